From an optimization exercise on the open Yosys and OpenROAD flow, aimed at small area and a short achievable clock period; shortcuts taken in it are not production practice. RTL that was checked went through simulation tests only; none was proved equivalent to the original. The runs stand in the order in which they began. Some may have run side by side, so a run need not build on the results above it, and the first need not be the original design. Some runs may be left out. An edit can pass the tests and still lose a function that they never use. For runs 4 to 7, 15, 16, 23, 30 to 32, 34, 39 and 40, only the layout was checked, not whether the RTL still works. Power and IR drop assume default switching activity.

**config.mk**
```make
export PLATFORM = sky130hd
export DESIGN_NAME = float_adder
export DESIGN_NICKNAME = float_adder
export VERILOG_FILES = /design/flow/design.v
export SDC_FILE = /design/flow/constraint.sdc
export NUM_CORES = 4
export LEC_CHECK = 0
export CAP_MARGIN = 20
export CORE_MARGIN = 2
export CORE_UTILIZATION = 40
export SLEW_MARGIN = 20
```
**constraint.sdc**
```tcl
create_clock -name core_clock -period 5.0 [get_ports {clk}]
set_input_delay 1.0000 -clock core_clock [delete_from_list [all_inputs] [get_ports {clk}]]
set_output_delay 1.0000 -clock core_clock [all_outputs]
set_load 0.01 [all_outputs]
```
**run.sh**
```bash
#!/bin/bash
# synth_recipe.tcl (not shown) runs the flow's synth.tcl, then flattens the netlist and writes it again
# the make line also repeats each setting of config.mk as NAME=value (left out here)
make -C /OpenROAD-flow-scripts/flow DESIGN_CONFIG=/design/flow/config.mk WORK_HOME=/design/flow/orfs CLKGATE_MAP_FILE= SYNTH_SCRIPT=/design/flow/synth_recipe.tcl finish
```
**design.v**
```verilog
module float_adder(
    input   clk,
    input   rst,
    input   [31:0]  x,
    input   [31:0]  y,
    output  reg [31:0]  z,
    output  reg [1:0]   overflow  
);
    reg [24:0] m_x, m_y, m_z;
    reg [27:0] m_x_ext, m_y_ext, m_z_ext;
    reg [7:0] e_x, e_y, e_z;
    reg [2:0] s_x, s_y, s_z;
    reg [2:0] state_now;
    parameter S_start = 3'b000;
    parameter S_align = 3'b001;
    parameter S_add = 3'b010;
    parameter S_normal = 3'b011;
    parameter S_overflow = 3'b100;
    parameter S_zerocheck = 3'b101;
    parameter S_IDLE = 3'b110;
    wire [5:0] shift_bit;
    FHB32 fhb32_x(
        .x({4'b0, m_z_ext}),
        .high_bit(shift_bit)
    );
    always @(posedge clk or negedge rst) begin
        if (!rst) begin
            state_now <= S_start;
        end
        else begin
            case(state_now)
                S_start: begin
                    if ((x[30:23] == 8'd255 && x[22:0] != 0) || (y[30:23] == 8'd255 && y[22:0] != 0))
                        state_now <= S_overflow;
                    else if ((x[30:23] == 8'd255 && x[22:0] == 0) || (y[30:23] == 8'd255 && y[22:0] == 0))
                        state_now <= S_overflow;
                    else
                        state_now <= S_zerocheck;
                end
                S_zerocheck: begin
                    if ((m_x[22:0] == 0 && e_x == 8'b0) || (m_y[22:0] == 0 && e_y == 8'b0))
                        state_now <= S_overflow;
                    else
                        state_now <= S_align;
                end
                S_align: state_now <= S_add;
                S_add: begin
                    if (s_x != s_y && m_x_ext == m_y_ext)
                        state_now <= S_overflow;
                    else
                        state_now <= S_normal;
                end
                S_normal: state_now <= S_overflow;
                default: state_now <= S_IDLE;
            endcase
        end
    end
    always @(posedge clk) begin
        case(state_now)
            S_start: begin
                e_x <= x[30:23];
                e_y <= y[30:23];
                m_x <= {2'b01, x[22:0]};  
                m_y <= {2'b01, y[22:0]};
                s_x <= {2'b0, x[31]};
                s_y <= {2'b0, y[31]};
                if ((x[30:23] == 8'd255 && x[22:0] != 0) || (y[30:23] == 8'd255 && y[22:0] != 0)) begin
                    overflow <= 2'b11;
                    s_z <= 3'd1;
                    e_z <= 8'd255;
                    m_z <= 25'h7fffff;
                end
                else if ((x[30:23] == 8'd255 && x[22:0] == 0) || (y[30:23] == 8'd255 && y[22:0] == 0)) begin
                    overflow <= 2'b11;
                    s_z <= {2'b0, x[31]};
                    e_z <= 8'd255;
                    if ((x[30:23] == 8'd255 && x[22:0] == 0) && (y[30:23] == 8'd255 && y[22:0] == 0) && x[31] != y[31]) begin
                        m_z <= 25'h7fffff;
                    end else begin
                        m_z <= 25'b0;
                    end
                end
                else begin
                    overflow <= 2'b00;
                end
            end
            S_zerocheck: begin
                if (m_x[22:0] == 0 && e_x == 8'b0) begin
                    s_z <= s_y;
                    e_z <= e_y;
                    m_z <= m_y;
                end
                else if (m_y[22:0] == 0 && e_y == 8'b0) begin
                    s_z <= s_x;
                    e_z <= e_x;
                    m_z <= m_x;
                end
            end
            S_align: begin
                if (e_x == e_y) begin
                    e_z <= e_x;
                    m_x_ext <= {m_x[23:0], 3'b0};
                    m_y_ext <= {m_y[23:0], 3'b0};
                end else if (e_x < e_y) begin
                    e_z <= e_y;
                    m_x_ext <= {m_x >> (e_y - e_x), 3'b0};
                    m_y_ext <= {m_y[23:0], 3'b0};
                end else begin
                    e_z <= e_x;
                    m_x_ext <= {m_x[23:0], 3'b0};
                    m_y_ext <= {m_y >> (e_x - e_y), 3'b0};
                end
            end
            S_add: begin
                if (s_x == s_y) begin
                    m_z_ext <= m_x_ext + m_y_ext;
                    s_z <= s_x;
                end else begin
                    if (m_x_ext < m_y_ext) begin
                        m_z_ext <= m_y_ext - m_x_ext;
                        s_z <= s_y;
                    end else if (m_x_ext > m_y_ext) begin
                        m_z_ext <= m_x_ext - m_y_ext;
                        s_z <= s_x;
                    end else begin
                        m_z <= 25'd0;
                        e_z <= 8'd0;
                        s_z <= 3'd0;
                    end
                end
            end
            S_normal: begin
                if (m_z_ext[27] == 1'b1) begin
                    if (e_z == 8'd254) begin
                        s_z <= s_x;
                        e_z <= 8'd255;
                        m_z <= 0;
                        overflow <= 2'b01;
                    end else begin
                        m_z <= {1'b0, m_z_ext[26:4]};
                        e_z <= e_z + 8'b1;
                    end
                end else begin
                    if (m_z_ext[26] == 1'b0 && e_z >= 1) begin
                        m_z <= (m_z_ext << (6'd26 - shift_bit)) >> 3;
                        e_z <= e_z + shift_bit - 6'd26;
                    end
                    else begin
                        m_z <= m_z_ext[27:3];
                    end
                end
            end
            S_overflow: begin
                z <= {s_z[0], e_z[7:0], m_z[22:0]};
            end
            default: ;
        endcase
    end
endmodule
module FHB32(
    input [31:0] x,
    output reg [5:0] high_bit
);
    integer i;
    always @(*) begin
        high_bit = 0;
        for (i = 0; i < 32; i = i + 1)
            if (x[i] == 1'b1) high_bit = i[5:0];
    end
endmodule
```
==> flow_metrics.env, run 1 <==
export IMPL_status="finished clean"
export IMPL_h_tree_depth=1
export IMPL_finish_instance_area_um2=19800
export IMPL_critPathMaxFanout=22
export IMPL_cp_arrival_ps=4870
export IMPL_syn2layout_area_growth_pct=13.3
export IMPL_post_route_drc_count=0
export IMPL_drive_above_1_share_pct=9.61
export IMPL_min_period_ps=4530
export IMPL_cts_hold_buf=0
export IMPL_fmax_mhz=221
export IMPL_dpl_cell_area_um2=19000
export IMPL_r2r_end="m_x_ext[23]"
export IMPL_grtUsageTotal_pct=26.4
export IMPL_syn_area_um2=17400
export IMPL_die_h_um=213
export IMPL_yosysTopAreaCell="edfxtp_1"
export IMPL_first_global_vias=15100
export IMPL_gp_congestion=1.01
export IMPL_grt_pass1_wl_um=91500
export IMPL_post_drt_wl_per_cell_um=23.6
export IMPL_worstRegToRegCells=12
export IMPL_crit_path_start_kind="flip-flop"
export IMPL_cts_sinks=206
export IMPL_slew_headroom_pct=29.5
export IMPL_slew_viol_final=0
export IMPL_clkTransAtPathRegs_ps=60
export IMPL_hold_class="flip-flop to flip-flop"
export IMPL_critPathSlowestCell="nor3_1"
export IMPL_num_io_pins=100
export IMPL_crit_path_end_kind="flip-flop"
export IMPL_port_buffers=99
export IMPL_dr_pass1_iters=6
export IMPL_clk_latency_ps=550
export IMPL_cts_tree="done"
export IMPL_synth_top_cell_area_share_pct=34.9
export IMPL_timing_final_crit_share_pct=90.6
export IMPL_synth_ff_type="edfxtp_1"
export IMPL_synth_cells=1929
export IMPL_synth_edf_count=203
export IMPL_rsz0062_at_grt="no"
export IMPL_core_area_um2=43100
export IMPL_rrSetupSlack_ps=470
export IMPL_ant_nets=0
export IMPL_holdWs_ps=417
export IMPL_rows=76
export IMPL_worst_slew_pin_slew_ps=1060
export IMPL_post_cts_setup_buffer_count=0
export IMPL_cp_depth=12
export IMPL_syn_nets=2108
export IMPL_path_cells="inv_1 -> ha_2 -> inv_1 -> fa_1 -> a21o_1 -> a21oi_1 -> o21bai_1 -> a2111oi_0 -> o21bai_2 -> nor3_1 -> nand3_1 -> o21ai_0"
export IMPL_synth_common_cells="203 x edfxtp_1, 187 x a21oi_1, 166 x nand2_1"
export IMPL_via_per_inst=6.18
export IMPL_clockRootBuffer="clkbuf_16"
export IMPL_ctsResizeCount=0
export IMPL_antenna_found_initial=1
export IMPL_ys_warn_count=2
export IMPL_critical_path_max_stage_delay_ps=740
export IMPL_required_ps=5340
export IMPL_dpl_hpwl_um=46700
export IMPL_synthMostInstantiatedCell="edfxtp_1"
export IMPL_hold_violations=0
export IMPL_grt_overflow_total=0
export IMPL_wl_um=60700
export IMPL_synth_area_leaders="edfxtp_1 35%, ha_1 7.7%, a21oi_1 5.4%, nand2_1 3.6%, o21ai_0 3.5%"
export IMPL_drv_cap=0
export IMPL_yosysSeqAreaShare_pct=35.4
export IMPL_path_buf_inv=2
export IMPL_async_flop_share_pct=1.46
export IMPL_vias=15900
export IMPL_grt_max_degree=66
export IMPL_setup_violations=0
export IMPL_die_x_um=213
export IMPL_cpLargestDelayFamily="compound AO/OA/AOI/OAI gates"
export IMPL_crit_end="m_x_ext[23]"
export IMPL_dieArea_um2=45300
export IMPL_initial_core_util_pct=40.5
export IMPL_reg2reg_from="e_x[0]"
export IMPL_dr_first_iter_drc_count=1806
export IMPL_critical_path_most_common_cell="inv_1"
export IMPL_instances_no_fill=2573
export IMPL_fin_skew_ps=15.2
export IMPL_cts_path_max_buffers=3
export IMPL_crit_type="flip-flop to flip-flop"
export IMPL_dpl_cell_count=2528
export IMPL_syn_avg_cell_area_um2=9.04
export IMPL_synth_distinct_cells=107
export IMPL_ys_ff_latch=206
export IMPL_cts_buffers=24
export IMPL_diodes=0
export IMPL_critPathLaunch="e_x[0]"
export IMPL_setup_tns_ps=0
export IMPL_nets=2149
-- logic make-up (layout without fill, tap and decap cells) --
family          Yosys count  count (layout)  share of synthesized area, %
fa+ha+maj               113             113                          8.36
mux                     102             102                          7.40
xor+xnor                 43              43                          2.31
flops                   206             206                          35.4
compound gates          639             639                          24.3
simple gates            574             574                          16.3
buf+inv                 252             311                          5.92
-- worst min-delay path by stage --
stage,from,end,slack [ps],cells after the start
after global routing,m_z[16],z[16],430,0
final,m_z[7],z[7],420,0
after detailed placement,m_z[7],z[7],410,0
after floorplan,m_z[0],z[0],400,0
after global placement,m_z[7],z[7],400,0
after CTS,m_z[7],z[7],420,0
-- sequential cells by signal, summed over array words and instances, names as in the netlist, 3 cells and up --
name and count:
m_y_ext 24, m_z_ext 25, z 32, m_y 23
m_x_ext 24, e_z 8, m_x 23, m_z 23
e_x 8, state_now 3, e_y 8
-- worst reg2reg max path, stage by stage (launching register included) --
cell and delay [ps]:
edfxtp_1 460, inv_1 110, ha_2 180, inv_1 50, fa_1 460, a21o_1 210, a21oi_1 250, o21bai_1 120
a2111oi_0 630, o21bai_2 480, nor3_1 750, nand3_1 250, o21ai_0 370
-- stage by stage --
stage               worst slack, ps  util [%]
CTS                             487      45.8
global placement                638      44.0
finish                          470      45.9
detailed placement              481      44.1
floorplan                       187         -
global route                    244      45.9
-- area by class of cell --
class / instances / area [um2]
Multi-Input combinational cell: 1471 / 10300
Tap cell: 585 / 732
Clock inverter: 12 / 111
Sequential cell: 206 / 6170
Timing Repair Buffer: 138 / 1290
Clock buffer: 32 / 652
Fill cell: 4101 / 23300
Inverter: 129 / 492
-- metal layers --
layer  vias up  wire length, um  track usage (%)
met5         -                0                0
met4         0             2850             11.2
met3       155             4720             3.87
met2       847            28100             43.0
met1      7569            25100             35.1
li1       7343                -                -
-- layout by cell type, fill, tap and decap left out, types with 25 or more instances in the layout --
cell type	count
a31oi_1	25
ha_1	106
xnor2_1	27
nor3_1	54
nor2_1	128
clkbuf_16	25
a21oi_1	185
nor4_1	42
nand3_1	36
nand2_1	166
clkdlybuf4s50_1	99
mux2i_1	61
a21o_1	33
inv_1	124
buf_4	38
edfxtp_1	203
a211oi_1	42
o21ai_0	123
Power of run 1 is not shown: the default activity estimate is doubtful for this run.
==> run 2, diff against run 1 <==
==> design.v (replaced) <==
module float_adder(
    input   clk,
    input   rst,
    input   [31:0]  x,
    input   [31:0]  y,
    output  reg [31:0]  z,
    output  reg [1:0]   overflow  
);
    reg [1:0] cnt;
    always @(posedge clk or negedge rst) begin
        if (!rst)
            cnt <= 2'd0;
        else if (cnt != 2'd3)
            cnt <= cnt + 2'd1;
    end
    reg [31:0] xr, yr;
    always @(posedge clk) begin
        xr <= x;
        yr <= y;
    end
    wire [7:0] ex = xr[30:23], ey = yr[30:23];
    wire [22:0] mx = xr[22:0], my = yr[22:0];
    wire sx = xr[31], sy = yr[31];
    wire zx = (xr[30:0] == 31'd0);
    wire zy = (yr[30:0] == 31'd0);
    wire hx = ~zx;           
    wire hy = ~zy | zx;      
    wire x_big = xr[30:0] > yr[30:0];
    wire [7:0] dxy = ex - ey;
    wire [7:0] dyx = ey - ex;
    wire [7:0] de = x_big ? dxy : dyx;
    wire [22:0] m_big = x_big ? mx : my;        
    wire [23:0] s_sml = x_big ? {hy, my} : {hx, mx};
    wire [7:0]  e_big = x_big ? ex : ey;
    wire [23:0] s_al = (de[7:5] != 3'd0) ? 24'd0 : (s_sml >> de[4:0]);
    wire nanx = (ex == 8'd255) && (mx != 23'd0);
    wire nany = (ey == 8'd255) && (my != 23'd0);
    wire infx = (ex == 8'd255) && (mx == 23'd0);
    wire infy = (ey == 8'd255) && (my == 23'd0);
    wire spec = (ex == 8'd255) || (ey == 8'd255);
    wire ones = nanx || nany || (infx && infy && (sx != sy));
    wire sgn = spec ? (sx | nanx | nany) : (x_big ? sx : sy);
    reg [22:0] a_big;
    reg [23:0] a_sml;
    reg [7:0]  a_e;
    reg a_sgn, a_sub, a_spec, a_ones;
    always @(posedge clk) begin
        a_big  <= m_big;
        a_sml  <= s_al;
        a_e    <= e_big;
        a_sgn  <= sgn;
        a_sub  <= sx ^ sy;
        a_spec <= spec;
        a_ones <= ones;
    end
    wire [24:0] s_add = {1'b0, 1'b1, a_big} + {1'b0, a_sml};
    wire [24:0] s_sub = {1'b0, 1'b1, a_big} - {1'b0, a_sml};
    wire [24:0] s_res = a_sub ? {1'b0, s_sub[23:0]} : s_add;
    reg [24:0] m_sum;
    reg [7:0]  m_e;
    reg m_sgn, m_spec, m_ones;
    always @(posedge clk) begin
        if (cnt == 2'd2) begin
            m_sum  <= s_res;
            m_e    <= a_e;
            m_sgn  <= a_sgn;
            m_spec <= a_spec;
            m_ones <= a_ones;
        end
    end
    reg [4:0] lz;
    integer i;
    always @(*) begin
        lz = 5'd0;
        for (i = 0; i < 24; i = i + 1)
            if (m_sum[i]) lz = 5'd23 - i[4:0];
    end
    wire [4:0]  nsh = (m_e == 8'd0) ? 5'd0 : lz;
    wire [23:0] nrm = m_sum[23:0] << nsh;
    wire [7:0]  e_n = m_e - {3'd0, nsh};
    wire zero = (m_sum == 25'd0);
    wire ovf  = m_sum[24] && (m_e == 8'd254);
    always @(posedge clk) begin
        if (m_spec) begin
            z <= {m_sgn, 8'd255, {23{m_ones}}};
            overflow <= 2'b11;
        end else if (zero) begin
            z <= 32'd0;
            overflow <= 2'b00;
        end else if (m_sum[24]) begin
            z <= ovf ? {m_sgn, 8'd255, 23'd0} : {m_sgn, m_e + 8'd1, m_sum[23:1]};
            overflow <= {1'b0, ovf};
        end else begin
            z <= {m_sgn, e_n, nrm[22:0]};
            overflow <= 2'b00;
        end
    end
endmodule
==> flow_metrics.env, run 2 <==
export IMPL_reg2reg_from="xr[26]"
export IMPL_post_drt_wl_per_cell_um=17.7
export IMPL_post_cts_setup_buffer_count=0
export IMPL_core_area_um2=29500
export IMPL_slew_viol_final=0
export IMPL_worstHoldPathCells=0
export IMPL_syn_nets=1445
export IMPL_r2r_end="a_sml[0]"
export IMPL_nets=1529
export IMPL_p_sw_share_pct=32.4
export IMPL_h_tree_depth=4
export IMPL_crit_path_start_kind="flip-flop"
export IMPL_syn2layout_area_growth_pct=16.4
export IMPL_synthMostInstantiatedCell="dfxtp_1"
export IMPL_clkTransAtPathRegs_ps=80
export IMPL_cts_sinks=195
export IMPL_post_route_drc_count=0
export IMPL_setup_violations=0
export IMPL_timing_final_crit_share_pct=86.6
export IMPL_drive_above_1_share_pct=8.43
export IMPL_rrSetupSlack_ps=670
export IMPL_vias=9651
export IMPL_synth_common_cells="157 x dfxtp_1, 105 x inv_1, 95 x ha_1"
export IMPL_die_h_um=177
export IMPL_first_global_vias=9607
export IMPL_rows=63
export IMPL_seqPwrFrac_pct=41.5
export IMPL_ys_ff_latch=195
export IMPL_async_flop_share_pct=1.03
export IMPL_diodes=0
export IMPL_vdd_ir_drop_max_mv=0.230
export IMPL_syn_avg_cell_area_um2=9.33
export IMPL_cts_tree="done"
export IMPL_synth_distinct_cells=84
export IMPL_grtUsageMet3_pct=2.75
export IMPL_crit_type="flip-flop to flip-flop"
export IMPL_rsz0062_at_grt="no"
export IMPL_p_int_mw=2.89
export IMPL_die_x_um=177
export IMPL_status="finished clean"
export IMPL_regArea_um2=4270
export IMPL_gp_congestion=0.901
export IMPL_synth_top_cell_area_share_pct=26.3
export IMPL_hold_end="m_spec"
export IMPL_cts_buffers=17
export IMPL_combPwrFrac_pct=26.5
export IMPL_nFillCells=2869
export IMPL_dpl_cell_area_um2=13300
export IMPL_dieArea_um2=31200
export IMPL_dpl_hpwl_um=24500
export IMPL_yosysSeqAreaShare_pct=35.8
export IMPL_slew_headroom_pct=37.9
export IMPL_globalRouteMet2Util_pct=34.4
export IMPL_critPathMaxFanout=30
export IMPL_min_period_ps=4330
export IMPL_worstHoldStart="a_spec"
export IMPL_required_ps=5300
export IMPL_crit_path_end_kind="flip-flop"
export IMPL_clk_latency_ps=450
export IMPL_power_frac_clock_pct=32.0
export IMPL_grtUsageTotal_pct=20.2
export IMPL_hold_violations=0
export IMPL_antenna_found_initial=0
export IMPL_yosysTopAreaCell="dfxtp_1"
export IMPL_met1_usage_pct=25.3
export IMPL_fin_skew_ps=16.7
export IMPL_ctsResizeCount=0
export IMPL_grt_pass1_wl_um=50000
export IMPL_fin_util_pct=47.1
export IMPL_wl_um=31200
export IMPL_ant_nets=0
export IMPL_final_common_cell="dfxtp_1"
export IMPL_reg_top3="xr: 32 flops, yr: 32 flops, z: 32 flops"
export IMPL_cts_hold_buf=0
export IMPL_grt_busiest_layer="met2"
export IMPL_dr_first_iter_drc_count=709
export IMPL_worstRegToRegCells=12
export IMPL_p_switching_mw=1.38
export IMPL_grt_overflow_total=0
export IMPL_setup_tns_ps=0
export IMPL_dr_pass1_iters=5
export IMPL_syn_area_um2=11900
export IMPL_hold_class="flip-flop to flip-flop"
export IMPL_clockRootBuffer="clkbuf_16"
export IMPL_mostFrequentLayoutCells="157 x dfxtp_1, 105 x inv_1, 99 x clkdlybuf4s50_1"
export IMPL_multi_input_area_um2=7000
export IMPL_worst_slew_pin_slew_ps=928
export IMPL_cts_path_max_buffers=2
export IMPL_port_buffers=99
export IMPL_grt_max_degree=47
export IMPL_synth_ff_type="dfxtp_1"
export IMPL_synth_area_leaders="dfxtp_1 26%, ha_1 10%, edfxtp_1 9.1%, mux2i_1 6.8%, inv_1 3.3%"
export IMPL_p_leak_nw=5.80
export IMPL_finish_instance_area_um2=13900
export IMPL_via_per_inst=5.46
export IMPL_num_io_pins=100
export IMPL_drv_cap=0
export IMPL_initial_core_util_pct=40.5
export IMPL_synth_cells=1279
export IMPL_cp_arrival_ps=4640
export IMPL_fmax_mhz=231
export IMPL_synth_edf_count=36
export IMPL_ys_warn_count=1
export IMPL_holdWs_ps=404
export IMPL_power_density_nw_per_um2=308
run 2: cell count changes in the layout (fill, tap and decap cells not counted), sizes merged, moves of 18 or more:
| cell | delta |
|---|---|
| mux2i | +22 |
| dfxtp | +157 |
| buf | -21 |
| a211oi | -31 |
| a21oi | -111 |
| o21ai | -58 |
| edfxtp | -167 |
| nor3 | -32 |
| nor4 | -24 |
| a31oi | -18 |
| nor2 | -54 |
| nand2 | -77 |
run 2: cell families after synthesis:
logic type	after synthesis	share of synthesized area (%)
AO/OA/AOI/OAI	312	17.1
buffers and inverters	160	5.71
XOR/XNOR	43	3.34
AND/OR/NAND/NOR	334	13.6
multiplexers	135	13.7
flip-flops	195	35.8
adder cells (fa/ha/maj)	100	10.8
run 2: per-stage QoR:
step           instances  total power, mW  worst slack [ps]
2_1_floorplan       1279             2.63              1330
3_3_place_gp        1734             2.92               808
3_5_place_dp        1734             2.92               704
4_1_cts             1766             4.30               694
5_1_grt             1766             4.49               419
6_report            1766             4.27               669
run 2: area by class of cell:
| class | instances | area share, % |
|---|---|---|
| multi-input cells | 924 | 50.4 |
| flip-flops and latches | 195 | 30.8 |
| repair buffers | 117 | 8.20 |
| well taps | 390 | 3.51 |
| clock buffers | 18 | 3.16 |
| inverters | 108 | 2.92 |
| clock inverters | 14 | 1.08 |
run 2: critical path, cell delays in order, from the launching register on:
cell      delay (ps)
dfxtp_1          380
inv_1             80
ha_1             480
and4_4           280
a211o_1          290
o22a_1           190
a41oi_1          210
a21o_4           390
buf_4            450
mux4_1           670
mux2_2           310
o21ai_0          300
o221ai_2         150
run 2: worst max-delay path by stage:
stage | start | endpoint | slack [ps] | cells past startpoint
after detailed placement | xr[26] | a_sml[0] | 700 | 12
final | xr[26] | a_sml[0] | 670 | 12
after global routing | xr[26] | a_sml[0] | 420 | 15
after floorplan | m_e[1] | z[30] | 1330 | 18
after global placement | xr[26] | a_sml[9] | 810 | 13
after CTS | xr[26] | a_sml[0] | 690 | 12
run 2: power by group through the flow:
| stage | combinational [mW] | sequential (mW) | clock (mW) |
|---|---|---|---|
| finish | 1.13 | 1.77 | 1.37 |
| global route | 1.25 | 1.78 | 1.46 |
| CTS | 1.12 | 1.77 | 1.40 |
| detailed placement | 1.11 | 1.81 | 0 |
| global placement | 1.11 | 1.81 | 0 |
| floorplan | 0.855 | 1.78 | 0 |
run 2: routing by layer:
metal | wire length [um] | up-vias
met1 | 14100 | 4501
met3 | 1190 | 71
li1 | - | 4799
met4 | 1290 | 0
met5 | 0 | -
met2 | 14700 | 280
==> run 3, diff against run 2 <==
--- a/config.mk
+++ b/config.mk
@@ -8,4 +8,5 @@
 export CAP_MARGIN = 20
 export CORE_MARGIN = 2
 export CORE_UTILIZATION = 40
+export SETUP_SLACK_MARGIN = 2.0
 export SLEW_MARGIN = 20
==> flow_metrics.env, run 3 <==
export IMPL_status="finished clean"
export IMPL_die_x_um=177
export IMPL_num_io_pins=100
export IMPL_syn_area_um2=11900
export IMPL_hold_violations=0
export IMPL_first_global_vias=10200
export IMPL_synth_cells=1279
export IMPL_cts_buffers=17
export IMPL_vdd_ir_drop_max_mv=0.190
export IMPL_wl_um=36700
export IMPL_worstRegToRegCells=15
export IMPL_required_ps=5320
export IMPL_ys_ff_latch=195
export IMPL_ant_nets=0
export IMPL_worstHoldStart="a_ones"
export IMPL_synth_distinct_cells=84
export IMPL_slew_viol_final=0
export IMPL_grt_max_degree=47
export IMPL_diodes=0
export IMPL_cts_path_max_buffers=2
export IMPL_ys_warn_count=1
export IMPL_fin_util_pct=56.0
export IMPL_drv_cap=0
export IMPL_grtUsageTotal_pct=22.5
export IMPL_grt_overflow_total=0
export IMPL_async_flop_share_pct=1.03
export IMPL_crit_path_end_kind="flip-flop"
export IMPL_r2r_end="a_sml[0]"
export IMPL_syn2layout_area_growth_pct=38.4
export IMPL_cp_arrival_ps=3820
export IMPL_grt_pass1_wl_um=55000
export IMPL_finish_instance_area_um2=16500
export IMPL_min_period_ps=3500
export IMPL_port_buffers=99
export IMPL_initial_core_util_pct=40.5
export IMPL_final_common_cell="dfxtp_1"
export IMPL_cts_hold_buf=0
export IMPL_dieArea_um2=31200
export IMPL_timing_final_crit_share_pct=70.1
export IMPL_clkTransAtPathRegs_ps=70
export IMPL_dr_pass1_iters=5
export IMPL_synth_area_leaders="dfxtp_1 26%, ha_1 10%, edfxtp_1 9.1%, mux2i_1 6.8%, inv_1 3.3%"
export IMPL_worstHoldPathCells=0
export IMPL_clk_latency_ps=440
export IMPL_rsz0062_at_grt="yes"
export IMPL_cts_tree="done"
export IMPL_antenna_found_initial=0
export IMPL_rows=63
export IMPL_nets=1661
export IMPL_vias=10700
export IMPL_core_area_um2=29500
export IMPL_cts_sinks=195
export IMPL_mostFrequentLayoutCells="122 x dfxtp_1, 114 x buf_4, 99 x clkdlybuf4s50_1"
export IMPL_hold_class="flip-flop to flip-flop"
export IMPL_dpl_hpwl_um=24900
export IMPL_synth_top_cell_area_share_pct=26.3
export IMPL_reg2reg_from="yr[23]"
export IMPL_yosysTopAreaCell="dfxtp_1"
export IMPL_setup_violations=0
export IMPL_gp_congestion=0.903
export IMPL_drive_above_1_share_pct=30.2
export IMPL_setup_tns_ps=0
export IMPL_power_density_nw_per_um2=285
export IMPL_hold_end="m_ones"
export IMPL_die_h_um=177
export IMPL_dpl_cell_area_um2=13500
export IMPL_syn_avg_cell_area_um2=9.33
export IMPL_h_tree_depth=4
export IMPL_dr_first_iter_drc_count=954
export IMPL_clockRootBuffer="clkbuf_16"
export IMPL_synth_common_cells="157 x dfxtp_1, 105 x inv_1, 95 x ha_1"
export IMPL_syn_nets=1445
export IMPL_post_drt_wl_per_cell_um=19.3
export IMPL_via_per_inst=5.65
export IMPL_yosysSeqAreaShare_pct=35.8
export IMPL_p_leak_nw=6.64
export IMPL_crit_path_start_kind="flip-flop"
export IMPL_synthMostInstantiatedCell="dfxtp_1"
export IMPL_synth_ff_type="dfxtp_1"
export IMPL_synth_edf_count=36
export IMPL_reg_top3="xr: 32 flops, yr: 32 flops, z: 32 flops"
export IMPL_crit_type="flip-flop to flip-flop"
export IMPL_post_route_drc_count=0
export IMPL_slew_headroom_pct=52.4
export IMPL_nFillCells=2556
export IMPL_critPathMaxFanout=8
export IMPL_rrSetupSlack_ps=1500
export IMPL_worst_slew_pin_slew_ps=711
export IMPL_fmax_mhz=285
export IMPL_fin_skew_ps=11.3
run 3: cell counts after synthesis:
Identical to the previous run, type by type.
run 3: where the power goes:
| group | total (mW) | switching, mW | internal (mW) |
|---|---|---|---|
| Clock | 1.32 | 0.616 | 0.703 |
| Combinational | 1.62 | 0.826 | 0.790 |
| Sequential | 1.78 | 0.0746 | 1.70 |
run 3: kinds of logic (layout without fill, tap and decap cells):
logic type | Yosys count | count (layout) | share of synthesized area [%]
xor gates and xnor gates | 43 | 45 | 3.34
AOI/OAI and AO/OA | 312 | 314 | 17.1
DFF | 195 | 195 | 35.8
and+or+nand+nor | 334 | 336 | 13.6
muxes | 135 | 135 | 13.7
adders and majority gates | 100 | 100 | 10.8
buffers and inverters | 160 | 383 | 5.71
run 3: per-layer routing:
layer / part of all wire (%) / routed length, um / vias up / GRT usage [%]
met2: 50 / 18200 / 421 / 38.6
met1: 41 / 15000 / 5089 / 27.3
met4: 5.2 / 1910 / 0 / 12.1
met5: 0 / 0 / - / 0
li1: - / - / 5085 / -
met3: 4.3 / 1570 / 127 / 3.24
run 3: layout make-up:
class / instances / area [um2] / share of cell area (%)
Inverter: 108 / 418 / 2.53
Clock buffer: 21 / 450 / 2.73
Multi-Input combinational cell: 930 / 8400 / 50.8
Sequential cell: 195 / 4350 / 26.3
Timing Repair Buffer: 243 / 2320 / 14.0
Tap cell: 390 / 488 / 2.95
Clock inverter: 11 / 101 / 0.613
run 3: what timing repair did:
| item | in CTS | in global routing |
|---|---|---|
| endpoints found under the hold margin | 0 | 0 |
| setup buffers | 69 | 57 |
| endpoints found under the setup margin | 75 | 58 |
| pin swaps | 31 | 62 |
| resized for setup | 138 | 163 |
| cloned | 6 | 4 |
run 3: critical path, stage by stage (launching register included):
cell and delay [ps]:
dfxtp_4 350, inv_2 40, ha_4 150, fa_2 360, a211o_1 270, o22a_4 230, a41oi_4 210, a21o_4 280
buf_6 140, mux2i_4 270, buf_12 170, buf_6 130, mux2_4 340, a21oi_4 180, or2b_1 140, o221ai_2 70
run 3: through the flow:
step	hold slack (ps)	setup slack, ps	cells	power, mW
final	404	1500	1898	4.71
after floorplan	386	1780	1279	2.68
after CTS	404	1560	1837	4.53
after global placement	389	880	1730	2.95
after global routing	411	1410	1898	4.95
after detailed placement	389	851	1730	2.95
run 3: how the worst max path moves through the flow:
stage | start | endpoint | depth (start not counted)
3_5_place_dp | xr[25] | a_sml[1] | 14
4_1_cts | yr[23] | a_sml[7] | 14
2_1_floorplan | m_e[1] | z[30] | 19
5_1_grt | yr[23] | a_sml[4] | 15
3_3_place_gp | yr[23] | a_sml[1] | 14
6_report | yr[23] | a_sml[0] | 15
==> run 4, diff against run 3 <==
==> design.v (replaced) <==
module float_adder(
    input   clk,
    input   rst,
    input   [31:0]  x,
    input   [31:0]  y,
    output  [31:0]  z,
    output  [1:0]   overflow  
);
    reg [1:0] cnt;
    always @(posedge clk or negedge rst) begin
        if (!rst)
            cnt <= 2'd0;
        else if (cnt != 2'd3)
            cnt <= cnt + 2'd1;
    end
    wire [7:0] ex = x[30:23], ey = y[30:23];
    wire [8:0] dxy = {1'b0, ex} - {1'b0, ey};
    wire [7:0] dyx = ey - ex;
    wire [7:0] ad = dxy[8] ? dyx : dxy[7:0];
    wire x_gt = (ex > ey) || ((ex == ey) && (x[22:0] > y[22:0]));
    reg [31:0] xr, yr;
    reg [4:0]  i_sh;
    reg        i_far, i_xb;
    always @(posedge clk) begin
        xr    <= x;
        yr    <= y;
        i_sh  <= ad[4:0];
        i_far <= ad[7:5] != 3'd0;
        i_xb  <= x_gt;
    end
    wire [7:0] rex = xr[30:23], rey = yr[30:23];
    wire [22:0] mx = xr[22:0], my = yr[22:0];
    wire sx = xr[31], sy = yr[31];
    wire zx = (xr[30:0] == 31'd0);
    wire zy = (yr[30:0] == 31'd0);
    wire hx = ~zx;           
    wire hy = ~zy | zx;      
    wire [22:0] m_big = i_xb ? mx : my;         
    wire [23:0] s_sml = i_xb ? {hy, my} : {hx, mx};
    wire [7:0]  e_big = i_xb ? rex : rey;
    wire [23:0] s_al  = i_far ? 24'd0 : (s_sml >> i_sh);
    wire ex1 = (rex == 8'd255), ey1 = (rey == 8'd255);
    wire nan  = (ex1 && (mx != 23'd0)) || (ey1 && (my != 23'd0));
    wire spec = ex1 || ey1;
    wire ones = nan || (ex1 && ey1 && (sx != sy));
    wire sgn = spec ? (sx | nan) : (i_xb ? sx : sy);
    reg [22:0] a_big;
    reg [23:0] a_sml;
    reg [7:0]  a_e;
    reg a_sgn, a_sub, a_spec, a_ones;
    always @(posedge clk) begin
        a_big  <= m_big;
        a_sml  <= s_al;
        a_e    <= e_big;
        a_sgn  <= sgn;
        a_sub  <= sx ^ sy;
        a_spec <= spec;
        a_ones <= ones;
    end
    wire [24:0] s_res = {2'b01, a_big} + ({1'b0, a_sml} ^ {25{a_sub}}) + {24'd0, a_sub};
    reg [24:0] m_sum;
    reg [7:0]  m_e;
    reg m_sgn, m_spec, m_ones;
    always @(posedge clk) begin
        if (cnt == 2'd2) begin
            m_sum  <= {s_res[24] & ~a_sub, s_res[23:0]};
            m_e    <= a_e;
            m_sgn  <= a_sgn;
            m_spec <= a_spec;
            m_ones <= a_ones;
        end
    end
    reg [4:0] lz;
    integer i;
    always @(*) begin
        lz = 5'd0;
        for (i = 0; i < 24; i = i + 1)
            if (m_sum[i]) lz = 5'd23 - i[4:0];
    end
    wire carry = m_sum[24];
    wire zero  = (m_sum == 25'd0);
    wire [4:0]  nsh = (m_e == 8'd0 || carry) ? 5'd0 : lz;
    wire [23:0] crs = m_sum[23:0] << {nsh[4:3], 3'b000};
    wire ovf = carry && (m_e == 8'd254);
    wire [7:0] e_res = carry ? m_e + 8'd1 : m_e - {3'd0, nsh};
    reg [23:0] n_m;
    reg [2:0]  n_sh;
    reg        n_car, n_ones, n_clr;
    reg [7:0]  n_e;
    reg        n_s;
    reg [1:0]  n_ov;
    always @(posedge clk) begin
        n_m    <= crs;
        n_sh   <= nsh[2:0];
        n_car  <= carry;
        n_ones <= m_spec & m_ones;
        n_clr  <= m_spec | ovf | zero;
        n_e    <= (m_spec | ovf) ? 8'd255 : (zero ? 8'd0 : e_res);
        n_s    <= zero & ~m_spec ? 1'b0 : m_sgn;
        n_ov   <= m_spec ? 2'b11 : {1'b0, ovf};
    end
    wire [23:0] fin = n_m << n_sh;
    reg [22:0] z_m;
    always @(posedge clk) begin
        if (n_ones)
            z_m <= {23{1'b1}};
        else if (n_clr)
            z_m <= 23'd0;
        else if (n_car)
            z_m <= n_m[23:1];
        else
            z_m <= fin[22:0];
    end
    assign z = {n_s, n_e, z_m};
    assign overflow = n_ov;
endmodule
--- a/config.mk
+++ b/config.mk
@@ -8,5 +8,4 @@
 export CAP_MARGIN = 20
 export CORE_MARGIN = 2
 export CORE_UTILIZATION = 40
-export SETUP_SLACK_MARGIN = 2.0
 export SLEW_MARGIN = 20
==> flow_metrics.env, run 4 <==
export IMPL_rrSetupSlack_ps=1130
export IMPL_grt_pass1_wl_um=43100
export IMPL_ant_nets=0
export IMPL_path_cells="nor2_1 -> a211oi_1 -> o311a_1 -> nor3_1 -> inv_1 -> ha_1 -> nor2b_1 -> ha_1 -> a21o_1 -> a21oi_1 -> o21ai_0 -> o41ai_1 -> xor2_1 -> xnor2_1 -> o21ai_1"
export IMPL_critical_path_max_stage_delay_ps=500
export IMPL_cts_tree="done"
export IMPL_p_leak_nw=5.66
export IMPL_grt_max_degree=44
export IMPL_h_tree_depth=1
export IMPL_worstRegToRegCells=15
export IMPL_syn_area_um2=11800
export IMPL_p_total_mw=5.21
export IMPL_reg2reg_from="m_sum[7]"
export IMPL_clkTransAtPathRegs_ps=60
export IMPL_syn_avg_cell_area_um2=10.1
export IMPL_r2r_end="n_e[7]"
export IMPL_dpl_hpwl_um=20800
export IMPL_via_per_inst=5.18
export IMPL_synth_ff_type="dfxtp_1"
export IMPL_power_density_nw_per_um2=371
export IMPL_port_buffers=99
export IMPL_slew_headroom_pct=37.6
export IMPL_post_cts_setup_buffer_count=0
export IMPL_worst_slew_pin_slew_ps=934
export IMPL_num_io_pins=100
export IMPL_first_global_vias=8372
export IMPL_die_h_um=176
export IMPL_fin_skew_ps=24.7
export IMPL_required_ps=5380
export IMPL_cts_hold_buf=0
export IMPL_dr_first_iter_drc_count=536
export IMPL_reg_top3="xr: 32 flops, yr: 32 flops, m_sum: 25 flops"
export IMPL_synth_common_cells="194 x dfxtp_1, 103 x nand2_1, 78 x nor2_1"
export IMPL_vdd_ir_drop_max_mv=0.286
export IMPL_cts_buffers=26
export IMPL_post_drt_wl_per_cell_um=15.9
export IMPL_post_place_ws_ps=1080
export IMPL_antenna_found_initial=0
export IMPL_yosysSeqAreaShare_pct=42.5
export IMPL_setup_tns_ps=0
export IMPL_crit_path_end_kind="flip-flop"
export IMPL_drive_above_1_share_pct=10.7
export IMPL_cts_path_max_buffers=3
export IMPL_crit_path_start_kind="flip-flop"
export IMPL_drv_cap=0
export IMPL_synth_top_cell_area_share_pct=32.9
export IMPL_diodes=0
export IMPL_post_route_drc_count=0
export IMPL_critPathMaxFanout=5
export IMPL_fin_ws_ps=1130
export IMPL_ctsResizeCount=0
export IMPL_rsz0062_at_grt="no"
export IMPL_rows=62
export IMPL_fin_util_pct=48.6
export IMPL_crit_end="n_e[7]"
export IMPL_cp_arrival_ps=4250
export IMPL_hold_violations=0
export IMPL_setup_violations=0
export IMPL_critPathLaunch="m_sum[7]"
export IMPL_ys_ff_latch=232
export IMPL_clockRootBuffer="clkbuf_16"
export IMPL_mostFrequentLayoutCells="192 x dfxtp_1, 103 x nand2_1, 99 x clkdlybuf4s50_1"
export IMPL_instances_no_fill=1653
export IMPL_min_period_ps=3870
export IMPL_synth_area_leaders="dfxtp_1 33%, edfxtp_1 9.2%, ha_1 7.4%, mux2i_1 4.7%, mux4_2 4.6%"
export IMPL_dpl_cell_count=1607
export IMPL_grtUsageTotal_pct=17.1
export IMPL_initial_core_util_pct=40.9
export IMPL_slew_viol_final=0
export IMPL_hold_class="flip-flop to flip-flop"
export IMPL_syn_nets=1305
export IMPL_async_flop_share_pct=0.862
export IMPL_synthMostInstantiatedCell="dfxtp_1"
export IMPL_fmax_mhz=259
export IMPL_synth_cells=1165
export IMPL_critPathSlowestCell="edfxtp_1"
export IMPL_syn2layout_area_growth_pct=18.8
export IMPL_die_x_um=176
export IMPL_core_area_um2=28900
export IMPL_timing_final_crit_share_pct=77.3
export IMPL_synth_edf_count=36
export IMPL_vias=8561
export IMPL_dr_pass1_iters=5
export IMPL_crit_type="flip-flop to flip-flop"
export IMPL_ys_warn_count=1
export IMPL_dieArea_um2=30900
export IMPL_status="finished clean"
export IMPL_grt_overflow_total=0
export IMPL_synth_distinct_cells=79
export IMPL_wl_um=26400
export IMPL_final_common_cell="dfxtp_1"
export IMPL_clk_latency_ps=530
export IMPL_gp_congestion=0.891
export IMPL_nets=1391
export IMPL_cts_sinks=232
export IMPL_critical_path_most_common_cell="ha_1"
export IMPL_yosysTopAreaCell="dfxtp_1"
-- run 4: cell count changes after synthesis, sizes merged, moves of 25 or more --
cell	delta
mux2i	-27
xor2	+26
dfxtp	+37
inv	-40
ha	-25
o21ai	-38
-- run 4: report_power, final --
| part | internal [mW] | switching (mW) |
|---|---|---|
| logic | 0.514 | 0.575 |
| registers | 2.02 | 0.125 |
| clock network | 1.23 | 0.742 |
| total | 3.77 | 1.44 |
-- run 4: logic make-up after synthesis --
| logic type | after synthesis | synth area share, % |
|---|---|---|
| buffers and inverters | 114 | 4.08 |
| AND/OR/NAND/NOR | 308 | 12.5 |
| AO/OA/AOI/OAI | 257 | 14.9 |
| adder cells (fa/ha/maj) | 74 | 8.10 |
| multiplexers | 123 | 13.7 |
| flip-flops | 232 | 42.5 |
| XOR/XNOR | 57 | 4.23 |
-- run 4: critical path: cells and delay by family, from the launching register on --
family	cells	cell delay (ps)
fa+ha+maj	2	550
buf+inv	1	90
compound gates	7	1370
xor+xnor	2	370
simple gates	3	850
flops	1	500
-- run 4: final cells by class --
| type | count | area [um2] |
|---|---|---|
| repair buffers | 106 | 1040 |
| multi-input cells | 819 | 6310 |
| clock inverters | 9 | 118 |
| clock buffers | 37 | 806 |
| fillers | 2709 | 14800 |
| flip-flops and latches | 232 | 5020 |
| inverters | 66 | 248 |
| well taps | 384 | 480 |
-- run 4: per-stage QoR --
stage / hold WS (ps) / instance area [um2]
2_1_floorplan: 386 / 11800
3_3_place_gp: 390 / 13100
3_5_place_dp: 396 / 13100
4_1_cts: 412 / 14000
5_1_grt: 413 / 14000
6_report: 408 / 14000
-- run 4: how the worst min path moves through the flow --
stage	startpoint	to	cells past startpoint
6_report	a_spec	m_spec	0
5_1_grt	a_spec	m_spec	0
4_1_cts	a_e[4]	m_e[4]	0
3_5_place_dp	a_spec	m_spec	0
3_3_place_gp	a_e[0]	m_e[0]	0
2_1_floorplan	a_e[0]	m_e[0]	0
-- run 4: layer usage --
| metal | global-route usage (%) | vias up | part of all wire, % | wire length (um) |
|---|---|---|---|---|
| met2 | 30.2 | 194 | 49 | 12900 |
| met3 | 2.08 | 44 | 3.7 | 985 |
| li1 | - | 4373 | - | - |
| met1 | 21.9 | 3950 | 45 | 11800 |
| met5 | 0 | - | 0 | 0 |
| met4 | 4.96 | 0 | 2.4 | 631 |
==> run 5, diff against run 4 <==
--- a/config.mk
+++ b/config.mk
@@ -8,4 +8,5 @@
 export CAP_MARGIN = 20
 export CORE_MARGIN = 2
 export CORE_UTILIZATION = 40
+export SETUP_SLACK_MARGIN = 2.5
 export SLEW_MARGIN = 20
==> flow_metrics.env, run 5 <==
export IMPL_critPathMaxFanout=3
export IMPL_globalRouteMet2Util_pct=32.2
export IMPL_syn_avg_cell_area_um2=10.1
export IMPL_met1_usage_pct=21.9
export IMPL_synthSimpleGateAreaFrac_pct=12.5
export IMPL_post_route_drc_count=0
export IMPL_syn_nets=1305
export IMPL_ys_ff_latch=232
export IMPL_h_tree_depth=1
export IMPL_rows=62
export IMPL_diodes=0
export IMPL_mostFrequentLayoutCells="188 x dfxtp_1, 106 x buf_4, 97 x nand2_1"
export IMPL_critical_path_max_stage_delay_ps=490
export IMPL_setup_violations=0
export IMPL_initial_core_util_pct=40.9
export IMPL_core_area_um2=28900
export IMPL_fin_skew_ps=17.7
export IMPL_p_sw_share_pct=29.1
export IMPL_antenna_found_initial=0
export IMPL_nets=1504
export IMPL_fmax_mhz=297
export IMPL_synth_cells=1165
export IMPL_final_common_cell="dfxtp_1"
export IMPL_ys_warn_count=1
export IMPL_p_switching_mw=1.56
export IMPL_post_drt_wl_per_cell_um=16.5
export IMPL_synthMostInstantiatedCell="dfxtp_1"
export IMPL_vdd_ir_drop_max_mv=0.254
export IMPL_via_per_inst=5.24
export IMPL_clockRootBuffer="clkbuf_16"
export IMPL_syn_area_um2=11800
export IMPL_vias=9258
export IMPL_synth_edf_count=36
export IMPL_dpl_hpwl_um=20300
export IMPL_yosysSeqAreaShare_pct=42.5
export IMPL_power_density_nw_per_um2=343
export IMPL_grtUsageTotal_pct=17.9
export IMPL_synthAdderAreaFrac_pct=8.10
export IMPL_synth_distinct_cells=79
export IMPL_p_leak_nw=6.32
export IMPL_synth_top_family_by_area="compound AO/OA/AOI/OAI gates"
export IMPL_cp_arrival_ps=3740
export IMPL_reg_top3="xr: 32 flops, yr: 32 flops, m_sum: 25 flops"
export IMPL_gp_congestion=0.933
export IMPL_hold_class="flip-flop to flip-flop"
export IMPL_first_global_vias=8754
export IMPL_setup_tns_ps=0
export IMPL_post_place_ws_ps=1320
export IMPL_async_flop_share_pct=0.862
export IMPL_clkTransAtPathRegs_ps=60
export IMPL_dieArea_um2=30900
export IMPL_fin_util_pct=54.1
export IMPL_rsz0062_at_grt="yes"
export IMPL_crit_type="flip-flop to flip-flop"
export IMPL_syn2layout_area_growth_pct=32.2
export IMPL_num_io_pins=100
export IMPL_combPwrFrac_pct=25.9
export IMPL_ant_nets=0
export IMPL_yosysTopAreaCell="dfxtp_1"
export IMPL_seqPwrFrac_pct=40.2
export IMPL_grt_busiest_layer="met2"
export IMPL_fin_ws_ps=1630
export IMPL_hold_violations=0
export IMPL_worst_slew_pin_slew_ps=892
export IMPL_grtUsageMet3_pct=2.25
export IMPL_critPathSlowestCell="edfxtp_1"
export IMPL_min_period_ps=3370
export IMPL_status="finished clean"
export IMPL_grt_overflow_total=0
export IMPL_grt_max_degree=44
export IMPL_drv_cap=0
export IMPL_die_h_um=176
export IMPL_synth_area_leaders="dfxtp_1 33%, edfxtp_1 9.2%, ha_1 7.4%, mux2i_1 4.7%, mux4_2 4.6%"
export IMPL_cts_tree="done"
export IMPL_synth_top_cell_area_share_pct=32.9
export IMPL_crit_path_end_kind="flip-flop"
export IMPL_port_buffers=99
export IMPL_p_int_mw=3.79
export IMPL_path_cells="buf_4 -> nor2_1 -> o21ai_1 -> a211o_1 -> a31oi_4 -> inv_2 -> ha_4 -> nor2b_4 -> ha_4 -> a21o_1 -> a21oi_2 -> o21ai_2 -> o41ai_2 -> xor2_1 -> xnor2_1 -> o21ai_1"
export IMPL_cts_path_max_buffers=3
export IMPL_power_frac_clock_pct=33.9
export IMPL_synth_ff_type="dfxtp_1"
export IMPL_synth_common_cells="194 x dfxtp_1, 103 x nand2_1, 78 x nor2_1"
export IMPL_cts_sinks=232
export IMPL_rrSetupSlack_ps=1630
export IMPL_required_ps=5380
export IMPL_drive_above_1_share_pct=28.3
export IMPL_synth_xor_area_share_pct=4.23
export IMPL_dr_first_iter_drc_count=589
export IMPL_slew_viol_final=0
export IMPL_die_x_um=176
export IMPL_wl_um=29100
export IMPL_dr_pass1_iters=8
export IMPL_synth_mux_area_fraction_pct=13.7
export IMPL_clk_latency_ps=540
export IMPL_grt_pass1_wl_um=44900
export IMPL_timing_final_crit_share_pct=67.3
export IMPL_synth_compound_area_share_pct=14.9
export IMPL_cts_buffers=26
export IMPL_crit_path_start_kind="flip-flop"
export IMPL_slew_headroom_pct=40.0
[run 5: what timing repair did]
action / CTS / global route
resized for setup: 143 / 80
pin swaps: 55 / 43
gates cloned: 0 / 2
setup endpoints to repair: 45 / 38
setup buffers: 63 / 48
hold buffers: 0 / 0
[run 5: area by class of cell]
| cell class | instances | area, um2 |
|---|---|---|
| fill | 2561 | 13300 |
| multi-input combinational | 819 | 7100 |
| sequential | 232 | 5030 |
| timing repair buffer | 217 | 1890 |
| clock buffer | 37 | 773 |
| tap | 384 | 480 |
| inverter | 66 | 263 |
| clock inverter | 10 | 61.3 |
| timing repair inverter | 2 | 10.0 |
[run 5: final timing paths]
check / depth (start not counted) / endpoint / from
setup / recovery: 16 / n_e[7] / m_sum[5]
hold / removal: 0 / m_e[0] / a_e[0]
setup reg to reg: 16 / n_e[7] / m_sum[5]
hold reg to reg: 0 / m_e[0] / a_e[0]
max in group asynchronous: 1 / cnt[0] / rst
min in group asynchronous: 1 / cnt[1] / rst
[run 5: logic make-up (layout without fill, tap and decap cells)]
family                     count (synthesis)  in the layout
adders and majority gates                 74             74
DFF                                      232            232
xor gates and xnor gates                  57             57
muxes                                    123            123
and+or+nand+nor                          308            308
buffers and inverters                    114            332
AOI/OAI and AO/OA                        257            257
[run 5: metal layers]
metal / part of all wire (%) / wire length [um]
met1: 43 / 12400
met2: 50 / 14600
met3: 3.6 / 1060
met4: 3.4 / 978
met5: 0 / 0
[run 5: metrics by stage]
stage | cells | total power [mW] | hold slack (ps) | cell area (um2)
final | 1767 | 5.35 | 409 | 15600
after global placement | 1607 | 3.27 | 390 | 13200
after floorplan | 1165 | 3.01 | 386 | 12000
after CTS | 1717 | 5.22 | 411 | 15000
after detailed placement | 1607 | 3.27 | 393 | 13200
after global routing | 1767 | 5.60 | 420 | 15600
[run 5: critical path: cells and delay by family, from the launching register on]
kind	cells	cell delay [ps]
AOI/OAI and AO/OA	8	1410
xor gates and xnor gates	2	330
adders and majority gates	2	460
buffers and inverters	2	270
DFF	1	490
and+or+nand+nor	2	240
[run 5: power by group through the flow]
stage | registers, mW | logic, mW | clock network (mW)
2_1_floorplan | 2.10 | 0.905 | 0
3_3_place_gp | 2.19 | 1.08 | 0
3_5_place_dp | 2.19 | 1.08 | 0
4_1_cts | 2.15 | 1.22 | 1.85
5_1_grt | 2.16 | 1.50 | 1.93
6_report | 2.15 | 1.39 | 1.81
==> run 6, diff against run 5 <==
==> design.v (replaced) <==
module float_adder(
    input   clk,
    input   rst,
    input   [31:0]  x,
    input   [31:0]  y,
    output  [31:0]  z,
    output  [1:0]   overflow  
);
    reg [1:0] cnt;
    always @(posedge clk or negedge rst) begin
        if (!rst)
            cnt <= 2'd0;
        else if (cnt != 2'd3)
            cnt <= cnt + 2'd1;
    end
    wire [8:0] d = {1'b0, x[30:23]} - {1'b0, y[30:23]};
    wire x_gt = x[30:0] > y[30:0];       
    reg [31:0] xr, yr;
    reg [8:0]  i_d;
    reg        i_xb;
    always @(posedge clk) begin
        xr   <= x;
        yr   <= y;
        i_d  <= d;
        i_xb <= x_gt;
    end
    wire [7:0] ex = xr[30:23], ey = yr[30:23];
    wire [22:0] mx = xr[22:0], my = yr[22:0];
    wire sx = xr[31], sy = yr[31];
    wire sub = sx ^ sy;
    wire neg = i_d[8];                   
    wire zx = (xr[30:0] == 31'd0);
    wire zy = (yr[30:0] == 31'd0);
    wire hx = ~zx;           
    wire hy = ~zy | zx;      
    wire [23:0] s_sml = i_xb ? {hy, my} : (neg ? {1'b0, hx, mx[22:1]} : {hx, mx});
    wire [4:0]  sh    = i_d[4:0] ^ {5{neg}};
    wire        far   = neg ? (i_d[7:5] != 3'b111) : (i_d[7:5] != 3'b000);
    wire [23:0] s_al  = far ? 24'd0 : (s_sml >> sh);
    wire [22:0] m_big = i_xb ? mx : my;         
    wire [7:0]  e_big = i_xb ? ex : ey;
    wire ex1 = (ex == 8'd255), ey1 = (ey == 8'd255);
    wire nan  = (ex1 && (mx != 23'd0)) || (ey1 && (my != 23'd0));
    wire spec = ex1 || ey1;
    wire ones = nan || (ex1 && ey1 && sub);
    wire sgn = spec ? (sx | nan) : (i_xb ? sx : sy);
    reg [22:0] a_big;
    reg [23:0] a_sml;
    reg [7:0]  a_e;
    reg a_sgn, a_sub, a_spec, a_ones;
    always @(posedge clk) begin
        a_big  <= m_big;
        a_sml  <= s_al ^ {24{sub}};
        a_e    <= e_big;
        a_sgn  <= sgn;
        a_sub  <= sub;
        a_spec <= spec;
        a_ones <= ones;
    end
    wire [25:0] s_res = {2'b01, a_big, 1'b1} + {a_sub, a_sml, a_sub};
    wire [24:0] sum = {s_res[25] & ~a_sub, s_res[24:1]};
    reg [24:0] m_sum;
    reg [7:0]  m_ep1;        
    reg m_sgn, m_spec, m_ones;
    always @(posedge clk) begin
        if (cnt == 2'd2) begin
            m_sum  <= sum;
            m_ep1  <= a_e + 8'd1;
            m_sgn  <= a_sgn;
            m_spec <= a_spec;
            m_ones <= a_ones;
        end
    end
    wire e0 = (m_ep1 == 8'd1);
    wire [24:0] lzin = {m_sum[24], m_sum[23] | e0, m_sum[22:0]};
    reg [4:0] k;
    integer i;
    always @(*) begin
        k = 5'd0;
        for (i = 0; i < 25; i = i + 1)
            if (lzin[i]) k = 5'd24 - i[4:0];
    end
    wire [23:0] crs  = m_sum[23:0] << {k[4:3], 3'b000};
    wire zero = (m_sum == 25'd0);
    wire ovf  = m_sum[24] && (m_ep1 == 8'd255);
    reg [23:0] n_m;
    reg [4:0]  n_k;
    reg [7:0]  n_ep1;
    reg        n_ones, n_clr, n_e255, n_e0;
    reg        n_s;
    reg [1:0]  n_ov;
    always @(posedge clk) begin
        n_m    <= crs;
        n_k    <= k;
        n_ep1  <= m_ep1;
        n_ones <= m_spec & m_ones;
        n_clr  <= m_spec | ovf;
        n_e255 <= m_spec | ovf;
        n_e0   <= zero & ~m_spec;
        n_s    <= (zero & ~m_spec) ? 1'b0 : m_sgn;
        n_ov   <= m_spec ? 2'b11 : {1'b0, ovf};
    end
    wire [23:0] fin = n_m << n_k[2:0];
    reg [22:0] z_m;
    reg [7:0]  z_e;
    always @(posedge clk) begin
        z_m <= n_ones ? {23{1'b1}} : (n_clr ? 23'd0 : fin[23:1]);
        z_e <= n_e255 ? 8'd255 : (n_e0 ? 8'd0 : n_ep1 - {3'd0, n_k});
    end
    assign z = {n_s, z_e, z_m};
    assign overflow = n_ov;
endmodule
==> flow_metrics.env, run 6 <==
export IMPL_status="finished clean"
export IMPL_synth_distinct_cells=72
export IMPL_hold_violations=0
export IMPL_final_common_cell="dfxtp_1"
export IMPL_worstHoldStart="m_ep1[3]"
export IMPL_post_drt_wl_per_cell_um=16.3
export IMPL_cp_arrival_ps=2970
export IMPL_h_tree_depth=1
export IMPL_crit_path_start_kind="flip-flop"
export IMPL_required_ps=5270
export IMPL_fin_skew_ps=19.7
export IMPL_p_leak_nw=6.09
export IMPL_syn2layout_area_growth_pct=26.5
export IMPL_nets=1437
export IMPL_dr_first_iter_drc_count=511
export IMPL_clkTransAtPathRegs_ps=60
export IMPL_async_flop_share_pct=0.816
export IMPL_grtUsageTotal_pct=17.5
export IMPL_regArea_um2=5310
export IMPL_initial_core_util_pct=40.7
export IMPL_dieArea_um2=31600
export IMPL_cts_sinks=245
export IMPL_ant_nets=0
export IMPL_num_io_pins=100
export IMPL_cts_path_max_buffers=3
export IMPL_synth_top_cell_area_share_pct=34.3
export IMPL_p_total_mw=5.73
export IMPL_setup_violations=0
export IMPL_via_per_inst=5.18
export IMPL_cts_buffers=27
export IMPL_reg_top3="xr: 32 flops, yr: 32 flops, m_sum: 25 flops"
export IMPL_min_period_ps=2700
export IMPL_port_buffers=99
export IMPL_timing_final_crit_share_pct=54.0
export IMPL_crit_path_end_kind="flip-flop"
export IMPL_hold_class="flip-flop to flip-flop"
export IMPL_critPathLaunch="a_sml[6]"
export IMPL_synth_edf_count=36
export IMPL_worst_slew_pin_slew_ps=909
export IMPL_multi_input_area_um2=6920
export IMPL_fin_util_pct=51.5
export IMPL_slew_headroom_pct=39.3
export IMPL_critPathMaxFanout=5
export IMPL_slew_viol_final=0
export IMPL_cpLargestDelayFamily="compound AO/OA/AOI/OAI gates"
export IMPL_drive_above_1_share_pct=20.8
export IMPL_grt_overflow_total=0
export IMPL_core_area_um2=29600
export IMPL_syn_nets=1310
export IMPL_crit_type="flip-flop to flip-flop"
export IMPL_vias=8890
export IMPL_cts_tree="done"
export IMPL_fmax_mhz=370
export IMPL_path_buf_inv=0
export IMPL_post_route_drc_count=0
export IMPL_instances_no_fill=1716
export IMPL_synth_cells=1178
export IMPL_clockRootBuffer="clkbuf_16"
export IMPL_antenna_found_initial=0
export IMPL_vdd_ir_drop_max_mv=0.276
export IMPL_reg2reg_from="a_sml[6]"
export IMPL_cts_hold_buf=0
export IMPL_gp_congestion=0.851
export IMPL_nFillCells=2717
export IMPL_dr_pass1_iters=5
export IMPL_grt_max_degree=53
export IMPL_holdWs_ps=396
export IMPL_critical_path_max_stage_delay_ps=450
export IMPL_syn_area_um2=12100
export IMPL_synthMostInstantiatedCell="dfxtp_1"
export IMPL_first_global_vias=8675
export IMPL_drv_cap=0
export IMPL_wl_um=28000
export IMPL_mostFrequentLayoutCells="191 x dfxtp_1, 96 x clkdlybuf4s50_1, 76 x mux2i_1"
export IMPL_ys_ff_latch=245
export IMPL_synth_common_cells="207 x dfxtp_1, 79 x mux2i_1, 71 x nor2_1"
export IMPL_power_density_nw_per_um2=375
export IMPL_dpl_hpwl_um=20900
export IMPL_yosysSeqAreaShare_pct=43.7
export IMPL_syn_avg_cell_area_um2=10.2
export IMPL_clk_latency_ps=540
export IMPL_path_cells="ha_4 -> a211o_1 -> a21oi_2 -> a2bb2oi_2 -> o21ai_2 -> o41ai_4 -> o311a_1 -> o21bai_1 -> a21oi_1 -> xor2_1"
export IMPL_setup_tns_ps=0
export IMPL_rsz0062_at_grt="yes"
export IMPL_ys_warn_count=1
export IMPL_diodes=0
export IMPL_grt_pass1_wl_um=44600
export IMPL_synth_ff_type="dfxtp_1"
export IMPL_die_x_um=178
export IMPL_critPathSlowestCell="o41ai_4"
export IMPL_dpl_cell_count=1630
export IMPL_yosysTopAreaCell="dfxtp_1"
export IMPL_synth_area_leaders="dfxtp_1 34%, edfxtp_1 9.0%, mux2i_1 6.6%, ha_1 6.5%, mux2_2 5.9%"
export IMPL_die_h_um=178
export IMPL_rows=63
==> run 6: cell types whose count changed after synthesis, moves of 7 or more <==
cell and change:
mux2_2 +24, xnor2_1 +19, nor3_1 +7, and3_1 +7
mux4_2 -14, dfxtp_1 +13, mux2i_1 +24, nor2_1 -7
nand2_1 -49, xor2_1 -12, o21ai_1 -7, ha_1 -7
==> run 6: repair_timing <==
| action | CTS | global route |
|---|---|---|
| pin swaps | 40 | 39 |
| setup endpoints to repair | 46 | 48 |
| gates resized for setup | 76 | 61 |
| gates cloned | 0 | 1 |
| buffers inserted | 19 | 16 |
==> run 6: routing by layer <==
metal / vias to the layer above / track usage [%] / routed length (um)
met2: 179 / 32.0 / 14000
met3: 59 / 2.38 / 903
met5: - / 0 / 0
li1: 4523 / - / -
met1: 4129 / 21.1 / 12200
met4: 0 / 5.53 / 858
==> run 6: stage by stage <==
step | worst slack [ps] | cell area [um2]
3_3_place_gp | 1450 | 13500
6_report | 2300 | 15300
2_1_floorplan | 2520 | 12100
3_5_place_dp | 1480 | 13500
4_1_cts | 2340 | 14900
5_1_grt | 2160 | 15300
==> run 6: path summary, 6_finish.rpt <==
path,slack (ps),cells after the start,to
setup reg to reg,2300,10,m_sum[23]
min in group asynchronous,640,1,cnt[1]
max in group asynchronous,4240,1,cnt[0]
hold / removal,400,0,n_ep1[3]
hold reg to reg,400,0,n_ep1[3]
setup / recovery,2300,10,m_sum[23]
==> run 6: final cells by class <==
| class | instances | area share [%] |
|---|---|---|
| inverter | 69 | 1.73 |
| clock buffer | 36 | 4.78 |
| timing repair buffer | 147 | 9.28 |
| tap | 390 | 3.20 |
| sequential | 245 | 34.8 |
| multi-input combinational | 815 | 45.3 |
| clock inverter | 14 | 0.918 |
==> run 6: logic make-up after synthesis <==
kind of cell	share of synthesized area, %
and+or+nand+nor	11.6
muxes	14.3
xor gates and xnor gates	4.91
DFF	43.7
adders and majority gates	7.03
buffers and inverters	3.87
AOI/OAI and AO/OA	14.6
==> run 6: power breakdown <==
part	internal [mW]	leakage, nW	switching (mW)
clock	1.13	0.415	0.771
combinational	0.733	3.61	0.831
sequential	2.16	2.07	0.103
==> run 7, diff against run 6 <==
--- a/config.mk
+++ b/config.mk
@@ -8,5 +8,4 @@
 export CAP_MARGIN = 20
 export CORE_MARGIN = 2
 export CORE_UTILIZATION = 40
-export SETUP_SLACK_MARGIN = 2.5
 export SLEW_MARGIN = 20
==> flow_metrics.env, run 7 <==
export IMPL_fin_skew_ps=15.9
export IMPL_dpl_cell_count=1630
export IMPL_hold_violations=0
export IMPL_worstHoldStart="m_ep1[3]"
export IMPL_antenna_found_initial=0
export IMPL_die_h_um=178
export IMPL_post_cts_setup_buffer_count=0
export IMPL_num_io_pins=100
export IMPL_ctsResizeCount=0
export IMPL_cts_buffers=26
export IMPL_syn_area_um2=12100
export IMPL_async_flop_share_pct=0.816
export IMPL_grt_overflow_total=0
export IMPL_p_switching_mw=1.58
export IMPL_dpl_hpwl_um=21200
export IMPL_syn2layout_area_growth_pct=18.9
export IMPL_slew_viol_final=0
export IMPL_final_common_cell="dfxtp_1"
export IMPL_cts_hold_buf=0
export IMPL_power_frac_clock_pct=35.4
export IMPL_synth_cells=1178
export IMPL_worst_slew_pin_slew_ps=1030
export IMPL_rrSetupSlack_ps=1670
export IMPL_synth_common_cells="207 x dfxtp_1, 79 x mux2i_1, 71 x nor2_1"
export IMPL_die_x_um=178
export IMPL_worstRegToRegCells=7
export IMPL_status="finished clean"
export IMPL_drive_above_1_share_pct=12.1
export IMPL_cts_sinks=245
export IMPL_p_leak_nw=5.82
export IMPL_hold_end="n_ep1[3]"
export IMPL_cts_path_max_buffers=3
export IMPL_reg2reg_from="i_d[8]"
export IMPL_yosysSeqAreaShare_pct=43.7
export IMPL_reg_top3="xr: 32 flops, yr: 32 flops, m_sum: 25 flops"
export IMPL_worstHoldPathCells=0
export IMPL_slew_headroom_pct=31.4
export IMPL_first_global_vias=8543
export IMPL_critPathMaxFanout=44
export IMPL_clk_latency_ps=530
export IMPL_clkTransAtPathRegs_ps=60
export IMPL_dr_first_iter_drc_count=502
export IMPL_syn_avg_cell_area_um2=10.2
export IMPL_ys_ff_latch=245
export IMPL_holdWs_ps=404
export IMPL_crit_path_end_kind="flip-flop"
export IMPL_synth_edf_count=36
export IMPL_seqPwrFrac_pct=40.8
export IMPL_crit_path_start_kind="flip-flop"
export IMPL_instances_no_fill=1677
export IMPL_h_tree_depth=1
export IMPL_synth_distinct_cells=72
export IMPL_cts_tree="done"
export IMPL_yosysTopAreaCell="dfxtp_1"
export IMPL_rows=63
export IMPL_wl_um=27100
export IMPL_rsz0062_at_grt="no"
export IMPL_synth_area_leaders="dfxtp_1 34%, edfxtp_1 9.0%, mux2i_1 6.6%, ha_1 6.5%, mux2_2 5.9%"
export IMPL_timing_final_crit_share_pct=66.5
export IMPL_hold_class="flip-flop to flip-flop"
export IMPL_initial_core_util_pct=40.7
export IMPL_min_period_ps=3330
export IMPL_nets=1401
export IMPL_p_sw_share_pct=28.6
export IMPL_fmax_mhz=301
export IMPL_nFillCells=2806
export IMPL_grt_pass1_wl_um=43500
export IMPL_r2r_end="a_sml[1]"
export IMPL_syn_nets=1310
export IMPL_ant_nets=0
export IMPL_p_int_mw=3.96
export IMPL_mostFrequentLayoutCells="205 x dfxtp_1, 99 x clkdlybuf4s50_1, 79 x mux2i_1"
export IMPL_dieArea_um2=31600
export IMPL_setup_violations=0
export IMPL_gp_congestion=0.956
export IMPL_clockRootBuffer="clkbuf_16"
export IMPL_via_per_inst=5.20
export IMPL_core_area_um2=29600
export IMPL_drv_cap=0
export IMPL_dr_pass1_iters=5
export IMPL_ys_warn_count=1
export IMPL_vias=8713
export IMPL_port_buffers=99
export IMPL_grtUsageTotal_pct=17.0
export IMPL_setup_tns_ps=0
export IMPL_diodes=0
export IMPL_synth_top_cell_area_share_pct=34.3
export IMPL_synth_ff_type="dfxtp_1"
export IMPL_synthMostInstantiatedCell="dfxtp_1"
export IMPL_vdd_ir_drop_max_mv=0.262
export IMPL_power_density_nw_per_um2=386
export IMPL_post_drt_wl_per_cell_um=16.1
export IMPL_cp_arrival_ps=3730
export IMPL_post_route_drc_count=0
export IMPL_required_ps=5400
export IMPL_combPwrFrac_pct=23.7
export IMPL_grt_max_degree=45
export IMPL_crit_type="flip-flop to flip-flop"
-- run 7: cell counts after synthesis --
No cell type changed its count.
-- run 7: layout make-up --
class	instances	area, um2	share of cell area (%)
clock buffers	33	738	5.14
clock inverters	13	153	1.06
inverters	69	259	1.81
multi-input cells	815	6340	44.2
flip-flops and latches	245	5280	36.8
well taps	390	488	3.40
repair buffers	112	1090	7.61
-- run 7: layer usage --
layer,wire length [um],track usage (%),vias up,part of all wire [%]
li1,-,-,4447,-
met1,12000,20.9,4022,44
met2,13200,30.7,178,49
met3,951,2.21,66,3.5
met4,935,5.70,0,3.5
met5,0,0,-,0
-- run 7: stage by stage --
step	worst slack, ps	total power, mW	utilization [%]	cell area (um2)
after detailed placement	1080	3.60	45.4	13400
after floorplan	2350	3.26	-	12100
after CTS	1630	5.58	48.4	14300
final	1670	5.54	48.4	14300
after global placement	1150	3.60	45.4	13400
after global routing	1350	5.83	48.4	14300
-- run 7: cells by family after synthesis --
group                      share of synthesized area [%]
AOI/OAI and AO/OA                                   14.6
xor gates and xnor gates                            4.91
adders and majority gates                           7.03
buffers and inverters                               3.87
DFF                                                 43.7
muxes                                               14.3
and+or+nand+nor                                     11.6
-- run 7: how the worst max path moves through the flow --
stage,cells past startpoint,endpoint,startpoint
after floorplan,10,m_sum[24],a_big[0]
after global placement,8,i_xb,y[29]
after detailed placement,8,i_xb,y[29]
after CTS,8,i_xb,y[29]
after global routing,8,a_sml[0],i_xb
final,7,a_sml[1],i_d[8]
-- run 7: power by group through the flow --
stage                     clock, mW  combinational, mW  sequential (mW)
final                          1.96               1.31             2.26
after global routing           2.10               1.46             2.28
after CTS                      2.01               1.30             2.26
after detailed placement          0               1.29             2.31
after global placement            0               1.29             2.30
after floorplan                   0               1.02             2.24
-- run 7: critical path, stage by stage (launching register included) --
cell     delay (ps)
dfxtp_2        1010
inv_1           370
nand2_1         200
nand3_1         500
nor2_1          690
a221o_1         240
a21oi_1          50
xnor2_1         120
==> run 8, diff against run 7 <==
--- a/design.v
+++ b/design.v
@@ -6,19 +6,23 @@
     output  [31:0]  z,
     output  [1:0]   overflow  
 );
-    reg [1:0] cnt;
+    reg [2:0] cnt;
     always @(posedge clk or negedge rst) begin
         if (!rst)
-            cnt <= 2'd0;
-        else if (cnt != 2'd3)
-            cnt <= cnt + 2'd1;
+            cnt <= 3'd0;
+        else if (cnt != 3'd7)
+            cnt <= cnt + 3'd1;
     end
     wire [8:0] d = {1'b0, x[30:23]} - {1'b0, y[30:23]};
     wire x_gt = x[30:0] > y[30:0];       
+    wire zx = (x[30:0] == 31'd0);
+    wire zy = (y[30:0] == 31'd0);
     reg [31:0] xr, yr;
     reg [8:0]  i_d;
-    reg        i_xb;
+    reg        i_xb, i_hx, i_hy;
     always @(posedge clk) begin
+        i_hx <= ~zx;             
+        i_hy <= ~zy | zx;        
         xr   <= x;
         yr   <= y;
         i_d  <= d;
@@ -29,10 +33,7 @@
     wire sx = xr[31], sy = yr[31];
     wire sub = sx ^ sy;
     wire neg = i_d[8];                   
-    wire zx = (xr[30:0] == 31'd0);
-    wire zy = (yr[30:0] == 31'd0);
-    wire hx = ~zx;           
-    wire hy = ~zy | zx;      
+    wire hx = i_hx, hy = i_hy;
     wire [23:0] s_sml = i_xb ? {hy, my} : (neg ? {1'b0, hx, mx[22:1]} : {hx, mx});
     wire [4:0]  sh    = i_d[4:0] ^ {5{neg}};
     wire        far   = neg ? (i_d[7:5] != 3'b111) : (i_d[7:5] != 3'b000);
@@ -63,13 +64,11 @@
     reg [7:0]  m_ep1;        
     reg m_sgn, m_spec, m_ones;
     always @(posedge clk) begin
-        if (cnt == 2'd2) begin
-            m_sum  <= sum;
-            m_ep1  <= a_e + 8'd1;
-            m_sgn  <= a_sgn;
-            m_spec <= a_spec;
-            m_ones <= a_ones;
-        end
+        m_sum  <= sum;
+        m_ep1  <= a_e + 8'd1;
+        m_sgn  <= a_sgn;
+        m_spec <= a_spec;
+        m_ones <= a_ones;
     end
     wire e0 = (m_ep1 == 8'd1);
     wire [24:0] lzin = {m_sum[24], m_sum[23] | e0, m_sum[22:0]};
@@ -87,9 +86,7 @@
     reg [4:0]  n_k;
     reg [7:0]  n_ep1;
     reg        n_ones, n_clr, n_e255, n_e0;
-    reg        n_s;
-    reg [1:0]  n_ov;
-    always @(posedge clk) begin
+        always @(posedge clk) begin
         n_m    <= crs;
         n_k    <= k;
         n_ep1  <= m_ep1;
@@ -97,16 +94,24 @@
         n_clr  <= m_spec | ovf;
         n_e255 <= m_spec | ovf;
         n_e0   <= zero & ~m_spec;
-        n_s    <= (zero & ~m_spec) ? 1'b0 : m_sgn;
-        n_ov   <= m_spec ? 2'b11 : {1'b0, ovf};
+    end
+    reg        z_s;
+    reg [1:0]  z_ov;
+    always @(posedge clk) begin
+        if (cnt == 3'd3) begin
+            z_s    <= (zero & ~m_spec) ? 1'b0 : m_sgn;
+            z_ov   <= m_spec ? 2'b11 : {1'b0, ovf};
+        end
     end
     wire [23:0] fin = n_m << n_k[2:0];
     reg [22:0] z_m;
     reg [7:0]  z_e;
     always @(posedge clk) begin
+        if (cnt == 3'd4) begin
         z_m <= n_ones ? {23{1'b1}} : (n_clr ? 23'd0 : fin[23:1]);
         z_e <= n_e255 ? 8'd255 : (n_e0 ? 8'd0 : n_ep1 - {3'd0, n_k});
+        end
     end
-    assign z = {n_s, z_e, z_m};
-    assign overflow = n_ov;
+    assign z = {z_s, z_e, z_m};
+    assign overflow = z_ov;
 endmodule
--- a/config.mk
+++ b/config.mk
@@ -8,4 +8,5 @@
 export CAP_MARGIN = 20
 export CORE_MARGIN = 2
 export CORE_UTILIZATION = 40
+export SETUP_SLACK_MARGIN = 3.0
 export SLEW_MARGIN = 20
==> flow_metrics.env, run 8 <==
export IMPL_setup_tns_ps=0
export IMPL_core_area_um2=32400
export IMPL_hold_class="flip-flop to flip-flop"
export IMPL_vdd_ir_drop_max_mv=0.245
export IMPL_synth_top_cell_area_share_pct=32.3
export IMPL_regArea_um2=5360
export IMPL_rows=66
export IMPL_synth_ff_type="dfxtp_1"
export IMPL_critPathMaxFanout=8
export IMPL_dr_pass1_iters=7
export IMPL_setup_violations=0
export IMPL_hold_violations=0
export IMPL_slew_viol_final=0
export IMPL_grt_pass1_wl_um=59700
export IMPL_syn_avg_cell_area_um2=10.2
export IMPL_min_period_ps=2360
export IMPL_nets=1629
export IMPL_dpl_hpwl_um=27300
export IMPL_power_density_nw_per_um2=493
export IMPL_port_buffers=99
export IMPL_clk_latency_ps=550
export IMPL_post_place_ws_ps=1830
export IMPL_slew_headroom_pct=53.3
export IMPL_finish_instance_area_um2=17800
export IMPL_final_common_cell="dfxtp_1"
export IMPL_drive_above_1_share_pct=35.9
export IMPL_syn2layout_area_growth_pct=36.1
export IMPL_grt_overflow_total=0
export IMPL_ys_ff_latch=248
export IMPL_die_x_um=185
export IMPL_synthAdderAreaFrac_pct=6.68
export IMPL_yosysSeqAreaShare_pct=40.7
export IMPL_grt_max_degree=32
export IMPL_h_tree_depth=1
export IMPL_mostFrequentLayoutCells="198 x dfxtp_1, 90 x buf_4, 64 x nand2_1, 64 x nor2_1, 59 x buf_2"
export IMPL_fmax_mhz=423
export IMPL_grtUsageTotal_pct=22.3
export IMPL_synth_distinct_cells=93
export IMPL_ys_warn_count=1
export IMPL_status="finished clean"
export IMPL_via_per_inst=5.63
export IMPL_cts_path_max_buffers=3
export IMPL_p_leak_nw=7.23
export IMPL_synth_mux_area_fraction_pct=13.1
export IMPL_antenna_found_initial=1
export IMPL_drv_cap=0
export IMPL_clkTransAtPathRegs_ps=60
export IMPL_worst_slew_pin_slew_ps=697
export IMPL_crit_path_start_kind="flip-flop"
export IMPL_nFillCells=2815
export IMPL_cp_arrival_ps=2790
export IMPL_synth_common_cells="211 x dfxtp_1, 73 x nand2_1, 73 x nor2_1"
export IMPL_timing_final_crit_share_pct=47.3
export IMPL_crit_path_end_kind="flip-flop"
export IMPL_num_io_pins=100
export IMPL_cts_hold_buf=0
export IMPL_yosysTopAreaCell="dfxtp_1"
export IMPL_required_ps=5420
export IMPL_cts_sinks=248
export IMPL_syn_nets=1417
export IMPL_synth_top_family_by_area="compound AO/OA/AOI/OAI gates"
export IMPL_fin_skew_ps=16.3
export IMPL_gp_congestion=0.947
export IMPL_synth_area_leaders="dfxtp_1 32%, edfxtp_1 7.8%, ha_1 6.2%, mux2_2 4.8%, mux2i_1 3.8%"
export IMPL_synthSimpleGateAreaFrac_pct=12.5
export IMPL_reg_top3="xr: 32 flops, yr: 32 flops, m_sum: 25 flops"
export IMPL_dr_first_iter_drc_count=732
export IMPL_cts_tree="done"
export IMPL_vias=11000
export IMPL_synth_cells=1283
export IMPL_ant_nets=0
export IMPL_initial_core_util_pct=40.4
export IMPL_die_h_um=185
export IMPL_clockRootBuffer="clkbuf_16"
export IMPL_fin_ws_ps=2640
export IMPL_crit_type="flip-flop to flip-flop"
export IMPL_post_drt_wl_per_cell_um=20.2
export IMPL_synth_compound_area_share_pct=17.1
export IMPL_syn_area_um2=13100
export IMPL_first_global_vias=10700
export IMPL_async_flop_share_pct=1.21
export IMPL_post_route_drc_count=0
export IMPL_diodes=0
export IMPL_rsz0062_at_grt="yes"
export IMPL_dpl_cell_area_um2=14600
export IMPL_cts_buffers=27
export IMPL_synthMostInstantiatedCell="dfxtp_1"
export IMPL_synth_xor_area_share_pct=5.22
export IMPL_wl_um=39500
export IMPL_dieArea_um2=34100
export IMPL_synth_edf_count=34
export IMPL_multi_input_area_um2=8550
-- run 8: path summary, 6_finish.rpt --
kind | startpoint | endpoint | slack, ps | depth (start not counted)
max | i_d[8] | a_sml[3] | 2640 | 11
min | a_spec | m_spec | 330 | 0
max reg2reg | i_d[8] | a_sml[3] | 2640 | 11
min reg2reg | a_spec | m_spec | 330 | 0
max in group asynchronous | rst | cnt[0] | 4190 | 1
min in group asynchronous | rst | cnt[2] | 650 | 1
-- run 8: critical path, stage by stage (launching register included) --
cell,delay [ps]
dfxtp_4,400
buf_12,170
xnor2_4,200
buf_12,140
buf_16,120
buf_12,100
o211ai_1,130
a31oi_1,330
mux2i_1,170
a211oi_2,280
a221oi_2,70
xnor2_1,130
-- run 8: report_power, final --
part / internal [mW] / switching (mW) / leakage, nW / total [mW]
logic: 1.95 / 1.94 / 4.69 / 3.88
registers: 2.48 / 0.417 / 2.11 / 2.90
clock network: 1.19 / 0.805 / 0.432 / 1.99
-- run 8: cells by family after synthesis --
| family | count (synthesis) |
|---|---|
| muxes | 135 |
| buffers and inverters | 125 |
| DFF | 248 |
| xor gates and xnor gates | 71 |
| and+or+nand+nor | 322 |
| AOI/OAI and AO/OA | 314 |
| adders and majority gates | 68 |
-- run 8: layout make-up --
class                   count  area share (%)
repair buffers            234            12.0
clock buffers              37            4.12
clock inverters            12           0.886
multi-input cells         915            48.0
inverters                  69            1.74
well taps                 442            3.11
flip-flops and latches    248            30.1
-- run 8: metrics by stage --
| stage | util, % | power, mW | hold WS [ps] | std cells |
|---|---|---|---|---|
| finish | 55.0 | 8.77 | 325 | 1957 |
| global route | 55.0 | 9.23 | 330 | 1957 |
| CTS | 52.6 | 8.41 | 326 | 1918 |
| detailed placement | 45.2 | 5.73 | 312 | 1783 |
| global placement | 45.2 | 5.71 | 312 | 1783 |
| floorplan | - | 5.03 | 310 | 1283 |
-- run 8: repair_timing --
item	in CTS	in global routing
gates cloned	11	3
pin swaps	77	70
gates resized for setup	481	109
endpoints found under the setup margin	106	101
buffers inserted	75	36
-- run 8: routing by layer --
metal  global-route usage (%)  vias to the layer above  share of wire [%]
met4                     8.76                        0                5.0
met5                        0                        -                  0
met1                     28.1                     5203                 41
met3                     3.13                      152                6.4
met2                     38.5                      507                 48
li1                         -                     5160                  -
==> run 9, diff against run 8 <==
--- a/config.mk
+++ b/config.mk
@@ -8,5 +8,5 @@
 export CAP_MARGIN = 20
 export CORE_MARGIN = 2
 export CORE_UTILIZATION = 40
-export SETUP_SLACK_MARGIN = 3.0
+export SETUP_SLACK_MARGIN = 2.5
 export SLEW_MARGIN = 20
==> flow_metrics.env, run 9 <==
export IMPL_drive_above_1_share_pct=16.7
export IMPL_crit_path_start_kind="flip-flop"
export IMPL_cts_sinks=248
export IMPL_via_per_inst=5.44
export IMPL_num_io_pins=100
export IMPL_dpl_cell_area_um2=14400
export IMPL_die_h_um=185
export IMPL_synth_common_cells="211 x dfxtp_1, 73 x nand2_1, 73 x nor2_1"
export IMPL_critical_path_max_stage_delay_ps=380
export IMPL_ant_nets=0
export IMPL_drv_cap=0
export IMPL_path_cells="buf_12 -> buf_4 -> mux2_2 -> mux2i_2 -> mux2i_1 -> a222oi_1 -> a22oi_1 -> o211a_1 -> xnor2_1"
export IMPL_synth_ff_type="dfxtp_1"
export IMPL_initial_core_util_pct=40.4
export IMPL_dr_first_iter_drc_count=597
export IMPL_crit_path_end_kind="flip-flop"
export IMPL_cpLargestDelayFamily="multiplexers"
export IMPL_nFillCells=3041
export IMPL_p_int_mw=5.14
export IMPL_critPathMaxFanout=10
export IMPL_h_tree_depth=1
export IMPL_power_density_nw_per_um2=495
export IMPL_clockRootBuffer="clkbuf_16"
export IMPL_synth_cells=1283
export IMPL_fmax_mhz=399
export IMPL_dr_pass1_iters=7
export IMPL_p_total_mw=7.89
export IMPL_grt_max_degree=81
export IMPL_synth_edf_count=34
export IMPL_core_area_um2=32400
export IMPL_cts_tree="done"
export IMPL_p_switching_mw=2.75
export IMPL_rows=66
export IMPL_yosysSeqAreaShare_pct=40.7
export IMPL_synth_distinct_cells=93
export IMPL_fin_util_pct=49.2
export IMPL_post_drt_wl_per_cell_um=19.0
export IMPL_required_ps=5410
export IMPL_reg_top3="xr: 32 flops, yr: 32 flops, m_sum: 25 flops"
export IMPL_synth_top_cell_area_share_pct=32.3
export IMPL_worstRegToRegCells=9
export IMPL_nets=1527
export IMPL_hold_class="flip-flop to flip-flop"
export IMPL_cts_hold_buf=0
export IMPL_cp_arrival_ps=2910
export IMPL_clk_latency_ps=530
export IMPL_power_frac_clock_pct=25.5
export IMPL_path_buf_inv=2
export IMPL_first_global_vias=10100
export IMPL_combPwrFrac_pct=38.4
export IMPL_syn_nets=1417
export IMPL_synthMostInstantiatedCell="dfxtp_1"
export IMPL_final_common_cell="dfxtp_1"
export IMPL_rsz0062_at_grt="yes"
export IMPL_status="finished clean"
export IMPL_worst_slew_pin_slew_ps=754
export IMPL_clkTransAtPathRegs_ps=60
export IMPL_p_sw_share_pct=34.9
export IMPL_grt_pass1_wl_um=54800
export IMPL_syn2layout_area_growth_pct=21.8
export IMPL_cp_depth=9
export IMPL_worstHoldPathCells=0
export IMPL_port_buffers=99
export IMPL_finish_instance_area_um2=15900
export IMPL_syn_area_um2=13100
export IMPL_slew_headroom_pct=49.5
export IMPL_ys_ff_latch=248
export IMPL_ys_warn_count=1
export IMPL_async_flop_share_pct=1.21
export IMPL_hold_violations=0
export IMPL_mostFrequentLayoutCells="204 x dfxtp_1, 86 x clkdlybuf4s50_1, 73 x nand2_1"
export IMPL_vias=10100
export IMPL_timing_final_crit_share_pct=50.1
export IMPL_syn_avg_cell_area_um2=10.2
export IMPL_die_x_um=185
export IMPL_dpl_hpwl_um=26800
export IMPL_diodes=0
export IMPL_min_period_ps=2500
export IMPL_gp_congestion=0.895
export IMPL_dieArea_um2=34100
export IMPL_setup_violations=0
export IMPL_setup_tns_ps=0
export IMPL_slew_viol_final=0
export IMPL_antenna_found_initial=1
export IMPL_holdWs_ps=324
export IMPL_cts_buffers=27
export IMPL_yosysTopAreaCell="dfxtp_1"
export IMPL_p_leak_nw=6.46
export IMPL_seqPwrFrac_pct=36.0
export IMPL_wl_um=35200
export IMPL_grtUsageTotal_pct=20.3
export IMPL_synth_area_leaders="dfxtp_1 32%, edfxtp_1 7.8%, ha_1 6.2%, mux2_2 4.8%, mux2i_1 3.8%"
export IMPL_critPathSlowestCell="dfxtp_4"
export IMPL_vdd_ir_drop_max_mv=0.229
export IMPL_fin_skew_ps=15.0
export IMPL_post_route_drc_count=0
export IMPL_crit_type="flip-flop to flip-flop"
export IMPL_grt_overflow_total=0
export IMPL_cts_path_max_buffers=3
## run 9: cells by family (layout without fill, tap and decap cells)
logic type	Yosys count	after routing	synth area share (%)
and+or+nand+nor	322	322	12.5
buffers and inverters	125	251	4.68
muxes	135	135	13.1
AOI/OAI and AO/OA	314	314	17.1
adders and majority gates	68	68	6.68
DFF	248	248	40.7
xor gates and xnor gates	71	75	5.22
## run 9: power by group through the flow
stage,logic [mW],clock network (mW),registers [mW]
floorplan,2.22,0,2.71
global placement,2.74,0,2.87
detailed placement,2.75,0,2.88
CTS,2.85,2.05,2.84
global route,3.32,2.13,2.89
finish,3.03,2.01,2.84
## run 9: metal layers
layer | track usage, % | up-vias | wire, um
li1 | - | 4959 | -
met3 | 2.54 | 77 | 1520
met2 | 34.2 | 310 | 16600
met5 | 0 | - | 0
met4 | 6.86 | 0 | 1230
met1 | 26.8 | 4750 | 15900
## run 9: final cells by class
cell class                 count  area (um2)  share of cell area (%)
timing repair buffer         133        1400                    8.79
sequential                   248        5330                    33.5
tap                          442         553                    3.47
clock inverter                 6        58.8                   0.369
inverter                      69         265                    1.67
multi-input combinational    914        7440                    46.8
clock buffer                  43         867                    5.45
## run 9: stage by stage
stage	worst slack, ps	instances
after floorplan	2510	1283
after global placement	1700	1779
after detailed placement	1660	1779
after CTS	2500	1837
after global routing	2460	1855
final	2500	1855
## run 9: worst paths after layout
path                       startpoint  endpoint  slack, ps
min                            a_ones    m_ones        320
max reg2reg                    i_d[8]  a_sml[5]       2500
min reg2reg                    a_ones    m_ones        320
max                            i_d[8]  a_sml[5]       2500
min in group asynchronous         rst    cnt[2]        660
max in group asynchronous         rst    cnt[0]       4180
## run 9: repair_timing
item	in CTS	in global routing
cloned	2	3
endpoints found under the setup margin	38	29
resized for setup	39	51
endpoints found under the hold margin	0	0
buffers inserted	7	15
pin swaps	6	12
## run 9: worst reg2reg max path: cells and delay by family, from the launching register on
family          cells  cell delay [ps]
mux                 3              820
compound gates      3              720
flops               1              380
buf+inv             2              330
xor+xnor            1              140
==> run 10, diff against run 9 <==
--- a/config.mk
+++ b/config.mk
@@ -7,6 +7,6 @@
 export LEC_CHECK = 0
 export CAP_MARGIN = 20
 export CORE_MARGIN = 2
-export CORE_UTILIZATION = 40
+export CORE_UTILIZATION = 65
 export SETUP_SLACK_MARGIN = 2.5
 export SLEW_MARGIN = 20
==> flow_metrics.env, run 10 <==
export IMPL_grtUsageTotal_pct=33.4
export IMPL_synth_edf_count=34
export IMPL_clkTransAtPathRegs_ps=60
export IMPL_post_drt_wl_per_cell_um=22.1
export IMPL_synth_distinct_cells=93
export IMPL_instances_no_fill=1670
export IMPL_nets=1523
export IMPL_hold_class="flip-flop to flip-flop"
export IMPL_synth_top_cell_area_share_pct=32.3
export IMPL_mostFrequentLayoutCells="202 x dfxtp_1, 79 x clkdlybuf4s50_1, 73 x nand2_1, 73 x nor2_1, 64 x inv_1"
export IMPL_clk_latency_ps=510
export IMPL_synth_common_cells="211 x dfxtp_1, 73 x nand2_1, 73 x nor2_1"
export IMPL_async_flop_share_pct=1.21
export IMPL_diodes=0
export IMPL_setup_tns_ps=0
export IMPL_cts_buffers=25
export IMPL_grt_pass1_wl_um=56700
export IMPL_cp_arrival_ps=2950
export IMPL_post_route_drc_count=0
export IMPL_synthMostInstantiatedCell="dfxtp_1"
export IMPL_finish_instance_area_um2=15500
export IMPL_hold_end="m_spec"
export IMPL_core_area_um2=19600
export IMPL_regArea_um2=5330
export IMPL_antenna_found_initial=1
export IMPL_required_ps=5430
export IMPL_port_buffers=99
export IMPL_status="finished clean"
export IMPL_dieArea_um2=21300
export IMPL_syn2layout_area_growth_pct=18.6
export IMPL_worstHoldPathCells=0
export IMPL_slew_headroom_pct=41.1
export IMPL_synth_cells=1283
export IMPL_dpl_hpwl_um=27100
export IMPL_rrSetupSlack_ps=2480
export IMPL_power_density_nw_per_um2=500
export IMPL_r2r_end="a_sml[0]"
export IMPL_critical_path_max_stage_delay_ps=470
export IMPL_crit_path_end_kind="flip-flop"
export IMPL_dr_pass1_iters=5
export IMPL_ant_nets=0
export IMPL_fin_skew_ps=11.3
export IMPL_rows=51
export IMPL_path_cells="buf_4 -> mux2_2 -> o21ai_0 -> mux2i_1 -> a22oi_1 -> a21oi_1 -> o221ai_1 -> xnor2_1"
export IMPL_drv_cap=0
export IMPL_wl_um=37000
export IMPL_synth_area_leaders="dfxtp_1 32%, edfxtp_1 7.8%, ha_1 6.2%, mux2_2 4.8%, mux2i_1 3.8%"
export IMPL_ys_ff_latch=248
export IMPL_reg2reg_from="i_d[8]"
export IMPL_num_io_pins=100
export IMPL_fin_ws_ps=2480
export IMPL_cts_path_max_buffers=3
export IMPL_yosysTopAreaCell="dfxtp_1"
export IMPL_crit_path_start_kind="flip-flop"
export IMPL_nFillCells=1271
export IMPL_final_common_cell="dfxtp_1"
export IMPL_worstHoldStart="a_spec"
export IMPL_critPathMaxFanout=11
export IMPL_drive_above_1_share_pct=16.2
export IMPL_vdd_ir_drop_max_mv=0.279
export IMPL_slew_viol_final=0
export IMPL_post_place_ws_ps=1720
export IMPL_rsz0062_at_grt="yes"
export IMPL_via_per_inst=6.35
export IMPL_gp_congestion=0.982
export IMPL_dr_first_iter_drc_count=880
export IMPL_worstRegToRegCells=8
export IMPL_vias=10600
export IMPL_dpl_cell_area_um2=14100
export IMPL_grt_overflow_total=0
export IMPL_first_global_vias=10500
export IMPL_ys_warn_count=1
export IMPL_h_tree_depth=1
export IMPL_yosysSeqAreaShare_pct=40.7
export IMPL_syn_avg_cell_area_um2=10.2
export IMPL_critPathSlowestCell="dfxtp_4"
export IMPL_die_h_um=146
export IMPL_setup_violations=0
export IMPL_worst_slew_pin_slew_ps=882
export IMPL_dpl_cell_count=1602
export IMPL_p_leak_nw=6.41
export IMPL_min_period_ps=2520
export IMPL_hold_violations=0
export IMPL_grt_max_degree=81
export IMPL_cts_tree="done"
export IMPL_multi_input_area_um2=7420
export IMPL_crit_type="flip-flop to flip-flop"
export IMPL_cts_sinks=248
export IMPL_syn_area_um2=13100
export IMPL_initial_core_util_pct=66.7
export IMPL_cts_hold_buf=0
export IMPL_die_x_um=146
export IMPL_synth_ff_type="dfxtp_1"
export IMPL_fmax_mhz=397
export IMPL_clockRootBuffer="clkbuf_16"
export IMPL_timing_final_crit_share_pct=50.4
export IMPL_reg_top3="xr: 32 flops, yr: 32 flops, m_sum: 25 flops"
export IMPL_syn_nets=1417
-- run 10: cell counts after synthesis --
No cell type changed its count.
-- run 10: worst max-delay path by stage --
stage / start / to / slack, ps / depth (start not counted)
floorplan: y[24] / i_xb / 2510 / 9
global placement: y[24] / i_xb / 1750 / 10
detailed placement: y[24] / i_xb / 1720 / 10
CTS: a_sub / m_sum[17] / 2500 / 9
global route: i_xb / a_sml[5] / 2420 / 8
finish: i_d[8] / a_sml[0] / 2480 / 8
-- run 10: layer usage --
| layer | share of wire [%] | up-vias | global-route usage [%] | wire length (um) |
|---|---|---|---|---|
| met5 | 0 | - | 0 | 0 |
| met4 | 3.1 | 0 | 11.4 | 1150 |
| met3 | 8.0 | 91 | 6.55 | 2950 |
| met2 | 50 | 512 | 58.5 | 18500 |
| met1 | 39 | 5058 | 41.3 | 14300 |
| li1 | - | 4951 | - | - |
-- run 10: repair_timing --
action | in CTS | in global routing
cloned | 2 | 3
endpoints found under the setup margin | 41 | 29
pin swaps | 6 | 15
setup buffers | 8 | 12
gates resized for setup | 39 | 51
-- run 10: cells by family (layout without fill, tap and decap cells) --
kind of cell	count (synthesis)	count (layout)	share of synthesized area, %
and+or+nand+nor	322	322	12.5
xor gates and xnor gates	71	74	5.22
DFF	248	248	40.7
AOI/OAI and AO/OA	314	314	17.1
adders and majority gates	68	68	6.68
buffers and inverters	125	244	4.68
muxes	135	135	13.1
-- run 10: per-stage QoR --
step | utilization [%] | power, mW | hold slack (ps)
6_report | 79.2 | 7.75 | 328
5_1_grt | 79.2 | 8.14 | 336
4_1_cts | 77.4 | 7.55 | 331
3_5_place_dp | 72.2 | 5.66 | 312
3_3_place_gp | 72.2 | 5.60 | 312
2_1_floorplan | - | 4.93 | 310
-- run 10: final cells by class --
class | instances | area share, %
Clock buffer | 36 | 4.62
Clock inverter | 7 | 0.468
Inverter | 69 | 1.71
Multi-Input combinational cell | 913 | 47.8
Sequential cell | 248 | 34.4
Tap cell | 265 | 2.14
Timing Repair Buffer | 132 | 8.83
-- run 10: power by group --
group | internal, mW | switching, mW
registers | 2.47 | 0.407
logic | 1.41 | 1.66
clock network | 1.05 | 0.749
-- run 10: worst max-delay path: cells and delay by family, from the launching register on --
kind	cells	cell delay, ps
xor gates and xnor gates	1	140
DFF	1	470
buffers and inverters	1	190
muxes	2	570
AOI/OAI and AO/OA	4	1070
==> run 11, diff against run 10 <==
--- a/config.mk
+++ b/config.mk
@@ -7,6 +7,8 @@
 export LEC_CHECK = 0
 export CAP_MARGIN = 20
 export CORE_MARGIN = 2
-export CORE_UTILIZATION = 65
+export CORE_UTILIZATION = 50
+export CTS_BUF_LIST = sky130_fd_sc_hd__clkbuf_8
+export CTS_CLUSTER_SIZE = 40
 export SETUP_SLACK_MARGIN = 2.5
 export SLEW_MARGIN = 20
==> flow_metrics.env, run 11 <==
export IMPL_dpl_cell_area_um2=14200
export IMPL_rows=59
export IMPL_path_cells="clkdlybuf4s50_1 -> inv_1 -> ha_4 -> a21o_1 -> a21o_1 -> a21oi_2 -> o21ai_2 -> a211o_1 -> a211oi_2 -> a21oi_1"
export IMPL_grt_pass1_wl_um=56400
export IMPL_reg2reg_from="i_d[8]"
export IMPL_fmax_mhz=398
export IMPL_core_area_um2=25800
export IMPL_initial_core_util_pct=50.6
export IMPL_min_period_ps=2510
export IMPL_critical_path_max_stage_delay_ps=490
export IMPL_drv_cap=0
export IMPL_syn_nets=1417
export IMPL_reg_top3="xr: 32 flops, yr: 32 flops, m_sum: 25 flops"
export IMPL_power_frac_clock_pct=23.1
export IMPL_yosysSeqAreaShare_pct=40.7
export IMPL_cp_depth=10
export IMPL_vias=10400
export IMPL_post_route_drc_count=0
export IMPL_h_tree_depth=2
export IMPL_async_flop_share_pct=1.21
export IMPL_worst_slew_pin_slew_ps=951
export IMPL_yosysTopAreaCell="dfxtp_1"
export IMPL_post_drt_wl_per_cell_um=20.6
export IMPL_clkTransAtPathRegs_ps=60
export IMPL_critPathMaxFanout=5
export IMPL_critPathLaunch="y[28]"
export IMPL_grtUsageTotal_pct=25.8
export IMPL_via_per_inst=5.86
export IMPL_slew_viol_final=0
export IMPL_synth_area_leaders="dfxtp_1 32%, edfxtp_1 7.8%, ha_1 6.2%, mux2_2 4.8%, mux2i_1 3.8%"
export IMPL_p_sw_share_pct=37.1
export IMPL_clockRootBuffer="clkbuf_8"
export IMPL_setup_violations=0
export IMPL_synth_distinct_cells=93
export IMPL_worstHoldStart="a_spec"
export IMPL_synthAdderAreaFrac_pct=6.68
export IMPL_num_io_pins=100
export IMPL_synth_mux_area_fraction_pct=13.1
export IMPL_synth_top_family_by_area="compound AO/OA/AOI/OAI gates"
export IMPL_cts_sinks=248
export IMPL_worstRegToRegCells=8
export IMPL_mostFrequentLayoutCells="203 x dfxtp_1, 92 x clkdlybuf4s50_1, 74 x inv_1"
export IMPL_vdd_ir_drop_max_mv=0.377
export IMPL_nets=1538
export IMPL_synthMostInstantiatedCell="dfxtp_1"
export IMPL_cts_tree="done"
export IMPL_synth_top_cell_area_share_pct=32.3
export IMPL_setup_tns_ps=0
export IMPL_r2r_end="a_sml[5]"
export IMPL_cts_buffers=41
export IMPL_grt_overflow_total=0
export IMPL_p_leak_nw=6.42
export IMPL_dpl_hpwl_um=27500
export IMPL_clk_latency_ps=560
export IMPL_hold_violations=0
export IMPL_dieArea_um2=27500
export IMPL_rsz0062_at_grt="yes"
export IMPL_synth_xor_area_share_pct=5.22
export IMPL_hold_end="m_spec"
export IMPL_seqPwrFrac_pct=37.7
export IMPL_critical_path_most_common_cell="a21o_1"
export IMPL_cpLargestDelayFamily="compound AO/OA/AOI/OAI gates"
export IMPL_wl_um=36400
export IMPL_ys_ff_latch=248
export IMPL_fin_skew_ps=22.4
export IMPL_antenna_found_initial=0
export IMPL_power_density_nw_per_um2=490
export IMPL_drive_above_1_share_pct=17.5
export IMPL_finish_instance_area_um2=15700
export IMPL_combPwrFrac_pct=39.2
export IMPL_timing_final_crit_share_pct=50.2
export IMPL_syn2layout_area_growth_pct=19.7
export IMPL_slew_headroom_pct=36.5
export IMPL_synth_common_cells="211 x dfxtp_1, 73 x nand2_1, 73 x nor2_1"
export IMPL_crit_path_start_kind="input port"
export IMPL_synth_ff_type="dfxtp_1"
export IMPL_syn_area_um2=13100
export IMPL_rrSetupSlack_ps=2580
export IMPL_holdWs_ps=328
export IMPL_fin_util_pct=60.6
export IMPL_worstHoldPathCells=0
export IMPL_gp_congestion=0.945
export IMPL_status="finished clean"
export IMPL_die_x_um=166
export IMPL_first_global_vias=10200
export IMPL_fin_ws_ps=2490
export IMPL_crit_path_end_kind="flip-flop"
export IMPL_p_switching_mw=2.85
export IMPL_dr_first_iter_drc_count=794
export IMPL_grt_max_degree=61
export IMPL_synth_compound_area_share_pct=17.1
export IMPL_dr_pass1_iters=5
export IMPL_syn_avg_cell_area_um2=10.2
export IMPL_synth_edf_count=34
export IMPL_ant_nets=0
export IMPL_critPathSlowestCell="clkdlybuf4s50_1"
export IMPL_die_h_um=166
export IMPL_crit_type="input port to flip-flop"
export IMPL_cts_hold_buf=0
export IMPL_synthSimpleGateAreaFrac_pct=12.5
export IMPL_required_ps=5440
export IMPL_final_common_cell="dfxtp_1"
export IMPL_cts_path_max_buffers=3
export IMPL_ys_warn_count=1
export IMPL_cp_arrival_ps=2950
export IMPL_p_int_mw=4.83
export IMPL_hold_class="flip-flop to flip-flop"
export IMPL_port_buffers=99
export IMPL_path_buf_inv=2
export IMPL_post_place_ws_ps=1780
export IMPL_nFillCells=2306
export IMPL_synth_cells=1283
==> run 11: cell counts after synthesis <==
No cell type changed its count.
==> run 11: metrics by stage <==
| stage | cells | total power, mW |
|---|---|---|
| floorplan | 1283 | 4.93 |
| global placement | 1672 | 5.67 |
| detailed placement | 1672 | 5.67 |
| CTS | 1751 | 7.53 |
| global route | 1768 | 8.13 |
| finish | 1769 | 7.68 |
==> run 11: layout make-up <==
class	instances	area [um2]	area share [%]
Inverter	69	270	1.73
Tap cell	335	419	2.68
Clock buffer	52	716	4.57
Sequential cell	248	5340	34.1
Multi-Input combinational cell	914	7450	47.6
Antenna cell	1	2.50	0.0160
Clock inverter	20	113	0.719
Timing Repair Buffer	130	1350	8.63
==> run 11: power by group through the flow <==
stage          clock, mW  combinational (mW)  sequential, mW
3_3_place_gp           0                2.76            2.91
2_1_floorplan          0                2.22            2.71
3_5_place_dp           0                2.75            2.91
5_1_grt             1.90                3.30            2.94
6_report            1.77                3.01            2.90
4_1_cts             1.81                2.84            2.87
==> run 11: logic make-up (layout without fill, tap and decap cells) <==
family | Yosys count | after routing
buf+inv | 125 | 271
fa+ha+maj | 68 | 68
other cells | 0 | 1
xor+xnor | 71 | 75
simple gates | 322 | 322
flops | 248 | 248
compound gates | 314 | 314
mux | 135 | 135
==> run 11: layer usage <==
layer	vias up	global-route usage, %	wire, um
met2	341	42.3	17000
met5	-	0	0
li1	4992	-	-
met1	4970	34.9	16300
met3	65	4.95	2320
met4	0	7.07	837
==> run 11: timing repair <==
action,in CTS,in global routing
resized for setup,32,55
hold endpoints to repair,0,0
cloned,1,5
setup buffers,6,12
pin swaps,6,11
setup endpoints to repair,34,36
==> run 11: worst max path at each step <==
stage,to
5_1_grt,i_xb
6_report,i_xb
2_1_floorplan,i_xb
4_1_cts,a_sml[10]
3_3_place_gp,i_xb
3_5_place_dp,i_xb
==> run 12, diff against run 11 <==
==> flow/run.sh (new file) <==
#!/bin/bash
# Standard layout, with the port buffers made from a plain buffer cell.
set -euo pipefail
export BUFFER_PORTS_ARGS="-buffer_cell sky130_fd_sc_hd__buf_2"
bash standard.sh > standard.log 2>&1
==> standard.sh (new file) <==
#!/bin/bash
# synth_recipe.tcl (not shown) runs the flow's synth.tcl, then flattens the netlist and writes it again
# the make line also repeats each setting of config.mk as NAME=value (left out here)
make -C /OpenROAD-flow-scripts/flow DESIGN_CONFIG=/design/flow/config.mk WORK_HOME=/design/flow/orfs CLKGATE_MAP_FILE= SYNTH_SCRIPT=/design/flow/synth_recipe.tcl "${@:-finish}"
--- a/config.mk
+++ b/config.mk
@@ -7,8 +7,6 @@
 export LEC_CHECK = 0
 export CAP_MARGIN = 20
 export CORE_MARGIN = 2
-export CORE_UTILIZATION = 50
-export CTS_BUF_LIST = sky130_fd_sc_hd__clkbuf_8
-export CTS_CLUSTER_SIZE = 40
+export CORE_UTILIZATION = 40
 export SETUP_SLACK_MARGIN = 2.5
 export SLEW_MARGIN = 20
removed: run.sh
==> flow_metrics.env, run 12 <==
export IMPL_status="finished clean"
export IMPL_critPathMaxFanout=3
export IMPL_post_drt_wl_per_cell_um=18.8
export IMPL_dpl_hpwl_um=26800
export IMPL_yosysSeqAreaShare_pct=40.7
export IMPL_grt_max_degree=81
export IMPL_worstRegToRegCells=8
export IMPL_core_area_um2=32400
export IMPL_clockRootBuffer="clkbuf_16"
export IMPL_worst_slew_pin_slew_ps=884
export IMPL_vias=10100
export IMPL_crit_path_start_kind="flip-flop"
export IMPL_reg2reg_from="a_big[0]"
export IMPL_synth_distinct_cells=93
export IMPL_synth_area_leaders="dfxtp_1 32%, edfxtp_1 7.8%, ha_1 6.2%, mux2_2 4.8%, mux2i_1 3.8%"
export IMPL_min_period_ps=2440
export IMPL_power_density_nw_per_um2=504
export IMPL_setup_violations=0
export IMPL_cp_arrival_ps=2820
export IMPL_regArea_um2=5340
export IMPL_clkTransAtPathRegs_ps=60
export IMPL_setup_tns_ps=0
export IMPL_clk_latency_ps=530
export IMPL_r2r_end="m_sum[22]"
export IMPL_syn_nets=1417
export IMPL_dieArea_um2=34100
export IMPL_die_h_um=185
export IMPL_timing_final_crit_share_pct=48.8
export IMPL_initial_core_util_pct=40.4
export IMPL_ant_nets=0
export IMPL_post_route_drc_count=0
export IMPL_diodes=0
export IMPL_syn2layout_area_growth_pct=15.5
export IMPL_synth_ff_type="dfxtp_1"
export IMPL_grt_overflow_total=0
export IMPL_crit_path_end_kind="flip-flop"
export IMPL_cts_tree="done"
export IMPL_nets=1524
export IMPL_drive_above_1_share_pct=22.4
export IMPL_synthMostInstantiatedCell="dfxtp_1"
export IMPL_gp_congestion=0.915
export IMPL_dr_pass1_iters=5
export IMPL_synth_common_cells="211 x dfxtp_1, 73 x nand2_1, 73 x nor2_1"
export IMPL_syn_avg_cell_area_um2=10.2
export IMPL_ys_warn_count=1
export IMPL_cts_sinks=248
export IMPL_critPathLaunch="a_big[0]"
export IMPL_syn_area_um2=13100
export IMPL_die_x_um=185
export IMPL_fin_skew_ps=19.1
export IMPL_via_per_inst=5.48
export IMPL_synth_cells=1283
export IMPL_grtUsageTotal_pct=20.1
export IMPL_cts_buffers=26
export IMPL_port_buffers=99
export IMPL_first_global_vias=9930
export IMPL_num_io_pins=100
export IMPL_rrSetupSlack_ps=2560
export IMPL_dr_first_iter_drc_count=594
export IMPL_mostFrequentLayoutCells="202 x dfxtp_1, 99 x buf_2, 73 x nand2_1, 73 x nor2_1, 65 x inv_1"
export IMPL_grt_pass1_wl_um=54100
export IMPL_rows=66
export IMPL_final_common_cell="dfxtp_1"
export IMPL_rsz0062_at_grt="yes"
export IMPL_wl_um=34800
export IMPL_fin_util_pct=46.7
export IMPL_nFillCells=3104
export IMPL_async_flop_share_pct=1.21
export IMPL_h_tree_depth=1
export IMPL_vdd_ir_drop_max_mv=0.278
export IMPL_reg_top3="xr: 32 flops, yr: 32 flops, m_sum: 25 flops"
export IMPL_synth_top_cell_area_share_pct=32.3
export IMPL_slew_viol_final=0
export IMPL_slew_headroom_pct=40.6
export IMPL_multi_input_area_um2=7320
export IMPL_p_leak_nw=6.28
export IMPL_required_ps=5380
export IMPL_hold_class="input port to asynchronous set/reset pin"
export IMPL_ys_ff_latch=248
export IMPL_fmax_mhz=410
export IMPL_antenna_found_initial=0
export IMPL_synth_edf_count=34
export IMPL_hold_violations=0
export IMPL_cts_path_max_buffers=3
export IMPL_drv_cap=0
export IMPL_crit_type="flip-flop to flip-flop"
export IMPL_yosysTopAreaCell="dfxtp_1"
run 12: cell counts after synthesis:
No cell type changed its count.
run 12: power breakdown:
| part | internal [mW] | switching, mW |
|---|---|---|
| logic | 1.37 | 1.56 |
| registers | 2.47 | 0.380 |
| clock network | 1.05 | 0.775 |
| total | 4.89 | 2.72 |
run 12: worst max-delay path by stage:
| stage | cells past startpoint | end | slack (ps) |
|---|---|---|---|
| global placement | 6 | a_sml[2] | 1980 |
| finish | 8 | m_sum[22] | 2560 |
| floorplan | 9 | i_xb | 2510 |
| detailed placement | 8 | a_sml[2] | 1980 |
| CTS | 8 | m_sum[24] | 2470 |
| global route | 8 | a_sml[0] | 2450 |
run 12: cell type report:
| class | instances | area share, % |
|---|---|---|
| well taps | 442 | 3.66 |
| inverters | 69 | 1.76 |
| repair buffers | 132 | 5.33 |
| multi-input cells | 913 | 48.5 |
| flip-flops and latches | 248 | 35.3 |
| clock buffers | 36 | 4.96 |
| clock inverters | 11 | 0.489 |
run 12: logic make-up (layout without fill, tap and decap cells):
group	Yosys count	after routing	share of synthesized area (%)
compound gates	314	314	17.1
xor+xnor	71	74	5.22
fa+ha+maj	68	68	6.68
buf+inv	125	248	4.68
flops	248	248	40.7
mux	135	135	13.1
simple gates	322	322	12.5
run 12: worst max-delay path, stage by stage (launching register included):
cell and delay (ps):
dfxtp_4 360, ha_1 290, a21o_1 190, a211oi_2 220
o211ai_1 140, a311o_1 400, a211o_1 370, nor4_2 260
a311oi_2 60
run 12: metrics by stage:
| stage | std cells | hold slack [ps] | setup WS [ps] | power [mW] | instance area, um2 |
|---|---|---|---|---|---|
| 3_5_place_dp | 1780 | 312 | 1980 | 5.60 | 13900 |
| 5_1_grt | 1851 | 246 | 2450 | 8.06 | 15100 |
| 4_1_cts | 1836 | 243 | 2470 | 7.49 | 14800 |
| 2_1_floorplan | 1283 | 310 | 2510 | 4.93 | 13100 |
| 6_report | 1851 | 267 | 2560 | 7.61 | 15100 |
| 3_3_place_gp | 1780 | 311 | 1980 | 5.60 | 13900 |
run 12: what timing repair did:
item                                    4_1_cts  5_1_grt
setup buffers                                 7       13
hold buffers                                  0        0
endpoints found under the setup margin       34       29
cloned                                        2        2
resized for setup                            11       35
pin swaps                                     3       10
run 12: metal layers:
layer  track usage, %  up-vias  wire length (um)
li1                 -     4965                 -
met1             27.4     4793             16000
met2             32.9      316             16200
met3             2.18       70              1450
met4             7.37        0              1140
met5                0        -                 0
==> run 13, diff against run 12 <==
==> run.sh (new file) <==
#!/bin/bash
# synth_recipe.tcl (not shown) runs the flow's synth.tcl, then flattens the netlist and writes it again
# the make line also repeats each setting of config.mk as NAME=value (left out here)
make -C /OpenROAD-flow-scripts/flow DESIGN_CONFIG=/design/flow/config.mk WORK_HOME=/design/flow/orfs CLKGATE_MAP_FILE= SYNTH_SCRIPT=/design/flow/synth_recipe.tcl finish
--- a/config.mk
+++ b/config.mk
@@ -5,6 +5,7 @@
 export SDC_FILE = /design/flow/constraint.sdc
 export NUM_CORES = 4
 export LEC_CHECK = 0
+export ABC_AREA = 1
 export CAP_MARGIN = 20
 export CORE_MARGIN = 2
 export CORE_UTILIZATION = 40
removed: flow/run.sh
removed: standard.sh
==> flow_metrics.env, run 13 <==
export IMPL_status="finished clean"
export IMPL_worst_slew_pin_slew_ps=632
export IMPL_wl_um=29900
export IMPL_vias=10100
export IMPL_ant_nets=0
export IMPL_port_buffers=99
export IMPL_h_tree_depth=1
export IMPL_setup_violations=0
export IMPL_synth_distinct_cells=45
export IMPL_critPathMaxFanout=1
export IMPL_first_global_vias=9663
export IMPL_fin_ws_ps=2600
export IMPL_synth_top_cell_area_share_pct=35.7
export IMPL_timing_final_crit_share_pct=48.0
export IMPL_post_route_drc_count=0
export IMPL_cts_hold_buf=0
export IMPL_p_leak_nw=6.44
export IMPL_cpLargestDelayFamily="buffers and inverters"
export IMPL_required_ps=4000
export IMPL_via_per_inst=5.10
export IMPL_crit_type="flip-flop to output pin"
export IMPL_path_buf_inv=1
export IMPL_critical_path_max_stage_delay_ps=530
export IMPL_die_x_um=176
export IMPL_gp_congestion=0.892
export IMPL_cts_tree="done"
export IMPL_combPwrFrac_pct=35.9
export IMPL_fmax_mhz=416
export IMPL_antenna_found_initial=0
export IMPL_grt_max_degree=58
export IMPL_grt_overflow_total=0
export IMPL_post_place_ws_ps=1770
export IMPL_reg_top3="xr: 32 flops, yr: 32 flops, m_sum: 25 flops"
export IMPL_post_drt_wl_per_cell_um=15.2
export IMPL_p_int_mw=4.84
export IMPL_critPathSlowestCell="clkdlybuf4s50_1"
export IMPL_synthMostInstantiatedCell="nand2_1"
export IMPL_ys_warn_count=1
export IMPL_clockRootBuffer="clkbuf_16"
export IMPL_hold_class="flip-flop to flip-flop"
export IMPL_hold_violations=0
export IMPL_die_h_um=176
export IMPL_dr_pass1_iters=6
export IMPL_clk_latency_ps=530
export IMPL_yosysSeqAreaShare_pct=44.9
export IMPL_syn_area_um2=11800
export IMPL_synth_cells=1452
export IMPL_mostFrequentLayoutCells="316 x nand2_1, 207 x dfxtp_1, 157 x inv_1"
export IMPL_path_cells="clkdlybuf4s50_1"
export IMPL_synth_ff_type="dfxtp_1"
export IMPL_synth_common_cells="317 x nand2_1, 211 x dfxtp_1, 164 x inv_1"
export IMPL_min_period_ps=2400
export IMPL_drv_cap=0
export IMPL_core_area_um2=29400
export IMPL_syn_nets=1586
export IMPL_cts_sinks=248
export IMPL_holdWs_ps=329
export IMPL_diodes=0
export IMPL_ys_ff_latch=248
export IMPL_yosysTopAreaCell="dfxtp_1"
export IMPL_crit_path_end_kind="output pin"
export IMPL_cts_buffers=27
export IMPL_slew_viol_final=0
export IMPL_drive_above_1_share_pct=7.65
export IMPL_clkTransAtPathRegs_ps=60
export IMPL_synth_area_leaders="dfxtp_1 36%, nand2_1 10%, edfxtp_1 8.6%, ha_1 6.9%, o21ai_0 5.4%"
export IMPL_nets=1695
export IMPL_grtUsageTotal_pct=19.1
export IMPL_synth_edf_count=34
export IMPL_grt_pass1_wl_um=47800
export IMPL_final_common_cell="nand2_1"
export IMPL_rows=63
export IMPL_dieArea_um2=31000
export IMPL_fin_skew_ps=10.2
export IMPL_async_flop_share_pct=1.21
export IMPL_seqPwrFrac_pct=36.6
export IMPL_power_frac_clock_pct=27.4
export IMPL_syn2layout_area_growth_pct=22.6
export IMPL_initial_core_util_pct=40.3
export IMPL_p_sw_share_pct=36.0
export IMPL_nFillCells=2833
export IMPL_crit_path_start_kind="flip-flop"
export IMPL_dpl_hpwl_um=23400
export IMPL_slew_headroom_pct=57.8
export IMPL_p_total_mw=7.56
export IMPL_cp_arrival_ps=1400
export IMPL_setup_tns_ps=0
export IMPL_rsz0062_at_grt="no"
export IMPL_num_io_pins=100
export IMPL_power_density_nw_per_um2=520
export IMPL_vdd_ir_drop_max_mv=0.299
export IMPL_p_switching_mw=2.72
export IMPL_dr_first_iter_drc_count=686
export IMPL_cts_path_max_buffers=3
export IMPL_syn_avg_cell_area_um2=8.16
run 13: final timing paths:
kind	startpoint	to	slack, ps	depth (start not counted)
max in group asynchronous	rst	cnt[0]	4180	1
worst max register to register	a_big[0]	m_sum[23]	2630	13
worst min register to register	a_ones	m_ones	330	0
worst min-delay path	a_ones	m_ones	330	0
min in group asynchronous	rst	cnt[2]	670	1
worst max-delay path	z_e[0]	z[23]	2600	1
run 13: metal layers:
| metal | routed length [um] | track usage [%] |
|---|---|---|
| met1 | 12700 | 23.3 |
| met2 | 14400 | 33.7 |
| met3 | 1410 | 2.69 |
| met4 | 1320 | 7.58 |
| met5 | 0 | 0 |
run 13: logic make-up (layout without fill, tap and decap cells):
family / count (synthesis) / after routing / share of synthesized area [%]
AOI/OAI and AO/OA: 312 / 312 / 14.9
buffers and inverters: 217 / 347 / 7.32
and+or+nand+nor: 515 / 515 / 18.2
muxes: 24 / 24 / 2.07
adders and majority gates: 68 / 68 / 7.37
xor gates and xnor gates: 68 / 68 / 5.22
DFF: 248 / 248 / 44.9
run 13: final cells by class:
cell class,count,area [um2],share of cell area (%)
clock buffers,39,822,5.66
inverters,166,642,4.42
well taps,390,488,3.36
flip-flops and latches,248,5330,36.7
repair buffers,129,1300,8.96
clock inverters,11,144,0.990
multi-input cells,987,5790,39.8
repair inverters,2,10.0,0.0689
run 13: per-stage QoR:
stage	cell area (um2)	util, %	cells
after floorplan	11800	-	1452
after global placement	13200	44.9	1903
after detailed placement	13200	44.9	1903
after CTS	14300	48.6	1961
after global routing	14500	49.4	1972
final	14500	49.4	1972
run 13: power by group through the flow:
| stage | sequential [mW] | clock [mW] | combinational [mW] |
|---|---|---|---|
| CTS | 2.77 | 2.12 | 2.63 |
| detailed placement | 2.81 | 0 | 2.55 |
| global route | 2.82 | 2.20 | 3.08 |
| finish | 2.77 | 2.07 | 2.72 |
| global placement | 2.81 | 0 | 2.55 |
| floorplan | 2.68 | 0 | 1.97 |
run 13: repair_timing:
item,in CTS,in global routing
pin swaps,3,5
gates cloned,1,3
gates resized for setup,19,52
endpoints found under the setup margin,28,44
buffers inserted,7,8
==> run 14, diff against run 13 <==
==> flow/run.sh (new file) <==
#!/bin/bash
# Standard layout, with the port buffers made from a plain buffer cell.
set -euo pipefail
export BUFFER_PORTS_ARGS="-buffer_cell sky130_fd_sc_hd__buf_2"
bash standard.sh > standard.log 2>&1
==> standard.sh (new file) <==
#!/bin/bash
# synth_recipe.tcl (not shown) runs the flow's synth.tcl, then flattens the netlist and writes it again
# the make line also repeats each setting of config.mk as NAME=value (left out here)
make -C /OpenROAD-flow-scripts/flow DESIGN_CONFIG=/design/flow/config.mk WORK_HOME=/design/flow/orfs CLKGATE_MAP_FILE= SYNTH_SCRIPT=/design/flow/synth_recipe.tcl "${@:-finish}"
--- a/config.mk
+++ b/config.mk
@@ -8,6 +8,8 @@
 export ABC_AREA = 1
 export CAP_MARGIN = 20
 export CORE_MARGIN = 2
-export CORE_UTILIZATION = 40
-export SETUP_SLACK_MARGIN = 2.5
+export CORE_UTILIZATION = 50
+export CTS_BUF_LIST = sky130_fd_sc_hd__clkbuf_8
+export CTS_CLUSTER_SIZE = 40
+export SETUP_SLACK_MARGIN = 2.8
 export SLEW_MARGIN = 20
removed: run.sh
==> flow_metrics.env, run 14 <==
export IMPL_status="finished clean"
export IMPL_h_tree_depth=2
export IMPL_multi_input_area_um2=6160
export IMPL_post_drt_wl_per_cell_um=16.4
export IMPL_grtUsageTotal_pct=25.3
export IMPL_cp_arrival_ps=2700
export IMPL_ant_nets=0
export IMPL_synth_area_leaders="dfxtp_1 36%, nand2_1 10%, edfxtp_1 8.6%, ha_1 6.9%, o21ai_0 5.4%"
export IMPL_crit_type="flip-flop to flip-flop"
export IMPL_slew_headroom_pct=56.6
export IMPL_r2r_end="a_sml[3]"
export IMPL_num_io_pins=100
export IMPL_via_per_inst=5.33
export IMPL_required_ps=5450
export IMPL_setup_tns_ps=0
export IMPL_reg2reg_from="i_xb"
export IMPL_final_common_cell="nand2_1"
export IMPL_grt_pass1_wl_um=49200
export IMPL_post_place_ws_ps=1840
export IMPL_ys_ff_latch=248
export IMPL_clk_latency_ps=530
export IMPL_gp_congestion=0.929
export IMPL_rows=56
export IMPL_rsz0062_at_grt="yes"
export IMPL_crit_path_start_kind="flip-flop"
export IMPL_crit_end="a_sml[3]"
export IMPL_power_density_nw_per_um2=524
export IMPL_syn2layout_area_growth_pct=23.9
export IMPL_fin_ws_ps=2760
export IMPL_drive_above_1_share_pct=21.9
export IMPL_cts_tree="done"
export IMPL_worst_slew_pin_slew_ps=650
export IMPL_cts_path_max_buffers=3
export IMPL_setup_violations=0
export IMPL_instances_no_fill=1978
export IMPL_dr_pass1_iters=5
export IMPL_clkTransAtPathRegs_ps=60
export IMPL_mostFrequentLayoutCells="306 x nand2_1, 201 x dfxtp_1, 163 x inv_1"
export IMPL_regArea_um2=5350
export IMPL_synth_distinct_cells=45
export IMPL_min_period_ps=2240
export IMPL_synth_edf_count=34
export IMPL_synth_top_cell_area_share_pct=35.7
export IMPL_critPathMaxFanout=9
export IMPL_syn_area_um2=11800
export IMPL_vias=10500
export IMPL_yosysSeqAreaShare_pct=44.9
export IMPL_synth_ff_type="dfxtp_1"
export IMPL_p_total_mw=7.68
export IMPL_fmax_mhz=446
export IMPL_grt_overflow_total=0
export IMPL_antenna_found_initial=0
export IMPL_nFillCells=2123
export IMPL_diodes=0
export IMPL_synth_common_cells="317 x nand2_1, 211 x dfxtp_1, 164 x inv_1"
export IMPL_cts_hold_buf=0
export IMPL_clockRootBuffer="clkbuf_8"
export IMPL_async_flop_share_pct=1.21
export IMPL_holdWs_ps=254
export IMPL_first_global_vias=9620
export IMPL_wl_um=32300
export IMPL_drv_cap=0
export IMPL_synth_cells=1452
export IMPL_critPathLaunch="i_xb"
export IMPL_die_h_um=158
export IMPL_post_route_drc_count=0
export IMPL_slew_viol_final=0
export IMPL_cts_buffers=40
export IMPL_hold_class="input port to asynchronous set/reset pin"
export IMPL_ys_warn_count=1
export IMPL_dpl_cell_count=1830
export IMPL_die_x_um=158
export IMPL_fin_skew_ps=26.3
export IMPL_core_area_um2=23300
export IMPL_syn_nets=1586
export IMPL_reg_top3="xr: 32 flops, yr: 32 flops, m_sum: 25 flops"
export IMPL_crit_path_end_kind="flip-flop"
export IMPL_dieArea_um2=24900
export IMPL_dpl_hpwl_um=23900
export IMPL_synthMostInstantiatedCell="nand2_1"
export IMPL_rrSetupSlack_ps=2760
export IMPL_nets=1761
export IMPL_port_buffers=99
export IMPL_p_leak_nw=6.68
export IMPL_vdd_ir_drop_max_mv=0.198
export IMPL_initial_core_util_pct=50.8
export IMPL_worstRegToRegCells=12
export IMPL_cts_sinks=248
export IMPL_grt_max_degree=33
export IMPL_dr_first_iter_drc_count=668
export IMPL_syn_avg_cell_area_um2=8.16
export IMPL_hold_violations=0
export IMPL_timing_final_crit_share_pct=44.9
export IMPL_yosysTopAreaCell="dfxtp_1"
[run 14: cell count changes in the layout (fill, tap and decap cells not counted), moves of 18 or more]
cell | before | now
buf_2 | 0 | 96
buf_4 | 23 | 62
clkbuf_16 | 29 | 2
clkbuf_8 | 10 | 51
clkdlybuf4s50_1 | 93 | 0
o21ai_0 | 108 | 88
o21ai_2 | 6 | 24
[run 14: per-layer routing]
layer	share of wire, %	wire [um]	global-route usage (%)	vias to the layer above
li1	-	-	-	5265
met4	3.3	1060	9.70	0
met2	46	15000	41.8	360
met5	0	0	0	-
met3	5.2	1690	3.42	65
met1	45	14600	33.6	4850
[run 14: worst min-delay path by stage]
stage | end | start
after floorplan | m_ones | a_ones
after global placement | m_sgn | a_sgn
after detailed placement | m_ones | a_ones
after CTS | cnt[0] | rst
after global routing | cnt[1] | rst
final | cnt[1] | rst
[run 14: cells by family after synthesis]
kind of cell,synth area share (%)
xor gates and xnor gates,5.22
and+or+nand+nor,18.2
buffers and inverters,7.32
DFF,44.9
AOI/OAI and AO/OA,14.9
muxes,2.07
adders and majority gates,7.37
[run 14: worst max-delay path, cell delays in order (launching register included)]
cell and delay, ps:
dfxtp_4 360, buf_12 100, clkinvlp_4 190, buf_4 230
o21ai_0 320, mux2i_1 120, buf_4 160, o21ai_0 150
o22ai_1 110, nand2_1 110, nand3_1 80, nand2_1 70
xor2_1 160
[run 14: area by class of cell]
class | count | share of cell area (%)
well taps | 319 | 2.72
flip-flops and latches | 248 | 36.4
clock inverters | 23 | 0.904
clock buffers | 51 | 4.78
multi-input cells | 988 | 42.0
inverters | 166 | 4.51
repair buffers | 174 | 8.35
repair inverters | 9 | 0.358
[run 14: what timing repair did]
| action | in CTS | in global routing |
|---|---|---|
| cloned | 6 | 8 |
| resized for setup | 60 | 125 |
| buffers inserted | 20 | 40 |
| pin swaps | 6 | 47 |
| setup endpoints to repair | 77 | 49 |
[run 14: power by group]
part	leakage, nW	switching, mW	internal (mW)
clock	0.478	0.766	0.974
combinational	4.09	1.87	1.29
sequential	2.11	0.296	2.49
total	6.68	2.93	4.76
[run 14: stage by stage]
step           instance area (um2)  utilization (%)
2_1_floorplan                11900                -
3_3_place_gp                 12600             54.1
3_5_place_dp                 12600             54.1
4_1_cts                      13900             59.6
5_1_grt                      14700             62.9
6_report                     14700             62.9
==> run 15, diff against run 14 <==
--- a/design.v
+++ b/design.v
@@ -17,27 +17,34 @@
     wire x_gt = x[30:0] > y[30:0];       
     wire zx = (x[30:0] == 31'd0);
     wire zy = (y[30:0] == 31'd0);
+    wire neg = d[8];                     
+    wire far = neg ? (d[7:5] != 3'b111) : (d[7:5] != 3'b000);
     reg [31:0] xr, yr;
-    reg [8:0]  i_d;
+    reg [4:0]  i_sh;
+    reg        i_neg, i_far;
     reg        i_xb, i_hx, i_hy;
     always @(posedge clk) begin
+        i_sh  <= d[4:0] ^ {5{neg}};
+        i_neg <= neg;
+        i_far <= far;
         i_hx <= ~zx;             
         i_hy <= ~zy | zx;        
         xr   <= x;
         yr   <= y;
-        i_d  <= d;
         i_xb <= x_gt;
     end
     wire [7:0] ex = xr[30:23], ey = yr[30:23];
     wire [22:0] mx = xr[22:0], my = yr[22:0];
     wire sx = xr[31], sy = yr[31];
     wire sub = sx ^ sy;
-    wire neg = i_d[8];                   
     wire hx = i_hx, hy = i_hy;
-    wire [23:0] s_sml = i_xb ? {hy, my} : (neg ? {1'b0, hx, mx[22:1]} : {hx, mx});
-    wire [4:0]  sh    = i_d[4:0] ^ {5{neg}};
-    wire        far   = neg ? (i_d[7:5] != 3'b111) : (i_d[7:5] != 3'b000);
-    wire [23:0] s_al  = far ? 24'd0 : (s_sml >> sh);
+    wire sel_y  = i_xb & ~i_far;
+    wire sel_x1 = ~i_xb & i_neg & ~i_far;
+    wire sel_x0 = ~i_xb & ~i_neg;
+    wire [23:0] s_sml = ({24{sel_y}}  & {hy, my}) |
+                        ({24{sel_x1}} & {1'b0, hx, mx[22:1]}) |
+                        ({24{sel_x0}} & {hx, mx});
+    wire [23:0] s_al  = s_sml >> i_sh;
     wire [22:0] m_big = i_xb ? mx : my;         
     wire [7:0]  e_big = i_xb ? ex : ey;
     wire ex1 = (ex == 8'd255), ey1 = (ey == 8'd255);
==> flow_metrics.env, run 15 <==
export IMPL_crit_path_end_kind="flip-flop"
export IMPL_grt_max_degree=35
export IMPL_nets=1710
export IMPL_cts_tree="done"
export IMPL_cts_path_max_buffers=3
export IMPL_power_density_nw_per_um2=560
export IMPL_ys_ff_latch=246
export IMPL_diodes=0
export IMPL_reg2reg_from="i_xb"
export IMPL_fmax_mhz=426
export IMPL_synth_ff_type="dfxtp_1"
export IMPL_hold_violations=0
export IMPL_critical_path_most_common_cell="a21oi_2"
export IMPL_p_sw_share_pct=38.7
export IMPL_die_h_um=158
export IMPL_clk_latency_ps=570
export IMPL_syn_area_um2=11900
export IMPL_h_tree_depth=2
export IMPL_vias=10300
export IMPL_timing_final_crit_share_pct=47.0
export IMPL_cpLargestDelayFamily="compound AO/OA/AOI/OAI gates"
export IMPL_clkTransAtPathRegs_ps=60
export IMPL_gp_congestion=0.939
export IMPL_setup_tns_ps=0
export IMPL_p_int_mw=4.98
export IMPL_grt_overflow_total=0
export IMPL_fin_skew_ps=27.6
export IMPL_grt_pass1_wl_um=50200
export IMPL_synth_cells=1432
export IMPL_hold_class="input port to asynchronous set/reset pin"
export IMPL_combPwrFrac_pct=39.3
export IMPL_crit_path_start_kind="input port"
export IMPL_post_route_drc_count=0
export IMPL_path_cells="buf_8 -> inv_4 -> ha_4 -> a21oi_2 -> o21ai_2 -> a21o_1 -> a21oi_2 -> inv_1 -> a21oi_2 -> nor2_1 -> nor2_1 -> xor2_1 -> nand3_1 -> nor2_2 -> a21oi_2"
export IMPL_reg_top3="xr: 32 flops, yr: 32 flops, m_sum: 25 flops"
export IMPL_min_period_ps=2350
export IMPL_yosysSeqAreaShare_pct=44.4
export IMPL_drive_above_1_share_pct=20.8
export IMPL_critPathSlowestCell="ha_4"
export IMPL_die_x_um=158
export IMPL_vdd_ir_drop_max_mv=0.281
export IMPL_dr_first_iter_drc_count=687
export IMPL_dpl_cell_count=1807
export IMPL_synth_area_leaders="dfxtp_1 35%, nand2_1 10%, edfxtp_1 8.6%, ha_1 6.8%, inv_1 5.1%"
export IMPL_slew_headroom_pct=43.9
export IMPL_clockRootBuffer="clkbuf_8"
export IMPL_syn_avg_cell_area_um2=8.30
export IMPL_mostFrequentLayoutCells="317 x nand2_1, 195 x dfxtp_1, 162 x inv_1"
export IMPL_synth_common_cells="321 x nand2_1, 209 x dfxtp_1, 163 x inv_1"
export IMPL_status="finished clean"
export IMPL_via_per_inst=5.34
export IMPL_required_ps=5430
export IMPL_cts_buffers=42
export IMPL_p_switching_mw=3.14
export IMPL_drv_cap=0
export IMPL_ant_nets=0
export IMPL_slew_viol_final=0
export IMPL_seqPwrFrac_pct=36.4
export IMPL_ys_warn_count=1
export IMPL_synth_distinct_cells=59
export IMPL_instances_no_fill=1925
export IMPL_syn2layout_area_growth_pct=21.8
export IMPL_rsz0062_at_grt="yes"
export IMPL_p_leak_nw=6.54
export IMPL_dr_pass1_iters=5
export IMPL_grtUsageTotal_pct=26.1
export IMPL_initial_core_util_pct=50.8
export IMPL_fin_ws_ps=2650
export IMPL_crit_type="input port to flip-flop"
export IMPL_antenna_found_initial=0
export IMPL_first_global_vias=9726
export IMPL_wl_um=33200
export IMPL_yosysTopAreaCell="dfxtp_1"
export IMPL_post_drt_wl_per_cell_um=17.2
export IMPL_core_area_um2=23400
export IMPL_async_flop_share_pct=1.22
export IMPL_worst_slew_pin_slew_ps=839
export IMPL_cts_sinks=246
export IMPL_synthMostInstantiatedCell="nand2_1"
export IMPL_post_place_ws_ps=1980
export IMPL_final_common_cell="nand2_1"
export IMPL_cts_hold_buf=0
export IMPL_port_buffers=99
export IMPL_dpl_hpwl_um=25300
export IMPL_critPathMaxFanout=3
export IMPL_cp_arrival_ps=2780
export IMPL_syn_nets=1566
export IMPL_critPathLaunch="y[25]"
export IMPL_dieArea_um2=25000
export IMPL_critical_path_max_stage_delay_ps=200
export IMPL_synth_edf_count=34
export IMPL_holdWs_ps=237
export IMPL_power_frac_clock_pct=24.3
export IMPL_setup_violations=0
export IMPL_rows=56
export IMPL_synth_top_cell_area_share_pct=35.2
export IMPL_num_io_pins=100
export IMPL_path_buf_inv=3
-- run 15: cell types whose count changed in the layout (fill, tap and decap cells not counted), sizes merged, moves of 4 or more --
cell | previous run | this run
nand2 | 318 | 324
nand3 | 53 | 45
nand4 | 20 | 25
mux2i | 20 | 25
o221ai | 4 | 24
a21oi | 83 | 76
buf | 170 | 138
o21ai | 150 | 111
a211oi | 1 | 5
inv | 169 | 174
mux2 | 4 | 0
clkinvlp | 20 | 10
-- run 15: area by class of cell --
type | count | area [um2]
fill | 2111 | 8920
multi-input combinational | 970 | 6240
sequential | 246 | 5310
timing repair buffer | 140 | 886
clock buffer | 52 | 716
inverter | 172 | 688
tap | 319 | 399
clock inverter | 22 | 214
timing repair inverter | 4 | 26.3
-- run 15: path summary, 6_finish.rpt --
check	endpoint	slack, ps	cells past startpoint
setup / recovery	i_far	2650	15
max in group asynchronous	cnt[0]	4660	1
setup reg to reg	a_sml[10]	2760	10
hold reg to reg	m_spec	330	0
min in group core_clock	m_spec	330	0
hold / removal	cnt[1]	240	1
-- run 15: layer usage --
layer | vias to the layer above | global-route usage (%) | routed length (um)
met5 | - | 0 | 0
met4 | 0 | 8.11 | 898
met3 | 69 | 4.41 | 1370
met2 | 270 | 49.0 | 17200
met1 | 4770 | 30.0 | 13700
li1 | 5162 | - | -
-- run 15: power groups by stage --
stage	registers, mW	clock network, mW	logic, mW
3_5_place_dp	2.93	0	2.75
2_1_floorplan	2.73	0	2.20
3_3_place_gp	2.93	0	2.75
4_1_cts	2.91	2.02	2.90
6_report	2.96	1.97	3.19
5_1_grt	3.00	2.10	3.56
-- run 15: repair_timing --
item	in CTS	in global routing
cloned	3	5
buffers inserted	10	26
gates resized for setup	40	95
pin swaps	6	33
endpoints found under the setup margin	60	64
-- run 15: worst register-to-register path: cells and delay by family, from the launching register on --
kind	cells	cell delay (ps)
AO/OA/AOI/OAI	3	540
AND/OR/NAND/NOR	3	470
multiplexers	2	440
flip-flops	1	390
XOR/XNOR	1	160
buffers and inverters	1	130
-- run 15: through the flow --
step                power (mW)  cell area (um2)  utilization [%]
CTS                       7.83            13900             59.2
floorplan                 4.93            11900                -
global placement          5.68            12600             53.9
finish                    8.11            14500             61.9
detailed placement        5.68            12600             53.9
global route              8.67            14500             61.9
-- run 15: cells by family after synthesis --
logic type	Yosys count	share of synthesized area [%]
buffers and inverters	219	7.46
adder cells (fa/ha/maj)	68	7.35
XOR/XNOR	63	4.70
AO/OA/AOI/OAI	289	15.1
multiplexers	25	2.10
AND/OR/NAND/NOR	522	18.9
flip-flops	246	44.4
==> run 16, diff against run 15 <==
--- a/config.mk
+++ b/config.mk
@@ -9,7 +9,5 @@
 export CAP_MARGIN = 20
 export CORE_MARGIN = 2
 export CORE_UTILIZATION = 50
-export CTS_BUF_LIST = sky130_fd_sc_hd__clkbuf_8
-export CTS_CLUSTER_SIZE = 40
 export SETUP_SLACK_MARGIN = 2.8
 export SLEW_MARGIN = 20
==> flow_metrics.env, run 16 <==
export IMPL_status="finished clean"
export IMPL_cts_path_max_buffers=3
export IMPL_reg_top3="xr: 32 flops, yr: 32 flops, m_sum: 25 flops"
export IMPL_cpLargestDelayFamily="compound AO/OA/AOI/OAI gates"
export IMPL_slew_headroom_pct=44.3
export IMPL_yosysTopAreaCell="dfxtp_1"
export IMPL_syn_avg_cell_area_um2=8.30
export IMPL_p_leak_nw=6.44
export IMPL_hold_violations=0
export IMPL_clockRootBuffer="clkbuf_16"
export IMPL_crit_path_start_kind="input port"
export IMPL_via_per_inst=5.35
export IMPL_path_cells="buf_6 -> ha_4 -> a21oi_2 -> o21ai_2 -> a21o_1 -> a21oi_2 -> inv_1 -> a21oi_2 -> nor2_1 -> nor2_1 -> xor2_1 -> nand3_1 -> nor2_2 -> a21oi_2"
export IMPL_rows=56
export IMPL_syn_area_um2=11900
export IMPL_first_global_vias=9599
export IMPL_crit_path_end_kind="flip-flop"
export IMPL_async_flop_share_pct=1.22
export IMPL_grt_overflow_total=0
export IMPL_syn_nets=1566
export IMPL_cts_buffers=27
export IMPL_antenna_found_initial=0
export IMPL_dpl_hpwl_um=25300
export IMPL_hold_class="input port to asynchronous set/reset pin"
export IMPL_setup_violations=0
export IMPL_post_drt_wl_per_cell_um=17.2
export IMPL_path_buf_inv=2
export IMPL_clkTransAtPathRegs_ps=60
export IMPL_yosysSeqAreaShare_pct=44.4
export IMPL_crit_type="input port to flip-flop"
export IMPL_port_buffers=99
export IMPL_cts_tree="done"
export IMPL_h_tree_depth=1
export IMPL_gp_congestion=0.939
export IMPL_critPathMaxFanout=3
export IMPL_dr_pass1_iters=7
export IMPL_synth_distinct_cells=59
export IMPL_mostFrequentLayoutCells="317 x nand2_1, 197 x dfxtp_1, 153 x inv_1"
export IMPL_diodes=0
export IMPL_synth_edf_count=34
export IMPL_post_route_drc_count=0
export IMPL_finish_instance_area_um2=14300
export IMPL_ys_warn_count=1
export IMPL_slew_viol_final=0
export IMPL_drive_above_1_share_pct=18.7
export IMPL_die_x_um=158
export IMPL_setup_tns_ps=0
export IMPL_clk_latency_ps=540
export IMPL_wl_um=32600
export IMPL_nets=1687
export IMPL_synth_ff_type="dfxtp_1"
export IMPL_fmax_mhz=422
export IMPL_cts_hold_buf=0
export IMPL_dpl_cell_area_um2=12600
export IMPL_min_period_ps=2370
export IMPL_dr_first_iter_drc_count=695
export IMPL_grtUsageTotal_pct=25.7
export IMPL_critPathSlowestCell="ha_4"
export IMPL_nFillCells=2134
export IMPL_ys_ff_latch=246
export IMPL_die_h_um=158
export IMPL_dieArea_um2=25000
export IMPL_rsz0062_at_grt="yes"
export IMPL_worst_slew_pin_slew_ps=833
export IMPL_critical_path_most_common_cell="a21oi_2"
export IMPL_ant_nets=0
export IMPL_final_common_cell="nand2_1"
export IMPL_vias=10100
export IMPL_synth_common_cells="321 x nand2_1, 209 x dfxtp_1, 163 x inv_1"
export IMPL_cts_sinks=246
export IMPL_synth_cells=1432
export IMPL_drv_cap=0
export IMPL_grt_max_degree=35
export IMPL_initial_core_util_pct=50.8
export IMPL_synth_area_leaders="dfxtp_1 35%, nand2_1 10%, edfxtp_1 8.6%, ha_1 6.8%, inv_1 5.1%"
export IMPL_synthMostInstantiatedCell="nand2_1"
export IMPL_num_io_pins=100
export IMPL_required_ps=5420
export IMPL_core_area_um2=23400
export IMPL_syn2layout_area_growth_pct=20.4
export IMPL_synth_top_cell_area_share_pct=35.2
export IMPL_fin_skew_ps=9.64
export IMPL_critical_path_max_stage_delay_ps=240
export IMPL_grt_pass1_wl_um=49900
export IMPL_timing_final_crit_share_pct=47.4
export IMPL_vdd_ir_drop_max_mv=0.288
export IMPL_cp_arrival_ps=2780
export IMPL_power_density_nw_per_um2=568
## run 16: worst reg2reg max path, stage by stage, from the launching register on
cell,delay (ps)
dfxtp_4,390
buf_4,160
nor2_8,180
inv_6,110
o22ai_1,160
a21oi_1,80
nand2_1,70
o21ai_1,100
o21ai_2,140
inv_2,50
nand2_1,50
o21ai_1,90
or2_1,250
nand2_1,60
nand2_1,70
xor2_1,140
## run 16: final timing paths
path                       startpoint       end  slack, ps  depth (start not counted)
max reg2reg                      i_xb  a_sml[1]       2780                         15
min reg2reg                    a_ones    m_ones        330                          0
max                             x[25]     i_far       2630                         14
max in group asynchronous         rst    cnt[0]       4650                          1
min in group core_clock        a_ones    m_ones        330                          0
min                               rst    cnt[2]        250                          1
## run 16: stage by stage
stage / hold WS (ps) / instances / setup slack (ps) / utilization (%) / total power [mW]
finish: 250 / 1893 / 2630 / 61.2 / 8.13
global route: 232 / 1893 / 2470 / 61.2 / 8.67
CTS: 231 / 1870 / 2720 / 59.1 / 7.87
detailed placement: 312 / 1807 / 1980 / 53.9 / 5.68
global placement: 311 / 1807 / 2100 / 53.9 / 5.68
floorplan: 310 / 1432 / 2400 / - / 4.93
## run 16: report_power, final
group	leakage (nW)	internal [mW]	total, mW	switching (mW)
Clock	0.467	1.27	2.05	0.784
Sequential	2.09	2.52	2.95	0.426
Combinational	3.89	1.27	3.14	1.86
Total	6.44	5.06	8.13	3.07
## run 16: layout make-up
type | count | area (um2) | area share, %
clock buffer | 40 | 805 | 5.62
clock inverter | 10 | 133 | 0.927
inverter | 172 | 674 | 4.71
multi-input combinational | 969 | 6150 | 43.0
sequential | 246 | 5300 | 37.0
tap | 319 | 399 | 2.79
timing repair buffer | 134 | 826 | 5.77
timing repair inverter | 3 | 20.0 | 0.140
## run 16: logic make-up after synthesis
kind of cell,after synthesis,share of synthesized area (%)
xor+xnor,63,4.70
fa+ha+maj,68,7.35
flops,246,44.4
compound gates,289,15.1
buf+inv,219,7.46
simple gates,522,18.9
mux,25,2.10
## run 16: layer usage
metal | part of all wire (%) | vias up | track usage, % | wire length [um]
met5 | 0 | - | 0 | 0
met4 | 3.0 | 0 | 7.38 | 963
met3 | 4.4 | 78 | 3.61 | 1420
met2 | 51 | 302 | 48.3 | 16700
met1 | 41 | 4653 | 30.3 | 13400
li1 | - | 5104 | - | -
## run 16: timing repair
action / CTS / global route
gates resized for setup: 41 / 78
gates cloned: 3 / 3
setup buffers: 10 / 20
pin swaps: 5 / 26
endpoints found under the hold margin: 0 / 0
endpoints found under the setup margin: 60 / 59
==> run 17, diff against run 16 <==
--- a/design.v
+++ b/design.v
@@ -17,34 +17,27 @@
     wire x_gt = x[30:0] > y[30:0];       
     wire zx = (x[30:0] == 31'd0);
     wire zy = (y[30:0] == 31'd0);
-    wire neg = d[8];                     
-    wire far = neg ? (d[7:5] != 3'b111) : (d[7:5] != 3'b000);
     reg [31:0] xr, yr;
-    reg [4:0]  i_sh;
-    reg        i_neg, i_far;
+    reg [8:0]  i_d;
     reg        i_xb, i_hx, i_hy;
     always @(posedge clk) begin
-        i_sh  <= d[4:0] ^ {5{neg}};
-        i_neg <= neg;
-        i_far <= far;
         i_hx <= ~zx;             
         i_hy <= ~zy | zx;        
         xr   <= x;
         yr   <= y;
+        i_d  <= d;
         i_xb <= x_gt;
     end
     wire [7:0] ex = xr[30:23], ey = yr[30:23];
     wire [22:0] mx = xr[22:0], my = yr[22:0];
     wire sx = xr[31], sy = yr[31];
     wire sub = sx ^ sy;
+    wire neg = i_d[8];                   
     wire hx = i_hx, hy = i_hy;
-    wire sel_y  = i_xb & ~i_far;
-    wire sel_x1 = ~i_xb & i_neg & ~i_far;
-    wire sel_x0 = ~i_xb & ~i_neg;
-    wire [23:0] s_sml = ({24{sel_y}}  & {hy, my}) |
-                        ({24{sel_x1}} & {1'b0, hx, mx[22:1]}) |
-                        ({24{sel_x0}} & {hx, mx});
-    wire [23:0] s_al  = s_sml >> i_sh;
+    wire [23:0] s_sml = i_xb ? {hy, my} : (neg ? {1'b0, hx, mx[22:1]} : {hx, mx});
+    wire [4:0]  sh    = i_d[4:0] ^ {5{neg}};
+    wire        far   = neg ? (i_d[7:5] != 3'b111) : (i_d[7:5] != 3'b000);
+    wire [23:0] s_al  = far ? 24'd0 : (s_sml >> sh);
     wire [22:0] m_big = i_xb ? mx : my;         
     wire [7:0]  e_big = i_xb ? ex : ey;
     wire ex1 = (ex == 8'd255), ey1 = (ey == 8'd255);
--- a/config.mk
+++ b/config.mk
@@ -9,5 +9,7 @@
 export CAP_MARGIN = 20
 export CORE_MARGIN = 2
 export CORE_UTILIZATION = 50
-export SETUP_SLACK_MARGIN = 2.8
+export CTS_BUF_LIST = sky130_fd_sc_hd__clkbuf_8
+export CTS_CLUSTER_SIZE = 40
+export SETUP_SLACK_MARGIN = 2.5
 export SLEW_MARGIN = 20
==> flow_metrics.env, run 17 <==
export IMPL_required_ps=5400
export IMPL_timing_final_crit_share_pct=47.9
export IMPL_vias=10100
export IMPL_mostFrequentLayoutCells="314 x nand2_1, 205 x dfxtp_1, 166 x inv_1"
export IMPL_grtUsageTotal_pct=24.8
export IMPL_synth_edf_count=34
export IMPL_synth_cells=1452
export IMPL_dpl_cell_area_um2=12600
export IMPL_ys_warn_count=1
export IMPL_fin_skew_ps=18.6
export IMPL_grt_pass1_wl_um=48400
export IMPL_cp_depth=12
export IMPL_synth_ff_type="dfxtp_1"
export IMPL_nFillCells=2195
export IMPL_yosysTopAreaCell="dfxtp_1"
export IMPL_combPwrFrac_pct=37.9
export IMPL_dieArea_um2=24900
export IMPL_rows=56
export IMPL_diodes=0
export IMPL_vdd_ir_drop_max_mv=0.269
export IMPL_port_buffers=99
export IMPL_via_per_inst=5.25
export IMPL_p_total_mw=7.32
export IMPL_initial_core_util_pct=50.8
export IMPL_syn2layout_area_growth_pct=17.2
export IMPL_setup_tns_ps=0
export IMPL_core_area_um2=23300
export IMPL_dr_first_iter_drc_count=670
export IMPL_reg_top3="xr: 32 flops, yr: 32 flops, m_sum: 25 flops"
export IMPL_p_leak_nw=6.40
export IMPL_syn_nets=1586
export IMPL_post_route_drc_count=0
export IMPL_cp_arrival_ps=2800
export IMPL_drv_cap=0
export IMPL_synth_common_cells="317 x nand2_1, 211 x dfxtp_1, 164 x inv_1"
export IMPL_critical_path_max_stage_delay_ps=400
export IMPL_die_h_um=158
export IMPL_gp_congestion=0.903
export IMPL_p_int_mw=4.54
export IMPL_clkTransAtPathRegs_ps=60
export IMPL_clockRootBuffer="clkbuf_8"
export IMPL_cts_buffers=40
export IMPL_final_common_cell="nand2_1"
export IMPL_dpl_hpwl_um=23700
export IMPL_syn_avg_cell_area_um2=8.16
export IMPL_path_cells="buf_12 -> xnor2_2 -> buf_4 -> clkinvlp_4 -> buf_4 -> nand2_1 -> o21ai_1 -> o22ai_1 -> nand2_1 -> nand3_1 -> nand3_1 -> xor2_1"
export IMPL_hold_class="input port to asynchronous set/reset pin"
export IMPL_ys_ff_latch=248
export IMPL_synthMostInstantiatedCell="nand2_1"
export IMPL_cpLargestDelayFamily="buffers and inverters"
export IMPL_fmax_mhz=417
export IMPL_crit_type="flip-flop to flip-flop"
export IMPL_min_period_ps=2400
export IMPL_synth_distinct_cells=45
export IMPL_p_sw_share_pct=38.0
export IMPL_seqPwrFrac_pct=38.5
export IMPL_rsz0062_at_grt="no"
export IMPL_status="finished clean"
export IMPL_power_frac_clock_pct=23.7
export IMPL_fin_util_pct=59.5
export IMPL_path_buf_inv=4
export IMPL_hold_violations=0
export IMPL_syn_area_um2=11800
export IMPL_crit_path_end_kind="flip-flop"
export IMPL_synth_top_cell_area_share_pct=35.7
export IMPL_num_io_pins=100
export IMPL_async_flop_share_pct=1.21
export IMPL_worst_slew_pin_slew_ps=693
export IMPL_first_global_vias=9445
export IMPL_drive_above_1_share_pct=15.3
export IMPL_antenna_found_initial=0
export IMPL_synth_area_leaders="dfxtp_1 36%, nand2_1 10%, edfxtp_1 8.6%, ha_1 6.9%, o21ai_0 5.4%"
export IMPL_power_density_nw_per_um2=527
export IMPL_wl_um=31100
export IMPL_post_drt_wl_per_cell_um=16.1
export IMPL_ant_nets=0
export IMPL_dr_pass1_iters=5
export IMPL_clk_latency_ps=540
export IMPL_post_place_ws_ps=1820
export IMPL_cts_tree="done"
export IMPL_p_switching_mw=2.78
export IMPL_grt_overflow_total=0
export IMPL_yosysSeqAreaShare_pct=44.9
export IMPL_setup_violations=0
export IMPL_slew_viol_final=0
export IMPL_critPathSlowestCell="dfxtp_4"
export IMPL_grt_max_degree=41
export IMPL_worstRegToRegCells=12
export IMPL_cts_sinks=248
export IMPL_cts_path_max_buffers=3
export IMPL_crit_path_start_kind="flip-flop"
export IMPL_nets=1714
export IMPL_fin_ws_ps=2600
export IMPL_h_tree_depth=2
export IMPL_finish_instance_area_um2=13900
export IMPL_slew_headroom_pct=53.3
export IMPL_die_x_um=158
export IMPL_critPathMaxFanout=26
==> run 17: power by group through the flow <==
stage / clock [mW] / combinational, mW / sequential, mW
after CTS: 1.78 / 2.60 / 2.82
after floorplan: 0 / 1.97 / 2.68
after detailed placement: 0 / 2.52 / 2.84
after global placement: 0 / 2.52 / 2.84
final: 1.73 / 2.77 / 2.81
after global routing: 1.87 / 3.11 / 2.86
==> run 17: through the flow <==
stage | std cells | hold slack, ps
2_1_floorplan | 1452 | 310
3_3_place_gp | 1830 | 311
3_5_place_dp | 1830 | 315
4_1_cts | 1910 | 200
5_1_grt | 1926 | 211
6_report | 1926 | 240
==> run 17: cell families (layout without fill, tap and decap cells) <==
family / after synthesis / in the layout / synth area share, %
muxes: 24 / 24 / 2.07
xor gates and xnor gates: 68 / 68 / 5.22
and+or+nand+nor: 515 / 515 / 18.2
buffers and inverters: 217 / 372 / 7.32
AOI/OAI and AO/OA: 312 / 312 / 14.9
DFF: 248 / 248 / 44.9
adders and majority gates: 68 / 68 / 7.37
==> run 17: final timing paths <==
path / slack (ps) / end / from
worst min register to register: 330 / m_spec / a_spec
max in group asynchronous: 4640 / cnt[1] / rst
min in group core_clock: 330 / m_spec / a_spec
worst min-delay path: 240 / cnt[2] / rst
worst max-delay path: 2600 / a_sml[0] / i_d[8]
worst max register to register: 2600 / a_sml[0] / i_d[8]
==> run 17: area by class of cell <==
class	instances	area, um2	share of cell area [%]
Multi-Input combinational cell	987	5790	41.7
Sequential cell	248	5340	38.4
Timing Repair Buffer	134	872	6.28
Clock buffer	51	702	5.05
Inverter	166	646	4.65
Tap cell	319	399	2.87
Clock inverter	18	119	0.856
Timing Repair inverter	3	20.0	0.144
==> run 17: repair_timing <==
| item | CTS | global route |
|---|---|---|
| setup endpoints to repair | 36 | 39 |
| gates resized for setup | 24 | 53 |
| hold endpoints to repair | 0 | 0 |
| hold buffers | 0 | 0 |
| pin swaps | 1 | 7 |
| cloned | 4 | 3 |
| buffers inserted | 7 | 13 |
==> run 17: per-layer routing <==
| layer | vias up | track usage (%) | wire length (um) |
|---|---|---|---|
| li1 | 5161 | - | - |
| met1 | 4631 | 33.9 | 14500 |
| met2 | 259 | 40.9 | 14500 |
| met3 | 55 | 3.42 | 1420 |
| met4 | 0 | 7.64 | 708 |
| met5 | - | 0 | 0 |
==> run 17: worst register-to-register path, delay by kind of cell (launching register included) <==
| family | cells | cell delay (ps) |
|---|---|---|
| xor+xnor | 2 | 270 |
| simple gates | 4 | 340 |
| compound gates | 2 | 280 |
| buf+inv | 4 | 990 |
| flops | 1 | 400 |
==> run 18, diff against run 17 <==
==> flow/run.sh (replaced) <==
#!/bin/bash
# Standard layout (standard.sh), with port buffers made from a plain buffer
# cell and clock tree synthesis without dummy loads.
set -euo pipefail
export BUFFER_PORTS_ARGS="-buffer_cell sky130_fd_sc_hd__buf_1"
export CTS_ARGS="-sink_clustering_enable -repair_clock_nets -dont_use_dummy_load -buf_list sky130_fd_sc_hd__clkbuf_8 -sink_clustering_size 40"
bash standard.sh > standard.log 2>&1
==> config.mk (replaced) <==
export PLATFORM = sky130hd
export DESIGN_NAME = float_adder
export DESIGN_NICKNAME = float_adder
export VERILOG_FILES = /design/flow/design.v
export SDC_FILE = /design/flow/constraint.sdc
export NUM_CORES = 4
export LEC_CHECK = 0
export ABC_AREA = 1
export CAP_MARGIN = 10
export CORE_MARGIN = 2
export CORE_UTILIZATION = 50
export SETUP_SLACK_MARGIN = 2.6
export SLEW_MARGIN = 10
==> flow_metrics.env, run 18 <==
export IMPL_cp_arrival_ps=2710
export IMPL_gp_congestion=0.904
export IMPL_status="finished clean"
export IMPL_core_area_um2=23300
export IMPL_finish_instance_area_um2=13700
export IMPL_synth_top_cell_area_share_pct=35.7
export IMPL_post_drt_wl_per_cell_um=16.5
export IMPL_ant_nets=0
export IMPL_cts_buffers=41
export IMPL_yosysSeqAreaShare_pct=44.9
export IMPL_path_buf_inv=4
export IMPL_synth_common_cells="317 x nand2_1, 211 x dfxtp_1, 164 x inv_1"
export IMPL_h_tree_depth=2
export IMPL_die_x_um=158
export IMPL_crit_path_end_kind="flip-flop"
export IMPL_timing_final_crit_share_pct=46.5
export IMPL_die_h_um=158
export IMPL_rows=56
export IMPL_fin_skew_ps=54.7
export IMPL_clk_latency_ps=540
export IMPL_rrSetupSlack_ps=2670
export IMPL_synth_cells=1452
export IMPL_p_leak_nw=6.05
export IMPL_rsz0062_at_grt="yes"
export IMPL_vias=10200
export IMPL_syn_avg_cell_area_um2=8.16
export IMPL_num_io_pins=100
export IMPL_cts_path_max_buffers=3
export IMPL_async_flop_share_pct=1.21
export IMPL_drive_above_1_share_pct=9.79
export IMPL_ys_ff_latch=248
export IMPL_first_global_vias=9542
export IMPL_dpl_hpwl_um=23500
export IMPL_critPathSlowestCell="dfxtp_4"
export IMPL_synth_ff_type="dfxtp_1"
export IMPL_slew_viol_final=0
export IMPL_initial_core_util_pct=50.8
export IMPL_hold_class="input port to asynchronous set/reset pin"
export IMPL_synthMostInstantiatedCell="nand2_1"
export IMPL_crit_path_start_kind="flip-flop"
export IMPL_critical_path_max_stage_delay_ps=390
export IMPL_cts_sinks=248
export IMPL_hold_violations=0
export IMPL_via_per_inst=5.35
export IMPL_grt_overflow_total=0
export IMPL_grtUsageTotal_pct=25.1
export IMPL_vdd_ir_drop_max_mv=0.209
export IMPL_setup_tns_ps=0
export IMPL_syn_area_um2=11800
export IMPL_reg_top3="xr: 32 flops, yr: 32 flops, m_sum: 25 flops"
export IMPL_synth_edf_count=34
export IMPL_wl_um=31500
export IMPL_critPathMaxFanout=26
export IMPL_clkTransAtPathRegs_ps=60
export IMPL_mostFrequentLayoutCells="316 x nand2_1, 205 x dfxtp_1, 157 x inv_1"
export IMPL_cpLargestDelayFamily="buffers and inverters"
export IMPL_clockRootBuffer="clkbuf_8"
export IMPL_slew_headroom_pct=22.8
export IMPL_reg2reg_from="i_d[8]"
export IMPL_syn_nets=1586
export IMPL_synth_area_leaders="dfxtp_1 36%, nand2_1 10%, edfxtp_1 8.6%, ha_1 6.9%, o21ai_0 5.4%"
export IMPL_path_cells="buf_12 -> xnor2_2 -> buf_12 -> clkinvlp_4 -> clkbuf_2 -> nor2_2 -> nand2_1 -> o21ai_2 -> nand2_1 -> a21oi_1 -> nand2_1 -> xor2_1"
export IMPL_synth_distinct_cells=45
export IMPL_dr_pass1_iters=5
export IMPL_final_common_cell="nand2_1"
export IMPL_dr_first_iter_drc_count=558
export IMPL_grt_max_degree=33
export IMPL_worst_slew_pin_slew_ps=1160
export IMPL_p_total_mw=7.07
export IMPL_power_density_nw_per_um2=515
export IMPL_ys_warn_count=1
export IMPL_cts_tree="done"
export IMPL_antenna_found_initial=1
export IMPL_drv_cap=0
export IMPL_dieArea_um2=24900
export IMPL_nFillCells=2190
export IMPL_cts_hold_buf=0
export IMPL_grt_pass1_wl_um=48900
export IMPL_min_period_ps=2330
export IMPL_fmax_mhz=430
export IMPL_r2r_end="a_sml[2]"
export IMPL_nets=1729
export IMPL_critical_path_most_common_cell="nand2_1"
export IMPL_port_buffers=99
export IMPL_diodes=0
export IMPL_required_ps=5380
export IMPL_yosysTopAreaCell="dfxtp_1"
export IMPL_dpl_cell_area_um2=12500
export IMPL_syn2layout_area_growth_pct=15.8
export IMPL_post_route_drc_count=0
export IMPL_crit_type="flip-flop to flip-flop"
export IMPL_worstRegToRegCells=12
export IMPL_setup_violations=0
-- run 18: cell counts after synthesis --
Identical to the previous run, type by type.
-- run 18: how the worst max path moves through the flow --
stage / start / endpoint / slack [ps] / cells after the start
floorplan: y[25] / i_d[7] / 2620 / 12
global placement: n_k[1] / z_e[7] / 1840 / 11
detailed placement: n_k[1] / z_e[7] / 1800 / 11
CTS: a_big[2] / m_sum[19] / 2590 / 12
global route: i_d[8] / a_sml[7] / 2520 / 16
finish: i_d[8] / a_sml[2] / 2670 / 12
-- run 18: cells by family after synthesis --
logic type | count (synthesis) | synth area share [%]
AND/OR/NAND/NOR | 515 | 18.2
AO/OA/AOI/OAI | 312 | 14.9
flip-flops | 248 | 44.9
buffers and inverters | 217 | 7.32
XOR/XNOR | 68 | 5.22
adder cells (fa/ha/maj) | 68 | 7.37
multiplexers | 24 | 2.07
-- run 18: area by class of cell --
| cell class | count | area (um2) | area share [%] |
|---|---|---|---|
| Sequential cell | 248 | 5340 | 38.9 |
| Multi-Input combinational cell | 987 | 5870 | 42.8 |
| Inverter | 166 | 646 | 4.71 |
| Clock buffer | 41 | 564 | 4.11 |
| Timing Repair inverter | 6 | 37.5 | 0.274 |
| Timing Repair Buffer | 145 | 866 | 6.31 |
| Tap cell | 319 | 399 | 2.91 |
-- run 18: timing repair --
item	in CTS	in global routing
cloned	7	4
endpoints found under the setup margin	49	34
pin swaps	2	15
buffers inserted	14	16
gates resized for setup	40	80
-- run 18: routing by layer --
metal | global-route usage, % | up-vias | share of wire, %
li1 | - | 5162 | -
met1 | 34.3 | 4675 | 46
met2 | 40.1 | 322 | 45
met3 | 3.78 | 68 | 5.2
met4 | 9.95 | 0 | 3.5
met5 | 0 | - | 0
-- run 18: worst register-to-register path: stages (launching register included) --
cell,delay [ps]
dfxtp_4,390
buf_12,160
xnor2_2,210
buf_12,210
clkinvlp_4,190
clkbuf_2,200
nor2_2,200
nand2_1,90
o21ai_2,70
nand2_1,100
a21oi_1,130
nand2_1,80
xor2_1,140
-- run 18: per-stage QoR --
step	utilization [%]	worst slack, ps	hold slack [ps]	std cells
final	58.8	2670	267	1912
after global routing	58.8	2520	234	1912
after CTS	57.3	2590	221	1892
after detailed placement	53.4	1800	312	1830
after global placement	53.4	1840	311	1830
after floorplan	-	2620	310	1452
-- run 18: where the power goes --
group          total [mW]  internal, mW  switching, mW
logic                2.85          1.12           1.74
registers            2.81          2.49          0.319
clock network        1.41         0.722          0.686
==> run 19, diff against run 18 <==
==> flow/run.sh (replaced) <==
#!/bin/bash
# Standard layout (standard.sh), with port buffers made from a plain buffer
# cell and clock tree synthesis without dummy loads.
set -euo pipefail
export BUFFER_PORTS_ARGS="-buffer_cell sky130_fd_sc_hd__buf_1"
export CTS_ARGS="-sink_clustering_enable -repair_clock_nets -dont_use_dummy_load -buf_list sky130_fd_sc_hd__clkbuf_16 -sink_clustering_size 30 -sink_clustering_max_diameter 200"
bash standard.sh > standard.log 2>&1
==> flow_metrics.env, run 19 <==
export IMPL_slew_viol_final=0
export IMPL_diodes=0
export IMPL_yosysSeqAreaShare_pct=44.9
export IMPL_syn2layout_area_growth_pct=13.7
export IMPL_regArea_um2=5340
export IMPL_synth_area_leaders="dfxtp_1 36%, nand2_1 10%, edfxtp_1 8.6%, ha_1 6.9%, o21ai_0 5.4%"
export IMPL_worst_slew_pin_slew_ps=1170
export IMPL_drv_cap=0
export IMPL_hold_violations=0
export IMPL_core_area_um2=23300
export IMPL_drive_above_1_share_pct=8.24
export IMPL_rsz0062_at_grt="yes"
export IMPL_initial_core_util_pct=50.8
export IMPL_synthMostInstantiatedCell="nand2_1"
export IMPL_synth_common_cells="317 x nand2_1, 211 x dfxtp_1, 164 x inv_1"
export IMPL_dpl_cell_area_um2=12500
export IMPL_synth_edf_count=34
export IMPL_p_leak_nw=5.92
export IMPL_cts_tree="done"
export IMPL_first_global_vias=9245
export IMPL_synth_top_cell_area_share_pct=35.7
export IMPL_path_cells="ha_2 -> a21oi_2 -> o21ai_4 -> a21oi_4 -> o21ai_4 -> a21oi_4 -> o21bai_4 -> buf_4 -> buf_4 -> buf_4 -> buf_4 -> xor2_1"
export IMPL_cp_arrival_ps=2710
export IMPL_critical_path_max_stage_delay_ps=400
export IMPL_nFillCells=2200
export IMPL_port_buffers=99
export IMPL_timing_final_crit_share_pct=46.7
export IMPL_critPathMaxFanout=5
export IMPL_final_common_cell="nand2_1"
export IMPL_required_ps=5370
export IMPL_async_flop_share_pct=1.21
export IMPL_crit_path_end_kind="flip-flop"
export IMPL_setup_tns_ps=0
export IMPL_syn_nets=1586
export IMPL_synth_cells=1452
export IMPL_cts_path_max_buffers=3
export IMPL_critPathSlowestCell="dfxtp_1"
export IMPL_clkTransAtPathRegs_ps=110
export IMPL_rrSetupSlack_ps=2660
export IMPL_cpLargestDelayFamily="compound AO/OA/AOI/OAI gates"
export IMPL_mostFrequentLayoutCells="315 x nand2_1, 205 x dfxtp_1, 157 x inv_1"
export IMPL_p_total_mw=6.71
export IMPL_path_buf_inv=4
export IMPL_grtUsageTotal_pct=24.6
export IMPL_ant_nets=0
export IMPL_crit_type="flip-flop to flip-flop"
export IMPL_wl_um=31200
export IMPL_post_route_drc_count=0
export IMPL_num_io_pins=100
export IMPL_synth_ff_type="dfxtp_1"
export IMPL_dieArea_um2=24900
export IMPL_vias=10100
export IMPL_min_period_ps=2340
export IMPL_dr_first_iter_drc_count=672
export IMPL_crit_path_start_kind="flip-flop"
export IMPL_slew_headroom_pct=21.6
export IMPL_ys_ff_latch=248
export IMPL_fmax_mhz=428
export IMPL_finish_instance_area_um2=13500
export IMPL_via_per_inst=5.36
export IMPL_yosysTopAreaCell="dfxtp_1"
export IMPL_clockRootBuffer="clkbuf_16"
export IMPL_grt_overflow_total=0
export IMPL_hold_class="input port to asynchronous set/reset pin"
export IMPL_nets=1701
export IMPL_setup_violations=0
export IMPL_dpl_hpwl_um=23500
export IMPL_vdd_ir_drop_max_mv=0.245
export IMPL_cts_sinks=248
export IMPL_clk_latency_ps=480
export IMPL_reg_top3="xr: 32 flops, yr: 32 flops, m_sum: 25 flops"
export IMPL_fin_skew_ps=58.2
export IMPL_critical_path_most_common_cell="buf_4"
export IMPL_ys_warn_count=1
export IMPL_dr_pass1_iters=5
export IMPL_die_h_um=158
export IMPL_rows=56
export IMPL_grt_pass1_wl_um=48200
export IMPL_cts_hold_buf=0
export IMPL_synth_distinct_cells=45
export IMPL_syn_avg_cell_area_um2=8.16
export IMPL_cts_buffers=12
export IMPL_die_x_um=158
export IMPL_grt_max_degree=33
export IMPL_multi_input_area_um2=5880
export IMPL_status="finished clean"
export IMPL_syn_area_um2=11800
export IMPL_post_drt_wl_per_cell_um=16.6
export IMPL_power_density_nw_per_um2=498
export IMPL_h_tree_depth=1
export IMPL_gp_congestion=0.904
export IMPL_antenna_found_initial=0
-- run 19: kinds of logic (layout without fill, tap and decap cells) --
family	Yosys count	after routing	synth area share, %
DFF	248	248	44.9
muxes	24	24	2.07
buffers and inverters	217	330	7.32
AOI/OAI and AO/OA	312	312	14.9
xor gates and xnor gates	68	68	5.22
adders and majority gates	68	68	7.37
and+or+nand+nor	515	515	18.2
-- run 19: final timing paths --
| kind | startpoint | endpoint | cells past startpoint |
|---|---|---|---|
| worst min-delay path | rst | cnt[1] | 1 |
| worst max register to register | a_big[2] | m_sum[19] | 12 |
| worst min register to register | a_spec | m_spec | 0 |
| worst max-delay path | a_big[2] | m_sum[19] | 12 |
| max in group asynchronous | rst | cnt[2] | 1 |
| min in group core_clock | a_spec | m_spec | 0 |
-- run 19: power by group --
part	internal, mW	switching, mW	leakage (nW)
Sequential	2.49	0.312	2.10
Clock	0.435	0.584	0.148
Combinational	1.13	1.76	3.66
Total	4.05	2.66	5.92
-- run 19: area by class of cell --
| cell class | count | area share (%) |
|---|---|---|
| timing repair inverter | 7 | 0.334 |
| tap | 319 | 2.96 |
| multi-input combinational | 987 | 43.6 |
| inverter | 166 | 4.79 |
| clock buffer | 12 | 2.23 |
| sequential | 248 | 39.6 |
| timing repair buffer | 145 | 6.43 |
-- run 19: timing repair --
action | in CTS | in global routing
gates resized for setup | 43 | 79
pin swaps | 2 | 14
endpoints found under the setup margin | 52 | 36
cloned | 8 | 4
setup buffers | 10 | 20
-- run 19: layer usage --
metal | wire (um) | vias up | global-route usage, % | share of wire (%)
li1 | - | 5105 | - | -
met3 | 1360 | 63 | 2.66 | 4.4
met2 | 14200 | 293 | 40.3 | 46
met4 | 1070 | 0 | 6.91 | 3.4
met5 | 0 | - | 0 | 0
met1 | 14500 | 4641 | 34.5 | 47
-- run 19: per-stage QoR --
step / utilization, % / worst slack (ps) / std cells / hold slack [ps]
final: 57.8 / 2660 / 1884 / 318
after global placement: 53.4 / 1840 / 1830 / 311
after detailed placement: 53.4 / 1800 / 1830 / 312
after global routing: 57.8 / 2550 / 1884 / 313
after floorplan: - / 2620 / 1452 / 310
after CTS: 56.1 / 2590 / 1860 / 308
==> run 20, diff against run 19 <==
==> flow/run.sh (replaced) <==
#!/bin/bash
# Standard layout (standard.sh), with port buffers made from a plain buffer
# cell and clock tree synthesis without dummy loads.
set -euo pipefail
export BUFFER_PORTS_ARGS="-buffer_cell sky130_fd_sc_hd__buf_1"
export CTS_ARGS="-sink_clustering_enable -repair_clock_nets -dont_use_dummy_load -buf_list sky130_fd_sc_hd__clkbuf_8 -sink_clustering_size 20 -sink_clustering_max_diameter 200"
bash standard.sh > standard.log 2>&1
==> flow_metrics.env, run 20 <==
export IMPL_critPathSlowestCell="dfxtp_4"
export IMPL_setup_violations=0
export IMPL_synth_common_cells="317 x nand2_1, 211 x dfxtp_1, 164 x inv_1"
export IMPL_syn_avg_cell_area_um2=8.16
export IMPL_clkTransAtPathRegs_ps=120
export IMPL_syn2layout_area_growth_pct=12.8
export IMPL_first_global_vias=9260
export IMPL_clockRootBuffer="clkbuf_8"
export IMPL_path_buf_inv=3
export IMPL_drv_cap=0
export IMPL_port_buffers=99
export IMPL_synth_ff_type="dfxtp_1"
export IMPL_antenna_found_initial=0
export IMPL_die_x_um=158
export IMPL_synth_top_cell_area_share_pct=35.7
export IMPL_grt_max_degree=36
export IMPL_post_route_drc_count=0
export IMPL_drive_above_1_share_pct=8.08
export IMPL_reg_top3="xr: 32 flops, yr: 32 flops, m_sum: 25 flops"
export IMPL_cts_hold_buf=0
export IMPL_ys_warn_count=1
export IMPL_wl_um=31000
export IMPL_rsz0062_at_grt="yes"
export IMPL_vias=10000
export IMPL_fin_ws_ps=2690
export IMPL_critPathLaunch="i_d[8]"
export IMPL_critical_path_max_stage_delay_ps=420
export IMPL_power_density_nw_per_um2=488
export IMPL_cpLargestDelayFamily="buffers and inverters"
export IMPL_nets=1707
export IMPL_yosysSeqAreaShare_pct=44.9
export IMPL_yosysTopAreaCell="dfxtp_1"
export IMPL_dieArea_um2=24900
export IMPL_dr_pass1_iters=5
export IMPL_fin_util_pct=57.3
export IMPL_synth_edf_count=34
export IMPL_core_area_um2=23300
export IMPL_via_per_inst=5.32
export IMPL_grt_pass1_wl_um=48000
export IMPL_clk_latency_ps=510
export IMPL_fmax_mhz=432
export IMPL_post_place_ws_ps=1800
export IMPL_p_total_mw=6.52
export IMPL_synth_distinct_cells=45
export IMPL_synth_cells=1452
export IMPL_p_leak_nw=5.87
export IMPL_nFillCells=2225
export IMPL_crit_end="a_sml[3]"
export IMPL_min_period_ps=2310
export IMPL_cts_path_max_buffers=3
export IMPL_crit_path_start_kind="flip-flop"
export IMPL_crit_type="flip-flop to flip-flop"
export IMPL_syn_nets=1586
export IMPL_setup_tns_ps=0
export IMPL_rrSetupSlack_ps=2690
export IMPL_cts_tree="done"
export IMPL_synthMostInstantiatedCell="nand2_1"
export IMPL_grtUsageTotal_pct=24.5
export IMPL_h_tree_depth=1
export IMPL_slew_viol_final=0
export IMPL_path_cells="buf_12 -> clkinvlp_4 -> buf_6 -> o211ai_1 -> o21ai_1 -> mux2i_1 -> mux2i_1 -> o21ai_1 -> nand2_1 -> nand3_1 -> nand2_1 -> xor2_1"
export IMPL_dpl_hpwl_um=23500
export IMPL_timing_final_crit_share_pct=46.3
export IMPL_dr_first_iter_drc_count=615
export IMPL_cts_sinks=248
export IMPL_cp_arrival_ps=2710
export IMPL_worstRegToRegCells=12
export IMPL_cts_buffers=16
export IMPL_ant_nets=0
export IMPL_hold_class="input port to asynchronous set/reset pin"
export IMPL_final_common_cell="nand2_1"
export IMPL_r2r_end="a_sml[3]"
export IMPL_cp_depth=12
export IMPL_required_ps=5390
export IMPL_rows=56
export IMPL_hold_violations=0
export IMPL_syn_area_um2=11800
export IMPL_ys_ff_latch=248
export IMPL_async_flop_share_pct=1.21
export IMPL_diodes=0
export IMPL_worst_slew_pin_slew_ps=1160
export IMPL_die_h_um=158
export IMPL_fin_skew_ps=60.8
export IMPL_instances_no_fill=1890
export IMPL_dpl_cell_count=1830
export IMPL_status="finished clean"
export IMPL_slew_headroom_pct=22.3
export IMPL_gp_congestion=0.904
export IMPL_synth_area_leaders="dfxtp_1 36%, nand2_1 10%, edfxtp_1 8.6%, ha_1 6.9%, o21ai_0 5.4%"
export IMPL_vdd_ir_drop_max_mv=0.200
export IMPL_mostFrequentLayoutCells="315 x nand2_1, 204 x dfxtp_1, 157 x inv_1"
export IMPL_grt_overflow_total=0
export IMPL_reg2reg_from="i_d[8]"
export IMPL_initial_core_util_pct=50.8
export IMPL_crit_path_end_kind="flip-flop"
export IMPL_critPathMaxFanout=6
export IMPL_num_io_pins=100
export IMPL_post_drt_wl_per_cell_um=16.4
[run 20: layout make-up]
class	instances	area, um2	area share, %
sequential	248	5340	40.0
inverter	166	649	4.86
timing repair inverter	7	45.0	0.337
clock buffer	16	220	1.65
timing repair buffer	147	875	6.54
tap	319	399	2.99
multi-input combinational	987	5840	43.7
[run 20: cell families (layout without fill, tap and decap cells)]
family / count (synthesis) / count (layout) / synth area share, %
and+or+nand+nor: 515 / 515 / 18.2
AOI/OAI and AO/OA: 312 / 312 / 14.9
DFF: 248 / 248 / 44.9
buffers and inverters: 217 / 336 / 7.32
adders and majority gates: 68 / 68 / 7.37
xor gates and xnor gates: 68 / 68 / 5.22
muxes: 24 / 24 / 2.07
[run 20: worst min path at each step]
stage	startpoint	end	slack (ps)	cells past startpoint
5_1_grt	rst	cnt[2]	260	1
3_3_place_gp	a_sgn	m_sgn	310	0
2_1_floorplan	a_ones	m_ones	310	0
6_report	rst	cnt[2]	280	1
3_5_place_dp	a_spec	m_spec	310	0
4_1_cts	rst	cnt[2]	250	1
[run 20: report_power, final]
part	total, mW	switching, mW	internal, mW
sequential	2.79	0.299	2.49
combinational	2.87	1.75	1.12
clock	0.860	0.568	0.292
total	6.52	2.62	3.90
[run 20: routing by layer]
metal	up-vias	share of wire, %	GRT usage [%]
met5	-	0	0
met4	0	3.0	7.68
met3	60	4.4	2.57
met2	260	46	39.5
met1	4616	47	34.6
li1	5112	-	-
[run 20: repair_timing]
item | CTS | global route
pin swaps | 2 | 15
endpoints found under the setup margin | 49 | 36
resized for setup | 40 | 66
cloned | 7 | 5
buffers inserted | 9 | 23
[run 20: metrics by stage]
step	instance area [um2]	hold slack [ps]
5_1_grt	13400	256
4_1_cts	13000	249
2_1_floorplan	11900	310
3_5_place_dp	12500	312
6_report	13400	281
3_3_place_gp	12500	311
==> run 21, diff against run 20 <==
==> flow/run.sh (replaced) <==
#!/bin/bash
# Standard layout (standard.sh), with port buffers made from a plain buffer
# cell and clock tree synthesis without dummy loads.
set -euo pipefail
export BUFFER_PORTS_ARGS="-buffer_cell sky130_fd_sc_hd__buf_1"
export CTS_ARGS="-sink_clustering_enable -repair_clock_nets -dont_use_dummy_load -buf_list sky130_fd_sc_hd__clkbuf_16 -sink_clustering_size 24 -sink_clustering_max_diameter 120"
bash standard.sh > standard.log 2>&1
--- a/config.mk
+++ b/config.mk
@@ -9,5 +9,5 @@
 export CAP_MARGIN = 10
 export CORE_MARGIN = 2
 export CORE_UTILIZATION = 50
-export SETUP_SLACK_MARGIN = 2.6
+export SETUP_SLACK_MARGIN = 2.9
 export SLEW_MARGIN = 10
==> flow_metrics.env, run 21 <==
export IMPL_status="finished clean"
export IMPL_ys_ff_latch=248
export IMPL_dpl_hpwl_um=23700
export IMPL_worstRegToRegCells=15
export IMPL_holdWs_ps=322
export IMPL_wl_um=33000
export IMPL_synth_edf_count=34
export IMPL_min_period_ps=2240
export IMPL_instances_no_fill=1934
export IMPL_rrSetupSlack_ps=2760
export IMPL_critical_path_most_common_cell="nand2_1"
export IMPL_dieArea_um2=24900
export IMPL_crit_path_end_kind="flip-flop"
export IMPL_p_leak_nw=6.22
export IMPL_post_drt_wl_per_cell_um=17.1
export IMPL_gp_congestion=0.923
export IMPL_hold_class="input port to asynchronous set/reset pin"
export IMPL_grtUsageTotal_pct=25.6
export IMPL_synth_ff_type="dfxtp_1"
export IMPL_final_common_cell="nand2_1"
export IMPL_initial_core_util_pct=50.8
export IMPL_yosysTopAreaCell="dfxtp_1"
export IMPL_cts_path_max_buffers=3
export IMPL_crit_end="a_sml[1]"
export IMPL_mostFrequentLayoutCells="303 x nand2_1, 195 x dfxtp_1, 147 x inv_1"
export IMPL_required_ps=5350
export IMPL_critical_path_max_stage_delay_ps=400
export IMPL_reg2reg_from="i_d[8]"
export IMPL_cp_arrival_ps=2580
export IMPL_synthMostInstantiatedCell="nand2_1"
export IMPL_rows=56
export IMPL_clk_latency_ps=470
export IMPL_critPathSlowestCell="dfxtp_4"
export IMPL_vdd_ir_drop_max_mv=0.247
export IMPL_die_x_um=158
export IMPL_fin_skew_ps=35.4
export IMPL_hold_violations=0
export IMPL_port_buffers=99
export IMPL_fmax_mhz=447
export IMPL_fin_util_pct=61.9
export IMPL_timing_final_crit_share_pct=44.7
export IMPL_vias=10500
export IMPL_rsz0062_at_grt="yes"
export IMPL_grt_max_degree=33
export IMPL_syn_area_um2=11800
export IMPL_cts_tree="done"
export IMPL_dpl_cell_count=1830
export IMPL_synth_top_cell_area_share_pct=35.7
export IMPL_synth_distinct_cells=45
export IMPL_nFillCells=2073
export IMPL_ys_warn_count=1
export IMPL_crit_path_start_kind="flip-flop"
export IMPL_grt_pass1_wl_um=50000
export IMPL_synth_cells=1452
export IMPL_async_flop_share_pct=1.21
export IMPL_die_h_um=158
export IMPL_dr_pass1_iters=6
export IMPL_critPathLaunch="i_d[8]"
export IMPL_via_per_inst=5.41
export IMPL_slew_viol_final=0
export IMPL_cts_buffers=14
export IMPL_multi_input_area_um2=6350
export IMPL_critPathMaxFanout=5
export IMPL_regArea_um2=5360
export IMPL_dr_first_iter_drc_count=901
export IMPL_nets=1750
export IMPL_antenna_found_initial=1
export IMPL_drv_cap=0
export IMPL_first_global_vias=9618
export IMPL_slew_headroom_pct=59.9
export IMPL_setup_violations=0
export IMPL_worst_slew_pin_slew_ps=595
export IMPL_synth_area_leaders="dfxtp_1 36%, nand2_1 10%, edfxtp_1 8.6%, ha_1 6.9%, o21ai_0 5.4%"
export IMPL_syn2layout_area_growth_pct=22.0
export IMPL_setup_tns_ps=0
export IMPL_ant_nets=0
export IMPL_h_tree_depth=1
export IMPL_core_area_um2=23300
export IMPL_syn_nets=1586
export IMPL_num_io_pins=100
export IMPL_cpLargestDelayFamily="simple AND/OR/NAND/NOR gates"
export IMPL_post_route_drc_count=0
export IMPL_cts_sinks=248
export IMPL_clockRootBuffer="clkbuf_16"
export IMPL_syn_avg_cell_area_um2=8.16
export IMPL_r2r_end="a_sml[1]"
export IMPL_cp_depth=15
export IMPL_yosysSeqAreaShare_pct=44.9
export IMPL_drive_above_1_share_pct=17.3
export IMPL_crit_type="flip-flop to flip-flop"
export IMPL_grt_overflow_total=0
export IMPL_path_cells="buf_12 -> clkinvlp_4 -> buf_6 -> nand2_1 -> nand3_1 -> o21ai_1 -> mux2i_1 -> nand2_1 -> o21ai_2 -> nand2_1 -> o21ai_2 -> nand2_2 -> a21oi_2 -> nand2_1 -> xor2_1"
export IMPL_path_buf_inv=3
export IMPL_clkTransAtPathRegs_ps=90
export IMPL_power_density_nw_per_um2=503
export IMPL_synth_common_cells="317 x nand2_1, 211 x dfxtp_1, 164 x inv_1"
export IMPL_reg_top3="xr: 32 flops, yr: 32 flops, m_sum: 25 flops"
[run 21: worst reg2reg max path, stage by stage, from the launching register on]
cell	delay, ps
dfxtp_4	400
buf_12	150
clkinvlp_4	120
buf_6	120
nand2_1	50
nand3_1	60
o21ai_1	100
mux2i_1	200
nand2_1	90
o21ai_2	100
nand2_1	130
o21ai_2	110
nand2_2	80
a21oi_2	180
nand2_1	100
xor2_1	140
[run 21: area by class of cell]
| type | count | share of cell area, % |
|---|---|---|
| Antenna cell | 1 | 0.0173 |
| Clock buffer | 14 | 2.42 |
| Inverter | 166 | 4.58 |
| Multi-Input combinational cell | 988 | 43.9 |
| Sequential cell | 248 | 37.1 |
| Tap cell | 319 | 2.76 |
| Timing Repair Buffer | 186 | 8.65 |
| Timing Repair inverter | 12 | 0.554 |
[run 21: through the flow]
stage | worst slack (ps) | area, um2 | power, mW
floorplan | 2700 | 11900 | 4.68
global placement | 1930 | 12500 | 5.37
detailed placement | 1920 | 12500 | 5.37
CTS | 2810 | 13800 | 6.88
global route | 2640 | 14500 | 7.74
finish | 2760 | 14500 | 7.27
[run 21: power breakdown]
group | switching (mW) | leakage [nW] | internal [mW] | total [mW]
Clock | 0.604 | 0.173 | 0.503 | 1.11
Combinational | 1.98 | 3.94 | 1.39 | 3.37
Sequential | 0.297 | 2.11 | 2.49 | 2.79
Total | 2.88 | 6.22 | 4.39 | 7.27
[run 21: what timing repair did]
item	4_1_cts	5_1_grt
setup endpoints to repair	82	51
buffers inserted	40	31
hold buffers	0	0
resized for setup	148	109
pin swaps	43	64
gates cloned	13	4
[run 21: worst min path at each step]
stage | slack, ps | start | to | depth (start not counted)
4_1_cts | 310 | rst | cnt[0] | 1
5_1_grt | 320 | rst | cnt[2] | 1
3_3_place_gp | 310 | a_sgn | m_sgn | 0
3_5_place_dp | 320 | a_spec | m_spec | 0
6_report | 320 | rst | cnt[0] | 1
2_1_floorplan | 310 | a_ones | m_ones | 0
[run 21: logic make-up after synthesis]
group	Yosys count	share of synthesized area [%]
DFF	248	44.9
buffers and inverters	217	7.32
adders and majority gates	68	7.37
xor gates and xnor gates	68	5.22
AOI/OAI and AO/OA	312	14.9
muxes	24	2.07
and+or+nand+nor	515	18.2
[run 21: routing by layer]
metal	global-route usage [%]	share of wire, %	up-vias
met5	0	0	-
met4	7.42	3.2	0
met3	2.87	5.3	75
met2	43.8	48	362
met1	34.1	44	4825
li1	-	-	5199
==> run 22, diff against run 21 <==
--- a/config.mk
+++ b/config.mk
@@ -9,5 +9,5 @@
 export CAP_MARGIN = 10
 export CORE_MARGIN = 2
 export CORE_UTILIZATION = 50
-export SETUP_SLACK_MARGIN = 2.9
+export SETUP_SLACK_MARGIN = 2.6
 export SLEW_MARGIN = 10
==> flow_metrics.env, run 22 <==
export IMPL_first_global_vias=9257
export IMPL_min_period_ps=2320
export IMPL_synth_common_cells="317 x nand2_1, 211 x dfxtp_1, 164 x inv_1"
export IMPL_syn_avg_cell_area_um2=8.16
export IMPL_dpl_hpwl_um=23500
export IMPL_final_common_cell="nand2_1"
export IMPL_vdd_ir_drop_max_mv=0.210
export IMPL_rsz0062_at_grt="yes"
export IMPL_setup_tns_ps=0
export IMPL_reg_top3="xr: 32 flops, yr: 32 flops, m_sum: 25 flops"
export IMPL_grtUsageTotal_pct=24.5
export IMPL_synth_area_leaders="dfxtp_1 36%, nand2_1 10%, edfxtp_1 8.6%, ha_1 6.9%, o21ai_0 5.4%"
export IMPL_yosysTopAreaCell="dfxtp_1"
export IMPL_synth_top_cell_area_share_pct=35.7
export IMPL_dr_first_iter_drc_count=678
export IMPL_dpl_cell_count=1830
export IMPL_synth_distinct_cells=45
export IMPL_ys_ff_latch=248
export IMPL_rows=56
export IMPL_crit_path_end_kind="flip-flop"
export IMPL_dr_pass1_iters=6
export IMPL_slew_viol_final=0
export IMPL_cts_path_max_buffers=3
export IMPL_hold_violations=0
export IMPL_port_buffers=99
export IMPL_grt_max_degree=36
export IMPL_crit_type="flip-flop to flip-flop"
export IMPL_vias=10100
export IMPL_diodes=0
export IMPL_fin_skew_ps=28.2
export IMPL_cts_buffers=14
export IMPL_ant_nets=0
export IMPL_syn_nets=1586
export IMPL_gp_congestion=0.904
export IMPL_critPathMaxFanout=5
export IMPL_cp_arrival_ps=2730
export IMPL_num_io_pins=100
export IMPL_post_place_ws_ps=1800
export IMPL_instances_no_fill=1889
export IMPL_required_ps=5410
export IMPL_yosysSeqAreaShare_pct=44.9
export IMPL_post_route_drc_count=0
export IMPL_synthMostInstantiatedCell="nand2_1"
export IMPL_antenna_found_initial=0
export IMPL_async_flop_share_pct=1.21
export IMPL_h_tree_depth=1
export IMPL_synth_ff_type="dfxtp_1"
export IMPL_crit_path_start_kind="flip-flop"
export IMPL_p_leak_nw=5.93
export IMPL_via_per_inst=5.36
export IMPL_initial_core_util_pct=50.8
export IMPL_dieArea_um2=24900
export IMPL_holdWs_ps=325
export IMPL_fin_ws_ps=2680
export IMPL_drv_cap=0
export IMPL_fmax_mhz=431
export IMPL_status="finished clean"
export IMPL_drive_above_1_share_pct=8.09
export IMPL_grt_pass1_wl_um=48000
export IMPL_ys_warn_count=1
export IMPL_hold_class="input port to asynchronous set/reset pin"
export IMPL_syn2layout_area_growth_pct=14.0
export IMPL_p_total_mw=6.79
export IMPL_worst_slew_pin_slew_ps=1190
export IMPL_grt_overflow_total=0
export IMPL_core_area_um2=23300
export IMPL_cts_tree="done"
export IMPL_synth_cells=1452
export IMPL_clkTransAtPathRegs_ps=100
export IMPL_setup_violations=0
export IMPL_wl_um=31300
export IMPL_clk_latency_ps=480
export IMPL_synth_edf_count=34
export IMPL_timing_final_crit_share_pct=46.4
export IMPL_die_x_um=158
export IMPL_slew_headroom_pct=20.4
export IMPL_power_density_nw_per_um2=503
export IMPL_clockRootBuffer="clkbuf_16"
export IMPL_post_drt_wl_per_cell_um=16.6
export IMPL_syn_area_um2=11800
export IMPL_nets=1706
export IMPL_mostFrequentLayoutCells="316 x nand2_1, 205 x dfxtp_1, 157 x inv_1"
export IMPL_cts_sinks=248
export IMPL_die_h_um=158
==> run 22: cell families (layout without fill, tap and decap cells) <==
kind of cell,after synthesis,count (layout),synth area share (%)
xor+xnor,68,68,5.22
mux,24,24,2.07
buf+inv,217,335,7.32
flops,248,248,44.9
simple gates,515,515,18.2
compound gates,312,312,14.9
fa+ha+maj,68,68,7.37
==> run 22: cell type report <==
type | instances | area (um2)
Timing Repair Buffer | 149 | 877
Fill cell | 2217 | 9830
Inverter | 166 | 646
Tap cell | 319 | 399
Clock buffer | 14 | 350
Multi-Input combinational cell | 987 | 5850
Timing Repair inverter | 6 | 40.0
Sequential cell | 248 | 5340
==> run 22: routing by layer <==
metal  GRT usage, %  routed length, um  vias up
li1               -                  -     5104
met1           34.5              14600     4660
met2           39.7              14400      313
met3           2.60               1530       52
met4           7.51                858        0
met5              0                  0        -
==> run 22: power breakdown <==
| group | total [mW] | internal, mW | switching (mW) |
|---|---|---|---|
| logic | 2.89 | 1.13 | 1.77 |
| registers | 2.79 | 2.49 | 0.298 |
| clock network | 1.11 | 0.503 | 0.608 |
| total | 6.79 | 4.12 | 2.67 |
==> run 22: worst max-delay path, cell delays in order (launching register included) <==
cell	delay (ps)
dfxtp_1	320
ha_2	380
a21oi_1	110
o21ai_0	220
a21oi_2	70
o21a_1	200
o21ai_1	180
nand3_1	90
o211ai_1	180
nand2_1	160
o21ai_1	190
xor2_1	150
==> run 22: through the flow <==
stage          utilization (%)  cell area, um2
3_5_place_dp              53.4           12500
6_report                  57.9           13500
4_1_cts                   56.3           13100
3_3_place_gp              53.4           12500
2_1_floorplan                -           11900
5_1_grt                   57.9           13500
==> run 22: worst paths after layout <==
| kind | end | start | cells past startpoint | slack [ps] |
|---|---|---|---|---|
| setup / recovery | m_sum[22] | a_sml[3] | 11 | 2680 |
| hold / removal | cnt[2] | rst | 1 | 320 |
| setup reg to reg | m_sum[22] | a_sml[3] | 11 | 2680 |
| hold reg to reg | m_sgn | a_sgn | 0 | 330 |
| max in group asynchronous | cnt[0] | rst | 1 | 4510 |
| min in group core_clock | m_sgn | a_sgn | 0 | 330 |
==> run 22: repair_timing <==
| action | in CTS | in global routing |
|---|---|---|
| pin swaps | 2 | 9 |
| hold buffers | 0 | 0 |
| gates resized for setup | 44 | 57 |
| endpoints found under the setup margin | 48 | 36 |
| gates cloned | 6 | 4 |
| buffers inserted | 13 | 22 |
==> run 23, diff against run 22 <==
--- a/design.v
+++ b/design.v
@@ -13,38 +13,42 @@
         else if (cnt != 3'd7)
             cnt <= cnt + 3'd1;
     end
-    wire [8:0] d = {1'b0, x[30:23]} - {1'b0, y[30:23]};
+    wire [7:0] ex = x[30:23], ey = y[30:23];
+    wire [22:0] mx = x[22:0], my = y[22:0];
+    wire [8:0] d = {1'b0, ex} - {1'b0, ey};
     wire x_gt = x[30:0] > y[30:0];       
     wire zx = (x[30:0] == 31'd0);
     wire zy = (y[30:0] == 31'd0);
-    reg [31:0] xr, yr;
-    reg [8:0]  i_d;
-    reg        i_xb, i_hx, i_hy;
+    wire hx = ~zx;           
+    wire hy = ~zy | zx;      
+    reg [22:0] i_bm;         
+    reg [7:0]  i_be;         
+    reg        i_bs;         
+    reg [23:0] i_sml;        
+    reg [8:0]  i_d;          
+    reg        i_sub, i_xb;
     always @(posedge clk) begin
-        i_hx <= ~zx;             
-        i_hy <= ~zy | zx;        
-        xr   <= x;
-        yr   <= y;
-        i_d  <= d;
-        i_xb <= x_gt;
+        i_bm  <= x_gt ? mx : my;
+        i_be  <= x_gt ? ex : ey;
+        i_bs  <= x_gt ? x[31] : y[31];
+        i_sml <= x_gt ? {hy, my} : {hx, mx};
+        i_d   <= d;
+        i_sub <= x[31] ^ y[31];
+        i_xb  <= x_gt;
     end
-    wire [7:0] ex = xr[30:23], ey = yr[30:23];
-    wire [22:0] mx = xr[22:0], my = yr[22:0];
-    wire sx = xr[31], sy = yr[31];
-    wire sub = sx ^ sy;
-    wire neg = i_d[8];                   
-    wire hx = i_hx, hy = i_hy;
-    wire [23:0] s_sml = i_xb ? {hy, my} : (neg ? {1'b0, hx, mx[22:1]} : {hx, mx});
+    wire neg = i_d[8];
+    wire sub = i_sub;
+    wire [23:0] s_sml = neg ? {1'b0, i_sml[23:1]} : i_sml;
     wire [4:0]  sh    = i_d[4:0] ^ {5{neg}};
     wire        far   = neg ? (i_d[7:5] != 3'b111) : (i_d[7:5] != 3'b000);
     wire [23:0] s_al  = far ? 24'd0 : (s_sml >> sh);
-    wire [22:0] m_big = i_xb ? mx : my;         
-    wire [7:0]  e_big = i_xb ? ex : ey;
-    wire ex1 = (ex == 8'd255), ey1 = (ey == 8'd255);
-    wire nan  = (ex1 && (mx != 23'd0)) || (ey1 && (my != 23'd0));
-    wire spec = ex1 || ey1;
-    wire ones = nan || (ex1 && ey1 && sub);
-    wire sgn = spec ? (sx | nan) : (i_xb ? sx : sy);
+    wire [22:0] m_big = i_bm;
+    wire [7:0]  e_big = i_be;
+    wire spec = (i_be == 8'd255);
+    wire nan  = spec && (i_bm != 23'd0);
+    wire ones = nan || (spec && (i_d[7:0] == 8'd0) && sub);
+    wire sx   = i_xb ? i_bs : (i_bs ^ sub);
+    wire sgn = spec ? (sx | nan) : i_bs;
     reg [22:0] a_big;
     reg [23:0] a_sml;
     reg [7:0]  a_e;
==> flow_metrics.env, run 23 <==
export IMPL_power_frac_clock_pct=15.8
export IMPL_largest_register="m_sum"
export IMPL_timing_final_crit_share_pct=50.2
export IMPL_antenna_found_initial=0
export IMPL_instances_no_fill=1861
export IMPL_combPwrFrac_pct=42.1
export IMPL_dpl_cell_count=1808
export IMPL_die_h_um=158
export IMPL_hold_violations=0
export IMPL_ys_ff_latch=239
export IMPL_syn_nets=1565
export IMPL_cts_tree="done"
export IMPL_power_density_nw_per_um2=491
export IMPL_initial_core_util_pct=50.5
export IMPL_fin_skew_ps=35.8
export IMPL_crit_type="input port to flip-flop"
export IMPL_dieArea_um2=24800
export IMPL_syn2layout_area_growth_pct=15.6
export IMPL_wl_um=30700
export IMPL_vdd_ir_drop_max_mv=0.250
export IMPL_syn_area_um2=11800
export IMPL_clkTransAtPathRegs_ps=90
export IMPL_largest_reg_flops=25
export IMPL_ys_warn_count=1
export IMPL_vias=9810
export IMPL_post_drt_wl_per_cell_um=16.5
export IMPL_synthSimpleGateAreaFrac_pct=18.2
export IMPL_synth_compound_area_share_pct=17.0
export IMPL_holdWs_ps=305
export IMPL_port_buffers=99
export IMPL_status="finished clean"
export IMPL_num_io_pins=100
export IMPL_fmax_mhz=399
export IMPL_p_int_mw=4.01
export IMPL_synth_edf_count=34
export IMPL_required_ps=5410
export IMPL_nFillCells=2172
export IMPL_min_period_ps=2510
export IMPL_synth_xor_area_share_pct=5.43
export IMPL_die_x_um=158
export IMPL_rsz0062_at_grt="yes"
export IMPL_crit_path_end_kind="flip-flop"
export IMPL_dr_pass1_iters=5
export IMPL_synthAdderAreaFrac_pct=7.41
export IMPL_seqPwrFrac_pct=42.1
export IMPL_slew_headroom_pct=58.1
export IMPL_setup_tns_ps=0
export IMPL_via_per_inst=5.27
export IMPL_cts_hold_buf=0
export IMPL_slew_viol_final=0
export IMPL_h_tree_depth=1
export IMPL_worst_slew_pin_slew_ps=622
export IMPL_synth_area_leaders="dfxtp_1 34%, nand2_1 10%, edfxtp_1 8.7%, ha_1 6.9%, o21ai_0 4.5%"
export IMPL_synth_distinct_cells=54
export IMPL_cts_path_max_buffers=3
export IMPL_post_route_drc_count=0
export IMPL_drv_cap=0
export IMPL_yosysSeqAreaShare_pct=43.6
export IMPL_grt_max_degree=54
export IMPL_gp_congestion=0.940
export IMPL_async_flop_share_pct=1.26
export IMPL_nets=1678
export IMPL_cp_arrival_ps=2920
export IMPL_p_switching_mw=2.68
export IMPL_synth_top_cell_area_share_pct=34.3
export IMPL_hold_class="input port to asynchronous set/reset pin"
export IMPL_dpl_hpwl_um=23500
export IMPL_clk_latency_ps=490
export IMPL_rows=56
export IMPL_synth_cells=1431
export IMPL_final_common_cell="nand2_1"
export IMPL_cts_buffers=13
export IMPL_grt_pass1_wl_um=47500
export IMPL_synth_ff_type="dfxtp_1"
export IMPL_mostFrequentLayoutCells="302 x nand2_1, 197 x dfxtp_1, 127 x inv_1"
export IMPL_core_area_um2=23300
export IMPL_first_global_vias=9096
export IMPL_diodes=0
export IMPL_clockRootBuffer="clkbuf_16"
export IMPL_critPathMaxFanout=8
export IMPL_crit_path_start_kind="input port"
export IMPL_grt_overflow_total=0
export IMPL_drive_above_1_share_pct=12.9
export IMPL_cts_sinks=239
export IMPL_setup_violations=0
export IMPL_rrSetupSlack_ps=2730
export IMPL_synth_mux_area_fraction_pct=1.10
export IMPL_dr_first_iter_drc_count=638
export IMPL_synthMostInstantiatedCell="nand2_1"
export IMPL_synth_common_cells="316 x nand2_1, 202 x dfxtp_1, 138 x inv_1"
export IMPL_synth_top_family_by_area="simple AND/OR/NAND/NOR gates"
export IMPL_grtUsageTotal_pct=24.3
export IMPL_p_sw_share_pct=40.1
export IMPL_yosysTopAreaCell="dfxtp_1"
export IMPL_syn_avg_cell_area_um2=8.24
export IMPL_ant_nets=0
export IMPL_p_leak_nw=5.84
[run 23: critical path, cell delays in order]
cell and delay, ps:
buf_1 70, inv_1 100, ha_4 290, nand2_1 90, nor2_1 150, a21oi_1 90, o221ai_1 220, nand2_1 80
nand2_1 80, nand3_2 90, nand2_4 100, nand2_8 120, buf_12 160, buf_16 130, o21ai_0 140
[run 23: path summary, 6_finish.rpt]
path,startpoint,end,depth (start not counted)
hold / removal,rst,cnt[1],1
setup / recovery,y[10],i_be[3],15
min in group core_clock,a_spec,m_spec,0
setup reg to reg,i_d[8],a_sml[5],7
hold reg to reg,a_spec,m_spec,0
max in group asynchronous,rst,cnt[2],1
[run 23: kinds of logic (layout without fill, tap and decap cells)]
family / after synthesis / count (layout)
and+or+nand+nor: 503 / 505
AOI/OAI and AO/OA: 337 / 337
DFF: 239 / 239
buffers and inverters: 203 / 311
adders and majority gates: 68 / 68
xor gates and xnor gates: 68 / 69
muxes: 13 / 13
[run 23: power groups by stage]
stage          Combinational (mW)  Clock [mW]  Sequential (mW)
5_1_grt                      3.17        1.14             2.87
2_1_floorplan                2.10           0             2.67
3_3_place_gp                 2.58           0             2.87
3_5_place_dp                 2.59           0             2.87
6_report                     2.82        1.06             2.82
4_1_cts                      2.67        1.08             2.83
[run 23: metal layers]
metal / wire [um] / vias up / share of wire (%) / track usage, %
li1: - / 5047 / - / -
met1: 14900 / 4482 / 48 / 34.7
met2: 14000 / 243 / 46 / 40.1
met3: 1260 / 38 / 4.1 / 2.44
met4: 580 / 0 / 1.9 / 5.24
met5: 0 / - / 0 / 0
[run 23: metrics by stage]
step	util, %	worst slack (ps)	cell area, um2	power, mW
finish	58.4	2490	13600	6.70
floorplan	-	2420	12000	4.77
detailed placement	53.5	1360	12500	5.46
CTS	55.9	2590	13000	6.58
global placement	53.5	1420	12500	5.45
global route	58.4	2400	13600	7.19
[run 23: repair_timing]
item / CTS / global route
endpoints found under the hold margin: 0 / 0
setup buffers: 9 / 23
cloned: 3 / 4
endpoints found under the setup margin: 97 / 85
resized for setup: 34 / 118
pin swaps: 5 / 24
[run 23: final cells by class]
cell class	instances	area (um2)	area share, %
repair inverters	2	16.3	0.119
clock buffers	13	325	2.39
well taps	319	399	2.93
repair buffers	141	882	6.47
multi-input cells	992	6200	45.5
inverters	155	653	4.79
flip-flops and latches	239	5150	37.8
==> run 24, diff against run 23 <==
--- a/design.v
+++ b/design.v
@@ -13,42 +13,38 @@
         else if (cnt != 3'd7)
             cnt <= cnt + 3'd1;
     end
-    wire [7:0] ex = x[30:23], ey = y[30:23];
-    wire [22:0] mx = x[22:0], my = y[22:0];
-    wire [8:0] d = {1'b0, ex} - {1'b0, ey};
+    wire [8:0] d = {1'b0, x[30:23]} - {1'b0, y[30:23]};
     wire x_gt = x[30:0] > y[30:0];       
     wire zx = (x[30:0] == 31'd0);
     wire zy = (y[30:0] == 31'd0);
-    wire hx = ~zx;           
-    wire hy = ~zy | zx;      
-    reg [22:0] i_bm;         
-    reg [7:0]  i_be;         
-    reg        i_bs;         
-    reg [23:0] i_sml;        
-    reg [8:0]  i_d;          
-    reg        i_sub, i_xb;
+    reg [31:0] xr, yr;
+    reg [8:0]  i_d;
+    reg        i_xb, i_hx, i_hy;
     always @(posedge clk) begin
-        i_bm  <= x_gt ? mx : my;
-        i_be  <= x_gt ? ex : ey;
-        i_bs  <= x_gt ? x[31] : y[31];
-        i_sml <= x_gt ? {hy, my} : {hx, mx};
-        i_d   <= d;
-        i_sub <= x[31] ^ y[31];
-        i_xb  <= x_gt;
+        i_hx <= ~zx;             
+        i_hy <= ~zy | zx;        
+        xr   <= x;
+        yr   <= y;
+        i_d  <= d;
+        i_xb <= x_gt;
     end
-    wire neg = i_d[8];
-    wire sub = i_sub;
-    wire [23:0] s_sml = neg ? {1'b0, i_sml[23:1]} : i_sml;
+    wire [7:0] ex = xr[30:23], ey = yr[30:23];
+    wire [22:0] mx = xr[22:0], my = yr[22:0];
+    wire sx = xr[31], sy = yr[31];
+    wire sub = sx ^ sy;
+    wire neg = i_d[8];                   
+    wire hx = i_hx, hy = i_hy;
+    wire [23:0] s_sml = i_xb ? {hy, my} : (neg ? {1'b0, hx, mx[22:1]} : {hx, mx});
     wire [4:0]  sh    = i_d[4:0] ^ {5{neg}};
     wire        far   = neg ? (i_d[7:5] != 3'b111) : (i_d[7:5] != 3'b000);
     wire [23:0] s_al  = far ? 24'd0 : (s_sml >> sh);
-    wire [22:0] m_big = i_bm;
-    wire [7:0]  e_big = i_be;
-    wire spec = (i_be == 8'd255);
-    wire nan  = spec && (i_bm != 23'd0);
-    wire ones = nan || (spec && (i_d[7:0] == 8'd0) && sub);
-    wire sx   = i_xb ? i_bs : (i_bs ^ sub);
-    wire sgn = spec ? (sx | nan) : i_bs;
+    wire [22:0] m_big = i_xb ? mx : my;         
+    wire [7:0]  e_big = i_xb ? ex : ey;
+    wire ex1 = (ex == 8'd255), ey1 = (ey == 8'd255);
+    wire nan  = (ex1 && (mx != 23'd0)) || (ey1 && (my != 23'd0));
+    wire spec = ex1 || ey1;
+    wire ones = nan || (ex1 && ey1 && sub);
+    wire sgn = spec ? (sx | nan) : (i_xb ? sx : sy);
     reg [22:0] a_big;
     reg [23:0] a_sml;
     reg [7:0]  a_e;
--- a/config.mk
+++ b/config.mk
@@ -6,8 +6,8 @@
 export NUM_CORES = 4
 export LEC_CHECK = 0
 export ABC_AREA = 1
-export CAP_MARGIN = 10
+export CAP_MARGIN = 0
 export CORE_MARGIN = 2
-export CORE_UTILIZATION = 50
+export CORE_UTILIZATION = 62
 export SETUP_SLACK_MARGIN = 2.6
-export SLEW_MARGIN = 10
+export SLEW_MARGIN = 0
==> flow_metrics.env, run 24 <==
export IMPL_synth_cells=1452
export IMPL_grt_overflow_total=0
export IMPL_fmax_mhz=436
export IMPL_gp_congestion=0.965
export IMPL_antenna_found_initial=0
export IMPL_rsz0062_at_grt="yes"
export IMPL_vias=10200
export IMPL_power_density_nw_per_um2=506
export IMPL_cts_buffers=14
export IMPL_dpl_hpwl_um=22800
export IMPL_nets=1694
export IMPL_worstRegToRegCells=12
export IMPL_crit_path_end_kind="flip-flop"
export IMPL_port_buffers=99
export IMPL_status="finished clean"
export IMPL_yosysTopAreaCell="dfxtp_1"
export IMPL_grt_pass1_wl_um=46700
export IMPL_synth_top_cell_area_share_pct=35.7
export IMPL_reg_top3="xr: 32 flops, yr: 32 flops, m_sum: 25 flops"
export IMPL_worst_slew_pin_slew_ps=1130
export IMPL_num_io_pins=100
export IMPL_p_total_mw=6.69
export IMPL_setup_tns_ps=0
export IMPL_core_area_um2=18700
export IMPL_slew_viol_final=0
export IMPL_drive_above_1_share_pct=7.19
export IMPL_async_flop_share_pct=1.21
export IMPL_timing_final_crit_share_pct=45.9
export IMPL_die_x_um=142
export IMPL_synth_common_cells="317 x nand2_1, 211 x dfxtp_1, 164 x inv_1"
export IMPL_post_route_drc_count=0
export IMPL_clk_latency_ps=470
export IMPL_p_leak_nw=5.85
export IMPL_synth_edf_count=34
export IMPL_rrSetupSlack_ps=2710
export IMPL_crit_path_start_kind="flip-flop"
export IMPL_cts_path_max_buffers=3
export IMPL_cts_hold_buf=0
export IMPL_drv_cap=0
export IMPL_fin_util_pct=70.7
export IMPL_synthMostInstantiatedCell="nand2_1"
export IMPL_dr_first_iter_drc_count=781
export IMPL_setup_violations=0
export IMPL_r2r_end="a_sml[2]"
export IMPL_rows=50
export IMPL_dr_pass1_iters=5
export IMPL_mostFrequentLayoutCells="315 x nand2_1, 204 x dfxtp_1, 157 x inv_1"
export IMPL_first_global_vias=9275
export IMPL_required_ps=5350
export IMPL_hold_class="input port to asynchronous set/reset pin"
export IMPL_hold_violations=0
export IMPL_synth_ff_type="dfxtp_1"
export IMPL_syn2layout_area_growth_pct=11.6
export IMPL_ys_ff_latch=248
export IMPL_syn_avg_cell_area_um2=8.16
export IMPL_dpl_cell_area_um2=12400
export IMPL_ys_warn_count=1
export IMPL_synth_distinct_cells=45
export IMPL_min_period_ps=2290
export IMPL_diodes=0
export IMPL_grt_max_degree=33
export IMPL_via_per_inst=5.70
export IMPL_initial_core_util_pct=63.3
export IMPL_syn_nets=1586
export IMPL_wl_um=30100
export IMPL_slew_headroom_pct=24.9
export IMPL_crit_end="a_sml[2]"
export IMPL_crit_type="flip-flop to flip-flop"
export IMPL_ant_nets=0
export IMPL_dieArea_um2=20200
export IMPL_clkTransAtPathRegs_ps=90
export IMPL_fin_skew_ps=38.5
export IMPL_h_tree_depth=1
export IMPL_reg2reg_from="i_d[8]"
export IMPL_syn_area_um2=11800
export IMPL_cts_tree="done"
export IMPL_final_common_cell="nand2_1"
export IMPL_die_h_um=142
export IMPL_critPathLaunch="i_d[8]"
export IMPL_finish_instance_area_um2=13200
export IMPL_cp_arrival_ps=2640
export IMPL_vdd_ir_drop_max_mv=0.236
export IMPL_cts_sinks=248
export IMPL_grtUsageTotal_pct=29.1
export IMPL_post_drt_wl_per_cell_um=16.8
export IMPL_critPathMaxFanout=11
export IMPL_clockRootBuffer="clkbuf_16"
export IMPL_synth_area_leaders="dfxtp_1 36%, nand2_1 10%, edfxtp_1 8.6%, ha_1 6.9%, o21ai_0 5.4%"
export IMPL_yosysSeqAreaShare_pct=44.9
run 24: cell types whose count changed in the layout (fill, tap and decap cells not counted), moves of 9 or more:
cell / previous run / this run
o21ai_2: 40 / 8
nand2_2: 12 / 1
o21ai_1: 79 / 34
nand2_1: 302 / 315
buf_1: 85 / 97
nand3_1: 34 / 53
inv_1: 127 / 157
buf_6: 10 / 1
inv_2: 17 / 1
ha_4: 12 / 2
ha_1: 52 / 62
a21oi_1: 69 / 79
o21ai_0: 64 / 107
run 24: final cells by class:
type                    count  area (um2)
multi-input cells         987        5830
fillers                  1564        5480
flip-flops and latches    248        5340
repair buffers            139         731
inverters                 166         649
clock buffers              14         350
well taps                 234         293
repair inverters            4        25.0
run 24: critical path, cell delays in order, from the launching register on:
cell and delay [ps]:
dfxtp_4 410, buf_2 180, clkbuf_4 190, o21ai_0 170, o21ai_1 120, mux2_2 300, nand2_1 60, o21ai_1 80
o21ai_1 200, nand2_1 100, a21oi_1 140, nand2_1 80, xor2_1 140
run 24: layer usage:
layer	routed length (um)	vias to the layer above	global-route usage (%)
met1	13600	4735	40.1
met5	0	-	0
met3	1590	76	3.57
met2	13800	320	47.4
li1	-	5081	-
met4	1120	0	10.3
run 24: cell families (layout without fill, tap and decap cells):
logic type | after synthesis | in the layout | synth area share, %
AOI/OAI and AO/OA | 312 | 312 | 14.9
buffers and inverters | 217 | 323 | 7.32
and+or+nand+nor | 515 | 515 | 18.2
DFF | 248 | 248 | 44.9
muxes | 24 | 24 | 2.07
adders and majority gates | 68 | 68 | 7.37
xor gates and xnor gates | 68 | 68 | 5.22
run 24: through the flow:
stage	hold WS, ps	std cells	setup slack, ps
4_1_cts	320	1768	2570
5_1_grt	319	1792	2540
3_5_place_dp	313	1745	1790
2_1_floorplan	310	1452	2620
6_report	327	1792	2710
3_3_place_gp	310	1745	1840
run 24: where the power goes:
group | switching, mW | internal (mW)
logic | 1.72 | 1.07
registers | 0.308 | 2.49
clock network | 0.590 | 0.502
run 24: what timing repair did:
action | CTS | global route
gates cloned | 3 | 3
setup endpoints to repair | 50 | 33
gates resized for setup | 28 | 52
setup buffers | 6 | 21
pin swaps | 2 | 8
run 24: worst min-delay path by stage:
| stage | startpoint | cells after the start | to |
|---|---|---|---|
| after global routing | rst | 1 | cnt[0] |
| final | rst | 1 | cnt[0] |
| after CTS | rst | 1 | cnt[0] |
| after floorplan | a_ones | 0 | m_ones |
| after detailed placement | a_spec | 0 | m_spec |
| after global placement | a_sgn | 0 | m_sgn |
==> run 25, diff against run 24 <==
--- a/config.mk
+++ b/config.mk
@@ -6,8 +6,9 @@
 export NUM_CORES = 4
 export LEC_CHECK = 0
 export ABC_AREA = 1
-export CAP_MARGIN = 0
+export CAP_MARGIN = 10
 export CORE_MARGIN = 2
 export CORE_UTILIZATION = 62
+export PLACE_DENSITY = 0.75
 export SETUP_SLACK_MARGIN = 2.6
-export SLEW_MARGIN = 0
+export SLEW_MARGIN = 10
==> flow_metrics.env, run 25 <==
export IMPL_wl_um=29700
export IMPL_setup_violations=0
export IMPL_highest_layer="met4"
export IMPL_crit_path_start_kind="input port"
export IMPL_wl_met3_um=1790
export IMPL_nFillCells=1523
export IMPL_power_density_nw_per_um2=504
export IMPL_vdd_ir_drop_max_mv=0.254
export IMPL_drive_above_1_share_pct=7.46
export IMPL_status="finished clean"
export IMPL_synth_common_cells="317 x nand2_1, 211 x dfxtp_1, 164 x inv_1"
export IMPL_die_h_um=142
export IMPL_yosysTopAreaCell="dfxtp_1"
export IMPL_setup_tns_ps=0
export IMPL_critPathMaxFanout=3
export IMPL_ant_nets=0
export IMPL_drv_cap=0
export IMPL_post_route_drc_count=0
export IMPL_cts_tree="done"
export IMPL_dpl_hpwl_um=22200
export IMPL_min_period_ps=2370
export IMPL_multi_input_area_um2=5860
export IMPL_cp_arrival_ps=2780
export IMPL_async_flop_share_pct=1.21
export IMPL_antenna_found_initial=0
export IMPL_gp_congestion=0.991
export IMPL_ys_warn_count=1
export IMPL_grtUsageTotal_pct=29.3
export IMPL_grt_overflow_total=0
export IMPL_holdWs_ps=308
export IMPL_crit_path_end_kind="flip-flop"
export IMPL_dr_pass1_iters=6
export IMPL_worst_slew_pin_slew_ps=654
export IMPL_dieArea_um2=20200
export IMPL_cts_sinks=248
export IMPL_fmax_mhz=423
export IMPL_fin_ws_ps=2630
export IMPL_p_leak_nw=5.88
export IMPL_ys_ff_latch=248
export IMPL_syn2layout_area_growth_pct=12.4
export IMPL_synth_ff_type="dfxtp_1"
export IMPL_yosysSeqAreaShare_pct=44.9
export IMPL_wl_met2_um=14100
export IMPL_mostFrequentLayoutCells="314 x nand2_1, 205 x dfxtp_1, 158 x inv_1"
export IMPL_nets=1692
export IMPL_fin_util_pct=71.2
export IMPL_slew_viol_final=0
export IMPL_port_buffers=99
export IMPL_syn_nets=1586
export IMPL_syn_avg_cell_area_um2=8.16
export IMPL_clockRootBuffer="clkbuf_16"
export IMPL_vias=10200
export IMPL_post_drt_wl_per_cell_um=16.6
export IMPL_via_per_inst=5.70
export IMPL_die_x_um=142
export IMPL_cts_buffers=14
export IMPL_regArea_um2=5340
export IMPL_synthMostInstantiatedCell="nand2_1"
export IMPL_first_global_vias=9410
export IMPL_grt_max_degree=33
export IMPL_reg_top3="xr: 32 flops, yr: 32 flops, m_sum: 25 flops"
export IMPL_synth_area_leaders="dfxtp_1 36%, nand2_1 10%, edfxtp_1 8.6%, ha_1 6.9%, o21ai_0 5.4%"
export IMPL_clkTransAtPathRegs_ps=90
export IMPL_rows=50
export IMPL_m1WireLength_um=12900
export IMPL_initial_core_util_pct=63.3
export IMPL_grt_pass1_wl_um=47300
export IMPL_final_common_cell="nand2_1"
export IMPL_synth_top_cell_area_share_pct=35.7
export IMPL_cts_hold_buf=0
export IMPL_synth_distinct_cells=45
export IMPL_rsz0062_at_grt="yes"
export IMPL_required_ps=5420
export IMPL_cts_path_max_buffers=3
export IMPL_num_io_pins=100
export IMPL_post_place_ws_ps=1900
export IMPL_dr_first_iter_drc_count=819
export IMPL_syn_area_um2=11800
export IMPL_timing_final_crit_share_pct=47.3
export IMPL_fin_skew_ps=48.2
export IMPL_synth_cells=1452
export IMPL_clk_latency_ps=500
export IMPL_diodes=0
export IMPL_core_area_um2=18700
export IMPL_synth_edf_count=34
export IMPL_crit_type="input port to flip-flop"
export IMPL_hold_class="input port to asynchronous set/reset pin"
export IMPL_hold_violations=0
export IMPL_slew_headroom_pct=56.3
export IMPL_h_tree_depth=1
-- run 25: changes by cell type in the layout (fill, tap and decap cells not counted), sizes merged --
cell      delta
buf          -5
bufbuf       +2
clkbuf       -3
clkinvlp     +2
inv          +1
nand2        +1
-- run 25: path summary, 6_finish.rpt --
kind | startpoint | end | slack, ps | cells after the start
max in group asynchronous | rst | cnt[2] | 4530 | 1
min reg2reg | a_spec | m_spec | 340 | 0
min | rst | cnt[0] | 310 | 1
max | y[2] | i_xb | 2630 | 13
min in group core_clock | a_spec | m_spec | 340 | 0
max reg2reg | a_big[2] | m_sum[22] | 2690 | 11
-- run 25: repair_timing --
action                     4_1_cts  5_1_grt
gates resized for setup         31       71
cloned                           6        6
pin swaps                        2       10
setup endpoints to repair       47       42
buffers inserted                 9        9
-- run 25: cells by family (layout without fill, tap and decap cells) --
logic type | count (synthesis) | in the layout | share of synthesized area, %
multiplexers | 24 | 24 | 2.07
XOR/XNOR | 68 | 68 | 5.22
AO/OA/AOI/OAI | 312 | 312 | 14.9
adder cells (fa/ha/maj) | 68 | 68 | 7.37
flip-flops | 248 | 248 | 44.9
buffers and inverters | 217 | 320 | 7.32
AND/OR/NAND/NOR | 515 | 516 | 18.2
-- run 25: power by group --
| part | total [mW] | internal (mW) | switching [mW] |
|---|---|---|---|
| combinational | 2.80 | 1.09 | 1.71 |
| sequential | 2.80 | 2.49 | 0.316 |
| clock | 1.11 | 0.503 | 0.605 |
-- run 25: routing by layer --
| layer | GRT usage, % | vias to the layer above |
|---|---|---|
| li1 | - | 5078 |
| met1 | 39.4 | 4663 |
| met3 | 3.23 | 68 |
| met5 | 0 | - |
| met2 | 50.1 | 386 |
| met4 | 8.26 | 0 |
-- run 25: through the flow --
stage	std cells	power (mW)	instance area [um2]
final	1790	6.71	13300
after global routing	1790	7.18	13300
after CTS	1774	6.52	13000
after detailed placement	1745	5.31	12400
after global placement	1745	5.28	12400
after floorplan	1452	4.66	11900
-- run 25: critical path, stage by stage --
cell	delay, ps
buf_1	130
inv_1	60
ha_1	310
nand2_1	50
o21ai_0	150
a21oi_1	80
nor2_1	90
o21ai_1	90
a21oi_1	160
nor2_1	50
o221ai_1	330
nand2_1	120
a31oi_1	140
-- run 25: cell type report --
type	count	area share (%)
inverters	166	4.85
repair inverters	7	0.320
flip-flops and latches	248	40.1
multi-input cells	988	44.0
clock buffers	14	2.63
repair buffers	133	5.88
well taps	234	2.20
==> run 26, diff against run 25 <==
--- a/config.mk
+++ b/config.mk
@@ -8,7 +8,7 @@
 export ABC_AREA = 1
 export CAP_MARGIN = 10
 export CORE_MARGIN = 2
-export CORE_UTILIZATION = 62
-export PLACE_DENSITY = 0.75
+export CORE_UTILIZATION = 70
+export PLACE_DENSITY = 0.8
 export SETUP_SLACK_MARGIN = 2.6
 export SLEW_MARGIN = 10
==> flow_metrics.env, run 26 <==
export IMPL_status="finished clean"
export IMPL_rsz0062_at_grt="yes"
export IMPL_diodes=0
export IMPL_synth_distinct_cells=45
export IMPL_ys_ff_latch=248
export IMPL_min_period_ps=2400
export IMPL_ant_nets=0
export IMPL_cts_buffers=14
export IMPL_timing_final_crit_share_pct=47.9
export IMPL_synth_area_leaders="dfxtp_1 36%, nand2_1 10%, edfxtp_1 8.6%, ha_1 6.9%, o21ai_0 5.4%"
export IMPL_reg_top3="xr: 32 flops, yr: 32 flops, m_sum: 25 flops"
export IMPL_vias=10800
export IMPL_crit_path_start_kind="flip-flop"
export IMPL_rows=47
export IMPL_power_frac_clock_pct=16.3
export IMPL_yosysSeqAreaShare_pct=44.9
export IMPL_core_area_um2=16600
export IMPL_regArea_um2=5340
export IMPL_clk_latency_ps=470
export IMPL_hold_violations=0
export IMPL_synth_edf_count=34
export IMPL_synth_common_cells="317 x nand2_1, 211 x dfxtp_1, 164 x inv_1"
export IMPL_dr_first_iter_drc_count=1224
export IMPL_slew_headroom_pct=21.5
export IMPL_fin_util_pct=80.4
export IMPL_port_buffers=99
export IMPL_fmax_mhz=417
export IMPL_drv_cap=0
export IMPL_nets=1699
export IMPL_ys_warn_count=1
export IMPL_async_flop_share_pct=1.21
export IMPL_initial_core_util_pct=71.4
export IMPL_dr_pass1_iters=8
export IMPL_nFillCells=1132
export IMPL_syn_avg_cell_area_um2=8.16
export IMPL_first_global_vias=9847
export IMPL_p_sw_share_pct=39.5
export IMPL_holdWs_ps=329
export IMPL_post_drt_wl_per_cell_um=17.8
export IMPL_syn_nets=1586
export IMPL_p_leak_nw=5.91
export IMPL_instances_no_fill=1783
export IMPL_worst_slew_pin_slew_ps=1180
export IMPL_crit_path_end_kind="flip-flop"
export IMPL_via_per_inst=6.04
export IMPL_setup_violations=0
export IMPL_required_ps=5360
export IMPL_num_io_pins=100
export IMPL_clkTransAtPathRegs_ps=100
export IMPL_hold_class="input port to asynchronous set/reset pin"
export IMPL_cts_hold_buf=0
export IMPL_h_tree_depth=1
export IMPL_drive_above_1_share_pct=7.42
export IMPL_die_h_um=134
export IMPL_die_x_um=134
export IMPL_gp_congestion=0.994
export IMPL_clockRootBuffer="clkbuf_16"
export IMPL_antenna_found_initial=1
export IMPL_dpl_cell_count=1729
export IMPL_cp_arrival_ps=2760
export IMPL_mostFrequentLayoutCells="316 x nand2_1, 205 x dfxtp_1, 158 x inv_1"
export IMPL_post_route_drc_count=0
export IMPL_grtUsageTotal_pct=33.2
export IMPL_multi_input_area_um2=5850
export IMPL_dieArea_um2=18000
export IMPL_syn2layout_area_growth_pct=12.5
export IMPL_critPathMaxFanout=7
export IMPL_setup_tns_ps=0
export IMPL_crit_type="flip-flop to flip-flop"
export IMPL_final_common_cell="nand2_1"
export IMPL_fin_skew_ps=44.2
export IMPL_p_int_mw=4.08
export IMPL_cts_sinks=248
export IMPL_synthMostInstantiatedCell="nand2_1"
export IMPL_seqPwrFrac_pct=41.7
export IMPL_combPwrFrac_pct=42.0
export IMPL_power_density_nw_per_um2=506
export IMPL_vdd_ir_drop_max_mv=0.375
export IMPL_synth_cells=1452
export IMPL_p_switching_mw=2.67
export IMPL_grt_pass1_wl_um=47900
export IMPL_grt_overflow_total=0
export IMPL_rrSetupSlack_ps=2600
export IMPL_dpl_hpwl_um=22500
export IMPL_synth_top_cell_area_share_pct=35.7
export IMPL_syn_area_um2=11800
export IMPL_synth_ff_type="dfxtp_1"
export IMPL_slew_viol_final=0
export IMPL_grt_max_degree=42
export IMPL_yosysTopAreaCell="dfxtp_1"
export IMPL_cts_tree="done"
export IMPL_cts_path_max_buffers=3
export IMPL_wl_um=31700
run 26: cell counts after synthesis:
Identical to the previous run, type by type.
run 26: worst max-delay path, stage by stage, from the launching register on:
cell        delay [ps]
dfxtp_4            390
buf_12             160
clkinvlp_4         130
buf_4              140
nand2_1             60
nand3_1             80
o21ai_0            160
mux2i_1            340
o21ai_1            140
mux2i_1            220
nand2_1             70
nand3_1            100
o211ai_1           120
xor2_1             160
run 26: cell type report:
cell class	instances	area share [%]
multi-input cells	988	43.9
flip-flops and latches	248	40.1
repair buffers	142	6.27
inverters	166	4.85
clock buffers	14	2.63
well taps	220	2.07
repair inverters	5	0.244
run 26: layer usage:
| metal | wire length, um | GRT usage [%] | vias up |
|---|---|---|---|
| met4 | 1310 | 13.2 | 0 |
| li1 | - | - | 5102 |
| met1 | 12600 | 43.6 | 4940 |
| met5 | 0 | 0 | - |
| met3 | 2830 | 4.65 | 113 |
| met2 | 14900 | 55.9 | 608 |
run 26: per-stage QoR:
stage	setup WS, ps	power, mW	cell area [um2]
2_1_floorplan	2620	4.66	11900
3_3_place_gp	1900	5.26	12300
3_5_place_dp	1760	5.32	12300
4_1_cts	2600	6.51	12900
5_1_grt	2510	7.17	13300
6_report	2600	6.75	13300
run 26: logic make-up (layout without fill, tap and decap cells):
group | count (synthesis) | count (layout) | share of synthesized area, %
muxes | 24 | 24 | 2.07
xor gates and xnor gates | 68 | 69 | 5.22
AOI/OAI and AO/OA | 312 | 312 | 14.9
adders and majority gates | 68 | 68 | 7.37
buffers and inverters | 217 | 327 | 7.32
DFF | 248 | 248 | 44.9
and+or+nand+nor | 515 | 515 | 18.2
run 26: final timing paths:
path	startpoint	to	cells after the start
max	i_d[8]	a_sml[5]	13
min	rst	cnt[1]	1
max reg2reg	i_d[8]	a_sml[5]	13
min reg2reg	a_ones	m_ones	0
max in group asynchronous	rst	cnt[2]	1
min in group core_clock	a_ones	m_ones	0
run 26: power by group through the flow:
stage,logic (mW),registers (mW),clock network [mW]
after floorplan,1.97,2.68,0
after global placement,2.43,2.83,0
after detailed placement,2.48,2.84,0
after CTS,2.61,2.80,1.10
after global routing,3.14,2.85,1.17
final,2.84,2.81,1.10
run 26: repair_timing:
action	CTS	global route
endpoints found under the hold margin	0	0
resized for setup	34	62
endpoints found under the setup margin	48	33
pin swaps	3	17
gates cloned	4	7
setup buffers	12	17
==> run 27, diff against run 26 <==
--- a/config.mk
+++ b/config.mk
@@ -8,7 +8,6 @@
 export ABC_AREA = 1
 export CAP_MARGIN = 10
 export CORE_MARGIN = 2
-export CORE_UTILIZATION = 70
-export PLACE_DENSITY = 0.8
-export SETUP_SLACK_MARGIN = 2.6
+export CORE_UTILIZATION = 62
+export SETUP_SLACK_MARGIN = 2.5
 export SLEW_MARGIN = 10
==> flow_metrics.env, run 27 <==
export IMPL_syn2layout_area_growth_pct=10.5
export IMPL_dr_pass1_iters=7
export IMPL_synthSimpleGateAreaFrac_pct=18.2
export IMPL_synthMostInstantiatedCell="nand2_1"
export IMPL_synth_xor_area_share_pct=5.22
export IMPL_cp_arrival_ps=2830
export IMPL_seqPwrFrac_pct=42.7
export IMPL_syn_area_um2=11800
export IMPL_die_x_um=142
export IMPL_synth_edf_count=34
export IMPL_synth_mux_area_fraction_pct=2.07
export IMPL_cts_tree="done"
export IMPL_slew_viol_final=0
export IMPL_combPwrFrac_pct=40.5
export IMPL_slew_headroom_pct=23.0
export IMPL_post_drt_wl_per_cell_um=16.9
export IMPL_grt_pass1_wl_um=46800
export IMPL_grtUsageTotal_pct=29.0
export IMPL_num_io_pins=100
export IMPL_wl_met3_um=1850
export IMPL_clockRootBuffer="clkbuf_16"
export IMPL_synth_distinct_cells=45
export IMPL_mostFrequentLayoutCells="316 x nand2_1, 205 x dfxtp_1, 157 x inv_1"
export IMPL_wl_um=30100
export IMPL_status="finished clean"
export IMPL_worstRegToRegCells=8
export IMPL_nFillCells=1562
export IMPL_vdd_ir_drop_max_mv=0.235
export IMPL_hold_class="input port to asynchronous set/reset pin"
export IMPL_critical_path_max_stage_delay_ps=340
export IMPL_p_leak_nw=5.79
export IMPL_final_common_cell="nand2_1"
export IMPL_async_flop_share_pct=1.21
export IMPL_clkTransAtPathRegs_ps=90
export IMPL_finish_instance_area_um2=13100
export IMPL_cts_path_max_buffers=3
export IMPL_fin_skew_ps=44.8
export IMPL_synth_common_cells="317 x nand2_1, 211 x dfxtp_1, 164 x inv_1"
export IMPL_highest_layer="met5"
export IMPL_die_h_um=142
export IMPL_core_area_um2=18700
export IMPL_instances_no_fill=1782
export IMPL_dpl_cell_count=1743
export IMPL_post_route_drc_count=0
export IMPL_rows=50
export IMPL_synth_compound_area_share_pct=14.9
export IMPL_first_global_vias=9407
export IMPL_synth_area_leaders="dfxtp_1 36%, nand2_1 10%, edfxtp_1 8.6%, ha_1 6.9%, o21ai_0 5.4%"
export IMPL_grt_overflow_total=0
export IMPL_path_cells="buf_1 -> inv_1 -> ha_1 -> nand2_1 -> o21ai_0 -> a21oi_1 -> nor2_1 -> o21ai_1 -> a21oi_1 -> nor2_1 -> o221ai_1 -> nand2_1 -> a31oi_1"
export IMPL_timing_final_crit_share_pct=48.5
export IMPL_gp_congestion=0.930
export IMPL_synth_cells=1452
export IMPL_power_frac_clock_pct=16.7
export IMPL_grt_max_degree=61
export IMPL_vias=10300
export IMPL_dieArea_um2=20200
export IMPL_cts_sinks=248
export IMPL_worst_slew_pin_slew_ps=1150
export IMPL_ys_warn_count=1
export IMPL_power_density_nw_per_um2=505
export IMPL_crit_path_start_kind="input port"
export IMPL_rrSetupSlack_ps=2620
export IMPL_port_buffers=99
export IMPL_ys_ff_latch=248
export IMPL_yosysTopAreaCell="dfxtp_1"
export IMPL_wl_met2_um=14100
export IMPL_setup_violations=0
export IMPL_m1WireLength_um=13300
export IMPL_cts_hold_buf=0
export IMPL_crit_type="input port to flip-flop"
export IMPL_crit_path_end_kind="flip-flop"
export IMPL_p_switching_mw=2.60
export IMPL_reg_top3="xr: 32 flops, yr: 32 flops, m_sum: 25 flops"
export IMPL_dpl_hpwl_um=22800
export IMPL_dpl_cell_area_um2=12300
export IMPL_yosysSeqAreaShare_pct=44.9
export IMPL_critPathMaxFanout=3
export IMPL_setup_tns_ps=0
export IMPL_antenna_found_initial=1
export IMPL_r2r_end="a_sml[12]"
export IMPL_required_ps=5400
export IMPL_min_period_ps=2430
export IMPL_ant_nets=0
export IMPL_diodes=0
export IMPL_synth_ff_type="dfxtp_1"
export IMPL_syn_avg_cell_area_um2=8.16
export IMPL_nets=1684
export IMPL_syn_nets=1586
export IMPL_critPathLaunch="y[2]"
export IMPL_synth_top_family_by_area="simple AND/OR/NAND/NOR gates"
export IMPL_critPathSlowestCell="o221ai_1"
export IMPL_synthAdderAreaFrac_pct=7.37
export IMPL_fmax_mhz=412
export IMPL_h_tree_depth=1
export IMPL_clk_latency_ps=480
export IMPL_p_int_mw=4.01
export IMPL_initial_core_util_pct=63.3
export IMPL_synth_top_cell_area_share_pct=35.7
export IMPL_via_per_inst=5.75
export IMPL_reg2reg_from="i_d[8]"
export IMPL_cts_buffers=14
export IMPL_rsz0062_at_grt="yes"
export IMPL_p_sw_share_pct=39.4
export IMPL_hold_violations=0
export IMPL_drv_cap=0
export IMPL_drive_above_1_share_pct=5.56
export IMPL_fin_util_pct=70.0
export IMPL_dr_first_iter_drc_count=935
[run 27: cell counts after synthesis]
No cell type changed its count.
[run 27: logic make-up (layout without fill, tap and decap cells)]
family | count (synthesis) | after routing
AOI/OAI and AO/OA | 312 | 312
xor gates and xnor gates | 68 | 68
adders and majority gates | 68 | 68
buffers and inverters | 217 | 313
DFF | 248 | 248
muxes | 24 | 24
and+or+nand+nor | 515 | 515
[run 27: power by group through the flow]
stage / Clock (mW) / Sequential, mW / Combinational, mW
after floorplan: 0 / 2.68 / 1.97
after global placement: 0 / 2.86 / 2.43
after detailed placement: 0 / 2.86 / 2.46
after CTS: 1.12 / 2.83 / 2.52
after global routing: 1.20 / 2.87 / 3.00
final: 1.11 / 2.83 / 2.68
[run 27: through the flow]
step	hold slack [ps]	setup slack (ps)	total power [mW]
after global routing	302	2440	7.06
after floorplan	310	2550	4.66
after global placement	310	1880	5.29
after CTS	310	2490	6.47
final	326	2570	6.62
after detailed placement	316	1690	5.32
[run 27: layout make-up]
cell class	instances	area [um2]	area share, %
sequential	248	5340	40.8
inverter	166	649	4.96
clock buffer	14	350	2.68
tap	234	293	2.24
timing repair inverter	5	30.0	0.229
multi-input combinational	987	5770	44.1
timing repair buffer	128	662	5.06
[run 27: metal layers]
| layer | global-route usage, % | vias to the layer above |
|---|---|---|
| met5 | 0 | - |
| met4 | 6.95 | 2 |
| met3 | 3.43 | 70 |
| met2 | 49.6 | 415 |
| met1 | 39.5 | 4692 |
| li1 | - | 5076 |
[run 27: how the worst max path moves through the flow]
| stage | to | slack, ps | cells after the start |
|---|---|---|---|
| 6_report | i_xb | 2570 | 13 |
| 5_1_grt | a_sml[3] | 2440 | 11 |
| 4_1_cts | z_e[7] | 2490 | 11 |
| 3_5_place_dp | z_e[7] | 1690 | 11 |
| 3_3_place_gp | z_e[7] | 1880 | 11 |
| 2_1_floorplan | i_d[7] | 2550 | 12 |
[run 27: repair_timing]
action	CTS	global route
resized for setup	18	34
cloned	4	3
endpoints found under the setup margin	37	46
pin swaps	1	3
setup buffers	7	11
[run 27: critical path: cells and delay by family]
family,cells,cell delay (ps)
adders and majority gates,1,310
buffers and inverters,2,200
and+or+nand+nor,4,300
AOI/OAI and AO/OA,6,1020
==> run 28, diff against run 27 <==
--- a/config.mk
+++ b/config.mk
@@ -9,5 +9,5 @@
 export CAP_MARGIN = 10
 export CORE_MARGIN = 2
 export CORE_UTILIZATION = 62
-export SETUP_SLACK_MARGIN = 2.5
+export SETUP_SLACK_MARGIN = 2.7
 export SLEW_MARGIN = 10
==> flow_metrics.env, run 28 <==
export IMPL_yosysSeqAreaShare_pct=44.9
export IMPL_drive_above_1_share_pct=8.95
export IMPL_die_x_um=142
export IMPL_power_frac_clock_pct=16.1
export IMPL_path_cells="bufbuf_16 -> o21ai_0 -> o21ai_1 -> mux2_4 -> nand2_2 -> o21ai_2 -> o21ai_2 -> nand2_1 -> a21oi_1 -> nand2_1 -> xor2_1"
export IMPL_ys_warn_count=1
export IMPL_syn_nets=1586
export IMPL_cpLargestDelayFamily="compound AO/OA/AOI/OAI gates"
export IMPL_p_int_mw=4.13
export IMPL_drv_cap=0
export IMPL_reg2reg_from="i_d[8]"
export IMPL_multi_input_area_um2=5950
export IMPL_ant_nets=0
export IMPL_mostFrequentLayoutCells="314 x nand2_1, 203 x dfxtp_1, 157 x inv_1"
export IMPL_dieArea_um2=20200
export IMPL_critical_path_max_stage_delay_ps=390
export IMPL_slew_viol_final=0
export IMPL_post_drt_wl_per_cell_um=16.9
export IMPL_fmax_mhz=440
export IMPL_clk_latency_ps=480
export IMPL_timing_final_crit_share_pct=45.5
export IMPL_crit_path_start_kind="flip-flop"
export IMPL_nFillCells=1494
export IMPL_final_common_cell="nand2_1"
export IMPL_dr_first_iter_drc_count=920
export IMPL_die_h_um=142
export IMPL_combPwrFrac_pct=42.8
export IMPL_h_tree_depth=1
export IMPL_syn2layout_area_growth_pct=13.7
export IMPL_setup_tns_ps=0
export IMPL_seqPwrFrac_pct=41.1
export IMPL_p_leak_nw=5.94
export IMPL_core_area_um2=18700
export IMPL_nets=1700
export IMPL_gp_congestion=0.959
export IMPL_path_buf_inv=1
export IMPL_slew_headroom_pct=20.4
export IMPL_first_global_vias=9617
export IMPL_syn_avg_cell_area_um2=8.16
export IMPL_num_io_pins=100
export IMPL_hold_class="input port to asynchronous set/reset pin"
export IMPL_grt_overflow_total=0
export IMPL_post_route_drc_count=0
export IMPL_wl_um=30400
export IMPL_antenna_found_initial=0
export IMPL_status="finished clean"
export IMPL_clkTransAtPathRegs_ps=90
export IMPL_reg_top3="xr: 32 flops, yr: 32 flops, m_sum: 25 flops"
export IMPL_p_sw_share_pct=39.3
export IMPL_holdWs_ps=309
export IMPL_cts_tree="done"
export IMPL_syn_area_um2=11800
export IMPL_post_place_ws_ps=1740
export IMPL_synth_edf_count=34
export IMPL_ys_ff_latch=248
export IMPL_rsz0062_at_grt="yes"
export IMPL_cts_buffers=14
export IMPL_initial_core_util_pct=63.3
export IMPL_grtUsageTotal_pct=29.3
export IMPL_clockRootBuffer="clkbuf_16"
export IMPL_synth_ff_type="dfxtp_1"
export IMPL_fin_ws_ps=2730
export IMPL_dpl_hpwl_um=22600
export IMPL_critPathMaxFanout=17
export IMPL_critPathSlowestCell="dfxtp_4"
export IMPL_via_per_inst=5.75
export IMPL_port_buffers=99
export IMPL_min_period_ps=2270
export IMPL_dr_pass1_iters=6
export IMPL_fin_skew_ps=39.2
export IMPL_grt_pass1_wl_um=47400
export IMPL_vias=10300
export IMPL_cts_path_max_buffers=3
export IMPL_cts_sinks=248
export IMPL_worst_slew_pin_slew_ps=1190
export IMPL_yosysTopAreaCell="dfxtp_1"
export IMPL_vdd_ir_drop_max_mv=0.236
export IMPL_power_density_nw_per_um2=505
export IMPL_synth_area_leaders="dfxtp_1 36%, nand2_1 10%, edfxtp_1 8.6%, ha_1 6.9%, o21ai_0 5.4%"
export IMPL_synth_top_cell_area_share_pct=35.7
export IMPL_synth_cells=1452
export IMPL_diodes=0
export IMPL_required_ps=5340
export IMPL_critPathLaunch="i_d[8]"
export IMPL_p_switching_mw=2.67
export IMPL_rows=50
export IMPL_synth_distinct_cells=45
export IMPL_crit_path_end_kind="flip-flop"
export IMPL_cp_arrival_ps=2610
export IMPL_synthMostInstantiatedCell="nand2_1"
export IMPL_synth_common_cells="317 x nand2_1, 211 x dfxtp_1, 164 x inv_1"
export IMPL_hold_violations=0
export IMPL_setup_violations=0
export IMPL_regArea_um2=5340
export IMPL_grt_max_degree=33
export IMPL_async_flop_share_pct=1.21
export IMPL_crit_type="flip-flop to flip-flop"
==> run 28: kinds of logic (layout without fill, tap and decap cells) <==
group                      count (synthesis)  count (layout)  synth area share [%]
and+or+nand+nor                          515             515                  18.2
adders and majority gates                 68              68                  7.37
DFF                                      248             248                  44.9
buffers and inverters                    217             329                  7.32
muxes                                     24              24                  2.07
AOI/OAI and AO/OA                        312             312                  14.9
xor gates and xnor gates                  68              68                  5.22
==> run 28: per-layer routing <==
layer / global-route usage (%) / wire length [um] / up-vias
met5: 0 / 0 / -
met3: 3.67 / 1890 / 67
met1: 39.3 / 13200 / 4781
li1: - / - / 5092
met4: 9.74 / 892 / 0
met2: 49.4 / 14400 / 405
==> run 28: per-stage QoR <==
stage	power, mW	instance area, um2	std cells	util (%)
4_1_cts	6.57	13100	1780	70.0
6_report	6.80	13500	1798	72.0
3_3_place_gp	5.29	12400	1745	66.2
5_1_grt	7.25	13500	1798	72.0
3_5_place_dp	5.32	12400	1745	66.2
2_1_floorplan	4.66	11900	1452	-
==> run 28: timing repair <==
| item | 4_1_cts | 5_1_grt |
|---|---|---|
| cloned | 6 | 4 |
| hold buffers | 0 | 0 |
| setup endpoints to repair | 67 | 46 |
| endpoints found under the hold margin | 0 | 0 |
| pin swaps | 6 | 22 |
| buffers inserted | 15 | 14 |
| gates resized for setup | 49 | 84 |
==> run 28: path summary, 6_finish.rpt <==
check,endpoint,slack (ps),depth (start not counted)
hold reg to reg,m_sgn,340,0
min in group core_clock,m_sgn,340,0
setup reg to reg,a_sml[2],2730,11
max in group asynchronous,cnt[2],4530,1
setup / recovery,a_sml[2],2730,11
hold / removal,cnt[1],310,1
==> run 28: power groups by stage <==
stage	Sequential (mW)	Clock [mW]	Combinational [mW]
floorplan	2.68	0	1.98
global placement	2.83	0	2.46
detailed placement	2.84	0	2.48
CTS	2.80	1.11	2.66
global route	2.83	1.19	3.23
finish	2.79	1.09	2.91
==> run 28: final cells by class <==
class / instances / share of cell area (%)
Tap cell: 234 / 2.17
Inverter: 166 / 4.79
Timing Repair Buffer: 143 / 6.28
Timing Repair inverter: 6 / 0.297
Clock buffer: 14 / 2.60
Multi-Input combinational cell: 987 / 44.2
Sequential cell: 248 / 39.7
==> run 29, diff against run 28 <==
--- a/config.mk
+++ b/config.mk
@@ -9,5 +9,5 @@
 export CAP_MARGIN = 10
 export CORE_MARGIN = 2
 export CORE_UTILIZATION = 62
-export SETUP_SLACK_MARGIN = 2.7
+export SETUP_SLACK_MARGIN = 2.6
 export SLEW_MARGIN = 10
==> flow_metrics.env, run 29 <==
export IMPL_rsz0062_at_grt="yes"
export IMPL_syn_nets=1586
export IMPL_synth_distinct_cells=45
export IMPL_hold_violations=0
export IMPL_ant_nets=0
export IMPL_synth_common_cells="317 x nand2_1, 211 x dfxtp_1, 164 x inv_1"
export IMPL_vias=10200
export IMPL_reg_top3="xr: 32 flops, yr: 32 flops, m_sum: 25 flops"
export IMPL_hold_class="input port to asynchronous set/reset pin"
export IMPL_dpl_hpwl_um=22800
export IMPL_dieArea_um2=20200
export IMPL_synth_edf_count=34
export IMPL_final_common_cell="nand2_1"
export IMPL_rrSetupSlack_ps=2710
export IMPL_drive_above_1_share_pct=7.19
export IMPL_setup_violations=0
export IMPL_num_io_pins=100
export IMPL_cts_tree="done"
export IMPL_h_tree_depth=1
export IMPL_cts_path_max_buffers=3
export IMPL_synth_top_cell_area_share_pct=35.7
export IMPL_diodes=0
export IMPL_port_buffers=99
export IMPL_antenna_found_initial=0
export IMPL_grtUsageTotal_pct=29.1
export IMPL_crit_path_start_kind="flip-flop"
export IMPL_required_ps=5350
export IMPL_drv_cap=0
export IMPL_mostFrequentLayoutCells="315 x nand2_1, 204 x dfxtp_1, 157 x inv_1"
export IMPL_syn_area_um2=11800
export IMPL_status="finished clean"
export IMPL_crit_type="flip-flop to flip-flop"
export IMPL_post_route_drc_count=0
export IMPL_r2r_end="a_sml[2]"
export IMPL_cts_hold_buf=0
export IMPL_p_leak_nw=5.85
export IMPL_post_drt_wl_per_cell_um=16.8
export IMPL_dpl_cell_area_um2=12400
export IMPL_synth_ff_type="dfxtp_1"
export IMPL_cp_arrival_ps=2640
export IMPL_vdd_ir_drop_max_mv=0.236
export IMPL_core_area_um2=18700
export IMPL_die_h_um=142
export IMPL_dr_first_iter_drc_count=781
export IMPL_power_density_nw_per_um2=506
export IMPL_synthMostInstantiatedCell="nand2_1"
export IMPL_worstRegToRegCells=12
export IMPL_grt_pass1_wl_um=46700
export IMPL_synth_cells=1452
export IMPL_finish_instance_area_um2=13200
export IMPL_critPathMaxFanout=11
export IMPL_crit_end="a_sml[2]"
export IMPL_grt_max_degree=33
export IMPL_fmax_mhz=436
export IMPL_slew_viol_final=0
export IMPL_first_global_vias=9275
export IMPL_reg2reg_from="i_d[8]"
export IMPL_yosysSeqAreaShare_pct=44.9
export IMPL_clk_latency_ps=470
export IMPL_cts_buffers=14
export IMPL_syn2layout_area_growth_pct=11.6
export IMPL_yosysTopAreaCell="dfxtp_1"
export IMPL_clockRootBuffer="clkbuf_16"
export IMPL_syn_avg_cell_area_um2=8.16
export IMPL_worst_slew_pin_slew_ps=1130
export IMPL_timing_final_crit_share_pct=45.9
export IMPL_slew_headroom_pct=24.9
export IMPL_min_period_ps=2290
export IMPL_cts_sinks=248
export IMPL_wl_um=30100
export IMPL_rows=50
export IMPL_crit_path_end_kind="flip-flop"
export IMPL_ys_ff_latch=248
export IMPL_die_x_um=142
export IMPL_clkTransAtPathRegs_ps=90
export IMPL_grt_overflow_total=0
export IMPL_gp_congestion=0.965
export IMPL_setup_tns_ps=0
export IMPL_fin_skew_ps=38.5
export IMPL_nets=1694
export IMPL_ys_warn_count=1
export IMPL_critPathLaunch="i_d[8]"
export IMPL_initial_core_util_pct=63.3
export IMPL_synth_area_leaders="dfxtp_1 36%, nand2_1 10%, edfxtp_1 8.6%, ha_1 6.9%, o21ai_0 5.4%"
export IMPL_async_flop_share_pct=1.21
export IMPL_via_per_inst=5.70
export IMPL_dr_pass1_iters=5
==> run 29: cell counts after synthesis <==
No cell type changed its count.
==> run 29: report_power, final <==
part           total, mW  internal (mW)  leakage, nW  switching, mW
Sequential          2.80           2.49         2.10          0.308
Clock               1.09          0.502        0.173          0.590
Combinational       2.80           1.07         3.58           1.72
==> run 29: timing repair <==
item                       in CTS  in global routing
gates cloned                    3                  3
pin swaps                       2                  8
hold endpoints to repair        0                  0
setup buffers                   6                 21
setup endpoints to repair      50                 33
resized for setup              28                 52
==> run 29: stage by stage <==
stage,power (mW),hold WS (ps),utilization [%],instances,setup WS [ps]
global route,7.15,319,70.7,1792,2540
finish,6.69,327,70.7,1792,2710
detailed placement,5.33,313,66.1,1745,1790
CTS,6.49,320,68.9,1768,2570
global placement,5.31,310,66.1,1745,1840
floorplan,4.66,310,-,1452,2620
==> run 29: worst min-delay path by stage <==
stage                     slack [ps]  depth (start not counted)  endpoint
after floorplan                  310                          0    m_ones
after global placement           310                          0     m_sgn
after detailed placement         310                          0    m_spec
after CTS                        320                          1    cnt[0]
after global routing             320                          1    cnt[0]
final                            330                          1    cnt[0]
==> run 29: worst max-delay path, stage by stage (launching register included) <==
cell	delay, ps
dfxtp_4	410
buf_2	180
clkbuf_4	190
o21ai_0	170
o21ai_1	120
mux2_2	300
nand2_1	60
o21ai_1	80
o21ai_1	200
nand2_1	100
a21oi_1	140
nand2_1	80
xor2_1	140
==> run 29: final cells by class <==
cell class              instances  area [um2]
well taps                     234         293
flip-flops and latches        248        5340
fillers                      1564        5480
inverters                     166         649
multi-input cells             987        5830
repair inverters                4        25.0
repair buffers                139         731
clock buffers                  14         350
==> run 29: cells by family (layout without fill, tap and decap cells) <==
group / after synthesis / count (layout) / synth area share, %
buf+inv: 217 / 323 / 7.32
simple gates: 515 / 515 / 18.2
mux: 24 / 24 / 2.07
compound gates: 312 / 312 / 14.9
xor+xnor: 68 / 68 / 5.22
fa+ha+maj: 68 / 68 / 7.37
flops: 248 / 248 / 44.9
==> run 29: metal layers <==
metal  GRT usage [%]  wire, um
met5               0         0
met2            47.4     13800
met3            3.57      1590
met4            10.3      1120
met1            40.1     13600
==> run 30, diff against run 29 <==
--- a/design.v
+++ b/design.v
@@ -13,30 +13,31 @@
         else if (cnt != 3'd7)
             cnt <= cnt + 3'd1;
     end
-    wire [8:0] d = {1'b0, x[30:23]} - {1'b0, y[30:23]};
+    wire [7:0] dxy = x[30:23] - y[30:23];
+    wire [7:0] dyx = y[30:23] - x[30:23];
     wire x_gt = x[30:0] > y[30:0];       
     wire zx = (x[30:0] == 31'd0);
     wire zy = (y[30:0] == 31'd0);
     reg [31:0] xr, yr;
-    reg [8:0]  i_d;
+    reg [7:0]  i_dxy, i_dyx;
     reg        i_xb, i_hx, i_hy;
     always @(posedge clk) begin
         i_hx <= ~zx;             
         i_hy <= ~zy | zx;        
         xr   <= x;
         yr   <= y;
-        i_d  <= d;
+        i_dxy <= dxy;
+        i_dyx <= dyx;
         i_xb <= x_gt;
     end
     wire [7:0] ex = xr[30:23], ey = yr[30:23];
     wire [22:0] mx = xr[22:0], my = yr[22:0];
     wire sx = xr[31], sy = yr[31];
     wire sub = sx ^ sy;
-    wire neg = i_d[8];                   
     wire hx = i_hx, hy = i_hy;
-    wire [23:0] s_sml = i_xb ? {hy, my} : (neg ? {1'b0, hx, mx[22:1]} : {hx, mx});
-    wire [4:0]  sh    = i_d[4:0] ^ {5{neg}};
-    wire        far   = neg ? (i_d[7:5] != 3'b111) : (i_d[7:5] != 3'b000);
+    wire [23:0] s_sml = i_xb ? {hy, my} : {hx, mx};
+    wire [4:0]  sh    = i_xb ? i_dxy[4:0] : i_dyx[4:0];
+    wire        far   = i_xb ? (i_dxy[7:5] != 3'b000) : (i_dyx[7:5] != 3'b000);
     wire [23:0] s_al  = far ? 24'd0 : (s_sml >> sh);
     wire [22:0] m_big = i_xb ? mx : my;         
     wire [7:0]  e_big = i_xb ? ex : ey;
==> flow_metrics.env, run 30 <==
export IMPL_rows=50
export IMPL_die_h_um=143
export IMPL_worstRegToRegCells=11
export IMPL_nFillCells=1571
export IMPL_grt_overflow_total=0
export IMPL_crit_path_start_kind="flip-flop"
export IMPL_syn_avg_cell_area_um2=8.34
export IMPL_fmax_mhz=419
export IMPL_setup_tns_ps=0
export IMPL_synth_top_family_by_area="simple AND/OR/NAND/NOR gates"
export IMPL_p_leak_nw=5.85
export IMPL_drv_cap=0
export IMPL_gp_congestion=0.941
export IMPL_synth_distinct_cells=54
export IMPL_crit_type="flip-flop to flip-flop"
export IMPL_path_cells="ha_1 -> a21oi_1 -> o21ai_0 -> nand2_1 -> o211ai_1 -> a31oi_1 -> o21bai_1 -> a21o_1 -> a21o_1 -> nand4_1 -> o21ai_0"
export IMPL_die_x_um=143
export IMPL_ys_ff_latch=254
export IMPL_synth_top_cell_area_share_pct=36.3
export IMPL_cts_buffers=14
export IMPL_status="finished clean"
export IMPL_synth_xor_area_share_pct=5.11
export IMPL_via_per_inst=5.57
export IMPL_clk_latency_ps=470
export IMPL_post_route_drc_count=0
export IMPL_dr_first_iter_drc_count=681
export IMPL_nets=1672
export IMPL_syn2layout_area_growth_pct=10.1
export IMPL_cp_arrival_ps=2750
export IMPL_synth_edf_count=34
export IMPL_async_flop_share_pct=1.18
export IMPL_critPathMaxFanout=4
export IMPL_synthSimpleGateAreaFrac_pct=17.5
export IMPL_cts_tree="done"
export IMPL_power_density_nw_per_um2=477
export IMPL_critPathSlowestCell="ha_1"
export IMPL_critical_path_max_stage_delay_ps=360
export IMPL_setup_violations=0
export IMPL_synth_cells=1435
export IMPL_syn_area_um2=12000
export IMPL_yosysTopAreaCell="dfxtp_1"
export IMPL_reg_top3="xr: 32 flops, yr: 32 flops, m_sum: 25 flops"
export IMPL_cts_sinks=254
export IMPL_slew_headroom_pct=23.3
export IMPL_dpl_hpwl_um=22100
export IMPL_core_area_um2=18800
export IMPL_ant_nets=0
export IMPL_fin_util_pct=70.0
export IMPL_synth_area_leaders="dfxtp_1 36%, nand2_1 9.8%, edfxtp_1 8.5%, ha_1 7.4%, inv_1 5.1%"
export IMPL_vias=9959
export IMPL_mostFrequentLayoutCells="310 x nand2_1, 211 x dfxtp_1, 160 x inv_1"
export IMPL_num_io_pins=100
export IMPL_diodes=0
export IMPL_final_common_cell="nand2_1"
export IMPL_crit_path_end_kind="flip-flop"
export IMPL_worst_slew_pin_slew_ps=1150
export IMPL_cts_path_max_buffers=3
export IMPL_wl_um=29200
export IMPL_vdd_ir_drop_max_mv=0.208
export IMPL_rsz0062_at_grt="yes"
export IMPL_dieArea_um2=20400
export IMPL_min_period_ps=2380
export IMPL_synth_mux_area_fraction_pct=2.51
export IMPL_ys_warn_count=1
export IMPL_yosysSeqAreaShare_pct=45.4
export IMPL_timing_final_crit_share_pct=47.7
export IMPL_grtUsageTotal_pct=27.7
export IMPL_antenna_found_initial=0
export IMPL_h_tree_depth=1
export IMPL_first_global_vias=9127
export IMPL_initial_core_util_pct=63.6
export IMPL_grt_max_degree=70
export IMPL_required_ps=5360
export IMPL_synthAdderAreaFrac_pct=8.09
export IMPL_hold_violations=0
export IMPL_fin_skew_ps=32.2
export IMPL_cp_depth=11
export IMPL_cpLargestDelayFamily="compound AO/OA/AOI/OAI gates"
export IMPL_clockRootBuffer="clkbuf_16"
export IMPL_post_drt_wl_per_cell_um=16.3
export IMPL_grt_pass1_wl_um=44800
export IMPL_synth_common_cells="311 x nand2_1, 217 x dfxtp_1, 163 x inv_1"
export IMPL_path_buf_inv=0
export IMPL_synthMostInstantiatedCell="nand2_1"
export IMPL_syn_nets=1576
export IMPL_synth_ff_type="dfxtp_1"
export IMPL_cts_hold_buf=0
export IMPL_hold_class="input port to asynchronous set/reset pin"
export IMPL_dr_pass1_iters=5
export IMPL_clkTransAtPathRegs_ps=90
export IMPL_slew_viol_final=0
export IMPL_synth_compound_area_share_pct=14.3
export IMPL_drive_above_1_share_pct=4.97
export IMPL_port_buffers=99
run 30: changes by cell type after synthesis, moves of 7 or more:
cell,delta
a21oi_1,-9
nor2_1,-8
mux2i_1,+10
nand3_1,-10
o211ai_1,-8
xor2_1,+9
o221ai_1,+7
o21ai_0,-9
o21ai_1,-9
run 30: logic make-up (layout without fill, tap and decap cells):
family / after synthesis / in the layout
adders and majority gates: 75 / 75
AOI/OAI and AO/OA: 292 / 295
xor gates and xnor gates: 69 / 69
muxes: 30 / 30
and+or+nand+nor: 498 / 499
DFF: 254 / 254
buffers and inverters: 217 / 307
run 30: per-stage QoR:
step           std cells  cell area (um2)  setup slack, ps  power, mW  hold slack (ps)
2_1_floorplan       1435            12000             2630       4.44              310
5_1_grt             1789            13200             2490       6.71              308
4_1_cts             1768            12900             2600       6.16              305
3_5_place_dp        1748            12500             1820       5.02              314
3_3_place_gp        1748            12500             1920       5.00              310
6_report            1789            13200             2620       6.29              314
run 30: metal layers:
metal | vias up | GRT usage, % | part of all wire (%)
li1 | 5006 | - | -
met1 | 4579 | 38.0 | 45
met2 | 329 | 46.8 | 47
met3 | 45 | 2.68 | 5.7
met4 | 0 | 7.56 | 2.2
met5 | - | 0 | 0
run 30: worst register-to-register path, cell delays in order (launching register included):
cell and delay (ps):
dfxtp_1 350, ha_1 360, a21oi_1 200, o21ai_0 160
nand2_1 100, o211ai_1 110, a31oi_1 290, o21bai_1 170
a21o_1 210, a21o_1 190, nand4_1 80, o21ai_0 80
run 30: timing repair:
| action | 4_1_cts | 5_1_grt |
|---|---|---|
| resized for setup | 22 | 20 |
| setup endpoints to repair | 42 | 48 |
| gates cloned | 3 | 5 |
| pin swaps | 1 | 5 |
| buffers inserted | 3 | 16 |
run 30: power by group:
group | internal [mW] | leakage [nW] | switching, mW | total, mW
Clock | 0.503 | 0.173 | 0.605 | 1.11
Sequential | 2.53 | 2.15 | 0.300 | 2.83
Combinational | 0.885 | 3.52 | 1.47 | 2.35
Total | 3.92 | 5.85 | 2.37 | 6.29
run 30: worst paths after layout:
| kind | start | endpoint | slack [ps] |
|---|---|---|---|
| hold / removal | rst | cnt[2] | 310 |
| min in group core_clock | a_sgn | m_sgn | 330 |
| max in group asynchronous | rst | cnt[1] | 4530 |
| hold reg to reg | a_sgn | m_sgn | 330 |
| setup reg to reg | a_big[1] | m_sum[24] | 2620 |
| setup / recovery | a_big[1] | m_sum[24] | 2620 |
run 30: layout make-up:
class                   count  area (um2)  area share (%)
flip-flops and latches    254        5460            41.4
inverters                 169         659            5.00
multi-input cells         968        5800            44.0
well taps                 260         325            2.47
repair inverters            3        17.5           0.133
clock buffers              14         350            2.66
repair buffers            121         572            4.34
==> run 31, diff against run 30 <==
--- a/design.v
+++ b/design.v
@@ -13,31 +13,30 @@
         else if (cnt != 3'd7)
             cnt <= cnt + 3'd1;
     end
-    wire [7:0] dxy = x[30:23] - y[30:23];
-    wire [7:0] dyx = y[30:23] - x[30:23];
+    wire [8:0] d = {1'b0, x[30:23]} - {1'b0, y[30:23]};
     wire x_gt = x[30:0] > y[30:0];       
     wire zx = (x[30:0] == 31'd0);
     wire zy = (y[30:0] == 31'd0);
     reg [31:0] xr, yr;
-    reg [7:0]  i_dxy, i_dyx;
+    reg [8:0]  i_d;
     reg        i_xb, i_hx, i_hy;
     always @(posedge clk) begin
         i_hx <= ~zx;             
         i_hy <= ~zy | zx;        
         xr   <= x;
         yr   <= y;
-        i_dxy <= dxy;
-        i_dyx <= dyx;
+        i_d  <= d;
         i_xb <= x_gt;
     end
     wire [7:0] ex = xr[30:23], ey = yr[30:23];
     wire [22:0] mx = xr[22:0], my = yr[22:0];
     wire sx = xr[31], sy = yr[31];
     wire sub = sx ^ sy;
+    wire neg = i_d[8];                   
     wire hx = i_hx, hy = i_hy;
-    wire [23:0] s_sml = i_xb ? {hy, my} : {hx, mx};
-    wire [4:0]  sh    = i_xb ? i_dxy[4:0] : i_dyx[4:0];
-    wire        far   = i_xb ? (i_dxy[7:5] != 3'b000) : (i_dyx[7:5] != 3'b000);
+    wire [23:0] s_sml = i_xb ? {hy, my} : (neg ? {1'b0, hx, mx[22:1]} : {hx, mx});
+    wire [4:0]  sh    = i_d[4:0] ^ {5{neg}};
+    wire        far   = neg ? (i_d[7:5] != 3'b111) : (i_d[7:5] != 3'b000);
     wire [23:0] s_al  = far ? 24'd0 : (s_sml >> sh);
     wire [22:0] m_big = i_xb ? mx : my;         
     wire [7:0]  e_big = i_xb ? ex : ey;
@@ -59,8 +58,22 @@
         a_spec <= spec;
         a_ones <= ones;
     end
-    wire [25:0] s_res = {2'b01, a_big, 1'b1} + {a_sub, a_sml, a_sub};
-    wire [24:0] sum = {s_res[25] & ~a_sub, s_res[24:1]};
+    wire [23:0] pa = {1'b1, a_big};
+    wire [24:0] g0 = {pa & a_sml, a_sub};
+    wire [24:0] p0 = {pa ^ a_sml, 1'b0};
+    reg  [24:0] gg, pp;
+    integer l, j;
+    always @(*) begin
+        gg = g0;
+        pp = p0;
+        for (l = 0; l < 5; l = l + 1)
+            for (j = 0; j < 25; j = j + 1)
+                if (j[l]) begin
+                    gg[j] = gg[j] | (pp[j] & gg[((j >> l) << l) - 1]);
+                    pp[j] = pp[j] & pp[((j >> l) << l) - 1];
+                end
+    end
+    wire [24:0] sum = {gg[24] & ~a_sub, p0[24:1] ^ gg[23:0]};
     reg [24:0] m_sum;
     reg [7:0]  m_ep1;        
     reg m_sgn, m_spec, m_ones;
==> flow_metrics.env, run 31 <==
export IMPL_synth_top_cell_area_share_pct=36.1
export IMPL_vdd_ir_drop_max_mv=0.278
export IMPL_num_io_pins=100
export IMPL_fin_util_pct=69.5
export IMPL_dr_first_iter_drc_count=771
export IMPL_cts_hold_buf=0
export IMPL_synthMostInstantiatedCell="nand2_1"
export IMPL_post_drt_wl_per_cell_um=16.5
export IMPL_p_total_mw=6.51
export IMPL_vias=9638
export IMPL_cts_sinks=248
export IMPL_required_ps=5380
export IMPL_critPathMaxFanout=22
export IMPL_core_area_um2=18600
export IMPL_gp_congestion=0.927
export IMPL_crit_type="flip-flop to flip-flop"
export IMPL_timing_final_crit_share_pct=45.4
export IMPL_synth_area_leaders="dfxtp_1 36%, nand2_1 9.5%, edfxtp_1 8.7%, ha_1 6.8%, inv_1 5.0%"
export IMPL_ys_ff_latch=248
export IMPL_synth_distinct_cells=50
export IMPL_yosysSeqAreaShare_pct=45.5
export IMPL_first_global_vias=8739
export IMPL_min_period_ps=2270
export IMPL_slew_viol_final=0
export IMPL_mostFrequentLayoutCells="293 x nand2_1, 206 x dfxtp_1, 151 x inv_1"
export IMPL_syn2layout_area_growth_pct=10.3
export IMPL_fin_skew_ps=45.5
export IMPL_dr_pass1_iters=5
export IMPL_syn_area_um2=11700
export IMPL_synth_ff_type="dfxtp_1"
export IMPL_grt_overflow_total=0
export IMPL_h_tree_depth=1
export IMPL_die_h_um=141
export IMPL_cts_path_max_buffers=3
export IMPL_drive_above_1_share_pct=5.71
export IMPL_port_buffers=99
export IMPL_slew_headroom_pct=21.6
export IMPL_die_x_um=141
export IMPL_dpl_hpwl_um=21500
export IMPL_synth_cells=1393
export IMPL_crit_path_end_kind="flip-flop"
export IMPL_worstRegToRegCells=6
export IMPL_synth_edf_count=34
export IMPL_yosysTopAreaCell="dfxtp_1"
export IMPL_antenna_found_initial=0
export IMPL_nets=1628
export IMPL_reg_top3="xr: 32 flops, yr: 32 flops, m_sum: 25 flops"
export IMPL_initial_core_util_pct=63.0
export IMPL_fmax_mhz=441
export IMPL_p_leak_nw=5.76
export IMPL_syn_nets=1530
export IMPL_rsz0062_at_grt="no"
export IMPL_worst_slew_pin_slew_ps=1180
export IMPL_r2r_end="a_sml[9]"
export IMPL_synth_common_cells="297 x nand2_1, 211 x dfxtp_1, 156 x inv_1"
export IMPL_cp_arrival_ps=2650
export IMPL_power_density_nw_per_um2=504
export IMPL_syn_avg_cell_area_um2=8.40
export IMPL_setup_tns_ps=0
export IMPL_reg2reg_from="i_d[8]"
export IMPL_dieArea_um2=20000
export IMPL_ys_warn_count=1
export IMPL_status="finished clean"
export IMPL_cts_tree="done"
export IMPL_async_flop_share_pct=1.21
export IMPL_grt_max_degree=59
export IMPL_diodes=0
export IMPL_rows=50
export IMPL_hold_class="input port to asynchronous set/reset pin"
export IMPL_cts_buffers=14
export IMPL_wl_um=28400
export IMPL_grt_pass1_wl_um=44100
export IMPL_via_per_inst=5.59
export IMPL_ant_nets=0
export IMPL_clk_latency_ps=480
export IMPL_hold_violations=0
export IMPL_post_route_drc_count=0
export IMPL_clkTransAtPathRegs_ps=100
export IMPL_clockRootBuffer="clkbuf_16"
export IMPL_crit_path_start_kind="flip-flop"
export IMPL_drv_cap=0
export IMPL_final_common_cell="nand2_1"
export IMPL_grtUsageTotal_pct=27.7
export IMPL_setup_violations=0
export IMPL_rrSetupSlack_ps=2730
run 31: metal layers:
metal / track usage [%] / vias up / share of wire (%)
li1: - / 4870 / -
met1: 38.0 / 4360 / 45
met2: 44.5 / 344 / 45
met3: 4.29 / 64 / 6.5
met4: 10.2 / 0 / 3.3
met5: 0 / - / 0
run 31: kinds of logic after synthesis:
family | count (synthesis) | synth area share [%]
multiplexers | 24 | 2.05
XOR/XNOR | 63 | 5.17
buffers and inverters | 212 | 7.39
AO/OA/AOI/OAI | 289 | 14.4
adder cells (fa/ha/maj) | 71 | 8.04
flip-flops | 248 | 45.5
AND/OR/NAND/NOR | 486 | 17.5
run 31: area by class of cell:
cell class              count  area, um2
fillers                  1545       5670
well taps                 234        293
flip-flops and latches    248       5330
clock buffers              14        350
repair buffers            126        631
inverters                 162        639
multi-input cells         935       5640
repair inverters            4       22.5
run 31: how the worst max path moves through the flow:
stage               startpoint  depth (start not counted)   endpoint
global placement        n_k[1]                         11     z_e[7]
detailed placement      n_k[1]                         11     z_e[7]
CTS                     n_k[1]                         11     z_e[7]
floorplan                y[25]                         10     i_d[7]
finish                  i_d[8]                          6   a_sml[9]
global route          a_sml[0]                         12  m_sum[15]
run 31: timing repair:
item                                    CTS  global route
setup buffers                             8            14
resized for setup                        18            29
gates cloned                              4             3
pin swaps                                 6             9
endpoints found under the hold margin     0             0
endpoints found under the setup margin   58            43
run 31: report_power, final:
part / internal (mW) / leakage, nW / switching [mW]
Clock: 0.503 / 0.173 / 0.599
Combinational: 1.00 / 3.49 / 1.57
Sequential: 2.49 / 2.10 / 0.341
Total: 3.99 / 5.76 / 2.51
run 31: per-stage QoR:
step           instance area (um2)  hold WS, ps  worst slack (ps)  std cells
2_1_floorplan                11700          310              2600       1393
3_3_place_gp                 12100          310              2080       1680
3_5_place_dp                 12100          318              1990       1680
4_1_cts                      12700          308              2570       1706
5_1_grt                      12900          306              2600       1723
6_report                     12900          315              2730       1723
run 31: worst max-delay path: stages, from the launching register on:
cell and delay [ps]:
dfxtp_4 380, buf_12 170, xnor2_4 510, clkinvlp_2 580, o21ai_0 290, nor2_1 90, xor2_1 140
==> run 32, diff against run 31 <==
--- a/design.v
+++ b/design.v
@@ -13,8 +13,22 @@
         else if (cnt != 3'd7)
             cnt <= cnt + 3'd1;
     end
-    wire [8:0] d = {1'b0, x[30:23]} - {1'b0, y[30:23]};
-    wire x_gt = x[30:0] > y[30:0];       
+    wire [7:0] dd;
+    wire       nb;           
+    pfx_add #(.W(8)) u_d (.a(x[30:23]), .b(~y[30:23]), .ci(1'b1), .s(dd), .co(nb));
+    wire [8:0] d = {~nb, dd};
+    reg [31:0] cg, ce;
+    integer cl, cj;
+    always @(*) begin
+        cg = {1'b0, x[30:0] & ~y[30:0]};
+        ce = {1'b1, ~(x[30:0] ^ y[30:0])};
+        for (cl = 0; cl < 5; cl = cl + 1)
+            for (cj = 0; cj < 32; cj = cj + (2 << cl)) begin
+                cg[cj] = cg[cj + (1 << cl)] | (ce[cj + (1 << cl)] & cg[cj]);
+                ce[cj] = ce[cj + (1 << cl)] & ce[cj];
+            end
+    end
+    wire x_gt = cg[0];
     wire zx = (x[30:0] == 31'd0);
     wire zy = (y[30:0] == 31'd0);
     reg [31:0] xr, yr;
@@ -58,22 +72,10 @@
         a_spec <= spec;
         a_ones <= ones;
     end
-    wire [23:0] pa = {1'b1, a_big};
-    wire [24:0] g0 = {pa & a_sml, a_sub};
-    wire [24:0] p0 = {pa ^ a_sml, 1'b0};
-    reg  [24:0] gg, pp;
-    integer l, j;
-    always @(*) begin
-        gg = g0;
-        pp = p0;
-        for (l = 0; l < 5; l = l + 1)
-            for (j = 0; j < 25; j = j + 1)
-                if (j[l]) begin
-                    gg[j] = gg[j] | (pp[j] & gg[((j >> l) << l) - 1]);
-                    pp[j] = pp[j] & pp[((j >> l) << l) - 1];
-                end
-    end
-    wire [24:0] sum = {gg[24] & ~a_sub, p0[24:1] ^ gg[23:0]};
+    wire [23:0] s_lo;
+    wire        s_co;
+    pfx_add #(.W(24)) u_s (.a({1'b1, a_big}), .b(a_sml), .ci(a_sub), .s(s_lo), .co(s_co));
+    wire [24:0] sum = {s_co & ~a_sub, s_lo};
     reg [24:0] m_sum;
     reg [7:0]  m_ep1;        
     reg m_sgn, m_spec, m_ones;
@@ -118,14 +120,39 @@
         end
     end
     wire [23:0] fin = n_m << n_k[2:0];
+    wire [7:0]  e_dif;       
+    wire        e_nb;
+    pfx_add #(.W(8)) u_e (.a(n_ep1), .b({3'b111, ~n_k}), .ci(1'b1), .s(e_dif), .co(e_nb));
     reg [22:0] z_m;
     reg [7:0]  z_e;
     always @(posedge clk) begin
         if (cnt == 3'd4) begin
         z_m <= n_ones ? {23{1'b1}} : (n_clr ? 23'd0 : fin[23:1]);
-        z_e <= n_e255 ? 8'd255 : (n_e0 ? 8'd0 : n_ep1 - {3'd0, n_k});
+        z_e <= n_e255 ? 8'd255 : (n_e0 ? 8'd0 : e_dif);
         end
     end
     assign z = {z_s, z_e, z_m};
     assign overflow = z_ov;
 endmodule
+module pfx_add #(parameter W = 8) (
+    input  [W-1:0] a,
+    input  [W-1:0] b,
+    input          ci,
+    output [W-1:0] s,
+    output         co
+);
+    reg [W:0] g, p;
+    integer l, j;
+    always @(*) begin
+        g = {a & b, ci};
+        p = {a ^ b, 1'b0};
+        for (l = 0; (1 << l) <= W; l = l + 1)
+            for (j = 0; j <= W; j = j + 1)
+                if (j[l]) begin
+                    g[j] = g[j] | (p[j] & g[((j >> l) << l) - 1]);
+                    p[j] = p[j] & p[((j >> l) << l) - 1];
+                end
+    end
+    assign s  = (a ^ b) ^ g[W-1:0];
+    assign co = g[W];
+endmodule
==> flow_metrics.env, run 32 <==
export IMPL_status="finished clean"
export IMPL_cts_tree="done"
export IMPL_diodes=0
export IMPL_r2r_end="m_sum[15]"
export IMPL_worstRegToRegCells=13
export IMPL_required_ps=5380
export IMPL_synth_edf_count=34
export IMPL_hold_violations=0
export IMPL_async_flop_share_pct=1.21
export IMPL_synthAdderAreaFrac_pct=8.47
export IMPL_first_global_vias=8617
export IMPL_p_leak_nw=5.80
export IMPL_synth_compound_area_share_pct=14.3
export IMPL_cp_arrival_ps=2790
export IMPL_post_route_drc_count=0
export IMPL_gp_congestion=0.929
export IMPL_cts_sinks=248
export IMPL_power_density_nw_per_um2=496
export IMPL_cts_path_max_buffers=3
export IMPL_ys_ff_latch=248
export IMPL_synth_xor_area_share_pct=5.01
export IMPL_synthMostInstantiatedCell="nand2_1"
export IMPL_grt_pass1_wl_um=43200
export IMPL_hold_class="input port to asynchronous set/reset pin"
export IMPL_fmax_mhz=415
export IMPL_synth_top_cell_area_share_pct=36.2
export IMPL_synth_cells=1385
export IMPL_synth_distinct_cells=51
export IMPL_via_per_inst=5.46
export IMPL_crit_path_end_kind="flip-flop"
export IMPL_clk_latency_ps=480
export IMPL_setup_tns_ps=0
export IMPL_die_x_um=141
export IMPL_cts_buffers=14
export IMPL_drv_cap=0
export IMPL_rsz0062_at_grt="yes"
export IMPL_clockRootBuffer="clkbuf_16"
export IMPL_yosysTopAreaCell="dfxtp_1"
export IMPL_antenna_found_initial=1
export IMPL_dieArea_um2=19900
export IMPL_drive_above_1_share_pct=7.16
export IMPL_worst_slew_pin_slew_ps=1150
export IMPL_ys_warn_count=3
export IMPL_crit_type="flip-flop to flip-flop"
export IMPL_timing_final_crit_share_pct=48.2
export IMPL_synthSimpleGateAreaFrac_pct=17.1
export IMPL_reg2reg_from="a_sub"
export IMPL_h_tree_depth=1
export IMPL_syn_avg_cell_area_um2=8.43
export IMPL_rows=50
export IMPL_slew_headroom_pct=23.4
export IMPL_synth_area_leaders="dfxtp_1 36%, nand2_1 9.5%, edfxtp_1 8.7%, ha_1 6.8%, inv_1 5.3%"
export IMPL_critPathMaxFanout=3
export IMPL_synth_mux_area_fraction_pct=1.97
export IMPL_mostFrequentLayoutCells="288 x nand2_1, 206 x dfxtp_1, 160 x inv_1"
export IMPL_setup_violations=0
export IMPL_vias=9360
export IMPL_final_common_cell="nand2_1"
export IMPL_syn_nets=1524
export IMPL_slew_viol_final=0
export IMPL_syn2layout_area_growth_pct=11.0
export IMPL_yosysSeqAreaShare_pct=45.6
export IMPL_dpl_hpwl_um=20900
export IMPL_rrSetupSlack_ps=2590
export IMPL_grt_overflow_total=0
export IMPL_dr_pass1_iters=8
export IMPL_vdd_ir_drop_max_mv=0.210
export IMPL_wl_um=27100
export IMPL_die_h_um=141
export IMPL_reg_top3="xr: 32 flops, yr: 32 flops, m_sum: 25 flops"
export IMPL_initial_core_util_pct=62.8
export IMPL_synth_top_family_by_area="simple AND/OR/NAND/NOR gates"
export IMPL_synth_ff_type="dfxtp_1"
export IMPL_ant_nets=0
export IMPL_syn_area_um2=11700
export IMPL_grt_max_degree=60
export IMPL_num_io_pins=100
export IMPL_post_drt_wl_per_cell_um=15.8
export IMPL_port_buffers=99
export IMPL_crit_path_start_kind="flip-flop"
export IMPL_synth_common_cells="296 x nand2_1, 211 x dfxtp_1, 164 x inv_1"
export IMPL_clkTransAtPathRegs_ps=90
export IMPL_dr_first_iter_drc_count=652
export IMPL_min_period_ps=2410
export IMPL_core_area_um2=18600
export IMPL_nets=1622
export IMPL_grtUsageTotal_pct=27.0
export IMPL_p_total_mw=6.42
export IMPL_fin_skew_ps=51.7
==> run 32: changes by cell type in the layout (fill, tap and decap cells not counted), sizes merged, moves of 3 or more <==
| cell | before | now |
|---|---|---|
| a211oi | 6 | 2 |
| a21oi | 81 | 65 |
| buf | 124 | 127 |
| clkinvlp | 8 | 3 |
| fa | 7 | 10 |
| inv | 156 | 169 |
| nor2 | 74 | 67 |
| nor4 | 27 | 21 |
| o211ai | 22 | 27 |
| o21a | 1 | 5 |
| o21ai | 129 | 140 |
| xor2 | 49 | 45 |
==> run 32: kinds of logic (layout without fill, tap and decap cells) <==
kind of cell	Yosys count	count (layout)
DFF	248	248
buffers and inverters	222	317
xor gates and xnor gates	62	63
and+or+nand+nor	471	471
adders and majority gates	73	73
AOI/OAI and AO/OA	286	286
muxes	23	23
==> run 32: repair_timing <==
action,4_1_cts,5_1_grt
cloned,2,1
buffers inserted,9,14
endpoints found under the setup margin,61,44
resized for setup,25,33
hold endpoints to repair,0,0
pin swaps,6,9
hold buffers,0,0
==> run 32: where the power goes <==
group / internal [mW] / leakage, nW / switching [mW] / total [mW]
registers: 2.49 / 2.10 / 0.321 / 2.81
clock network: 0.503 / 0.173 / 0.599 / 1.10
logic: 0.984 / 3.52 / 1.53 / 2.51
==> run 32: layout make-up <==
type / count / area (um2)
timing repair inverter: 1 / 5.00
tap: 234 / 293
sequential: 248 / 5340
fill: 1571 / 5620
multi-input combinational: 916 / 5630
timing repair buffer: 129 / 681
inverter: 173 / 664
clock buffer: 14 / 350
==> run 32: critical path, cell delays in order, from the launching register on <==
cell,delay (ps)
dfxtp_4,360
inv_2,40
fa_2,380
inv_2,70
nand3_2,60
nand2_2,90
nand2_2,60
nand2_2,80
nand2_2,80
a31oi_4,200
a21oi_2,90
o21a_2,250
fa_2,520
inv_1,30
==> run 32: how the worst max path moves through the flow <==
stage	start	end	slack [ps]	depth (start not counted)
floorplan	y[25]	i_d[7]	2460	10
global placement	n_k[1]	z_e[7]	1990	10
detailed placement	n_k[1]	z_e[7]	1870	10
CTS	a_big[0]	m_sum[16]	2600	13
global route	a_sub	m_sum[15]	2500	13
finish	a_sub	m_sum[15]	2590	13
==> run 32: layer usage <==
| layer | routed length, um | up-vias | track usage, % |
|---|---|---|---|
| met4 | 565 | 0 | 6.74 |
| met3 | 1440 | 44 | 2.85 |
| li1 | - | 4806 | - |
| met1 | 12400 | 4223 | 37.0 |
| met5 | 0 | - | 0 |
| met2 | 12700 | 287 | 46.0 |
==> run 32: through the flow <==
stage / worst slack, ps / cells / utilization (%) / hold WS [ps] / area, um2
after global placement: 1990 / 1675 / 65.5 / 311 / 12200
after floorplan: 2460 / 1385 / - / 310 / 11700
final: 2590 / 1715 / 69.8 / 309 / 13000
after global routing: 2500 / 1715 / 69.8 / 312 / 13000
after CTS: 2600 / 1700 / 68.3 / 309 / 12700
after detailed placement: 1870 / 1675 / 65.5 / 312 / 12200
==> run 33, diff against run 32 <==
--- a/design.v
+++ b/design.v
@@ -13,10 +13,7 @@
         else if (cnt != 3'd7)
             cnt <= cnt + 3'd1;
     end
-    wire [7:0] dd;
-    wire       nb;           
-    pfx_add #(.W(8)) u_d (.a(x[30:23]), .b(~y[30:23]), .ci(1'b1), .s(dd), .co(nb));
-    wire [8:0] d = {~nb, dd};
+    wire [8:0] d = {1'b0, x[30:23]} - {1'b0, y[30:23]};
     reg [31:0] cg, ce;
     integer cl, cj;
     always @(*) begin
@@ -72,10 +69,22 @@
         a_spec <= spec;
         a_ones <= ones;
     end
-    wire [23:0] s_lo;
-    wire        s_co;
-    pfx_add #(.W(24)) u_s (.a({1'b1, a_big}), .b(a_sml), .ci(a_sub), .s(s_lo), .co(s_co));
-    wire [24:0] sum = {s_co & ~a_sub, s_lo};
+    wire [23:0] pa = {1'b1, a_big};
+    wire [24:0] g0 = {pa & a_sml, a_sub};
+    wire [24:0] p0 = {pa ^ a_sml, 1'b0};
+    reg  [24:0] gg, pp;
+    integer l, j;
+    always @(*) begin
+        gg = g0;
+        pp = p0;
+        for (l = 0; l < 5; l = l + 1)
+            for (j = 0; j < 25; j = j + 1)
+                if (j[l]) begin
+                    gg[j] = gg[j] | (pp[j] & gg[((j >> l) << l) - 1]);
+                    pp[j] = pp[j] & pp[((j >> l) << l) - 1];
+                end
+    end
+    wire [24:0] sum = {gg[24] & ~a_sub, p0[24:1] ^ gg[23:0]};
     reg [24:0] m_sum;
     reg [7:0]  m_ep1;        
     reg m_sgn, m_spec, m_ones;
@@ -120,39 +129,14 @@
         end
     end
     wire [23:0] fin = n_m << n_k[2:0];
-    wire [7:0]  e_dif;       
-    wire        e_nb;
-    pfx_add #(.W(8)) u_e (.a(n_ep1), .b({3'b111, ~n_k}), .ci(1'b1), .s(e_dif), .co(e_nb));
     reg [22:0] z_m;
     reg [7:0]  z_e;
     always @(posedge clk) begin
         if (cnt == 3'd4) begin
         z_m <= n_ones ? {23{1'b1}} : (n_clr ? 23'd0 : fin[23:1]);
-        z_e <= n_e255 ? 8'd255 : (n_e0 ? 8'd0 : e_dif);
+        z_e <= n_e255 ? 8'd255 : (n_e0 ? 8'd0 : n_ep1 - {3'd0, n_k});
         end
     end
     assign z = {z_s, z_e, z_m};
     assign overflow = z_ov;
 endmodule
-module pfx_add #(parameter W = 8) (
-    input  [W-1:0] a,
-    input  [W-1:0] b,
-    input          ci,
-    output [W-1:0] s,
-    output         co
-);
-    reg [W:0] g, p;
-    integer l, j;
-    always @(*) begin
-        g = {a & b, ci};
-        p = {a ^ b, 1'b0};
-        for (l = 0; (1 << l) <= W; l = l + 1)
-            for (j = 0; j <= W; j = j + 1)
-                if (j[l]) begin
-                    g[j] = g[j] | (p[j] & g[((j >> l) << l) - 1]);
-                    p[j] = p[j] & p[((j >> l) << l) - 1];
-                end
-    end
-    assign s  = (a ^ b) ^ g[W-1:0];
-    assign co = g[W];
-endmodule
==> flow_metrics.env, run 33 <==
export IMPL_synth_common_cells="317 x nand2_1, 211 x dfxtp_1, 139 x inv_1"
export IMPL_diodes=0
export IMPL_wl_met3_um=1340
export IMPL_grt_overflow_total=0
export IMPL_min_period_ps=2290
export IMPL_grt_pass1_wl_um=42600
export IMPL_initial_core_util_pct=62.7
export IMPL_via_per_inst=5.52
export IMPL_power_density_nw_per_um2=499
export IMPL_clockRootBuffer="clkbuf_16"
export IMPL_h_tree_depth=1
export IMPL_synth_xor_area_share_pct=5.23
export IMPL_first_global_vias=8609
export IMPL_hold_violations=0
export IMPL_num_io_pins=100
export IMPL_setup_tns_ps=0
export IMPL_cts_buffers=14
export IMPL_syn_area_um2=11600
export IMPL_reg2reg_from="a_big[0]"
export IMPL_synthMostInstantiatedCell="nand2_1"
export IMPL_drive_above_1_share_pct=5.36
export IMPL_required_ps=5380
export IMPL_yosysTopAreaCell="dfxtp_1"
export IMPL_dieArea_um2=19900
export IMPL_fin_util_pct=69.0
export IMPL_syn2layout_area_growth_pct=10.2
export IMPL_p_switching_mw=2.44
export IMPL_m1WireLength_um=12400
export IMPL_post_route_drc_count=0
export IMPL_power_frac_clock_pct=17.1
export IMPL_p_int_mw=3.96
export IMPL_cts_hold_buf=0
export IMPL_core_area_um2=18600
export IMPL_clkTransAtPathRegs_ps=80
export IMPL_wl_um=27000
export IMPL_critPathMaxFanout=4
export IMPL_hold_class="input port to asynchronous set/reset pin"
export IMPL_cts_path_max_buffers=3
export IMPL_p_sw_share_pct=38.2
export IMPL_synth_top_cell_area_share_pct=36.3
export IMPL_seqPwrFrac_pct=43.8
export IMPL_mostFrequentLayoutCells="315 x nand2_1, 206 x dfxtp_1, 137 x inv_1"
export IMPL_crit_path_start_kind="input port"
export IMPL_vias=9438
export IMPL_synth_edf_count=34
export IMPL_clk_latency_ps=480
export IMPL_synth_mux_area_fraction_pct=1.81
export IMPL_slew_viol_final=0
export IMPL_synth_area_leaders="dfxtp_1 36%, nand2_1 10%, edfxtp_1 8.8%, ha_1 6.8%, o21ai_0 4.8%"
export IMPL_synth_distinct_cells=54
export IMPL_worst_slew_pin_slew_ps=1170
export IMPL_wl_met2_um=12500
export IMPL_synthSimpleGateAreaFrac_pct=18.4
export IMPL_crit_path_end_kind="flip-flop"
export IMPL_grtUsageTotal_pct=26.5
export IMPL_cp_arrival_ps=2670
export IMPL_dpl_hpwl_um=20700
export IMPL_nets=1613
export IMPL_cts_tree="done"
export IMPL_syn_avg_cell_area_um2=8.39
export IMPL_highest_layer="met4"
export IMPL_rrSetupSlack_ps=2720
export IMPL_timing_final_crit_share_pct=45.9
export IMPL_ys_ff_latch=248
export IMPL_fmax_mhz=436
export IMPL_gp_congestion=0.921
export IMPL_async_flop_share_pct=1.21
export IMPL_rows=50
export IMPL_finish_instance_area_um2=12800
export IMPL_final_common_cell="nand2_1"
export IMPL_post_drt_wl_per_cell_um=15.8
export IMPL_setup_violations=0
export IMPL_slew_headroom_pct=21.7
export IMPL_synth_compound_area_share_pct=14.0
export IMPL_r2r_end="m_sum[15]"
export IMPL_ys_warn_count=1
export IMPL_combPwrFrac_pct=39.1
export IMPL_fin_skew_ps=45.2
export IMPL_status="finished clean"
export IMPL_synth_top_family_by_area="simple AND/OR/NAND/NOR gates"
export IMPL_syn_nets=1523
export IMPL_synth_cells=1387
export IMPL_reg_top3="xr: 32 flops, yr: 32 flops, m_sum: 25 flops"
export IMPL_vdd_ir_drop_max_mv=0.235
export IMPL_antenna_found_initial=1
export IMPL_yosysSeqAreaShare_pct=45.7
export IMPL_synth_ff_type="dfxtp_1"
export IMPL_dr_pass1_iters=5
export IMPL_dpl_cell_area_um2=12100
export IMPL_p_leak_nw=5.69
export IMPL_port_buffers=99
export IMPL_grt_max_degree=62
export IMPL_synthAdderAreaFrac_pct=7.97
export IMPL_die_x_um=141
export IMPL_cts_sinks=248
export IMPL_rsz0062_at_grt="yes"
export IMPL_die_h_um=141
export IMPL_crit_type="input port to flip-flop"
export IMPL_worstRegToRegCells=12
export IMPL_ant_nets=0
export IMPL_dr_first_iter_drc_count=824
export IMPL_drv_cap=0
-- run 33: cell type report --
class | count | area [um2]
Sequential cell | 248 | 5330
Timing Repair Buffer | 121 | 627
Timing Repair inverter | 2 | 15.0
Clock buffer | 14 | 350
Inverter | 147 | 586
Fill cell | 1571 | 5750
Multi-Input combinational cell | 943 | 5620
Tap cell | 234 | 293
-- run 33: worst max path at each step --
stage | endpoint | from | slack, ps | depth (start not counted)
2_1_floorplan | i_d[8] | x[23] | 2620 | 9
6_report | i_d[8] | x[23] | 2710 | 10
3_5_place_dp | z_e[7] | n_k[1] | 1620 | 11
5_1_grt | a_sml[0] | i_d[8] | 2560 | 14
4_1_cts | z_e[7] | n_k[1] | 2560 | 11
3_3_place_gp | z_e[7] | n_k[1] | 1670 | 11
-- run 33: kinds of logic after synthesis --
| group | Yosys count |
|---|---|
| simple gates | 505 |
| mux | 21 |
| buf+inv | 197 |
| fa+ha+maj | 70 |
| xor+xnor | 64 |
| compound gates | 282 |
| flops | 248 |
-- run 33: power groups by stage --
stage	Clock [mW]	Combinational [mW]	Sequential, mW
after floorplan	0	1.84	2.69
after global placement	0	2.25	2.84
after detailed placement	0	2.28	2.85
after CTS	1.11	2.34	2.81
after global routing	1.18	2.84	2.85
final	1.10	2.50	2.80
-- run 33: worst max-delay path: stages --
cell and delay (ps):
buf_1 180, inv_1 70, ha_1 220, fa_1 410
o21ai_1 240, a21oi_1 110, o21bai_1 200, a21oi_1 100
nor2_1 90, nor2_1 40
-- run 33: timing repair --
| item | 4_1_cts | 5_1_grt |
|---|---|---|
| buffers inserted | 5 | 9 |
| gates resized for setup | 23 | 31 |
| endpoints found under the setup margin | 49 | 54 |
| gates cloned | 3 | 3 |
| pin swaps | 6 | 5 |
-- run 33: per-stage QoR --
step	std cells	setup slack [ps]	total power [mW]	hold slack (ps)
4_1_cts	1697	2560	6.27	309
3_5_place_dp	1675	1620	5.12	312
6_report	1709	2710	6.40	319
3_3_place_gp	1675	1670	5.10	311
5_1_grt	1709	2560	6.87	310
2_1_floorplan	1387	2620	4.54	310
-- run 33: routing by layer --
metal	GRT usage (%)	vias up
met1	36.4	4262
met3	3.36	53
met2	43.8	297
met5	0	-
met4	8.47	0
li1	-	4826
==> run 34, diff against run 33 <==
--- a/design.v
+++ b/design.v
@@ -29,24 +29,28 @@
     wire zx = (x[30:0] == 31'd0);
     wire zy = (y[30:0] == 31'd0);
     reg [31:0] xr, yr;
-    reg [8:0]  i_d;
+    reg [7:5]  i_d;
+    reg [4:0]  i_sh;
+    reg        i_neg;
     reg        i_xb, i_hx, i_hy;
     always @(posedge clk) begin
         i_hx <= ~zx;             
         i_hy <= ~zy | zx;        
         xr   <= x;
         yr   <= y;
-        i_d  <= d;
+        i_d   <= d[7:5];
+        i_sh  <= d[4:0] ^ {5{d[8]}};
+        i_neg <= d[8];
         i_xb <= x_gt;
     end
     wire [7:0] ex = xr[30:23], ey = yr[30:23];
     wire [22:0] mx = xr[22:0], my = yr[22:0];
     wire sx = xr[31], sy = yr[31];
     wire sub = sx ^ sy;
-    wire neg = i_d[8];                   
+    wire neg = i_neg;                    
     wire hx = i_hx, hy = i_hy;
     wire [23:0] s_sml = i_xb ? {hy, my} : (neg ? {1'b0, hx, mx[22:1]} : {hx, mx});
-    wire [4:0]  sh    = i_d[4:0] ^ {5{neg}};
+    wire [4:0]  sh    = i_sh;
     wire        far   = neg ? (i_d[7:5] != 3'b111) : (i_d[7:5] != 3'b000);
     wire [23:0] s_al  = far ? 24'd0 : (s_sml >> sh);
     wire [22:0] m_big = i_xb ? mx : my;         
==> flow_metrics.env, run 34 <==
export IMPL_status="finished clean"
export IMPL_hold_violations=0
export IMPL_die_h_um=141
export IMPL_post_drt_wl_per_cell_um=15.9
export IMPL_first_global_vias=8835
export IMPL_setup_tns_ps=0
export IMPL_hold_class="input port to asynchronous set/reset pin"
export IMPL_h_tree_depth=1
export IMPL_critPathMaxFanout=8
export IMPL_ant_nets=0
export IMPL_final_common_cell="nand2_1"
export IMPL_critPathSlowestCell="dfxtp_4"
export IMPL_syn_avg_cell_area_um2=8.39
export IMPL_fin_ws_ps=2600
export IMPL_diodes=0
export IMPL_critical_path_most_common_cell="o21ai_1"
export IMPL_ys_ff_latch=248
export IMPL_synth_common_cells="308 x nand2_1, 211 x dfxtp_1, 135 x inv_1"
export IMPL_timing_final_crit_share_pct=47.9
export IMPL_grtUsageTotal_pct=27.1
export IMPL_num_io_pins=100
export IMPL_mostFrequentLayoutCells="303 x nand2_1, 203 x dfxtp_1, 131 x inv_1"
export IMPL_instances_no_fill=1712
export IMPL_core_area_um2=18500
export IMPL_vdd_ir_drop_max_mv=0.311
export IMPL_cts_tree="done"
export IMPL_port_buffers=99
export IMPL_die_x_um=141
export IMPL_dr_pass1_iters=5
export IMPL_required_ps=5350
export IMPL_drv_cap=0
export IMPL_grt_pass1_wl_um=43400
export IMPL_post_place_ws_ps=1560
export IMPL_fin_util_pct=69.9
export IMPL_syn_nets=1519
export IMPL_power_density_nw_per_um2=499
export IMPL_ys_warn_count=1
export IMPL_yosysSeqAreaShare_pct=45.8
export IMPL_antenna_found_initial=0
export IMPL_grt_max_degree=33
export IMPL_nets=1616
export IMPL_critical_path_max_stage_delay_ps=380
export IMPL_path_cells="buf_12 -> clkinvlp_4 -> buf_12 -> o211ai_2 -> o21ai_1 -> mux2i_1 -> mux2i_1 -> nand2_1 -> o21ai_1 -> or2_1 -> o21ai_1 -> nand2_1 -> xor2_1"
export IMPL_synthMostInstantiatedCell="nand2_1"
export IMPL_dpl_cell_count=1673
export IMPL_slew_viol_final=0
export IMPL_slew_headroom_pct=23.7
export IMPL_crit_path_end_kind="flip-flop"
export IMPL_dpl_hpwl_um=20900
export IMPL_worst_slew_pin_slew_ps=1140
export IMPL_cts_path_max_buffers=3
export IMPL_wl_um=27200
export IMPL_rsz0062_at_grt="yes"
export IMPL_reg_top3="xr: 32 flops, yr: 32 flops, m_sum: 25 flops"
export IMPL_synth_ff_type="dfxtp_1"
export IMPL_via_per_inst=5.55
export IMPL_dr_first_iter_drc_count=820
export IMPL_syn_area_um2=11600
export IMPL_synth_cells=1383
export IMPL_async_flop_share_pct=1.21
export IMPL_gp_congestion=0.913
export IMPL_vias=9496
export IMPL_min_period_ps=2400
export IMPL_synth_top_cell_area_share_pct=36.4
export IMPL_clockRootBuffer="clkbuf_16"
export IMPL_grt_overflow_total=0
export IMPL_synth_edf_count=34
export IMPL_cts_buffers=14
export IMPL_post_route_drc_count=0
export IMPL_drive_above_1_share_pct=7.44
export IMPL_setup_violations=0
export IMPL_cts_sinks=248
export IMPL_syn2layout_area_growth_pct=11.5
export IMPL_clkTransAtPathRegs_ps=90
export IMPL_initial_core_util_pct=62.7
export IMPL_dieArea_um2=19800
export IMPL_clk_latency_ps=480
export IMPL_worstRegToRegCells=13
export IMPL_rows=50
export IMPL_crit_path_start_kind="flip-flop"
export IMPL_synth_distinct_cells=50
export IMPL_crit_type="flip-flop to flip-flop"
export IMPL_synth_area_leaders="dfxtp_1 36%, nand2_1 10%, edfxtp_1 8.8%, ha_1 6.8%, inv_1 4.4%"
export IMPL_fmax_mhz=417
export IMPL_yosysTopAreaCell="dfxtp_1"
export IMPL_cp_arrival_ps=2750
export IMPL_p_leak_nw=5.72
export IMPL_fin_skew_ps=48.4
[run 34: cell count changes after synthesis, sizes merged, moves of 5 or more]
cell / before / now
a21oi: 70 / 75
nand2: 318 / 308
nor2: 64 / 72
nor3: 22 / 15
nor4: 27 / 22
or2: 4 / 9
[run 34: where the power goes]
| group | total, mW | internal [mW] | switching [mW] |
|---|---|---|---|
| Sequential | 2.84 | 2.49 | 0.344 |
| Combinational | 2.51 | 0.994 | 1.52 |
| Clock | 1.11 | 0.503 | 0.604 |
[run 34: metal layers]
metal  up-vias  share of wire [%]  track usage, %
li1       4827                  -               -
met1      4343                 46            37.5
met2       284                 47            46.3
met3        42                4.9            2.45
met4         0                2.2            7.00
met5         -                  0               0
[run 34: layout make-up]
class,instances,area [um2]
Tap cell,234,293
Fill cell,1541,5580
Timing Repair Buffer,130,741
Sequential cell,248,5340
Clock buffer,14,350
Inverter,143,558
Multi-Input combinational cell,943,5660
[run 34: worst paths after layout]
kind                       startpoint        to  slack, ps
hold reg to reg                a_spec    m_spec        330
max in group asynchronous         rst    cnt[0]       4510
min in group core_clock        a_spec    m_spec        330
setup / recovery                 i_xb  a_sml[2]       2600
hold / removal                    rst    cnt[2]        320
setup reg to reg                 i_xb  a_sml[2]       2600
[run 34: timing repair]
| item | in CTS | in global routing |
|---|---|---|
| cloned | 2 | 3 |
| pin swaps | 5 | 23 |
| hold buffers | 0 | 0 |
| endpoints found under the setup margin | 65 | 43 |
| resized for setup | 25 | 37 |
| hold endpoints to repair | 0 | 0 |
| buffers inserted | 6 | 14 |
[run 34: critical path, delay by kind of cell, from the launching register on]
kind / cells / cell delay, ps
buffers and inverters: 3 / 530
and+or+nand+nor: 3 / 440
muxes: 2 / 390
DFF: 1 / 380
AOI/OAI and AO/OA: 4 / 380
xor gates and xnor gates: 1 / 150
[run 34: stage by stage]
| stage | total power, mW | hold slack (ps) | instance area [um2] |
|---|---|---|---|
| after global placement | 5.13 | 311 | 12100 |
| after detailed placement | 5.17 | 312 | 12100 |
| after global routing | 6.92 | 312 | 12900 |
| after CTS | 6.33 | 312 | 12700 |
| final | 6.46 | 319 | 12900 |
| after floorplan | 4.56 | 310 | 11700 |
[run 34: logic make-up after synthesis]
group           Yosys count  share of synthesized area (%)
simple gates            501                           18.2
compound gates          287                           14.8
flops                   248                           45.8
buf+inv                 192                           6.59
fa+ha+maj                70                           8.00
xor+xnor                 64                           4.83
mux                      21                           1.81
==> run 35, diff against run 34 <==
--- a/design.v
+++ b/design.v
@@ -29,28 +29,24 @@
     wire zx = (x[30:0] == 31'd0);
     wire zy = (y[30:0] == 31'd0);
     reg [31:0] xr, yr;
-    reg [7:5]  i_d;
-    reg [4:0]  i_sh;
-    reg        i_neg;
+    reg [8:0]  i_d;
     reg        i_xb, i_hx, i_hy;
     always @(posedge clk) begin
         i_hx <= ~zx;             
         i_hy <= ~zy | zx;        
         xr   <= x;
         yr   <= y;
-        i_d   <= d[7:5];
-        i_sh  <= d[4:0] ^ {5{d[8]}};
-        i_neg <= d[8];
+        i_d  <= d;
         i_xb <= x_gt;
     end
     wire [7:0] ex = xr[30:23], ey = yr[30:23];
     wire [22:0] mx = xr[22:0], my = yr[22:0];
     wire sx = xr[31], sy = yr[31];
     wire sub = sx ^ sy;
-    wire neg = i_neg;                    
+    wire neg = i_d[8];                   
     wire hx = i_hx, hy = i_hy;
     wire [23:0] s_sml = i_xb ? {hy, my} : (neg ? {1'b0, hx, mx[22:1]} : {hx, mx});
-    wire [4:0]  sh    = i_sh;
+    wire [4:0]  sh    = i_d[4:0] ^ {5{neg}};
     wire        far   = neg ? (i_d[7:5] != 3'b111) : (i_d[7:5] != 3'b000);
     wire [23:0] s_al  = far ? 24'd0 : (s_sml >> sh);
     wire [22:0] m_big = i_xb ? mx : my;         
--- a/config.mk
+++ b/config.mk
@@ -9,5 +9,5 @@
 export CAP_MARGIN = 10
 export CORE_MARGIN = 2
 export CORE_UTILIZATION = 62
-export SETUP_SLACK_MARGIN = 2.6
+export SETUP_SLACK_MARGIN = 2.7
 export SLEW_MARGIN = 10
==> flow_metrics.env, run 35 <==
export IMPL_yosysSeqAreaShare_pct=45.7
export IMPL_p_leak_nw=5.78
export IMPL_gp_congestion=0.947
export IMPL_critical_path_max_stage_delay_ps=440
export IMPL_dpl_cell_count=1675
export IMPL_dr_pass1_iters=5
export IMPL_synth_ff_type="dfxtp_1"
export IMPL_core_area_um2=18600
export IMPL_dr_first_iter_drc_count=662
export IMPL_dieArea_um2=19900
export IMPL_clockRootBuffer="clkbuf_16"
export IMPL_diodes=0
export IMPL_fin_skew_ps=49.2
export IMPL_reg_top3="xr: 32 flops, yr: 32 flops, m_sum: 25 flops"
export IMPL_cpLargestDelayFamily="adder cells"
export IMPL_min_period_ps=2280
export IMPL_crit_type="flip-flop to flip-flop"
export IMPL_hold_class="input port to asynchronous set/reset pin"
export IMPL_path_buf_inv=2
export IMPL_final_common_cell="nand2_1"
export IMPL_fin_ws_ps=2720
export IMPL_instances_no_fill=1724
export IMPL_ant_nets=0
export IMPL_syn2layout_area_growth_pct=12.8
export IMPL_holdWs_ps=318
export IMPL_die_x_um=141
export IMPL_crit_path_start_kind="flip-flop"
export IMPL_initial_core_util_pct=62.7
export IMPL_rsz0062_at_grt="yes"
export IMPL_num_io_pins=100
export IMPL_ys_ff_latch=248
export IMPL_via_per_inst=5.52
export IMPL_slew_headroom_pct=22.0
export IMPL_syn_area_um2=11600
export IMPL_rrSetupSlack_ps=2720
export IMPL_status="finished clean"
export IMPL_cts_tree="done"
export IMPL_dpl_hpwl_um=20900
export IMPL_crit_path_end_kind="flip-flop"
export IMPL_post_drt_wl_per_cell_um=15.9
export IMPL_mostFrequentLayoutCells="314 x nand2_1, 203 x dfxtp_1, 134 x inv_1"
export IMPL_grt_overflow_total=0
export IMPL_regArea_um2=5340
export IMPL_vias=9517
export IMPL_h_tree_depth=1
export IMPL_worst_slew_pin_slew_ps=1170
export IMPL_cts_buffers=14
export IMPL_grt_pass1_wl_um=43300
export IMPL_timing_final_crit_share_pct=45.5
export IMPL_hold_violations=0
export IMPL_nFillCells=1554
export IMPL_vdd_ir_drop_max_mv=0.253
export IMPL_critPathSlowestCell="fa_1"
export IMPL_post_route_drc_count=0
export IMPL_synth_distinct_cells=54
export IMPL_setup_violations=0
export IMPL_critPathMaxFanout=3
export IMPL_async_flop_share_pct=1.21
export IMPL_r2r_end="m_sum[15]"
export IMPL_synth_area_leaders="dfxtp_1 36%, nand2_1 10%, edfxtp_1 8.8%, ha_1 6.8%, o21ai_0 4.8%"
export IMPL_drive_above_1_share_pct=8.52
export IMPL_fmax_mhz=439
export IMPL_cts_sinks=248
export IMPL_grt_max_degree=62
export IMPL_setup_tns_ps=0
export IMPL_critical_path_most_common_cell="nand2_2"
export IMPL_drv_cap=0
export IMPL_rows=50
export IMPL_required_ps=5350
export IMPL_p_total_mw=6.56
export IMPL_cp_arrival_ps=2630
export IMPL_syn_nets=1523
export IMPL_synth_common_cells="317 x nand2_1, 211 x dfxtp_1, 139 x inv_1"
export IMPL_ys_warn_count=1
export IMPL_synth_top_cell_area_share_pct=36.3
export IMPL_slew_viol_final=0
export IMPL_reg2reg_from="a_big[0]"
export IMPL_die_h_um=141
export IMPL_synthMostInstantiatedCell="nand2_1"
export IMPL_clk_latency_ps=480
export IMPL_worstRegToRegCells=12
export IMPL_port_buffers=99
export IMPL_clkTransAtPathRegs_ps=100
export IMPL_first_global_vias=8822
export IMPL_synth_cells=1387
export IMPL_yosysTopAreaCell="dfxtp_1"
export IMPL_antenna_found_initial=1
export IMPL_cts_path_max_buffers=3
export IMPL_power_density_nw_per_um2=499
export IMPL_wl_um=27400
export IMPL_grtUsageTotal_pct=26.9
export IMPL_multi_input_area_um2=5750
export IMPL_post_place_ws_ps=1540
export IMPL_nets=1628
export IMPL_syn_avg_cell_area_um2=8.39
export IMPL_path_cells="inv_2 -> fa_2 -> inv_2 -> nand3_2 -> nand2_2 -> nand3_2 -> nand2_2 -> nand2_2 -> a21oi_4 -> a21oi_4 -> o21ai_4 -> fa_1"
export IMPL_synth_edf_count=34
## run 35: worst max path at each step
stage / slack (ps) / cells after the start / start / endpoint
floorplan: 2680 / 9 / x[23] / i_d[8]
global route: 2600 / 11 / n_k[1] / z_e[7]
CTS: 2630 / 11 / n_k[1] / z_e[7]
finish: 2720 / 12 / a_big[0] / m_sum[15]
detailed placement: 1540 / 11 / n_k[1] / z_e[7]
global placement: 1670 / 11 / n_k[1] / z_e[7]
## run 35: stage by stage
| step | area (um2) | util [%] |
|---|---|---|
| after detailed placement | 12100 | 65.1 |
| final | 13100 | 70.7 |
| after CTS | 12700 | 68.5 |
| after global placement | 12100 | 65.1 |
| after floorplan | 11700 | - |
| after global routing | 13100 | 70.7 |
## run 35: what timing repair did
action,CTS,global route
pin swaps,7,18
gates cloned,2,4
setup buffers,17,12
endpoints found under the setup margin,60,62
hold buffers,0,0
gates resized for setup,36,58
hold endpoints to repair,0,0
## run 35: power breakdown
| part | leakage [nW] | switching (mW) | total, mW | internal (mW) |
|---|---|---|---|---|
| logic | 3.51 | 1.61 | 2.67 | 1.06 |
| registers | 2.10 | 0.317 | 2.81 | 2.49 |
| clock network | 0.173 | 0.584 | 1.09 | 0.502 |
## run 35: worst register-to-register path: cells and delay by family, from the launching register on
family,cells,cell delay [ps]
and+or+nand+nor,5,380
buffers and inverters,2,110
adders and majority gates,2,820
DFF,1,330
AOI/OAI and AO/OA,3,510
## run 35: area by class of cell
class                           count  share of cell area (%)
Clock buffer                       14                    2.67
Inverter                          147                    4.59
Multi-Input combinational cell    943                    43.8
Sequential cell                   248                    40.6
Tap cell                          234                    2.23
Timing Repair Buffer              136                    5.98
Timing Repair inverter              2                   0.114
## run 35: cells by family after synthesis
family | synth area share [%]
buf+inv | 6.96
fa+ha+maj | 7.97
simple gates | 18.4
compound gates | 14.0
mux | 1.81
flops | 45.7
xor+xnor | 5.23
## run 35: routing by layer
metal	share of wire [%]	global-route usage [%]	up-vias
met5	0	0	-
met4	2.1	7.37	0
met3	4.2	2.24	39
met2	48	46.1	255
met1	45	36.7	4357
li1	-	-	4866
==> run 36, diff against run 35 <==
--- a/config.mk
+++ b/config.mk
@@ -9,5 +9,5 @@
 export CAP_MARGIN = 10
 export CORE_MARGIN = 2
 export CORE_UTILIZATION = 62
-export SETUP_SLACK_MARGIN = 2.7
+export SETUP_SLACK_MARGIN = 2.8
 export SLEW_MARGIN = 10
==> flow_metrics.env, run 36 <==
export IMPL_status="finished clean"
export IMPL_synth_edf_count=34
export IMPL_rows=50
export IMPL_reg_top3="xr: 32 flops, yr: 32 flops, m_sum: 25 flops"
export IMPL_final_common_cell="nand2_1"
export IMPL_critPathMaxFanout=3
export IMPL_required_ps=5370
export IMPL_nFillCells=1461
export IMPL_dpl_cell_area_um2=12100
export IMPL_mostFrequentLayoutCells="308 x nand2_1, 203 x dfxtp_1, 132 x inv_1"
export IMPL_antenna_found_initial=0
export IMPL_p_leak_nw=5.90
export IMPL_critical_path_most_common_cell="nand2_2"
export IMPL_synth_common_cells="317 x nand2_1, 211 x dfxtp_1, 139 x inv_1"
export IMPL_cts_sinks=248
export IMPL_cts_tree="done"
export IMPL_power_density_nw_per_um2=504
export IMPL_via_per_inst=5.60
export IMPL_ys_ff_latch=248
export IMPL_cpLargestDelayFamily="adder cells"
export IMPL_post_drt_wl_per_cell_um=16.5
export IMPL_setup_violations=0
export IMPL_post_route_drc_count=0
export IMPL_min_period_ps=2270
export IMPL_grt_pass1_wl_um=44400
export IMPL_rsz0062_at_grt="yes"
export IMPL_slew_headroom_pct=26.4
export IMPL_wl_um=28800
export IMPL_diodes=0
export IMPL_die_x_um=141
export IMPL_syn2layout_area_growth_pct=15.8
export IMPL_cts_buffers=14
export IMPL_hold_violations=0
export IMPL_dieArea_um2=19900
export IMPL_dpl_cell_count=1675
export IMPL_setup_tns_ps=0
export IMPL_ys_warn_count=1
export IMPL_syn_nets=1523
export IMPL_synth_cells=1387
export IMPL_crit_type="flip-flop to flip-flop"
export IMPL_grtUsageTotal_pct=27.8
export IMPL_syn_avg_cell_area_um2=8.39
export IMPL_vias=9751
export IMPL_worst_slew_pin_slew_ps=1100
export IMPL_crit_path_start_kind="flip-flop"
export IMPL_first_global_vias=8725
export IMPL_synth_distinct_cells=54
export IMPL_async_flop_share_pct=1.21
export IMPL_worstRegToRegCells=12
export IMPL_gp_congestion=0.929
export IMPL_synth_ff_type="dfxtp_1"
export IMPL_port_buffers=99
export IMPL_clkTransAtPathRegs_ps=100
export IMPL_clk_latency_ps=480
export IMPL_drive_above_1_share_pct=11.4
export IMPL_synthMostInstantiatedCell="nand2_1"
export IMPL_timing_final_crit_share_pct=45.3
export IMPL_dr_first_iter_drc_count=747
export IMPL_cts_hold_buf=0
export IMPL_crit_path_end_kind="flip-flop"
export IMPL_core_area_um2=18600
export IMPL_drv_cap=0
export IMPL_p_total_mw=6.80
export IMPL_slew_viol_final=0
export IMPL_critPathSlowestCell="fa_1"
export IMPL_yosysTopAreaCell="dfxtp_1"
export IMPL_vdd_ir_drop_max_mv=0.254
export IMPL_path_buf_inv=2
export IMPL_cp_depth=12
export IMPL_grt_max_degree=62
export IMPL_fin_skew_ps=51.3
export IMPL_yosysSeqAreaShare_pct=45.7
export IMPL_dr_pass1_iters=6
export IMPL_dpl_hpwl_um=21300
export IMPL_clockRootBuffer="clkbuf_16"
export IMPL_synth_area_leaders="dfxtp_1 36%, nand2_1 10%, edfxtp_1 8.8%, ha_1 6.8%, o21ai_0 4.8%"
export IMPL_cp_arrival_ps=2630
export IMPL_critical_path_max_stage_delay_ps=440
export IMPL_h_tree_depth=1
export IMPL_num_io_pins=100
export IMPL_ant_nets=0
export IMPL_nets=1645
export IMPL_path_cells="inv_1 -> fa_2 -> inv_2 -> nand3_2 -> nand2_2 -> nand3_2 -> nand2_2 -> nand2_2 -> a21oi_4 -> a21oi_4 -> o21ai_4 -> fa_1"
export IMPL_initial_core_util_pct=62.7
export IMPL_fmax_mhz=441
export IMPL_hold_class="input port to asynchronous set/reset pin"
export IMPL_instances_no_fill=1741
export IMPL_die_h_um=141
export IMPL_grt_overflow_total=0
export IMPL_finish_instance_area_um2=13500
export IMPL_cts_path_max_buffers=3
export IMPL_syn_area_um2=11600
export IMPL_synth_top_cell_area_share_pct=36.3
[run 36: repair_timing]
item,in CTS,in global routing
gates resized for setup,44,100
setup buffers,20,23
endpoints found under the setup margin,83,73
gates cloned,3,6
pin swaps,7,27
[run 36: path summary, 6_finish.rpt]
check                            end  startpoint  slack [ps]
setup / recovery           m_sum[15]    a_big[0]        2730
hold / removal                cnt[0]         rst         330
setup reg to reg           m_sum[15]    a_big[0]        2730
hold reg to reg                m_sgn       a_sgn         340
max in group asynchronous     cnt[2]         rst        4500
min in group core_clock        m_sgn       a_sgn         340
[run 36: logic make-up after synthesis]
family / share of synthesized area, %
AND/OR/NAND/NOR: 18.4
AO/OA/AOI/OAI: 14.0
flip-flops: 45.7
buffers and inverters: 6.96
adder cells (fa/ha/maj): 7.97
XOR/XNOR: 5.23
multiplexers: 1.81
[run 36: metal layers]
layer  GRT usage [%]  wire [um]  vias up
li1                -          -     4904
met5               0          0        -
met1            38.9      13200     4480
met2            46.0      13500      302
met4            7.95        724        0
met3            2.79       1370       65
[run 36: worst register-to-register path, delay by kind of cell (launching register included)]
family | cells | cell delay, ps
simple gates | 5 | 380
fa+ha+maj | 2 | 800
compound gates | 3 | 510
buf+inv | 2 | 130
flops | 1 | 330
[run 36: power breakdown]
part | leakage [nW] | switching (mW) | internal (mW)
Sequential | 2.10 | 0.326 | 2.49
Clock | 0.173 | 0.602 | 0.503
Combinational | 3.63 | 1.70 | 1.18
[run 36: cell type report]
class | instances | area, um2 | share of cell area (%)
multi-input cells | 943 | 5900 | 43.8
repair buffers | 152 | 956 | 7.09
well taps | 234 | 293 | 2.17
inverters | 147 | 616 | 4.57
repair inverters | 3 | 23.8 | 0.176
flip-flops and latches | 248 | 5340 | 39.6
clock buffers | 14 | 350 | 2.60
[run 36: through the flow]
step | hold WS (ps) | setup WS [ps] | utilization (%)
2_1_floorplan | 310 | 2700 | -
3_3_place_gp | 311 | 2050 | 65.2
3_5_place_dp | 318 | 1980 | 65.2
4_1_cts | 311 | 2740 | 68.9
5_1_grt | 313 | 2630 | 72.5
6_report | 326 | 2730 | 72.5
==> run 37, diff against run 36 <==
--- a/flow/run.sh
+++ b/flow/run.sh
@@ -4,4 +4,5 @@
 set -euo pipefail
 export BUFFER_PORTS_ARGS="-buffer_cell sky130_fd_sc_hd__buf_1"
 export CTS_ARGS="-sink_clustering_enable -repair_clock_nets -dont_use_dummy_load -buf_list sky130_fd_sc_hd__clkbuf_16 -sink_clustering_size 24 -sink_clustering_max_diameter 120"
+export RECOVER_POWER=100
 bash standard.sh > standard.log 2>&1
--- a/config.mk
+++ b/config.mk
@@ -9,5 +9,5 @@
 export CAP_MARGIN = 10
 export CORE_MARGIN = 2
 export CORE_UTILIZATION = 62
-export SETUP_SLACK_MARGIN = 2.8
+export SETUP_SLACK_MARGIN = 2.6
 export SLEW_MARGIN = 10
==> flow_metrics.env, run 37 <==
export IMPL_syn_avg_cell_area_um2=8.39
export IMPL_combPwrFrac_pct=38.5
export IMPL_wl_um=27000
export IMPL_diodes=0
export IMPL_slew_viol_final=0
export IMPL_clockRootBuffer="clkbuf_16"
export IMPL_fmax_mhz=309
export IMPL_final_common_cell="nand2_1"
export IMPL_crit_path_start_kind="flip-flop"
export IMPL_cts_hold_buf=0
export IMPL_setup_violations=0
export IMPL_ys_warn_count=1
export IMPL_reg_top3="xr: 32 flops, yr: 32 flops, m_sum: 25 flops"
export IMPL_dr_pass1_iters=5
export IMPL_slew_headroom_pct=11.8
export IMPL_dr_first_iter_drc_count=786
export IMPL_dieArea_um2=19900
export IMPL_rrSetupSlack_ps=1760
export IMPL_yosysTopAreaCell="dfxtp_1"
export IMPL_timing_final_crit_share_pct=64.8
export IMPL_vias=9431
export IMPL_post_route_drc_count=0
export IMPL_worstRegToRegCells=9
export IMPL_post_drt_wl_per_cell_um=15.8
export IMPL_synth_common_cells="317 x nand2_1, 211 x dfxtp_1, 139 x inv_1"
export IMPL_cts_buffers=14
export IMPL_yosysSeqAreaShare_pct=45.7
export IMPL_grtUsageTotal_pct=26.5
export IMPL_core_area_um2=18600
export IMPL_drive_above_1_share_pct=4.00
export IMPL_post_place_ws_ps=1620
export IMPL_synth_top_cell_area_share_pct=36.3
export IMPL_h_tree_depth=1
export IMPL_p_leak_nw=5.65
export IMPL_r2r_end="a_sml[8]"
export IMPL_synth_area_leaders="dfxtp_1 36%, nand2_1 10%, edfxtp_1 8.8%, ha_1 6.8%, o21ai_0 4.8%"
export IMPL_cts_sinks=248
export IMPL_synthMostInstantiatedCell="nand2_1"
export IMPL_critPathMaxFanout=61
export IMPL_num_io_pins=100
export IMPL_seqPwrFrac_pct=44.2
export IMPL_syn2layout_area_growth_pct=9.08
export IMPL_vdd_ir_drop_max_mv=0.235
export IMPL_syn_nets=1523
export IMPL_first_global_vias=8609
export IMPL_cts_path_max_buffers=3
export IMPL_async_flop_share_pct=1.21
export IMPL_synth_edf_count=34
export IMPL_rows=50
export IMPL_die_h_um=141
export IMPL_cts_tree="done"
export IMPL_drv_cap=0
export IMPL_via_per_inst=5.52
export IMPL_p_total_mw=6.33
export IMPL_grt_pass1_wl_um=42600
export IMPL_required_ps=5330
export IMPL_clkTransAtPathRegs_ps=90
export IMPL_ant_nets=0
export IMPL_min_period_ps=3240
export IMPL_p_sw_share_pct=38.1
export IMPL_instances_no_fill=1709
export IMPL_power_density_nw_per_um2=498
export IMPL_fin_skew_ps=45.6
export IMPL_reg2reg_from="i_xb"
export IMPL_synth_ff_type="dfxtp_1"
export IMPL_cp_arrival_ps=3570
export IMPL_rsz0062_at_grt="yes"
export IMPL_clk_latency_ps=480
export IMPL_crit_path_end_kind="flip-flop"
export IMPL_power_frac_clock_pct=17.3
export IMPL_crit_type="flip-flop to flip-flop"
export IMPL_p_int_mw=3.92
export IMPL_syn_area_um2=11600
export IMPL_synth_distinct_cells=54
export IMPL_fin_ws_ps=1760
export IMPL_nets=1613
export IMPL_dpl_hpwl_um=20700
export IMPL_setup_tns_ps=0
export IMPL_dpl_cell_count=1675
export IMPL_ys_ff_latch=248
export IMPL_status="finished clean"
export IMPL_grt_max_degree=62
export IMPL_port_buffers=99
export IMPL_critPathLaunch="i_xb"
export IMPL_die_x_um=141
export IMPL_p_switching_mw=2.41
export IMPL_antenna_found_initial=1
export IMPL_fin_util_pct=68.4
export IMPL_gp_congestion=0.921
export IMPL_hold_violations=0
export IMPL_hold_class="input port to asynchronous set/reset pin"
export IMPL_worst_slew_pin_slew_ps=1320
export IMPL_grt_overflow_total=0
export IMPL_initial_core_util_pct=62.7
export IMPL_mostFrequentLayoutCells="317 x nand2_1, 208 x dfxtp_1, 139 x inv_1"
export IMPL_synth_cells=1387
-- run 37: cell counts after synthesis --
Identical to the previous run, type by type.
-- run 37: repair_timing --
action                                  4_1_cts  5_1_grt
gates resized for setup                      23       31
buffers inserted                              5        9
endpoints found under the setup margin       49       54
pin swaps                                     6        5
gates cloned                                  3        3
-- run 37: kinds of logic (layout without fill, tap and decap cells) --
family / after synthesis / in the layout / share of synthesized area [%]
AND/OR/NAND/NOR: 505 / 505 / 18.4
AO/OA/AOI/OAI: 282 / 282 / 14.0
flip-flops: 248 / 248 / 45.7
buffers and inverters: 197 / 284 / 6.96
adder cells (fa/ha/maj): 70 / 70 / 7.97
XOR/XNOR: 64 / 65 / 5.23
multiplexers: 21 / 21 / 1.81
-- run 37: worst max-delay path by stage --
stage	to	cells after the start
detailed placement	z_e[7]	11
floorplan	i_d[8]	9
finish	a_sml[8]	9
global route	a_sml[3]	10
CTS	z_e[7]	11
global placement	z_e[7]	11
-- run 37: worst max-delay path, stage by stage, from the launching register on --
cell	delay, ps
dfxtp_1	370
clkbuf_1	980
inv_12	220
o21ai_0	340
nand2_1	100
o21ai_0	160
o21ai_0	180
o21ai_0	390
a21oi_1	150
xor2_1	170
-- run 37: layout make-up --
cell class,instances,area [um2]
Clock buffer,14,350
Multi-Input combinational cell,943,5550
Fill cell,1597,5880
Inverter,147,586
Sequential cell,248,5330
Timing Repair inverter,2,15.0
Timing Repair Buffer,121,582
Tap cell,234,293
-- run 37: routing by layer --
layer / up-vias / global-route usage, % / routed length (um)
met1: 4272 / 36.4 / 12200
li1: 4820 / - / -
met5: - / 0 / 0
met4: 0 / 8.47 / 786
met2: 290 / 43.8 / 12500
met3: 49 / 3.36 / 1460
-- run 37: power groups by stage --
| stage | Combinational, mW | Sequential (mW) | Clock, mW |
|---|---|---|---|
| final | 2.44 | 2.80 | 1.10 |
| after global routing | 2.77 | 2.84 | 1.18 |
| after CTS | 2.34 | 2.81 | 1.11 |
| after detailed placement | 2.28 | 2.85 | 0 |
| after global placement | 2.25 | 2.84 | 0 |
| after floorplan | 1.84 | 2.69 | 0 |
-- run 37: per-stage QoR --
step | hold slack, ps | area [um2]
after floorplan | 310 | 11600
after global placement | 311 | 12100
after detailed placement | 312 | 12100
after CTS | 309 | 12600
after global routing | 310 | 12700
final | 319 | 12700
==> run 38, diff against run 37 <==
--- a/flow/run.sh
+++ b/flow/run.sh
@@ -4,5 +4,4 @@
 set -euo pipefail
 export BUFFER_PORTS_ARGS="-buffer_cell sky130_fd_sc_hd__buf_1"
 export CTS_ARGS="-sink_clustering_enable -repair_clock_nets -dont_use_dummy_load -buf_list sky130_fd_sc_hd__clkbuf_16 -sink_clustering_size 24 -sink_clustering_max_diameter 120"
-export RECOVER_POWER=100
 bash standard.sh > standard.log 2>&1
--- a/config.mk
+++ b/config.mk
@@ -9,5 +9,6 @@
 export CAP_MARGIN = 10
 export CORE_MARGIN = 2
 export CORE_UTILIZATION = 62
+export GPL_ROUTABILITY_DRIVEN = 0
 export SETUP_SLACK_MARGIN = 2.6
 export SLEW_MARGIN = 10
==> flow_metrics.env, run 38 <==
export IMPL_holdWs_ps=325
export IMPL_core_area_um2=18600
export IMPL_nFillCells=1553
export IMPL_dr_first_iter_drc_count=520
export IMPL_dpl_cell_area_um2=12100
export IMPL_mostFrequentLayoutCells="314 x nand2_1, 207 x dfxtp_1, 135 x inv_1"
export IMPL_grt_overflow_total=0
export IMPL_drive_above_1_share_pct=5.62
export IMPL_synth_top_cell_area_share_pct=36.3
export IMPL_fmax_mhz=439
export IMPL_cts_sinks=248
export IMPL_cts_path_max_buffers=3
export IMPL_vdd_ir_drop_max_mv=0.303
export IMPL_synthMostInstantiatedCell="nand2_1"
export IMPL_setup_violations=0
export IMPL_synth_cells=1387
export IMPL_crit_path_end_kind="flip-flop"
export IMPL_syn_area_um2=11600
export IMPL_finish_instance_area_um2=12800
export IMPL_synth_edf_count=34
export IMPL_status="finished clean"
export IMPL_crit_path_start_kind="flip-flop"
export IMPL_multi_input_area_um2=5650
export IMPL_dpl_cell_count=1677
export IMPL_die_x_um=141
export IMPL_ys_warn_count=1
export IMPL_cts_buffers=14
export IMPL_combPwrFrac_pct=39.3
export IMPL_first_global_vias=8685
export IMPL_reg_top3="xr: 32 flops, yr: 32 flops, m_sum: 25 flops"
export IMPL_via_per_inst=5.50
export IMPL_min_period_ps=2280
export IMPL_worst_slew_pin_slew_ps=1170
export IMPL_die_h_um=141
export IMPL_cts_tree="done"
export IMPL_clkTransAtPathRegs_ps=100
export IMPL_clockRootBuffer="clkbuf_16"
export IMPL_synth_ff_type="dfxtp_1"
export IMPL_drv_cap=0
export IMPL_hold_class="input port to asynchronous set/reset pin"
export IMPL_p_switching_mw=2.43
export IMPL_initial_core_util_pct=62.7
export IMPL_ant_nets=0
export IMPL_critPathLaunch="a_big[0]"
export IMPL_final_common_cell="nand2_1"
export IMPL_port_buffers=99
export IMPL_power_density_nw_per_um2=498
export IMPL_cp_arrival_ps=2630
export IMPL_required_ps=5350
export IMPL_crit_type="flip-flop to flip-flop"
export IMPL_reg2reg_from="a_big[0]"
export IMPL_num_io_pins=100
export IMPL_p_leak_nw=5.66
export IMPL_vias=9402
export IMPL_power_frac_clock_pct=17.1
export IMPL_rows=50
export IMPL_synth_area_leaders="dfxtp_1 36%, nand2_1 10%, edfxtp_1 8.8%, ha_1 6.8%, o21ai_0 4.8%"
export IMPL_post_place_ws_ps=1600
export IMPL_fin_ws_ps=2720
export IMPL_post_drt_wl_per_cell_um=15.5
export IMPL_dr_pass1_iters=6
export IMPL_dieArea_um2=19900
export IMPL_r2r_end="m_sum[15]"
export IMPL_syn_nets=1523
export IMPL_slew_viol_final=0
export IMPL_grt_max_degree=62
export IMPL_wl_um=26600
export IMPL_rsz0062_at_grt="yes"
export IMPL_grtUsageTotal_pct=26.6
export IMPL_instances_no_fill=1711
export IMPL_ys_ff_latch=248
export IMPL_h_tree_depth=1
export IMPL_slew_headroom_pct=21.6
export IMPL_nets=1614
export IMPL_grt_pass1_wl_um=42900
export IMPL_setup_tns_ps=0
export IMPL_async_flop_share_pct=1.21
export IMPL_syn_avg_cell_area_um2=8.39
export IMPL_synth_common_cells="317 x nand2_1, 211 x dfxtp_1, 139 x inv_1"
export IMPL_synth_distinct_cells=54
export IMPL_worstRegToRegCells=12
export IMPL_fin_skew_ps=48.4
export IMPL_hold_violations=0
export IMPL_timing_final_crit_share_pct=45.6
export IMPL_crit_end="m_sum[15]"
export IMPL_seqPwrFrac_pct=43.6
export IMPL_clk_latency_ps=470
export IMPL_yosysTopAreaCell="dfxtp_1"
export IMPL_regArea_um2=5330
export IMPL_rrSetupSlack_ps=2720
export IMPL_dpl_hpwl_um=20600
export IMPL_post_route_drc_count=0
export IMPL_critPathMaxFanout=3
export IMPL_p_sw_share_pct=38.1
export IMPL_p_int_mw=3.96
export IMPL_yosysSeqAreaShare_pct=45.7
export IMPL_syn2layout_area_growth_pct=10.2
export IMPL_antenna_found_initial=0
run 38: per-layer routing:
| layer | track usage, % | part of all wire [%] | up-vias |
|---|---|---|---|
| li1 | - | - | 4829 |
| met1 | 36.4 | 46 | 4260 |
| met2 | 43.7 | 46 | 256 |
| met3 | 2.99 | 4.6 | 57 |
| met4 | 10.0 | 3.7 | 0 |
| met5 | 0 | 0 | - |
run 38: worst min-delay path by stage:
stage,start,to,slack [ps],depth (start not counted)
after global placement,a_spec,m_spec,310,0
after CTS,rst,cnt[1],310,1
final,rst,cnt[1],320,1
after global routing,rst,cnt[1],320,1
after floorplan,a_ones,m_ones,310,0
after detailed placement,a_spec,m_spec,310,0
run 38: critical path: stages (launching register included):
cell     delay [ps]
dfxtp_2         340
inv_1            60
fa_2            380
inv_2            60
nand3_1          70
nand2_2          80
nand3_1          80
nand2_2          80
nand2_2          70
a21oi_4         170
a21oi_4         100
o21ai_4         230
fa_1            440
run 38: cells by family after synthesis:
family	Yosys count	synth area share, %
AO/OA/AOI/OAI	282	14.0
XOR/XNOR	64	5.23
adder cells (fa/ha/maj)	70	7.97
buffers and inverters	197	6.96
flip-flops	248	45.7
multiplexers	21	1.81
AND/OR/NAND/NOR	505	18.4
run 38: layout make-up:
cell class                      count  area share, %
Antenna cell                        1         0.0195
Timing Repair inverter              2          0.117
Timing Repair Buffer              122           4.72
Inverter                          147           4.58
Sequential cell                   248           41.5
Multi-Input combinational cell    943           44.0
Clock buffer                       14           2.73
Tap cell                          234           2.28
run 38: what timing repair did:
item                       4_1_cts  5_1_grt
buffers inserted                 7        8
setup endpoints to repair       48       62
hold buffers                     0        0
gates cloned                     3        1
pin swaps                        6        8
gates resized for setup         19       42
hold endpoints to repair         0        0
run 38: stage by stage:
| step | util (%) | power (mW) |
|---|---|---|
| 2_1_floorplan | - | 4.54 |
| 3_3_place_gp | 65.1 | 5.09 |
| 3_5_place_dp | 65.1 | 5.13 |
| 4_1_cts | 67.7 | 6.29 |
| 5_1_grt | 69.1 | 6.85 |
| 6_report | 69.1 | 6.39 |
run 38: power groups by stage:
stage / Clock, mW / Sequential, mW / Combinational [mW]
final: 1.09 / 2.79 / 2.51
after detailed placement: 0 / 2.82 / 2.31
after global routing: 1.18 / 2.83 / 2.84
after CTS: 1.12 / 2.77 / 2.39
after floorplan: 0 / 2.69 / 1.84
after global placement: 0 / 2.82 / 2.28
==> run 39, diff against run 38 <==
--- a/design.v
+++ b/design.v
@@ -29,24 +29,28 @@
     wire zx = (x[30:0] == 31'd0);
     wire zy = (y[30:0] == 31'd0);
     reg [31:0] xr, yr;
-    reg [8:0]  i_d;
+    reg [7:5]  i_d;
+    reg [4:0]  i_sh;
+    reg        i_neg;
     reg        i_xb, i_hx, i_hy;
     always @(posedge clk) begin
         i_hx <= ~zx;             
         i_hy <= ~zy | zx;        
         xr   <= x;
         yr   <= y;
-        i_d  <= d;
+        i_d   <= d[7:5];
+        i_sh  <= d[4:0] ^ {5{d[8]}};
+        i_neg <= d[8];
         i_xb <= x_gt;
     end
     wire [7:0] ex = xr[30:23], ey = yr[30:23];
     wire [22:0] mx = xr[22:0], my = yr[22:0];
     wire sx = xr[31], sy = yr[31];
     wire sub = sx ^ sy;
-    wire neg = i_d[8];                   
+    wire neg = i_neg;                    
     wire hx = i_hx, hy = i_hy;
     wire [23:0] s_sml = i_xb ? {hy, my} : (neg ? {1'b0, hx, mx[22:1]} : {hx, mx});
-    wire [4:0]  sh    = i_d[4:0] ^ {5{neg}};
+    wire [4:0]  sh    = i_sh;
     wire        far   = neg ? (i_d[7:5] != 3'b111) : (i_d[7:5] != 3'b000);
     wire [23:0] s_al  = far ? 24'd0 : (s_sml >> sh);
     wire [22:0] m_big = i_xb ? mx : my;         
@@ -62,7 +66,7 @@
     reg a_sgn, a_sub, a_spec, a_ones;
     always @(posedge clk) begin
         a_big  <= m_big;
-        a_sml  <= s_al ^ {24{sub}};
+        a_sml  <= s_al;
         a_e    <= e_big;
         a_sgn  <= sgn;
         a_sub  <= sub;
@@ -70,8 +74,9 @@
         a_ones <= ones;
     end
     wire [23:0] pa = {1'b1, a_big};
-    wire [24:0] g0 = {pa & a_sml, a_sub};
-    wire [24:0] p0 = {pa ^ a_sml, 1'b0};
+    wire [23:0] bx = a_sml ^ {24{a_sub}};
+    wire [24:0] g0 = {pa & bx, a_sub};
+    wire [24:0] p0 = {pa ^ bx, 1'b0};
     reg  [24:0] gg, pp;
     integer l, j;
     always @(*) begin
==> flow_metrics.env, run 39 <==
export IMPL_hold_violations=0
export IMPL_yosysSeqAreaShare_pct=44.9
export IMPL_yosysTopAreaCell="dfxtp_1"
export IMPL_cts_sinks=248
export IMPL_synth_area_leaders="dfxtp_1 36%, nand2_1 10%, edfxtp_1 8.6%, ha_1 6.7%, inv_1 5.5%"
export IMPL_syn2layout_area_growth_pct=9.74
export IMPL_setup_tns_ps=0
export IMPL_dr_first_iter_drc_count=681
export IMPL_critical_path_most_common_cell="nand2_2"
export IMPL_clkTransAtPathRegs_ps=90
export IMPL_status="finished clean"
export IMPL_fin_ws_ps=2480
export IMPL_ant_nets=0
export IMPL_mostFrequentLayoutCells="326 x nand2_1, 206 x dfxtp_1, 170 x inv_1"
export IMPL_cp_arrival_ps=2950
export IMPL_synth_cells=1438
export IMPL_synth_ff_type="dfxtp_1"
export IMPL_required_ps=5430
export IMPL_reg_top3="xr: 32 flops, yr: 32 flops, m_sum: 25 flops"
export IMPL_synth_top_cell_area_share_pct=35.7
export IMPL_dieArea_um2=20200
export IMPL_initial_core_util_pct=63.3
export IMPL_rows=50
export IMPL_antenna_found_initial=0
export IMPL_timing_final_crit_share_pct=50.4
export IMPL_vias=9704
export IMPL_grt_pass1_wl_um=43400
export IMPL_post_drt_wl_per_cell_um=15.5
export IMPL_clk_latency_ps=480
export IMPL_core_area_um2=18700
export IMPL_ys_ff_latch=248
export IMPL_grt_overflow_total=0
export IMPL_critPathSlowestCell="fa_1"
export IMPL_critPathMaxFanout=6
export IMPL_dpl_hpwl_um=21100
export IMPL_syn_nets=1573
export IMPL_fin_skew_ps=48.5
export IMPL_port_buffers=99
export IMPL_slew_headroom_pct=46.6
export IMPL_cts_hold_buf=0
export IMPL_nets=1659
export IMPL_clockRootBuffer="clkbuf_16"
export IMPL_grt_max_degree=59
export IMPL_async_flop_share_pct=1.21
export IMPL_synthMostInstantiatedCell="nand2_1"
export IMPL_holdWs_ps=314
export IMPL_cts_buffers=14
export IMPL_crit_path_start_kind="flip-flop"
export IMPL_h_tree_depth=1
export IMPL_drv_cap=0
export IMPL_path_cells="buf_12 -> xor2_1 -> ha_1 -> a21oi_2 -> o21ai_2 -> nand3_2 -> nand2_2 -> nand2_2 -> nand3b_4 -> a31oi_4 -> inv_2 -> a21oi_4 -> fa_1 -> inv_1"
export IMPL_post_route_drc_count=0
export IMPL_wl_um=27300
export IMPL_post_place_ws_ps=1780
export IMPL_ys_warn_count=1
export IMPL_cts_path_max_buffers=3
export IMPL_num_io_pins=100
export IMPL_dr_pass1_iters=5
export IMPL_setup_violations=0
export IMPL_first_global_vias=8967
export IMPL_final_common_cell="nand2_1"
export IMPL_rsz0062_at_grt="yes"
export IMPL_p_total_mw=6.28
export IMPL_crit_type="flip-flop to flip-flop"
export IMPL_drive_above_1_share_pct=5.78
export IMPL_power_density_nw_per_um2=483
export IMPL_fmax_mhz=397
export IMPL_syn_area_um2=11800
export IMPL_die_h_um=142
export IMPL_syn_avg_cell_area_um2=8.24
export IMPL_critical_path_max_stage_delay_ps=420
export IMPL_crit_path_end_kind="flip-flop"
export IMPL_synth_distinct_cells=54
export IMPL_synth_common_cells="328 x nand2_1, 211 x dfxtp_1, 173 x inv_1"
export IMPL_p_leak_nw=5.90
export IMPL_cts_tree="done"
export IMPL_hold_class="input port to asynchronous set/reset pin"
export IMPL_slew_viol_final=0
export IMPL_synth_edf_count=34
export IMPL_via_per_inst=5.53
export IMPL_worst_slew_pin_slew_ps=799
export IMPL_min_period_ps=2520
export IMPL_grtUsageTotal_pct=26.9
export IMPL_die_x_um=142
export IMPL_diodes=0
export IMPL_vdd_ir_drop_max_mv=0.246
-- run 39: changes by cell type in the layout (fill, tap and decap cells not counted), moves of 6 or more --
cell | before | now
inv_1 | 135 | 170
nor2_1 | 61 | 68
nand3_1 | 49 | 55
o211ai_1 | 20 | 14
a211oi_1 | 4 | 10
o21ai_0 | 103 | 86
xnor2_1 | 8 | 14
mux2i_1 | 21 | 27
nand2_1 | 314 | 326
xor2_1 | 51 | 41
-- run 39: power breakdown --
part / switching (mW) / internal (mW)
Combinational: 1.46 / 0.925
Sequential: 0.359 / 2.45
Clock: 0.589 / 0.502
-- run 39: metal layers --
metal  wire (um)  global-route usage (%)  up-vias  part of all wire, %
met3        1600                    3.16       64                  5.9
met1       12300                    37.1     4392                   45
met4         847                    8.95        0                  3.1
met5           0                       0        -                    0
met2       12500                    44.4      304                   46
li1            -                       -     4944                    -
-- run 39: cell families after synthesis --
group | share of synthesized area (%)
AO/OA/AOI/OAI | 13.7
multiplexers | 2.28
AND/OR/NAND/NOR | 19.4
buffers and inverters | 7.82
adder cells (fa/ha/maj) | 7.67
XOR/XNOR | 4.29
flip-flops | 44.9
-- run 39: layout make-up --
cell class                 instances  area, um2
timing repair buffer             119        587
timing repair inverter             1       5.00
clock buffer                      14        350
inverter                         180        699
tap                              234        293
multi-input combinational        960       5730
sequential                       248       5340
fill                            1537       5710
-- run 39: timing repair --
action	CTS	global route
gates cloned	2	1
endpoints found under the hold margin	0	0
gates resized for setup	21	24
pin swaps	7	7
setup endpoints to repair	62	52
setup buffers	10	4
-- run 39: per-stage QoR --
| step | area [um2] | std cells | util (%) |
|---|---|---|---|
| after floorplan | 11900 | 1438 | - |
| after global placement | 12300 | 1724 | 66.0 |
| after detailed placement | 12300 | 1724 | 66.0 |
| after CTS | 12900 | 1750 | 68.7 |
| after global routing | 13000 | 1756 | 69.5 |
| final | 13000 | 1756 | 69.5 |
-- run 39: final timing paths --
kind | startpoint | endpoint | slack [ps] | cells past startpoint
max | a_sub | m_sum[15] | 2480 | 14
min | rst | cnt[0] | 310 | 1
max reg2reg | a_sub | m_sum[15] | 2480 | 14
min reg2reg | a_ones | m_ones | 330 | 0
max in group asynchronous | rst | cnt[2] | 4530 | 1
min in group core_clock | a_ones | m_ones | 330 | 0
-- run 39: critical path: cells and delay by family, from the launching register on --
kind            cells  cell delay, ps
fa+ha+maj           2             730
compound gates      4             620
flops               1             380
simple gates        4             310
buf+inv             3             280
xor+xnor            1             160
==> run 40, diff against run 39 <==
--- a/config.mk
+++ b/config.mk
@@ -10,5 +10,5 @@
 export CORE_MARGIN = 2
 export CORE_UTILIZATION = 62
 export GPL_ROUTABILITY_DRIVEN = 0
-export SETUP_SLACK_MARGIN = 2.6
+export SETUP_SLACK_MARGIN = 2.8
 export SLEW_MARGIN = 10
==> flow_metrics.env, run 40 <==
export IMPL_setup_violations=0
export IMPL_cts_tree="done"
export IMPL_reg_top3="xr: 32 flops, yr: 32 flops, m_sum: 25 flops"
export IMPL_synth_common_cells="328 x nand2_1, 211 x dfxtp_1, 173 x inv_1"
export IMPL_nFillCells=1526
export IMPL_h_tree_depth=1
export IMPL_vdd_ir_drop_max_mv=0.224
export IMPL_crit_path_end_kind="flip-flop"
export IMPL_syn_nets=1573
export IMPL_mostFrequentLayoutCells="324 x nand2_1, 203 x dfxtp_1, 162 x inv_1"
export IMPL_critPathSlowestCell="dfxtp_4"
export IMPL_worstRegToRegCells=9
export IMPL_p_int_mw=3.98
export IMPL_status="finished clean"
export IMPL_p_leak_nw=6.05
export IMPL_combPwrFrac_pct=40.0
export IMPL_crit_path_start_kind="flip-flop"
export IMPL_drive_above_1_share_pct=10.4
export IMPL_yosysSeqAreaShare_pct=44.9
export IMPL_power_density_nw_per_um2=482
export IMPL_rows=50
export IMPL_min_period_ps=2530
export IMPL_fmax_mhz=396
export IMPL_nets=1677
export IMPL_wl_um=29000
export IMPL_setup_tns_ps=0
export IMPL_initial_core_util_pct=63.3
export IMPL_slew_viol_final=0
export IMPL_timing_final_crit_share_pct=50.6
export IMPL_first_global_vias=9239
export IMPL_rrSetupSlack_ps=2470
export IMPL_ys_ff_latch=248
export IMPL_path_buf_inv=3
export IMPL_cts_sinks=248
export IMPL_required_ps=5430
export IMPL_vias=9915
export IMPL_grt_max_degree=59
export IMPL_ant_nets=0
export IMPL_hold_class="input port to asynchronous set/reset pin"
export IMPL_cpLargestDelayFamily="adder cells"
export IMPL_crit_type="flip-flop to flip-flop"
export IMPL_cp_arrival_ps=2960
export IMPL_post_route_drc_count=0
export IMPL_met1_usage_pct=38.4
export IMPL_critPathMaxFanout=9
export IMPL_grt_overflow_total=0
export IMPL_die_h_um=142
export IMPL_path_cells="buf_12 -> xor2_1 -> ha_1 -> or2_2 -> a31oi_4 -> inv_2 -> a21oi_4 -> fa_2 -> inv_2"
export IMPL_grt_pass1_wl_um=45400
export IMPL_synth_ff_type="dfxtp_1"
export IMPL_syn_area_um2=11800
export IMPL_port_buffers=99
export IMPL_p_sw_share_pct=38.9
export IMPL_power_frac_clock_pct=16.8
export IMPL_critical_path_most_common_cell="inv_2"
export IMPL_post_drt_wl_per_cell_um=16.4
export IMPL_grt_busiest_layer="met2"
export IMPL_fin_util_pct=72.2
export IMPL_reg2reg_from="a_sub"
export IMPL_clockRootBuffer="clkbuf_16"
export IMPL_cts_buffers=14
export IMPL_dieArea_um2=20200
export IMPL_synthMostInstantiatedCell="nand2_1"
export IMPL_synth_area_leaders="dfxtp_1 36%, nand2_1 10%, edfxtp_1 8.6%, ha_1 6.7%, inv_1 5.5%"
export IMPL_r2r_end="m_sum[15]"
export IMPL_worst_slew_pin_slew_ps=1150
export IMPL_die_x_um=142
export IMPL_dpl_hpwl_um=21500
export IMPL_holdWs_ps=311
export IMPL_ys_warn_count=1
export IMPL_syn2layout_area_growth_pct=13.9
export IMPL_rsz0062_at_grt="yes"
export IMPL_synth_cells=1438
export IMPL_diodes=0
export IMPL_dr_first_iter_drc_count=786
export IMPL_synth_top_cell_area_share_pct=35.7
export IMPL_seqPwrFrac_pct=43.1
export IMPL_num_io_pins=100
export IMPL_via_per_inst=5.59
export IMPL_slew_headroom_pct=23.4
export IMPL_grtUsageMet3_pct=3.30
export IMPL_critical_path_max_stage_delay_ps=480
export IMPL_clkTransAtPathRegs_ps=90
export IMPL_yosysTopAreaCell="dfxtp_1"
export IMPL_dr_pass1_iters=5
export IMPL_drv_cap=0
export IMPL_async_flop_share_pct=1.21
export IMPL_synth_distinct_cells=54
export IMPL_cts_path_max_buffers=3
export IMPL_antenna_found_initial=0
export IMPL_fin_skew_ps=23.4
export IMPL_core_area_um2=18700
export IMPL_final_common_cell="nand2_1"
export IMPL_syn_avg_cell_area_um2=8.24
export IMPL_clk_latency_ps=470
export IMPL_grtUsageTotal_pct=28.1
export IMPL_synth_edf_count=34
export IMPL_globalRouteMet2Util_pct=47.6
export IMPL_hold_violations=0
export IMPL_p_switching_mw=2.53
==> run 40: cell type report <==
type	count	area [um2]	share of cell area, %
repair inverters	3	23.8	0.176
repair buffers	135	762	5.65
flip-flops and latches	248	5340	39.6
clock buffers	14	350	2.60
well taps	234	293	2.17
multi-input cells	960	6000	44.4
inverters	180	729	5.40
==> run 40: power groups by stage <==
stage | clock network, mW | registers, mW | logic, mW
CTS | 1.12 | 2.79 | 2.38
floorplan | 0 | 2.64 | 1.86
finish | 1.09 | 2.81 | 2.61
detailed placement | 0 | 2.84 | 2.24
global placement | 0 | 2.84 | 2.21
global route | 1.18 | 2.84 | 2.92
==> run 40: routing by layer <==
metal	up-vias	part of all wire, %
li1	4996	-
met1	4528	45
met2	344	47
met3	47	5.5
met4	0	2.7
met5	-	0
==> run 40: cell families (layout without fill, tap and decap cells) <==
family,count (synthesis),in the layout,share of synthesized area (%)
xor gates and xnor gates,58,58,4.29
adders and majority gates,69,69,7.67
DFF,248,248,44.9
muxes,27,27,2.28
and+or+nand+nor,535,536,19.4
AOI/OAI and AO/OA,270,270,13.7
buffers and inverters,231,332,7.82
==> run 40: what timing repair did <==
action | 4_1_cts | 5_1_grt
endpoints found under the hold margin | 0 | 0
hold buffers | 0 | 0
gates resized for setup | 38 | 85
setup buffers | 14 | 17
setup endpoints to repair | 101 | 72
pin swaps | 15 | 30
cloned | 3 | 3
==> run 40: worst max path at each step <==
stage	end	slack (ps)	from	cells after the start
2_1_floorplan	m_sum[15]	2510	a_sub	15
6_report	m_sum[15]	2470	a_sub	9
4_1_cts	m_sum[15]	2550	a_sub	13
3_3_place_gp	m_sum[23]	1910	a_sub	11
3_5_place_dp	m_sum[23]	1760	a_sub	11
5_1_grt	m_sum[15]	2360	a_sub	13
==> run 40: stage by stage <==
| stage | power (mW) | setup slack, ps | instances | cell area [um2] |
|---|---|---|---|---|
| 2_1_floorplan | 4.50 | 2510 | 1438 | 12000 |
| 3_3_place_gp | 5.05 | 1910 | 1723 | 12400 |
| 3_5_place_dp | 5.09 | 1760 | 1723 | 12400 |
| 4_1_cts | 6.30 | 2550 | 1754 | 13000 |
| 5_1_grt | 6.95 | 2360 | 1774 | 13500 |
| 6_report | 6.51 | 2470 | 1774 | 13500 |
==> run 41, diff against run 40 <==
--- a/design.v
+++ b/design.v
@@ -29,28 +29,24 @@
     wire zx = (x[30:0] == 31'd0);
     wire zy = (y[30:0] == 31'd0);
     reg [31:0] xr, yr;
-    reg [7:5]  i_d;
-    reg [4:0]  i_sh;
-    reg        i_neg;
+    reg [8:0]  i_d;
     reg        i_xb, i_hx, i_hy;
     always @(posedge clk) begin
         i_hx <= ~zx;             
         i_hy <= ~zy | zx;        
         xr   <= x;
         yr   <= y;
-        i_d   <= d[7:5];
-        i_sh  <= d[4:0] ^ {5{d[8]}};
-        i_neg <= d[8];
+        i_d  <= d;
         i_xb <= x_gt;
     end
     wire [7:0] ex = xr[30:23], ey = yr[30:23];
     wire [22:0] mx = xr[22:0], my = yr[22:0];
     wire sx = xr[31], sy = yr[31];
     wire sub = sx ^ sy;
-    wire neg = i_neg;                    
+    wire neg = i_d[8];                   
     wire hx = i_hx, hy = i_hy;
     wire [23:0] s_sml = i_xb ? {hy, my} : (neg ? {1'b0, hx, mx[22:1]} : {hx, mx});
-    wire [4:0]  sh    = i_sh;
+    wire [4:0]  sh    = i_d[4:0] ^ {5{neg}};
     wire        far   = neg ? (i_d[7:5] != 3'b111) : (i_d[7:5] != 3'b000);
     wire [23:0] s_al  = far ? 24'd0 : (s_sml >> sh);
     wire [22:0] m_big = i_xb ? mx : my;         
@@ -66,7 +62,7 @@
     reg a_sgn, a_sub, a_spec, a_ones;
     always @(posedge clk) begin
         a_big  <= m_big;
-        a_sml  <= s_al;
+        a_sml  <= s_al ^ {24{sub}};
         a_e    <= e_big;
         a_sgn  <= sgn;
         a_sub  <= sub;
@@ -74,9 +70,8 @@
         a_ones <= ones;
     end
     wire [23:0] pa = {1'b1, a_big};
-    wire [23:0] bx = a_sml ^ {24{a_sub}};
-    wire [24:0] g0 = {pa & bx, a_sub};
-    wire [24:0] p0 = {pa ^ bx, 1'b0};
+    wire [24:0] g0 = {pa & a_sml, a_sub};
+    wire [24:0] p0 = {pa ^ a_sml, 1'b0};
     reg  [24:0] gg, pp;
     integer l, j;
     always @(*) begin
==> flow/run.sh (replaced) <==
#!/bin/bash
# Standard layout (standard.sh), with port buffers made from a plain buffer
# cell and clock tree synthesis without dummy loads.
set -euo pipefail
export BUFFER_PORTS_ARGS="-buffer_cell sky130_fd_sc_hd__buf_1"
export CTS_ARGS="-sink_clustering_enable -repair_clock_nets -dont_use_dummy_load -buf_list sky130_fd_sc_hd__clkbuf_16 -sink_clustering_size 30 -sink_clustering_max_diameter 150"
bash standard.sh > standard.log 2>&1
--- a/config.mk
+++ b/config.mk
@@ -10,5 +10,5 @@
 export CORE_MARGIN = 2
 export CORE_UTILIZATION = 62
 export GPL_ROUTABILITY_DRIVEN = 0
-export SETUP_SLACK_MARGIN = 2.8
+export SETUP_SLACK_MARGIN = 2.65
 export SLEW_MARGIN = 10
==> flow_metrics.env, run 41 <==
export IMPL_crit_path_start_kind="flip-flop"
export IMPL_synth_compound_area_share_pct=14.0
export IMPL_vias=9413
export IMPL_slew_viol_final=0
export IMPL_synth_mux_area_fraction_pct=1.81
export IMPL_grt_pass1_wl_um=41600
export IMPL_post_route_drc_count=0
export IMPL_syn_nets=1523
export IMPL_core_area_um2=18600
export IMPL_dr_pass1_iters=5
export IMPL_drv_cap=0
export IMPL_globalRouteMet2Util_pct=43.3
export IMPL_yosysSeqAreaShare_pct=45.7
export IMPL_cts_tree="done"
export IMPL_clockRootBuffer="clkbuf_16"
export IMPL_worst_slew_pin_slew_ps=1140
export IMPL_grtUsageMet3_pct=2.62
export IMPL_dpl_hpwl_um=20300
export IMPL_synth_top_family_by_area="simple AND/OR/NAND/NOR gates"
export IMPL_grt_max_degree=62
export IMPL_post_drt_wl_per_cell_um=15.5
export IMPL_via_per_inst=5.51
export IMPL_mostFrequentLayoutCells="314 x nand2_1, 205 x dfxtp_1, 136 x inv_1"
export IMPL_reg_top3="xr: 32 flops, yr: 32 flops, m_sum: 25 flops"
export IMPL_synth_area_leaders="dfxtp_1 36%, nand2_1 10%, edfxtp_1 8.8%, ha_1 6.8%, o21ai_0 4.8%"
export IMPL_post_place_ws_ps=1580
export IMPL_ant_nets=0
export IMPL_synth_cells=1387
export IMPL_hold_violations=0
export IMPL_nets=1611
export IMPL_p_leak_nw=5.68
export IMPL_num_io_pins=100
export IMPL_rsz0062_at_grt="yes"
export IMPL_synth_distinct_cells=54
export IMPL_fin_util_pct=69.1
export IMPL_p_total_mw=6.32
export IMPL_first_global_vias=8503
export IMPL_setup_violations=0
export IMPL_grtUsageTotal_pct=26.0
export IMPL_ys_warn_count=1
export IMPL_cts_path_max_buffers=3
export IMPL_cts_buffers=12
export IMPL_required_ps=5360
export IMPL_timing_final_crit_share_pct=44.9
export IMPL_synth_ff_type="dfxtp_1"
export IMPL_power_density_nw_per_um2=492
export IMPL_min_period_ps=2240
export IMPL_synth_common_cells="317 x nand2_1, 211 x dfxtp_1, 139 x inv_1"
export IMPL_die_x_um=141
export IMPL_grt_overflow_total=0
export IMPL_rows=50
export IMPL_fin_ws_ps=2760
export IMPL_syn_area_um2=11600
export IMPL_slew_headroom_pct=23.9
export IMPL_synthAdderAreaFrac_pct=7.97
export IMPL_ys_ff_latch=248
export IMPL_clk_latency_ps=470
export IMPL_setup_tns_ps=0
export IMPL_cts_sinks=248
export IMPL_fmax_mhz=446
export IMPL_drive_above_1_share_pct=5.91
export IMPL_syn2layout_area_growth_pct=10.3
export IMPL_port_buffers=99
export IMPL_initial_core_util_pct=62.7
export IMPL_dr_first_iter_drc_count=745
export IMPL_crit_type="flip-flop to flip-flop"
export IMPL_wl_um=26500
export IMPL_final_common_cell="nand2_1"
export IMPL_status="finished clean"
export IMPL_dieArea_um2=19900
export IMPL_vdd_ir_drop_max_mv=0.221
export IMPL_met1_usage_pct=35.7
export IMPL_diodes=0
export IMPL_die_h_um=141
export IMPL_critPathMaxFanout=13
export IMPL_syn_avg_cell_area_um2=8.39
export IMPL_synth_edf_count=34
export IMPL_fin_skew_ps=56.2
export IMPL_async_flop_share_pct=1.21
export IMPL_cp_arrival_ps=2610
export IMPL_h_tree_depth=1
export IMPL_synthMostInstantiatedCell="nand2_1"
export IMPL_clkTransAtPathRegs_ps=110
export IMPL_synth_xor_area_share_pct=5.23
export IMPL_crit_path_end_kind="flip-flop"
export IMPL_antenna_found_initial=1
export IMPL_cts_hold_buf=0
export IMPL_synthSimpleGateAreaFrac_pct=18.4
export IMPL_yosysTopAreaCell="dfxtp_1"
export IMPL_grt_busiest_layer="met2"
export IMPL_hold_class="input port to asynchronous set/reset pin"
export IMPL_synth_top_cell_area_share_pct=36.3
run 41: metal layers:
| metal | part of all wire (%) | vias to the layer above |
|---|---|---|
| met4 | 3.3 | 0 |
| met3 | 4.1 | 54 |
| li1 | - | 4833 |
| met2 | 46 | 249 |
| met1 | 46 | 4277 |
| met5 | 0 | - |
run 41: layout make-up:
class | count | area, um2
inverters | 147 | 589
flip-flops and latches | 248 | 5340
repair buffers | 121 | 637
fillers | 1573 | 5740
clock buffers | 12 | 300
repair inverters | 2 | 15.0
multi-input cells | 943 | 5670
well taps | 234 | 293
run 41: through the flow:
stage	hold slack [ps]	instance area [um2]	std cells
4_1_cts	308	12600	1697
5_1_grt	317	12800	1707
6_report	310	12800	1707
2_1_floorplan	310	11600	1387
3_5_place_dp	313	12100	1676
3_3_place_gp	310	12100	1676
run 41: logic make-up after synthesis:
group / Yosys count
buffers and inverters: 197
adder cells (fa/ha/maj): 70
AND/OR/NAND/NOR: 505
XOR/XNOR: 64
multiplexers: 21
AO/OA/AOI/OAI: 282
flip-flops: 248
run 41: worst max-delay path: stages (launching register included):
cell,delay (ps)
dfxtp_4,390
clkbuf_16,180
xnor2_4,350
inv_1,240
nor2_4,210
inv_1,230
a21oi_1,190
o21ai_0,160
xor2_1,180
run 41: power breakdown:
group / switching, mW / internal, mW
registers: 0.300 / 2.49
logic: 1.56 / 0.968
clock network: 0.575 / 0.434
total: 2.43 / 3.89
run 41: final timing paths:
path                             start   endpoint  slack (ps)  cells past startpoint
worst max-delay path            i_d[8]  a_sml[13]        2760                      8
worst min-delay path               rst     cnt[2]         310                      1
worst max register to register  i_d[8]  a_sml[13]        2760                      8
worst min register to register  a_spec     m_spec         340                      0
max in group asynchronous          rst     cnt[0]        4540                      1
min in group core_clock         a_spec     m_spec         340                      0
run 41: timing repair:
action,in CTS,in global routing
gates resized for setup,28,36
cloned,2,5
pin swaps,8,7
buffers inserted,7,5
endpoints found under the setup margin,51,57
==> run 42, diff against run 41 <==
==> flow/run.sh (replaced) <==
#!/bin/bash
# Standard layout (standard.sh), with port buffers made from a plain buffer
# cell and clock tree synthesis without dummy loads.
set -euo pipefail
export BUFFER_PORTS_ARGS="-buffer_cell sky130_fd_sc_hd__buf_1"
export CTS_ARGS="-sink_clustering_enable -repair_clock_nets -dont_use_dummy_load -buf_list sky130_fd_sc_hd__clkbuf_16 -sink_clustering_size 24 -sink_clustering_max_diameter 120"
bash standard.sh > standard.log 2>&1
--- a/config.mk
+++ b/config.mk
@@ -8,7 +8,7 @@
 export ABC_AREA = 1
 export CAP_MARGIN = 10
 export CORE_MARGIN = 2
-export CORE_UTILIZATION = 62
+export CORE_UTILIZATION = 58
 export GPL_ROUTABILITY_DRIVEN = 0
-export SETUP_SLACK_MARGIN = 2.65
+export SETUP_SLACK_MARGIN = 2.6
 export SLEW_MARGIN = 10
==> flow_metrics.env, run 42 <==
export IMPL_multi_input_area_um2=5640
export IMPL_hold_class="input port to asynchronous set/reset pin"
export IMPL_cts_tree="done"
export IMPL_setup_violations=0
export IMPL_fmax_mhz=436
export IMPL_dpl_hpwl_um=21200
export IMPL_crit_type="flip-flop to flip-flop"
export IMPL_dr_first_iter_drc_count=743
export IMPL_worstRegToRegCells=13
export IMPL_setup_tns_ps=0
export IMPL_final_common_cell="nand2_1"
export IMPL_critical_path_most_common_cell="nand2_1"
export IMPL_ant_nets=0
export IMPL_cpLargestDelayFamily="compound AO/OA/AOI/OAI gates"
export IMPL_cp_arrival_ps=2650
export IMPL_crit_path_start_kind="flip-flop"
export IMPL_min_period_ps=2290
export IMPL_wl_um=27300
export IMPL_clkTransAtPathRegs_ps=90
export IMPL_syn_area_um2=11600
export IMPL_cts_sinks=248
export IMPL_vdd_ir_drop_max_mv=0.226
export IMPL_required_ps=5360
export IMPL_nets=1611
export IMPL_rows=51
export IMPL_ys_warn_count=1
export IMPL_post_route_drc_count=0
export IMPL_core_area_um2=19600
export IMPL_synth_area_leaders="dfxtp_1 36%, nand2_1 10%, edfxtp_1 8.8%, ha_1 6.8%, o21ai_0 4.8%"
export IMPL_grt_overflow_total=0
export IMPL_synth_cells=1387
export IMPL_async_flop_share_pct=1.21
export IMPL_critical_path_max_stage_delay_ps=410
export IMPL_first_global_vias=8789
export IMPL_path_cells="buf_12 -> clkbuf_16 -> o21ai_0 -> o21ai_0 -> mux2i_1 -> nand2_1 -> o21ai_1 -> nand2_1 -> o21ai_1 -> nand2_1 -> a21oi_2 -> nand2_1 -> xor2_1"
export IMPL_reg_top3="xr: 32 flops, yr: 32 flops, m_sum: 25 flops"
export IMPL_synth_ff_type="dfxtp_1"
export IMPL_rsz0062_at_grt="yes"
export IMPL_p_total_mw=6.42
export IMPL_synth_top_cell_area_share_pct=36.3
export IMPL_timing_final_crit_share_pct=45.8
export IMPL_slew_headroom_pct=27.5
export IMPL_status="finished clean"
export IMPL_post_drt_wl_per_cell_um=15.7
export IMPL_drive_above_1_share_pct=5.43
export IMPL_critPathSlowestCell="dfxtp_4"
export IMPL_cts_buffers=14
export IMPL_worst_slew_pin_slew_ps=1080
export IMPL_drv_cap=0
export IMPL_path_buf_inv=2
export IMPL_diodes=0
export IMPL_cts_path_max_buffers=3
export IMPL_dieArea_um2=21200
export IMPL_mostFrequentLayoutCells="314 x nand2_1, 208 x dfxtp_1, 136 x inv_1"
export IMPL_p_leak_nw=5.68
export IMPL_num_io_pins=100
export IMPL_dr_pass1_iters=5
export IMPL_dpl_cell_count=1709
export IMPL_initial_core_util_pct=59.4
export IMPL_antenna_found_initial=1
export IMPL_grtUsageTotal_pct=25.3
export IMPL_syn2layout_area_growth_pct=10.6
export IMPL_fin_util_pct=65.7
export IMPL_rrSetupSlack_ps=2710
export IMPL_yosysSeqAreaShare_pct=45.7
export IMPL_syn_avg_cell_area_um2=8.39
export IMPL_die_h_um=146
export IMPL_grt_pass1_wl_um=44000
export IMPL_slew_viol_final=0
export IMPL_clk_latency_ps=490
export IMPL_vias=9437
export IMPL_synthMostInstantiatedCell="nand2_1"
export IMPL_instances_no_fill=1738
export IMPL_syn_nets=1523
export IMPL_die_x_um=146
export IMPL_critPathMaxFanout=15
export IMPL_ys_ff_latch=248
export IMPL_clockRootBuffer="clkbuf_16"
export IMPL_power_density_nw_per_um2=498
export IMPL_hold_violations=0
export IMPL_reg2reg_from="i_d[8]"
export IMPL_synth_edf_count=34
export IMPL_yosysTopAreaCell="dfxtp_1"
export IMPL_port_buffers=99
export IMPL_synth_distinct_cells=54
export IMPL_grt_max_degree=62
export IMPL_r2r_end="a_sml[1]"
export IMPL_h_tree_depth=1
export IMPL_synth_common_cells="317 x nand2_1, 211 x dfxtp_1, 139 x inv_1"
export IMPL_fin_skew_ps=50.1
export IMPL_via_per_inst=5.43
export IMPL_regArea_um2=5330
export IMPL_crit_path_end_kind="flip-flop"
export IMPL_nFillCells=1733
## run 42: changes by cell type in the layout (fill, tap and decap cells not counted), moves of 2 or more
cell | before | now
buf_1 | 99 | 97
buf_12 | 2 | 5
buf_6 | 2 | 0
clkbuf_2 | 0 | 2
dfxtp_1 | 205 | 208
dfxtp_2 | 3 | 0
nand3_1 | 47 | 49
nand3_2 | 2 | 0
o21ai_0 | 106 | 98
o21ai_1 | 27 | 37
o21ai_2 | 5 | 3
## run 42: area by class of cell
| type | count | area share [%] |
|---|---|---|
| Multi-Input combinational cell | 943 | 43.8 |
| Sequential cell | 248 | 41.4 |
| Timing Repair Buffer | 119 | 4.83 |
| Inverter | 147 | 4.57 |
| Clock buffer | 14 | 2.72 |
| Tap cell | 265 | 2.58 |
| Timing Repair inverter | 2 | 0.117 |
## run 42: metal layers
metal / vias up / part of all wire [%] / track usage (%)
li1: 4826 / - / -
met2: 261 / 46 / 41.3
met5: - / 0.029 / 0
met3: 39 / 4.8 / 3.45
met1: 4309 / 47 / 35.1
met4: 2 / 2.2 / 7.50
## run 42: logic make-up (layout without fill, tap and decap cells)
logic type / count (synthesis) / count (layout) / synth area share, %
adder cells (fa/ha/maj): 70 / 70 / 7.97
multiplexers: 21 / 21 / 1.81
flip-flops: 248 / 248 / 45.7
XOR/XNOR: 64 / 65 / 5.23
AO/OA/AOI/OAI: 282 / 282 / 14.0
buffers and inverters: 197 / 282 / 6.96
AND/OR/NAND/NOR: 505 / 505 / 18.4
## run 42: how the worst max path moves through the flow
| stage | end | from | cells after the start | slack, ps |
|---|---|---|---|---|
| after floorplan | i_d[8] | x[23] | 9 | 2620 |
| after global placement | z_e[7] | n_k[1] | 11 | 1660 |
| after detailed placement | z_e[7] | n_k[1] | 11 | 1440 |
| after CTS | z_e[7] | n_k[1] | 11 | 2590 |
| after global routing | a_sml[1] | i_d[8] | 13 | 2570 |
| final | a_sml[1] | i_d[8] | 13 | 2710 |
## run 42: worst register-to-register path, delay by kind of cell, from the launching register on
kind / cells / cell delay (ps)
AOI/OAI and AO/OA: 5 / 720
DFF: 1 / 410
and+or+nand+nor: 4 / 340
muxes: 1 / 250
xor gates and xnor gates: 1 / 140
buffers and inverters: 2 / 300
## run 42: repair_timing
action | 4_1_cts | 5_1_grt
gates resized for setup | 31 | 36
pin swaps | 4 | 9
cloned | 2 | 3
endpoints found under the setup margin | 50 | 47
setup buffers | 5 | 5
hold buffers | 0 | 0
endpoints found under the hold margin | 0 | 0
## run 42: stage by stage
stage	hold slack [ps]	instance area (um2)	setup slack, ps
finish	314	12900	2710
global route	318	12900	2570
CTS	300	12700	2590
detailed placement	312	12100	1440
global placement	310	12100	1660
floorplan	310	11600	2620
## run 42: report_power, final
part / switching [mW] / total [mW] / internal, mW
combinational: 1.56 / 2.53 / 0.967
clock: 0.603 / 1.11 / 0.503
sequential: 0.296 / 2.78 / 2.49
total: 2.46 / 6.42 / 3.96

[port drivers added, routing unchanged]
No port has a modelled driver above. Below, the same layouts with a new extraction and two added sets of constraints. Step 1 assumes that a clkbuf_16 drives the clock port and a buf_2 every other input. Step 2 times the ports against the registers' clock, not the clock port: input delays grow and output delays shrink by t, the midpoint of the rising clock arrivals with the driver on. a / b / c = no drivers / after step 1 / after step 2; a / b = the first two.
run	t, ns	slack for setup (ns)	worst hold slack (ns)	slew at the worst register clock pin (ns)	worst data-port slew with drivers (ns)
run 1	0.601	0.470 / 0.470 / 0.470	0.417 / 0.417 / 0.417	0.07 / 0.07	0.07
run 2	0.487	0.669 / 0.669 / 0.669	0.404 / 0.404 / 0.404	0.09 / 0.09	0.04
run 3	0.485	1.497 / 1.497 / 1.497	0.404 / 0.404 / 0.404	0.07 / 0.07	0.03
run 4	0.569	1.134 / 1.134 / 1.087	0.408 / 0.408 / 0.408	0.06 / 0.06	0.03
run 5	0.577	1.634 / 1.634 / 1.634	0.409 / 0.409 / 0.409	0.07 / 0.07	0.07
run 6	0.576	2.299 / 2.299 / 2.013	0.396 / 0.396 / 0.396	0.06 / 0.06	0.04
run 7	0.571	1.674 / 1.674 / 1.226	0.404 / 0.404 / 0.404	0.06 / 0.06	0.04
run 8	0.599	2.637 / 2.637 / 2.407	0.325 / 0.325 / 0.325	0.07 / 0.07	0.04
run 9	0.577	2.496 / 2.496 / 2.064	0.324 / 0.324 / 0.324	0.06 / 0.06	0.04
run 10	0.548	2.482 / 2.482 / 2.010	0.328 / 0.328 / 0.328	0.07 / 0.07	0.04
run 11	0.589	2.488 / 2.508 / 1.918	0.328 / 0.328 / 0.328	0.08 / 0.08	0.04
run 12	0.572	2.559 / 2.559 / 2.100	0.267 / 0.245 / 0.328	0.07 / 0.07	0.03
run 13	0.571	2.598 / 2.550 / 2.055	0.329 / 0.329 / 0.329	0.06 / 0.06	0.07
run 14	0.565	2.757 / 2.757 / 2.286	0.254 / 0.229 / 0.326	0.07 / 0.07	0.05
run 15	0.601	2.650 / 2.653 / 2.052	0.237 / 0.214 / 0.326	0.06 / 0.06	0.06
run 16	0.580	2.631 / 2.639 / 2.059	0.250 / 0.225 / 0.326	0.06 / 0.06	0.05
run 17	0.573	2.604 / 2.604 / 2.278	0.240 / 0.218 / 0.328	0.06 / 0.06	0.03
run 18	0.558	2.675 / 2.675 / 2.238	0.267 / 0.241 / 0.297	0.06 / 0.06	0.03
run 19	0.500	2.665 / 2.665 / 2.271	0.318 / 0.293 / 0.338	0.11 / 0.11	0.03
run 20	0.524	2.687 / 2.687 / 2.231	0.281 / 0.260 / 0.337	0.12 / 0.12	0.03
run 21	0.502	2.763 / 2.763 / 2.463	0.322 / 0.300 / 0.338	0.10 / 0.10	0.07
run 22	0.515	2.681 / 2.681 / 2.236	0.325 / 0.299 / 0.333	0.10 / 0.10	0.03
run 23	0.520	2.491 / 2.510 / 1.990	0.305 / 0.280 / 0.332	0.10 / 0.10	0.05
run 24	0.500	2.706 / 2.706 / 2.285	0.327 / 0.310 / 0.332	0.10 / 0.10	0.04
run 25	0.520	2.634 / 2.659 / 2.138	0.308 / 0.285 / 0.339	0.10 / 0.10	0.03
run 26	0.498	2.603 / 2.603 / 2.235	0.329 / 0.306 / 0.336	0.10 / 0.10	0.04
run 27	0.502	2.573 / 2.593 / 2.091	0.326 / 0.305 / 0.335	0.10 / 0.10	0.04
run 28	0.508	2.726 / 2.726 / 2.238	0.309 / 0.290 / 0.335	0.09 / 0.09	0.04
run 29	0.500	2.706 / 2.706 / 2.285	0.327 / 0.310 / 0.332	0.10 / 0.10	0.04
run 30	0.506	2.616 / 2.616 / 2.230	0.314 / 0.292 / 0.334	0.09 / 0.09	0.04
run 31	0.502	2.730 / 2.730 / 2.252	0.315 / 0.293 / 0.338	0.10 / 0.10	0.04
run 32	0.504	2.589 / 2.589 / 2.255	0.309 / 0.290 / 0.332	0.10 / 0.10	0.03
run 33	0.502	2.705 / 2.719 / 2.228	0.319 / 0.295 / 0.332	0.10 / 0.10	0.03
run 34	0.508	2.603 / 2.603 / 2.254	0.319 / 0.294 / 0.334	0.10 / 0.10	0.04
run 35	0.498	2.724 / 2.724 / 2.355	0.318 / 0.298 / 0.325	0.10 / 0.10	0.04
run 36	0.504	2.733 / 2.733 / 2.395	0.326 / 0.304 / 0.340	0.10 / 0.10	0.04
run 37	0.500	1.760 / 1.760 / 1.760	0.319 / 0.294 / 0.332	0.10 / 0.10	0.03
run 38	0.498	2.720 / 2.720 / 2.269	0.325 / 0.304 / 0.334	0.10 / 0.10	0.03
run 39	0.502	2.480 / 2.480 / 2.290	0.314 / 0.291 / 0.333	0.10 / 0.10	0.03
run 40	0.505	2.472 / 2.472 / 2.234	0.311 / 0.299 / 0.339	0.09 / 0.09	0.07
run 41	0.500	2.756 / 2.756 / 2.326	0.310 / 0.286 / 0.336	0.11 / 0.11	0.04
run 42	0.512	2.708 / 2.708 / 2.304	0.314 / 0.288 / 0.334	0.10 / 0.10	0.03
After both steps every run listed still meets setup and hold. For run 15, which loses most, drivers alone change the setup slack by +0.003 ns; drivers and shift together by -0.598 ns.
